This is an optimization exercise on Yosys and OpenROAD, whose aim is small area, a short achievable clock period and few clock cycles per item, not a production implementation. At most, simulation tests tie the RTL to the original design; equivalence was not proved. Runs are listed by start time; runs that overlapped did not see each other's results, and the first one shown may already differ from the original design. The series may have gaps, and a smaller design here may also do less where the tests do not look. For runs 2 to 8, 10, 11, 15, 16, 18, 19, 21, 22, 24 and 27, only the layout was checked, not whether the RTL still works.

$ cat flow/run.sh
#!/bin/bash
# synth_recipe.tcl (not shown) runs the flow's synth.tcl, then flattens the netlist and writes it again
# the make line also repeats each setting of config.mk as NAME=value (left out here)
make -C /OpenROAD-flow-scripts/flow DESIGN_CONFIG=/design/flow/config.mk WORK_HOME=/design/flow/orfs CLKGATE_MAP_FILE= SYNTH_SCRIPT=/design/flow/synth_recipe.tcl finish
$ cat flow/config.mk
export PLATFORM = sky130hd
export DESIGN_NAME = SystolicArrayAxiWrapper
export DESIGN_NICKNAME = SystolicArrayAxiWrapper
export VERILOG_FILES = /design/flow/design.v
export SDC_FILE = /design/flow/constraint.sdc
export NUM_CORES = 4
export LEC_CHECK = 0
export CAP_MARGIN = 20
export CORE_MARGIN = 2
export CORE_UTILIZATION = 40
export SLEW_MARGIN = 20
$ cat flow/constraint.sdc
create_clock -name core_clock -period 6.5 [get_ports {axi_clk}]
set_input_delay 1.3000 -clock core_clock [delete_from_list [all_inputs] [get_ports {axi_clk}]]
set_output_delay 1.3000 -clock core_clock [all_outputs]
set_load 0.01 [all_outputs]
$ cat flow/design.v
module InputBuffer #(DATA_WIDTH=24, ADDR_WIDTH=2)(
    input logic i_clk, i_rst_n,
    input logic i_rd, i_wr,
    input logic [DATA_WIDTH-1:0] i_wr_data,
    output logic [DATA_WIDTH-1:0] o_data,
    output logic o_is_empty,
    output logic o_is_full
);
logic [DATA_WIDTH-1:0] mem[(2**ADDR_WIDTH)-1:0];
logic [ADDR_WIDTH-1:0]rd_pntr, wr_pntr;
logic [ADDR_WIDTH-1:0] next_wr;
integer i;
always_ff @(posedge i_clk) begin
    if (!i_rst_n) begin
        for (i=0; i<(2**ADDR_WIDTH); ++i) begin
            mem[i] <= 0;
        end
        rd_pntr <= 0;
        wr_pntr <= 0;
    end
    else begin 
        if (i_rd && !o_is_empty) begin
            rd_pntr <= rd_pntr + 1;
        end
        if (i_wr && !o_is_full) begin
            mem[wr_pntr] <= i_wr_data;
            wr_pntr <= wr_pntr + 1;
        end
    end
end
assign o_data = mem[rd_pntr];
assign o_is_empty = (rd_pntr == wr_pntr);
assign next_wr = wr_pntr+1;
assign o_is_full = (next_wr == rd_pntr);
endmodule
`timescale 1ns / 1ps
module MAC(
input i_clk,
input i_rst_n,
input logic signed [7:0] i_a,
input logic signed [7:0] i_b,
output logic [7:0] o_x,
output logic [7:0] o_y,
output logic signed [15:0] o_out,
output logic [3:0] o_transaction_cnt
);
logic [7:0] x_d;
logic [7:0] y_d;
logic [15:0] out_d;
always_comb begin
    x_d = i_a;
    y_d = i_b;
end
always_comb begin
    out_d = i_a*i_b + o_out;
end
always @(posedge i_clk) begin
    if (!i_rst_n) begin
        o_transaction_cnt <= 0;
        o_x <= 0;
        o_y <= 0;
        o_out <= 0;
    end else begin
        o_x <= x_d;
        o_y <= y_d;
        o_out <= out_d;
        if (o_transaction_cnt != 7) begin
            o_transaction_cnt <= o_transaction_cnt + 1;
        end
    end
end
endmodule
`timescale 1ns / 1ps
module SystolicArray(
input logic i_clk,
input logic i_rst_n,
input logic [23:0] i_A,
input logic [23:0] i_B,
output logic [143:0] o_C,
output logic o_C_valid
);
logic [3:0] transaction_cnt;
assign o_C_valid = (transaction_cnt == 7) ? 1 : 0;
logic [7:0] A11;
logic [7:0] A21;
logic [7:0] A31;
logic [7:0] B11;
logic [7:0] B12;
logic [7:0] B13;
always_comb begin
    A11 = i_A[7:0];
    A21 = i_A[15:8];
    A31 = i_A[23:16]; 
    B11 = i_B[7:0];
    B12 = i_B[15:8];
    B13 = i_B[23:16]; 
end
logic [7:0] a11_12, a12_13,
            a21_22, a22_23,
            a31_32, a32_33,
            b11_21, b21_31,
            b12_22, b22_32,
            b13_23, b23_33;
logic [7:0] a21_buffer;
logic [7:0] a31_buffer1, a31_buffer2;
logic [7:0] b12_buffer;
logic [7:0] b13_buffer1, b13_buffer2;
always_ff @(posedge i_clk) begin
    if (!i_rst_n) begin
        a21_buffer <= 0;
        a31_buffer1 <= 0;
        a31_buffer2 <= 0;
        b12_buffer <= 0;
        b13_buffer1 <= 0;
        b13_buffer2 <= 0;
    end else begin
        a21_buffer <= A21;
        a31_buffer1 <= A31;
        a31_buffer2 <= a31_buffer1;
        b12_buffer <= B12;
        b13_buffer1 <= B13;
        b13_buffer2 <= b13_buffer1;
    end
end
MAC mac11 (i_clk, i_rst_n, A11, B11, a11_12, b11_21, o_C[15:0], transaction_cnt);
MAC mac12 (i_clk, i_rst_n, a11_12, b12_buffer, a12_13, b12_22, o_C[31:16]);
MAC mac13 (i_clk, i_rst_n, a12_13, b13_buffer2, , b13_23, o_C[47:32]);
MAC mac21 (i_clk, i_rst_n, a21_buffer, b11_21, a21_22, b21_31, o_C[63:48]);
MAC mac22 (i_clk, i_rst_n, a21_22, b12_22, a22_23, b22_32, o_C[79:64]);
MAC mac23 (i_clk, i_rst_n, a22_23, b13_23, , b23_33, o_C[95:80]);
MAC mac31 (i_clk, i_rst_n, a31_buffer2, b21_31, a31_32, , o_C[111:96]);
MAC mac32 (i_clk, i_rst_n, a31_32, b22_32, a32_33, , o_C[127:112]);
MAC mac33 (i_clk, i_rst_n, a32_33, b23_33, , , o_C[143:128]);
endmodule
module ArrayController(
    input logic i_clk,
    input logic i_rst_n,
    input logic s_axis_valid,
    output logic s_axis_ready,
    input logic m_axis_ready,
    output logic m_axis_valid,
    input logic buff_is_empty, buff_is_full,
    output logic buff_rst_n,
    output logic buff_rd, buff_wr,
    input logic arr_C_valid,
    output logic arr_rst_n
);
typedef enum {WAIT, FILL, PROCESS, OUT} states;
states PS, NS;
always_ff @(posedge i_clk) begin
    if (!i_rst_n) begin
        PS <= WAIT;
    end
    else begin
        PS <= NS;
    end
end
always_comb begin
    m_axis_valid = 0;
    buff_rst_n = 1;
    buff_rd = 0;
    buff_wr = 0;
    arr_rst_n = 1;
    case (PS)
        WAIT: begin
            buff_rst_n = 0;
            arr_rst_n = 0;
            if (s_axis_valid && !buff_is_full) begin
                buff_wr = 1;
                buff_rst_n = 1;
                NS = FILL;
            end
            else NS = WAIT;
        end
        FILL: begin
            if (!buff_is_full && s_axis_valid) begin
                buff_wr = 1;
                NS = FILL;
            end
            else if (buff_is_full) begin
                arr_rst_n = 0;
                buff_wr = 0;
                NS = PROCESS;
            end
            else begin
                buff_wr = 0;
                NS = FILL;
            end
        end
        PROCESS: begin
            if (!arr_C_valid && !buff_is_empty) begin
                buff_rd = 1;
                NS = PROCESS;
            end
            else if (!arr_C_valid) begin
            	buff_rd = 0;
				NS = PROCESS;
            end
            else begin
            	buff_rd = 0;
                NS = OUT;
            end        
        end
        OUT: begin
            m_axis_valid = 1;
            buff_rd = 0;
            if (!m_axis_ready) begin
                NS = OUT;
            end
            else begin
				buff_rst_n = 0;
                NS = WAIT;
            end
        end
        default: NS = WAIT;
    endcase
end
assign s_axis_ready = !buff_is_full && (PS == WAIT || PS == FILL);
endmodule
module SystolicArrayAxiWrapper(
    input axi_clk,
    input axi_rst_n,
    input s_axis_valid,
    input [47:0] s_axis_data,
    output s_axis_ready,
    output m_axis_valid,
    output [143:0] m_axis_data,
    input m_axis_ready
);
parameter DATA_WIDTH=24, ADDR_WIDTH=2;
logic buff_rst_n;
logic buff_rd, buff_wr;  
logic buff_rst_n_all;    
assign buff_rst_n_all = buff_rst_n && axi_rst_n;
logic [DATA_WIDTH-1:0] buff_wr_data_a, o_data_a;
logic o_is_empty_a, o_is_full_a;
assign buff_wr_data_a = s_axis_data[23:0];
InputBuffer #(DATA_WIDTH, ADDR_WIDTH) A_Buffer (
    axi_clk, 
    buff_rst_n_all,
    buff_rd, 
    buff_wr, 
    buff_wr_data_a, 
    o_data_a, 
    o_is_empty_a, 
    o_is_full_a
);
logic [DATA_WIDTH-1:0] buff_wr_data_b, o_data_b;
logic o_is_empty_b, o_is_full_b;
assign buff_wr_data_b = s_axis_data[47:24];
InputBuffer #(DATA_WIDTH, ADDR_WIDTH) B_Buffer (
    axi_clk, 
    buff_rst_n_all,
    buff_rd, 
    buff_wr, 
    buff_wr_data_b, 
    o_data_b, 
    o_is_empty_b, 
    o_is_full_b
);
logic arr_rst_n;
logic arr_C_valid;
SystolicArray Array(
    .i_clk (axi_clk),
    .i_rst_n (arr_rst_n),
    .i_A (o_data_a),
    .i_B (o_data_b),
    .o_C (m_axis_data),
    .o_C_valid (arr_C_valid)
);
logic buff_is_empty, buff_is_full;
assign buff_is_empty = o_is_empty_a || o_is_empty_b;
assign buff_is_full = o_is_full_a || o_is_full_b;
ArrayController Controller(
    .i_clk (axi_clk),
    .i_rst_n (axi_rst_n),
    .s_axis_valid (s_axis_valid),
    .s_axis_ready (s_axis_ready),
    .m_axis_ready (m_axis_ready),
    .m_axis_valid (m_axis_valid),
    .buff_is_empty (buff_is_empty), 
    .buff_is_full (buff_is_full),
    .buff_rst_n (buff_rst_n),
    .buff_rd (buff_rd), 
    .buff_wr (buff_wr),
    .arr_C_valid (arr_C_valid),
    .arr_rst_n (arr_rst_n)
);
endmodule
==> results of run 1 <==
[cell type report]
class | count | area (µm²) | share of cell area [%]
flip-flops and latches | 498 | 11890 | 24.56
multi-input cells | 2667 | 28000 | 57.82
repair buffers | 212 | 2085 | 4.305
well taps | 1391 | 1740 | 3.594
inverters | 707 | 2654 | 5.481
clock inverters | 42 | 476.7 | 0.9845
clock buffers | 72 | 1577 | 3.256
[cell families (layout without fill, tap and decap cells)]
kind of cell	after synthesis	after routing
AOI/OAI and AO/OA	250	250
xor gates and xnor gates	185	185
adders and majority gates	977	977
buffers and inverters	784	1033
DFF	498	498
muxes	52	52
and+or+nand+nor	1203	1203
[worst paths after layout]
| path | depth (start not counted) | slack (ps) | to | from |
|---|---|---|---|---|
| worst min-delay path | 1 | 430 | Array.b13_buffer2[1]$_SDFF_PN0_ | Array.b13_buffer1[1]$_SDFF_PN0_ |
| worst max-delay path | 15 | 690 | Array.mac11.o_out[13]$_SDFF_PN0_ | register |
| worst max register to register | 15 | 690 | Array.mac11.o_out[13]$_SDFF_PN0_ | register |
| worst min register to register | 1 | 430 | Array.b13_buffer2[1]$_SDFF_PN0_ | Array.b13_buffer1[1]$_SDFF_PN0_ |
[state kept, by name (all words and copies together) (netlist names), 16 cells and up, named ones only]
signal and flops:
Array.mac31.o_out 16, Array.mac33.o_out 16, Array.mac21.o_out 16, Array.mac13.o_out 16, Array.mac22.o_out 16, B_Buffer.mem 96, Array.mac12.o_out 16, Array.mac32.o_out 16
Array.mac11.o_out 16, A_Buffer.mem 96, Array.mac23.o_out 16
[layout by cell type (no fill, tap or decap), drive strengths merged, types with 5 or more instances in the layout]
| master | n |
|---|---|
| a21boi | 7 |
| a21o | 43 |
| a21oi | 67 |
| a31o | 6 |
| a31oi | 10 |
| and2 | 701 |
| and3 | 6 |
| buf | 15 |
| bufinv | 8 |
| clkbuf | 72 |
| clkdlybuf4s50 | 197 |
| clkinv | 30 |
| dfxtp | 306 |
| edfxtp | 192 |
| fa | 639 |
| ha | 338 |
| inv | 709 |
| mux4 | 47 |
| nand2 | 232 |
| nand2b | 30 |
| nand3 | 8 |
| nand4 | 8 |
| nor2 | 170 |
| nor2b | 5 |
| nor3 | 33 |
| o21a | 24 |
| o21ai | 54 |
| o21bai | 13 |
| xnor2 | 139 |
| xor2 | 46 |
[metal layers]
| metal | track usage, % | part of all wire [%] |
|---|---|---|
| met1 | 25.14 | 46 |
| met2 | 30.97 | 47 |
| met3 | 3.683 | 5.1 |
| met4 | 3.935 | 1.9 |
| met5 | 0 | 0 |
[stage by stage]
step           utilization (%)  instances  hold WS (ps)  worst slack, ps
2_1_floorplan                -       3949         405.7             1004
3_3_place_gp             43.92       5475         412.2            859.7
3_5_place_dp             43.92       5475         416.0            728.9
4_1_cts                  45.87       5589         429.9            679.4
5_1_grt                  45.87       5589         459.9            272.8
6_report                 45.87       5589         430.4            689.8
[worst max-delay path: stages, from the launching register on]
cell and delay (ps):
dfxtp_1 650, mux4_2 680, and2_1 400, inv_1 150, fa_1 410, inv_1 80
fa_1 440, fa_1 560, fa_1 430, fa_1 380, ha_1 260, a2111oi_0 400
o21ai_0 290, a41oi_1 310, xor2_1 180, nor2_1 50
==> summary.txt, run 1 <==
Worst setup path
  • Worst setup EP type: register
  • Crit-path max FO: 9
  • Startpoint types: register
  • Required time worst endpoint: 7050 ps
  • Critical setup path kind: reg -> reg
  • CP arrival: 6360 ps

Synthesis
  • Post-synth top area cell: fa_1
  • Main area contributors after synthesis: fa_1, dfxtp_1, edfxtp_1, and2_1, ha_1
  • Post-synthesis xor/xnor area fraction: 3.809%
  • Area share of the largest cell type after synthesis: 29.94%
  • Synth Cell Area: 42730 µm²
  • Post-Syn Nets: 4978
  • Yosys cell types: 53
  • Number of synthesized flops with an enable pin: 192
  • Post-synthesis mux area share: 2.600%
  • Async S/R FF share, synth: 0%
  • Synth top cells by count: inv_1, and2_1, fa_1
  • Complex-gate fraction of the synthesized area: 3.780%
  • Post-Synth Simple-Gate Area: 15.20%
  • Main flop type after synthesis: dfxtp_1
  • Adder-cell share of the synthesized area: 39.83%
  • Syn_area_per_cell: 10.82 µm²
  • Count leader, synth: inv_1
  • Synth warnings: 4
  • Main combinational cell family by area after synthesis: adder cells
  • #FFs+latches synth: 498
  • Cells after Synth: 3949
  • Sequential share of the synthesized area: 27.83%

Routing
  • First-pass detailed-route iteration total: 5
  • Routed len/inst: 17.48 µm
  • Final wirelength: 97690 µm
  • Via/cell ratio: 4.773
  • # DRC: 0
  • Starting DRT DRC Count: 1243
  • Via Count: 26680
  • Routed Antenna Nets: 0

STA
  • Setup Skew: 41.70 ps
  • Final Hold Vio Count: 0
  • Max-slew violation count: 0
  • RSZ-0062 raised after global routing: no
  • Setup TNS: 0 ps
  • Max Fclk: 0.1721 GHz
  • Clock period minus worst slack: 5810 ps
  • Worst-Margin Slew: 1068 ps
  • Final period util: 89.39%
  • Slew headroom: 28.83%
  • Final setup fails: 0

Clock network
  • Post-CTS setup buffers: 0
  • Resize count post-CTS: 0
  • Bufs on Longest Clock Path: 3
  • CTS hold repair buffers: 0
  • CTS tree: built
  • Clock transition at path regs: 60 ps
  • CTS sink cnt: 498
  • CTS Buf Count: 60
  • Clock root buffer: clkbuf_16
  • Worst-Skew Late Latency: 680 ps
  • H-tree depth: 2

Floorplanning
  • Die width: 330.9 µm
  • Rows: 119
  • Total I/O pin count: 198
  • Starting Density: 40.48%
  • CORE AREA: 105600 µm²
  • Total die area: 109500 µm²
  • Die Ht: 330.9 µm

Cells and area
  • # diodes: 0
  • Fin area: 48420 µm²
  • Fill cell count: 9798
  • P&R area growth vs syn: 13.31%
  • Share of cells above drive strength 1: 4.478%
  • Fin nets: 5175

Min path
  • Min-Delay Path Class: reg -> reg

Global routing
  • Gr ovfl total: 0
  • Vias in the first global route: 28830
  • Total track usage: 18.59%
  • First-pass GRT wire length: 159000 µm
  • Largest net degree at the start of global routing: 93
  • Initial antenna violation count: 1

Job
  • Max cap viols: 0

Place
  • Placed cell area: 46370 µm²
  • GPL Wtd Cong: 0.8199
  • Count of input and output buffers: 197
  • DP HPWL: 77040 µm

Run status
  • Outcome: timing/DRC/antenna clean
Testbench counts, summed over its fixed seeds: cycles 4,160, items 320.
Power of run 1 is not shown: the default activity estimate is doubtful for this run.
==> inputs of run 2 (changes only) <==
==> flow/design.v (replaced) <==
module SystolicArrayAxiWrapper(
    input axi_clk,
    input axi_rst_n,
    input s_axis_valid,
    input [47:0] s_axis_data,
    output s_axis_ready,
    output m_axis_valid,
    output [143:0] m_axis_data,
    input m_axis_ready
);
logic [1:0] beat;      
logic       ovalid;    
logic [15:0] acc [0:8];
wire fire = s_axis_valid && s_axis_ready;
wire first = (beat == 2'd0);
assign s_axis_ready = !ovalid || m_axis_ready;
assign m_axis_valid = ovalid;
always_ff @(posedge axi_clk) begin
    if (!axi_rst_n) begin
        beat <= 2'd0;
        ovalid <= 1'b0;
    end else begin
        if (fire) beat <= (beat == 2'd2) ? 2'd0 : beat + 2'd1;
        if (fire && beat == 2'd2) ovalid <= 1'b1;
        else if (m_axis_ready) ovalid <= 1'b0;
    end
end
genvar i, j;
generate
    for (i = 0; i < 3; i++) begin : g_row
        for (j = 0; j < 3; j++) begin : g_col
            wire signed [7:0] a = s_axis_data[8*i +: 8];
            wire signed [7:0] b = s_axis_data[24 + 8*j +: 8];
            always_ff @(posedge axi_clk) begin
                if (fire) acc[3*i+j] <= (first ? 16'd0 : acc[3*i+j]) + 16'(a * b);
            end
            assign m_axis_data[16*(3*i+j) +: 16] = acc[3*i+j];
        end
    end
endgenerate
endmodule
==> run 2 against run 1 <==
  * Synthesized area decreased by 27%
  * Still clean on timing, DRC and antenna
  * Via count down 22%
  * Synthesized cell count is 23% lower
  * Final area is 26% lower
  * Worst setup slack worse by 47 ps
  * Clock skew is 25 ps lower
  * Routed wire length decreased by 26%
  * Critical path type is now in -> reg
  * Core utilization increased by 0.43 points
  * Global-route usage grew 0.96 points
  * Count of clock-buffer cells in the layout fell by 53
==> summary.txt, run 2 <==
Routing
  • Final wirelength: 72010 µm (-26%)
  • # DRC: 0 (unchanged)
  • Via Count: 20680 (-22%)
  • First-pass detailed-route iteration total: 6 (+1)
  • Via/cell ratio: 4.838 (+1.4%)
  • Starting DRT DRC Count: 875 (-30%)
  • Routed Antenna Nets: 0 (unchanged)
  • Routed len/inst: 16.84 µm (-3.6%)

Run status
  • Outcome: timing/DRC/antenna clean

Cells and area
  • Leading cell type in the layout, fill and taps excluded: fa_1
  • Biggest register: acc
  • Post-layout util: 46.30% (+0.43 points)
  • Share of cells above drive strength 1: 4.515% (+0.036 points)
  • Fin nets: 4245 (-18%)
  • Top flop regs: acc x144, beat x2, ovalid x1
  • Fin area: 35690 µm² (-26%)
  • Fill cell count: 7384 (-25%)
  • Max reg flops: 144
  • Leading cell types in the layout, fill and taps excluded: fa_1, inv_1, and2_1
  • P&R area growth vs syn: 15.00%

Worst setup path
  • Worst setup EP type: register
  • Worst R2R Path Depth: 18 (+3)
  • Max incr delay on CP: 630 ps (-50 ps)
  • Startpoint types: input pin
  • CP most frequent cell: fa_1
  • Worst reg2reg path startpoint: beat[1]$_SDFFE_PN0P_
  • Stages on the worst setup path: 15 (unchanged)
  • Crit path max-delay family: adder cells
  • Slowest stage cell, crit path: fa_1
  • Reg-to-reg slack, setup: 790 ps (+100 ps)
  • Bufs and invs on worst path: 3 (+1)
  • Critical Path, Cell by Cell: clkdlybuf4s50_1, inv_1, fa_1, fa_1, fa_1, fa_1, fa_1, inv_1, ha_1, o21ai_0, o21ai_1, a21oi_1, o21ai_1, a31oi_1, xnor2_1
  • Critical setup path kind: in -> reg
  • Crit path launch: s_axis_data[39]
  • Crit-path max FO: 6 (-3)
  • CP arrival: 6110 ps (-250 ps)
  • R2R Path End: acc[7][15]$_DFFE_PP_
  • Required time worst endpoint: 6760 ps (-290 ps)
  • End of the critical path: acc[7][15]$_DFFE_PP_

STA
  • Final setup fails: 0 (unchanged)
  • RSZ-0062 raised after global routing: no
  • Worst setup margin: 642.4 ps (-47.40 ps)
  • Setup TNS: 0 ps (unchanged)
  • Worst-Margin Slew: 707.0 ps (-360.6 ps)
  • Slew headroom: 52.87% (+24 points)
  • Final period util: 90.12% (+0.73 points)
  • Setup Skew: 16.59 ps (-25.11 ps)
  • Final Hold Vio Count: 0 (unchanged)
  • Max Fclk: 0.1707 GHz (-0.81%)
  • Clock period minus worst slack: 5858 ps (+47.40 ps)
  • Max-slew violation count: 0 (unchanged)

Clock network
  • CTS sink cnt: 147 (-70%)
  • Clock root buffer: clkbuf_16
  • Bufs on Longest Clock Path: 2 (-1)
  • Clock transition at path regs: 80 ps (+20 ps)
  • CTS Buf Count: 17 (-72%)
  • Post-CTS setup buffers: 0 (unchanged)
  • CTS hold repair buffers: 0 (unchanged)
  • H-tree depth: 4 (+2)
  • CTS tree: built
  • Resize count post-CTS: 0 (unchanged)
  • Worst-Skew Late Latency: 500 ps (-180 ps)

Synthesis
  • Async S/R FF share, synth: 0% (unchanged)
  • Main flop type after synthesis: edfxtp_1
  • Number of synthesized flops with an enable pin: 144 (-25%)
  • Count leader, synth: fa_1
  • Post-synth top area cell: fa_1
  • Syn_area_per_cell: 10.25 µm² (-5.3%)
  • #FFs+latches synth: 147 (-70%)
  • Sequential share of the synthesized area: 14.13% (-14 points)
  • Synth warnings: 2 (-2)
  • Yosys cell types: 46 (-13%)
  • Cells after Synth: 3028 (-23%)
  • Area share of the largest cell type after synthesis: 41.22% (+11 points)
  • Main area contributors after synthesis: fa_1, edfxtp_1, ha_1, and2_1, inv_1
  • Post-Syn Nets: 4052 (-19%)
  • Synth top cells by count: fa_1, inv_1, and2_1
  • Synth Cell Area: 31040 µm² (-27%)

Floorplanning
  • Total I/O pin count: 198 (unchanged)
  • Rows: 102 (-14%)
  • Starting Density: 40.26% (-0.22 points)
  • CORE AREA: 77080 µm² (-27%)
  • Total die area: 79830 µm² (-27%)
  • Die Ht: 282.6 µm (-15%)
  • Die width: 282.6 µm (-15%)

Place
  • Count of input and output buffers: 197 (unchanged)
  • GPL Wtd Cong: 0.8083 (-1.4%)
  • Pre-CTS setup slack: 142.2 ps (-586.7 ps)
  • Placed cell area: 35120 µm² (-24%)
  • DP HPWL: 57690 µm (-25%)

Global routing
  • Vias in the first global route: 22440 (-22%)
  • Gr ovfl total: 0 (unchanged)
  • Largest net degree at the start of global routing: 69 (-26%)
  • First-pass GRT wire length: 120500 µm (-24%)
  • Total track usage: 19.55% (+0.96 points)
  • Initial antenna violation count: 1 (unchanged)

Min path
  • Min-Delay Path Class: reg -> reg

Job
  • Max cap viols: 0 (unchanged)
## run 2: cell types whose count changed after synthesis, sizes merged, moves of 47 or more
cell,delta
and2,-340
dfxtp,-303
inv,-112
nand2,+90
nor2,-75
edfxtp,-48
mux4,-47
## run 2: how the worst min path moves through the flow
stage / slack [ps] / to / from / cells past startpoint
after floorplan: 490 / ovalid$_SDFFE_PN0P_ / beat[1]$_SDFFE_PN0P_ / 2
after global placement: 520 / ovalid$_SDFFE_PN0P_ / beat[1]$_SDFFE_PN0P_ / 2
after detailed placement: 520 / ovalid$_SDFFE_PN0P_ / beat[1]$_SDFFE_PN0P_ / 2
after CTS: 530 / ovalid$_SDFFE_PN0P_ / beat[1]$_SDFFE_PN0P_ / 2
after global routing: 560 / ovalid$_SDFFE_PN0P_ / beat[1]$_SDFFE_PN0P_ / 2
final: 530 / ovalid$_SDFFE_PN0P_ / beat[1]$_SDFFE_PN0P_ / 2
## run 2: cell families (layout without fill, tap and decap cells)
kind of cell | after synthesis | in the layout | synth area share [%]
adder cells (fa/ha/maj) | 972 | 972 | 54.64
flip-flops | 147 | 147 | 14.13
other | 0 | 1 | 0
AND/OR/NAND/NOR | 830 | 830 | 13.32
buffers and inverters | 707 | 913 | 8.567
XOR/XNOR | 183 | 183 | 5.164
AO/OA/AOI/OAI | 189 | 189 | 4.185
## run 2: area by class of cell
cell class              instances  area [µm²]  area share [%]
diodes                          1       2.502        0.007011
clock inverters                13       123.9          0.3471
repair buffers                286        3203           8.974
flip-flops and latches        147        4384           12.28
multi-input cells            2174       24000           67.23
well taps                    1040        1301           3.646
inverters                     595        2238           6.271
clock buffers                  19       442.9           1.241
## run 2: metrics by stage
stage          hold slack, ps  cells
2_1_floorplan           490.2   3028
3_3_place_gp            517.9   4242
3_5_place_dp            518.4   4242
4_1_cts                 531.2   4274
5_1_grt                 561.6   4274
6_report                529.4   4275
## run 2: metal layers
layer  vias up  GRT usage [%]  part of all wire, %
met2       310          32.55                   48
met3        54          2.486                  3.7
met4         0          4.993                  1.7
met1     10760          27.03                   46
met5         -              0                    0
li1       9560              -                    -
## run 2: tightest hold or removal path, stage by stage, from the launching register on
cell and delay, ps:
dfxtp_1 330, nand3b_1 80, a21boi_0 70
Power of run 2 is not shown: the default activity estimate is doubtful for this run.
==> inputs of run 3 (changes only) <==
==> flow/design.v (replaced) <==
module SystolicArrayAxiWrapper(
    input axi_clk,
    input axi_rst_n,
    input s_axis_valid,
    input [47:0] s_axis_data,
    output s_axis_ready,
    output m_axis_valid,
    output [143:0] m_axis_data,
    input m_axis_ready
);
logic [1:0]  beat_in;   
logic        v1;        
logic        f1, l1;    
logic [47:0] d1;
logic        ovalid;    
logic [15:0] acc [0:8];
wire stall2 = f1 && ovalid && !m_axis_ready;
wire go2 = v1 && !stall2;
assign s_axis_ready = !(v1 && stall2);
assign m_axis_valid = ovalid;
wire fire = s_axis_valid && s_axis_ready;
always_ff @(posedge axi_clk) begin
    if (!axi_rst_n) begin
        beat_in <= 2'd0;
        v1 <= 1'b0;
        ovalid <= 1'b0;
    end else begin
        if (fire) beat_in <= (beat_in == 2'd2) ? 2'd0 : beat_in + 2'd1;
        if (s_axis_ready) v1 <= s_axis_valid;
        if (go2 && l1) ovalid <= 1'b1;
        else if (m_axis_ready) ovalid <= 1'b0;
    end
end
always_ff @(posedge axi_clk) begin
    if (s_axis_ready) begin
        d1 <= s_axis_data;
        f1 <= (beat_in == 2'd0);
        l1 <= (beat_in == 2'd2);
    end
end
genvar i, j;
generate
    for (i = 0; i < 3; i++) begin : g_row
        for (j = 0; j < 3; j++) begin : g_col
            wire signed [7:0] a = d1[8*i +: 8];
            wire signed [7:0] b = d1[24 + 8*j +: 8];
            always_ff @(posedge axi_clk) begin
                if (go2) acc[3*i+j] <= (f1 ? 16'd0 : acc[3*i+j]) + 16'(a * b);
            end
            assign m_axis_data[16*(3*i+j) +: 16] = acc[3*i+j];
        end
    end
endgenerate
endmodule
==> run 3 against run 2 <==
  * Highest routed layer unchanged
  * Core utilization fell by 1.0 points
  * Critical path type is now reg -> reg
  * Register-to-register slack better by 20 ps
  * Sequential share of layout area grew 3.6 points
  * Critical path depth increased by 2
  * Critical endpoint is now acc[7][14]$_DFFE_PP_
  * Worst setup slack better by 170 ps
  * Still clean
  * Die area increased by 6.6%
  * Final cell count grew 3.2%
==> summary.txt, run 3 <==
Floorplanning
  • Die width: 291.7 µm (+3.2%)
  • Total die area: 85070 µm² (+6.6%)
  • Total I/O pin count: 198 (unchanged)
  • Starting Density: 40.38% (+0.12 points)
  • Rows: 105 (+2.9%)
  • Die Ht: 291.7 µm (+3.2%)
  • CORE AREA: 81980 µm² (+6.3%)

Cells and area
  • Fin nets: 4350 (+2.5%)
  • Share of cells above drive strength 1: 3.205% (-1.3 points)
  • Fill cell count: 7856 (+6.4%)
  • Area occupied by multi-input gates: 24510 µm² (+2.2%)
  • Max reg flops: 144 (unchanged)
  • Leading cell type in the layout, fill and taps excluded: fa_1
  • Top flop regs: acc x144, d1 x48, beat_in x2
  • Reg area: 5906 µm² (+35%)
  • Leading cell types in the layout, fill and taps excluded: fa_1, inv_1, ha_1
  • P&R area growth vs syn: 12.14%
  • Biggest register: acc

STA
  • Final setup fails: 0 (unchanged)
  • Setup Skew: 16.65 ps (+0.06130 ps)
  • Clock period minus worst slack: 5692 ps (-165.8 ps)
  • Final period util: 87.57% (-2.6 points)
  • Setup TNS: 0 ps (unchanged)
  • RSZ-0062 raised after global routing: no
  • Final Hold Vio Count: 0 (unchanged)
  • Slew headroom: 26.34% (-27 points)
  • Max Fclk: 0.1757 GHz (+2.9%)
  • Worst-Margin Slew: 1105 ps (+397.9 ps)
  • Max-slew violation count: 0 (unchanged)

Routing
  • Via/cell ratio: 4.886 (+0.99%)
  • Routed Antenna Nets: 0 (unchanged)
  • Routed len/inst: 17.75 µm (+5.4%)
  • # DRC: 0 (unchanged)
  • Final wirelength: 78300 µm (+8.7%)
  • First-pass detailed-route iteration total: 5 (-1)
  • Via Count: 21550 (+4.2%)
  • Starting DRT DRC Count: 1073 (+23%)

Worst setup path
  • CP arrival: 6060 ps (-50 ps)
  • Required time worst endpoint: 6870 ps (+110 ps)
  • Critical setup path kind: reg -> reg
  • Crit path launch: f1$_DFFE_PN_
  • Startpoint types: register
  • R2R Path End: acc[7][14]$_DFFE_PP_
  • End of the critical path: acc[7][14]$_DFFE_PP_
  • Crit-path max FO: 19 (+13)
  • Worst setup EP type: register
  • Reg-to-reg slack, setup: 810 ps (+20 ps)
  • Worst reg2reg path startpoint: f1$_DFFE_PN_
  • Worst R2R Path Depth: 17 (-1)

Synthesis
  • Post-synthesis mux area share: 0.1550% (+0.15 points)
  • Adder-cell share of the synthesized area: 51.23% (-3.4 points)
  • Synth top cells by count: fa_1, inv_1, ha_1
  • Synth warnings: 2 (unchanged)
  • Number of synthesized flops with an enable pin: 194 (+35%)
  • Sequential share of the synthesized area: 17.84% (+3.7 points)
  • Complex-gate fraction of the synthesized area: 3.617% (-0.57 points)
  • Yosys cell types: 58 (+26%)
  • Post-synthesis xor/xnor area fraction: 4.763% (-0.40 points)
  • Async S/R FF share, synth: 0% (unchanged)
  • Area share of the largest cell type after synthesis: 38.65% (-2.6 points)
  • Post-synth top area cell: fa_1
  • Synth Cell Area: 33100 µm² (+6.7%)
  • Cells after Synth: 3158 (+4.3%)
  • Count leader, synth: fa_1
  • Post-Syn Nets: 4182 (+3.2%)
  • #FFs+latches synth: 198 (+35%)
  • Post-Synth Simple-Gate Area: 14.22% (+0.90 points)
  • Main area contributors after synthesis: fa_1, edfxtp_1, ha_1, inv_1, and2_1
  • Main combinational cell family by area after synthesis: adder cells
  • Main flop type after synthesis: edfxtp_1
  • Syn_area_per_cell: 10.48 µm² (+2.3%)

Global routing
  • Gr ovfl total: 0 (unchanged)
  • Vias in the first global route: 23270 (+3.7%)
  • First-pass GRT wire length: 129800 µm (+7.7%)
  • Largest net degree at the start of global routing: 145 (+110%)
  • Total track usage: 19.71% (+0.16 points)
  • Initial antenna violation count: 0 (-1)

Clock network
  • Post-CTS setup buffers: 0 (unchanged)
  • CTS hold repair buffers: 0 (unchanged)
  • CTS sink cnt: 198 (+35%)
  • CTS Buf Count: 17 (unchanged)
  • Bufs on Longest Clock Path: 2 (unchanged)
  • Clock transition at path regs: 90 ps (about the same)
  • Worst-Skew Late Latency: 530 ps (+30 ps)
  • H-tree depth: 4 (unchanged)
  • Resize count post-CTS: 0 (unchanged)
  • Clock root buffer: clkbuf_16
  • CTS tree: built

Run status
  • Outcome: timing/DRC/antenna clean

Min path
  • Min-Delay Path Class: reg -> reg
  • HP Start: beat_in[1]$_SDFFE_PN0P_

Place
  • Count of input and output buffers: 197 (unchanged)
  • GPL Wtd Cong: 0.8191 (+1.3%)
  • DP HPWL: 61520 µm (+6.6%)

Job
  • Max cap viols: 0 (unchanged)
==> run 3: logic make-up (layout without fill, tap and decap cells) <==
family          Yosys count  count (layout)
fa+ha+maj               972             972
other cells               0               2
compound gates          179             179
buf+inv                 721             902
flops                   198             198
simple gates            903             903
xor+xnor                180             180
mux                       5               5
==> run 3: worst min-delay path by stage <==
stage | end | slack [ps] | depth (start not counted)
after floorplan | beat_in[1]$_SDFFE_PN0P_ | 460 | 2
after global placement | beat_in[1]$_SDFFE_PN0P_ | 480 | 2
after detailed placement | beat_in[1]$_SDFFE_PN0P_ | 480 | 2
after CTS | beat_in[1]$_SDFFE_PN0P_ | 490 | 2
after global routing | beat_in[0]$_SDFFE_PN0P_ | 550 | 2
final | beat_in[1]$_SDFFE_PN0P_ | 500 | 2
==> run 3: metal layers <==
metal,GRT usage [%],part of all wire (%)
met2,31.32,47
met3,2.436,3.5
met1,28.72,48
met5,0,0
met4,4.803,1.8
==> run 3: per-stage QoR <==
stage | worst slack, ps | util, % | instances | instance area (µm²) | hold slack [ps]
after global routing | 459.0 | 45.27 | 4409 | 37120 | 552.7
after detailed placement | 779.3 | 44.55 | 4377 | 36520 | 483.5
after CTS | 765.4 | 45.27 | 4409 | 37120 | 495.0
after floorplan | 799.8 | - | 3158 | 33110 | 460.2
after global placement | 920.9 | 44.55 | 4377 | 36520 | 482.4
final | 808.2 | 45.28 | 4411 | 37120 | 496.3
==> run 3: cell type report <==
cell class / count / area share (%)
multi-input cells: 2239 / 66.04
flip-flops and latches: 198 / 15.91
repair buffers: 261 / 6.674
inverters: 609 / 6.158
well taps: 1070 / 3.607
clock buffers: 20 / 1.230
clock inverters: 12 / 0.3708
diodes: 2 / 0.01348
==> run 3: critical path, cell delays in order (launching register included) <==
cell,delay (ps)
edfxtp_1,1040
buf_4,390
nand2b_1,170
fa_1,390
inv_1,80
fa_1,430
ha_1,290
inv_1,40
fa_1,470
inv_1,40
ha_1,260
ha_1,240
fa_1,470
a21o_2,210
a211oi_1,380
o21ai_0,240
a211o_1,300
o211ai_1,90
Power of run 3 is not shown: the default activity estimate is doubtful for this run.
==> inputs of run 4 (changes only) <==
==> flow/design.v (replaced) <==
module SystolicArrayAxiWrapper(
    input axi_clk,
    input axi_rst_n,
    input s_axis_valid,
    input [47:0] s_axis_data,
    output s_axis_ready,
    output m_axis_valid,
    output [143:0] m_axis_data,
    input m_axis_ready
);
logic ovalid;    
logic [15:0] acc [0:8];
logic [1:0]  beat_in;   
logic        v1;        
logic        first, last;    
logic [47:0] d;
wire stall = first && ovalid && !m_axis_ready;
wire go = v1 && !stall;
assign s_axis_ready = !(v1 && stall);
assign m_axis_valid = ovalid;
wire fire = s_axis_valid && s_axis_ready;
always_ff @(posedge axi_clk) begin
    if (!axi_rst_n) begin
        beat_in <= 2'd0;
        v1 <= 1'b0;
        ovalid <= 1'b0;
    end else begin
        if (fire) beat_in <= (beat_in == 2'd2) ? 2'd0 : beat_in + 2'd1;
        if (s_axis_ready) v1 <= s_axis_valid;
        if (go && last) ovalid <= 1'b1;
        else if (m_axis_ready) ovalid <= 1'b0;
    end
end
always_ff @(posedge axi_clk) begin
    if (s_axis_ready) begin
        d <= s_axis_data;
        first <= (beat_in == 2'd0);
        last <= (beat_in == 2'd2);
    end
end
logic [3:0] one [0:2], two [0:2], neg [0:2];
genvar j, r;
generate
    for (j = 0; j < 3; j++) begin : g_enc
        wire [8:0] b = {d[24 + 8*j +: 8], 1'b0};
        for (r = 0; r < 4; r++) begin : g_dig
            assign one[j][r] = go & (b[2*r+1] ^ b[2*r]);
            assign two[j][r] = go & ((b[2*r+2] & ~b[2*r+1] & ~b[2*r]) | (~b[2*r+2] & b[2*r+1] & b[2*r]));
            assign neg[j][r] = go & b[2*r+2];
        end
    end
endgenerate
wire clr = go && first;
genvar i, jj;
generate
    for (i = 0; i < 3; i++) begin : g_row
        for (jj = 0; jj < 3; jj++) begin : g_col
            wire [15:0] sum;
            wire [15:0] start = clr ? 16'h0100 : acc[3*i+jj];
            Mac u_mac (.a(d[8*i +: 8]), .one(one[jj]), .two(two[jj]), .neg(neg[jj]), .act(go), .acc(start), .sum(sum));
            always_ff @(posedge axi_clk) acc[3*i+jj] <= sum;
            assign m_axis_data[16*(3*i+jj) +: 16] = acc[3*i+jj];
        end
    end
endgenerate
endmodule
module Mac(
    input [7:0] a,
    input [3:0] one, two, neg,
    input act,
    input [15:0] acc,
    output [15:0] sum
);
    wire p0 = (one[0] & a[0]) ^ neg[0];
    wire p1 = ((one[0] & a[1]) | (two[0] & a[0])) ^ neg[0];
    wire p2 = ((one[0] & a[2]) | (two[0] & a[1])) ^ neg[0];
    wire p3 = ((one[0] & a[3]) | (two[0] & a[2])) ^ neg[0];
    wire p4 = ((one[0] & a[4]) | (two[0] & a[3])) ^ neg[0];
    wire p5 = ((one[0] & a[5]) | (two[0] & a[4])) ^ neg[0];
    wire p6 = ((one[0] & a[6]) | (two[0] & a[5])) ^ neg[0];
    wire p7 = ((one[0] & a[7]) | (two[0] & a[6])) ^ neg[0];
    wire p8 = ((one[0] & a[7]) | (two[0] & a[7])) ^ neg[0];
    wire p9 = ~p8 & act;
    wire p10 = (one[1] & a[0]) ^ neg[1];
    wire p11 = ((one[1] & a[1]) | (two[1] & a[0])) ^ neg[1];
    wire p12 = ((one[1] & a[2]) | (two[1] & a[1])) ^ neg[1];
    wire p13 = ((one[1] & a[3]) | (two[1] & a[2])) ^ neg[1];
    wire p14 = ((one[1] & a[4]) | (two[1] & a[3])) ^ neg[1];
    wire p15 = ((one[1] & a[5]) | (two[1] & a[4])) ^ neg[1];
    wire p16 = ((one[1] & a[6]) | (two[1] & a[5])) ^ neg[1];
    wire p17 = ((one[1] & a[7]) | (two[1] & a[6])) ^ neg[1];
    wire p18 = ((one[1] & a[7]) | (two[1] & a[7])) ^ neg[1];
    wire p19 = ~p18 & act;
    wire p20 = (one[2] & a[0]) ^ neg[2];
    wire p21 = ((one[2] & a[1]) | (two[2] & a[0])) ^ neg[2];
    wire p22 = ((one[2] & a[2]) | (two[2] & a[1])) ^ neg[2];
    wire p23 = ((one[2] & a[3]) | (two[2] & a[2])) ^ neg[2];
    wire p24 = ((one[2] & a[4]) | (two[2] & a[3])) ^ neg[2];
    wire p25 = ((one[2] & a[5]) | (two[2] & a[4])) ^ neg[2];
    wire p26 = ((one[2] & a[6]) | (two[2] & a[5])) ^ neg[2];
    wire p27 = ((one[2] & a[7]) | (two[2] & a[6])) ^ neg[2];
    wire p28 = ((one[2] & a[7]) | (two[2] & a[7])) ^ neg[2];
    wire p29 = ~p28 & act;
    wire p30 = (one[3] & a[0]) ^ neg[3];
    wire p31 = ((one[3] & a[1]) | (two[3] & a[0])) ^ neg[3];
    wire p32 = ((one[3] & a[2]) | (two[3] & a[1])) ^ neg[3];
    wire p33 = ((one[3] & a[3]) | (two[3] & a[2])) ^ neg[3];
    wire p34 = ((one[3] & a[4]) | (two[3] & a[3])) ^ neg[3];
    wire p35 = ((one[3] & a[5]) | (two[3] & a[4])) ^ neg[3];
    wire p36 = ((one[3] & a[6]) | (two[3] & a[5])) ^ neg[3];
    wire p37 = ((one[3] & a[7]) | (two[3] & a[6])) ^ neg[3];
    wire p38 = ((one[3] & a[7]) | (two[3] & a[7])) ^ neg[3];
    wire p39 = ~p38 & act;
    wire s40 = neg[0] ^ acc[0] ^ p0;
    wire c41 = (neg[0] & acc[0]) | (neg[0] & p0) | (acc[0] & p0);
    wire s42 = acc[1] ^ p1 ^ c41;
    wire c43 = (acc[1] & p1) | (acc[1] & c41) | (p1 & c41);
    wire s44 = neg[1] ^ acc[2] ^ p10;
    wire c45 = (neg[1] & acc[2]) | (neg[1] & p10) | (acc[2] & p10);
    wire s46 = p2 ^ s44 ^ c43;
    wire c47 = (p2 & s44) | (p2 & c43) | (s44 & c43);
    wire s48 = acc[3] ^ p11 ^ p3;
    wire c49 = (acc[3] & p11) | (acc[3] & p3) | (p11 & p3);
    wire s50 = c45 ^ s48 ^ c47;
    wire c51 = (c45 & s48) | (c45 & c47) | (s48 & c47);
    wire s52 = neg[2] ^ acc[4] ^ p12;
    wire c53 = (neg[2] & acc[4]) | (neg[2] & p12) | (acc[4] & p12);
    wire s54 = p20 ^ p4 ^ c49;
    wire c55 = (p20 & p4) | (p20 & c49) | (p4 & c49);
    wire s56 = s52 ^ s54 ^ c51;
    wire c57 = (s52 & s54) | (s52 & c51) | (s54 & c51);
    wire s58 = acc[5] ^ p13 ^ p21;
    wire c59 = (acc[5] & p13) | (acc[5] & p21) | (p13 & p21);
    wire s60 = p5 ^ c53 ^ s58;
    wire c61 = (p5 & c53) | (p5 & s58) | (c53 & s58);
    wire s62 = c55 ^ s60 ^ c57;
    wire c63 = (c55 & s60) | (c55 & c57) | (s60 & c57);
    wire s64 = neg[3] ^ acc[6] ^ p14;
    wire c65 = (neg[3] & acc[6]) | (neg[3] & p14) | (acc[6] & p14);
    wire s66 = p22 ^ p30 ^ p6;
    wire c67 = (p22 & p30) | (p22 & p6) | (p30 & p6);
    wire s68 = c59 ^ s64 ^ s66;
    wire c69 = (c59 & s64) | (c59 & s66) | (s64 & s66);
    wire s70 = c61 ^ s68 ^ c63;
    wire c71 = (c61 & s68) | (c61 & c63) | (s68 & c63);
    wire s72 = acc[7] ^ p15 ^ p23;
    wire c73 = (acc[7] & p15) | (acc[7] & p23) | (p15 & p23);
    wire s74 = p31 ^ p7 ^ c65;
    wire c75 = (p31 & p7) | (p31 & c65) | (p7 & c65);
    wire s76 = c67 ^ s72 ^ c69;
    wire c77 = (c67 & s72) | (c67 & c69) | (s72 & c69);
    wire s78 = s74 ^ s76 ^ c71;
    wire c79 = (s74 & s76) | (s74 & c71) | (s76 & c71);
    wire s80 = acc[8] ^ p16 ^ p24;
    wire c81 = (acc[8] & p16) | (acc[8] & p24) | (p16 & p24);
    wire s82 = p32 ^ p9 ^ c73;
    wire c83 = (p32 & p9) | (p32 & c73) | (p9 & c73);
    wire s84 = s80 ^ c75 ^ s82;
    wire c85 = (s80 & c75) | (s80 & s82) | (c75 & s82);
    wire s86 = c77 ^ s84 ^ c79;
    wire c87 = (c77 & s84) | (c77 & c79) | (s84 & c79);
    wire s88 = acc[9] ^ p17 ^ p25;
    wire c89 = (acc[9] & p17) | (acc[9] & p25) | (p17 & p25);
    wire s90 = p33 ^ c81 ^ s88;
    wire c91 = (p33 & c81) | (p33 & s88) | (c81 & s88);
    wire s92 = c83 ^ s90 ^ c85;
    wire c93 = (c83 & s90) | (c83 & c85) | (s90 & c85);
    wire s94 = acc[10] ^ p19 ^ p26;
    wire c95 = (acc[10] & p19) | (acc[10] & p26) | (p19 & p26);
    wire s96 = p34 ^ c89 ^ s94;
    wire c97 = (p34 & c89) | (p34 & s94) | (c89 & s94);
    wire s98 = c91 ^ s96 ^ c93;
    wire c99 = (c91 & s96) | (c91 & c93) | (s96 & c93);
    wire s100 = acc[11] ^ p27 ^ p35;
    wire c101 = (acc[11] & p27) | (acc[11] & p35) | (p27 & p35);
    wire s102 = c95 ^ s100 ^ c97;
    wire c103 = (c95 & s100) | (c95 & c97) | (s100 & c97);
    wire s104 = acc[12] ^ p29 ^ p36;
    wire c105 = (acc[12] & p29) | (acc[12] & p36) | (p29 & p36);
    wire s106 = c101 ^ s104 ^ c103;
    wire c107 = (c101 & s104) | (c101 & c103) | (s104 & c103);
    wire s108 = acc[13] ^ p37 ^ c105;
    wire c109 = (acc[13] & p37) | (acc[13] & c105) | (p37 & c105);
    wire s110 = acc[14] ^ p39 ^ c109;
    wire c111 = (acc[14] & p39) | (acc[14] & c109) | (p39 & c109);
    wire [15:0] rx = {acc[15], s110, s108, s106, s102, s98, s92, s86, s78, s70, s62, s56, s50, s46, s42, s40};
    wire [15:0] ry = {c111, 1'b0, c107, 1'b0, c99, 1'b0, c87, 1'b0, 1'b0, 1'b0, 1'b0, 1'b0, 1'b0, 1'b0, 1'b0, 1'b0};
    assign sum = rx + ry;
endmodule
==> run 4 against run 3 <==
  * Still clean
  * Final area is 23% lower
  * Fmax is 10% lower
  * First-iteration DRC count is 150% higher
  * Worst hold slack better by 4.3 ps
  * Non-clock buffer count is 135 higher
  * Core utilization is 1.2 points higher
  * Sequential cell count stayed put
  * Global-route usage is 7.4 points higher
==> summary.txt, run 4 <==
Global routing
  • Initial antenna violation count: 3 (+3)
  • Total track usage: 27.14% (+7.4 points)
  • Largest net degree at the start of global routing: 65 (-55%)
  • Gr ovfl total: 0 (unchanged)
  • Vias in the first global route: 22810 (-2.0%)
  • First-pass GRT wire length: 132900 µm (+2.4%)

Synthesis
  • Async S/R FF share, synth: 0% (unchanged)
  • Count leader, synth: o21ai_0
  • Syn_area_per_cell: 8.047 µm² (-23%)
  • Yosys cell types: 64 (+10%)
  • Adder-cell share of the synthesized area: 28.45% (-23 points)
  • Main area contributors after synthesis: fa_1, dfxtp_1, o21ai_0, edfxtp_1, nand2_1
  • Main combinational cell family by area after synthesis: adder cells
  • Synth top cells by count: o21ai_0, nand2_1, inv_1
  • Post-synth top area cell: fa_1
  • Post-synthesis mux area share: 1.590% (+1.4 points)
  • Post-Syn Nets: 3469 (-17%)
  • Number of synthesized flops with an enable pin: 50 (-74%)
  • Synth Cell Area: 24700 µm² (-25%)
  • Post-synthesis xor/xnor area fraction: 4.310% (-0.45 points)
  • Main flop type after synthesis: dfxtp_1
  • Sequential share of the synthesized area: 18.07% (+0.23 points)
  • Area share of the largest cell type after synthesis: 24.80% (-14 points)
  • Cells after Synth: 3070 (-2.8%)
  • Post-Synth Simple-Gate Area: 13.40% (-0.82 points)
  • Synth warnings: 9 (+7)
  • Complex-gate fraction of the synthesized area: 23.62% (+20 points)
  • #FFs+latches synth: 198 (unchanged)

Cells and area
  • Leading cell type in the layout, fill and taps excluded: o21ai_0
  • # diodes: 0 (-2)
  • Share of cells above drive strength 1: 9.991% (+6.8 points)
  • Top flop regs: acc x144, d x48, beat_in x2
  • Fin nets: 3549 (-18%)
  • Leading cell types in the layout, fill and taps excluded: o21ai_0, nand2_1, inv_1
  • Biggest register: acc
  • Max reg flops: 144 (unchanged)
  • P&R area growth vs syn: 15.35%
  • Fin cells: 3953 (-10%)

Place
  • Count of input and output buffers: 197 (unchanged)
  • GPL Wtd Cong: 0.9386 (+15%)
  • Pre-CTS setup slack: -661.6 ps (-1441 ps)
  • # placed instances: 3917 (-11%)
  • DP HPWL: 62760 µm (+2.0%)

STA
  • Final setup fails: 0 (unchanged)
  • Worst-Margin Slew: 1104 ps (-0.7786 ps)
  • Final Hold Vio Count: 0 (unchanged)
  • Setup Skew: 17.16 ps (+0.5088 ps)
  • Max Fclk: 0.1580 GHz (-10%)
  • Slew headroom: 26.39% (+0.052 points)
  • Max-slew violation count: 0 (unchanged)
  • Worst setup margin: 171.9 ps (-636.3 ps)
  • Clock period minus worst slack: 6328 ps (+636.3 ps)
  • Final period util: 97.36% (+9.8 points)

Floorplanning
  • Rows: 91 (-13%)
  • Total I/O pin count: 198 (unchanged)
  • Starting Density: 40.25% (-0.12 points)
  • Die Ht: 252.5 µm (-13%)
  • CORE AREA: 61370 µm² (-25%)
  • Total die area: 63760 µm² (-25%)
  • Die width: 252.5 µm (-13%)

Worst setup path
  • Startpoint types: input pin
  • Worst reg2reg path startpoint: d[27]$_DFFE_PN_
  • End of the critical path: acc[8][15]$_DFF_P_
  • Reg-to-reg slack, setup: 680 ps (-130 ps)
  • Critical setup path kind: in -> reg
  • Crit path launch: m_axis_ready
  • Required time worst endpoint: 6900 ps (+30 ps)
  • R2R Path End: acc[0][15]$_DFF_P_
  • Crit-path max FO: 15 (-4)
  • Worst R2R Path Depth: 19 (+2)
  • Worst setup EP type: register
  • CP arrival: 6730 ps (+670 ps)

Clock network
  • Clock transition at path regs: 80 ps (about the same)
  • CTS Buf Count: 17 (unchanged)
  • Bufs on Longest Clock Path: 2 (unchanged)
  • CTS sink cnt: 198 (unchanged)
  • Worst-Skew Late Latency: 520 ps (about the same)
  • CTS tree: built
  • Clock root buffer: clkbuf_16
  • H-tree depth: 4 (unchanged)

Routing
  • Routed len/inst: 21.75 µm (+23%)
  • First-pass detailed-route iteration total: 7 (+2)
  • Via Count: 22960 (+6.5%)
  • Final wirelength: 85990 µm (+9.8%)
  • Max Used Layer: met5
  • Met2 wire len: 39960 µm (+9.4%)
  • # DRC: 0 (unchanged)
  • Via/cell ratio: 5.808 (+19%)
  • Routed Antenna Nets: 0 (unchanged)
  • Met3 wire len: 8288 µm (+200%)
  • Starting DRT DRC Count: 2653 (+150%)
  • Routed met1 length: 34310 µm (-8.7%)

Job
  • Max cap viols: 0 (unchanged)

Min path
  • Min-Delay Path Class: reg -> reg

Run status
  • Outcome: timing/DRC/antenna clean
-- run 4: cell count changes after synthesis, moves of 97 or more --
cell      delta
edfxtp_1   -144
dfxtp_1    +144
inv_1      -296
fa_1       -333
ha_1       -292
and2_1     -211
o21ai_0    +311
nor2_1     +113
a22oi_1    +134
clkbuf_1    +98
xnor2_1     -97
a21oi_1    +104
-- run 4: worst min-delay path by stage --
stage,from,end,slack (ps),depth (start not counted)
4_1_cts,acc[8][0]$_DFF_P_,acc[8][0]$_DFF_P_,500,2
2_1_floorplan,beat_in[1]$_SDFFE_PN0P_,beat_in[1]$_SDFFE_PN0P_,470,2
6_report,acc[6][0]$_DFF_P_,acc[6][0]$_DFF_P_,500,2
5_1_grt,acc[5][0]$_DFF_P_,acc[5][0]$_DFF_P_,520,2
3_5_place_dp,acc[0][0]$_DFF_P_,acc[0][0]$_DFF_P_,490,2
3_3_place_gp,beat_in[1]$_SDFFE_PN0P_,beat_in[1]$_SDFFE_PN0P_,480,2
-- run 4: layer usage --
metal | GRT usage (%) | vias up
li1 | - | 10370
met1 | 35.33 | 11180
met2 | 42.94 | 1229
met3 | 6.694 | 178
met4 | 11.51 | 4
met5 | 0 | -
-- run 4: what timing repair did --
item / 4_1_cts / 5_1_grt
cloned: 1 / 1
hold endpoints to repair: 0 / 0
setup endpoints to repair: 2 / 32
setup buffers: 0 / 2
gates resized for setup: 2 / 42
hold buffers: 0 / 0
pin swaps: 1 / 5
-- run 4: layout make-up --
cell class	count	area (µm²)
inverter	319	1197
sequential	198	4464
tap	790	988.4
multi-input combinational	2218	17740
clock inverter	10	96.34
timing repair buffer	396	3561
clock buffer	22	444.2
fill	5915	32870
-- run 4: stage by stage --
step / cell area (µm²) / hold slack, ps / utilization (%) / setup TNS, ps
after floorplan: 24700 / 465.5 / - / 0
after global placement: 27810 / 475.3 / 45.32 / -13030
after detailed placement: 27810 / 490.9 / 45.32 / -16080
after CTS: 28360 / 502.6 / 46.22 / 0
after global routing: 28500 / 521.8 / 46.43 / -3.813
final: 28500 / 500.6 / 46.43 / 0
-- run 4: kinds of logic (layout without fill, tap and decap cells) --
| group | Yosys count | count (layout) |
|---|---|---|
| AOI/OAI and AO/OA | 923 | 923 |
| and+or+nand+nor | 749 | 751 |
| buffers and inverters | 656 | 747 |
| adders and majority gates | 386 | 386 |
| DFF | 198 | 198 |
| xor gates and xnor gates | 119 | 119 |
| muxes | 39 | 39 |
-- run 4: worst max-delay path, stage by stage --
cell             delay, ps
clkdlybuf4s50_1        470
nor2b_1                 60
buf_6                  140
or2_4                  320
buf_4                  220
and2_1                 190
fa_1                   440
fa_1                   360
inv_1                   70
fa_1                   180
inv_1                   50
fa_1                   380
fa_1                   390
fa_1                   410
fa_1                   380
inv_1                   70
fa_1                   170
inv_1                   70
ha_1                   200
ha_1                   200
a21oi_1                240
nor2_1                  70
o21ai_0                200
xnor2_1                100
Power of run 4 is not shown: the default activity estimate is doubtful for this run.
==> inputs of run 5 (changes only) <==
--- a/flow/design.v
+++ b/flow/design.v
@@ -12,28 +12,17 @@
 logic [15:0] acc [0:8];
-logic [1:0]  beat_in;   
-logic        v1;        
-logic        first, last;    
-logic [47:0] d;
-wire stall = first && ovalid && !m_axis_ready;
-wire go = v1 && !stall;
-assign s_axis_ready = !(v1 && stall);
+logic [1:0] beat;    
+assign s_axis_ready = !ovalid || m_axis_ready;
 assign m_axis_valid = ovalid;
-wire fire = s_axis_valid && s_axis_ready;
+wire go = s_axis_valid && s_axis_ready;
+wire first = (beat == 2'd0);
+wire last = (beat == 2'd2);
+wire [47:0] d = s_axis_data;
 always_ff @(posedge axi_clk) begin
     if (!axi_rst_n) begin
-        beat_in <= 2'd0;
-        v1 <= 1'b0;
+        beat <= 2'd0;
         ovalid <= 1'b0;
     end else begin
-        if (fire) beat_in <= (beat_in == 2'd2) ? 2'd0 : beat_in + 2'd1;
-        if (s_axis_ready) v1 <= s_axis_valid;
+        if (go) beat <= last ? 2'd0 : beat + 2'd1;
         if (go && last) ovalid <= 1'b1;
         else if (m_axis_ready) ovalid <= 1'b0;
-    end
-end
-always_ff @(posedge axi_clk) begin
-    if (s_axis_ready) begin
-        d <= s_axis_data;
-        first <= (beat_in == 2'd0);
-        last <= (beat_in == 2'd2);
     end
==> run 5 against run 4 <==
  * First-iteration DRC count decreased by 0.34%
  * Sequential share of layout area decreased by 5.1 points
  * Largest cell class unchanged
  * Routed wire length decreased by 1.7%
  * Synthesized area decreased by 6.2%
  * Highest routed layer unchanged
  * Register-to-register slack improved by 410 ps
  * Critical endpoint is now acc[4][15]$_DFF_P_
  * Die area decreased by 6.1%
  * Worst hold slack improved by 4.4 ps
  * Synthesized cell count decreased by 2.1%
==> summary.txt, run 5 <==
Synthesis
  • Main flop type after synthesis: dfxtp_1
  • Main area contributors after synthesis: fa_1, dfxtp_1, o21ai_0, nand2_1, inv_1
  • #FFs+latches synth: 147 (-26%)
  • Adder-cell share of the synthesized area: 30.33% (+1.9 points)
  • Post-Synth Simple-Gate Area: 14.48% (+1.1 points)
  • Yosys cell types: 65 (+1.6%)
  • Complex-gate fraction of the synthesized area: 24.44% (+0.82 points)
  • Sequential share of the synthesized area: 12.70% (-5.4 points)
  • Post-synth top area cell: fa_1
  • Synth top cells by count: nand2_1, o21ai_0, inv_1
  • Count leader, synth: nand2_1
  • Area share of the largest cell type after synthesis: 26.43% (+1.6 points)
  • Post-synthesis xor/xnor area fraction: 4.498% (+0.19 points)
  • Syn_area_per_cell: 7.707 µm² (-4.2%)
  • Cells after Synth: 3007 (-2.1%)
  • Synth Cell Area: 23170 µm² (-6.2%)
  • Main combinational cell family by area after synthesis: adder cells
  • Post-Syn Nets: 3406 (-1.8%)
  • Synth warnings: 9 (unchanged)
  • Number of synthesized flops with an enable pin: 0 (-100%)
  • Async S/R FF share, synth: 0% (unchanged)
  • Post-synthesis mux area share: 1.992% (+0.40 points)

Worst setup path
  • Startpoint types: input pin
  • CP arrival: 6750 ps (+20 ps)
  • Slowest stage cell, crit path: clkdlybuf4s50_1
  • Critical Path, Cell by Cell: clkdlybuf4s50_1, or3b_4, nand2b_4, buf_4, and2_4, fa_1, fa_1, inv_1, fa_1, inv_1, fa_1, fa_2, fa_2, fa_1, inv_1, fa_1, inv_1, ha_1, ha_2, a21oi_4, nor2_1, o21ai_1, xnor2_1
  • Required time worst endpoint: 6950 ps (+50 ps)
  • Crit-path max FO: 6 (-9)
  • Critical setup path kind: in -> reg
  • Worst R2R Path Depth: 22 (+3)
  • Max incr delay on CP: 460 ps (about the same)
  • CP most frequent cell: fa_1
  • Reg-to-reg slack, setup: 1090 ps (+410 ps)
  • Worst setup EP type: register

Routing
  • Via Count: 22740 (-0.96%)
  • Final wirelength: 84500 µm (-1.7%)
  • Routed Antenna Nets: 0 (unchanged)
  • Starting DRT DRC Count: 2644 (-0.34%)
  • First-pass detailed-route iteration total: 6 (-1)
  • Via/cell ratio: 5.703 (-1.8%)
  • # DRC: 0 (unchanged)
  • Routed len/inst: 21.19 µm (-2.6%)

Floorplanning
  • Total die area: 59880 µm² (-6.1%)
  • Die Ht: 244.7 µm (-3.1%)
  • Rows: 88 (-3.3%)
  • CORE AREA: 57480 µm² (-6.3%)
  • Total I/O pin count: 198 (unchanged)
  • Starting Density: 40.32% (+0.066 points)
  • Die width: 244.7 µm (-3.1%)

STA
  • Final period util: 97.00% (-0.35 points)
  • Worst setup margin: 194.9 ps (+23.01 ps)
  • Slew headroom: 41.41% (+15 points)
  • Final Hold Vio Count: 0 (unchanged)
  • Max-slew violation count: 0 (unchanged)
  • RSZ-0062 raised after global routing: yes
  • Max Fclk: 0.1586 GHz (+0.37%)
  • Setup Skew: 15.59 ps (-1.568 ps)
  • Worst-Margin Slew: 869.6 ps (-234.6 ps)
  • Clock period minus worst slack: 6305 ps (-23.02 ps)
  • Final setup fails: 0 (unchanged)

Clock network
  • CTS sink cnt: 147 (-26%)
  • CTS tree: built
  • Clock transition at path regs: 70 ps (about the same)
  • CTS hold repair buffers: 0 (unchanged)
  • Clock root buffer: clkbuf_16
  • Worst-Skew Late Latency: 510 ps (about the same)
  • H-tree depth: 4 (unchanged)
  • CTS Buf Count: 17 (unchanged)
  • Bufs on Longest Clock Path: 2 (unchanged)

Global routing
  • Largest net degree at the start of global routing: 57 (-12%)
  • Initial antenna violation count: 2 (-1)
  • Total track usage: 28.58% (+1.4 points)
  • Vias in the first global route: 22290 (-2.3%)
  • First-pass GRT wire length: 132100 µm (-0.58%)
  • Gr ovfl total: 0 (unchanged)

Cells and area
  • Top flop regs: acc x144, beat x2, ovalid x1
  • Max reg flops: 144 (unchanged)
  • Share of cells above drive strength 1: 15.24% (+5.2 points)
  • Fin nets: 3608 (+1.7%)
  • P&R area growth vs syn: 20.75%
  • Leading cell types in the layout, fill and taps excluded: nand2_1, o21ai_0, inv_1
  • Biggest register: acc
  • # diodes: 0 (unchanged)
  • Fin cells: 3987 (+0.86%)
  • Fin area: 27980 µm² (-1.8%)
  • Leading cell type in the layout, fill and taps excluded: nand2_1

Run status
  • Outcome: timing/DRC/antenna clean

Place
  • # placed instances: 3951 (+0.87%)
  • DP HPWL: 62940 µm (+0.30%)
  • GPL Wtd Cong: 0.9112 (-2.9%)
  • Placed cell area: 27160 µm² (-2.4%)
  • Pre-CTS setup slack: -772.4 ps (-110.8 ps)
  • Count of input and output buffers: 197 (unchanged)

Min path
  • Min-Delay Path Class: reg -> reg
  • Worst hold path depth: 2 (unchanged)

Job
  • Max cap viols: 0 (unchanged)
[run 5: critical path, delay by kind of cell]
kind | cells | cell delay, ps
AOI/OAI and AO/OA | 2 | 300
adders and majority gates | 10 | 3240
xor gates and xnor gates | 1 | 120
and+or+nand+nor | 4 | 870
buffers and inverters | 6 | 910
[run 5: metrics by stage]
stage	hold WS, ps	utilization, %	TNS (ps)
final	505.0	48.69	0
after global routing	527.7	48.69	-76.57
after CTS	504.4	48.43	0
after detailed placement	488.6	47.25	-25840
after global placement	477.7	47.25	-22260
after floorplan	460.1	-	0
[run 5: routing by layer]
layer / vias up / track usage, % / part of all wire [%]
li1: 10340 / - / -
met1: 11090 / 40.87 / 44
met2: 1134 / 42.44 / 44
met3: 163 / 5.511 / 8.6
met4: 4 / 11.03 / 3.4
met5: - / 0 / 0.031
[run 5: logic make-up (layout without fill, tap and decap cells)]
group                      count (synthesis)  count (layout)
AOI/OAI and AO/OA                        900             900
adders and majority gates                386             386
muxes                                     45              45
xor gates and xnor gates                 119             119
and+or+nand+nor                          760             762
DFF                                      147             147
buffers and inverters                    650             863
[run 5: final timing paths]
check / endpoint / from
max: acc[4][15]$_DFF_P_ / s_axis_valid
min: beat[1]$_SDFFE_PN0N_ / beat[1]$_SDFFE_PN0N_
max reg2reg: acc[4][15]$_DFF_P_ / beat[1]$_SDFFE_PN0N_
min reg2reg: beat[1]$_SDFFE_PN0N_ / beat[1]$_SDFFE_PN0N_
[run 5: cell type report]
cell class	instances	area, µm²
clock buffer	19	452.9
clock inverter	13	150.1
fill	5586	29490
inverter	321	1205
multi-input combinational	2212	17780
sequential	147	2943
tap	765	957.2
timing repair buffer	510	4498
[run 5: what timing repair did]
item	CTS	global route
setup endpoints to repair	16	30
gates resized for setup	24	47
buffers inserted	0	2
pin swaps	2	21
cloned	2	0
Power of run 5 is not shown: the default activity estimate is doubtful for this run.
==> inputs of run 6 (changes only) <==
==> flow/design.v (replaced) <==
module SystolicArrayAxiWrapper(
    input axi_clk,
    input axi_rst_n,
    input s_axis_valid,
    input [47:0] s_axis_data,
    output s_axis_ready,
    output m_axis_valid,
    output [143:0] m_axis_data,
    input m_axis_ready
);
logic ovalid;    
logic [15:0] acc [0:8];
logic [1:0]  beat_in;   
logic        v1;        
logic        first, last;    
logic [47:0] d;
wire stall = first && ovalid && !m_axis_ready;
wire go = v1 && !stall;
assign s_axis_ready = !(v1 && stall);
assign m_axis_valid = ovalid;
wire fire = s_axis_valid && s_axis_ready;
always_ff @(posedge axi_clk) begin
    if (!axi_rst_n) begin
        beat_in <= 2'd0;
        v1 <= 1'b0;
        ovalid <= 1'b0;
    end else begin
        if (fire) beat_in <= (beat_in == 2'd2) ? 2'd0 : beat_in + 2'd1;
        if (s_axis_ready) v1 <= s_axis_valid;
        if (go && last) ovalid <= 1'b1;
        else if (m_axis_ready) ovalid <= 1'b0;
    end
end
always_ff @(posedge axi_clk) begin
    if (s_axis_ready) begin
        d <= s_axis_data;
        first <= (beat_in == 2'd0);
        last <= (beat_in == 2'd2);
    end
end
logic [3:0] one [0:2], two [0:2], neg [0:2];
genvar j, r;
generate
    for (j = 0; j < 3; j++) begin : g_enc
        wire [8:0] b = {d[24 + 8*j +: 8], 1'b0};
        for (r = 0; r < 4; r++) begin : g_dig
            assign one[j][r] = gate & (b[2*r+1] ^ b[2*r]);
            assign two[j][r] = gate & ((b[2*r+2] & ~b[2*r+1] & ~b[2*r]) | (~b[2*r+2] & b[2*r+1] & b[2*r]));
            assign neg[j][r] = gate & b[2*r+2];
        end
    end
endgenerate
wire gate = 1'b1;
wire clr = first;
genvar i, jj;
generate
    for (i = 0; i < 3; i++) begin : g_row
        for (jj = 0; jj < 3; jj++) begin : g_col
            wire [15:0] sum;
            wire [15:0] start = clr ? 16'h0100 : acc[3*i+jj];
            Mac u_mac (.a(d[8*i +: 8]), .one(one[jj]), .two(two[jj]), .neg(neg[jj]), .act(gate), .acc(start), .sum(sum));
            always_ff @(posedge axi_clk) if (go) acc[3*i+jj] <= sum;
            assign m_axis_data[16*(3*i+jj) +: 16] = acc[3*i+jj];
        end
    end
endgenerate
endmodule
module Mac(
    input [7:0] a,
    input [3:0] one, two, neg,
    input act,
    input [15:0] acc,
    output [15:0] sum
);
    wire p0 = (one[0] & a[0]) ^ neg[0];
    wire p1 = ((one[0] & a[1]) | (two[0] & a[0])) ^ neg[0];
    wire p2 = ((one[0] & a[2]) | (two[0] & a[1])) ^ neg[0];
    wire p3 = ((one[0] & a[3]) | (two[0] & a[2])) ^ neg[0];
    wire p4 = ((one[0] & a[4]) | (two[0] & a[3])) ^ neg[0];
    wire p5 = ((one[0] & a[5]) | (two[0] & a[4])) ^ neg[0];
    wire p6 = ((one[0] & a[6]) | (two[0] & a[5])) ^ neg[0];
    wire p7 = ((one[0] & a[7]) | (two[0] & a[6])) ^ neg[0];
    wire p8 = ((one[0] & a[7]) | (two[0] & a[7])) ^ neg[0];
    wire p9 = ~p8 & act;
    wire p10 = (one[1] & a[0]) ^ neg[1];
    wire p11 = ((one[1] & a[1]) | (two[1] & a[0])) ^ neg[1];
    wire p12 = ((one[1] & a[2]) | (two[1] & a[1])) ^ neg[1];
    wire p13 = ((one[1] & a[3]) | (two[1] & a[2])) ^ neg[1];
    wire p14 = ((one[1] & a[4]) | (two[1] & a[3])) ^ neg[1];
    wire p15 = ((one[1] & a[5]) | (two[1] & a[4])) ^ neg[1];
    wire p16 = ((one[1] & a[6]) | (two[1] & a[5])) ^ neg[1];
    wire p17 = ((one[1] & a[7]) | (two[1] & a[6])) ^ neg[1];
    wire p18 = ((one[1] & a[7]) | (two[1] & a[7])) ^ neg[1];
    wire p19 = ~p18 & act;
    wire p20 = (one[2] & a[0]) ^ neg[2];
    wire p21 = ((one[2] & a[1]) | (two[2] & a[0])) ^ neg[2];
    wire p22 = ((one[2] & a[2]) | (two[2] & a[1])) ^ neg[2];
    wire p23 = ((one[2] & a[3]) | (two[2] & a[2])) ^ neg[2];
    wire p24 = ((one[2] & a[4]) | (two[2] & a[3])) ^ neg[2];
    wire p25 = ((one[2] & a[5]) | (two[2] & a[4])) ^ neg[2];
    wire p26 = ((one[2] & a[6]) | (two[2] & a[5])) ^ neg[2];
    wire p27 = ((one[2] & a[7]) | (two[2] & a[6])) ^ neg[2];
    wire p28 = ((one[2] & a[7]) | (two[2] & a[7])) ^ neg[2];
    wire p29 = ~p28 & act;
    wire p30 = (one[3] & a[0]) ^ neg[3];
    wire p31 = ((one[3] & a[1]) | (two[3] & a[0])) ^ neg[3];
    wire p32 = ((one[3] & a[2]) | (two[3] & a[1])) ^ neg[3];
    wire p33 = ((one[3] & a[3]) | (two[3] & a[2])) ^ neg[3];
    wire p34 = ((one[3] & a[4]) | (two[3] & a[3])) ^ neg[3];
    wire p35 = ((one[3] & a[5]) | (two[3] & a[4])) ^ neg[3];
    wire p36 = ((one[3] & a[6]) | (two[3] & a[5])) ^ neg[3];
    wire p37 = ((one[3] & a[7]) | (two[3] & a[6])) ^ neg[3];
    wire p38 = ((one[3] & a[7]) | (two[3] & a[7])) ^ neg[3];
    wire p39 = ~p38 & act;
    wire s40 = neg[2] ^ acc[4];
    wire c41 = neg[2] & acc[4];
    wire s42 = acc[5] ^ p13;
    wire c43 = acc[5] & p13;
    wire s44 = neg[3] ^ acc[6] ^ p14;
    wire c45 = (neg[3] & acc[6]) | (neg[3] & p14) | (acc[6] & p14);
    wire s46 = p22 ^ p30;
    wire c47 = p22 & p30;
    wire s48 = acc[7] ^ p15 ^ p23;
    wire c49 = (acc[7] & p15) | (acc[7] & p23) | (p15 & p23);
    wire s50 = p31 ^ p7;
    wire c51 = p31 & p7;
    wire s52 = acc[8] ^ p16 ^ p24;
    wire c53 = (acc[8] & p16) | (acc[8] & p24) | (p16 & p24);
    wire s54 = p32 ^ p9;
    wire c55 = p32 & p9;
    wire s56 = acc[9] ^ p17 ^ p25;
    wire c57 = (acc[9] & p17) | (acc[9] & p25) | (p17 & p25);
    wire s58 = acc[10] ^ p19;
    wire c59 = acc[10] & p19;
    wire s60 = neg[1] ^ acc[2];
    wire c61 = neg[1] & acc[2];
    wire s62 = acc[3] ^ p11;
    wire c63 = acc[3] & p11;
    wire s64 = p12 ^ p20 ^ p4;
    wire c65 = (p12 & p20) | (p12 & p4) | (p20 & p4);
    wire s66 = p21 ^ p5 ^ c41;
    wire c67 = (p21 & p5) | (p21 & c41) | (p5 & c41);
    wire s68 = p6 ^ c43 ^ s46;
    wire c69 = (p6 & c43) | (p6 & s46) | (c43 & s46);
    wire s70 = c47 ^ s50 ^ c45;
    wire c71 = (c47 & s50) | (c47 & c45) | (s50 & c45);
    wire s72 = c51 ^ s54 ^ c49;
    wire c73 = (c51 & s54) | (c51 & c49) | (s54 & c49);
    wire s74 = p33 ^ c55 ^ c53;
    wire c75 = (p33 & c55) | (p33 & c53) | (c55 & c53);
    wire s76 = p26 ^ p34 ^ s58;
    wire c77 = (p26 & p34) | (p26 & s58) | (p34 & s58);
    wire s78 = acc[11] ^ p27 ^ p35;
    wire c79 = (acc[11] & p27) | (acc[11] & p35) | (p27 & p35);
    wire s80 = acc[12] ^ p29;
    wire c81 = acc[12] & p29;
    wire s82 = neg[0] ^ acc[0];
    wire c83 = neg[0] & acc[0];
    wire s84 = acc[1] ^ p1;
    wire c85 = acc[1] & p1;
    wire s86 = p10 ^ p2 ^ s60;
    wire c87 = (p10 & p2) | (p10 & s60) | (p2 & s60);
    wire s88 = p3 ^ c61 ^ s62;
    wire c89 = (p3 & c61) | (p3 & s62) | (c61 & s62);
    wire s90 = c63 ^ s40 ^ s64;
    wire c91 = (c63 & s40) | (c63 & s64) | (s40 & s64);
    wire s92 = s42 ^ c65 ^ s66;
    wire c93 = (s42 & c65) | (s42 & s66) | (c65 & s66);
    wire s94 = s44 ^ c67 ^ s68;
    wire c95 = (s44 & c67) | (s44 & s68) | (c67 & s68);
    wire s96 = s48 ^ c69 ^ s70;
    wire c97 = (s48 & c69) | (s48 & s70) | (c69 & s70);
    wire s98 = s52 ^ c71 ^ s72;
    wire c99 = (s52 & c71) | (s52 & s72) | (c71 & s72);
    wire s100 = s56 ^ c73 ^ s74;
    wire c101 = (s56 & c73) | (s56 & s74) | (c73 & s74);
    wire s102 = c57 ^ s76 ^ c75;
    wire c103 = (c57 & s76) | (c57 & c75) | (s76 & c75);
    wire s104 = c59 ^ s78 ^ c77;
    wire c105 = (c59 & s78) | (c59 & c77) | (s78 & c77);
    wire s106 = p36 ^ s80 ^ c79;
    wire c107 = (p36 & s80) | (p36 & c79) | (s80 & c79);
    wire s108 = acc[13] ^ p37 ^ c81;
    wire c109 = (acc[13] & p37) | (acc[13] & c81) | (p37 & c81);
    wire s110 = acc[14] ^ p39;
    wire c111 = acc[14] & p39;
    wire [15:0] rx = {acc[15], s110, s108, s106, s104, c101, c99, c97, c95, c93, c91, c89, c87, c85, c83, p0};
    wire [15:0] ry = {c111, c109, c107, c105, c103, s102, s100, s98, s96, s94, s92, s90, s88, s86, s84, s82};
    assign sum = rx + ry;
endmodule
==> run 6 against run 5 <==
  * Highest routed layer is now met4
  * Non-clock buffer count is 220 lower
  * Synthesized area is 29% higher
  * Still clean
  * First-iteration DRC count is 7.0% higher
  * Final cell count is 15% higher
  * Critical path depth is 6 lower
  * Count of clock-buffer cells in the layout is 2 lower
  * Fmax is 13% higher
  * Routed wire length is 6.2% higher
==> summary.txt, run 6 <==
Worst setup path
  • Startpoint types: register
  • Required time worst endpoint: 6780 ps (-170 ps)
  • Critical Path, Cell by Cell: inv_2, nor2_1, nor2_1, a211oi_1, nor2_1, a221oi_1, fa_1, inv_1, fa_1, fa_1, inv_1, ha_1, o21a_1, o21a_1, a21boi_1, or4_1, and4_1
  • Crit path max-delay family: adder cells
  • Worst setup EP type: register
  • Bufs and invs on worst path: 3 (-3)
  • Crit-path max FO: 23 (+17)
  • Critical setup path kind: reg -> reg
  • Slowest stage cell, crit path: edfxtp_1
  • CP arrival: 5880 ps (-870 ps)
  • Max incr delay on CP: 870 ps (+410 ps)

Global routing
  • Vias in the first global route: 24330 (+9.1%)
  • Largest net degree at the start of global routing: 127 (+120%)
  • Gr ovfl total: 0 (unchanged)
  • Initial antenna violation count: 0 (-2)
  • First-pass GRT wire length: 140900 µm (+6.7%)
  • Total track usage: 23.07% (-5.5 points)

Synthesis
  • Cells after Synth: 3638 (+21%)
  • Main area contributors after synthesis: edfxtp_1, fa_1, ha_1, a21oi_1, inv_1
  • Count leader, synth: a21oi_1
  • Synth Cell Area: 29900 µm² (+29%)
  • Sequential share of the synthesized area: 19.75% (+7.1 points)
  • Synth warnings: 9 (unchanged)
  • Syn_area_per_cell: 8.219 µm² (+6.6%)
  • Number of synthesized flops with an enable pin: 194 (+194)
  • Post-Syn Nets: 4158 (+22%)
  • Area share of the largest cell type after synthesis: 19.48% (-7.0 points)
  • Main flop type after synthesis: edfxtp_1
  • #FFs+latches synth: 198 (+35%)
  • Post-synth top area cell: edfxtp_1
  • Synth top cells by count: a21oi_1, inv_1, nor2_1
  • Async S/R FF share, synth: 0% (unchanged)
  • Yosys cell types: 74 (+14%)

Routing
  • Routed len/inst: 19.51 µm (-8.0%)
  • Via/cell ratio: 5.701 (about the same)
  • Final wirelength: 89730 µm (+6.2%)
  • First-pass detailed-route iteration total: 6 (unchanged)
  • Starting DRT DRC Count: 2828 (+7.0%)
  • Via Count: 26220 (+15%)
  • Routed Antenna Nets: 0 (unchanged)
  • # DRC: 0 (unchanged)

Cells and area
  • Biggest register: acc
  • Fin nets: 4138 (+15%)
  • # diodes: 0 (unchanged)
  • Leading cell type in the layout, fill and taps excluded: a21oi_1
  • Top flop regs: acc x144, d x48, beat_in x2
  • P&R area growth vs syn: 10.93%
  • Max reg flops: 144 (unchanged)
  • Share of cells above drive strength 1: 4.214% (-11 points)
  • Leading cell types in the layout, fill and taps excluded: a21oi_1, inv_1, nor2_1

STA
  • Final period util: 86.13% (-11 points)
  • Max-slew violation count: 0 (unchanged)
  • Clock period minus worst slack: 5598 ps (-706.9 ps)
  • Slew headroom: 27.25% (-14 points)
  • Final setup fails: 0 (unchanged)
  • Worst-Margin Slew: 1091 ps (+221.6 ps)
  • Setup Skew: 18.55 ps (+2.957 ps)
  • Max Fclk: 0.1786 GHz (+13%)
  • Setup TNS: 0 ps (unchanged)
  • RSZ-0062 raised after global routing: no
  • Worst setup margin: 901.8 ps (+706.9 ps)
  • Final Hold Vio Count: 0 (unchanged)

Place
  • DP HPWL: 66580 µm (+5.8%)
  • Count of input and output buffers: 197 (unchanged)
  • Pre-CTS setup slack: 965.0 ps (+1737 ps)
  • GPL Wtd Cong: 0.8847 (-2.9%)

Floorplanning
  • Total I/O pin count: 198 (unchanged)
  • CORE AREA: 74200 µm² (+29%)
  • Total die area: 76950 µm² (+29%)
  • Rows: 100 (+14%)
  • Die width: 277.4 µm (+13%)
  • Die Ht: 277.4 µm (+13%)
  • Starting Density: 40.30% (about the same)

Clock network
  • CTS hold repair buffers: 0 (unchanged)
  • CTS Buf Count: 17 (unchanged)
  • Clock transition at path regs: 90 ps (+20 ps)
  • Resize count post-CTS: 0 (-100%)
  • CTS tree: built
  • Worst-Skew Late Latency: 520 ps (about the same)
  • Post-CTS setup buffers: 0 (unchanged)
  • CTS sink cnt: 198 (+35%)
  • Clock root buffer: clkbuf_16
  • H-tree depth: 4 (unchanged)
  • Bufs on Longest Clock Path: 2 (unchanged)

Job
  • Max cap viols: 0 (unchanged)

Run status
  • Outcome: timing/DRC/antenna clean

Min path
  • Min-Delay Path Class: reg -> reg
-- run 6: cell types whose count changed after synthesis, moves of 73 or more --
| cell | before | now |
|---|---|---|
| buf_2 | 112 | 24 |
| edfxtp_1 | 0 | 194 |
| dfxtp_1 | 147 | 4 |
| nor2b_1 | 21 | 143 |
| o22ai_1 | 30 | 116 |
| a221oi_1 | 3 | 76 |
| fa_1 | 306 | 225 |
| xnor2_1 | 62 | 139 |
| ha_1 | 41 | 243 |
| a21oi_1 | 137 | 440 |
| o21ai_0 | 337 | 143 |
| nand2_1 | 352 | 225 |
-- run 6: worst reg2reg max path, stage by stage, from the launching register on --
cell and delay (ps):
edfxtp_1 870, inv_2 320, nor2_1 580, nor2_1 80, a211oi_1 240, nor2_1 60
a221oi_1 360, fa_1 260, inv_1 60, fa_1 500, fa_1 550, inv_1 50
ha_1 320, o21a_1 200, o21a_1 170, a21boi_1 140, or4_1 400, and4_1 210
-- run 6: final timing paths --
path / end / from / slack, ps / cells after the start
setup / recovery: acc[2][13]$_DFFE_PP_ / d[44]$_DFFE_PN_ / 900 / 17
hold / removal: beat_in[1]$_SDFFE_PN0P_ / beat_in[0]$_SDFFE_PN0P_ / 510 / 2
setup reg to reg: acc[2][13]$_DFFE_PP_ / d[44]$_DFFE_PN_ / 900 / 17
hold reg to reg: beat_in[1]$_SDFFE_PN0P_ / beat_in[0]$_SDFFE_PN0P_ / 510 / 2
-- run 6: cell families after synthesis --
logic type	after synthesis	share of synthesized area, %
AOI/OAI and AO/OA	1168	24.58
xor gates and xnor gates	227	6.649
adders and majority gates	518	26.91
buffers and inverters	706	8.963
DFF	198	19.75
muxes	16	0.5356
and+or+nand+nor	805	12.62
-- run 6: metal layers --
layer  up-vias  wire length [µm]  GRT usage [%]
met1     12510             43380          34.77
met2       936             38130          33.83
met4         0              2095          6.633
li1      12670                 -              -
met3       114              6124          3.512
met5         -                 0              0
-- run 6: stage by stage --
| step | hold WS, ps | utilization, % | area (µm²) | instances |
|---|---|---|---|---|
| floorplan | 475.8 | - | 29900 | 3638 |
| global placement | 495.8 | 43.94 | 32600 | 4568 |
| detailed placement | 502.6 | 43.94 | 32600 | 4568 |
| CTS | 515.7 | 44.70 | 33170 | 4600 |
| global route | 560.5 | 44.70 | 33170 | 4600 |
| finish | 508.9 | 44.70 | 33170 | 4600 |
-- run 6: final cells by class --
| cell class | count | area (µm²) |
|---|---|---|
| clock buffer | 17 | 425.4 |
| clock inverter | 15 | 140.1 |
| fill | 7338 | 41030 |
| inverter | 377 | 1415 |
| multi-input combinational | 2734 | 21340 |
| sequential | 198 | 5906 |
| tap | 969 | 1212 |
| timing repair buffer | 290 | 2733 |
Power of run 6 is not shown: the default activity estimate is doubtful for this run.
==> inputs of run 7 (changes only) <==
--- a/flow/config.mk
+++ b/flow/config.mk
@@ -10,2 +10,3 @@
 export CORE_UTILIZATION = 40
+export SETUP_SLACK_MARGIN = 2.5
 export SLEW_MARGIN = 20
==> run 7 against run 6 <==
  * Count of clock-buffer cells in the layout increased by 1
  * Non-clock buffer count increased by 383
  * Global-route usage increased by 3.9 points
  * Core utilization increased by 11 points
  * Largest cell class unchanged
==> summary.txt, run 7 <==
Run status
  • Outcome: timing/DRC/antenna clean

Routing
  • First-pass detailed-route iteration total: 9 (+3)
  • Starting DRT DRC Count: 3212 (+14%)
  • # DRC: 0 (unchanged)
  • Routed len/inst: 22.15 µm (+14%)
  • Routed Antenna Nets: 0 (unchanged)
  • Via/cell ratio: 5.940 (+4.2%)
  • Final wirelength: 110700 µm (+23%)
  • Via Count: 29670 (+13%)

Synthesis
  • #FFs+latches synth: 198 (unchanged)
  • Count leader, synth: a21oi_1
  • Number of synthesized flops with an enable pin: 194 (unchanged)
  • Synth Cell Area: 29900 µm² (unchanged)
  • Cells after Synth: 3638 (unchanged)
  • Syn_area_per_cell: 8.219 µm² (unchanged)
  • Synth top cells by count: a21oi_1, inv_1, nor2_1
  • Post-synth top area cell: edfxtp_1
  • Synth warnings: 9 (unchanged)
  • Yosys cell types: 74 (unchanged)
  • Post-Syn Nets: 4158 (unchanged)
  • Area share of the largest cell type after synthesis: 19.48% (unchanged)
  • Main flop type after synthesis: edfxtp_1
  • Async S/R FF share, synth: 0% (unchanged)
  • Main area contributors after synthesis: edfxtp_1, fa_1, ha_1, a21oi_1, inv_1
  • Sequential share of the synthesized area: 19.75% (unchanged)

Cells and area
  • Leading cell types in the layout, fill and taps excluded: a21oi_1, buf_4, inv_1
  • # diodes: 0 (unchanged)
  • Max reg flops: 144 (unchanged)
  • Post-layout util: 55.59% (+11 points)
  • Leading cell type in the layout, fill and taps excluded: a21oi_1
  • Share of cells above drive strength 1: 27.22% (+23 points)
  • P&R area growth vs syn: 37.93%
  • Fin nets: 4533 (+9.5%)
  • Top flop regs: acc x144, d x48, beat_in x2
  • Biggest register: acc

Floorplanning
  • Total die area: 76950 µm² (unchanged)
  • Total I/O pin count: 198 (unchanged)
  • Starting Density: 40.30% (unchanged)
  • Rows: 100 (unchanged)
  • CORE AREA: 74200 µm² (unchanged)
  • Die Ht: 277.4 µm (unchanged)
  • Die width: 277.4 µm (unchanged)

Worst setup path
  • Crit path launch: d[43]$_DFFE_PN_
  • Critical setup path kind: reg -> reg
  • Worst setup EP type: register
  • Worst reg2reg path startpoint: d[43]$_DFFE_PN_
  • CP arrival: 4680 ps (-1200 ps)
  • Slowest stage cell, crit path: fa_1
  • Worst R2R Path Depth: 17 (unchanged)
  • Critical Path, Cell by Cell: buf_12, buf_12, xor2_4, and2_4, a221oi_4, ha_4, fa_1, inv_2, fa_1, inv_2, ha_4, a21oi_2, o22ai_2, a211oi_4, a21boi_2, or4_1, and4_1
  • Startpoint types: register
  • Reg-to-reg slack, setup: 2090 ps (+1190 ps)
  • Crit-path max FO: 6 (-74%)
  • Required time worst endpoint: 6770 ps (about the same)
  • Max incr delay on CP: 510 ps (-360 ps)

Clock network
  • Bufs on Longest Clock Path: 2 (unchanged)
  • CTS sink cnt: 198 (unchanged)
  • CTS Buf Count: 17 (unchanged)
  • Clock transition at path regs: 80 ps (about the same)
  • Worst-Skew Late Latency: 520 ps (about the same)
  • Clock root buffer: clkbuf_16
  • H-tree depth: 4 (unchanged)
  • CTS hold repair buffers: 0 (unchanged)
  • CTS tree: built

STA
  • Clock period minus worst slack: 4405 ps (-1193 ps)
  • Final setup fails: 0 (unchanged)
  • Slew headroom: 41.30% (+14 points)
  • Final period util: 67.77% (-18 points)
  • Max Fclk: 0.2270 GHz (+27%)
  • Setup Skew: 14.21 ps (-4.342 ps)
  • Final Hold Vio Count: 0 (unchanged)
  • Max-slew violation count: 0 (unchanged)
  • Worst-Margin Slew: 880.5 ps (-210.7 ps)
  • RSZ-0062 raised after global routing: yes
  • Setup TNS: 0 ps (unchanged)

Global routing
  • Total track usage: 26.96% (+3.9 points)
  • Initial antenna violation count: 1 (+1)
  • Gr ovfl total: 0 (unchanged)
  • Largest net degree at the start of global routing: 79 (-38%)
  • Vias in the first global route: 27810 (+14%)
  • First-pass GRT wire length: 162700 µm (+15%)

Min path
  • Worst hold path depth: 2 (unchanged)
  • HP Start: last$_DFFE_PN_
  • Min-Delay Path Class: reg -> reg

Place
  • GPL Wtd Cong: 0.8808 (-0.44%)
  • Count of input and output buffers: 197 (unchanged)
  • DP HPWL: 68430 µm (+2.8%)

Job
  • Max cap viols: 0 (unchanged)
## run 7: per-layer routing
metal | wire length, µm | GRT usage, %
met5 | 0 | 0
met4 | 5708 | 11.98
met3 | 9878 | 4.245
met2 | 51170 | 43.65
met1 | 43900 | 35.54
## run 7: worst paths after layout
check,endpoint
worst max-delay path,acc[2][13]$_DFFE_PP_
worst min-delay path,ovalid$_SDFFE_PN0P_
worst max register to register,acc[2][13]$_DFFE_PP_
worst min register to register,ovalid$_SDFFE_PN0P_
## run 7: cell type report
class                      count  area [µm²]
sequential                   198        5906
inverter                     377        1519
clock buffer                  18       429.2
multi-input combinational   2746       24850
fill                        6441       32950
timing repair buffer         673        7144
clock inverter                14       186.4
tap                          969        1212
## run 7: worst max-delay path: cells and delay by family, from the launching register on
family	cells	cell delay [ps]
adder cells (fa/ha/maj)	4	1490
flip-flops	1	430
AO/OA/AOI/OAI	5	990
XOR/XNOR	1	150
buffers and inverters	4	380
AND/OR/NAND/NOR	3	710
## run 7: what timing repair did
| action | 4_1_cts | 5_1_grt |
|---|---|---|
| pin swaps | 221 | 204 |
| endpoints found under the setup margin | 94 | 79 |
| gates cloned | 27 | 13 |
| resized for setup | 496 | 272 |
| setup buffers | 282 | 80 |
## run 7: kinds of logic (layout without fill, tap and decap cells)
| group | count (synthesis) | after routing | synth area share [%] |
|---|---|---|---|
| flip-flops | 198 | 198 | 19.75 |
| adder cells (fa/ha/maj) | 518 | 518 | 26.91 |
| XOR/XNOR | 227 | 227 | 6.649 |
| AO/OA/AOI/OAI | 1168 | 1168 | 24.58 |
| multiplexers | 16 | 16 | 0.5356 |
| AND/OR/NAND/NOR | 805 | 817 | 12.62 |
| buffers and inverters | 706 | 1082 | 8.963 |
## run 7: through the flow
step / setup slack [ps] / hold slack, ps / cell area, µm² / instances
6_report: 2095 / 503.9 / 41240 / 4995
3_5_place_dp: 1032 / 490.6 / 33460 / 4561
4_1_cts: 2169 / 509.4 / 39140 / 4902
5_1_grt: 1965 / 550.6 / 41240 / 4995
3_3_place_gp: 1091 / 495.5 / 33460 / 4561
2_1_floorplan: 2239 / 475.8 / 31270 / 3638
Power of run 7 is not shown: the default activity estimate is doubtful for this run.
==> inputs of run 8 (changes only) <==
--- a/flow/design.v
+++ b/flow/design.v
@@ -35,3 +35,3 @@
     if (s_axis_ready) begin
-        d <= s_axis_data;
+        d <= s_axis_data;   
         first <= (beat_in == 2'd0);
@@ -40,2 +40,4 @@
 end
+wire gate = 1'b1;
+wire clr = first;
 logic [3:0] one [0:2], two [0:2], neg [0:2];
@@ -44,7 +46,14 @@
     for (j = 0; j < 3; j++) begin : g_enc
-        wire [8:0] b = {d[24 + 8*j +: 8], 1'b0};
+        wire [8:0] b = {s_axis_data[24 + 8*j +: 8], 1'b0};
         for (r = 0; r < 4; r++) begin : g_dig
-            assign one[j][r] = gate & (b[2*r+1] ^ b[2*r]);
-            assign two[j][r] = gate & ((b[2*r+2] & ~b[2*r+1] & ~b[2*r]) | (~b[2*r+2] & b[2*r+1] & b[2*r]));
-            assign neg[j][r] = gate & b[2*r+2];
+            wire one_d = b[2*r+1] ^ b[2*r];
+            wire two_d = (b[2*r+2] & ~b[2*r+1] & ~b[2*r]) | (~b[2*r+2] & b[2*r+1] & b[2*r]);
+            wire neg_d = b[2*r+2];
+            always_ff @(posedge axi_clk) begin
+                if (s_axis_ready) begin
+                    one[j][r] <= one_d;
+                    two[j][r] <= two_d;
+                    neg[j][r] <= neg_d;
+                end
+            end
         end
@@ -52,4 +61,2 @@
 endgenerate
-wire gate = 1'b1;
-wire clr = first;
 genvar i, jj;
==> run 8 against run 7 <==
  * Still clean
  * Critical path depth decreased by 2
  * Sequential cell count increased by 12
  * First-iteration DRC count decreased by 48%
  * Synthesized area decreased by 13%
  * Via count decreased by 26%
  * Register-to-register slack improved by 220 ps
  * Worst hold slack improved by 2.1 ps
  * Global-route usage decreased by 1.7 points
  * Sequential share of layout area increased by 3.4 points
  * Non-clock buffer count decreased by 121
  * Routed wire length decreased by 20%
  * Final area decreased by 14%
==> summary.txt, run 8 <==
Run status
  • Outcome: timing/DRC/antenna clean

Place
  • GPL Wtd Cong: 0.8639 (-1.9%)
  • DP HPWL: 53640 µm (-22%)
  • Placed cell area: 29140 µm² (-13%)
  • Count of input and output buffers: 197 (unchanged)
  • Pre-CTS setup slack: 1705 ps (+672.7 ps)

STA
  • Final Hold Vio Count: 0 (unchanged)
  • Slew headroom: 30.03% (-11 points)
  • Worst-Margin Slew: 1050 ps (+169.0 ps)
  • Max Fclk: 0.2391 GHz (+5.3%)
  • Max-slew violation count: 0 (unchanged)
  • Final setup fails: 0 (unchanged)
  • Setup Skew: 20.40 ps (+6.195 ps)
  • RSZ-0062 raised after global routing: yes
  • Setup TNS: 0 ps (unchanged)
  • Worst setup margin: 2318 ps (+223.4 ps)
  • Clock period minus worst slack: 4182 ps (-223.4 ps)
  • Final period util: 64.33% (-3.4 points)

Routing
  • Routed len/inst: 22.30 µm (+0.66%)
  • Starting DRT DRC Count: 1656 (-48%)
  • Via/cell ratio: 5.561 (-6.4%)
  • Routed Antenna Nets: 0 (unchanged)
  • # DRC: 0 (unchanged)
  • First-pass detailed-route iteration total: 6 (-3)
  • Final wirelength: 88490 µm (-20%)
  • Via Count: 22070 (-26%)

Floorplanning
  • Die width: 259.1 µm (-6.6%)
  • Die Ht: 259.1 µm (-6.6%)
  • Starting Density: 40.46% (+0.17 points)
  • CORE AREA: 64350 µm² (-13%)
  • Total die area: 67150 µm² (-13%)
  • Total I/O pin count: 198 (unchanged)
  • Rows: 93 (-7.0%)

Synthesis
  • Cells after Synth: 2672 (-27%)
  • Area share of the largest cell type after synthesis: 23.76% (+4.3 points)
  • Post-Syn Nets: 3192 (-23%)
  • Post-synth top area cell: edfxtp_1
  • Number of synthesized flops with an enable pin: 206 (+6.2%)
  • Sequential share of the synthesized area: 24.07% (+4.3 points)
  • Main flop type after synthesis: edfxtp_1
  • Synth warnings: 9 (unchanged)
  • #FFs+latches synth: 210 (+6.1%)
  • Async S/R FF share, synth: 0% (unchanged)
  • Synth Cell Area: 26040 µm² (-13%)
  • Syn_area_per_cell: 9.745 µm² (+19%)
  • Yosys cell types: 62 (-16%)
  • Main area contributors after synthesis: edfxtp_1, fa_1, ha_1, xnor2_1, a22oi_1
  • Synth top cells by count: inv_1, xnor2_1, a22oi_1
  • Count leader, synth: inv_1

Cells and area
  • Leading cell types in the layout, fill and taps excluded: inv_1, xnor2_1, buf_4
  • P&R area growth vs syn: 35.96%
  • Max reg flops: 144 (unchanged)
  • Share of cells above drive strength 1: 24.87% (-2.4 points)
  • Leading cell type in the layout, fill and taps excluded: inv_1
  • Fin nets: 3612 (-20%)
  • Top flop regs: acc x144, d x24
  • Fin area: 35400 µm² (-14%)
  • Biggest register: acc
  • Fill cell count: 5348 (-17%)

Min path
  • Min-Delay Path Class: reg -> reg

Clock network
  • CTS hold repair buffers: 0 (unchanged)
  • Worst-Skew Late Latency: 590 ps (+70 ps)
  • Clock root buffer: clkbuf_16
  • CTS Buf Count: 27 (+10)
  • Bufs on Longest Clock Path: 3 (+1)
  • H-tree depth: 1 (-3)
  • CTS sink cnt: 210 (+6.1%)
  • CTS tree: built
  • Clock transition at path regs: 70 ps (about the same)

Global routing
  • Largest net degree at the start of global routing: 145 (+84%)
  • Initial antenna violation count: 0 (-1)
  • Total track usage: 25.23% (-1.7 points)
  • Vias in the first global route: 22710 (-18%)
  • Gr ovfl total: 0 (unchanged)
  • First-pass GRT wire length: 131600 µm (-19%)

Worst setup path
  • Worst setup EP type: register
  • Critical setup path kind: reg -> reg
  • Required time worst endpoint: 6840 ps (+70 ps)
  • Startpoint types: register
  • CP arrival: 4520 ps (-160 ps)
  • Crit-path max FO: 4 (-2)

Job
  • Max cap viols: 0 (unchanged)
## run 8: cell types whose count changed after synthesis, sizes merged, moves of 48 or more
cell	previous run	this run
a211oi	70	12
a221oi	78	5
buf	88	26
maj3	50	0
a22oi	63	254
o22ai	116	1
xor2	88	136
nor2	272	55
nand2	225	66
o21ai	173	114
xnor2	139	319
a21oi	441	105
clkbuf	241	135
## run 8: metrics by stage
step / std cells / utilization (%) / hold slack (ps)
after floorplan: 2672 / - / 475.8
after global placement: 3613 / 45.26 / 494.4
after detailed placement: 3614 / 45.28 / 501.4
after CTS: 3891 / 52.00 / 509.5
after global routing: 3967 / 55.01 / 567.6
final: 3968 / 55.02 / 506.0
## run 8: final timing paths
check | start | end | slack [ps] | cells past startpoint
setup / recovery | d[22]$_DFFE_PN_ | acc[7][15]$_DFFE_PP_ | 2320 | 15
hold / removal | last$_DFFE_PN_ | ovalid$_SDFFE_PN0P_ | 510 | 2
setup reg to reg | d[22]$_DFFE_PN_ | acc[7][15]$_DFFE_PP_ | 2320 | 15
hold reg to reg | last$_DFFE_PN_ | ovalid$_SDFFE_PN0P_ | 510 | 2
## run 8: logic make-up after synthesis
group	synth area share, %
simple gates	7.751
buf+inv	7.977
compound gates	15.93
flops	24.07
fa+ha+maj	28.98
xor+xnor	15.31
## run 8: cell type report
class	count	area [µm²]	area share (%)
clock buffer	29	683.2	1.930
tap	855	1070	3.022
sequential	210	6266	17.70
multi-input combinational	1910	19830	56.01
clock inverter	20	176.4	0.4983
timing repair buffer	552	5907	16.69
antenna	1	2.502	0.007069
inverter	391	1468	4.146
## run 8: routing by layer
| layer | vias up | GRT usage [%] | share of wire, % |
|---|---|---|---|
| met5 | - | 0 | 0 |
| met3 | 268 | 3.818 | 7.9 |
| met1 | 10940 | 32.41 | 40 |
| met2 | 966 | 42.48 | 47 |
| li1 | 9892 | - | - |
| met4 | 0 | 10.42 | 4.9 |
## run 8: worst max-delay path, stage by stage (launching register included)
cell	delay [ps]
edfxtp_1	440
buf_6	160
bufbuf_16	260
buf_4	140
a22oi_2	220
xor2_1	210
fa_1	430
inv_1	80
fa_1	460
ha_4	270
and2_4	180
a221oi_4	300
o211ai_1	190
a311oi_1	330
o21bai_1	110
xnor2_1	130
## run 8: what timing repair did
action	4_1_cts	5_1_grt
buffers inserted	218	70
setup endpoints to repair	80	58
resized for setup	196	275
gates cloned	10	6
pin swaps	106	216
Power of run 8 is not shown: the default activity estimate is doubtful for this run.
==> inputs of run 9 (changes only) <==
==> flow/design.v (replaced) <==
module SystolicArrayAxiWrapper(
    input axi_clk,
    input axi_rst_n,
    input s_axis_valid,
    input [47:0] s_axis_data,
    output s_axis_ready,
    output m_axis_valid,
    output [143:0] m_axis_data,
    input m_axis_ready
);
logic ovalid;    
logic [15:0] acc [0:8];
logic [1:0]  beat_in;   
logic        v1;        
logic        first, last;    
logic [47:0] d;
wire stall = first && ovalid && !m_axis_ready;
wire go = v1 && !stall;
assign s_axis_ready = !(v1 && stall);
assign m_axis_valid = ovalid;
wire fire = s_axis_valid && s_axis_ready;
always_ff @(posedge axi_clk) begin
    if (!axi_rst_n) begin
        beat_in <= 2'd0;
        v1 <= 1'b0;
        ovalid <= 1'b0;
    end else begin
        if (fire) beat_in <= (beat_in == 2'd2) ? 2'd0 : beat_in + 2'd1;
        if (s_axis_ready) v1 <= s_axis_valid;
        if (go && last) ovalid <= 1'b1;
        else if (m_axis_ready) ovalid <= 1'b0;
    end
end
always_ff @(posedge axi_clk) begin
    if (s_axis_ready) begin
        d <= s_axis_data;
        first <= (beat_in == 2'd0);
        last <= (beat_in == 2'd2);
    end
end
logic [3:0] one [0:2], two [0:2], neg [0:2];
genvar j, r;
generate
    for (j = 0; j < 3; j++) begin : g_enc
        wire [8:0] b = {d[24 + 8*j +: 8], 1'b0};
        for (r = 0; r < 4; r++) begin : g_dig
            assign one[j][r] = gate & (b[2*r+1] ^ b[2*r]);
            assign two[j][r] = gate & ((b[2*r+2] & ~b[2*r+1] & ~b[2*r]) | (~b[2*r+2] & b[2*r+1] & b[2*r]));
            assign neg[j][r] = gate & b[2*r+2];
        end
    end
endgenerate
wire gate = 1'b1;
wire clr = first;
genvar i, jj;
generate
    for (i = 0; i < 3; i++) begin : g_row
        for (jj = 0; jj < 3; jj++) begin : g_col
            wire [15:0] sum;
            wire [15:0] start = clr ? 16'h0100 : acc[3*i+jj];
            Mac u_mac (.a(d[8*i +: 8]), .one(one[jj]), .two(two[jj]), .neg(neg[jj]), .act(gate), .acc(start), .sum(sum));
            always_ff @(posedge axi_clk) if (go) acc[3*i+jj] <= sum;
            assign m_axis_data[16*(3*i+jj) +: 16] = acc[3*i+jj];
        end
    end
endgenerate
endmodule
module Mac(
    input [7:0] a,
    input [3:0] one, two, neg,
    input act,
    input [15:0] acc,
    output [15:0] sum
);
    wire p0 = (one[0] & a[0]) ^ neg[0];
    wire p1 = ((one[0] & a[1]) | (two[0] & a[0])) ^ neg[0];
    wire p2 = ((one[0] & a[2]) | (two[0] & a[1])) ^ neg[0];
    wire p3 = ((one[0] & a[3]) | (two[0] & a[2])) ^ neg[0];
    wire p4 = ((one[0] & a[4]) | (two[0] & a[3])) ^ neg[0];
    wire p5 = ((one[0] & a[5]) | (two[0] & a[4])) ^ neg[0];
    wire p6 = ((one[0] & a[6]) | (two[0] & a[5])) ^ neg[0];
    wire p7 = ((one[0] & a[7]) | (two[0] & a[6])) ^ neg[0];
    wire p8 = ((one[0] & a[7]) | (two[0] & a[7])) ^ neg[0];
    wire p9 = ~p8 & act;
    wire p10 = (one[1] & a[0]) ^ neg[1];
    wire p11 = ((one[1] & a[1]) | (two[1] & a[0])) ^ neg[1];
    wire p12 = ((one[1] & a[2]) | (two[1] & a[1])) ^ neg[1];
    wire p13 = ((one[1] & a[3]) | (two[1] & a[2])) ^ neg[1];
    wire p14 = ((one[1] & a[4]) | (two[1] & a[3])) ^ neg[1];
    wire p15 = ((one[1] & a[5]) | (two[1] & a[4])) ^ neg[1];
    wire p16 = ((one[1] & a[6]) | (two[1] & a[5])) ^ neg[1];
    wire p17 = ((one[1] & a[7]) | (two[1] & a[6])) ^ neg[1];
    wire p18 = ((one[1] & a[7]) | (two[1] & a[7])) ^ neg[1];
    wire p19 = ~p18 & act;
    wire p20 = (one[2] & a[0]) ^ neg[2];
    wire p21 = ((one[2] & a[1]) | (two[2] & a[0])) ^ neg[2];
    wire p22 = ((one[2] & a[2]) | (two[2] & a[1])) ^ neg[2];
    wire p23 = ((one[2] & a[3]) | (two[2] & a[2])) ^ neg[2];
    wire p24 = ((one[2] & a[4]) | (two[2] & a[3])) ^ neg[2];
    wire p25 = ((one[2] & a[5]) | (two[2] & a[4])) ^ neg[2];
    wire p26 = ((one[2] & a[6]) | (two[2] & a[5])) ^ neg[2];
    wire p27 = ((one[2] & a[7]) | (two[2] & a[6])) ^ neg[2];
    wire p28 = ((one[2] & a[7]) | (two[2] & a[7])) ^ neg[2];
    wire p29 = ~p28 & act;
    wire p30 = (one[3] & a[0]) ^ neg[3];
    wire p31 = ((one[3] & a[1]) | (two[3] & a[0])) ^ neg[3];
    wire p32 = ((one[3] & a[2]) | (two[3] & a[1])) ^ neg[3];
    wire p33 = ((one[3] & a[3]) | (two[3] & a[2])) ^ neg[3];
    wire p34 = ((one[3] & a[4]) | (two[3] & a[3])) ^ neg[3];
    wire p35 = ((one[3] & a[5]) | (two[3] & a[4])) ^ neg[3];
    wire p36 = ((one[3] & a[6]) | (two[3] & a[5])) ^ neg[3];
    wire p37 = ((one[3] & a[7]) | (two[3] & a[6])) ^ neg[3];
    wire p38 = ((one[3] & a[7]) | (two[3] & a[7])) ^ neg[3];
    wire p39 = ~p38 & act;
    wire s40 = neg[0] ^ acc[0] ^ p0;
    wire c41 = (neg[0] & acc[0]) | (neg[0] & p0) | (acc[0] & p0);
    wire s42 = acc[1] ^ p1 ^ c41;
    wire c43 = (acc[1] & p1) | (acc[1] & c41) | (p1 & c41);
    wire s44 = neg[1] ^ acc[2] ^ p10;
    wire c45 = (neg[1] & acc[2]) | (neg[1] & p10) | (acc[2] & p10);
    wire s46 = p2 ^ s44 ^ c43;
    wire c47 = (p2 & s44) | (p2 & c43) | (s44 & c43);
    wire s48 = acc[3] ^ p11 ^ p3;
    wire c49 = (acc[3] & p11) | (acc[3] & p3) | (p11 & p3);
    wire s50 = c45 ^ s48 ^ c47;
    wire c51 = (c45 & s48) | (c45 & c47) | (s48 & c47);
    wire s52 = neg[2] ^ acc[4] ^ p12;
    wire c53 = (neg[2] & acc[4]) | (neg[2] & p12) | (acc[4] & p12);
    wire s54 = p20 ^ p4 ^ c49;
    wire c55 = (p20 & p4) | (p20 & c49) | (p4 & c49);
    wire s56 = s52 ^ s54 ^ c51;
    wire c57 = (s52 & s54) | (s52 & c51) | (s54 & c51);
    wire s58 = acc[5] ^ p13 ^ p21;
    wire c59 = (acc[5] & p13) | (acc[5] & p21) | (p13 & p21);
    wire s60 = p5 ^ c53 ^ s58;
    wire c61 = (p5 & c53) | (p5 & s58) | (c53 & s58);
    wire s62 = c55 ^ s60 ^ c57;
    wire c63 = (c55 & s60) | (c55 & c57) | (s60 & c57);
    wire s64 = neg[3] ^ acc[6] ^ p14;
    wire c65 = (neg[3] & acc[6]) | (neg[3] & p14) | (acc[6] & p14);
    wire s66 = p22 ^ p30 ^ p6;
    wire c67 = (p22 & p30) | (p22 & p6) | (p30 & p6);
    wire s68 = c59 ^ s64 ^ s66;
    wire c69 = (c59 & s64) | (c59 & s66) | (s64 & s66);
    wire s70 = c61 ^ s68 ^ c63;
    wire c71 = (c61 & s68) | (c61 & c63) | (s68 & c63);
    wire s72 = acc[7] ^ p15 ^ p23;
    wire c73 = (acc[7] & p15) | (acc[7] & p23) | (p15 & p23);
    wire s74 = p31 ^ p7 ^ c65;
    wire c75 = (p31 & p7) | (p31 & c65) | (p7 & c65);
    wire s76 = c67 ^ s72 ^ c69;
    wire c77 = (c67 & s72) | (c67 & c69) | (s72 & c69);
    wire s78 = s74 ^ s76 ^ c71;
    wire c79 = (s74 & s76) | (s74 & c71) | (s76 & c71);
    wire s80 = acc[8] ^ p16 ^ p24;
    wire c81 = (acc[8] & p16) | (acc[8] & p24) | (p16 & p24);
    wire s82 = p32 ^ p9 ^ c73;
    wire c83 = (p32 & p9) | (p32 & c73) | (p9 & c73);
    wire s84 = s80 ^ c75 ^ s82;
    wire c85 = (s80 & c75) | (s80 & s82) | (c75 & s82);
    wire s86 = c77 ^ s84 ^ c79;
    wire c87 = (c77 & s84) | (c77 & c79) | (s84 & c79);
    wire s88 = acc[9] ^ p17 ^ p25;
    wire c89 = (acc[9] & p17) | (acc[9] & p25) | (p17 & p25);
    wire s90 = p33 ^ c81 ^ s88;
    wire c91 = (p33 & c81) | (p33 & s88) | (c81 & s88);
    wire s92 = c83 ^ s90 ^ c85;
    wire c93 = (c83 & s90) | (c83 & c85) | (s90 & c85);
    wire s94 = acc[10] ^ p19 ^ p26;
    wire c95 = (acc[10] & p19) | (acc[10] & p26) | (p19 & p26);
    wire s96 = p34 ^ c89 ^ s94;
    wire c97 = (p34 & c89) | (p34 & s94) | (c89 & s94);
    wire s98 = c91 ^ s96 ^ c93;
    wire c99 = (c91 & s96) | (c91 & c93) | (s96 & c93);
    wire s100 = acc[11] ^ p27 ^ p35;
    wire c101 = (acc[11] & p27) | (acc[11] & p35) | (p27 & p35);
    wire s102 = c95 ^ s100 ^ c97;
    wire c103 = (c95 & s100) | (c95 & c97) | (s100 & c97);
    wire s104 = acc[12] ^ p29 ^ p36;
    wire c105 = (acc[12] & p29) | (acc[12] & p36) | (p29 & p36);
    wire s106 = c101 ^ s104 ^ c103;
    wire c107 = (c101 & s104) | (c101 & c103) | (s104 & c103);
    wire s108 = acc[13] ^ p37 ^ c105;
    wire c109 = (acc[13] & p37) | (acc[13] & c105) | (p37 & c105);
    wire s110 = acc[14] ^ p39 ^ c109;
    wire c111 = (acc[14] & p39) | (acc[14] & c109) | (p39 & c109);
    wire [15:0] rx = {acc[15], s110, s108, s106, s102, s98, s92, s86, s78, s70, s62, s56, s50, s46, s42, s40};
    wire [15:0] ry = {c111, 1'b0, c107, 1'b0, c99, 1'b0, c87, 1'b0, 1'b0, 1'b0, 1'b0, 1'b0, 1'b0, 1'b0, 1'b0, 1'b0};
    assign sum = rx + ry;
endmodule
==> run 9 against run 8 <==
  * Count of clock-buffer cells in the layout is 11 lower
  * Worst hold slack got worse by 8.0 ps
  * First-iteration DRC count up 63%
  * Final area fell by 5.9%
  * Via count up 5.2%
  * Final cell count decreased by 1.9%
  * Critical path depth increased by 4
  * Clock skew decreased by 5.2 ps
  * Non-clock buffer count is 67 lower
==> summary.txt, run 9 <==
Worst setup path
  • Critical setup path kind: reg -> reg
  • CP arrival: 5340 ps (+820 ps)
  • Worst setup EP type: register
  • Startpoint types: register
  • Worst R2R Path Depth: 19 (+4)
  • R2R Path End: acc[8][15]$_DFFE_PP_
  • Reg-to-reg slack, setup: 1420 ps (-900 ps)
  • Crit-path max FO: 4 (unchanged)
  • Required time worst endpoint: 6760 ps (-80 ps)
  • Worst reg2reg path startpoint: d[41]$_DFFE_PN_

STA
  • Setup Skew: 15.20 ps (-5.201 ps)
  • Final Hold Vio Count: 0 (unchanged)
  • Max Fclk: 0.1967 GHz (-18%)
  • Slew headroom: 21.33% (-8.7 points)
  • RSZ-0062 raised after global routing: yes
  • Worst-Margin Slew: 1180 ps (+130.5 ps)
  • Final setup fails: 0 (unchanged)
  • Clock period minus worst slack: 5083 ps (+901.1 ps)
  • Max-slew violation count: 0 (unchanged)
  • Hold Slack: 498.0 ps (-8.000 ps)
  • Final period util: 78.20% (+14 points)
  • Setup TNS: 0 ps (unchanged)

Cells and area
  • Biggest register: acc
  • Fill cell count: 5985 (+12%)
  • Top flop regs: acc x144, d x48, beat_in x2
  • Leading cell type in the layout, fill and taps excluded: inv_1
  • Share of cells above drive strength 1: 20.84% (-4.0 points)
  • Leading cell types in the layout, fill and taps excluded: inv_1, fa_1, clkdlybuf4s50_1
  • P&R area growth vs syn: 22.88%
  • Area occupied by multi-input gates: 19580 µm² (-1.3%)
  • Max reg flops: 144 (unchanged)
  • Fin nets: 3403 (-5.8%)
  • # diodes: 0 (-1)
  • Reg area: 5906 µm² (-5.8%)

Synthesis
  • Yosys cell types: 62 (unchanged)
  • Synth warnings: 9 (unchanged)
  • Async S/R FF share, synth: 0% (unchanged)
  • Post-synth top area cell: fa_1
  • Count leader, synth: fa_1
  • Cells after Synth: 2860 (+7.0%)
  • Main flop type after synthesis: edfxtp_1
  • Area share of the largest cell type after synthesis: 22.59% (-1.2 points)
  • Synth Cell Area: 27120 µm² (+4.2%)
  • Post-Syn Nets: 3258 (+2.1%)
  • Syn_area_per_cell: 9.483 µm² (-2.7%)
  • Main area contributors after synthesis: fa_1, edfxtp_1, inv_1, buf_2, a21oi_1
  • Synth top cells by count: fa_1, inv_1, edfxtp_1
  • Number of synthesized flops with an enable pin: 194 (-5.8%)
  • #FFs+latches synth: 198 (-5.7%)
  • Sequential share of the synthesized area: 21.78% (-2.3 points)

Clock network
  • CTS tree: built
  • Worst-Skew Late Latency: 520 ps (-70 ps)
  • CTS sink cnt: 198 (-5.7%)
  • CTS Buf Count: 17 (-37%)
  • Clock root buffer: clkbuf_16
  • H-tree depth: 4 (+3)
  • Bufs on Longest Clock Path: 2 (-1)
  • Clock transition at path regs: 80 ps (about the same)

Place
  • DP HPWL: 60090 µm (+12%)
  • GPL Wtd Cong: 0.8783 (+1.7%)
  • Count of input and output buffers: 197 (unchanged)

Job
  • Max cap viols: 0 (unchanged)

Routing
  • First-pass detailed-route iteration total: 7 (+1)
  • Via Count: 23230 (+5.2%)
  • Via/cell ratio: 5.969 (+7.3%)
  • Starting DRT DRC Count: 2698 (+63%)
  • # DRC: 0 (unchanged)
  • Routed Antenna Nets: 0 (unchanged)
  • Routed len/inst: 23.72 µm (+6.3%)
  • Final wirelength: 92280 µm (+4.3%)

Global routing
  • Vias in the first global route: 22120 (-2.6%)
  • First-pass GRT wire length: 139100 µm (+5.7%)
  • Initial antenna violation count: 1 (+1)
  • Total track usage: 26.10% (+0.87 points)
  • Gr ovfl total: 0 (unchanged)
  • Largest net degree at the start of global routing: 145 (unchanged)

Floorplanning
  • Die Ht: 264.4 µm (+2.0%)
  • Rows: 95 (+2.2%)
  • CORE AREA: 67160 µm² (+4.4%)
  • Starting Density: 40.38% (-0.080 points)
  • Die width: 264.4 µm (+2.0%)
  • Total I/O pin count: 198 (unchanged)
  • Total die area: 69900 µm² (+4.1%)

Min path
  • HP Start: beat_in[0]$_SDFFE_PN0P_
  • Worst Hold Endpoint: beat_in[0]$_SDFFE_PN0P_
  • Worst hold path depth: 2 (unchanged)
  • Min-Delay Path Class: reg -> reg

Run status
  • Outcome: timing/DRC/antenna clean
-- run 9: worst max path at each step --
stage	slack, ps	to	start
CTS	1460	acc[8][15]$_DFFE_PP_	d[41]$_DFFE_PN_
global route	1310	acc[8][15]$_DFFE_PP_	d[41]$_DFFE_PN_
detailed placement	840	acc[3][15]$_DFFE_PP_	d[26]$_DFFE_PN_
finish	1420	acc[8][15]$_DFFE_PP_	d[41]$_DFFE_PN_
floorplan	1700	acc[3][15]$_DFFE_PP_	d[25]$_DFFE_PN_
global placement	1010	acc[3][15]$_DFFE_PP_	d[26]$_DFFE_PN_
-- run 9: stage by stage --
stage          utilization (%)  std cells  setup slack (ps)  instance area (µm²)
2_1_floorplan                -       2860              1701                27860
3_3_place_gp             44.78       3683              1006                30080
3_5_place_dp             44.80       3684             844.0                30090
4_1_cts                  48.61       3855              1464                32650
5_1_grt                  49.62       3891              1310                33330
6_report                 49.62       3891              1417                33330
-- run 9: final cells by class --
cell class,instances,area share [%]
well taps,873,3.278
clock buffers,18,1.318
inverters,288,3.296
repair buffers,485,15.22
flip-flops and latches,198,17.72
multi-input cells,2015,58.75
clock inverters,14,0.4205
-- run 9: worst max-delay path, stage by stage (launching register included) --
cell and delay, ps:
edfxtp_1 500, buf_6 190, xor2_4 190, and2_4 180
a221o_1 310, fa_2 540, inv_2 40, fa_2 340
fa_2 380, fa_2 370, fa_2 340, fa_2 340
inv_2 60, fa_2 270, inv_2 90, ha_4 160
ha_4 160, a21oi_4 150, o21ai_2 80, xnor2_1 130
-- run 9: layer usage --
layer / routed length, µm / track usage [%] / share of wire, % / vias to the layer above
met4: 2180 / 7.448 / 2.4 / 4
met3: 7161 / 4.162 / 7.8 / 124
met1: 41450 / 38.52 / 45 / 11730
li1: - / - / - / 10320
met5: 24 / 0 / 0.026 / -
met2: 41470 / 39.52 / 45 / 1045
-- run 9: timing repair --
item	CTS	global route
pin swaps	27	24
endpoints found under the setup margin	89	81
gates resized for setup	153	78
buffers inserted	129	31
gates cloned	10	5
hold buffers	0	0
-- run 9: logic make-up (layout without fill, tap and decap cells) --
logic type                 Yosys count  after routing  share of synthesized area (%)
DFF                                198            198                          21.78
and+or+nand+nor                    613            613                          12.91
adders and majority gates          421            421                          27.21
xor gates and xnor gates           141            141                          4.650
muxes                               51             51                          1.998
AOI/OAI and AO/OA                  789            789                          21.27
buffers and inverters              647            805                          10.19
Testbench counts for the RTL of run 9, summed over its fixed seeds: cycles 976, items 320.
Power of run 9 is not shown: the default activity estimate is doubtful for this run.
==> inputs of run 10 (changes only) <==
==> flow/design.v (replaced) <==
module SystolicArrayAxiWrapper(
    input axi_clk,
    input axi_rst_n,
    input s_axis_valid,
    input [47:0] s_axis_data,
    output s_axis_ready,
    output m_axis_valid,
    output [143:0] m_axis_data,
    input m_axis_ready
);
logic ovalid;    
logic [15:0] acc [0:8];
logic cy [0:8];
logic [1:0]  beat_in;   
logic        v1;        
logic        first, last;    
logic [47:0] d;
wire stall = first && ovalid && !m_axis_ready;
wire go = v1 && !stall;
assign s_axis_ready = !(v1 && stall);
assign m_axis_valid = ovalid;
wire fire = s_axis_valid && s_axis_ready;
always_ff @(posedge axi_clk) begin
    if (!axi_rst_n) begin
        beat_in <= 2'd0;
        v1 <= 1'b0;
        ovalid <= 1'b0;
    end else begin
        if (fire) beat_in <= (beat_in == 2'd2) ? 2'd0 : beat_in + 2'd1;
        if (s_axis_ready) v1 <= s_axis_valid;
        if (go && last) ovalid <= 1'b1;
        else if (m_axis_ready) ovalid <= 1'b0;
    end
end
always_ff @(posedge axi_clk) begin
    if (s_axis_ready) begin
        d <= s_axis_data;
        first <= (beat_in == 2'd0);
        last <= (beat_in == 2'd2);
    end
end
wire gate = 1'b1;
wire clr = first;
logic [3:0] one [0:2], two [0:2], neg [0:2];
genvar j, r;
generate
    for (j = 0; j < 3; j++) begin : g_enc
        wire [8:0] b = {s_axis_data[24 + 8*j +: 8], 1'b0};
        for (r = 0; r < 4; r++) begin : g_dig
            wire one_d = b[2*r+1] ^ b[2*r];
            wire two_d = (b[2*r+2] & ~b[2*r+1] & ~b[2*r]) | (~b[2*r+2] & b[2*r+1] & b[2*r]);
            wire neg_d = b[2*r+2];
            always_ff @(posedge axi_clk) begin
                if (s_axis_ready) begin
                    one[j][r] <= one_d;
                    two[j][r] <= two_d;
                    neg[j][r] <= neg_d;
                end
            end
        end
    end
endgenerate
genvar i, jj;
generate
    for (i = 0; i < 3; i++) begin : g_row
        for (jj = 0; jj < 3; jj++) begin : g_col
            wire [15:0] sum;
            wire cout;
            wire [15:0] start = clr ? 16'h0100 : acc[3*i+jj];
            Mac u_mac (.a(d[8*i +: 8]), .one(one[jj]), .two(two[jj]), .neg(neg[jj]), .act(gate), .acc(start), .cin(!clr && cy[3*i+jj]), .cout(cout), .sum(sum));
            always_ff @(posedge axi_clk) if (go) cy[3*i+jj] <= cout;
            always_ff @(posedge axi_clk) if (go) acc[3*i+jj] <= sum;
            assign m_axis_data[16*(3*i+jj) +: 16] = {acc[3*i+jj][15:8] + 8'(cy[3*i+jj]), acc[3*i+jj][7:0]};
        end
    end
endgenerate
endmodule
module Mac(
    input [7:0] a,
    input [3:0] one, two, neg,
    input act,
    input [15:0] acc,
    input cin,
    output cout,
    output [15:0] sum
);
    wire p0 = (one[0] & a[0]) ^ neg[0];
    wire p1 = ((one[0] & a[1]) | (two[0] & a[0])) ^ neg[0];
    wire p2 = ((one[0] & a[2]) | (two[0] & a[1])) ^ neg[0];
    wire p3 = ((one[0] & a[3]) | (two[0] & a[2])) ^ neg[0];
    wire p4 = ((one[0] & a[4]) | (two[0] & a[3])) ^ neg[0];
    wire p5 = ((one[0] & a[5]) | (two[0] & a[4])) ^ neg[0];
    wire p6 = ((one[0] & a[6]) | (two[0] & a[5])) ^ neg[0];
    wire p7 = ((one[0] & a[7]) | (two[0] & a[6])) ^ neg[0];
    wire p8 = ((one[0] & a[7]) | (two[0] & a[7])) ^ neg[0];
    wire p9 = ~p8 & act;
    wire p10 = (one[1] & a[0]) ^ neg[1];
    wire p11 = ((one[1] & a[1]) | (two[1] & a[0])) ^ neg[1];
    wire p12 = ((one[1] & a[2]) | (two[1] & a[1])) ^ neg[1];
    wire p13 = ((one[1] & a[3]) | (two[1] & a[2])) ^ neg[1];
    wire p14 = ((one[1] & a[4]) | (two[1] & a[3])) ^ neg[1];
    wire p15 = ((one[1] & a[5]) | (two[1] & a[4])) ^ neg[1];
    wire p16 = ((one[1] & a[6]) | (two[1] & a[5])) ^ neg[1];
    wire p17 = ((one[1] & a[7]) | (two[1] & a[6])) ^ neg[1];
    wire p18 = ((one[1] & a[7]) | (two[1] & a[7])) ^ neg[1];
    wire p19 = ~p18 & act;
    wire p20 = (one[2] & a[0]) ^ neg[2];
    wire p21 = ((one[2] & a[1]) | (two[2] & a[0])) ^ neg[2];
    wire p22 = ((one[2] & a[2]) | (two[2] & a[1])) ^ neg[2];
    wire p23 = ((one[2] & a[3]) | (two[2] & a[2])) ^ neg[2];
    wire p24 = ((one[2] & a[4]) | (two[2] & a[3])) ^ neg[2];
    wire p25 = ((one[2] & a[5]) | (two[2] & a[4])) ^ neg[2];
    wire p26 = ((one[2] & a[6]) | (two[2] & a[5])) ^ neg[2];
    wire p27 = ((one[2] & a[7]) | (two[2] & a[6])) ^ neg[2];
    wire p28 = ((one[2] & a[7]) | (two[2] & a[7])) ^ neg[2];
    wire p29 = ~p28 & act;
    wire p30 = (one[3] & a[0]) ^ neg[3];
    wire p31 = ((one[3] & a[1]) | (two[3] & a[0])) ^ neg[3];
    wire p32 = ((one[3] & a[2]) | (two[3] & a[1])) ^ neg[3];
    wire p33 = ((one[3] & a[3]) | (two[3] & a[2])) ^ neg[3];
    wire p34 = ((one[3] & a[4]) | (two[3] & a[3])) ^ neg[3];
    wire p35 = ((one[3] & a[5]) | (two[3] & a[4])) ^ neg[3];
    wire p36 = ((one[3] & a[6]) | (two[3] & a[5])) ^ neg[3];
    wire p37 = ((one[3] & a[7]) | (two[3] & a[6])) ^ neg[3];
    wire p38 = ((one[3] & a[7]) | (two[3] & a[7])) ^ neg[3];
    wire p39 = ~p38 & act;
    wire s40 = neg[2] ^ acc[4];
    wire c41 = neg[2] & acc[4];
    wire s42 = acc[5] ^ p13;
    wire c43 = acc[5] & p13;
    wire s44 = neg[3] ^ acc[6] ^ p14;
    wire c45 = (neg[3] & acc[6]) | (neg[3] & p14) | (acc[6] & p14);
    wire s46 = p22 ^ p30;
    wire c47 = p22 & p30;
    wire s48 = acc[7] ^ p15 ^ p23;
    wire c49 = (acc[7] & p15) | (acc[7] & p23) | (p15 & p23);
    wire s50 = p31 ^ p7;
    wire c51 = p31 & p7;
    wire s52 = acc[8] ^ cin ^ p16;
    wire c53 = (acc[8] & cin) | (acc[8] & p16) | (cin & p16);
    wire s54 = p24 ^ p32 ^ p9;
    wire c55 = (p24 & p32) | (p24 & p9) | (p32 & p9);
    wire s56 = acc[9] ^ p17 ^ p25;
    wire c57 = (acc[9] & p17) | (acc[9] & p25) | (p17 & p25);
    wire s58 = acc[10] ^ p19;
    wire c59 = acc[10] & p19;
    wire s60 = neg[1] ^ acc[2];
    wire c61 = neg[1] & acc[2];
    wire s62 = acc[3] ^ p11;
    wire c63 = acc[3] & p11;
    wire s64 = p12 ^ p20 ^ p4;
    wire c65 = (p12 & p20) | (p12 & p4) | (p20 & p4);
    wire s66 = p21 ^ p5 ^ c41;
    wire c67 = (p21 & p5) | (p21 & c41) | (p5 & c41);
    wire s68 = p6 ^ c43 ^ s46;
    wire c69 = (p6 & c43) | (p6 & s46) | (c43 & s46);
    wire s70 = c47 ^ s50 ^ c45;
    wire c71 = (c47 & s50) | (c47 & c45) | (s50 & c45);
    wire s72 = c51 ^ c49 ^ s52;
    wire c73 = (c51 & c49) | (c51 & s52) | (c49 & s52);
    wire s74 = p33 ^ c53 ^ c55;
    wire c75 = (p33 & c53) | (p33 & c55) | (c53 & c55);
    wire s76 = p26 ^ p34 ^ s58;
    wire c77 = (p26 & p34) | (p26 & s58) | (p34 & s58);
    wire s78 = acc[11] ^ p27 ^ p35;
    wire c79 = (acc[11] & p27) | (acc[11] & p35) | (p27 & p35);
    wire s80 = acc[12] ^ p29;
    wire c81 = acc[12] & p29;
    wire s82 = neg[0] ^ acc[0];
    wire c83 = neg[0] & acc[0];
    wire s84 = acc[1] ^ p1;
    wire c85 = acc[1] & p1;
    wire s86 = p10 ^ p2 ^ s60;
    wire c87 = (p10 & p2) | (p10 & s60) | (p2 & s60);
    wire s88 = p3 ^ c61 ^ s62;
    wire c89 = (p3 & c61) | (p3 & s62) | (c61 & s62);
    wire s90 = c63 ^ s40 ^ s64;
    wire c91 = (c63 & s40) | (c63 & s64) | (s40 & s64);
    wire s92 = s42 ^ c65 ^ s66;
    wire c93 = (s42 & c65) | (s42 & s66) | (c65 & s66);
    wire s94 = s44 ^ c67 ^ s68;
    wire c95 = (s44 & c67) | (s44 & s68) | (c67 & s68);
    wire s96 = s48 ^ c69 ^ s70;
    wire c97 = (s48 & c69) | (s48 & s70) | (c69 & s70);
    wire s98 = s54 ^ c71 ^ s72;
    wire c99 = (s54 & c71) | (s54 & s72) | (c71 & s72);
    wire s100 = s56 ^ c73 ^ s74;
    wire c101 = (s56 & c73) | (s56 & s74) | (c73 & s74);
    wire s102 = c57 ^ s76 ^ c75;
    wire c103 = (c57 & s76) | (c57 & c75) | (s76 & c75);
    wire s104 = c59 ^ s78 ^ c77;
    wire c105 = (c59 & s78) | (c59 & c77) | (s78 & c77);
    wire s106 = p36 ^ s80 ^ c79;
    wire c107 = (p36 & s80) | (p36 & c79) | (s80 & c79);
    wire s108 = acc[13] ^ p37 ^ c81;
    wire c109 = (acc[13] & p37) | (acc[13] & c81) | (p37 & c81);
    wire s110 = acc[14] ^ p39;
    wire c111 = acc[14] & p39;
    wire [15:0] rx = {acc[15], s110, s108, s106, s104, c101, c99, c97, c95, c93, c91, c89, c87, c85, c83, p0};
    wire [15:0] ry = {c111, c109, c107, c105, c103, s102, s100, s98, s96, s94, s92, s90, s88, s86, s84, s82};
    assign {cout, sum[7:0]} = rx[7:0] + ry[7:0];
    assign sum[15:8] = rx[15:8] + ry[15:8];
endmodule
--- a/flow/config.mk
+++ b/flow/config.mk
@@ -10,3 +10,3 @@
 export CORE_UTILIZATION = 40
-export SETUP_SLACK_MARGIN = 2.5
+export SETUP_SLACK_MARGIN = 3.1
 export SLEW_MARGIN = 20
==> run 10 against run 9 <==
  * Sequential cell count grew 21
  * Highest routed layer is now met4
  * Critical path type unchanged
  * Still clean
  * Count of clock-buffer cells in the layout grew 14
  * Critical path depth shrank 2
  * Routed wire length shrank 7.7%
  * Critical endpoint is now acc[5][14]$_DFFE_PP_
  * Die area grew 0.58%
  * Largest cell class unchanged
  * Synthesized area grew 0.59%
  * Core utilization grew 3.8 points
==> summary.txt, run 10 <==
Worst setup path
  • Bufs and invs on worst path: 6 (+2)
  • Crit path max-delay family: adder cells
  • R2R Path End: acc[5][14]$_DFFE_PP_
  • CP arrival: 4500 ps (-840 ps)
  • Worst R2R Path Depth: 17 (-2)
  • Stages on the worst setup path: 17 (-2)
  • Startpoint types: register
  • Required time worst endpoint: 6830 ps (+70 ps)
  • Worst setup EP type: register
  • Worst reg2reg path startpoint: first$_DFFE_PN_
  • End of the critical path: acc[5][14]$_DFFE_PP_
  • Crit-path max FO: 7 (+3)
  • Slowest stage cell, crit path: fa_2
  • Critical setup path kind: reg -> reg
  • Max incr delay on CP: 530 ps (about the same)
  • Critical Path, Cell by Cell: buf_8, buf_16, buf_12, or2_4, fa_2, inv_2, fa_2, fa_1, inv_2, ha_4, inv_2, fa_2, nor2b_2, o21ai_2, a21boi_2, mux2i_1, nand2_1
  • Reg-to-reg slack, setup: 2330 ps (+910 ps)
  • Crit path launch: first$_DFFE_PN_

STA
  • RSZ-0062 raised after global routing: yes
  • Final setup fails: 0 (unchanged)
  • Max-slew violation count: 0 (unchanged)
  • Setup TNS: 0 ps (unchanged)
  • Setup Skew: 28.51 ps (+13.31 ps)
  • Worst-Margin Slew: 990.6 ps (-189.4 ps)
  • Max Fclk: 0.2398 GHz (+22%)
  • Final Hold Vio Count: 0 (unchanged)
  • Clock period minus worst slack: 4171 ps (-912.0 ps)
  • Slew headroom: 33.96% (+13 points)
  • Final period util: 64.16% (-14 points)

Place
  • DP HPWL: 54330 µm (-9.6%)
  • Count of input and output buffers: 197 (unchanged)
  • GPL Wtd Cong: 0.8860 (+0.88%)

Cells and area
  • Leading cell types in the layout, fill and taps excluded: xnor2_1, inv_1, buf_4
  • Post-layout util: 53.42% (+3.8 points)
  • Share of cells above drive strength 1: 27.04% (+6.2 points)
  • Leading cell type in the layout, fill and taps excluded: xnor2_1
  • Top flop regs: acc x144, d x24
  • Max reg flops: 144 (unchanged)
  • # diodes: 0 (unchanged)
  • Fin nets: 3712 (+9.1%)
  • Biggest register: acc
  • P&R area growth vs syn: 31.98%

Floorplanning
  • Total I/O pin count: 198 (unchanged)
  • Total die area: 70310 µm² (+0.58%)
  • Rows: 95 (unchanged)
  • Starting Density: 40.48% (+0.095 points)
  • Die Ht: 265.2 µm (+0.29%)
  • CORE AREA: 67400 µm² (+0.35%)
  • Die width: 265.2 µm (+0.29%)

Synthesis
  • Main area contributors after synthesis: edfxtp_1, fa_1, xnor2_1, ha_1, a22oi_1
  • #FFs+latches synth: 219 (+11%)
  • Post-Syn Nets: 3322 (+2.0%)
  • Area share of the largest cell type after synthesis: 23.67% (+1.1 points)
  • Yosys cell types: 47 (-24%)
  • Syn_area_per_cell: 9.831 µm² (+3.7%)
  • Post-synth top area cell: edfxtp_1
  • Async S/R FF share, synth: 0% (unchanged)
  • Synth top cells by count: inv_1, xnor2_1, a22oi_1, ha_1, fa_1
  • Synth Cell Area: 27280 µm² (+0.59%)
  • Count leader, synth: inv_1
  • Sequential share of the synthesized area: 23.96% (+2.2 points)
  • Main flop type after synthesis: edfxtp_1
  • Synth warnings: 11 (+2)
  • Cells after Synth: 2775 (-3.0%)
  • Number of synthesized flops with an enable pin: 215 (+11%)

Clock network
  • CTS tree: built
  • H-tree depth: 1 (-3)
  • CTS sink cnt: 219 (+11%)
  • CTS Buf Count: 29 (+12)
  • Clock transition at path regs: 60 ps (-20 ps)
  • Worst-Skew Late Latency: 610 ps (+90 ps)
  • Clock root buffer: clkbuf_16
  • CTS hold repair buffers: 0 (unchanged)
  • Bufs on Longest Clock Path: 3 (+1)

Global routing
  • Vias in the first global route: 22330 (+0.94%)
  • Initial antenna violation count: 0 (-1)
  • Largest net degree at the start of global routing: 154 (+6.2%)
  • First-pass GRT wire length: 130200 µm (-6.4%)
  • Total track usage: 23.72% (-2.4 points)
  • Gr ovfl total: 0 (unchanged)

Routing
  • First-pass detailed-route iteration total: 5 (-2)
  • # DRC: 0 (unchanged)
  • Final wirelength: 85200 µm (-7.7%)
  • Routed len/inst: 20.98 µm (-12%)
  • Starting DRT DRC Count: 1800 (-33%)
  • Via Count: 21790 (-6.2%)
  • Routed Antenna Nets: 0 (unchanged)
  • Via/cell ratio: 5.365 (-10%)

Run status
  • Outcome: timing/DRC/antenna clean

Min path
  • Min-Delay Path Class: reg -> reg

Job
  • Max cap viols: 0 (unchanged)
[run 10: what timing repair did]
action,CTS,global route
pin swaps,173,139
resized for setup,403,232
setup buffers,263,58
cloned,9,1
setup endpoints to repair,174,119
[run 10: worst min-delay path, stage by stage (launching register included)]
cell and delay [ps]:
dfxtp_1 340, nand2_1 70, a21boi_1 60
[run 10: worst min-delay path by stage]
stage,startpoint,to,cells past startpoint
final,beat_in[1]$_SDFFE_PN0P_,beat_in[1]$_SDFFE_PN0P_,2
after global routing,last$_DFFE_PN_,ovalid$_SDFFE_PN0P_,2
after CTS,beat_in[1]$_SDFFE_PN0P_,beat_in[1]$_SDFFE_PN0P_,2
after detailed placement,beat_in[1]$_SDFFE_PN0P_,beat_in[1]$_SDFFE_PN0P_,2
after global placement,beat_in[1]$_SDFFE_PN0P_,beat_in[1]$_SDFFE_PN0P_,2
after floorplan,beat_in[1]$_SDFFE_PN0P_,beat_in[1]$_SDFFE_PN0P_,2
[run 10: area by class of cell]
type | count | area (µm²)
Clock buffer | 32 | 737.0
Clock inverter | 22 | 210.2
Fill cell | 5710 | 31390
Inverter | 378 | 1430
Multi-Input combinational cell | 1945 | 20240
Sequential cell | 219 | 6536
Tap cell | 873 | 1092
Timing Repair Buffer | 592 | 5763
[run 10: through the flow]
step	setup WS (ps)	cell area, µm²	cells	hold slack [ps]
5_1_grt	2217	36010	4061	539.0
3_3_place_gp	1818	29900	3676	480.5
3_5_place_dp	1719	29900	3676	509.9
6_report	2329	36010	4061	510.4
4_1_cts	2363	34640	4002	519.5
2_1_floorplan	1990	27740	2775	468.9
[run 10: routing by layer]
layer | up-vias | routed length, µm | track usage (%)
met3 | 157 | 5888 | 2.962
met2 | 880 | 39780 | 38.80
met4 | 0 | 2897 | 7.681
met5 | - | 0 | 0
met1 | 10820 | 36630 | 32.67
li1 | 9929 | - | -
[run 10: logic make-up after synthesis]
family,synth area share (%)
adders and majority gates,29.39
buffers and inverters,9.567
and+or+nand+nor,9.659
AOI/OAI and AO/OA,11.58
muxes,0.1835
xor gates and xnor gates,15.67
DFF,23.96
Power of run 10 is not shown: the default activity estimate is doubtful for this run.
==> inputs of run 11 (changes only) <==
--- a/flow/design.v
+++ b/flow/design.v
@@ -126,76 +126,76 @@
     wire p39 = ~p38 & act;
-    wire s40 = neg[2] ^ acc[4];
-    wire c41 = neg[2] & acc[4];
-    wire s42 = acc[5] ^ p13;
-    wire c43 = acc[5] & p13;
-    wire s44 = neg[3] ^ acc[6] ^ p14;
-    wire c45 = (neg[3] & acc[6]) | (neg[3] & p14) | (acc[6] & p14);
-    wire s46 = p22 ^ p30;
-    wire c47 = p22 & p30;
-    wire s48 = acc[7] ^ p15 ^ p23;
-    wire c49 = (acc[7] & p15) | (acc[7] & p23) | (p15 & p23);
-    wire s50 = p31 ^ p7;
-    wire c51 = p31 & p7;
-    wire s52 = acc[8] ^ cin ^ p16;
-    wire c53 = (acc[8] & cin) | (acc[8] & p16) | (cin & p16);
-    wire s54 = p24 ^ p32 ^ p9;
-    wire c55 = (p24 & p32) | (p24 & p9) | (p32 & p9);
-    wire s56 = acc[9] ^ p17 ^ p25;
-    wire c57 = (acc[9] & p17) | (acc[9] & p25) | (p17 & p25);
-    wire s58 = acc[10] ^ p19;
-    wire c59 = acc[10] & p19;
-    wire s60 = neg[1] ^ acc[2];
-    wire c61 = neg[1] & acc[2];
-    wire s62 = acc[3] ^ p11;
-    wire c63 = acc[3] & p11;
-    wire s64 = p12 ^ p20 ^ p4;
-    wire c65 = (p12 & p20) | (p12 & p4) | (p20 & p4);
-    wire s66 = p21 ^ p5 ^ c41;
-    wire c67 = (p21 & p5) | (p21 & c41) | (p5 & c41);
-    wire s68 = p6 ^ c43 ^ s46;
-    wire c69 = (p6 & c43) | (p6 & s46) | (c43 & s46);
-    wire s70 = c47 ^ s50 ^ c45;
-    wire c71 = (c47 & s50) | (c47 & c45) | (s50 & c45);
-    wire s72 = c51 ^ c49 ^ s52;
-    wire c73 = (c51 & c49) | (c51 & s52) | (c49 & s52);
-    wire s74 = p33 ^ c53 ^ c55;
-    wire c75 = (p33 & c53) | (p33 & c55) | (c53 & c55);
-    wire s76 = p26 ^ p34 ^ s58;
-    wire c77 = (p26 & p34) | (p26 & s58) | (p34 & s58);
-    wire s78 = acc[11] ^ p27 ^ p35;
-    wire c79 = (acc[11] & p27) | (acc[11] & p35) | (p27 & p35);
-    wire s80 = acc[12] ^ p29;
-    wire c81 = acc[12] & p29;
-    wire s82 = neg[0] ^ acc[0];
-    wire c83 = neg[0] & acc[0];
-    wire s84 = acc[1] ^ p1;
-    wire c85 = acc[1] & p1;
-    wire s86 = p10 ^ p2 ^ s60;
-    wire c87 = (p10 & p2) | (p10 & s60) | (p2 & s60);
-    wire s88 = p3 ^ c61 ^ s62;
-    wire c89 = (p3 & c61) | (p3 & s62) | (c61 & s62);
-    wire s90 = c63 ^ s40 ^ s64;
-    wire c91 = (c63 & s40) | (c63 & s64) | (s40 & s64);
-    wire s92 = s42 ^ c65 ^ s66;
-    wire c93 = (s42 & c65) | (s42 & s66) | (c65 & s66);
-    wire s94 = s44 ^ c67 ^ s68;
-    wire c95 = (s44 & c67) | (s44 & s68) | (c67 & s68);
-    wire s96 = s48 ^ c69 ^ s70;
-    wire c97 = (s48 & c69) | (s48 & s70) | (c69 & s70);
-    wire s98 = s54 ^ c71 ^ s72;
-    wire c99 = (s54 & c71) | (s54 & s72) | (c71 & s72);
-    wire s100 = s56 ^ c73 ^ s74;
-    wire c101 = (s56 & c73) | (s56 & s74) | (c73 & s74);
-    wire s102 = c57 ^ s76 ^ c75;
-    wire c103 = (c57 & s76) | (c57 & c75) | (s76 & c75);
-    wire s104 = c59 ^ s78 ^ c77;
-    wire c105 = (c59 & s78) | (c59 & c77) | (s78 & c77);
-    wire s106 = p36 ^ s80 ^ c79;
-    wire c107 = (p36 & s80) | (p36 & c79) | (s80 & c79);
-    wire s108 = acc[13] ^ p37 ^ c81;
-    wire c109 = (acc[13] & p37) | (acc[13] & c81) | (p37 & c81);
-    wire s110 = acc[14] ^ p39;
-    wire c111 = acc[14] & p39;
-    wire [15:0] rx = {acc[15], s110, s108, s106, s104, c101, c99, c97, c95, c93, c91, c89, c87, c85, c83, p0};
-    wire [15:0] ry = {c111, c109, c107, c105, c103, s102, s100, s98, s96, s94, s92, s90, s88, s86, s84, s82};
+    wire s40 = neg[2] ^ p12;
+    wire c41 = neg[2] & p12;
+    wire s42 = p13 ^ p21;
+    wire c43 = p13 & p21;
+    wire s44 = neg[3] ^ p14 ^ p22;
+    wire c45 = (neg[3] & p14) | (neg[3] & p22) | (p14 & p22);
+    wire s46 = p30 ^ p6;
+    wire c47 = p30 & p6;
+    wire s48 = p15 ^ p23 ^ p31;
+    wire c49 = (p15 & p23) | (p15 & p31) | (p23 & p31);
+    wire s50 = p7 ^ acc[7];
+    wire c51 = p7 & acc[7];
+    wire s52 = p16 ^ p24 ^ p32;
+    wire c53 = (p16 & p24) | (p16 & p32) | (p24 & p32);
+    wire s54 = p9 ^ acc[8] ^ cin;
+    wire c55 = (p9 & acc[8]) | (p9 & cin) | (acc[8] & cin);
+    wire s56 = p17 ^ p25 ^ p33;
+    wire c57 = (p17 & p25) | (p17 & p33) | (p25 & p33);
+    wire s58 = p19 ^ p26;
+    wire c59 = p19 & p26;
+    wire s60 = neg[1] ^ p10;
+    wire c61 = neg[1] & p10;
+    wire s62 = p11 ^ p3;
+    wire c63 = p11 & p3;
+    wire s64 = p20 ^ p4 ^ s40;
+    wire c65 = (p20 & p4) | (p20 & s40) | (p4 & s40);
+    wire s66 = p5 ^ c41 ^ s42;
+    wire c67 = (p5 & c41) | (p5 & s42) | (c41 & s42);
+    wire s68 = c43 ^ s46 ^ s44;
+    wire c69 = (c43 & s46) | (c43 & s44) | (s46 & s44);
+    wire s70 = c47 ^ c45 ^ s48;
+    wire c71 = (c47 & c45) | (c47 & s48) | (c45 & s48);
+    wire s72 = c49 ^ s52 ^ c51;
+    wire c73 = (c49 & s52) | (c49 & c51) | (s52 & c51);
+    wire s74 = c53 ^ s56 ^ acc[9];
+    wire c75 = (c53 & s56) | (c53 & acc[9]) | (s56 & acc[9]);
+    wire s76 = p34 ^ s58 ^ c57;
+    wire c77 = (p34 & s58) | (p34 & c57) | (s58 & c57);
+    wire s78 = p27 ^ p35 ^ c59;
+    wire c79 = (p27 & p35) | (p27 & c59) | (p35 & c59);
+    wire s80 = p29 ^ p36;
+    wire c81 = p29 & p36;
+    wire s82 = neg[0] ^ p0;
+    wire c83 = neg[0] & p0;
+    wire s84 = p1 ^ acc[1];
+    wire c85 = p1 & acc[1];
+    wire s86 = p2 ^ s60 ^ acc[2];
+    wire c87 = (p2 & s60) | (p2 & acc[2]) | (s60 & acc[2]);
+    wire s88 = c61 ^ s62 ^ acc[3];
+    wire c89 = (c61 & s62) | (c61 & acc[3]) | (s62 & acc[3]);
+    wire s90 = c63 ^ acc[4] ^ s64;
+    wire c91 = (c63 & acc[4]) | (c63 & s64) | (acc[4] & s64);
+    wire s92 = acc[5] ^ c65 ^ s66;
+    wire c93 = (acc[5] & c65) | (acc[5] & s66) | (c65 & s66);
+    wire s94 = acc[6] ^ c67 ^ s68;
+    wire c95 = (acc[6] & c67) | (acc[6] & s68) | (c67 & s68);
+    wire s96 = c69 ^ s70 ^ s50;
+    wire c97 = (c69 & s70) | (c69 & s50) | (s70 & s50);
+    wire s98 = c71 ^ s54 ^ s72;
+    wire c99 = (c71 & s54) | (c71 & s72) | (s54 & s72);
+    wire s100 = c55 ^ s74 ^ c73;
+    wire c101 = (c55 & s74) | (c55 & c73) | (s74 & c73);
+    wire s102 = acc[10] ^ s76 ^ c75;
+    wire c103 = (acc[10] & s76) | (acc[10] & c75) | (s76 & c75);
+    wire s104 = acc[11] ^ s78 ^ c77;
+    wire c105 = (acc[11] & s78) | (acc[11] & c77) | (s78 & c77);
+    wire s106 = s80 ^ c79 ^ acc[12];
+    wire c107 = (s80 & c79) | (s80 & acc[12]) | (c79 & acc[12]);
+    wire s108 = p37 ^ c81 ^ acc[13];
+    wire c109 = (p37 & c81) | (p37 & acc[13]) | (c81 & acc[13]);
+    wire s110 = p39 ^ acc[14];
+    wire c111 = p39 & acc[14];
+    wire [15:0] rx = {acc[15], s110, c107, s106, s104, s102, c99, c97, c95, c93, c91, c89, c87, c85, c83, s82};
+    wire [15:0] ry = {c111, c109, s108, c105, c103, c101, s100, s98, s96, s94, s92, s90, s88, s86, s84, acc[0]};
     assign {cout, sum[7:0]} = rx[7:0] + ry[7:0];
--- a/flow/config.mk
+++ b/flow/config.mk
@@ -10,3 +10,3 @@
 export CORE_UTILIZATION = 40
-export SETUP_SLACK_MARGIN = 3.1
+export SETUP_SLACK_MARGIN = 2.6
 export SLEW_MARGIN = 20
==> run 11 against run 10 <==
  * Worst setup slack worse by 12 ps
  * Sequential cell count unchanged
  * Core utilization fell by 1.4 points
  * Die area grew 0.17%
  * Worst hold slack lost 9.6 ps
  * Final area fell by 2.6%
  * Fmax fell by 0.29%
  * Critical path depth unchanged
  * Critical path type unchanged
  * Critical endpoint is now acc[1][14]$_DFFE_PP_
  * Largest cell class unchanged
==> summary.txt, run 11 <==
Cells and area
  • Biggest register: acc
  • P&R area growth vs syn: 28.34%
  • Leading cell types in the layout, fill and taps excluded: inv_1, xnor2_1, fa_1
  • Share of cells above drive strength 1: 22.12% (-4.9 points)
  • Fin nets: 3663 (-1.3%)
  • # diodes: 0 (unchanged)
  • Fill cell count: 5816 (+1.9%)
  • Top flop regs: acc x144, d x24
  • Max reg flops: 144 (unchanged)
  • Leading cell type in the layout, fill and taps excluded: inv_1

Floorplanning
  • CORE AREA: 67400 µm² (unchanged)
  • Starting Density: 40.55% (+0.069 points)
  • Total I/O pin count: 198 (unchanged)
  • Die width: 265.4 µm (about the same)
  • Die Ht: 265.4 µm (about the same)
  • Rows: 95 (unchanged)
  • Total die area: 70430 µm² (+0.17%)

Worst setup path
  • Startpoint types: register
  • Crit-path max FO: 3 (-4)
  • Bufs and invs on worst path: 5 (-1)
  • Slowest stage cell, crit path: fa_2
  • Required time worst endpoint: 6850 ps (+20 ps)
  • Max incr delay on CP: 540 ps (about the same)
  • CP arrival: 4530 ps (+30 ps)
  • Critical Path, Cell by Cell: buf_6, buf_4, a22oi_2, xnor2_1, fa_1, inv_1, fa_1, inv_1, fa_2, ha_4, inv_2, fa_2, nor2b_4, o21ai_2, a21boi_2, nor4_1, a311o_1
  • Crit path max-delay family: adder cells
  • Critical setup path kind: reg -> reg
  • Worst setup EP type: register

Place
  • GPL Wtd Cong: 0.8822 (-0.43%)
  • DP HPWL: 53690 µm (-1.2%)
  • Pre-CTS setup slack: 1758 ps (+38.58 ps)
  • Count of input and output buffers: 197 (unchanged)

Synthesis
  • Post-synth top area cell: edfxtp_1
  • Main area contributors after synthesis: edfxtp_1, fa_1, ha_1, xnor2_1, a22oi_1
  • Syn_area_per_cell: 9.777 µm² (-0.55%)
  • Synth warnings: 11 (unchanged)
  • Async S/R FF share, synth: 0% (unchanged)
  • #FFs+latches synth: 219 (unchanged)
  • Synth Cell Area: 27330 µm² (+0.17%)
  • Area share of the largest cell type after synthesis: 23.63% (-0.040 points)
  • Count leader, synth: inv_1
  • Cells after Synth: 2795 (+0.72%)
  • Sequential share of the synthesized area: 23.92% (-0.041 points)
  • Synth top cells by count: inv_1, xnor2_1, a22oi_1
  • Yosys cell types: 47 (unchanged)
  • Number of synthesized flops with an enable pin: 215 (unchanged)
  • Main flop type after synthesis: edfxtp_1
  • Post-Syn Nets: 3339 (+0.51%)

STA
  • Max-slew violation count: 0 (unchanged)
  • Slew headroom: 37.94% (+4.0 points)
  • Worst setup margin: 2317 ps (-11.97 ps)
  • Setup Skew: 12.21 ps (-16.31 ps)
  • Worst-Margin Slew: 930.9 ps (-59.72 ps)
  • Final Hold Vio Count: 0 (unchanged)
  • Clock period minus worst slack: 4183 ps (+11.97 ps)
  • Final period util: 64.35% (+0.18 points)
  • Max Fclk: 0.2391 GHz (-0.29%)
  • Setup TNS: 0 ps (unchanged)
  • RSZ-0062 raised after global routing: yes
  • Final setup fails: 0 (unchanged)

Clock network
  • CTS Buf Count: 31 (+6.9%)
  • H-tree depth: 1 (unchanged)
  • CTS tree: built
  • Bufs on Longest Clock Path: 3 (unchanged)
  • Clock root buffer: clkbuf_16
  • CTS sink cnt: 219 (unchanged)
  • Worst-Skew Late Latency: 600 ps (about the same)
  • Clock transition at path regs: 60 ps (about the same)

Global routing
  • Initial antenna violation count: 1 (+1)
  • First-pass GRT wire length: 126600 µm (-2.8%)
  • Gr ovfl total: 0 (unchanged)
  • Total track usage: 22.93% (-0.79 points)
  • Largest net degree at the start of global routing: 94 (-39%)
  • Vias in the first global route: 22670 (+1.5%)

Routing
  • Final wirelength: 81570 µm (-4.3%)
  • Routed Antenna Nets: 0 (unchanged)
  • Via/cell ratio: 5.358 (-0.13%)
  • Via Count: 21510 (-1.3%)
  • Routed len/inst: 20.32 µm (-3.2%)
  • First-pass detailed-route iteration total: 6 (+1)
  • # DRC: 0 (unchanged)
  • Starting DRT DRC Count: 1521 (-16%)

Job
  • Max cap viols: 0 (unchanged)

Min path
  • Min-Delay Path Class: reg -> reg

Run status
  • Outcome: timing/DRC/antenna clean
run 11: changes by cell type in the layout (fill, tap and decap cells not counted), moves of 21 or more:
cell,before,now
a22oi_1,192,161
a22oi_2,60,91
buf_12,30,51
buf_4,250,213
buf_6,98,57
clkdlybuf4s50_1,139,191
dlygate4sd2_1,29,0
fa_1,192,218
fa_2,51,25
ha_1,182,215
ha_4,61,23
inv_1,324,363
nand2b_1,39,68
run 11: kinds of logic after synthesis:
family / count (synthesis) / synth area share, %
DFF: 219 / 23.92
AOI/OAI and AO/OA: 461 / 11.45
muxes: 6 / 0.2198
and+or+nand+nor: 498 / 9.803
xor gates and xnor gates: 485 / 15.54
adders and majority gates: 492 / 29.20
buffers and inverters: 634 / 9.867
run 11: final cells by class:
type / instances / area (µm²) / share of cell area (%)
flip-flops and latches: 219 / 6536 / 18.64
clock buffers: 35 / 820.8 / 2.340
repair buffers: 524 / 5364 / 15.29
clock inverters: 21 / 157.7 / 0.4495
multi-input cells: 1942 / 19580 / 55.83
inverters: 401 / 1519 / 4.331
well taps: 873 / 1092 / 3.115
run 11: repair_timing:
action                     4_1_cts  5_1_grt
pin swaps                      119      180
gates cloned                     2        0
hold buffers                     0        0
setup buffers                  232       32
setup endpoints to repair       97       70
gates resized for setup        174      207
run 11: stage by stage:
step / utilization [%] / instances / cell area (µm²) / hold WS, ps
2_1_floorplan: - / 2795 / 27950 / 468.9
3_3_place_gp: 44.34 / 3693 / 29880 / 480.0
3_5_place_dp: 44.34 / 3693 / 29880 / 496.8
4_1_cts: 50.28 / 3983 / 33890 / 504.3
5_1_grt: 52.04 / 4015 / 35070 / 530.3
6_report: 52.04 / 4015 / 35070 / 500.9
run 11: per-layer routing:
layer  share of wire, %  track usage, %
met5              0.016               0
met1                 40           28.95
met4                3.4           8.047
met2                 49           39.83
met3                7.1           3.527
run 11: final timing paths:
path         cells past startpoint                     from                       to  slack [ps]
max                             17      two[1][3]$_DFFE_PN_     acc[1][14]$_DFFE_PP_        2320
max reg2reg                     17      two[1][3]$_DFFE_PN_     acc[1][14]$_DFFE_PP_        2320
min                              2  beat_in[1]$_SDFFE_PN0P_  beat_in[1]$_SDFFE_PN0P_         500
min reg2reg                      2  beat_in[1]$_SDFFE_PN0P_  beat_in[1]$_SDFFE_PN0P_         500
run 11: worst min-delay path, stage by stage (launching register included):
cell,delay (ps)
dfxtp_1,340
nand2_1,60
a21boi_1,50
Power of run 11 is not shown: the default activity estimate is doubtful for this run.
==> inputs of run 12 (changes only) <==
--- a/flow/design.v
+++ b/flow/design.v
@@ -12,3 +12,3 @@
 logic [15:0] acc [0:8];
-logic cy [0:8];
+logic [2:0] cy [0:8];
 logic [1:0]  beat_in;   
@@ -67,8 +67,8 @@
             wire [15:0] sum;
-            wire cout;
+            wire [2:0] cout;
             wire [15:0] start = clr ? 16'h0100 : acc[3*i+jj];
-            Mac u_mac (.a(d[8*i +: 8]), .one(one[jj]), .two(two[jj]), .neg(neg[jj]), .act(gate), .acc(start), .cin(!clr && cy[3*i+jj]), .cout(cout), .sum(sum));
+            Mac u_mac (.a(d[8*i +: 8]), .one(one[jj]), .two(two[jj]), .neg(neg[jj]), .act(gate), .acc(start), .cin(clr ? 3'd0 : cy[3*i+jj]), .cout(cout), .sum(sum));
             always_ff @(posedge axi_clk) if (go) cy[3*i+jj] <= cout;
             always_ff @(posedge axi_clk) if (go) acc[3*i+jj] <= sum;
-            assign m_axis_data[16*(3*i+jj) +: 16] = {acc[3*i+jj][15:8] + 8'(cy[3*i+jj]), acc[3*i+jj][7:0]};
+            assign m_axis_data[16*(3*i+jj) +: 16] = acc[3*i+jj] + {1'b0, 1'b0, 1'b0, cy[3*i+jj][2], 1'b0, 1'b0, 1'b0, cy[3*i+jj][1], 1'b0, 1'b0, 1'b0, cy[3*i+jj][0], 1'b0, 1'b0, 1'b0, 1'b0};
         end
@@ -82,4 +82,4 @@
     input [15:0] acc,
-    input cin,
-    output cout,
+    input [2:0] cin,
+    output [2:0] cout,
     output [15:0] sum
@@ -126,4 +126,4 @@
     wire p39 = ~p38 & act;
-    wire s40 = neg[2] ^ p12;
-    wire c41 = neg[2] & p12;
+    wire s40 = neg[2] ^ p12 ^ p20;
+    wire c41 = (neg[2] & p12) | (neg[2] & p20) | (p12 & p20);
     wire s42 = p13 ^ p21;
@@ -140,4 +140,4 @@
     wire c53 = (p16 & p24) | (p16 & p32) | (p24 & p32);
-    wire s54 = p9 ^ acc[8] ^ cin;
-    wire c55 = (p9 & acc[8]) | (p9 & cin) | (acc[8] & cin);
+    wire s54 = p9 ^ acc[8] ^ cin[1];
+    wire c55 = (p9 & acc[8]) | (p9 & cin[1]) | (acc[8] & cin[1]);
     wire s56 = p17 ^ p25 ^ p33;
@@ -150,6 +150,6 @@
     wire c63 = p11 & p3;
-    wire s64 = p20 ^ p4 ^ s40;
-    wire c65 = (p20 & p4) | (p20 & s40) | (p4 & s40);
-    wire s66 = p5 ^ c41 ^ s42;
-    wire c67 = (p5 & c41) | (p5 & s42) | (c41 & s42);
+    wire s64 = p4 ^ s40 ^ acc[4];
+    wire c65 = (p4 & s40) | (p4 & acc[4]) | (s40 & acc[4]);
+    wire s66 = p5 ^ s42 ^ c41;
+    wire c67 = (p5 & s42) | (p5 & c41) | (s42 & c41);
     wire s68 = c43 ^ s46 ^ s44;
@@ -166,4 +166,4 @@
     wire c79 = (p27 & p35) | (p27 & c59) | (p35 & c59);
-    wire s80 = p29 ^ p36;
-    wire c81 = p29 & p36;
+    wire s80 = p29 ^ p36 ^ acc[12];
+    wire c81 = (p29 & p36) | (p29 & acc[12]) | (p36 & acc[12]);
     wire s82 = neg[0] ^ p0;
@@ -176,6 +176,6 @@
     wire c89 = (c61 & s62) | (c61 & acc[3]) | (s62 & acc[3]);
-    wire s90 = c63 ^ acc[4] ^ s64;
-    wire c91 = (c63 & acc[4]) | (c63 & s64) | (acc[4] & s64);
-    wire s92 = acc[5] ^ c65 ^ s66;
-    wire c93 = (acc[5] & c65) | (acc[5] & s66) | (c65 & s66);
+    wire s90 = c63 ^ cin[0] ^ s64;
+    wire c91 = (c63 & cin[0]) | (c63 & s64) | (cin[0] & s64);
+    wire s92 = acc[5] ^ s66 ^ c65;
+    wire c93 = (acc[5] & s66) | (acc[5] & c65) | (s66 & c65);
     wire s94 = acc[6] ^ c67 ^ s68;
@@ -192,12 +192,14 @@
     wire c105 = (acc[11] & s78) | (acc[11] & c77) | (s78 & c77);
-    wire s106 = s80 ^ c79 ^ acc[12];
-    wire c107 = (s80 & c79) | (s80 & acc[12]) | (c79 & acc[12]);
-    wire s108 = p37 ^ c81 ^ acc[13];
-    wire c109 = (p37 & c81) | (p37 & acc[13]) | (c81 & acc[13]);
+    wire s106 = c79 ^ cin[2] ^ s80;
+    wire c107 = (c79 & cin[2]) | (c79 & s80) | (cin[2] & s80);
+    wire s108 = p37 ^ acc[13] ^ c81;
+    wire c109 = (p37 & acc[13]) | (p37 & c81) | (acc[13] & c81);
     wire s110 = p39 ^ acc[14];
     wire c111 = p39 & acc[14];
-    wire [15:0] rx = {acc[15], s110, c107, s106, s104, s102, c99, c97, c95, c93, c91, c89, c87, c85, c83, s82};
-    wire [15:0] ry = {c111, c109, s108, c105, c103, c101, s100, s98, s96, s94, s92, s90, s88, s86, s84, acc[0]};
-    assign {cout, sum[7:0]} = rx[7:0] + ry[7:0];
-    assign sum[15:8] = rx[15:8] + ry[15:8];
+    wire [15:0] rx = {acc[15], s110, c107, c105, s104, s102, c99, c97, c95, s94, c91, c89, c87, c85, c83, s82};
+    wire [15:0] ry = {c111, c109, s108, s106, c103, c101, s100, s98, s96, c93, s92, s90, s88, s86, s84, acc[0]};
+    assign {cout[0], sum[3:0]} = rx[3:0] + ry[3:0];
+    assign {cout[1], sum[7:4]} = rx[7:4] + ry[7:4];
+    assign {cout[2], sum[11:8]} = rx[11:8] + ry[11:8];
+    assign sum[15:12] = rx[15:12] + ry[15:12];
 endmodule
--- a/flow/config.mk
+++ b/flow/config.mk
@@ -10,3 +10,3 @@
 export CORE_UTILIZATION = 40
-export SETUP_SLACK_MARGIN = 2.6
+export SETUP_SLACK_MARGIN = 3.0
 export SLEW_MARGIN = 20
==> run 12 against run 11 <==
  * Critical path type unchanged
  * Global-route usage grew 0.27 points
  * Critical endpoint is now acc[2][9]$_DFFE_PP_
  * Fmax rose by 14%
  * Synthesized area is 5.3% higher
  * First-iteration DRC count is 8.7% higher
  * Worst hold slack lost 2.0 ps
  * Largest cell class unchanged
  * Register-to-register slack better by 520 ps
==> summary.txt, run 12 <==
Worst setup path
  • Critical setup path kind: reg -> reg
  • Startpoint types: register
  • CP arrival: 4030 ps (-500 ps)
  • Crit-path max FO: 7 (+4)
  • Worst reg2reg path startpoint: d[2]$_DFFE_PN_
  • Worst setup EP type: register
  • Required time worst endpoint: 6870 ps (+20 ps)
  • Crit path launch: d[2]$_DFFE_PN_

Place
  • Pre-CTS setup slack: 2018 ps (+259.6 ps)
  • GPL Wtd Cong: 0.8356 (-5.3%)
  • Count of input and output buffers: 197 (unchanged)
  • DP HPWL: 54070 µm (+0.72%)

STA
  • Slew headroom: 28.98% (-9.0 points)
  • Final Hold Vio Count: 0 (unchanged)
  • RSZ-0062 raised after global routing: yes
  • Setup Skew: 16.99 ps (+4.784 ps)
  • Clock period minus worst slack: 3667 ps (-515.9 ps)
  • Setup TNS: 0 ps (unchanged)
  • Max-slew violation count: 0 (unchanged)
  • Worst setup margin: 2833 ps (+515.9 ps)
  • Final period util: 56.41% (-7.9 points)
  • Max Fclk: 0.2727 GHz (+14%)
  • Worst-Margin Slew: 1065 ps (+134.4 ps)
  • Final setup fails: 0 (unchanged)

Global routing
  • First-pass GRT wire length: 135800 µm (+7.2%)
  • Vias in the first global route: 24110 (+6.4%)
  • Largest net degree at the start of global routing: 114 (+21%)
  • Initial antenna violation count: 0 (-1)
  • Total track usage: 23.20% (+0.27 points)
  • Gr ovfl total: 0 (unchanged)

Cells and area
  • Fill cell count: 6322 (+8.7%)
  • Share of cells above drive strength 1: 24.43% (+2.3 points)
  • Biggest register: acc
  • Max reg flops: 144 (unchanged)
  • Fin nets: 3695 (+0.87%)
  • Leading cell type in the layout, fill and taps excluded: xnor2_1
  • Reg area: 7077 µm² (+8.3%)
  • Area occupied by multi-input gates: 21470 µm² (+9.6%)
  • P&R area growth vs syn: 28.20%
  • Leading cell types in the layout, fill and taps excluded: xnor2_1, inv_1, fa_1
  • Top flop regs: acc x144, cy x27, d x24
  • # diodes: 0 (unchanged)

Synthesis
  • Sequential share of the synthesized area: 24.59% (+0.67 points)
  • Count leader, synth: xnor2_1
  • Post-synth top area cell: edfxtp_1
  • Synth warnings: 11 (unchanged)
  • Main area contributors after synthesis: edfxtp_1, fa_1, ha_1, xnor2_1, a22oi_1
  • Post-Syn Nets: 3388 (+1.5%)
  • Yosys cell types: 51 (+8.5%)
  • Syn_area_per_cell: 10.22 µm² (+4.5%)
  • Synth Cell Area: 28780 µm² (+5.3%)
  • Cells after Synth: 2817 (+0.79%)
  • #FFs+latches synth: 237 (+8.2%)
  • Async S/R FF share, synth: 0% (unchanged)
  • Number of synthesized flops with an enable pin: 233 (+8.4%)
  • Main flop type after synthesis: edfxtp_1
  • Synth top cells by count: xnor2_1, inv_1, fa_1
  • Area share of the largest cell type after synthesis: 24.31% (+0.68 points)

Floorplanning
  • Die Ht: 272.2 µm (+2.6%)
  • Total I/O pin count: 198 (unchanged)
  • CORE AREA: 71360 µm² (+5.9%)
  • Total die area: 74110 µm² (+5.2%)
  • Starting Density: 40.33% (-0.22 points)
  • Rows: 98 (+3.2%)
  • Die width: 272.2 µm (+2.6%)

Clock network
  • Worst-Skew Late Latency: 610 ps (about the same)
  • Clock transition at path regs: 60 ps (about the same)
  • Clock root buffer: clkbuf_16
  • CTS sink cnt: 237 (+8.2%)
  • CTS tree: built
  • CTS Buf Count: 30 (-3.2%)
  • H-tree depth: 1 (unchanged)
  • Bufs on Longest Clock Path: 3 (unchanged)

Job
  • Max cap viols: 0 (unchanged)

Routing
  • Final wirelength: 87560 µm (+7.3%)
  • Starting DRT DRC Count: 1653 (+8.7%)
  • First-pass detailed-route iteration total: 6 (unchanged)
  • # DRC: 0 (unchanged)
  • Routed len/inst: 21.37 µm (+5.2%)
  • Via Count: 22680 (+5.4%)
  • Via/cell ratio: 5.534 (+3.3%)
  • Routed Antenna Nets: 0 (unchanged)

Min path
  • Min-Delay Path Class: reg -> reg
  • HP Start: v1$_SDFFE_PN0N_

Run status
  • Outcome: timing/DRC/antenna clean
-- run 12: critical path, stage by stage, from the launching register on --
cell      delay, ps
edfxtp_1        420
buf_12          150
buf_8           120
buf_8           130
a22oi_1         190
xnor2_1         130
fa_1            540
fa_2            410
fa_1            540
ha_2            180
inv_2            40
fa_2            520
inv_2            30
-- run 12: cell type report --
type / count / share of cell area, %
multi-input combinational: 2027 / 58.19
inverter: 340 / 3.506
tap: 950 / 3.221
sequential: 237 / 19.18
timing repair buffer: 488 / 13.16
clock inverter: 23 / 0.6205
clock buffer: 33 / 2.123
-- run 12: cells by family (layout without fill, tap and decap cells) --
group                    count (synthesis)  after routing  synth area share [%]
buffers and inverters                  553            884                 7.955
flip-flops                             237            237                 24.59
adder cells (fa/ha/maj)                519            519                 29.60
multiplexers                            20             20                0.7347
AND/OR/NAND/NOR                        521            521                 10.66
AO/OA/AOI/OAI                          502            502                 12.30
XOR/XNOR                               465            465                 14.15
-- run 12: final timing paths --
path / to / slack, ps / depth (start not counted)
setup reg to reg: acc[2][9]$_DFFE_PP_ / 2830 / 12
hold / removal: ovalid$_SDFFE_PN0P_ / 500 / 2
hold reg to reg: ovalid$_SDFFE_PN0P_ / 500 / 2
setup / recovery: acc[2][9]$_DFFE_PP_ / 2830 / 12
-- run 12: through the flow --
| stage | instances | hold slack [ps] | utilization, % | instance area [µm²] |
|---|---|---|---|---|
| floorplan | 2817 | 454.3 | - | 28940 |
| global placement | 3789 | 464.8 | 43.85 | 31290 |
| detailed placement | 3790 | 499.4 | 43.89 | 31320 |
| CTS | 4060 | 511.1 | 50.08 | 35740 |
| global route | 4098 | 527.2 | 51.71 | 36900 |
| finish | 4098 | 498.8 | 51.71 | 36900 |
-- run 12: routing by layer --
| metal | track usage [%] | part of all wire [%] | up-vias |
|---|---|---|---|
| met4 | 6.434 | 2.7 | 0 |
| li1 | - | - | 10170 |
| met2 | 40.77 | 50 | 778 |
| met3 | 3.615 | 6.5 | 150 |
| met5 | 0 | 0 | - |
| met1 | 29.50 | 41 | 11580 |
-- run 12: what timing repair did --
action	CTS	global route
hold buffers	0	0
pin swaps	197	191
cloned	5	1
gates resized for setup	520	208
setup buffers	209	37
endpoints found under the setup margin	199	133
hold endpoints to repair	0	0
Testbench counts for the RTL of run 12, summed over its fixed seeds: cycles 976, items 320.
Power of run 12 is not shown: the default activity estimate is doubtful for this run.
==> inputs of run 13 (changes only) <==
==> flow/flow/run.sh (new file) <==
#!/bin/bash
# The standard layout, with plain buf_1 cells as the port buffers instead of the delay-cell
# buffers buffer_ports picks by default. Each port still gets its own buffer.
set -euo pipefail
export BUFFER_PORTS_ARGS="-buffer_cell sky130_fd_sc_hd__buf_1"
bash standard.sh > standard.log 2>&1
==> flow/standard.sh (new file) <==
#!/bin/bash
# synth_recipe.tcl (not shown) runs the flow's synth.tcl, then flattens the netlist and writes it again
# the make line also repeats each setting of config.mk as NAME=value (left out here)
make -C /OpenROAD-flow-scripts/flow DESIGN_CONFIG=/design/flow/config.mk WORK_HOME=/design/flow/orfs CLKGATE_MAP_FILE= SYNTH_SCRIPT=/design/flow/synth_recipe.tcl "${@:-finish}"
removed: flow/run.sh
==> run 13 against run 12 <==
  * Clock skew barely moved
  * Synthesized cell count did not move
  * Worst setup slack got worse by 36 ps
  * Fmax fell by 0.97%
  * Count of clock-buffer cells in the layout rose by 2
  * Largest cell class unchanged
  * Highest routed layer is now met5
==> summary.txt, run 13 <==
Routing
  • First-pass detailed-route iteration total: 6 (unchanged)
  • Routed len/inst: 21.70 µm (+1.6%)
  • Final wirelength: 89470 µm (+2.2%)
  • Routed Antenna Nets: 0 (unchanged)
  • Via Count: 22880 (+0.90%)
  • Starting DRT DRC Count: 1777 (+7.5%)
  • Via/cell ratio: 5.551 (+0.31%)
  • # DRC: 0 (unchanged)

Floorplanning
  • Total I/O pin count: 198 (unchanged)
  • Total die area: 74110 µm² (unchanged)
  • Die Ht: 272.2 µm (unchanged)
  • CORE AREA: 71360 µm² (unchanged)
  • Die width: 272.2 µm (unchanged)
  • Rows: 98 (unchanged)
  • Starting Density: 40.33% (unchanged)

Worst setup path
  • Bufs and invs on worst path: 6 (+1)
  • Critical setup path kind: reg -> reg
  • Worst setup EP type: register
  • Max incr delay on CP: 550 ps (about the same)
  • Worst reg2reg path startpoint: d[17]$_DFFE_PN_
  • CP arrival: 4040 ps (about the same)
  • Crit-path max FO: 6 (-1)
  • Required time worst endpoint: 6840 ps (-30 ps)
  • Startpoint types: register
  • Critical Path, Cell by Cell: buf_4, buf_12, buf_4, a22oi_2, xor2_1, fa_1, inv_1, fa_1, inv_1, fa_1, inv_1, ha_4, nor2b_1, o21ai_1, nand2b_1
  • Crit path max-delay family: adder cells
  • Crit path launch: d[17]$_DFFE_PN_
  • Slowest stage cell, crit path: fa_1

Synthesis
  • Sequential share of the synthesized area: 24.59% (unchanged)
  • Async S/R FF share, synth: 0% (unchanged)
  • Number of synthesized flops with an enable pin: 233 (unchanged)
  • Post-Syn Nets: 3388 (unchanged)
  • Yosys cell types: 51 (unchanged)
  • Synth warnings: 11 (unchanged)
  • Cells after Synth: 2817 (unchanged)
  • Synth Cell Area: 28780 µm² (unchanged)
  • Syn_area_per_cell: 10.22 µm² (unchanged)
  • Synth top cells by count: xnor2_1, inv_1, fa_1
  • Main flop type after synthesis: edfxtp_1
  • #FFs+latches synth: 237 (unchanged)
  • Main area contributors after synthesis: edfxtp_1, fa_1, ha_1, xnor2_1, a22oi_1
  • Area share of the largest cell type after synthesis: 24.31% (unchanged)
  • Count leader, synth: xnor2_1
  • Post-synth top area cell: edfxtp_1

Cells and area
  • Share of cells above drive strength 1: 23.90% (-0.53 points)
  • Leading cell types in the layout, fill and taps excluded: inv_1, xnor2_1, fa_1
  • Fill cell count: 6317 (-0.079%)
  • Max reg flops: 144 (unchanged)
  • Top flop regs: acc x144, cy x27, d x24
  • Post-layout util: 50.53% (-1.2 points)
  • # diodes: 0 (unchanged)
  • Fin area: 36060 µm² (-2.3%)
  • Fin nets: 3721 (+0.70%)
  • P&R area growth vs syn: 25.29%
  • Reg area: 7077 µm² (unchanged)
  • Biggest register: acc
  • Area occupied by multi-input gates: 21390 µm² (-0.36%)
  • Leading cell type in the layout, fill and taps excluded: inv_1

STA
  • Max-slew violation count: 0 (unchanged)
  • Final setup fails: 0 (unchanged)
  • Max Fclk: 0.2701 GHz (-0.97%)
  • Final Hold Vio Count: 0 (unchanged)
  • Final period util: 56.96% (+0.55 points)
  • Worst-Margin Slew: 933.2 ps (-132.1 ps)
  • Setup Skew: 16.75 ps (-0.2388 ps)
  • Slew headroom: 37.79% (+8.8 points)
  • Worst setup margin: 2797 ps (-35.91 ps)
  • Clock period minus worst slack: 3703 ps (+35.91 ps)
  • RSZ-0062 raised after global routing: yes
  • Setup TNS: 0 ps (unchanged)

Min path
  • Min-Delay Path Class: reg -> reg
  • HP Start: beat_in[1]$_SDFFE_PN0P_

Global routing
  • Total track usage: 23.35% (+0.15 points)
  • Largest net degree at the start of global routing: 114 (unchanged)
  • First-pass GRT wire length: 136500 µm (+0.50%)
  • Gr ovfl total: 0 (unchanged)
  • Vias in the first global route: 24150 (+0.16%)
  • Initial antenna violation count: 1 (+1)

Place
  • Pre-CTS setup slack: 1998 ps (-19.84 ps)
  • DP HPWL: 54900 µm (+1.5%)
  • GPL Wtd Cong: 0.8466 (+1.3%)
  • Count of input and output buffers: 197 (unchanged)
  • Placed cell area: 30070 µm² (-4.0%)

Clock network
  • CTS sink cnt: 237 (unchanged)
  • CTS Buf Count: 29 (-3.3%)
  • H-tree depth: 1 (unchanged)
  • Clock root buffer: clkbuf_16
  • Bufs on Longest Clock Path: 3 (unchanged)
  • Worst-Skew Late Latency: 600 ps (about the same)
  • CTS hold repair buffers: 0 (unchanged)
  • Clock transition at path regs: 60 ps (about the same)
  • CTS tree: built

Run status
  • Outcome: timing/DRC/antenna clean

Job
  • Max cap viols: 0 (unchanged)
-- run 13: cell counts after synthesis --
No cell type changed its count.
-- run 13: layout make-up --
| type | instances | area share (%) |
|---|---|---|
| repair buffers | 515 | 11.58 |
| well taps | 950 | 3.296 |
| flip-flops and latches | 237 | 19.62 |
| clock inverters | 18 | 0.5205 |
| inverters | 340 | 3.574 |
| multi-input cells | 2027 | 59.33 |
| clock buffers | 35 | 2.075 |
-- run 13: timing repair --
item	4_1_cts	5_1_grt
buffers inserted	212	57
cloned	8	3
pin swaps	111	166
setup endpoints to repair	155	133
gates resized for setup	250	261
-- run 13: path summary, 6_finish.rpt --
path	endpoint	slack, ps	depth (start not counted)
worst min-delay path	beat_in[1]$_SDFFE_PN0P_	490	2
worst max-delay path	cy[7][1]$_DFFE_PP_	2800	15
worst max register to register	cy[7][1]$_DFFE_PP_	2800	15
worst min register to register	beat_in[1]$_SDFFE_PN0P_	490	2
-- run 13: cells by family (layout without fill, tap and decap cells) --
logic type,count (synthesis),after routing,share of synthesized area (%)
adders and majority gates,519,519,29.60
xor gates and xnor gates,465,465,14.15
AOI/OAI and AO/OA,502,502,12.30
muxes,20,20,0.7347
and+or+nand+nor,521,521,10.66
DFF,237,237,24.59
buffers and inverters,553,908,7.955
-- run 13: layer usage --
| metal | vias to the layer above | share of wire [%] | GRT usage [%] |
|---|---|---|---|
| li1 | 10220 | - | - |
| met1 | 11570 | 39 | 29.48 |
| met2 | 900 | 50 | 40.97 |
| met3 | 195 | 7.9 | 3.773 |
| met4 | 2 | 3.4 | 6.940 |
| met5 | - | 0.013 | 0 |
-- run 13: through the flow --
step                      instances  hold WS [ps]
final                          4122         491.4
after global routing           4122         531.1
after CTS                      4062         495.8
after detailed placement       3789         486.9
after global placement         3789         465.4
after floorplan                2817         454.3
-- run 13: worst reg2reg max path: cells and delay by family (launching register included) --
| family | cells | cell delay, ps |
|---|---|---|
| DFF | 1 | 370 |
| adders and majority gates | 4 | 1770 |
| xor gates and xnor gates | 1 | 100 |
| buffers and inverters | 6 | 690 |
| AOI/OAI and AO/OA | 2 | 300 |
| and+or+nand+nor | 2 | 210 |
Power of run 13 is not shown: the default activity estimate is doubtful for this run.
==> inputs of run 14 (changes only) <==
==> flow/run.sh (new file) <==
#!/bin/bash
# synth_recipe.tcl (not shown) runs the flow's synth.tcl, then flattens the netlist and writes it again
# the make line also repeats each setting of config.mk as NAME=value (left out here)
make -C /OpenROAD-flow-scripts/flow DESIGN_CONFIG=/design/flow/config.mk WORK_HOME=/design/flow/orfs CLKGATE_MAP_FILE= SYNTH_SCRIPT=/design/flow/synth_recipe.tcl finish
--- a/flow/config.mk
+++ b/flow/config.mk
@@ -10,3 +10,3 @@
 export CORE_UTILIZATION = 40
-export SETUP_SLACK_MARGIN = 3.0
+export SETUP_SLACK_MARGIN = 2.6
 export SLEW_MARGIN = 20
removed: flow/flow/run.sh
removed: flow/standard.sh
==> run 14 against run 13 <==
  * Still clean on timing, DRC and antenna
  * Critical path type is now reg -> out
  * Core utilization fell by 2.8 points
  * Sequential cell count is the same
  * Worst setup slack lost 140 ps
  * Register-to-register slack lost 60 ps
  * Largest cell class unchanged
==> summary.txt, run 14 <==
Min path
  • HP Start: beat_in[0]$_SDFFE_PN0P_
  • Min-Delay Path Class: reg -> reg

Synthesis
  • Post-synthesis xor/xnor area fraction: 14.15% (unchanged)
  • Syn_area_per_cell: 10.22 µm² (unchanged)
  • Area share of the largest cell type after synthesis: 24.31% (unchanged)
  • Yosys cell types: 51 (unchanged)
  • Adder-cell share of the synthesized area: 29.60% (unchanged)
  • Number of synthesized flops with an enable pin: 233 (unchanged)
  • Synth Cell Area: 28780 µm² (unchanged)
  • Complex-gate fraction of the synthesized area: 12.30% (unchanged)
  • Synth warnings: 11 (unchanged)
  • Post-synthesis mux area share: 0.7347% (unchanged)
  • Post-Syn Nets: 3388 (unchanged)
  • Cells after Synth: 2817 (unchanged)
  • Main flop type after synthesis: edfxtp_1
  • Main combinational cell family by area after synthesis: adder cells
  • Post-synth top area cell: edfxtp_1
  • Main area contributors after synthesis: edfxtp_1, fa_1, ha_1, xnor2_1, a22oi_1
  • Count leader, synth: xnor2_1
  • Async S/R FF share, synth: 0% (unchanged)
  • Post-Synth Simple-Gate Area: 10.66% (unchanged)
  • #FFs+latches synth: 237 (unchanged)
  • Synth top cells by count: xnor2_1, inv_1, fa_1
  • Sequential share of the synthesized area: 24.59% (unchanged)

Cells and area
  • Biggest register: acc
  • P&R area growth vs syn: 18.31%
  • Leading cell types in the layout, fill and taps excluded: xnor2_1, inv_1, fa_1
  • Fin area: 34050 µm² (-5.6%)
  • Top flop regs: acc x144, cy x27, d x24
  • Fin nets: 3599 (-3.3%)
  • Leading cell type in the layout, fill and taps excluded: xnor2_1
  • Max reg flops: 144 (unchanged)
  • Share of cells above drive strength 1: 9.639% (-14 points)

Worst setup path
  • End of the critical path: m_axis_data[125]
  • Crit-path max FO: 3 (-3)
  • Crit path launch: cy[7][2]$_DFFE_PP_
  • Worst R2R Path Depth: 13 (-2)
  • Reg-to-reg slack, setup: 2740 ps (-60 ps)
  • Worst reg2reg path startpoint: d[6]$_DFFE_PN_
  • R2R Path End: cy[2][2]$_DFFE_PP_
  • CP arrival: 2540 ps (-1500 ps)
  • Startpoint types: register
  • Required time worst endpoint: 5200 ps (-1640 ps)
  • Worst setup EP type: primary output
  • Critical setup path kind: reg -> out

Global routing
  • Initial antenna violation count: 1 (unchanged)
  • Vias in the first global route: 22640 (-6.3%)
  • Gr ovfl total: 0 (unchanged)
  • Largest net degree at the start of global routing: 109 (-4.4%)
  • First-pass GRT wire length: 126700 µm (-7.1%)
  • Total track usage: 21.63% (-1.7 points)

Routing
  • Via Count: 21910 (-4.2%)
  • Routed len/inst: 20.35 µm (-6.2%)
  • Routed Antenna Nets: 0 (unchanged)
  • Starting DRT DRC Count: 1772 (-0.28%)
  • # DRC: 0 (unchanged)
  • Via/cell ratio: 5.477 (-1.3%)
  • First-pass detailed-route iteration total: 5 (-1)
  • Final wirelength: 81420 µm (-9.0%)

Clock network
  • CTS sink cnt: 237 (unchanged)
  • CTS hold repair buffers: 0 (unchanged)
  • Clock root buffer: clkbuf_16
  • Worst-Skew Late Latency: 610 ps (about the same)
  • Bufs on Longest Clock Path: 3 (unchanged)
  • H-tree depth: 1 (unchanged)
  • CTS Buf Count: 31 (+6.9%)
  • CTS tree: built
  • Clock transition at path regs: 60 ps (about the same)

Floorplanning
  • Die width: 272.2 µm (unchanged)
  • CORE AREA: 71360 µm² (unchanged)
  • Starting Density: 40.33% (unchanged)
  • Total die area: 74110 µm² (unchanged)
  • Total I/O pin count: 198 (unchanged)
  • Die Ht: 272.2 µm (unchanged)
  • Rows: 98 (unchanged)

Place
  • Placed cell area: 31210 µm² (+3.8%)
  • GPL Wtd Cong: 0.8414 (-0.61%)
  • DP HPWL: 53390 µm (-2.7%)
  • Count of input and output buffers: 197 (unchanged)

Job
  • Max cap viols: 0 (unchanged)

STA
  • Slew headroom: 30.73% (-7.1 points)
  • Worst-Margin Slew: 1039 ps (+106.0 ps)
  • Final setup fails: 0 (unchanged)
  • Clock period minus worst slack: 3843 ps (+140.3 ps)
  • Setup TNS: 0 ps (unchanged)
  • RSZ-0062 raised after global routing: yes
  • Final Hold Vio Count: 0 (unchanged)
  • Final period util: 59.12% (+2.2 points)
  • Setup Skew: 23.00 ps (+6.253 ps)
  • Max Fclk: 0.2602 GHz (-3.7%)
  • Max-slew violation count: 0 (unchanged)

Run status
  • Outcome: timing/DRC/antenna clean
## run 14: cell count changes in the layout (fill, tap and decap cells not counted), moves of 50 or more
cell             before  now
buf_1               154    0
clkdlybuf4s50_1       0  149
a22oi_1             165  241
a22oi_2              87   11
buf_4               204  135
ha_1                185  235
## run 14: logic make-up (layout without fill, tap and decap cells)
logic type,after synthesis,in the layout
buf+inv,553,786
simple gates,521,521
fa+ha+maj,519,519
compound gates,502,502
xor+xnor,465,465
flops,237,237
mux,20,20
other cells,0,1
## run 14: how the worst min path moves through the flow
stage,end,slack [ps],depth (start not counted)
4_1_cts,beat_in[0]$_SDFFE_PN0P_,500,2
2_1_floorplan,beat_in[1]$_SDFFE_PN0P_,450,2
5_1_grt,beat_in[0]$_SDFFE_PN0P_,540,2
3_3_place_gp,beat_in[1]$_SDFFE_PN0P_,470,2
3_5_place_dp,beat_in[0]$_SDFFE_PN0P_,490,2
6_report,beat_in[0]$_SDFFE_PN0P_,500,2
## run 14: critical path: stages, from the launching register on
cell and delay, ps:
edfxtp_1 500, ha_4 330, nand4_1 150, or4_1 530, o2111ai_1 130, dlygate4sd2_1 300
## run 14: layout make-up
type | instances | area (µm²)
well taps | 950 | 1189
clock buffers | 37 | 798.3
flip-flops and latches | 237 | 7077
repair buffers | 391 | 3851
clock inverters | 18 | 163.9
multi-input cells | 2027 | 19690
inverters | 340 | 1284
fillers | 6630 | 37310
diodes | 1 | 2.502
## run 14: timing repair
| item | in CTS | in global routing |
|---|---|---|
| endpoints found under the setup margin | 104 | 64 |
| resized for setup | 57 | 38 |
| setup buffers | 89 | 72 |
| pin swaps | 2 | 9 |
## run 14: stage by stage
| step | hold WS [ps] | utilization, % | setup slack (ps) | std cells |
|---|---|---|---|---|
| after floorplan | 454.3 | - | 1990 | 2817 |
| after global placement | 467.3 | 43.73 | 2326 | 3784 |
| after detailed placement | 490.4 | 43.73 | 2242 | 3784 |
| after CTS | 498.2 | 46.38 | 2607 | 3928 |
| after global routing | 536.8 | 47.72 | 2557 | 4001 |
| final | 495.8 | 47.72 | 2657 | 4001 |
## run 14: metal layers
layer | share of wire, % | global-route usage, % | wire length, µm | vias to the layer above
met5 | 0 | 0 | 0 | -
met4 | 2.4 | 5.654 | 1933 | 0
met3 | 7.0 | 3.218 | 5739 | 120
met2 | 49 | 36.49 | 39650 | 776
met1 | 42 | 29.02 | 34100 | 11030
li1 | - | - | - | 9991
Power of run 14 is not shown: the default activity estimate is doubtful for this run.
==> inputs of run 15 (changes only) <==
--- a/flow/design.v
+++ b/flow/design.v
@@ -126,76 +126,76 @@
     wire p39 = ~p38 & act;
-    wire s40 = neg[2] ^ p12 ^ p20;
-    wire c41 = (neg[2] & p12) | (neg[2] & p20) | (p12 & p20);
-    wire s42 = p13 ^ p21;
-    wire c43 = p13 & p21;
-    wire s44 = neg[3] ^ p14 ^ p22;
-    wire c45 = (neg[3] & p14) | (neg[3] & p22) | (p14 & p22);
-    wire s46 = p30 ^ p6;
-    wire c47 = p30 & p6;
-    wire s48 = p15 ^ p23 ^ p31;
-    wire c49 = (p15 & p23) | (p15 & p31) | (p23 & p31);
-    wire s50 = p7 ^ acc[7];
-    wire c51 = p7 & acc[7];
-    wire s52 = p16 ^ p24 ^ p32;
-    wire c53 = (p16 & p24) | (p16 & p32) | (p24 & p32);
-    wire s54 = p9 ^ acc[8] ^ cin[1];
-    wire c55 = (p9 & acc[8]) | (p9 & cin[1]) | (acc[8] & cin[1]);
-    wire s56 = p17 ^ p25 ^ p33;
-    wire c57 = (p17 & p25) | (p17 & p33) | (p25 & p33);
-    wire s58 = p19 ^ p26;
-    wire c59 = p19 & p26;
-    wire s60 = neg[1] ^ p10;
-    wire c61 = neg[1] & p10;
-    wire s62 = p11 ^ p3;
-    wire c63 = p11 & p3;
-    wire s64 = p4 ^ s40 ^ acc[4];
-    wire c65 = (p4 & s40) | (p4 & acc[4]) | (s40 & acc[4]);
-    wire s66 = p5 ^ s42 ^ c41;
-    wire c67 = (p5 & s42) | (p5 & c41) | (s42 & c41);
-    wire s68 = c43 ^ s46 ^ s44;
-    wire c69 = (c43 & s46) | (c43 & s44) | (s46 & s44);
-    wire s70 = c47 ^ c45 ^ s48;
-    wire c71 = (c47 & c45) | (c47 & s48) | (c45 & s48);
-    wire s72 = c49 ^ s52 ^ c51;
-    wire c73 = (c49 & s52) | (c49 & c51) | (s52 & c51);
-    wire s74 = c53 ^ s56 ^ acc[9];
-    wire c75 = (c53 & s56) | (c53 & acc[9]) | (s56 & acc[9]);
-    wire s76 = p34 ^ s58 ^ c57;
-    wire c77 = (p34 & s58) | (p34 & c57) | (s58 & c57);
-    wire s78 = p27 ^ p35 ^ c59;
-    wire c79 = (p27 & p35) | (p27 & c59) | (p35 & c59);
-    wire s80 = p29 ^ p36 ^ acc[12];
-    wire c81 = (p29 & p36) | (p29 & acc[12]) | (p36 & acc[12]);
-    wire s82 = neg[0] ^ p0;
-    wire c83 = neg[0] & p0;
-    wire s84 = p1 ^ acc[1];
-    wire c85 = p1 & acc[1];
-    wire s86 = p2 ^ s60 ^ acc[2];
-    wire c87 = (p2 & s60) | (p2 & acc[2]) | (s60 & acc[2]);
-    wire s88 = c61 ^ s62 ^ acc[3];
-    wire c89 = (c61 & s62) | (c61 & acc[3]) | (s62 & acc[3]);
-    wire s90 = c63 ^ cin[0] ^ s64;
-    wire c91 = (c63 & cin[0]) | (c63 & s64) | (cin[0] & s64);
-    wire s92 = acc[5] ^ s66 ^ c65;
-    wire c93 = (acc[5] & s66) | (acc[5] & c65) | (s66 & c65);
-    wire s94 = acc[6] ^ c67 ^ s68;
-    wire c95 = (acc[6] & c67) | (acc[6] & s68) | (c67 & s68);
-    wire s96 = c69 ^ s70 ^ s50;
-    wire c97 = (c69 & s70) | (c69 & s50) | (s70 & s50);
-    wire s98 = c71 ^ s54 ^ s72;
-    wire c99 = (c71 & s54) | (c71 & s72) | (s54 & s72);
-    wire s100 = c55 ^ s74 ^ c73;
-    wire c101 = (c55 & s74) | (c55 & c73) | (s74 & c73);
-    wire s102 = acc[10] ^ s76 ^ c75;
-    wire c103 = (acc[10] & s76) | (acc[10] & c75) | (s76 & c75);
-    wire s104 = acc[11] ^ s78 ^ c77;
-    wire c105 = (acc[11] & s78) | (acc[11] & c77) | (s78 & c77);
-    wire s106 = c79 ^ cin[2] ^ s80;
-    wire c107 = (c79 & cin[2]) | (c79 & s80) | (cin[2] & s80);
-    wire s108 = p37 ^ acc[13] ^ c81;
-    wire c109 = (p37 & acc[13]) | (p37 & c81) | (acc[13] & c81);
-    wire s110 = p39 ^ acc[14];
-    wire c111 = p39 & acc[14];
-    wire [15:0] rx = {acc[15], s110, c107, c105, s104, s102, c99, c97, c95, s94, c91, c89, c87, c85, c83, s82};
-    wire [15:0] ry = {c111, c109, s108, s106, c103, c101, s100, s98, s96, c93, s92, s90, s88, s86, s84, acc[0]};
+    wire s40 = neg[0] ^ p0 ^ acc[0];
+    wire c41 = (neg[0] & p0) | (neg[0] & acc[0]) | (p0 & acc[0]);
+    wire s42 = neg[1] ^ p10 ^ p2;
+    wire c43 = (neg[1] & p10) | (neg[1] & p2) | (p10 & p2);
+    wire s44 = p11 ^ p3 ^ acc[3];
+    wire c45 = (p11 & p3) | (p11 & acc[3]) | (p3 & acc[3]);
+    wire s46 = neg[2] ^ p12 ^ p20;
+    wire c47 = (neg[2] & p12) | (neg[2] & p20) | (p12 & p20);
+    wire s48 = p4 ^ acc[4] ^ cin[0];
+    wire c49 = (p4 & acc[4]) | (p4 & cin[0]) | (acc[4] & cin[0]);
+    wire s50 = p13 ^ p21 ^ p5;
+    wire c51 = (p13 & p21) | (p13 & p5) | (p21 & p5);
+    wire s52 = neg[3] ^ p14 ^ p22;
+    wire c53 = (neg[3] & p14) | (neg[3] & p22) | (p14 & p22);
+    wire s54 = p30 ^ p6 ^ acc[6];
+    wire c55 = (p30 & p6) | (p30 & acc[6]) | (p6 & acc[6]);
+    wire s56 = p15 ^ p23 ^ p31;
+    wire c57 = (p15 & p23) | (p15 & p31) | (p23 & p31);
+    wire s58 = p16 ^ p24 ^ p32;
+    wire c59 = (p16 & p24) | (p16 & p32) | (p24 & p32);
+    wire s60 = p9 ^ acc[8] ^ cin[1];
+    wire c61 = (p9 & acc[8]) | (p9 & cin[1]) | (acc[8] & cin[1]);
+    wire s62 = p17 ^ p25 ^ p33;
+    wire c63 = (p17 & p25) | (p17 & p33) | (p25 & p33);
+    wire s64 = p19 ^ p26 ^ p34;
+    wire c65 = (p19 & p26) | (p19 & p34) | (p26 & p34);
+    wire s66 = p27 ^ p35 ^ acc[11];
+    wire c67 = (p27 & p35) | (p27 & acc[11]) | (p35 & acc[11]);
+    wire s68 = p29 ^ p36 ^ acc[12];
+    wire c69 = (p29 & p36) | (p29 & acc[12]) | (p36 & acc[12]);
+    wire s70 = p1 ^ acc[1] ^ c41;
+    wire c71 = (p1 & acc[1]) | (p1 & c41) | (acc[1] & c41);
+    wire s72 = s46 ^ c45 ^ s48;
+    wire c73 = (s46 & c45) | (s46 & s48) | (c45 & s48);
+    wire s74 = c47 ^ s50 ^ acc[5];
+    wire c75 = (c47 & s50) | (c47 & acc[5]) | (s50 & acc[5]);
+    wire s76 = c51 ^ s52 ^ s54;
+    wire c77 = (c51 & s52) | (c51 & s54) | (s52 & s54);
+    wire s78 = p7 ^ c53 ^ s56;
+    wire c79 = (p7 & c53) | (p7 & s56) | (c53 & s56);
+    wire s80 = c57 ^ s58 ^ s60;
+    wire c81 = (c57 & s58) | (c57 & s60) | (s58 & s60);
+    wire s82 = c59 ^ s62 ^ acc[9];
+    wire c83 = (c59 & s62) | (c59 & acc[9]) | (s62 & acc[9]);
+    wire s84 = c63 ^ s64 ^ acc[10];
+    wire c85 = (c63 & s64) | (c63 & acc[10]) | (s64 & acc[10]);
+    wire s86 = cin[2] ^ c67 ^ s68;
+    wire c87 = (cin[2] & c67) | (cin[2] & s68) | (c67 & s68);
+    wire s88 = p37 ^ acc[13] ^ c69;
+    wire c89 = (p37 & acc[13]) | (p37 & c69) | (acc[13] & c69);
+    wire s90 = s42 ^ acc[2] ^ c71;
+    wire c91 = (s42 & acc[2]) | (s42 & c71) | (acc[2] & c71);
+    wire s92 = c49 ^ s74 ^ c73;
+    wire c93 = (c49 & s74) | (c49 & c73) | (s74 & c73);
+    wire s94 = acc[7] ^ s78 ^ c55;
+    wire c95 = (acc[7] & s78) | (acc[7] & c55) | (s78 & c55);
+    wire s96 = c61 ^ s82 ^ c81;
+    wire c97 = (c61 & s82) | (c61 & c81) | (s82 & c81);
+    wire s98 = c65 ^ c85 ^ s66;
+    wire c99 = (c65 & c85) | (c65 & s66) | (c85 & s66);
+    wire s100 = p39 ^ acc[14] ^ c89;
+    wire c101 = (p39 & acc[14]) | (p39 & c89) | (acc[14] & c89);
+    wire s102 = c43 ^ s44 ^ c91;
+    wire c103 = (c43 & s44) | (c43 & c91) | (s44 & c91);
+    wire s104 = c75 ^ s76 ^ c93;
+    wire c105 = (c75 & s76) | (c75 & c93) | (s76 & c93);
+    wire s106 = c79 ^ c95 ^ s80;
+    wire c107 = (c79 & c95) | (c79 & s80) | (c95 & s80);
+    wire s108 = c83 ^ s84 ^ c97;
+    wire c109 = (c83 & s84) | (c83 & c97) | (s84 & c97);
+    wire s110 = c77 ^ s94 ^ c105;
+    wire c111 = (c77 & s94) | (c77 & c105) | (s94 & c105);
+    wire [15:0] rx = {acc[15], s100, c87, c99, s98, s108, c107, s106, s110, s104, s92, s72, s102, s90, s70, s40};
+    wire [15:0] ry = {c101, 1'b0, s88, s86, c109, 1'b0, s96, c111, 1'b0, 1'b0, 1'b0, c103, 1'b0, 1'b0, 1'b0, 1'b0};
     assign {cout[0], sum[3:0]} = rx[3:0] + ry[3:0];
--- a/flow/config.mk
+++ b/flow/config.mk
@@ -10,3 +10,3 @@
 export CORE_UTILIZATION = 40
-export SETUP_SLACK_MARGIN = 2.6
+export SETUP_SLACK_MARGIN = 3.0
 export SLEW_MARGIN = 20
==> run 15 against run 14 <==
  * Worst hold slack improved by 3.3 ps
  * Count of clock-buffer cells in the layout up 4
  * Sequential cell count shrank 9
  * Clock skew down 1.7 ps
  * Fmax fell by 6.0%
  * Register-to-register slack got worse by 330 ps
  * Routed wire length decreased by 5.5%
  * Global-route usage is 1.8 points higher
  * Synthesized cell count fell by 15%
  * Critical path type is now reg -> reg
==> summary.txt, run 15 <==
STA
  • Setup Skew: 21.31 ps (-1.694 ps)
  • Final setup fails: 0 (unchanged)
  • Slew headroom: 27.38% (-3.3 points)
  • Max-slew violation count: 0 (unchanged)
  • Final period util: 62.89% (+3.8 points)
  • Setup TNS: 0 ps (unchanged)
  • Worst-Margin Slew: 1089 ps (+50.13 ps)
  • Final Hold Vio Count: 0 (unchanged)
  • Max Fclk: 0.2446 GHz (-6.0%)
  • RSZ-0062 raised after global routing: yes
  • Clock period minus worst slack: 4088 ps (+244.9 ps)

Routing
  • Routed Antenna Nets: 0 (unchanged)
  • # DRC: 0 (unchanged)
  • Via/cell ratio: 5.377 (-1.8%)
  • Final wirelength: 76900 µm (-5.5%)
  • Starting DRT DRC Count: 1544 (-13%)
  • First-pass detailed-route iteration total: 6 (+1)
  • Via Count: 18960 (-13%)
  • Routed len/inst: 21.81 µm (+7.2%)

Cells and area
  • Leading cell type in the layout, fill and taps excluded: inv_1
  • Biggest register: acc
  • Fill cell count: 5604 (-15%)
  • Leading cell types in the layout, fill and taps excluded: inv_1, fa_1, xnor2_1
  • Top flop regs: acc x144, d x24, cy x18
  • Fin nets: 3117 (-13%)
  • Share of cells above drive strength 1: 23.48% (+14 points)
  • Max reg flops: 144 (unchanged)
  • P&R area growth vs syn: 26.62%

Clock network
  • CTS Buf Count: 34 (+9.7%)
  • Bufs on Longest Clock Path: 3 (unchanged)
  • CTS sink cnt: 228 (-3.8%)
  • Clock transition at path regs: 50 ps (about the same)
  • Worst-Skew Late Latency: 560 ps (-50 ps)
  • Clock root buffer: clkbuf_16
  • H-tree depth: 2 (+1)
  • CTS hold repair buffers: 0 (unchanged)
  • CTS tree: built

Job
  • Max cap viols: 0 (unchanged)

Synthesis
  • Syn_area_per_cell: 10.73 µm² (+5.0%)
  • Synth top cells by count: inv_1, fa_1, a22oi_1
  • Area share of the largest cell type after synthesis: 26.32% (+2.0 points)
  • Synth warnings: 11 (unchanged)
  • Post-Syn Nets: 2839 (-16%)
  • Yosys cell types: 40 (-22%)
  • Async S/R FF share, synth: 0% (unchanged)
  • Post-synth top area cell: edfxtp_1
  • #FFs+latches synth: 228 (-3.8%)
  • Main flop type after synthesis: edfxtp_1
  • Main area contributors after synthesis: edfxtp_1, fa_1, xnor2_1, a22oi_1, xor2_1
  • Sequential share of the synthesized area: 26.64% (+2.0 points)
  • Cells after Synth: 2382 (-15%)
  • Count leader, synth: inv_1
  • Synth Cell Area: 25550 µm² (-11%)
  • Number of synthesized flops with an enable pin: 224 (-3.9%)

Floorplanning
  • Starting Density: 40.51% (+0.18 points)
  • Die width: 256.8 µm (-5.7%)
  • Rows: 92 (-6.1%)
  • Die Ht: 256.8 µm (-5.7%)
  • Total I/O pin count: 198 (unchanged)
  • Total die area: 65920 µm² (-11%)
  • CORE AREA: 63080 µm² (-12%)

Worst setup path
  • Crit path max-delay family: adder cells
  • Bufs and invs on worst path: 2 (+1)
  • Worst reg2reg path startpoint: one[1][1]$_DFFE_PN_
  • CP arrival: 4380 ps (+1840 ps)
  • Crit-path max FO: 4 (+1)
  • Critical Path, Cell by Cell: buf_4, a22oi_2, xor2_2, fa_1, inv_1, fa_1, fa_2, fa_2, fa_2, ha_4, fa_2, a31o_2
  • Worst setup EP type: register
  • Slowest stage cell, crit path: edfxtp_1
  • Crit path launch: one[1][1]$_DFFE_PN_
  • Required time worst endpoint: 6800 ps (+1600 ps)
  • Startpoint types: register
  • CP most frequent cell: fa_2
  • Max incr delay on CP: 470 ps (-60 ps)
  • Critical setup path kind: reg -> reg

Min path
  • HP Start: beat_in[0]$_SDFFE_PN0P_
  • Min-Delay Path Class: reg -> reg

Place
  • DP HPWL: 48150 µm (-9.8%)
  • Count of input and output buffers: 197 (unchanged)
  • GPL Wtd Cong: 0.8363 (-0.61%)

Global routing
  • Vias in the first global route: 20290 (-10%)
  • First-pass GRT wire length: 119700 µm (-5.5%)
  • Total track usage: 23.46% (+1.8 points)
  • Largest net degree at the start of global routing: 163 (+50%)
  • Gr ovfl total: 0 (unchanged)
  • Initial antenna violation count: 1 (unchanged)

Run status
  • Outcome: timing/DRC/antenna clean
## run 15: cell types whose count changed after synthesis, moves of 24 or more
cell | before | now
a21o_1 | 56 | 6
a21oi_1 | 42 | 18
buf_2 | 63 | 93
buf_4 | 36 | 81
clkbuf_1 | 112 | 58
fa_1 | 270 | 306
ha_1 | 249 | 99
nand2_1 | 123 | 63
nand2b_1 | 38 | 65
nor2b_1 | 174 | 107
o21ai_0 | 79 | 50
xnor2_1 | 348 | 232
xor2_1 | 117 | 209
## run 15: layer usage
metal / track usage [%] / up-vias / part of all wire [%]
met3: 4.913 / 135 / 8.2
met1: 31.36 / 9692 / 41
met5: 0 / - / 0
met4: 7.930 / 0 / 3.9
met2: 37.90 / 795 / 47
li1: - / 8337 / -
## run 15: stage by stage
step | instance area (µm²) | worst slack, ps | cells | hold WS [ps] | util [%]
after CTS | 31850 | 2423 | 3510 | 503.5 | 50.50
final | 32360 | 2412 | 3526 | 499.1 | 51.29
after detailed placement | 28160 | 1847 | 3245 | 496.6 | 44.65
after global routing | 32360 | 2300 | 3526 | 518.3 | 51.29
after floorplan | 26170 | 1990 | 2382 | 454.7 | -
after global placement | 28160 | 1884 | 3245 | 464.1 | 44.65
## run 15: cell type report
type,instances,area (µm²),area share (%)
Sequential cell,228,6807,21.04
Clock buffer,41,918.4,2.838
Timing Repair Buffer,480,4875,15.07
Multi-Input combinational cell,1599,17360,53.65
Clock inverter,14,147.6,0.4563
Inverter,317,1190,3.677
Antenna cell,1,2.502,0.007734
Tap cell,846,1059,3.271
## run 15: worst paths after layout
kind,cells past startpoint,slack [ps],endpoint
hold reg to reg,2,500,beat_in[0]$_SDFFE_PN0P_
hold / removal,2,500,beat_in[0]$_SDFFE_PN0P_
setup / recovery,12,2410,cy[1][2]$_DFFE_PP_
setup reg to reg,12,2410,cy[1][2]$_DFFE_PP_
## run 15: timing repair
action	CTS	global route
cloned	4	1
setup buffers	206	14
pin swaps	93	67
resized for setup	200	115
endpoints found under the setup margin	161	106
## run 15: worst reg2reg max path, stage by stage (launching register included)
cell	delay (ps)
edfxtp_1	470
buf_4	200
a22oi_2	200
xor2_2	180
fa_1	440
inv_1	80
fa_1	420
fa_2	350
fa_2	340
fa_2	380
ha_4	180
fa_2	340
a31o_2	230
## run 15: kinds of logic after synthesis
| logic type | Yosys count | synth area share [%] |
|---|---|---|
| compound gates | 361 | 10.22 |
| xor+xnor | 441 | 15.11 |
| fa+ha+maj | 405 | 28.82 |
| flops | 228 | 26.64 |
| simple gates | 363 | 8.059 |
| mux | 29 | 1.224 |
| buf+inv | 555 | 9.925 |
Power of run 15 is not shown: the default activity estimate is doubtful for this run.
==> inputs of run 16 (changes only) <==
--- a/flow/design.v
+++ b/flow/design.v
@@ -12,3 +12,3 @@
 logic [15:0] acc [0:8];
-logic [2:0] cy [0:8];
+logic [1:0] cy [0:8];
 logic [1:0]  beat_in;   
@@ -67,8 +67,8 @@
             wire [15:0] sum;
-            wire [2:0] cout;
+            wire [1:0] cout;
             wire [15:0] start = clr ? 16'h0100 : acc[3*i+jj];
-            Mac u_mac (.a(d[8*i +: 8]), .one(one[jj]), .two(two[jj]), .neg(neg[jj]), .act(gate), .acc(start), .cin(clr ? 3'd0 : cy[3*i+jj]), .cout(cout), .sum(sum));
+            Mac u_mac (.a(d[8*i +: 8]), .one(one[jj]), .two(two[jj]), .neg(neg[jj]), .act(gate), .acc(start), .cin(clr ? 2'd0 : cy[3*i+jj]), .cout(cout), .sum(sum));
             always_ff @(posedge axi_clk) if (go) cy[3*i+jj] <= cout;
             always_ff @(posedge axi_clk) if (go) acc[3*i+jj] <= sum;
-            assign m_axis_data[16*(3*i+jj) +: 16] = acc[3*i+jj] + {1'b0, 1'b0, 1'b0, cy[3*i+jj][2], 1'b0, 1'b0, 1'b0, cy[3*i+jj][1], 1'b0, 1'b0, 1'b0, cy[3*i+jj][0], 1'b0, 1'b0, 1'b0, 1'b0};
+            assign m_axis_data[16*(3*i+jj) +: 16] = acc[3*i+jj] + {1'b0, 1'b0, 1'b0, 1'b0, 1'b0, cy[3*i+jj][1], 1'b0, 1'b0, 1'b0, 1'b0, cy[3*i+jj][0], 1'b0, 1'b0, 1'b0, 1'b0, 1'b0};
         end
@@ -82,4 +82,4 @@
     input [15:0] acc,
-    input [2:0] cin,
-    output [2:0] cout,
+    input [1:0] cin,
+    output [1:0] cout,
     output [15:0] sum
@@ -134,72 +134,71 @@
     wire c47 = (neg[2] & p12) | (neg[2] & p20) | (p12 & p20);
-    wire s48 = p4 ^ acc[4] ^ cin[0];
-    wire c49 = (p4 & acc[4]) | (p4 & cin[0]) | (acc[4] & cin[0]);
-    wire s50 = p13 ^ p21 ^ p5;
-    wire c51 = (p13 & p21) | (p13 & p5) | (p21 & p5);
-    wire s52 = neg[3] ^ p14 ^ p22;
-    wire c53 = (neg[3] & p14) | (neg[3] & p22) | (p14 & p22);
-    wire s54 = p30 ^ p6 ^ acc[6];
-    wire c55 = (p30 & p6) | (p30 & acc[6]) | (p6 & acc[6]);
-    wire s56 = p15 ^ p23 ^ p31;
-    wire c57 = (p15 & p23) | (p15 & p31) | (p23 & p31);
-    wire s58 = p16 ^ p24 ^ p32;
-    wire c59 = (p16 & p24) | (p16 & p32) | (p24 & p32);
-    wire s60 = p9 ^ acc[8] ^ cin[1];
-    wire c61 = (p9 & acc[8]) | (p9 & cin[1]) | (acc[8] & cin[1]);
-    wire s62 = p17 ^ p25 ^ p33;
-    wire c63 = (p17 & p25) | (p17 & p33) | (p25 & p33);
-    wire s64 = p19 ^ p26 ^ p34;
-    wire c65 = (p19 & p26) | (p19 & p34) | (p26 & p34);
-    wire s66 = p27 ^ p35 ^ acc[11];
-    wire c67 = (p27 & p35) | (p27 & acc[11]) | (p35 & acc[11]);
-    wire s68 = p29 ^ p36 ^ acc[12];
-    wire c69 = (p29 & p36) | (p29 & acc[12]) | (p36 & acc[12]);
-    wire s70 = p1 ^ acc[1] ^ c41;
-    wire c71 = (p1 & acc[1]) | (p1 & c41) | (acc[1] & c41);
-    wire s72 = s46 ^ c45 ^ s48;
-    wire c73 = (s46 & c45) | (s46 & s48) | (c45 & s48);
-    wire s74 = c47 ^ s50 ^ acc[5];
-    wire c75 = (c47 & s50) | (c47 & acc[5]) | (s50 & acc[5]);
-    wire s76 = c51 ^ s52 ^ s54;
-    wire c77 = (c51 & s52) | (c51 & s54) | (s52 & s54);
-    wire s78 = p7 ^ c53 ^ s56;
-    wire c79 = (p7 & c53) | (p7 & s56) | (c53 & s56);
-    wire s80 = c57 ^ s58 ^ s60;
-    wire c81 = (c57 & s58) | (c57 & s60) | (s58 & s60);
-    wire s82 = c59 ^ s62 ^ acc[9];
-    wire c83 = (c59 & s62) | (c59 & acc[9]) | (s62 & acc[9]);
-    wire s84 = c63 ^ s64 ^ acc[10];
-    wire c85 = (c63 & s64) | (c63 & acc[10]) | (s64 & acc[10]);
-    wire s86 = cin[2] ^ c67 ^ s68;
-    wire c87 = (cin[2] & c67) | (cin[2] & s68) | (c67 & s68);
-    wire s88 = p37 ^ acc[13] ^ c69;
-    wire c89 = (p37 & acc[13]) | (p37 & c69) | (acc[13] & c69);
-    wire s90 = s42 ^ acc[2] ^ c71;
-    wire c91 = (s42 & acc[2]) | (s42 & c71) | (acc[2] & c71);
-    wire s92 = c49 ^ s74 ^ c73;
-    wire c93 = (c49 & s74) | (c49 & c73) | (s74 & c73);
-    wire s94 = acc[7] ^ s78 ^ c55;
-    wire c95 = (acc[7] & s78) | (acc[7] & c55) | (s78 & c55);
-    wire s96 = c61 ^ s82 ^ c81;
-    wire c97 = (c61 & s82) | (c61 & c81) | (s82 & c81);
-    wire s98 = c65 ^ c85 ^ s66;
-    wire c99 = (c65 & c85) | (c65 & s66) | (c85 & s66);
-    wire s100 = p39 ^ acc[14] ^ c89;
-    wire c101 = (p39 & acc[14]) | (p39 & c89) | (acc[14] & c89);
-    wire s102 = c43 ^ s44 ^ c91;
-    wire c103 = (c43 & s44) | (c43 & c91) | (s44 & c91);
-    wire s104 = c75 ^ s76 ^ c93;
-    wire c105 = (c75 & s76) | (c75 & c93) | (s76 & c93);
-    wire s106 = c79 ^ c95 ^ s80;
-    wire c107 = (c79 & c95) | (c79 & s80) | (c95 & s80);
-    wire s108 = c83 ^ s84 ^ c97;
-    wire c109 = (c83 & s84) | (c83 & c97) | (s84 & c97);
-    wire s110 = c77 ^ s94 ^ c105;
-    wire c111 = (c77 & s94) | (c77 & c105) | (s94 & c105);
-    wire [15:0] rx = {acc[15], s100, c87, c99, s98, s108, c107, s106, s110, s104, s92, s72, s102, s90, s70, s40};
-    wire [15:0] ry = {c101, 1'b0, s88, s86, c109, 1'b0, s96, c111, 1'b0, 1'b0, 1'b0, c103, 1'b0, 1'b0, 1'b0, 1'b0};
-    assign {cout[0], sum[3:0]} = rx[3:0] + ry[3:0];
-    assign {cout[1], sum[7:4]} = rx[7:4] + ry[7:4];
-    assign {cout[2], sum[11:8]} = rx[11:8] + ry[11:8];
-    assign sum[15:12] = rx[15:12] + ry[15:12];
+    wire s48 = p13 ^ p21 ^ p5;
+    wire c49 = (p13 & p21) | (p13 & p5) | (p21 & p5);
+    wire s50 = neg[3] ^ p14 ^ p22;
+    wire c51 = (neg[3] & p14) | (neg[3] & p22) | (p14 & p22);
+    wire s52 = p30 ^ p6 ^ acc[6];
+    wire c53 = (p30 & p6) | (p30 & acc[6]) | (p6 & acc[6]);
+    wire s54 = p15 ^ p23 ^ p31;
+    wire c55 = (p15 & p23) | (p15 & p31) | (p23 & p31);
+    wire s56 = p16 ^ p24 ^ p32;
+    wire c57 = (p16 & p24) | (p16 & p32) | (p24 & p32);
+    wire s58 = p17 ^ p25 ^ p33;
+    wire c59 = (p17 & p25) | (p17 & p33) | (p25 & p33);
+    wire s60 = p19 ^ p26 ^ p34;
+    wire c61 = (p19 & p26) | (p19 & p34) | (p26 & p34);
+    wire s62 = p27 ^ p35 ^ acc[11];
+    wire c63 = (p27 & p35) | (p27 & acc[11]) | (p35 & acc[11]);
+    wire s64 = p29 ^ p36 ^ acc[12];
+    wire c65 = (p29 & p36) | (p29 & acc[12]) | (p36 & acc[12]);
+    wire s66 = p1 ^ acc[1] ^ c41;
+    wire c67 = (p1 & acc[1]) | (p1 & c41) | (acc[1] & c41);
+    wire s68 = p4 ^ s46 ^ acc[4];
+    wire c69 = (p4 & s46) | (p4 & acc[4]) | (s46 & acc[4]);
+    wire s70 = c47 ^ s48 ^ acc[5];
+    wire c71 = (c47 & s48) | (c47 & acc[5]) | (s48 & acc[5]);
+    wire s72 = c49 ^ s50 ^ s52;
+    wire c73 = (c49 & s50) | (c49 & s52) | (s50 & s52);
+    wire s74 = p7 ^ c51 ^ s54;
+    wire c75 = (p7 & c51) | (p7 & s54) | (c51 & s54);
+    wire s76 = p9 ^ c55 ^ s56;
+    wire c77 = (p9 & c55) | (p9 & s56) | (c55 & s56);
+    wire s78 = c57 ^ s58 ^ acc[9];
+    wire c79 = (c57 & s58) | (c57 & acc[9]) | (s58 & acc[9]);
+    wire s80 = c59 ^ s60 ^ acc[10];
+    wire c81 = (c59 & s60) | (c59 & acc[10]) | (s60 & acc[10]);
+    wire s82 = p37 ^ acc[13] ^ c65;
+    wire c83 = (p37 & acc[13]) | (p37 & c65) | (acc[13] & c65);
+    wire s84 = s42 ^ acc[2] ^ c67;
+    wire c85 = (s42 & acc[2]) | (s42 & c67) | (acc[2] & c67);
+    wire s86 = cin[0] ^ c69 ^ s70;
+    wire c87 = (cin[0] & c69) | (cin[0] & s70) | (c69 & s70);
+    wire s88 = acc[7] ^ s74 ^ c53;
+    wire c89 = (acc[7] & s74) | (acc[7] & c53) | (s74 & c53);
+    wire s90 = acc[8] ^ c75 ^ s76;
+    wire c91 = (acc[8] & c75) | (acc[8] & s76) | (c75 & s76);
+    wire s92 = cin[1] ^ c79 ^ s80;
+    wire c93 = (cin[1] & c79) | (cin[1] & s80) | (c79 & s80);
+    wire s94 = c61 ^ c81 ^ s62;
+    wire c95 = (c61 & c81) | (c61 & s62) | (c81 & s62);
+    wire s96 = p39 ^ acc[14] ^ c83;
+    wire c97 = (p39 & acc[14]) | (p39 & c83) | (acc[14] & c83);
+    wire s98 = c43 ^ s44 ^ c85;
+    wire c99 = (c43 & s44) | (c43 & c85) | (s44 & c85);
+    wire s100 = c71 ^ c87 ^ s72;
+    wire c101 = (c71 & c87) | (c71 & s72) | (c87 & s72);
+    wire s102 = c77 ^ s78 ^ c91;
+    wire c103 = (c77 & s78) | (c77 & c91) | (s78 & c91);
+    wire s104 = c63 ^ s64 ^ c95;
+    wire c105 = (c63 & s64) | (c63 & c95) | (s64 & c95);
+    wire s106 = c45 ^ s68 ^ c99;
+    wire c107 = (c45 & s68) | (c45 & c99) | (s68 & c99);
+    wire s108 = c73 ^ s88 ^ c101;
+    wire c109 = (c73 & s88) | (c73 & c101) | (s88 & c101);
+    wire s110 = s90 ^ c89 ^ c109;
+    wire c111 = (s90 & c89) | (s90 & c109) | (c89 & c109);
+    wire [15:0] rx = {acc[15], s96, s82, s104, c93, s92, s102, s110, s108, s100, s86, s106, s98, s84, s66, s40};
+    wire [15:0] ry = {c97, 1'b0, c105, 1'b0, s94, c103, c111, 1'b0, 1'b0, 1'b0, c107, 1'b0, 1'b0, 1'b0, 1'b0, 1'b0};
+    assign {cout[0], sum[4:0]} = rx[4:0] + ry[4:0];
+    assign {cout[1], sum[9:5]} = rx[9:5] + ry[9:5];
+    assign sum[15:10] = rx[15:10] + ry[15:10];
 endmodule
--- a/flow/config.mk
+++ b/flow/config.mk
@@ -10,3 +10,3 @@
 export CORE_UTILIZATION = 40
-export SETUP_SLACK_MARGIN = 3.0
+export SETUP_SLACK_MARGIN = 2.6
 export SLEW_MARGIN = 20
==> run 16 against run 15 <==
  * Via count fell by 8.9%
  * Sequential share of layout area increased by 0.32 points
  * Die area down 5.2%
  * Worst setup slack worse by 43 ps
  * Clock skew down 1.6 ps
==> summary.txt, run 16 <==
Synthesis
  • Async S/R FF share, synth: 0% (unchanged)
  • Main flop type after synthesis: edfxtp_1
  • Synth Cell Area: 24190 µm² (-5.3%)
  • Number of synthesized flops with an enable pin: 215 (-4.0%)
  • Area share of the largest cell type after synthesis: 26.68% (+0.36 points)
  • Cells after Synth: 2208 (-7.3%)
  • Count leader, synth: fa_1
  • Syn_area_per_cell: 10.96 µm² (+2.1%)
  • Post-synth top area cell: edfxtp_1
  • #FFs+latches synth: 219 (-3.9%)
  • Synth top cells by count: fa_1, a22oi_1, inv_1
  • Synth warnings: 11 (unchanged)
  • Post-Syn Nets: 2638 (-7.1%)
  • Main area contributors after synthesis: edfxtp_1, fa_1, xnor2_1, xor2_1, a22oi_1
  • Yosys cell types: 37 (-7.5%)
  • Sequential share of the synthesized area: 27.02% (+0.38 points)

Place
  • GPL Wtd Cong: 0.8281 (-0.98%)
  • Count of input and output buffers: 197 (unchanged)
  • DP HPWL: 45090 µm (-6.4%)

Routing
  • Via Count: 17280 (-8.9%)
  • Final wirelength: 71250 µm (-7.3%)
  • First-pass detailed-route iteration total: 5 (-1)
  • Max Used Layer: met4
  • Met2 wire len: 34830 µm (-3.5%)
  • Starting DRT DRC Count: 1433 (-7.2%)
  • Via/cell ratio: 5.337 (-0.75%)
  • Routed Antenna Nets: 0 (unchanged)
  • Routed met1 length: 29030 µm (-8.0%)
  • Routed len/inst: 22.01 µm (+0.92%)
  • Met3 wire len: 5077 µm (-19%)
  • # DRC: 0 (unchanged)

Worst setup path
  • Worst reg2reg path startpoint: one[0][0]$_DFFE_PN_
  • Critical setup path kind: reg -> reg
  • CP most frequent cell: fa_2
  • Critical Path, Cell by Cell: buf_4, a22oi_1, xnor2_1, fa_1, fa_1, ha_2, fa_2, fa_2, fa_2, ha_4, and3_4, a31o_2
  • Slowest stage cell, crit path: fa_1
  • Required time worst endpoint: 6830 ps (+30 ps)
  • Crit path max-delay family: adder cells
  • Crit-path max FO: 6 (+2)
  • CP arrival: 4460 ps (+80 ps)
  • Max incr delay on CP: 500 ps (+30 ps)
  • Startpoint types: register
  • Crit path launch: one[0][0]$_DFFE_PN_
  • Worst setup EP type: register
  • Bufs and invs on worst path: 1 (-1)

STA
  • Final setup fails: 0 (unchanged)
  • Clock period minus worst slack: 4131 ps (+43.10 ps)
  • Max Fclk: 0.2421 GHz (-1.0%)
  • Max-slew violation count: 0 (unchanged)
  • Worst-Margin Slew: 1010 ps (-79.69 ps)
  • Slew headroom: 32.70% (+5.3 points)
  • Setup TNS: 0 ps (unchanged)
  • Final Hold Vio Count: 0 (unchanged)
  • RSZ-0062 raised after global routing: yes
  • Setup Skew: 19.67 ps (-1.636 ps)
  • Final period util: 63.55% (+0.66 points)

Clock network
  • CTS tree: built
  • H-tree depth: 1 (-1)
  • Clock transition at path regs: 60 ps (about the same)
  • Worst-Skew Late Latency: 590 ps (+30 ps)
  • CTS Buf Count: 29 (-15%)
  • Bufs on Longest Clock Path: 3 (unchanged)
  • CTS sink cnt: 219 (-3.9%)
  • Clock root buffer: clkbuf_16

Floorplanning
  • Total die area: 62470 µm² (-5.2%)
  • Die Ht: 249.9 µm (-2.7%)
  • Starting Density: 40.24% (-0.28 points)
  • Die width: 249.9 µm (-2.7%)
  • Rows: 90 (-2.2%)
  • CORE AREA: 60130 µm² (-4.7%)
  • Total I/O pin count: 198 (unchanged)

Global routing
  • Vias in the first global route: 18830 (-7.2%)
  • Gr ovfl total: 0 (unchanged)
  • First-pass GRT wire length: 110200 µm (-7.9%)
  • Initial antenna violation count: 1 (unchanged)
  • Total track usage: 22.75% (-0.70 points)
  • Largest net degree at the start of global routing: 154 (-5.5%)

Cells and area
  • Fill cell count: 5278 (-5.8%)
  • Fin nets: 2863 (-8.1%)
  • Biggest register: acc
  • Leading cell types in the layout, fill and taps excluded: inv_1, fa_1, edfxtp_1
  • P&R area growth vs syn: 26.51% (about the same)
  • Leading cell type in the layout, fill and taps excluded: inv_1
  • Max reg flops: 144 (unchanged)
  • Top flop regs: acc x144, d x24
  • Share of cells above drive strength 1: 24.37% (+0.89 points)

Min path
  • HP Start: beat_in[1]$_SDFFE_PN0P_
  • Min-Delay Path Class: reg -> reg

Job
  • Max cap viols: 0 (unchanged)

Run status
  • Outcome: timing/DRC/antenna clean
==> run 16: final cells by class <==
class	instances	area [µm²]	area share, %
tap	782	978.4	3.197
inverter	248	930.9	3.041
clock inverter	13	117.6	0.3842
multi-input combinational	1490	16650	54.38
sequential	219	6536	21.35
clock buffer	39	793.3	2.592
timing repair buffer	445	4604	15.04
antenna	1	2.502	0.008175
==> run 16: metrics by stage <==
step	instances	area [µm²]	hold slack, ps	utilization (%)	setup WS [ps]
floorplan	2208	24750	454.3	-	1990
global placement	2992	26560	463.7	44.17	1820
detailed placement	2992	26560	495.8	44.17	1775
CTS	3214	29630	501.8	49.27	2406
global route	3236	30610	519.8	50.90	2261
finish	3237	30610	498.6	50.90	2369
==> run 16: cells by family after synthesis <==
kind of cell	synth area share, %
AND/OR/NAND/NOR	7.106
adder cells (fa/ha/maj)	28.76
XOR/XNOR	16.09
flip-flops	27.02
AO/OA/AOI/OAI	9.965
buffers and inverters	9.774
multiplexers	1.288
==> run 16: path summary, 6_finish.rpt <==
path / endpoint / slack (ps) / cells after the start
max reg2reg: cy[6][1]$_DFFE_PP_ / 2370 / 12
min reg2reg: beat_in[1]$_SDFFE_PN0P_ / 500 / 2
max: cy[6][1]$_DFFE_PP_ / 2370 / 12
min: beat_in[1]$_SDFFE_PN0P_ / 500 / 2
==> run 16: layer usage <==
layer / track usage, % / vias up
li1: - / 7623
met5: 0 / -
met1: 29.68 / 8848
met2: 38.34 / 664
met4: 8.383 / 0
met3: 3.473 / 140
==> run 16: worst reg2reg max path, stage by stage (launching register included) <==
cell      delay, ps
edfxtp_1        440
buf_4           210
a22oi_1         200
xnor2_1         190
fa_1            500
fa_1            480
ha_2            200
fa_2            330
fa_2            350
fa_2            410
ha_4            230
and3_4          160
a31o_2          190
==> run 16: repair_timing <==
item                       CTS  global route
cloned                       2             2
setup endpoints to repair   85            60
setup buffers              168            20
pin swaps                   82           132
gates resized for setup    118           172
hold buffers                 0             0
Power of run 16 is not shown: the default activity estimate is doubtful for this run.
==> inputs of run 17 (changes only) <==
==> flow/design.v: back to that of run 12 <==
--- a/flow/config.mk
+++ b/flow/config.mk
@@ -10,3 +10,3 @@
 export CORE_UTILIZATION = 40
-export SETUP_SLACK_MARGIN = 2.6
+export SETUP_SLACK_MARGIN = 2.2
 export SLEW_MARGIN = 20
==> run 17 against run 16 <==
  * Still clean
  * Non-clock buffer count shrank 191
  * First-iteration DRC count grew 2.2%
  * Synthesized cell count grew 28%
  * Critical endpoint is now m_axis_data[125]
==> summary.txt, run 17 <==
Run status
  • Outcome: timing/DRC/antenna clean

Job
  • Max cap viols: 0 (unchanged)

Synthesis
  • Yosys cell types: 51 (+38%)
  • Main flop type after synthesis: edfxtp_1
  • Main area contributors after synthesis: edfxtp_1, fa_1, ha_1, xnor2_1, a22oi_1
  • Count leader, synth: xnor2_1
  • Area share of the largest cell type after synthesis: 24.31% (-2.4 points)
  • #FFs+latches synth: 237 (+8.2%)
  • Post-synth top area cell: edfxtp_1
  • Synth top cells by count: xnor2_1, inv_1, fa_1
  • Async S/R FF share, synth: 0% (unchanged)
  • Synth Cell Area: 28780 µm² (+19%)
  • Synth warnings: 11 (unchanged)
  • Post-Syn Nets: 3388 (+28%)
  • Syn_area_per_cell: 10.22 µm² (-6.8%)
  • Sequential share of the synthesized area: 24.59% (-2.4 points)
  • Cells after Synth: 2817 (+28%)
  • Number of synthesized flops with an enable pin: 233 (+8.4%)

STA
  • Final setup fails: 0 (unchanged)
  • Max-slew violation count: 0 (unchanged)
  • Worst-Margin Slew: 1061 ps (+51.74 ps)
  • Final Hold Vio Count: 0 (unchanged)
  • Slew headroom: 29.25% (-3.4 points)
  • Setup Skew: 26.39 ps (+6.719 ps)
  • Clock period minus worst slack: 4156 ps (+25.27 ps)
  • RSZ-0062 raised after global routing: yes
  • Max Fclk: 0.2406 GHz (-0.61%)
  • Setup TNS: 0 ps (unchanged)
  • Final period util: 63.94% (+0.39 points)

Clock network
  • Clock root buffer: clkbuf_16
  • CTS sink cnt: 237 (+8.2%)
  • Resize count post-CTS: 0 (-100%)
  • CTS tree: built
  • Bufs on Longest Clock Path: 3 (unchanged)
  • Worst-Skew Late Latency: 600 ps (about the same)
  • Clock transition at path regs: 60 ps (about the same)
  • H-tree depth: 1 (unchanged)
  • CTS Buf Count: 30 (+3.4%)

Place
  • GPL Wtd Cong: 0.8446 (+2.0%)
  • Count of input and output buffers: 197 (unchanged)
  • # placed instances: 3784 (+26%)
  • DP HPWL: 54090 µm (+20%)
  • Placed cell area: 31210 µm² (+18%)

Floorplanning
  • Rows: 98 (+8.9%)
  • Total I/O pin count: 198 (unchanged)
  • Die Ht: 272.2 µm (+8.9%)
  • CORE AREA: 71360 µm² (+19%)
  • Starting Density: 40.33% (+0.096 points)
  • Total die area: 74110 µm² (+19%)
  • Die width: 272.2 µm (+8.9%)

Routing
  • First-pass detailed-route iteration total: 5 (unchanged)
  • Via Count: 21210 (+23%)
  • Routed len/inst: 20.00 µm (-9.1%)
  • Routed Antenna Nets: 0 (unchanged)
  • Via/cell ratio: 5.488 (+2.8%)
  • Final wirelength: 77300 µm (+8.5%)
  • # DRC: 0 (unchanged)
  • Starting DRT DRC Count: 1465 (+2.2%)

Cells and area
  • Fin nets: 3461 (+21%)
  • Leading cell types in the layout, fill and taps excluded: xnor2_1, inv_1, fa_1
  • Share of cells above drive strength 1: 4.393% (-20 points)
  • Fill cell count: 6637 (+26%)
  • Leading cell type in the layout, fill and taps excluded: xnor2_1
  • Biggest register: acc
  • P&R area growth vs syn: 13.25%
  • Max reg flops: 144 (unchanged)
  • Top flop regs: acc x144, cy x27, d x24
  • Fin area: 32600 µm² (+6.5%)
  • Fin cells: 3865 (+19%)

Global routing
  • Initial antenna violation count: 1 (unchanged)
  • Largest net degree at the start of global routing: 135 (-12%)
  • Vias in the first global route: 22150 (+18%)
  • First-pass GRT wire length: 119800 µm (+8.7%)
  • Total track usage: 20.01% (-2.7 points)
  • Gr ovfl total: 0 (unchanged)

Worst setup path
  • Worst setup EP type: primary output
  • CP arrival: 2860 ps (-1600 ps)
  • Startpoint types: register
  • Critical setup path kind: reg -> out
  • Crit-path max FO: 3 (-3)
  • Required time worst endpoint: 5200 ps (-1630 ps)

Min path
  • Min-Delay Path Class: reg -> reg
run 17: cell count changes after synthesis, sizes merged, moves of 55 or more:
cell	delta
a21o	+55
buf	-83
ha	+168
inv	+92
nand2	+68
nor2b	+73
xnor2	+120
xor2	-96
run 17: worst paths after layout:
kind,from,to,slack [ps],cells past startpoint
worst max-delay path,cy[7][2]$_DFFE_PP_,m_axis_data[125],2340,5
worst min register to register,beat_in[1]$_SDFFE_PN0P_,beat_in[1]$_SDFFE_PN0P_,490,2
worst max register to register,two[1][1]$_DFFE_PN_,acc[7][11]$_DFFE_PP_,2380,10
worst min-delay path,beat_in[1]$_SDFFE_PN0P_,beat_in[1]$_SDFFE_PN0P_,490,2
run 17: cells by family after synthesis:
group / count (synthesis) / share of synthesized area (%)
xor gates and xnor gates: 465 / 14.15
and+or+nand+nor: 521 / 10.66
adders and majority gates: 519 / 29.60
AOI/OAI and AO/OA: 502 / 12.30
DFF: 237 / 24.59
buffers and inverters: 553 / 7.955
muxes: 20 / 0.7347
run 17: layout make-up:
type / instances / area [µm²] / area share [%]
Antenna cell: 1 / 2.502 / 0.007677
Clock buffer: 39 / 855.8 / 2.626
Clock inverter: 17 / 240.2 / 0.7370
Inverter: 340 / 1276 / 3.915
Multi-Input combinational cell: 2027 / 19420 / 59.58
Sequential cell: 237 / 7077 / 21.71
Tap cell: 950 / 1189 / 3.647
Timing Repair Buffer: 254 / 2534 / 7.773
run 17: routing by layer:
layer,global-route usage (%),routed length [µm],share of wire (%),vias up
met5,0,0,0,-
met4,5.133,2150,2.8,0
met3,3.138,5129,6.6,115
met2,34.99,38250,49,734
met1,25.73,31770,41,10650
li1,-,-,-,9710
run 17: worst max-delay path: stages (launching register included):
cell and delay [ps]:
edfxtp_1 450, ha_1 380, nand4_1 180, or4_1 540
o2111ai_1 130, clkdlybuf4s50_1 580
run 17: metrics by stage:
step | hold slack, ps | setup WS, ps | utilization, %
finish | 488.0 | 2344 | 45.68
global route | 514.9 | 2181 | 45.68
CTS | 490.4 | 2218 | 45.27
detailed placement | 480.6 | 2228 | 43.73
global placement | 465.3 | 2334 | 43.73
floorplan | 454.3 | 1990 | -
run 17: repair_timing:
item                       CTS  global route
buffers inserted             0            24
setup endpoints to repair    0            31
hold buffers                 0             0
Testbench counts for the RTL of run 17, summed over its fixed seeds: cycles 976, items 320.
Power of run 17 is not shown: the default activity estimate is doubtful for this run.
==> inputs of run 18 (changes only) <==
--- a/flow/design.v
+++ b/flow/design.v
@@ -178,6 +178,6 @@
     wire c91 = (c63 & cin[0]) | (c63 & s64) | (cin[0] & s64);
-    wire s92 = acc[5] ^ s66 ^ c65;
-    wire c93 = (acc[5] & s66) | (acc[5] & c65) | (s66 & c65);
-    wire s94 = acc[6] ^ c67 ^ s68;
-    wire c95 = (acc[6] & c67) | (acc[6] & s68) | (c67 & s68);
+    wire s92 = s66 ^ acc[5] ^ c65;
+    wire c93 = (s66 & acc[5]) | (s66 & c65) | (acc[5] & c65);
+    wire s94 = c67 ^ s68 ^ acc[6];
+    wire c95 = (c67 & s68) | (c67 & acc[6]) | (s68 & acc[6]);
     wire s96 = c69 ^ s70 ^ s50;
@@ -188,6 +188,6 @@
     wire c101 = (c55 & s74) | (c55 & c73) | (s74 & c73);
-    wire s102 = acc[10] ^ s76 ^ c75;
-    wire c103 = (acc[10] & s76) | (acc[10] & c75) | (s76 & c75);
-    wire s104 = acc[11] ^ s78 ^ c77;
-    wire c105 = (acc[11] & s78) | (acc[11] & c77) | (s78 & c77);
+    wire s102 = s76 ^ acc[10] ^ c75;
+    wire c103 = (s76 & acc[10]) | (s76 & c75) | (acc[10] & c75);
+    wire s104 = s78 ^ c77 ^ acc[11];
+    wire c105 = (s78 & c77) | (s78 & acc[11]) | (c77 & acc[11]);
     wire s106 = c79 ^ cin[2] ^ s80;
--- a/flow/config.mk
+++ b/flow/config.mk
@@ -10,3 +10,3 @@
 export CORE_UTILIZATION = 40
-export SETUP_SLACK_MARGIN = 2.2
+export SETUP_SLACK_MARGIN = 2.6
 export SLEW_MARGIN = 20
==> run 18 against run 17 <==
  * First-iteration DRC count up 22%
  * Fmax increased by 9.1%
  * Largest cell class unchanged
  * Synthesized cell count fell by 0.50%
  * Critical path type is now reg -> reg
  * Global-route usage is 1.4 points higher
  * Core utilization increased by 1.9 points
  * Register-to-register slack gained 310 ps
==> summary.txt, run 18 <==
Run status
  • Outcome: timing/DRC/antenna clean

Synthesis
  • Synth warnings: 11 (unchanged)
  • Post-synth top area cell: edfxtp_1
  • Sequential share of the synthesized area: 24.63% (+0.041 points)
  • Number of synthesized flops with an enable pin: 233 (unchanged)
  • Yosys cell types: 51 (unchanged)
  • Synth Cell Area: 28730 µm² (-0.17%)
  • Async S/R FF share, synth: 0% (unchanged)
  • Count leader, synth: xnor2_1
  • Syn_area_per_cell: 10.25 µm² (+0.33%)
  • Main flop type after synthesis: edfxtp_1
  • Main area contributors after synthesis: edfxtp_1, fa_1, ha_1, xnor2_1, a22oi_1
  • #FFs+latches synth: 237 (unchanged)
  • Synth top cells by count: xnor2_1, inv_1, fa_1
  • Cells after Synth: 2803 (-0.50%)
  • Area share of the largest cell type after synthesis: 24.35% (+0.040 points)
  • Post-Syn Nets: 3374 (-0.41%)

Routing
  • Starting DRT DRC Count: 1783 (+22%)
  • Final wirelength: 80180 µm (+3.7%)
  • Via/cell ratio: 5.461 (-0.49%)
  • First-pass detailed-route iteration total: 6 (+1)
  • # DRC: 0 (unchanged)
  • Via Count: 21610 (+1.9%)
  • Routed len/inst: 20.26 µm (+1.3%)
  • Routed Antenna Nets: 0 (unchanged)

Clock network
  • Clock root buffer: clkbuf_16
  • Worst-Skew Late Latency: 610 ps (about the same)
  • CTS tree: built
  • CTS hold repair buffers: 0 (unchanged)
  • Clock transition at path regs: 60 ps (about the same)
  • H-tree depth: 1 (unchanged)
  • CTS sink cnt: 237 (unchanged)
  • Bufs on Longest Clock Path: 3 (unchanged)
  • CTS Buf Count: 31 (+3.3%)

STA
  • Final period util: 58.63% (-5.3 points)
  • Hold Slack: 489.0 ps (+1.065 ps)
  • Max Fclk: 0.2624 GHz (+9.1%)
  • Max-slew violation count: 0 (unchanged)
  • Setup Skew: 28.64 ps (+2.246 ps)
  • RSZ-0062 raised after global routing: yes
  • Worst-Margin Slew: 1001 ps (-59.98 ps)
  • Clock period minus worst slack: 3811 ps (-345.3 ps)
  • Slew headroom: 33.25% (+4.0 points)
  • Final setup fails: 0 (unchanged)
  • Setup TNS: 0 ps (unchanged)
  • Final Hold Vio Count: 0 (unchanged)

Place
  • DP HPWL: 53630 µm (-0.85%)
  • Count of input and output buffers: 197 (unchanged)
  • GPL Wtd Cong: 0.8261 (-2.2%)

Worst setup path
  • Worst setup EP type: register
  • CP arrival: 4170 ps (+1310 ps)
  • Reg-to-reg slack, setup: 2690 ps (+310 ps)
  • Slowest stage cell, crit path: edfxtp_1
  • Max incr delay on CP: 550 ps (-30 ps)
  • Critical Path, Cell by Cell: buf_12, a22oi_1, xnor2_1, fa_1, fa_1, inv_1, fa_1, inv_1, ha_1, inv_1, fa_2, nor2b_1, o21ai_0, nand2b_1
  • Required time worst endpoint: 6860 ps (+1660 ps)
  • Startpoint types: register
  • Crit-path max FO: 7 (+4)
  • Critical setup path kind: reg -> reg

Cells and area
  • P&R area growth vs syn: 18.10%
  • Biggest register: acc
  • Leading cell type in the layout, fill and taps excluded: xnor2_1
  • Top flop regs: acc x144, cy x27, d x24
  • Share of cells above drive strength 1: 9.145% (+4.8 points)
  • Leading cell types in the layout, fill and taps excluded: xnor2_1, inv_1, fa_1
  • Max reg flops: 144 (unchanged)
  • Fin nets: 3554 (+2.7%)

Floorplanning
  • Total I/O pin count: 198 (unchanged)
  • CORE AREA: 71360 µm² (unchanged)
  • Total die area: 73990 µm² (-0.16%)
  • Starting Density: 40.26% (-0.067 points)
  • Rows: 98 (unchanged)
  • Die Ht: 272.0 µm (about the same)
  • Die width: 272.0 µm (about the same)

Global routing
  • Initial antenna violation count: 3 (+2)
  • Total track usage: 21.38% (+1.4 points)
  • Vias in the first global route: 22300 (+0.67%)
  • Gr ovfl total: 0 (unchanged)
  • Largest net degree at the start of global routing: 134 (-0.74%)
  • First-pass GRT wire length: 126200 µm (+5.4%)

Min path
  • Min-Delay Path Class: reg -> reg

Job
  • Max cap viols: 0 (unchanged)
[run 18: changes by cell type in the layout (fill, tap and decap cells not counted), moves of 10 or more]
cell / before / now
ha_4: 0 / 13
buf_6: 12 / 23
a22oi_2: 0 / 10
dlygate4sd2_1: 0 / 37
a22oi_1: 252 / 242
buf_12: 3 / 21
ha_1: 249 / 233
clkdlybuf4s50_1: 197 / 152
buf_4: 35 / 117
inv_1: 338 / 310
[run 18: final timing paths]
| path | from | end | cells past startpoint |
|---|---|---|---|
| max | d[17]$_DFFE_PN_ | cy[7][2]$_DFFE_PP_ | 14 |
| min | beat_in[1]$_SDFFE_PN0P_ | beat_in[1]$_SDFFE_PN0P_ | 2 |
| max reg2reg | d[17]$_DFFE_PN_ | cy[7][2]$_DFFE_PP_ | 14 |
| min reg2reg | beat_in[1]$_SDFFE_PN0P_ | beat_in[1]$_SDFFE_PN0P_ | 2 |
[run 18: through the flow]
| stage | area (µm²) | utilization [%] | instances | setup WS, ps |
|---|---|---|---|---|
| 2_1_floorplan | 28740 | - | 2803 | 1985 |
| 3_3_place_gp | 31200 | 43.72 | 3773 | 2043 |
| 3_5_place_dp | 31230 | 43.76 | 3774 | 1949 |
| 4_1_cts | 33060 | 46.33 | 3890 | 2604 |
| 5_1_grt | 33930 | 47.55 | 3957 | 2534 |
| 6_report | 33940 | 47.55 | 3958 | 2689 |
[run 18: timing repair]
| action | in CTS | in global routing |
|---|---|---|
| resized for setup | 61 | 53 |
| pin swaps | 1 | 11 |
| setup endpoints to repair | 109 | 63 |
| buffers inserted | 59 | 67 |
[run 18: final cells by class]
| class | count | area, µm² |
|---|---|---|
| Multi-Input combinational cell | 2036 | 19820 |
| Sequential cell | 237 | 7077 |
| Timing Repair Buffer | 363 | 3573 |
| Antenna cell | 1 | 2.502 |
| Clock buffer | 33 | 783.3 |
| Tap cell | 950 | 1189 |
| Fill cell | 6588 | 37430 |
| Clock inverter | 24 | 306.5 |
| Inverter | 314 | 1187 |
[run 18: kinds of logic (layout without fill, tap and decap cells)]
kind of cell | count (synthesis) | in the layout | share of synthesized area (%)
compound gates | 502 | 502 | 12.28
xor+xnor | 465 | 465 | 14.17
fa+ha+maj | 519 | 519 | 29.65
buf+inv | 530 | 734 | 7.655
flops | 237 | 237 | 24.63
mux | 20 | 20 | 0.7316
other cells | 0 | 1 | 0
simple gates | 530 | 530 | 10.88
[run 18: layer usage]
metal  wire, µm  part of all wire [%]  track usage [%]
met3       5613                   7.0            3.535
met2      37720                    47            35.30
met5         43                 0.054                0
met4       2555                   3.2            6.680
met1      34240                    43            28.72
[run 18: critical path: cells and delay by family (launching register included)]
| kind | cells | cell delay [ps] |
|---|---|---|
| simple gates | 2 | 140 |
| compound gates | 2 | 370 |
| flops | 1 | 550 |
| buf+inv | 4 | 410 |
| fa+ha+maj | 5 | 1960 |
| xor+xnor | 1 | 170 |
Power of run 18 is not shown: the default activity estimate is doubtful for this run.
==> inputs of run 19 (changes only) <==
==> flow/design.v: back to that of run 16 <==
--- a/flow/config.mk
+++ b/flow/config.mk
@@ -12 +12,2 @@
 export SLEW_MARGIN = 20
+export TNS_END_PERCENT = 0
==> run 19 against run 18 <==
  * Still clean on timing, DRC and antenna
  * Count of clock-buffer cells in the layout increased by 2
  * Non-clock buffer count increased by 87
  * Critical path depth decreased by 2
  * Routed wire length decreased by 15%
  * Largest cell class unchanged
  * Highest routed layer unchanged
==> summary.txt, run 19 <==
Run status
  • Outcome: timing/DRC/antenna clean

Cells and area
  • Leading cell type in the layout, fill and taps excluded: fa_1
  • Max reg flops: 144 (unchanged)
  • Fin area: 29420 µm² (-13%)
  • Top flop regs: acc x144, d x24
  • Share of cells above drive strength 1: 17.08% (+7.9 points)
  • Leading cell types in the layout, fill and taps excluded: fa_1, inv_1, xnor2_1
  • Biggest register: acc
  • Fin nets: 2867 (-19%)
  • P&R area growth vs syn: 21.60%
  • # diodes: 0 (-1)

Worst setup path
  • CP arrival: 4530 ps (+360 ps)
  • Crit-path max FO: 4 (-3)
  • Worst setup EP type: register
  • Critical setup path kind: reg -> reg
  • Bufs and invs on worst path: 2 (-2)
  • Critical Path, Cell by Cell: buf_6, a22oi_2, xor2_1, fa_1, inv_1, fa_1, fa_1, fa_2, fa_2, ha_4, and3_4, a31o_2
  • Slowest stage cell, crit path: fa_1
  • Crit path max-delay family: adder cells
  • Startpoint types: register
  • Max incr delay on CP: 570 ps (+20 ps)
  • Required time worst endpoint: 6820 ps (-40 ps)
  • CP most frequent cell: fa_1

Floorplanning
  • Total die area: 62470 µm² (-16%)
  • CORE AREA: 60130 µm² (-16%)
  • Total I/O pin count: 198 (unchanged)
  • Die Ht: 249.9 µm (-8.1%)
  • Rows: 90 (-8.2%)
  • Die width: 249.9 µm (-8.1%)
  • Starting Density: 40.24% (about the same)

Clock network
  • Clock root buffer: clkbuf_16
  • Worst-Skew Late Latency: 580 ps (-30 ps)
  • CTS hold repair buffers: 0 (unchanged)
  • Bufs on Longest Clock Path: 3 (unchanged)
  • H-tree depth: 1 (unchanged)
  • CTS sink cnt: 219 (-7.6%)
  • CTS tree: built
  • CTS Buf Count: 28 (-9.7%)
  • Clock transition at path regs: 60 ps (about the same)

STA
  • Worst-Margin Slew: 1131 ps (+129.2 ps)
  • Final Hold Vio Count: 0 (unchanged)
  • Hold Slack: 493.0 ps (+3.945 ps)
  • Clock period minus worst slack: 4208 ps (+397.3 ps)
  • Max-slew violation count: 0 (unchanged)
  • Setup Skew: 14.78 ps (-13.85 ps)
  • Max Fclk: 0.2376 GHz (-9.4%)
  • Setup TNS: 0 ps (unchanged)
  • Slew headroom: 24.63% (-8.6 points)
  • RSZ-0062 raised after global routing: yes
  • Final period util: 64.74% (+6.1 points)
  • Final setup fails: 0 (unchanged)

Synthesis
  • Yosys cell types: 37 (-27%)
  • Synth top cells by count: fa_1, a22oi_1, inv_1
  • Synth warnings: 11 (unchanged)
  • Number of synthesized flops with an enable pin: 215 (-7.7%)
  • Area share of the largest cell type after synthesis: 26.68% (+2.3 points)
  • Post-synth top area cell: edfxtp_1
  • #FFs+latches synth: 219 (-7.6%)
  • Sequential share of the synthesized area: 27.02% (+2.4 points)
  • Cells after Synth: 2208 (-21%)
  • Count leader, synth: fa_1
  • Post-Syn Nets: 2638 (-22%)
  • Main area contributors after synthesis: edfxtp_1, fa_1, xnor2_1, xor2_1, a22oi_1
  • Synth Cell Area: 24190 µm² (-16%)
  • Syn_area_per_cell: 10.96 µm² (+6.9%)
  • Main flop type after synthesis: edfxtp_1
  • Async S/R FF share, synth: 0% (unchanged)

Routing
  • Via Count: 17200 (-20%)
  • Final wirelength: 68250 µm (-15%)
  • First-pass detailed-route iteration total: 5 (-1)
  • Starting DRT DRC Count: 1308 (-27%)
  • Routed len/inst: 21.06 µm (+3.9%)
  • # DRC: 0 (unchanged)
  • Via/cell ratio: 5.308 (-2.8%)
  • Routed Antenna Nets: 0 (unchanged)

Global routing
  • Initial antenna violation count: 2 (-1)
  • Largest net degree at the start of global routing: 154 (+15%)
  • First-pass GRT wire length: 106600 µm (-16%)
  • Total track usage: 21.92% (+0.54 points)
  • Gr ovfl total: 0 (unchanged)
  • Vias in the first global route: 18320 (-18%)

Min path
  • Min-Delay Path Class: reg -> reg

Place
  • DP HPWL: 45220 µm (-16%)
  • Count of input and output buffers: 197 (unchanged)
  • Placed cell area: 26200 µm² (-16%)
  • GPL Wtd Cong: 0.8645 (+4.6%)

Job
  • Max cap viols: 0 (unchanged)
-- run 19: changes by cell type in the layout (fill, tap and decap cells not counted), moves of 55 or more --
cell,before,now
a21o_1,56,1
nand2_1,126,55
nor2b_1,179,102
xnor2_1,346,219
xor2_1,117,210
buf_4,117,195
ha_1,233,69
inv_1,310,247
-- run 19: worst paths after layout --
kind,end,depth (start not counted),start,slack (ps)
worst max-delay path,cy[7][1]$_DFFE_PP_,12,one[1][1]$_DFFE_PN_,2290
worst min-delay path,beat_in[1]$_SDFFE_PN0P_,2,beat_in[1]$_SDFFE_PN0P_,490
worst min register to register,beat_in[1]$_SDFFE_PN0P_,2,beat_in[1]$_SDFFE_PN0P_,490
worst max register to register,cy[7][1]$_DFFE_PP_,12,one[1][1]$_DFFE_PN_,2290
-- run 19: metrics by stage --
stage	std cells	worst slack, ps	utilization [%]
2_1_floorplan	2208	1990	-
3_3_place_gp	2995	1707	43.57
3_5_place_dp	2995	1563	43.57
4_1_cts	3218	2305	48.17
5_1_grt	3241	2169	48.92
6_report	3241	2292	48.92
-- run 19: worst reg2reg max path: cells and delay by family (launching register included) --
family	cells	cell delay, ps
compound gates	2	430
xor+xnor	1	120
fa+ha+maj	6	2520
buf+inv	2	260
flops	1	500
simple gates	1	140
-- run 19: routing by layer --
layer / vias up / share of wire, % / track usage [%]
met4: 4 / 3.6 / 7.494
li1: 7643 / - / -
met1: 8735 / 42 / 29.12
met5: - / 0.041 / 0
met2: 683 / 48 / 36.96
met3: 137 / 6.4 / 2.879
-- run 19: cells by family after synthesis --
family,share of synthesized area (%)
mux,1.288
simple gates,7.106
compound gates,9.965
buf+inv,9.774
flops,27.02
fa+ha+maj,28.76
xor+xnor,16.09
-- run 19: layout make-up --
cell class | count | area [µm²]
clock inverters | 17 | 130.1
multi-input cells | 1490 | 15760
well taps | 782 | 978.4
fillers | 5448 | 30710
repair buffers | 450 | 4339
inverters | 248 | 930.9
flip-flops and latches | 219 | 6536
clock buffers | 35 | 748.2
-- run 19: what timing repair did --
action,CTS,global route
gates resized for setup,65,57
pin swaps,49,48
gates cloned,2,0
endpoints found under the setup margin,85,71
setup buffers,169,23
Power of run 19 is not shown: the default activity estimate is doubtful for this run.
==> inputs of run 20 (changes only) <==
--- a/flow/design.v
+++ b/flow/design.v
@@ -72,3 +72,3 @@
             always_ff @(posedge axi_clk) if (go) acc[3*i+jj] <= sum;
-            assign m_axis_data[16*(3*i+jj) +: 16] = acc[3*i+jj] + {1'b0, 1'b0, 1'b0, 1'b0, 1'b0, cy[3*i+jj][1], 1'b0, 1'b0, 1'b0, 1'b0, cy[3*i+jj][0], 1'b0, 1'b0, 1'b0, 1'b0, 1'b0};
+            assign m_axis_data[16*(3*i+jj) +: 16] = acc[3*i+jj] + {1'b0, 1'b0, 1'b0, cy[3*i+jj][1], 1'b0, 1'b0, 1'b0, 1'b0, 1'b0, cy[3*i+jj][0], 1'b0, 1'b0, 1'b0, 1'b0, 1'b0, 1'b0};
         end
@@ -126,79 +126,79 @@
     wire p39 = ~p38 & act;
-    wire s40 = neg[0] ^ p0 ^ acc[0];
-    wire c41 = (neg[0] & p0) | (neg[0] & acc[0]) | (p0 & acc[0]);
-    wire s42 = neg[1] ^ p10 ^ p2;
-    wire c43 = (neg[1] & p10) | (neg[1] & p2) | (p10 & p2);
-    wire s44 = p11 ^ p3 ^ acc[3];
-    wire c45 = (p11 & p3) | (p11 & acc[3]) | (p3 & acc[3]);
-    wire s46 = neg[2] ^ p12 ^ p20;
-    wire c47 = (neg[2] & p12) | (neg[2] & p20) | (p12 & p20);
-    wire s48 = p13 ^ p21 ^ p5;
-    wire c49 = (p13 & p21) | (p13 & p5) | (p21 & p5);
-    wire s50 = neg[3] ^ p14 ^ p22;
-    wire c51 = (neg[3] & p14) | (neg[3] & p22) | (p14 & p22);
-    wire s52 = p30 ^ p6 ^ acc[6];
-    wire c53 = (p30 & p6) | (p30 & acc[6]) | (p6 & acc[6]);
-    wire s54 = p15 ^ p23 ^ p31;
-    wire c55 = (p15 & p23) | (p15 & p31) | (p23 & p31);
-    wire s56 = p16 ^ p24 ^ p32;
-    wire c57 = (p16 & p24) | (p16 & p32) | (p24 & p32);
-    wire s58 = p17 ^ p25 ^ p33;
-    wire c59 = (p17 & p25) | (p17 & p33) | (p25 & p33);
-    wire s60 = p19 ^ p26 ^ p34;
-    wire c61 = (p19 & p26) | (p19 & p34) | (p26 & p34);
-    wire s62 = p27 ^ p35 ^ acc[11];
-    wire c63 = (p27 & p35) | (p27 & acc[11]) | (p35 & acc[11]);
-    wire s64 = p29 ^ p36 ^ acc[12];
-    wire c65 = (p29 & p36) | (p29 & acc[12]) | (p36 & acc[12]);
-    wire s66 = p1 ^ acc[1] ^ c41;
-    wire c67 = (p1 & acc[1]) | (p1 & c41) | (acc[1] & c41);
-    wire s68 = p4 ^ s46 ^ acc[4];
-    wire c69 = (p4 & s46) | (p4 & acc[4]) | (s46 & acc[4]);
-    wire s70 = c47 ^ s48 ^ acc[5];
-    wire c71 = (c47 & s48) | (c47 & acc[5]) | (s48 & acc[5]);
-    wire s72 = c49 ^ s50 ^ s52;
-    wire c73 = (c49 & s50) | (c49 & s52) | (s50 & s52);
-    wire s74 = p7 ^ c51 ^ s54;
-    wire c75 = (p7 & c51) | (p7 & s54) | (c51 & s54);
-    wire s76 = p9 ^ c55 ^ s56;
-    wire c77 = (p9 & c55) | (p9 & s56) | (c55 & s56);
-    wire s78 = c57 ^ s58 ^ acc[9];
-    wire c79 = (c57 & s58) | (c57 & acc[9]) | (s58 & acc[9]);
-    wire s80 = c59 ^ s60 ^ acc[10];
-    wire c81 = (c59 & s60) | (c59 & acc[10]) | (s60 & acc[10]);
-    wire s82 = p37 ^ acc[13] ^ c65;
-    wire c83 = (p37 & acc[13]) | (p37 & c65) | (acc[13] & c65);
-    wire s84 = s42 ^ acc[2] ^ c67;
-    wire c85 = (s42 & acc[2]) | (s42 & c67) | (acc[2] & c67);
-    wire s86 = cin[0] ^ c69 ^ s70;
-    wire c87 = (cin[0] & c69) | (cin[0] & s70) | (c69 & s70);
-    wire s88 = acc[7] ^ s74 ^ c53;
-    wire c89 = (acc[7] & s74) | (acc[7] & c53) | (s74 & c53);
-    wire s90 = acc[8] ^ c75 ^ s76;
-    wire c91 = (acc[8] & c75) | (acc[8] & s76) | (c75 & s76);
-    wire s92 = cin[1] ^ c79 ^ s80;
-    wire c93 = (cin[1] & c79) | (cin[1] & s80) | (c79 & s80);
-    wire s94 = c61 ^ c81 ^ s62;
-    wire c95 = (c61 & c81) | (c61 & s62) | (c81 & s62);
-    wire s96 = p39 ^ acc[14] ^ c83;
-    wire c97 = (p39 & acc[14]) | (p39 & c83) | (acc[14] & c83);
-    wire s98 = c43 ^ s44 ^ c85;
-    wire c99 = (c43 & s44) | (c43 & c85) | (s44 & c85);
-    wire s100 = c71 ^ c87 ^ s72;
-    wire c101 = (c71 & c87) | (c71 & s72) | (c87 & s72);
-    wire s102 = c77 ^ s78 ^ c91;
-    wire c103 = (c77 & s78) | (c77 & c91) | (s78 & c91);
-    wire s104 = c63 ^ s64 ^ c95;
-    wire c105 = (c63 & s64) | (c63 & c95) | (s64 & c95);
-    wire s106 = c45 ^ s68 ^ c99;
-    wire c107 = (c45 & s68) | (c45 & c99) | (s68 & c99);
-    wire s108 = c73 ^ s88 ^ c101;
-    wire c109 = (c73 & s88) | (c73 & c101) | (s88 & c101);
-    wire s110 = s90 ^ c89 ^ c109;
-    wire c111 = (s90 & c89) | (s90 & c109) | (c89 & c109);
-    wire [15:0] rx = {acc[15], s96, s82, s104, c93, s92, s102, s110, s108, s100, s86, s106, s98, s84, s66, s40};
-    wire [15:0] ry = {c97, 1'b0, c105, 1'b0, s94, c103, c111, 1'b0, 1'b0, 1'b0, c107, 1'b0, 1'b0, 1'b0, 1'b0, 1'b0};
-    assign {cout[0], sum[4:0]} = rx[4:0] + ry[4:0];
-    assign {cout[1], sum[9:5]} = rx[9:5] + ry[9:5];
-    assign sum[15:10] = rx[15:10] + ry[15:10];
+    wire s40 = neg[0] ^ acc[0] ^ p0;
+    wire c41 = (neg[0] & acc[0]) | (neg[0] & p0) | (acc[0] & p0);
+    wire s42 = neg[1] ^ acc[2] ^ p10;
+    wire c43 = (neg[1] & acc[2]) | (neg[1] & p10) | (acc[2] & p10);
+    wire s44 = acc[3] ^ p11 ^ p3;
+    wire c45 = (acc[3] & p11) | (acc[3] & p3) | (p11 & p3);
+    wire s46 = neg[2] ^ acc[4] ^ p12;
+    wire c47 = (neg[2] & acc[4]) | (neg[2] & p12) | (acc[4] & p12);
+    wire s48 = acc[5] ^ p13 ^ p21;
+    wire c49 = (acc[5] & p13) | (acc[5] & p21) | (p13 & p21);
+    wire s50 = neg[3] ^ acc[6] ^ cin[0];
+    wire c51 = (neg[3] & acc[6]) | (neg[3] & cin[0]) | (acc[6] & cin[0]);
+    wire s52 = p14 ^ p22 ^ p30;
+    wire c53 = (p14 & p22) | (p14 & p30) | (p22 & p30);
+    wire s54 = acc[7] ^ p15 ^ p23;
+    wire c55 = (acc[7] & p15) | (acc[7] & p23) | (p15 & p23);
+    wire s56 = acc[8] ^ p16 ^ p24;
+    wire c57 = (acc[8] & p16) | (acc[8] & p24) | (p16 & p24);
+    wire s58 = acc[9] ^ p17 ^ p25;
+    wire c59 = (acc[9] & p17) | (acc[9] & p25) | (p17 & p25);
+    wire s60 = acc[10] ^ p19 ^ p26;
+    wire c61 = (acc[10] & p19) | (acc[10] & p26) | (p19 & p26);
+    wire s62 = acc[11] ^ p27 ^ p35;
+    wire c63 = (acc[11] & p27) | (acc[11] & p35) | (p27 & p35);
+    wire s64 = acc[12] ^ cin[1] ^ p29;
+    wire c65 = (acc[12] & cin[1]) | (acc[12] & p29) | (cin[1] & p29);
+    wire s66 = acc[1] ^ p1 ^ c41;
+    wire c67 = (acc[1] & p1) | (acc[1] & c41) | (p1 & c41);
+    wire s68 = p20 ^ p4 ^ c45;
+    wire c69 = (p20 & p4) | (p20 & c45) | (p4 & c45);
+    wire s70 = p5 ^ c47 ^ s48;
+    wire c71 = (p5 & c47) | (p5 & s48) | (c47 & s48);
+    wire s72 = p6 ^ c49 ^ s50;
+    wire c73 = (p6 & c49) | (p6 & s50) | (c49 & s50);
+    wire s74 = p31 ^ p7 ^ c51;
+    wire c75 = (p31 & p7) | (p31 & c51) | (p7 & c51);
+    wire s76 = p32 ^ p9 ^ c55;
+    wire c77 = (p32 & p9) | (p32 & c55) | (p9 & c55);
+    wire s78 = p33 ^ c57 ^ s58;
+    wire c79 = (p33 & c57) | (p33 & s58) | (c57 & s58);
+    wire s80 = p34 ^ c59 ^ s60;
+    wire c81 = (p34 & c59) | (p34 & s60) | (c59 & s60);
+    wire s82 = p36 ^ c63 ^ s64;
+    wire c83 = (p36 & c63) | (p36 & s64) | (c63 & s64);
+    wire s84 = acc[13] ^ p37 ^ c65;
+    wire c85 = (acc[13] & p37) | (acc[13] & c65) | (p37 & c65);
+    wire s86 = p2 ^ s42 ^ c67;
+    wire c87 = (p2 & s42) | (p2 & c67) | (s42 & c67);
+    wire s88 = s52 ^ c71 ^ s72;
+    wire c89 = (s52 & c71) | (s52 & s72) | (c71 & s72);
+    wire s90 = c53 ^ s54 ^ c73;
+    wire c91 = (c53 & s54) | (c53 & c73) | (s54 & c73);
+    wire s92 = s56 ^ c75 ^ s76;
+    wire c93 = (s56 & c75) | (s56 & s76) | (c75 & s76);
+    wire s94 = c61 ^ s62 ^ c81;
+    wire c95 = (c61 & s62) | (c61 & c81) | (s62 & c81);
+    wire s96 = acc[14] ^ p39 ^ c85;
+    wire c97 = (acc[14] & p39) | (acc[14] & c85) | (p39 & c85);
+    wire s98 = c43 ^ s44 ^ c87;
+    wire c99 = (c43 & s44) | (c43 & c87) | (s44 & c87);
+    wire s100 = s74 ^ c89 ^ s90;
+    wire c101 = (s74 & c89) | (s74 & s90) | (c89 & s90);
+    wire s102 = c77 ^ s78 ^ c93;
+    wire c103 = (c77 & s78) | (c77 & c93) | (s78 & c93);
+    wire s104 = s46 ^ s68 ^ c99;
+    wire c105 = (s46 & s68) | (s46 & c99) | (s68 & c99);
+    wire s106 = c91 ^ s92 ^ c101;
+    wire c107 = (c91 & s92) | (c91 & c101) | (s92 & c101);
+    wire s108 = c79 ^ s80 ^ c103;
+    wire c109 = (c79 & s80) | (c79 & c103) | (s80 & c103);
+    wire s110 = c69 ^ s70 ^ c105;
+    wire c111 = (c69 & s70) | (c69 & c105) | (s70 & c105);
+    wire [15:0] rx = {acc[15], s96, c83, s82, s94, s108, s102, s106, s100, s88, s110, s104, s98, s86, s66, s40};
+    wire [15:0] ry = {c97, 1'b0, s84, c95, c109, 1'b0, c107, 1'b0, 1'b0, c111, 1'b0, 1'b0, 1'b0, 1'b0, 1'b0, 1'b0};
+    assign {cout[0], sum[5:0]} = rx[5:0] + ry[5:0];
+    assign {cout[1], sum[11:6]} = rx[11:6] + ry[11:6];
+    assign sum[15:12] = rx[15:12] + ry[15:12];
 endmodule
--- a/flow/config.mk
+++ b/flow/config.mk
@@ -12,2 +12 @@
 export SLEW_MARGIN = 20
-export TNS_END_PERCENT = 0
==> run 20 against run 19 <==
  * Global-route usage is 0.77 points higher
  * Still clean
  * Sequential cell count unchanged
  * Die area rose by 0.84%
  * Highest routed layer is now met4
  * Synthesized cell count is 2.9% higher
  * Synthesized area rose by 0.86%
  * Final cell count up 0.46%
  * Core utilization increased by 0.43 points
  * Worst setup slack gained 230 ps
==> summary.txt, run 20 <==
Clock network
  • CTS Buf Count: 28 (unchanged)
  • Bufs on Longest Clock Path: 3 (unchanged)
  • H-tree depth: 1 (unchanged)
  • Clock transition at path regs: 60 ps (about the same)
  • CTS tree: built
  • CTS hold repair buffers: 0 (unchanged)
  • Clock root buffer: clkbuf_16
  • Worst-Skew Late Latency: 590 ps (about the same)
  • CTS sink cnt: 219 (unchanged)

STA
  • Setup Skew: 13.41 ps (-1.376 ps)
  • Max-slew violation count: 0 (unchanged)
  • Worst setup margin: 2525 ps (+233.5 ps)
  • RSZ-0062 raised after global routing: yes
  • Setup TNS: 0 ps (unchanged)
  • Slew headroom: 30.27% (+5.6 points)
  • Final period util: 61.15% (-3.6 points)
  • Final setup fails: 0 (unchanged)
  • Worst-Margin Slew: 1046 ps (-84.55 ps)
  • Clock period minus worst slack: 3975 ps (-233.5 ps)
  • Final Hold Vio Count: 0 (unchanged)
  • Max Fclk: 0.2516 GHz (+5.9%)

Synthesis
  • Count leader, synth: inv_1
  • Post-synth top area cell: edfxtp_1
  • Synth warnings: 11 (unchanged)
  • Cells after Synth: 2272 (+2.9%)
  • Yosys cell types: 34 (-8.1%)
  • Main area contributors after synthesis: edfxtp_1, fa_1, xnor2_1, a22oi_1, xor2_1
  • Main flop type after synthesis: edfxtp_1
  • Async S/R FF share, synth: 0% (unchanged)
  • #FFs+latches synth: 219 (unchanged)
  • Number of synthesized flops with an enable pin: 215 (unchanged)
  • Sequential share of the synthesized area: 26.79% (-0.23 points)
  • Post-Syn Nets: 2711 (+2.8%)
  • Synth Cell Area: 24400 µm² (+0.86%)
  • Syn_area_per_cell: 10.74 µm² (-2.0%)
  • Area share of the largest cell type after synthesis: 26.46% (-0.23 points)
  • Synth top cells by count: inv_1, fa_1, xnor2_1

Cells and area
  • Leading cell type in the layout, fill and taps excluded: inv_1
  • Fin cells: 3256 (+0.46%)
  • P&R area growth vs syn: 22.08%
  • Max reg flops: 144 (unchanged)
  • Top flop regs: acc x144, d x24
  • Fin area: 29790 µm² (+1.3%)
  • Fin nets: 2893 (+0.91%)
  • Fill cell count: 5425 (-0.42%)
  • Share of cells above drive strength 1: 19.94% (+2.9 points)
  • Leading cell types in the layout, fill and taps excluded: inv_1, xnor2_1, fa_1
  • Biggest register: acc

Global routing
  • Initial antenna violation count: 2 (unchanged)
  • Total track usage: 22.69% (+0.77 points)
  • Gr ovfl total: 0 (unchanged)
  • First-pass GRT wire length: 109700 µm (+2.9%)
  • Vias in the first global route: 18570 (+1.4%)
  • Largest net degree at the start of global routing: 154 (unchanged)

Worst setup path
  • Crit path max-delay family: adder cells
  • Worst setup EP type: register
  • Crit-path max FO: 5 (+1)
  • Required time worst endpoint: 6830 ps (about the same)
  • CP most frequent cell: fa_2
  • CP arrival: 4300 ps (-230 ps)
  • Critical setup path kind: reg -> reg
  • Critical Path, Cell by Cell: buf_6, buf_6, a22oi_2, xnor2_2, fa_2, inv_2, fa_2, fa_2, fa_2, fa_2, ha_4, a41oi_2, nor2_1, xor2_1
  • Bufs and invs on worst path: 3 (+1)
  • Slowest stage cell, crit path: fa_2
  • Max incr delay on CP: 570 ps (about the same)
  • Startpoint types: register

Floorplanning
  • CORE AREA: 60360 µm² (+0.37%)
  • Total I/O pin count: 198 (unchanged)
  • Total die area: 63000 µm² (+0.84%)
  • Die width: 251.0 µm (+0.42%)
  • Rows: 90 (unchanged)
  • Die Ht: 251.0 µm (+0.42%)
  • Starting Density: 40.43% (+0.19 points)

Routing
  • First-pass detailed-route iteration total: 5 (unchanged)
  • Final wirelength: 71400 µm (+4.6%)
  • # DRC: 0 (unchanged)
  • Routed len/inst: 21.93 µm (+4.1%)
  • Routed Antenna Nets: 0 (unchanged)
  • Via/cell ratio: 5.281 (-0.50%)
  • Via Count: 17200 (-0.035%)
  • Starting DRT DRC Count: 1336 (+2.1%)

Place
  • Pre-CTS setup slack: 1773 ps (+209.9 ps)
  • Count of input and output buffers: 197 (unchanged)
  • # placed instances: 3048 (+1.8%)
  • GPL Wtd Cong: 0.8603 (-0.49%)
  • Placed cell area: 26410 µm² (+0.81%)
  • DP HPWL: 47160 µm (+4.3%)

Min path
  • Min-Delay Path Class: reg -> reg

Run status
  • Outcome: timing/DRC/antenna clean

Job
  • Max cap viols: 0 (unchanged)
[run 20: cell count changes after synthesis, moves of 10 or more]
cell / previous run / this run
and3_1: 13 / 1
nand2_1: 55 / 43
buf_2: 84 / 136
buf_4: 95 / 124
clkbuf_1: 67 / 6
nand3_1: 41 / 17
inv_1: 248 / 349
mux2i_1: 12 / 2
xnor2_1: 224 / 261
a21oi_1: 9 / 19
nor2_1: 12 / 24
xor2_1: 213 / 153
[run 20: path summary, 6_finish.rpt]
check / slack, ps / cells past startpoint / from / to
worst max-delay path: 2530 / 14 / d[9]$_DFFE_PN_ / acc[3][11]$_DFFE_PP_
worst min-delay path: 490 / 2 / beat_in[1]$_SDFFE_PN0P_ / beat_in[1]$_SDFFE_PN0P_
worst max register to register: 2530 / 14 / d[9]$_DFFE_PN_ / acc[3][11]$_DFFE_PP_
worst min register to register: 490 / 2 / beat_in[1]$_SDFFE_PN0P_ / beat_in[1]$_SDFFE_PN0P_
[run 20: cell families (layout without fill, tap and decap cells)]
kind of cell | count (synthesis) | count (layout) | synth area share (%)
compound gates | 345 | 345 | 9.942
xor+xnor | 414 | 414 | 14.86
fa+ha+maj | 387 | 387 | 29.26
buf+inv | 621 | 822 | 12.23
flops | 219 | 219 | 26.79
mux | 11 | 11 | 0.4974
other cells | 0 | 1 | 0
simple gates | 275 | 275 | 6.425
[run 20: what timing repair did]
item | in CTS | in global routing
endpoints found under the setup margin | 85 | 35
endpoints found under the hold margin | 0 | 0
buffers inserted | 146 | 12
pin swaps | 57 | 43
resized for setup | 113 | 139
[run 20: per-layer routing]
layer | vias up | share of wire [%] | routed length [µm] | track usage, %
met5 | - | 0 | 0 | 0
met1 | 8826 | 41 | 29280 | 30.39
met3 | 119 | 7.8 | 5600 | 3.572
met4 | 0 | 2.8 | 1978 | 6.548
met2 | 683 | 48 | 34540 | 38.13
li1 | 7568 | - | - | -
[run 20: area by class of cell]
cell class                 instances  area (µm²)  area share [%]
timing repair buffer             421        4063           13.64
inverter                         352        1355           4.549
antenna                            1       2.502        0.008400
multi-input combinational       1432       16000           53.71
tap                              782       978.4           3.284
clock inverter                    11       116.4          0.3906
sequential                       219        6536           21.94
clock buffer                      38       738.2           2.478
[run 20: metrics by stage]
step / hold WS (ps) / util, %
after detailed placement: 488.3 / 43.76
after floorplan: 454.3 / -
after global routing: 515.9 / 49.35
after CTS: 495.8 / 48.10
final: 493.2 / 49.36
after global placement: 464.2 / 43.76
[run 20: worst reg2reg max path, stage by stage (launching register included)]
cell and delay [ps]:
edfxtp_1 500, buf_6 190, buf_6 130, a22oi_2 180, xnor2_2 120, fa_2 570, inv_2 40, fa_2 350
fa_2 350, fa_2 340, fa_2 360, ha_4 300, a41oi_2 80, nor2_1 150, xor2_1 80
Testbench counts for the RTL of run 20, summed over its fixed seeds: cycles 976, items 320.
Power of run 20 is not shown: the default activity estimate is doubtful for this run.
==> inputs of run 21 (changes only) <==
--- a/flow/design.v
+++ b/flow/design.v
@@ -12,3 +12,3 @@
 logic [15:0] acc [0:8];
-logic [1:0] cy [0:8];
+logic [0:0] cy [0:8];
 logic [1:0]  beat_in;   
@@ -67,8 +67,8 @@
             wire [15:0] sum;
-            wire [1:0] cout;
+            wire [0:0] cout;
             wire [15:0] start = clr ? 16'h0100 : acc[3*i+jj];
-            Mac u_mac (.a(d[8*i +: 8]), .one(one[jj]), .two(two[jj]), .neg(neg[jj]), .act(gate), .acc(start), .cin(clr ? 2'd0 : cy[3*i+jj]), .cout(cout), .sum(sum));
+            Mac u_mac (.a(d[8*i +: 8]), .one(one[jj]), .two(two[jj]), .neg(neg[jj]), .act(gate), .acc(start), .cin(clr ? 1'd0 : cy[3*i+jj]), .cout(cout), .sum(sum));
             always_ff @(posedge axi_clk) if (go) cy[3*i+jj] <= cout;
             always_ff @(posedge axi_clk) if (go) acc[3*i+jj] <= sum;
-            assign m_axis_data[16*(3*i+jj) +: 16] = acc[3*i+jj] + {1'b0, 1'b0, 1'b0, cy[3*i+jj][1], 1'b0, 1'b0, 1'b0, 1'b0, 1'b0, cy[3*i+jj][0], 1'b0, 1'b0, 1'b0, 1'b0, 1'b0, 1'b0};
+            assign m_axis_data[16*(3*i+jj) +: 16] = {acc[3*i+jj][15:7] + 9'(cy[3*i+jj]), acc[3*i+jj][6:0]};
         end
@@ -82,4 +82,4 @@
     input [15:0] acc,
-    input [1:0] cin,
-    output [1:0] cout,
+    input [0:0] cin,
+    output [0:0] cout,
     output [15:0] sum
@@ -136,69 +136,68 @@
     wire c49 = (acc[5] & p13) | (acc[5] & p21) | (p13 & p21);
-    wire s50 = neg[3] ^ acc[6] ^ cin[0];
-    wire c51 = (neg[3] & acc[6]) | (neg[3] & cin[0]) | (acc[6] & cin[0]);
-    wire s52 = p14 ^ p22 ^ p30;
-    wire c53 = (p14 & p22) | (p14 & p30) | (p22 & p30);
-    wire s54 = acc[7] ^ p15 ^ p23;
-    wire c55 = (acc[7] & p15) | (acc[7] & p23) | (p15 & p23);
-    wire s56 = acc[8] ^ p16 ^ p24;
-    wire c57 = (acc[8] & p16) | (acc[8] & p24) | (p16 & p24);
-    wire s58 = acc[9] ^ p17 ^ p25;
-    wire c59 = (acc[9] & p17) | (acc[9] & p25) | (p17 & p25);
-    wire s60 = acc[10] ^ p19 ^ p26;
-    wire c61 = (acc[10] & p19) | (acc[10] & p26) | (p19 & p26);
-    wire s62 = acc[11] ^ p27 ^ p35;
-    wire c63 = (acc[11] & p27) | (acc[11] & p35) | (p27 & p35);
-    wire s64 = acc[12] ^ cin[1] ^ p29;
-    wire c65 = (acc[12] & cin[1]) | (acc[12] & p29) | (cin[1] & p29);
-    wire s66 = acc[1] ^ p1 ^ c41;
-    wire c67 = (acc[1] & p1) | (acc[1] & c41) | (p1 & c41);
-    wire s68 = p20 ^ p4 ^ c45;
-    wire c69 = (p20 & p4) | (p20 & c45) | (p4 & c45);
-    wire s70 = p5 ^ c47 ^ s48;
-    wire c71 = (p5 & c47) | (p5 & s48) | (c47 & s48);
-    wire s72 = p6 ^ c49 ^ s50;
-    wire c73 = (p6 & c49) | (p6 & s50) | (c49 & s50);
-    wire s74 = p31 ^ p7 ^ c51;
-    wire c75 = (p31 & p7) | (p31 & c51) | (p7 & c51);
-    wire s76 = p32 ^ p9 ^ c55;
-    wire c77 = (p32 & p9) | (p32 & c55) | (p9 & c55);
-    wire s78 = p33 ^ c57 ^ s58;
-    wire c79 = (p33 & c57) | (p33 & s58) | (c57 & s58);
-    wire s80 = p34 ^ c59 ^ s60;
-    wire c81 = (p34 & c59) | (p34 & s60) | (c59 & s60);
-    wire s82 = p36 ^ c63 ^ s64;
-    wire c83 = (p36 & c63) | (p36 & s64) | (c63 & s64);
-    wire s84 = acc[13] ^ p37 ^ c65;
-    wire c85 = (acc[13] & p37) | (acc[13] & c65) | (p37 & c65);
-    wire s86 = p2 ^ s42 ^ c67;
-    wire c87 = (p2 & s42) | (p2 & c67) | (s42 & c67);
-    wire s88 = s52 ^ c71 ^ s72;
-    wire c89 = (s52 & c71) | (s52 & s72) | (c71 & s72);
-    wire s90 = c53 ^ s54 ^ c73;
-    wire c91 = (c53 & s54) | (c53 & c73) | (s54 & c73);
-    wire s92 = s56 ^ c75 ^ s76;
-    wire c93 = (s56 & c75) | (s56 & s76) | (c75 & s76);
-    wire s94 = c61 ^ s62 ^ c81;
-    wire c95 = (c61 & s62) | (c61 & c81) | (s62 & c81);
-    wire s96 = acc[14] ^ p39 ^ c85;
-    wire c97 = (acc[14] & p39) | (acc[14] & c85) | (p39 & c85);
-    wire s98 = c43 ^ s44 ^ c87;
-    wire c99 = (c43 & s44) | (c43 & c87) | (s44 & c87);
-    wire s100 = s74 ^ c89 ^ s90;
-    wire c101 = (s74 & c89) | (s74 & s90) | (c89 & s90);
-    wire s102 = c77 ^ s78 ^ c93;
-    wire c103 = (c77 & s78) | (c77 & c93) | (s78 & c93);
-    wire s104 = s46 ^ s68 ^ c99;
-    wire c105 = (s46 & s68) | (s46 & c99) | (s68 & c99);
-    wire s106 = c91 ^ s92 ^ c101;
-    wire c107 = (c91 & s92) | (c91 & c101) | (s92 & c101);
-    wire s108 = c79 ^ s80 ^ c103;
-    wire c109 = (c79 & s80) | (c79 & c103) | (s80 & c103);
-    wire s110 = c69 ^ s70 ^ c105;
-    wire c111 = (c69 & s70) | (c69 & c105) | (s70 & c105);
-    wire [15:0] rx = {acc[15], s96, c83, s82, s94, s108, s102, s106, s100, s88, s110, s104, s98, s86, s66, s40};
-    wire [15:0] ry = {c97, 1'b0, s84, c95, c109, 1'b0, c107, 1'b0, 1'b0, c111, 1'b0, 1'b0, 1'b0, 1'b0, 1'b0, 1'b0};
-    assign {cout[0], sum[5:0]} = rx[5:0] + ry[5:0];
-    assign {cout[1], sum[11:6]} = rx[11:6] + ry[11:6];
-    assign sum[15:12] = rx[15:12] + ry[15:12];
+    wire s50 = neg[3] ^ acc[6] ^ p14;
+    wire c51 = (neg[3] & acc[6]) | (neg[3] & p14) | (acc[6] & p14);
+    wire s52 = p22 ^ p30 ^ p6;
+    wire c53 = (p22 & p30) | (p22 & p6) | (p30 & p6);
+    wire s54 = acc[7] ^ cin[0] ^ p15;
+    wire c55 = (acc[7] & cin[0]) | (acc[7] & p15) | (cin[0] & p15);
+    wire s56 = p23 ^ p31 ^ p7;
+    wire c57 = (p23 & p31) | (p23 & p7) | (p31 & p7);
+    wire s58 = acc[8] ^ p16 ^ p24;
+    wire c59 = (acc[8] & p16) | (acc[8] & p24) | (p16 & p24);
+    wire s60 = acc[9] ^ p17 ^ p25;
+    wire c61 = (acc[9] & p17) | (acc[9] & p25) | (p17 & p25);
+    wire s62 = acc[10] ^ p19 ^ p26;
+    wire c63 = (acc[10] & p19) | (acc[10] & p26) | (p19 & p26);
+    wire s64 = acc[11] ^ p27 ^ p35;
+    wire c65 = (acc[11] & p27) | (acc[11] & p35) | (p27 & p35);
+    wire s66 = acc[12] ^ p29 ^ p36;
+    wire c67 = (acc[12] & p29) | (acc[12] & p36) | (p29 & p36);
+    wire s68 = acc[1] ^ p1 ^ c41;
+    wire c69 = (acc[1] & p1) | (acc[1] & c41) | (p1 & c41);
+    wire s70 = p20 ^ p4 ^ c45;
+    wire c71 = (p20 & p4) | (p20 & c45) | (p4 & c45);
+    wire s72 = p5 ^ c47 ^ s48;
+    wire c73 = (p5 & c47) | (p5 & s48) | (c47 & s48);
+    wire s74 = c49 ^ s50 ^ s52;
+    wire c75 = (c49 & s50) | (c49 & s52) | (s50 & s52);
+    wire s76 = c51 ^ c53 ^ s54;
+    wire c77 = (c51 & c53) | (c51 & s54) | (c53 & s54);
+    wire s78 = p32 ^ p9 ^ c55;
+    wire c79 = (p32 & p9) | (p32 & c55) | (p9 & c55);
+    wire s80 = p33 ^ c59 ^ s60;
+    wire c81 = (p33 & c59) | (p33 & s60) | (c59 & s60);
+    wire s82 = p34 ^ c61 ^ s62;
+    wire c83 = (p34 & c61) | (p34 & s62) | (c61 & s62);
+    wire s84 = acc[13] ^ p37 ^ c67;
+    wire c85 = (acc[13] & p37) | (acc[13] & c67) | (p37 & c67);
+    wire s86 = p2 ^ s42 ^ c69;
+    wire c87 = (p2 & s42) | (p2 & c69) | (s42 & c69);
+    wire s88 = s56 ^ c75 ^ s76;
+    wire c89 = (s56 & c75) | (s56 & s76) | (c75 & s76);
+    wire s90 = c57 ^ s58 ^ c77;
+    wire c91 = (c57 & s58) | (c57 & c77) | (s58 & c77);
+    wire s92 = c63 ^ s64 ^ c83;
+    wire c93 = (c63 & s64) | (c63 & c83) | (s64 & c83);
+    wire s94 = acc[14] ^ p39 ^ c85;
+    wire c95 = (acc[14] & p39) | (acc[14] & c85) | (p39 & c85);
+    wire s96 = c43 ^ s44 ^ c87;
+    wire c97 = (c43 & s44) | (c43 & c87) | (s44 & c87);
+    wire s98 = s78 ^ c89 ^ s90;
+    wire c99 = (s78 & c89) | (s78 & s90) | (c89 & s90);
+    wire s100 = c79 ^ s80 ^ c91;
+    wire c101 = (c79 & s80) | (c79 & c91) | (s80 & c91);
+    wire s102 = c65 ^ s66 ^ c93;
+    wire c103 = (c65 & s66) | (c65 & c93) | (s66 & c93);
+    wire s104 = s46 ^ s70 ^ c97;
+    wire c105 = (s46 & s70) | (s46 & c97) | (s70 & c97);
+    wire s106 = c81 ^ s82 ^ c101;
+    wire c107 = (c81 & s82) | (c81 & c101) | (s82 & c101);
+    wire s108 = c71 ^ s72 ^ c105;
+    wire c109 = (c71 & s72) | (c71 & c105) | (s72 & c105);
+    wire s110 = c73 ^ s74 ^ c109;
+    wire c111 = (c73 & s74) | (c73 & c109) | (s74 & c109);
+    wire [15:0] rx = {acc[15], s94, s84, s102, s92, s106, c99, s98, s88, s110, s108, s104, s96, s86, s68, s40};
+    wire [15:0] ry = {c95, 1'b0, c103, 1'b0, c107, 1'b0, s100, 1'b0, c111, 1'b0, 1'b0, 1'b0, 1'b0, 1'b0, 1'b0, 1'b0};
+    assign {cout[0], sum[6:0]} = rx[6:0] + ry[6:0];
+    assign sum[15:7] = rx[15:7] + ry[15:7];
 endmodule
==> run 21 against run 20 <==
  * Still clean
  * Die area is 7.2% lower
  * Final area up 0.79%
  * Sequential share of layout area down 1.1 points
  * Count of clock-buffer cells in the layout shrank 5
  * Core utilization grew 4.1 points
  * Synthesized area down 7.3%
  * Global-route usage increased by 2.5 points
  * Sequential cell count is 9 lower
  * Critical path type unchanged
  * Largest cell class unchanged
==> summary.txt, run 21 <==
Synthesis
  • Main area contributors after synthesis: edfxtp_1, fa_1, xnor2_1, a22oi_1, xor2_1
  • Count leader, synth: fa_1
  • Syn_area_per_cell: 11.04 µm² (+2.8%)
  • Cells after Synth: 2048 (-9.9%)
  • Post-Syn Nets: 2451 (-9.6%)
  • Area share of the largest cell type after synthesis: 27.35% (+0.89 points)
  • Synth warnings: 11 (unchanged)
  • Post-synth top area cell: edfxtp_1
  • Synth Cell Area: 22620 µm² (-7.3%)
  • Synth top cells by count: fa_1, xnor2_1, inv_1
  • Number of synthesized flops with an enable pin: 206 (-4.2%)
  • Sequential share of the synthesized area: 27.70% (+0.92 points)
  • Async S/R FF share, synth: 0% (unchanged)
  • #FFs+latches synth: 210 (-4.1%)
  • Main flop type after synthesis: edfxtp_1
  • Yosys cell types: 34 (unchanged)

Clock network
  • Worst-Skew Late Latency: 610 ps (+20 ps)
  • CTS hold repair buffers: 0 (unchanged)
  • H-tree depth: 1 (unchanged)
  • CTS Buf Count: 30 (+7.1%)
  • Bufs on Longest Clock Path: 3 (unchanged)
  • Clock transition at path regs: 60 ps (about the same)
  • Clock root buffer: clkbuf_16
  • CTS sink cnt: 210 (-4.1%)
  • CTS tree: built

Min path
  • Min-Delay Path Class: reg -> reg

Global routing
  • Gr ovfl total: 0 (unchanged)
  • Largest net degree at the start of global routing: 145 (-5.8%)
  • Total track usage: 25.17% (+2.5 points)
  • Initial antenna violation count: 1 (-1)
  • Vias in the first global route: 18490 (-0.43%)
  • First-pass GRT wire length: 112700 µm (+2.7%)

Floorplanning
  • Die Ht: 241.8 µm (-3.7%)
  • Total die area: 58470 µm² (-7.2%)
  • Rows: 87 (-3.3%)
  • CORE AREA: 56170 µm² (-6.9%)
  • Die width: 241.8 µm (-3.7%)
  • Starting Density: 40.27% (-0.16 points)
  • Total I/O pin count: 198 (unchanged)

Cells and area
  • Leading cell types in the layout, fill and taps excluded: xnor2_1, inv_1, a22oi_1
  • Post-layout util: 53.46% (+4.1 points)
  • Biggest register: acc
  • Fill cell count: 4904 (-9.6%)
  • Fin area: 30030 µm² (+0.79%)
  • P&R area growth vs syn: 32.75%
  • Leading cell type in the layout, fill and taps excluded: xnor2_1
  • Share of cells above drive strength 1: 26.53% (+6.6 points)
  • Top flop regs: acc x144, d x24
  • Max reg flops: 144 (unchanged)
  • # diodes: 0 (-1)
  • Fin nets: 2821 (-2.5%)

STA
  • Worst-Margin Slew: 925.8 ps (-120.2 ps)
  • Hold Slack: 498.1 ps (+4.923 ps)
  • Clock period minus worst slack: 4259 ps (+284.5 ps)
  • Setup Skew: 28.94 ps (+15.53 ps)
  • Final Hold Vio Count: 0 (unchanged)
  • Setup TNS: 0 ps (unchanged)
  • RSZ-0062 raised after global routing: yes
  • Final setup fails: 0 (unchanged)
  • Max Fclk: 0.2348 GHz (-6.7%)
  • Final period util: 65.53% (+4.4 points)
  • Slew headroom: 38.28% (+8.0 points)
  • Max-slew violation count: 0 (unchanged)

Routing
  • Via/cell ratio: 5.395 (+2.2%)
  • Starting DRT DRC Count: 1501 (+12%)
  • Routed Antenna Nets: 0 (unchanged)
  • First-pass detailed-route iteration total: 5 (unchanged)
  • Via Count: 17240 (+0.24%)
  • # DRC: 0 (unchanged)
  • Final wirelength: 73710 µm (+3.2%)
  • Routed len/inst: 23.07 µm (+5.2%)

Worst setup path
  • Worst setup EP type: register
  • Crit path max-delay family: adder cells
  • Startpoint types: register
  • Max incr delay on CP: 410 ps (-160 ps)
  • Slowest stage cell, crit path: edfxtp_1
  • CP arrival: 4620 ps (+320 ps)
  • Crit-path max FO: 3 (-2)
  • Bufs and invs on worst path: 8 (+5)
  • Critical Path, Cell by Cell: buf_12, buf_12, buf_12, buf_6, nor2b_4, mux2_4, fa_2, fa_2, inv_2, fa_2, inv_2, fa_2, fa_2, inv_2, fa_2, inv_2, ha_4, ha_4, a21oi_4, nand4b_1, a21oi_2, xnor2_1
  • Critical setup path kind: reg -> reg
  • Required time worst endpoint: 6860 ps (+30 ps)
  • CP most frequent cell: fa_2

Place
  • Count of input and output buffers: 197 (unchanged)
  • Placed cell area: 25440 µm² (-3.7%)
  • GPL Wtd Cong: 0.8391 (-2.5%)
  • DP HPWL: 43770 µm (-7.2%)

Run status
  • Outcome: timing/DRC/antenna clean

Job
  • Max cap viols: 0 (unchanged)
==> run 21: changes by cell type in the layout (fill, tap and decap cells not counted), moves of 19 or more <==
cell and change:
xnor2_1 +19, inv_1 -97, ha_1 -27, xor2_1 -24, inv_2 +24, nor2b_2 +19, buf_4 +44, nor2b_1 -37
fa_1 -22
==> run 21: cells by family after synthesis <==
logic type,Yosys count,share of synthesized area (%)
AOI/OAI and AO/OA,364,11.10
xor gates and xnor gates,405,15.68
adders and majority gates,351,29.27
buffers and inverters,439,8.784
DFF,210,27.70
muxes,19,0.8906
and+or+nand+nor,260,6.571
==> run 21: path summary, 6_finish.rpt <==
path	start	end	slack, ps	depth (start not counted)
worst max-delay path	first$_DFFE_PN_	acc[4][15]$_DFFE_PP_	2240	22
worst min-delay path	beat_in[1]$_SDFFE_PN0P_	beat_in[1]$_SDFFE_PN0P_	500	2
worst max register to register	first$_DFFE_PN_	acc[4][15]$_DFFE_PP_	2240	22
worst min register to register	beat_in[1]$_SDFFE_PN0P_	beat_in[1]$_SDFFE_PN0P_	500	2
==> run 21: area by class of cell <==
class / instances / area (µm²) / share of cell area [%]
inverters: 279 / 1060 / 3.529
flip-flops and latches: 210 / 6266 / 20.87
multi-input cells: 1400 / 15730 / 52.38
repair buffers: 497 / 5044 / 16.80
clock buffers: 33 / 762.0 / 2.538
well taps: 756 / 945.9 / 3.150
clock inverters: 20 / 221.5 / 0.7376
==> run 21: worst reg2reg max path: cells and delay by family (launching register included) <==
| kind | cells | cell delay, ps |
|---|---|---|
| multiplexers | 1 | 270 |
| buffers and inverters | 8 | 710 |
| AND/OR/NAND/NOR | 2 | 200 |
| adder cells (fa/ha/maj) | 8 | 2050 |
| XOR/XNOR | 1 | 130 |
| flip-flops | 1 | 410 |
| AO/OA/AOI/OAI | 2 | 260 |
==> run 21: stage by stage <==
| stage | std cells | worst slack, ps |
|---|---|---|
| 6_report | 3195 | 2241 |
| 5_1_grt | 3195 | 2122 |
| 4_1_cts | 3175 | 2284 |
| 3_5_place_dp | 2893 | 1677 |
| 3_3_place_gp | 2893 | 1761 |
| 2_1_floorplan | 2048 | 2348 |
==> run 21: timing repair <==
action / CTS / global route
gates cloned: 11 / 0
pin swaps: 106 / 58
resized for setup: 230 / 63
setup endpoints to repair: 89 / 64
setup buffers: 218 / 20
endpoints found under the hold margin: 0 / 0
==> run 21: metal layers <==
layer | track usage [%] | up-vias | wire length, µm
li1 | - | 7450 | -
met3 | 5.150 | 108 | 6629
met5 | 0 | - | 0
met4 | 7.135 | 0 | 2023
met2 | 41.83 | 785 | 35860
met1 | 33.35 | 8894 | 29190
Power of run 21 is not shown: the default activity estimate is doubtful for this run.
==> inputs of run 22 (changes only) <==
--- a/flow/design.v
+++ b/flow/design.v
@@ -12,3 +12,3 @@
 logic [15:0] acc [0:8];
-logic [0:0] cy [0:8];
+logic [1:0] cy [0:8];
 logic [1:0]  beat_in;   
@@ -67,8 +67,8 @@
             wire [15:0] sum;
-            wire [0:0] cout;
+            wire [1:0] cout;
             wire [15:0] start = clr ? 16'h0100 : acc[3*i+jj];
-            Mac u_mac (.a(d[8*i +: 8]), .one(one[jj]), .two(two[jj]), .neg(neg[jj]), .act(gate), .acc(start), .cin(clr ? 1'd0 : cy[3*i+jj]), .cout(cout), .sum(sum));
+            Mac u_mac (.a(d[8*i +: 8]), .one(one[jj]), .two(two[jj]), .neg(neg[jj]), .act(gate), .acc(start), .cin(clr ? 2'd0 : cy[3*i+jj]), .cout(cout), .sum(sum));
             always_ff @(posedge axi_clk) if (go) cy[3*i+jj] <= cout;
             always_ff @(posedge axi_clk) if (go) acc[3*i+jj] <= sum;
-            assign m_axis_data[16*(3*i+jj) +: 16] = {acc[3*i+jj][15:7] + 9'(cy[3*i+jj]), acc[3*i+jj][6:0]};
+            assign m_axis_data[16*(3*i+jj) +: 16] = acc[3*i+jj] + {1'b0, 1'b0, 1'b0, cy[3*i+jj][1], 1'b0, 1'b0, 1'b0, 1'b0, cy[3*i+jj][0], 1'b0, 1'b0, 1'b0, 1'b0, 1'b0, 1'b0, 1'b0};
         end
@@ -82,4 +82,4 @@
     input [15:0] acc,
-    input [0:0] cin,
-    output [0:0] cout,
+    input [1:0] cin,
+    output [1:0] cout,
     output [15:0] sum
@@ -152,4 +152,4 @@
     wire c65 = (acc[11] & p27) | (acc[11] & p35) | (p27 & p35);
-    wire s66 = acc[12] ^ p29 ^ p36;
-    wire c67 = (acc[12] & p29) | (acc[12] & p36) | (p29 & p36);
+    wire s66 = acc[12] ^ cin[1] ^ p29;
+    wire c67 = (acc[12] & cin[1]) | (acc[12] & p29) | (cin[1] & p29);
     wire s68 = acc[1] ^ p1 ^ c41;
@@ -170,26 +170,26 @@
     wire c83 = (p34 & c61) | (p34 & s62) | (c61 & s62);
-    wire s84 = acc[13] ^ p37 ^ c67;
-    wire c85 = (acc[13] & p37) | (acc[13] & c67) | (p37 & c67);
-    wire s86 = p2 ^ s42 ^ c69;
-    wire c87 = (p2 & s42) | (p2 & c69) | (s42 & c69);
-    wire s88 = s56 ^ c75 ^ s76;
-    wire c89 = (s56 & c75) | (s56 & s76) | (c75 & s76);
-    wire s90 = c57 ^ s58 ^ c77;
-    wire c91 = (c57 & s58) | (c57 & c77) | (s58 & c77);
-    wire s92 = c63 ^ s64 ^ c83;
-    wire c93 = (c63 & s64) | (c63 & c83) | (s64 & c83);
-    wire s94 = acc[14] ^ p39 ^ c85;
-    wire c95 = (acc[14] & p39) | (acc[14] & c85) | (p39 & c85);
-    wire s96 = c43 ^ s44 ^ c87;
-    wire c97 = (c43 & s44) | (c43 & c87) | (s44 & c87);
-    wire s98 = s78 ^ c89 ^ s90;
-    wire c99 = (s78 & c89) | (s78 & s90) | (c89 & s90);
-    wire s100 = c79 ^ s80 ^ c91;
-    wire c101 = (c79 & s80) | (c79 & c91) | (s80 & c91);
-    wire s102 = c65 ^ s66 ^ c93;
-    wire c103 = (c65 & s66) | (c65 & c93) | (s66 & c93);
-    wire s104 = s46 ^ s70 ^ c97;
-    wire c105 = (s46 & s70) | (s46 & c97) | (s70 & c97);
-    wire s106 = c81 ^ s82 ^ c101;
-    wire c107 = (c81 & s82) | (c81 & c101) | (s82 & c101);
+    wire s84 = p36 ^ c65 ^ s66;
+    wire c85 = (p36 & c65) | (p36 & s66) | (c65 & s66);
+    wire s86 = acc[13] ^ p37 ^ c67;
+    wire c87 = (acc[13] & p37) | (acc[13] & c67) | (p37 & c67);
+    wire s88 = p2 ^ s42 ^ c69;
+    wire c89 = (p2 & s42) | (p2 & c69) | (s42 & c69);
+    wire s90 = s56 ^ c75 ^ s76;
+    wire c91 = (s56 & c75) | (s56 & s76) | (c75 & s76);
+    wire s92 = c57 ^ s58 ^ c77;
+    wire c93 = (c57 & s58) | (c57 & c77) | (s58 & c77);
+    wire s94 = c63 ^ s64 ^ c83;
+    wire c95 = (c63 & s64) | (c63 & c83) | (s64 & c83);
+    wire s96 = acc[14] ^ p39 ^ c87;
+    wire c97 = (acc[14] & p39) | (acc[14] & c87) | (p39 & c87);
+    wire s98 = c43 ^ s44 ^ c89;
+    wire c99 = (c43 & s44) | (c43 & c89) | (s44 & c89);
+    wire s100 = s78 ^ c91 ^ s92;
+    wire c101 = (s78 & c91) | (s78 & s92) | (c91 & s92);
+    wire s102 = c79 ^ s80 ^ c93;
+    wire c103 = (c79 & s80) | (c79 & c93) | (s80 & c93);
+    wire s104 = s46 ^ s70 ^ c99;
+    wire c105 = (s46 & s70) | (s46 & c99) | (s70 & c99);
+    wire s106 = c81 ^ s82 ^ c103;
+    wire c107 = (c81 & s82) | (c81 & c103) | (s82 & c103);
     wire s108 = c71 ^ s72 ^ c105;
@@ -198,6 +198,7 @@
     wire c111 = (c73 & s74) | (c73 & c109) | (s74 & c109);
-    wire [15:0] rx = {acc[15], s94, s84, s102, s92, s106, c99, s98, s88, s110, s108, s104, s96, s86, s68, s40};
-    wire [15:0] ry = {c95, 1'b0, c103, 1'b0, c107, 1'b0, s100, 1'b0, c111, 1'b0, 1'b0, 1'b0, 1'b0, 1'b0, 1'b0, 1'b0};
+    wire [15:0] rx = {acc[15], s96, c85, s84, s94, s106, c101, s100, s90, s110, s108, s104, s98, s88, s68, s40};
+    wire [15:0] ry = {c97, 1'b0, s86, c95, c107, 1'b0, s102, 1'b0, c111, 1'b0, 1'b0, 1'b0, 1'b0, 1'b0, 1'b0, 1'b0};
     assign {cout[0], sum[6:0]} = rx[6:0] + ry[6:0];
-    assign sum[15:7] = rx[15:7] + ry[15:7];
+    assign {cout[1], sum[11:7]} = rx[11:7] + ry[11:7];
+    assign sum[15:12] = rx[15:12] + ry[15:12];
 endmodule
==> run 22 against run 21 <==
  * Still clean on timing, DRC and antenna
  * Clock skew down 18 ps
  * Die area up 6.2%
  * Fmax is 6.9% higher
==> summary.txt, run 22 <==
Run status
  • Outcome: timing/DRC/antenna clean

Synthesis
  • Main combinational cell family by area after synthesis: adder cells
  • Synth Cell Area: 24060 µm² (+6.4%)
  • Post-synthesis mux area share: 0.8790% (-0.012 points)
  • Async S/R FF share, synth: 0% (unchanged)
  • Post-Syn Nets: 2646 (+8.0%)
  • Complex-gate fraction of the synthesized area: 9.784% (-1.3 points)
  • Area share of the largest cell type after synthesis: 26.84% (-0.51 points)
  • Synth top cells by count: inv_1, fa_1, xnor2_1
  • Synth warnings: 11 (unchanged)
  • Sequential share of the synthesized area: 27.17% (-0.53 points)
  • Post-Synth Simple-Gate Area: 6.013% (-0.56 points)
  • Number of synthesized flops with an enable pin: 215 (+4.4%)
  • Post-synth top area cell: edfxtp_1
  • Cells after Synth: 2207 (+7.8%)
  • Main area contributors after synthesis: edfxtp_1, fa_1, xnor2_1, a22oi_1, inv_1
  • Count leader, synth: inv_1
  • Yosys cell types: 29 (-15%)
  • Syn_area_per_cell: 10.90 µm² (-1.3%)
  • #FFs+latches synth: 219 (+4.3%)
  • Adder-cell share of the synthesized area: 29.68% (+0.41 points)
  • Post-synthesis xor/xnor area fraction: 14.75% (-0.94 points)
  • Main flop type after synthesis: edfxtp_1

STA
  • RSZ-0062 raised after global routing: yes
  • Max-slew violation count: 0 (unchanged)
  • Setup Skew: 10.91 ps (-18.03 ps)
  • Worst-Margin Slew: 985.2 ps (+59.48 ps)
  • Slew headroom: 34.32% (-4.0 points)
  • Final Hold Vio Count: 0 (unchanged)
  • Setup TNS: 0 ps (unchanged)
  • Max Fclk: 0.2510 GHz (+6.9%)
  • Clock period minus worst slack: 3984 ps (-275.6 ps)
  • Final period util: 61.29% (-4.2 points)
  • Final setup fails: 0 (unchanged)

Floorplanning
  • Total die area: 62120 µm² (+6.2%)
  • Starting Density: 40.61% (+0.34 points)
  • Total I/O pin count: 198 (unchanged)
  • Rows: 89 (+2.3%)
  • Die Ht: 249.2 µm (+3.1%)
  • CORE AREA: 59240 µm² (+5.5%)
  • Die width: 249.2 µm (+3.1%)

Routing
  • Via/cell ratio: 5.286 (-2.0%)
  • Routed len/inst: 22.55 µm (-2.2%)
  • Starting DRT DRC Count: 1256 (-16%)
  • Via Count: 16900 (-1.9%)
  • First-pass detailed-route iteration total: 7 (+2)
  • # DRC: 0 (unchanged)
  • Routed Antenna Nets: 0 (unchanged)
  • Final wirelength: 72130 µm (-2.1%)

Cells and area
  • Reg area: 6536 µm² (+4.3%)
  • Area occupied by multi-input gates: 15740 µm² (about the same)
  • Biggest register: acc
  • Leading cell type in the layout, fill and taps excluded: inv_1
  • Leading cell types in the layout, fill and taps excluded: inv_1, xnor2_1, fa_1
  • Share of cells above drive strength 1: 21.40% (-5.1 points)
  • Fin cells: 3198 (+0.094%)
  • # diodes: 0 (unchanged)
  • Max reg flops: 144 (unchanged)
  • P&R area growth vs syn: 23.82%
  • Fin nets: 2842 (+0.74%)
  • Fill cell count: 5240 (+6.9%)
  • Top flop regs: acc x144, d x24

Worst setup path
  • Worst setup EP type: register
  • Slowest stage cell, crit path: fa_2
  • Bufs and invs on worst path: 6 (-2)
  • Critical Path, Cell by Cell: buf_6, buf_12, nor2b_2, mux2_2, fa_2, fa_2, inv_2, fa_2, inv_1, fa_2, fa_2, inv_2, fa_2, inv_1, ha_4, ha_4, a21oi_2, nor2_1, xor2_1
  • Max incr delay on CP: 360 ps (-50 ps)
  • CP arrival: 4310 ps (-310 ps)
  • Critical setup path kind: reg -> reg
  • Crit-path max FO: 7 (+4)
  • Required time worst endpoint: 6830 ps (-30 ps)
  • CP most frequent cell: fa_2
  • Crit path max-delay family: adder cells
  • Startpoint types: register

Job
  • Max cap viols: 0 (unchanged)

Clock network
  • CTS tree: built
  • Clock transition at path regs: 60 ps (about the same)
  • CTS Buf Count: 30 (unchanged)
  • Bufs on Longest Clock Path: 3 (unchanged)
  • CTS sink cnt: 219 (+4.3%)
  • Clock root buffer: clkbuf_16
  • Worst-Skew Late Latency: 580 ps (-30 ps)
  • H-tree depth: 1 (unchanged)

Global routing
  • Vias in the first global route: 18190 (-1.6%)
  • Initial antenna violation count: 1 (unchanged)
  • First-pass GRT wire length: 110400 µm (-2.0%)
  • Gr ovfl total: 0 (unchanged)
  • Total track usage: 23.09% (-2.1 points)
  • Largest net degree at the start of global routing: 154 (+6.2%)

Min path
  • Min-Delay Path Class: reg -> reg

Place
  • # placed instances: 2974 (+2.8%)
  • GPL Wtd Cong: 0.8286 (-1.3%)
  • DP HPWL: 45930 µm (+4.9%)
  • Count of input and output buffers: 197 (unchanged)
-- run 22: worst min-delay path, cell delays in order (launching register included) --
cell	delay, ps
dfxtp_1	330
nand2_1	60
mux2i_1	50
-- run 22: path summary, 6_finish.rpt --
path | end | slack [ps] | from | cells past startpoint
setup / recovery | acc[6][11]$_DFFE_PP_ | 2520 | first$_DFFE_PN_ | 19
hold / removal | beat_in[0]$_SDFFE_PN0P_ | 500 | beat_in[0]$_SDFFE_PN0P_ | 2
setup reg to reg | acc[6][11]$_DFFE_PP_ | 2520 | first$_DFFE_PN_ | 19
hold reg to reg | beat_in[0]$_SDFFE_PN0P_ | 500 | beat_in[0]$_SDFFE_PN0P_ | 2
-- run 22: kinds of logic after synthesis --
group	after synthesis
multiplexers	20
XOR/XNOR	405
AO/OA/AOI/OAI	336
flip-flops	219
adder cells (fa/ha/maj)	387
AND/OR/NAND/NOR	257
buffers and inverters	583
-- run 22: cell type report --
| type | count | area share, % |
|---|---|---|
| flip-flops and latches | 219 | 21.94 |
| repair buffers | 432 | 14.73 |
| multi-input cells | 1405 | 52.83 |
| inverters | 315 | 4.020 |
| clock buffers | 35 | 2.655 |
| clock inverters | 19 | 0.5713 |
| well taps | 773 | 3.247 |
-- run 22: per-stage QoR --
| step | hold WS [ps] | utilization (%) | cell area (µm²) | setup slack (ps) |
|---|---|---|---|---|
| after floorplan | 454.3 | - | 24270 | 2201 |
| after detailed placement | 491.8 | 43.92 | 26020 | 1804 |
| after global placement | 464.1 | 43.92 | 26020 | 1898 |
| after CTS | 501.6 | 49.06 | 29070 | 2537 |
| final | 499.7 | 50.28 | 29790 | 2516 |
| after global routing | 525.7 | 50.28 | 29790 | 2389 |
-- run 22: what timing repair did --
item / in CTS / in global routing
pin swaps: 52 / 45
resized for setup: 137 / 126
setup endpoints to repair: 74 / 42
cloned: 6 / 2
hold buffers: 0 / 0
buffers inserted: 147 / 15
-- run 22: routing by layer --
layer | up-vias | track usage [%] | routed length [µm]
li1 | 7423 | - | -
met3 | 134 | 3.741 | 5092
met4 | 0 | 8.812 | 2944
met2 | 602 | 37.09 | 33770
met1 | 8745 | 31.40 | 30320
met5 | - | 0 | 0
Power of run 22 is not shown: the default activity estimate is doubtful for this run.
==> inputs of run 23 (changes only) <==
==> flow/design.v: back to that of run 20 <==
--- a/flow/config.mk
+++ b/flow/config.mk
@@ -12 +12,2 @@
 export SLEW_MARGIN = 20
+export TNS_END_PERCENT = 0
==> run 23 against run 22 <==
  * Critical path type unchanged
  * Fmax down 0.48%
  * Critical path depth fell by 5
  * Die area increased by 1.4%
  * Largest cell class unchanged
==> summary.txt, run 23 <==
Global routing
  • Gr ovfl total: 0 (unchanged)
  • Largest net degree at the start of global routing: 100 (-35%)
  • Vias in the first global route: 18090 (-0.53%)
  • First-pass GRT wire length: 108000 µm (-2.1%)
  • Total track usage: 22.32% (-0.77 points)
  • Initial antenna violation count: 1 (unchanged)

Synthesis
  • Area share of the largest cell type after synthesis: 26.46% (-0.38 points)
  • Main flop type after synthesis: edfxtp_1
  • Syn_area_per_cell: 10.74 µm² (-1.5%)
  • Count leader, synth: inv_1
  • Sequential share of the synthesized area: 26.79% (-0.39 points)
  • Async S/R FF share, synth: 0% (unchanged)
  • Yosys cell types: 34 (+17%)
  • Post-Syn Nets: 2711 (+2.5%)
  • Post-synth top area cell: edfxtp_1
  • Main area contributors after synthesis: edfxtp_1, fa_1, xnor2_1, a22oi_1, xor2_1
  • Number of synthesized flops with an enable pin: 215 (unchanged)
  • Synth top cells by count: inv_1, fa_1, xnor2_1
  • Synth Cell Area: 24400 µm² (+1.4%)
  • Synth warnings: 11 (unchanged)
  • Cells after Synth: 2272 (+2.9%)
  • #FFs+latches synth: 219 (unchanged)

STA
  • Worst setup margin: 2497 ps (-19.01 ps)
  • RSZ-0062 raised after global routing: yes
  • Slew headroom: 33.92% (-0.40 points)
  • Clock period minus worst slack: 4003 ps (+19.01 ps)
  • Max Fclk: 0.2498 GHz (-0.48%)
  • Worst-Margin Slew: 991.3 ps (+6.035 ps)
  • Final setup fails: 0 (unchanged)
  • Max-slew violation count: 0 (unchanged)
  • Setup TNS: 0 ps (unchanged)
  • Final period util: 61.58% (+0.29 points)
  • Final Hold Vio Count: 0 (unchanged)
  • Setup Skew: 16.16 ps (+5.258 ps)

Place
  • DP HPWL: 46140 µm (+0.46%)
  • Count of input and output buffers: 197 (unchanged)
  • GPL Wtd Cong: 0.8494 (+2.5%)
  • # placed instances: 3057 (+2.8%)
  • Pre-CTS setup slack: 1438 ps (-365.3 ps)

Job
  • Max cap viols: 0 (unchanged)

Worst setup path
  • Crit path max-delay family: adder cells
  • Startpoint types: register
  • Worst setup EP type: register
  • Required time worst endpoint: 6830 ps (about the same)
  • R2R Path End: acc[8][11]$_DFFE_PP_
  • Critical Path, Cell by Cell: buf_4, buf_4, a22oi_2, xnor2_1, fa_1, inv_1, fa_1, fa_2, fa_2, fa_2, ha_4, a41oi_2, nor2_1, xor2_1
  • Worst R2R Path Depth: 14 (-5)
  • Crit path launch: d[16]$_DFFE_PN_
  • Bufs and invs on worst path: 3 (-3)
  • Max incr delay on CP: 450 ps (+90 ps)
  • Stages on the worst setup path: 14 (-5)
  • Crit-path max FO: 10 (+3)
  • Slowest stage cell, crit path: fa_1
  • CP most frequent cell: fa_2
  • CP arrival: 4340 ps (+30 ps)
  • Worst reg2reg path startpoint: d[16]$_DFFE_PN_
  • Critical setup path kind: reg -> reg
  • Reg-to-reg slack, setup: 2500 ps (-20 ps)

Routing
  • Via/cell ratio: 5.210 (-1.4%)
  • Met2 wire len: 33260 µm (-1.5%)
  • First-pass detailed-route iteration total: 5 (-2)
  • Met3 wire len: 4967 µm (-2.5%)
  • Routed len/inst: 21.42 µm (-5.0%)
  • Routed met1 length: 29310 µm (-3.3%)
  • Routed Antenna Nets: 0 (unchanged)
  • Via Count: 17020 (+0.66%)
  • Starting DRT DRC Count: 1248 (-0.64%)
  • Max Used Layer: met4
  • Final wirelength: 69960 µm (-3.0%)
  • # DRC: 0 (unchanged)

Cells and area
  • Max reg flops: 144 (unchanged)
  • Top flop regs: acc x144, d x24
  • Fill cell count: 5351 (+2.1%)
  • Leading cell type in the layout, fill and taps excluded: inv_1
  • Share of cells above drive strength 1: 18.52% (-2.9 points)
  • Leading cell types in the layout, fill and taps excluded: inv_1, xnor2_1, fa_1
  • # diodes: 0 (unchanged)
  • Fin nets: 2900 (+2.0%)
  • Biggest register: acc
  • P&R area growth vs syn: 22.35%
  • Fin cells: 3266 (+2.1%)

Floorplanning
  • Rows: 90 (+1.1%)
  • Starting Density: 40.43% (-0.18 points)
  • CORE AREA: 60360 µm² (+1.9%)
  • Total I/O pin count: 198 (unchanged)
  • Die Ht: 251.0 µm (+0.71%)
  • Die width: 251.0 µm (+0.71%)
  • Total die area: 63000 µm² (+1.4%)

Clock network
  • Bufs on Longest Clock Path: 3 (unchanged)
  • Clock root buffer: clkbuf_16
  • CTS Buf Count: 29 (-3.3%)
  • CTS sink cnt: 219 (unchanged)
  • Worst-Skew Late Latency: 590 ps (about the same)
  • CTS hold repair buffers: 0 (unchanged)
  • CTS tree: built
  • H-tree depth: 1 (unchanged)
  • Clock transition at path regs: 60 ps (about the same)

Run status
  • Outcome: timing/DRC/antenna clean

Min path
  • Min-Delay Path Class: reg -> reg
  • Worst Hold Endpoint: beat_in[1]$_SDFFE_PN0P_
  • HP Start: beat_in[1]$_SDFFE_PN0P_
  • Worst hold path depth: 2 (unchanged)
## run 23: cell type report
type / instances / area, µm² / share of cell area, %
clock buffers: 33 / 760.7 / 2.548
clock inverters: 21 / 306.5 / 1.027
repair buffers: 427 / 4222 / 14.14
well taps: 782 / 978.4 / 3.277
multi-input cells: 1432 / 15710 / 52.61
flip-flops and latches: 219 / 6536 / 21.89
inverters: 352 / 1346 / 4.509
## run 23: metrics by stage
stage	hold slack, ps	area (µm²)	util [%]
6_report	511.3	29860	49.47
5_1_grt	531.7	29860	49.47
4_1_cts	503.5	29750	49.29
3_5_place_dp	490.7	26310	43.59
3_3_place_gp	465.8	26280	43.54
2_1_floorplan	454.3	24410	-
## run 23: timing repair
action,CTS,global route
endpoints found under the setup margin,67,40
cloned,4,0
resized for setup,206,19
setup buffers,150,1
pin swaps,82,16
## run 23: layer usage
metal,GRT usage [%],up-vias
li1,-,7595
met1,29.81,8679
met2,36.63,620
met3,3.914,121
met4,7.891,0
met5,0,-
## run 23: tightest hold or removal path, delay by kind of cell (launching register included)
kind	cells	cell delay, ps
DFF	1	330
and+or+nand+nor	1	70
muxes	1	60
## run 23: logic make-up (layout without fill, tap and decap cells)
logic type | count (synthesis) | count (layout) | synth area share, %
simple gates | 275 | 275 | 6.425
fa+ha+maj | 387 | 387 | 29.26
mux | 11 | 11 | 0.4974
buf+inv | 621 | 833 | 12.23
compound gates | 345 | 345 | 9.942
xor+xnor | 414 | 414 | 14.86
flops | 219 | 219 | 26.79
## run 23: how the worst max path moves through the flow
stage                      endpoint
2_1_floorplan   acc[0][0]$_DFFE_PP_
3_3_place_gp   acc[3][11]$_DFFE_PP_
3_5_place_dp   acc[3][11]$_DFFE_PP_
4_1_cts        acc[2][11]$_DFFE_PP_
5_1_grt        acc[4][11]$_DFFE_PP_
6_report       acc[8][11]$_DFFE_PP_
Testbench counts for the RTL of run 23, summed over its fixed seeds: cycles 976, items 320.
Power of run 23 is not shown: the default activity estimate is doubtful for this run.
==> inputs of run 24 (changes only) <==
--- a/flow/design.v
+++ b/flow/design.v
@@ -128,74 +128,74 @@
     wire c41 = (neg[0] & acc[0]) | (neg[0] & p0) | (acc[0] & p0);
-    wire s42 = neg[1] ^ acc[2] ^ p10;
-    wire c43 = (neg[1] & acc[2]) | (neg[1] & p10) | (acc[2] & p10);
-    wire s44 = acc[3] ^ p11 ^ p3;
-    wire c45 = (acc[3] & p11) | (acc[3] & p3) | (p11 & p3);
-    wire s46 = neg[2] ^ acc[4] ^ p12;
-    wire c47 = (neg[2] & acc[4]) | (neg[2] & p12) | (acc[4] & p12);
-    wire s48 = acc[5] ^ p13 ^ p21;
-    wire c49 = (acc[5] & p13) | (acc[5] & p21) | (p13 & p21);
-    wire s50 = neg[3] ^ acc[6] ^ cin[0];
-    wire c51 = (neg[3] & acc[6]) | (neg[3] & cin[0]) | (acc[6] & cin[0]);
-    wire s52 = p14 ^ p22 ^ p30;
-    wire c53 = (p14 & p22) | (p14 & p30) | (p22 & p30);
-    wire s54 = acc[7] ^ p15 ^ p23;
-    wire c55 = (acc[7] & p15) | (acc[7] & p23) | (p15 & p23);
-    wire s56 = acc[8] ^ p16 ^ p24;
-    wire c57 = (acc[8] & p16) | (acc[8] & p24) | (p16 & p24);
-    wire s58 = acc[9] ^ p17 ^ p25;
-    wire c59 = (acc[9] & p17) | (acc[9] & p25) | (p17 & p25);
-    wire s60 = acc[10] ^ p19 ^ p26;
-    wire c61 = (acc[10] & p19) | (acc[10] & p26) | (p19 & p26);
-    wire s62 = acc[11] ^ p27 ^ p35;
-    wire c63 = (acc[11] & p27) | (acc[11] & p35) | (p27 & p35);
-    wire s64 = acc[12] ^ cin[1] ^ p29;
-    wire c65 = (acc[12] & cin[1]) | (acc[12] & p29) | (cin[1] & p29);
-    wire s66 = acc[1] ^ p1 ^ c41;
-    wire c67 = (acc[1] & p1) | (acc[1] & c41) | (p1 & c41);
-    wire s68 = p20 ^ p4 ^ c45;
-    wire c69 = (p20 & p4) | (p20 & c45) | (p4 & c45);
-    wire s70 = p5 ^ c47 ^ s48;
-    wire c71 = (p5 & c47) | (p5 & s48) | (c47 & s48);
-    wire s72 = p6 ^ c49 ^ s50;
-    wire c73 = (p6 & c49) | (p6 & s50) | (c49 & s50);
-    wire s74 = p31 ^ p7 ^ c51;
-    wire c75 = (p31 & p7) | (p31 & c51) | (p7 & c51);
-    wire s76 = p32 ^ p9 ^ c55;
-    wire c77 = (p32 & p9) | (p32 & c55) | (p9 & c55);
-    wire s78 = p33 ^ c57 ^ s58;
-    wire c79 = (p33 & c57) | (p33 & s58) | (c57 & s58);
-    wire s80 = p34 ^ c59 ^ s60;
-    wire c81 = (p34 & c59) | (p34 & s60) | (c59 & s60);
-    wire s82 = p36 ^ c63 ^ s64;
-    wire c83 = (p36 & c63) | (p36 & s64) | (c63 & s64);
-    wire s84 = acc[13] ^ p37 ^ c65;
-    wire c85 = (acc[13] & p37) | (acc[13] & c65) | (p37 & c65);
-    wire s86 = p2 ^ s42 ^ c67;
-    wire c87 = (p2 & s42) | (p2 & c67) | (s42 & c67);
-    wire s88 = s52 ^ c71 ^ s72;
-    wire c89 = (s52 & c71) | (s52 & s72) | (c71 & s72);
-    wire s90 = c53 ^ s54 ^ c73;
-    wire c91 = (c53 & s54) | (c53 & c73) | (s54 & c73);
-    wire s92 = s56 ^ c75 ^ s76;
-    wire c93 = (s56 & c75) | (s56 & s76) | (c75 & s76);
-    wire s94 = c61 ^ s62 ^ c81;
-    wire c95 = (c61 & s62) | (c61 & c81) | (s62 & c81);
-    wire s96 = acc[14] ^ p39 ^ c85;
-    wire c97 = (acc[14] & p39) | (acc[14] & c85) | (p39 & c85);
-    wire s98 = c43 ^ s44 ^ c87;
-    wire c99 = (c43 & s44) | (c43 & c87) | (s44 & c87);
-    wire s100 = s74 ^ c89 ^ s90;
-    wire c101 = (s74 & c89) | (s74 & s90) | (c89 & s90);
-    wire s102 = c77 ^ s78 ^ c93;
-    wire c103 = (c77 & s78) | (c77 & c93) | (s78 & c93);
-    wire s104 = s46 ^ s68 ^ c99;
-    wire c105 = (s46 & s68) | (s46 & c99) | (s68 & c99);
-    wire s106 = c91 ^ s92 ^ c101;
-    wire c107 = (c91 & s92) | (c91 & c101) | (s92 & c101);
-    wire s108 = c79 ^ s80 ^ c103;
-    wire c109 = (c79 & s80) | (c79 & c103) | (s80 & c103);
-    wire s110 = c69 ^ s70 ^ c105;
-    wire c111 = (c69 & s70) | (c69 & c105) | (s70 & c105);
-    wire [15:0] rx = {acc[15], s96, c83, s82, s94, s108, s102, s106, s100, s88, s110, s104, s98, s86, s66, s40};
-    wire [15:0] ry = {c97, 1'b0, s84, c95, c109, 1'b0, c107, 1'b0, 1'b0, c111, 1'b0, 1'b0, 1'b0, 1'b0, 1'b0, 1'b0};
+    wire s42 = acc[1] ^ p1;
+    wire c43 = acc[1] & p1;
+    wire s44 = neg[1] ^ acc[2] ^ p10;
+    wire c45 = (neg[1] & acc[2]) | (neg[1] & p10) | (acc[2] & p10);
+    wire s46 = p2 ^ c43 ^ s44;
+    wire c47 = (p2 & c43) | (p2 & s44) | (c43 & s44);
+    wire s48 = acc[3] ^ p11 ^ p3;
+    wire c49 = (acc[3] & p11) | (acc[3] & p3) | (p11 & p3);
+    wire s50 = c45 ^ s48;
+    wire c51 = c45 & s48;
+    wire s52 = neg[2] ^ acc[4] ^ p12;
+    wire c53 = (neg[2] & acc[4]) | (neg[2] & p12) | (acc[4] & p12);
+    wire s54 = p20 ^ p4 ^ c49;
+    wire c55 = (p20 & p4) | (p20 & c49) | (p4 & c49);
+    wire s56 = s52 ^ c51 ^ s54;
+    wire c57 = (s52 & c51) | (s52 & s54) | (c51 & s54);
+    wire s58 = acc[5] ^ p13 ^ p21;
+    wire c59 = (acc[5] & p13) | (acc[5] & p21) | (p13 & p21);
+    wire s60 = p5 ^ c53 ^ s58;
+    wire c61 = (p5 & c53) | (p5 & s58) | (c53 & s58);
+    wire s62 = c55 ^ s60;
+    wire c63 = c55 & s60;
+    wire s64 = neg[3] ^ acc[6] ^ cin[0];
+    wire c65 = (neg[3] & acc[6]) | (neg[3] & cin[0]) | (acc[6] & cin[0]);
+    wire s66 = p14 ^ p22 ^ p30;
+    wire c67 = (p14 & p22) | (p14 & p30) | (p22 & p30);
+    wire s68 = p6 ^ c59 ^ s64;
+    wire c69 = (p6 & c59) | (p6 & s64) | (c59 & s64);
+    wire s70 = s66 ^ c61 ^ s68;
+    wire c71 = (s66 & c61) | (s66 & s68) | (c61 & s68);
+    wire s72 = acc[7] ^ p15 ^ p23;
+    wire c73 = (acc[7] & p15) | (acc[7] & p23) | (p15 & p23);
+    wire s74 = p31 ^ p7 ^ c65;
+    wire c75 = (p31 & p7) | (p31 & c65) | (p7 & c65);
+    wire s76 = c67 ^ s72 ^ c69;
+    wire c77 = (c67 & s72) | (c67 & c69) | (s72 & c69);
+    wire s78 = s74 ^ c71 ^ s76;
+    wire c79 = (s74 & c71) | (s74 & s76) | (c71 & s76);
+    wire s80 = acc[8] ^ p16 ^ p24;
+    wire c81 = (acc[8] & p16) | (acc[8] & p24) | (p16 & p24);
+    wire s82 = p32 ^ p9 ^ c73;
+    wire c83 = (p32 & p9) | (p32 & c73) | (p9 & c73);
+    wire s84 = s80 ^ c75 ^ s82;
+    wire c85 = (s80 & c75) | (s80 & s82) | (c75 & s82);
+    wire s86 = c77 ^ s84;
+    wire c87 = c77 & s84;
+    wire s88 = acc[9] ^ p17 ^ p25;
+    wire c89 = (acc[9] & p17) | (acc[9] & p25) | (p17 & p25);
+    wire s90 = p33 ^ c81 ^ s88;
+    wire c91 = (p33 & c81) | (p33 & s88) | (c81 & s88);
+    wire s92 = c83 ^ s90 ^ c85;
+    wire c93 = (c83 & s90) | (c83 & c85) | (s90 & c85);
+    wire s94 = acc[10] ^ p19 ^ p26;
+    wire c95 = (acc[10] & p19) | (acc[10] & p26) | (p19 & p26);
+    wire s96 = p34 ^ c89 ^ s94;
+    wire c97 = (p34 & c89) | (p34 & s94) | (c89 & s94);
+    wire s98 = c91 ^ s96;
+    wire c99 = c91 & s96;
+    wire s100 = acc[11] ^ p27 ^ p35;
+    wire c101 = (acc[11] & p27) | (acc[11] & p35) | (p27 & p35);
+    wire s102 = c95 ^ s100 ^ c97;
+    wire c103 = (c95 & s100) | (c95 & c97) | (s100 & c97);
+    wire s104 = acc[12] ^ cin[1] ^ p29;
+    wire c105 = (acc[12] & cin[1]) | (acc[12] & p29) | (cin[1] & p29);
+    wire s106 = p36 ^ c101 ^ s104;
+    wire c107 = (p36 & c101) | (p36 & s104) | (c101 & s104);
+    wire s108 = acc[13] ^ p37 ^ c105;
+    wire c109 = (acc[13] & p37) | (acc[13] & c105) | (p37 & c105);
+    wire s110 = acc[14] ^ p39;
+    wire c111 = acc[14] & p39;
+    wire [15:0] rx = {acc[15], s110, c107, s106, c99, s98, c87, s86, s78, c63, s62, s56, s50, s46, s42, s40};
+    wire [15:0] ry = {c111, c109, s108, c103, s102, c93, s92, c79, 1'b0, s70, c57, 1'b0, c47, 1'b0, c41, 1'b0};
     assign {cout[0], sum[5:0]} = rx[5:0] + ry[5:0];
--- a/flow/config.mk
+++ b/flow/config.mk
@@ -12,2 +12 @@
 export SLEW_MARGIN = 20
-export TNS_END_PERCENT = 0
==> run 24 against run 23 <==
  * Critical path depth decreased by 1
  * Clock skew is 4.0 ps higher
  * Non-clock buffer count fell by 16
  * Die area rose by 8.8%
  * Count of clock-buffer cells in the layout grew 1
  * Global-route usage up 0.40 points
==> summary.txt, run 24 <==
Run status
  • Outcome: timing/DRC/antenna clean

Worst setup path
  • Worst setup EP type: register
  • Reg-to-reg slack, setup: 2580 ps (+80 ps)
  • Slowest stage cell, crit path: fa_1
  • Max incr delay on CP: 580 ps (+130 ps)
  • Startpoint types: register
  • CP arrival: 4250 ps (-90 ps)
  • CP most frequent cell: fa_1
  • Required time worst endpoint: 6830 ps (about the same)
  • Critical setup path kind: reg -> reg
  • Critical Path, Cell by Cell: bufinv_16, nand2_2, fa_1, inv_1, fa_2, inv_2, fa_1, fa_1, inv_2, ha_4, a211oi_2, o21bai_1, a21o_1
  • Crit-path max FO: 7 (-3)

STA
  • Max-slew violation count: 0 (unchanged)
  • Slew headroom: 29.62% (-4.3 points)
  • Final period util: 60.35% (-1.2 points)
  • RSZ-0062 raised after global routing: yes
  • Hold Slack: 489.3 ps (-21.98 ps)
  • Final setup fails: 0 (unchanged)
  • Setup Skew: 20.18 ps (+4.017 ps)
  • Max Fclk: 0.2549 GHz (+2.0%)
  • Setup TNS: 0 ps (unchanged)
  • Clock period minus worst slack: 3923 ps (-79.95 ps)
  • Final Hold Vio Count: 0 (unchanged)
  • Worst-Margin Slew: 1056 ps (+64.45 ps)

Routing
  • Via Count: 20260 (+19%)
  • Final wirelength: 80340 µm (+15%)
  • Starting DRT DRC Count: 1693 (+36%)
  • First-pass detailed-route iteration total: 7 (+2)
  • Routed Antenna Nets: 0 (unchanged)
  • Via/cell ratio: 5.536 (+6.3%)
  • Routed len/inst: 21.95 µm (+2.5%)
  • # DRC: 0 (unchanged)

Clock network
  • CTS Buf Count: 29 (unchanged)
  • CTS hold repair buffers: 0 (unchanged)
  • Bufs on Longest Clock Path: 3 (unchanged)
  • CTS sink cnt: 228 (+4.1%)
  • Clock transition at path regs: 60 ps (about the same)
  • Worst-Skew Late Latency: 590 ps (about the same)
  • Clock root buffer: clkbuf_16
  • H-tree depth: 1 (unchanged)
  • CTS tree: built

Floorplanning
  • Die Ht: 261.8 µm (+4.3%)
  • Rows: 94 (+4.4%)
  • Total I/O pin count: 198 (unchanged)
  • Die width: 261.8 µm (+4.3%)
  • CORE AREA: 65750 µm² (+8.9%)
  • Total die area: 68550 µm² (+8.8%)
  • Starting Density: 40.44% (about the same)

Job
  • Max cap viols: 0 (unchanged)

Synthesis
  • Synth top cells by count: xnor2_1, inv_1, fa_1
  • Main area contributors after synthesis: edfxtp_1, fa_1, xnor2_1, ha_1, a22oi_1
  • Yosys cell types: 44 (+29%)
  • Count leader, synth: xnor2_1
  • Number of synthesized flops with an enable pin: 224 (+4.2%)
  • Main flop type after synthesis: edfxtp_1
  • Area share of the largest cell type after synthesis: 25.30% (-1.2 points)
  • Syn_area_per_cell: 10.44 µm² (-2.8%)
  • Cells after Synth: 2547 (+12%)
  • Sequential share of the synthesized area: 25.60% (-1.2 points)
  • Async S/R FF share, synth: 0% (unchanged)
  • Post-synth top area cell: edfxtp_1
  • Synth Cell Area: 26590 µm² (+9.0%)
  • #FFs+latches synth: 228 (+4.1%)
  • Post-Syn Nets: 3058 (+13%)
  • Synth warnings: 11 (unchanged)

Cells and area
  • Fin nets: 3284 (+13%)
  • Leading cell types in the layout, fill and taps excluded: xnor2_1, inv_1, fa_1
  • Biggest register: acc
  • Top flop regs: acc x144, d x24, cy x18
  • P&R area growth vs syn: 22.71%
  • Fill cell count: 5842 (+9.2%)
  • Max reg flops: 144 (unchanged)
  • Share of cells above drive strength 1: 17.45% (-1.1 points)
  • Fin cells: 3660 (+12%)
  • Leading cell type in the layout, fill and taps excluded: xnor2_1
  • Post-layout util: 49.63% (+0.17 points)
  • # diodes: 0 (unchanged)

Place
  • # placed instances: 3451 (+13%)
  • GPL Wtd Cong: 0.8857 (+4.3%)
  • Count of input and output buffers: 197 (unchanged)
  • DP HPWL: 51490 µm (+12%)

Min path
  • Min-Delay Path Class: reg -> reg

Global routing
  • Largest net degree at the start of global routing: 163 (+63%)
  • Gr ovfl total: 0 (unchanged)
  • Vias in the first global route: 20850 (+15%)
  • Total track usage: 22.72% (+0.40 points)
  • First-pass GRT wire length: 120300 µm (+11%)
  • Initial antenna violation count: 1 (unchanged)
## run 24: routing by layer
layer	up-vias	routed length, µm	global-route usage (%)	share of wire, %
met4	0	3084	7.876	3.8
met2	825	37770	37.53	47
met3	177	6519	3.492	8.1
li1	9025	-	-	-
met5	-	0	0	0
met1	10240	32960	30.39	41
## run 24: what timing repair did
action / CTS / global route
setup buffers: 121 / 27
resized for setup: 77 / 193
cloned: 3 / 4
pin swaps: 10 / 60
setup endpoints to repair: 67 / 47
## run 24: final cells by class
cell class	instances	area, µm²	share of cell area [%]
multi-input cells	1821	18430	56.49
well taps	864	1081	3.313
repair buffers	411	4095	12.55
clock inverters	20	254.0	0.7784
repair inverters	4	73.82	0.2262
clock buffers	34	794.5	2.435
flip-flops and latches	228	6807	20.86
inverters	278	1091	3.344
## run 24: per-stage QoR
step                instance area, µm²  setup slack, ps
floorplan                        26640             2613
global placement                 28920             1713
detailed placement               28920             1626
CTS                              31480             2569
global route                     32630             2491
finish                           32630             2577
## run 24: final timing paths
kind                                               from                      end  cells past startpoint
worst min-delay path            beat_in[1]$_SDFFE_PN0P_  beat_in[1]$_SDFFE_PN0P_                      2
worst max register to register          first$_DFFE_PN_       cy[1][1]$_DFFE_PP_                     13
worst max-delay path                    first$_DFFE_PN_       cy[1][1]$_DFFE_PP_                     13
worst min register to register  beat_in[1]$_SDFFE_PN0P_  beat_in[1]$_SDFFE_PN0P_                      2
## run 24: critical path: cells and delay by family (launching register included)
kind            cells  cell delay, ps
simple gates        1              70
fa+ha+maj           5            2070
flops               1             500
buf+inv             4             480
compound gates      3             530
## run 24: cells by family (layout without fill, tap and decap cells)
family                     count (synthesis)  count (layout)  synth area share, %
muxes                                     20              20               0.8376
adders and majority gates                459             459                28.97
buffers and inverters                    498             747                8.719
AOI/OAI and AO/OA                        453             453                11.87
xor gates and xnor gates                 481             481                15.84
DFF                                      228             228                25.60
and+or+nand+nor                          408             408                8.164
Power of run 24 is not shown: the default activity estimate is doubtful for this run.
==> inputs of run 25 (changes only) <==
==> flow/design.v: back to that of run 20 <==
--- a/flow/config.mk
+++ b/flow/config.mk
@@ -9,3 +9,3 @@
 export CORE_MARGIN = 2
-export CORE_UTILIZATION = 40
+export CORE_UTILIZATION = 55
 export SETUP_SLACK_MARGIN = 2.6
==> run 25 against run 24 <==
  * Synthesized area down 8.2%
  * Register-to-register slack got worse by 50 ps
  * Count of clock-buffer cells in the layout is 2 higher
  * Non-clock buffer count up 78
  * Via count decreased by 12%
  * Critical path type unchanged
==> summary.txt, run 25 <==
Synthesis
  • Count leader, synth: inv_1
  • Main area contributors after synthesis: edfxtp_1, fa_1, xnor2_1, a22oi_1, xor2_1
  • Async S/R FF share, synth: 0% (unchanged)
  • Synth top cells by count: inv_1, fa_1, xnor2_1
  • Main flop type after synthesis: edfxtp_1
  • Synth Cell Area: 24400 µm² (-8.2%)
  • Number of synthesized flops with an enable pin: 215 (-4.0%)
  • Area share of the largest cell type after synthesis: 26.46% (+1.2 points)
  • Syn_area_per_cell: 10.74 µm² (+2.9%)
  • Synth warnings: 11 (unchanged)
  • Post-Syn Nets: 2711 (-11%)
  • Post-synth top area cell: edfxtp_1
  • Yosys cell types: 34 (-23%)
  • Cells after Synth: 2272 (-11%)
  • Sequential share of the synthesized area: 26.79% (+1.2 points)
  • #FFs+latches synth: 219 (-3.9%)

Cells and area
  • Top flop regs: acc x144, d x24
  • Max reg flops: 144 (unchanged)
  • Leading cell type in the layout, fill and taps excluded: inv_1
  • Fin cells: 3137 (-14%)
  • Fill cell count: 3289 (-44%)
  • Biggest register: acc
  • P&R area growth vs syn: 25.98%
  • # diodes: 0 (unchanged)
  • Fin nets: 2962 (-9.8%)
  • Leading cell types in the layout, fill and taps excluded: inv_1, xnor2_1, fa_1
  • Share of cells above drive strength 1: 23.89% (+6.4 points)

Routing
  • Via/cell ratio: 5.702 (+3.0%)
  • Via Count: 17890 (-12%)
  • First-pass detailed-route iteration total: 6 (-1)
  • Routed Antenna Nets: 0 (unchanged)
  • Starting DRT DRC Count: 1624 (-4.1%)
  • Routed len/inst: 23.77 µm (+8.3%)
  • Final wirelength: 74570 µm (-7.2%)
  • # DRC: 0 (unchanged)

STA
  • Setup TNS: 0 ps (unchanged)
  • Max Fclk: 0.2516 GHz (-1.3%)
  • Max-slew violation count: 0 (unchanged)
  • Final Hold Vio Count: 0 (unchanged)
  • Clock period minus worst slack: 3975 ps (+52.50 ps)
  • Final setup fails: 0 (unchanged)
  • Final period util: 61.16% (+0.81 points)
  • RSZ-0062 raised after global routing: yes
  • Setup Skew: 29.42 ps (+9.241 ps)
  • Worst-Margin Slew: 1069 ps (+13.08 ps)
  • Slew headroom: 28.75% (-0.87 points)

Clock network
  • Clock transition at path regs: 60 ps (about the same)
  • CTS hold repair buffers: 0 (unchanged)
  • Clock root buffer: clkbuf_16
  • CTS Buf Count: 29 (unchanged)
  • CTS tree: built
  • H-tree depth: 1 (unchanged)
  • CTS sink cnt: 219 (-3.9%)
  • Worst-Skew Late Latency: 600 ps (about the same)
  • Bufs on Longest Clock Path: 3 (unchanged)

Worst setup path
  • Crit-path max FO: 5 (-2)
  • Slowest stage cell, crit path: fa_2
  • Max incr delay on CP: 540 ps (-40 ps)
  • Required time worst endpoint: 6840 ps (about the same)
  • Startpoint types: register
  • Critical Path, Cell by Cell: buf_4, buf_6, a22oi_1, xor2_1, fa_2, inv_1, fa_2, fa_2, fa_2, fa_2, ha_4, a41oi_2, nor2_1, xor2_1
  • Critical setup path kind: reg -> reg
  • Worst setup EP type: register
  • CP arrival: 4310 ps (+60 ps)
  • CP most frequent cell: fa_2
  • Bufs and invs on worst path: 3 (-1)
  • Crit path max-delay family: adder cells

Global routing
  • Vias in the first global route: 18770 (-10%)
  • Total track usage: 32.48% (+9.8 points)
  • First-pass GRT wire length: 113600 µm (-5.5%)
  • Gr ovfl total: 0 (unchanged)
  • Initial antenna violation count: 2 (+1)
  • Largest net degree at the start of global routing: 109 (-33%)

Floorplanning
  • Total I/O pin count: 198 (unchanged)
  • Total die area: 46070 µm² (-33%)
  • CORE AREA: 44030 µm² (-33%)
  • Starting Density: 55.42% (+15 points)
  • Die Ht: 214.6 µm (-18%)
  • Die width: 214.6 µm (-18%)
  • Rows: 77 (-18%)

Min path
  • Min-Delay Path Class: reg -> reg

Place
  • GPL Wtd Cong: 0.8707 (-1.7%)
  • # placed instances: 2853 (-17%)
  • DP HPWL: 44630 µm (-13%)
  • Count of input and output buffers: 197 (unchanged)

Job
  • Max cap viols: 0 (unchanged)

Run status
  • Outcome: timing/DRC/antenna clean
run 25: cell types whose count changed after synthesis, sizes merged, moves of 45 or more:
cell   change
ha       -117
xnor2    -100
nand2     -82
inv       +76
buf       +47
fa        +45
run 25: timing repair:
| item | CTS | global route |
|---|---|---|
| resized for setup | 134 | 162 |
| endpoints found under the setup margin | 69 | 41 |
| cloned | 6 | 2 |
| pin swaps | 63 | 91 |
| setup buffers | 201 | 22 |
run 25: area by class of cell:
type	count	area, µm²	share of cell area, %
Multi-Input combinational cell	1432	16240	52.83
Sequential cell	219	6536	21.26
Timing Repair Buffer	489	4913	15.98
Inverter	352	1355	4.408
Clock buffer	36	782.0	2.544
Tap cell	592	740.7	2.410
Clock inverter	17	172.7	0.5617
run 25: routing by layer:
layer  share of wire (%)  GRT usage, %  routed length [µm]
met1                  41         44.57               30360
met2                  46         51.88               34540
met3                 8.6         6.582                6434
met4                 4.3         10.86                3237
met5                   0             0                   0
run 25: final timing paths:
path | startpoint | end | slack (ps) | depth (start not counted)
worst max-delay path | d[11]$_DFFE_PN_ | acc[3][11]$_DFFE_PP_ | 2520 | 14
worst min-delay path | beat_in[1]$_SDFFE_PN0P_ | beat_in[1]$_SDFFE_PN0P_ | 500 | 2
worst max register to register | d[11]$_DFFE_PN_ | acc[3][11]$_DFFE_PP_ | 2520 | 14
worst min register to register | beat_in[1]$_SDFFE_PN0P_ | beat_in[1]$_SDFFE_PN0P_ | 500 | 2
run 25: cells by family after synthesis:
group	count (synthesis)	synth area share (%)
compound gates	345	9.942
xor+xnor	414	14.86
fa+ha+maj	387	29.26
buf+inv	621	12.23
flops	219	26.79
mux	11	0.4974
simple gates	275	6.425
run 25: per-stage QoR:
step	util [%]	setup slack (ps)	hold slack, ps	area, µm²
finish	69.82	2525	500.3	30740
global route	69.82	2411	526.2	30740
CTS	67.46	2527	505.3	29700
detailed placement	59.40	1766	496.2	26150
global placement	59.40	1799	467.3	26150
floorplan	-	2201	454.3	24640
run 25: worst min-delay path: cells and delay by family (launching register included):
family / cells / cell delay, ps
mux: 1 / 60
flops: 1 / 320
simple gates: 1 / 60
Testbench counts for the RTL of run 25, summed over its fixed seeds: cycles 976, items 320.
Power of run 25 is not shown: the default activity estimate is doubtful for this run.
==> inputs of run 26 (changes only) <==
--- a/flow/config.mk
+++ b/flow/config.mk
@@ -9,4 +9,4 @@
 export CORE_MARGIN = 2
-export CORE_UTILIZATION = 55
-export SETUP_SLACK_MARGIN = 2.6
+export CORE_UTILIZATION = 40
+export SETUP_SLACK_MARGIN = 2.8
 export SLEW_MARGIN = 20
==> run 26 against run 25 <==
  * Still clean
  * Synthesized cell count did not move
  * Count of clock-buffer cells in the layout fell by 2
  * Clock skew rose by 4.8 ps
  * Sequential share of layout area fell by 0.22 points
  * Non-clock buffer count decreased by 8
  * Routed wire length decreased by 2.5%
  * Sequential cell count is the same
  * Fmax barely moved
  * Die area rose by 37%
  * Final cell count increased by 6.0%
==> summary.txt, run 26 <==
Synthesis
  • Post-synth top area cell: edfxtp_1
  • Yosys cell types: 34 (unchanged)
  • Number of synthesized flops with an enable pin: 215 (unchanged)
  • Main area contributors after synthesis: edfxtp_1, fa_1, xnor2_1, a22oi_1, xor2_1
  • Synth top cells by count: inv_1, fa_1, xnor2_1
  • Sequential share of the synthesized area: 26.79% (unchanged)
  • Count leader, synth: inv_1
  • Cells after Synth: 2272 (unchanged)
  • Area share of the largest cell type after synthesis: 26.46% (unchanged)
  • #FFs+latches synth: 219 (unchanged)
  • Post-Syn Nets: 2711 (unchanged)
  • Async S/R FF share, synth: 0% (unchanged)
  • Syn_area_per_cell: 10.74 µm² (unchanged)
  • Main flop type after synthesis: edfxtp_1
  • Synth Cell Area: 24400 µm² (unchanged)
  • Synth warnings: 11 (unchanged)

Routing
  • First-pass detailed-route iteration total: 6 (unchanged)
  • Via Count: 17610 (-1.6%)
  • Final wirelength: 72700 µm (-2.5%)
  • Routed met1 length: 29370 µm (-3.3%)
  • Routed len/inst: 21.87 µm (-8.0%)
  • Met3 wire len: 5827 µm (-9.4%)
  • Met2 wire len: 34800 µm (+0.76%)
  • Max Used Layer: met5
  • # DRC: 0 (unchanged)
  • Starting DRT DRC Count: 1588 (-2.2%)
  • Via/cell ratio: 5.297 (-7.1%)
  • Routed Antenna Nets: 0 (unchanged)

Worst setup path
  • Critical Path, Cell by Cell: buf_12, buf_4, buf_4, nand2b_4, fa_2, inv_1, fa_2, fa_2, fa_2, fa_2, ha_4, a41oi_2, nor2_1, xor2_1
  • Reg-to-reg slack, setup: 2530 ps (about the same)
  • Worst setup EP type: register
  • Startpoint types: register
  • Critical setup path kind: reg -> reg
  • Crit-path max FO: 10 (+5)
  • Required time worst endpoint: 6850 ps (about the same)
  • Max incr delay on CP: 550 ps (about the same)
  • Worst R2R Path Depth: 14 (unchanged)
  • Worst reg2reg path startpoint: first$_DFFE_PN_
  • CP most frequent cell: fa_2
  • Slowest stage cell, crit path: fa_2
  • R2R Path End: acc[5][11]$_DFFE_PP_
  • Crit path max-delay family: adder cells
  • Bufs and invs on worst path: 4 (+1)
  • CP arrival: 4320 ps (about the same)

STA
  • Final Hold Vio Count: 0 (unchanged)
  • Final period util: 61.13% (about the same)
  • Setup Skew: 34.24 ps (+4.815 ps)
  • Final setup fails: 0 (unchanged)
  • Clock period minus worst slack: 3974 ps (-1.580 ps)
  • Max-slew violation count: 0 (unchanged)
  • Worst-Margin Slew: 990.0 ps (-78.81 ps)
  • Max Fclk: 0.2517 GHz (about the same)
  • Setup TNS: 0 ps (unchanged)
  • Slew headroom: 34.00% (+5.3 points)
  • RSZ-0062 raised after global routing: yes

Cells and area
  • # diodes: 0 (unchanged)
  • Fin area: 31060 µm² (+1.0%)
  • P&R area growth vs syn: 27.28%
  • Max reg flops: 144 (unchanged)
  • Leading cell types in the layout, fill and taps excluded: inv_1, xnor2_1, edfxtp_1
  • Biggest register: acc
  • Leading cell type in the layout, fill and taps excluded: inv_1
  • Top flop regs: acc x144, d x24
  • Share of cells above drive strength 1: 25.30% (+1.4 points)
  • Fin nets: 2956 (-0.20%)

Place
  • DP HPWL: 47200 µm (+5.8%)
  • GPL Wtd Cong: 0.8272 (-5.0%)
  • Count of input and output buffers: 197 (unchanged)
  • Placed cell area: 26750 µm² (+2.3%)

Min path
  • Worst Hold Endpoint: beat_in[1]$_SDFFE_PN0P_
  • Min-Delay Path Class: reg -> reg
  • Worst hold path depth: 2 (unchanged)
  • HP Start: beat_in[1]$_SDFFE_PN0P_

Clock network
  • Clock transition at path regs: 60 ps (about the same)
  • Clock root buffer: clkbuf_16
  • Worst-Skew Late Latency: 610 ps (about the same)
  • CTS Buf Count: 31 (+6.9%)
  • Bufs on Longest Clock Path: 3 (unchanged)
  • CTS tree: built
  • CTS hold repair buffers: 0 (unchanged)
  • CTS sink cnt: 219 (unchanged)
  • H-tree depth: 1 (unchanged)

Global routing
  • Largest net degree at the start of global routing: 117 (+7.3%)
  • Gr ovfl total: 0 (unchanged)
  • Initial antenna violation count: 2 (unchanged)
  • Total track usage: 23.06% (-9.4 points)
  • First-pass GRT wire length: 111300 µm (-2.1%)
  • Vias in the first global route: 18760 (-0.059%)

Floorplanning
  • Starting Density: 40.43% (-15 points)
  • Total I/O pin count: 198 (unchanged)
  • CORE AREA: 60360 µm² (+37%)
  • Rows: 90 (+17%)
  • Die Ht: 251.0 µm (+17%)
  • Total die area: 63000 µm² (+37%)
  • Die width: 251.0 µm (+17%)

Job
  • Max cap viols: 0 (unchanged)

Run status
  • Outcome: timing/DRC/antenna clean
## run 26: changes by cell type in the layout (fill, tap and decap cells not counted), sizes merged
cell | previous run | this run
bufinv | 3 | 5
clkinv | 9 | 14
clkbuf | 38 | 34
clkinvlp | 5 | 4
dlygate4sd2 | 0 | 1
buf | 287 | 282
dlymetal6s2s | 1 | 0
inv | 352 | 353
bufbuf | 3 | 2
## run 26: worst register-to-register path, delay by kind of cell, from the launching register on
family	cells	cell delay (ps)
compound gates	1	140
simple gates	2	220
fa+ha+maj	6	2250
buf+inv	4	550
flops	1	410
xor+xnor	1	160
## run 26: worst max-delay path by stage
stage                     from                   end  depth (start not counted)
2_1_floorplan     m_axis_ready   acc[0][0]$_DFFE_PP_                          2
3_3_place_gp   d[17]$_DFFE_PN_  acc[6][10]$_DFFE_PP_                         16
3_5_place_dp   d[17]$_DFFE_PN_  acc[6][11]$_DFFE_PP_                         15
4_1_cts        d[17]$_DFFE_PN_  acc[6][11]$_DFFE_PP_                         14
5_1_grt         d[1]$_DFFE_PN_  acc[2][11]$_DFFE_PP_                         13
6_report       first$_DFFE_PN_  acc[5][11]$_DFFE_PP_                         14
## run 26: cells by family (layout without fill, tap and decap cells)
family	after synthesis	in the layout	synth area share, %
adder cells (fa/ha/maj)	387	387	29.26
XOR/XNOR	414	414	14.86
flip-flops	219	219	26.79
AO/OA/AOI/OAI	345	345	9.942
multiplexers	11	11	0.4974
buffers and inverters	621	891	12.23
AND/OR/NAND/NOR	275	275	6.425
## run 26: final cells by class
cell class | instances | area [µm²]
clock inverter | 24 | 262.8
clock buffer | 34 | 787.0
fill | 5239 | 29300
timing repair buffer | 481 | 4793
multi-input combinational | 1432 | 16340
sequential | 219 | 6536
tap | 782 | 978.4
inverter | 352 | 1360
## run 26: metal layers
metal  track usage (%)  vias up
met3             4.556      169
met1             30.11     8947
met4             8.112        4
met5                 0        -
li1                  -     7699
met2             38.27      788
## run 26: stage by stage
| stage | util, % | instances | hold slack, ps | setup slack (ps) |
|---|---|---|---|---|
| floorplan | - | 2272 | 454.3 | 2201 |
| finish | 51.46 | 3324 | 493.4 | 2526 |
| detailed placement | 44.32 | 3047 | 488.6 | 2027 |
| global route | 51.46 | 3324 | 532.3 | 2441 |
| CTS | 50.40 | 3304 | 498.7 | 2497 |
| global placement | 44.32 | 3047 | 465.5 | 2106 |
## run 26: repair_timing
action / CTS / global route
gates resized for setup: 159 / 124
endpoints found under the hold margin: 0 / 0
endpoints found under the setup margin: 90 / 64
pin swaps: 89 / 76
buffers inserted: 197 / 20
gates cloned: 2 / 0
Power of run 26 is not shown: the default activity estimate is doubtful for this run.
==> inputs of run 27 (changes only) <==
--- a/flow/design.v
+++ b/flow/design.v
@@ -126,76 +126,76 @@
     wire p39 = ~p38 & act;
-    wire s40 = neg[0] ^ acc[0] ^ p0;
-    wire c41 = (neg[0] & acc[0]) | (neg[0] & p0) | (acc[0] & p0);
-    wire s42 = neg[1] ^ acc[2] ^ p10;
-    wire c43 = (neg[1] & acc[2]) | (neg[1] & p10) | (acc[2] & p10);
-    wire s44 = acc[3] ^ p11 ^ p3;
-    wire c45 = (acc[3] & p11) | (acc[3] & p3) | (p11 & p3);
-    wire s46 = neg[2] ^ acc[4] ^ p12;
-    wire c47 = (neg[2] & acc[4]) | (neg[2] & p12) | (acc[4] & p12);
-    wire s48 = acc[5] ^ p13 ^ p21;
-    wire c49 = (acc[5] & p13) | (acc[5] & p21) | (p13 & p21);
-    wire s50 = neg[3] ^ acc[6] ^ cin[0];
-    wire c51 = (neg[3] & acc[6]) | (neg[3] & cin[0]) | (acc[6] & cin[0]);
-    wire s52 = p14 ^ p22 ^ p30;
-    wire c53 = (p14 & p22) | (p14 & p30) | (p22 & p30);
-    wire s54 = acc[7] ^ p15 ^ p23;
-    wire c55 = (acc[7] & p15) | (acc[7] & p23) | (p15 & p23);
-    wire s56 = acc[8] ^ p16 ^ p24;
-    wire c57 = (acc[8] & p16) | (acc[8] & p24) | (p16 & p24);
-    wire s58 = acc[9] ^ p17 ^ p25;
-    wire c59 = (acc[9] & p17) | (acc[9] & p25) | (p17 & p25);
-    wire s60 = acc[10] ^ p19 ^ p26;
-    wire c61 = (acc[10] & p19) | (acc[10] & p26) | (p19 & p26);
-    wire s62 = acc[11] ^ p27 ^ p35;
-    wire c63 = (acc[11] & p27) | (acc[11] & p35) | (p27 & p35);
-    wire s64 = acc[12] ^ cin[1] ^ p29;
-    wire c65 = (acc[12] & cin[1]) | (acc[12] & p29) | (cin[1] & p29);
-    wire s66 = acc[1] ^ p1 ^ c41;
-    wire c67 = (acc[1] & p1) | (acc[1] & c41) | (p1 & c41);
-    wire s68 = p20 ^ p4 ^ c45;
-    wire c69 = (p20 & p4) | (p20 & c45) | (p4 & c45);
-    wire s70 = p5 ^ c47 ^ s48;
-    wire c71 = (p5 & c47) | (p5 & s48) | (c47 & s48);
-    wire s72 = p6 ^ c49 ^ s50;
-    wire c73 = (p6 & c49) | (p6 & s50) | (c49 & s50);
-    wire s74 = p31 ^ p7 ^ c51;
-    wire c75 = (p31 & p7) | (p31 & c51) | (p7 & c51);
-    wire s76 = p32 ^ p9 ^ c55;
-    wire c77 = (p32 & p9) | (p32 & c55) | (p9 & c55);
-    wire s78 = p33 ^ c57 ^ s58;
-    wire c79 = (p33 & c57) | (p33 & s58) | (c57 & s58);
-    wire s80 = p34 ^ c59 ^ s60;
-    wire c81 = (p34 & c59) | (p34 & s60) | (c59 & s60);
-    wire s82 = p36 ^ c63 ^ s64;
-    wire c83 = (p36 & c63) | (p36 & s64) | (c63 & s64);
-    wire s84 = acc[13] ^ p37 ^ c65;
-    wire c85 = (acc[13] & p37) | (acc[13] & c65) | (p37 & c65);
-    wire s86 = p2 ^ s42 ^ c67;
-    wire c87 = (p2 & s42) | (p2 & c67) | (s42 & c67);
-    wire s88 = s52 ^ c71 ^ s72;
-    wire c89 = (s52 & c71) | (s52 & s72) | (c71 & s72);
-    wire s90 = c53 ^ s54 ^ c73;
-    wire c91 = (c53 & s54) | (c53 & c73) | (s54 & c73);
-    wire s92 = s56 ^ c75 ^ s76;
-    wire c93 = (s56 & c75) | (s56 & s76) | (c75 & s76);
-    wire s94 = c61 ^ s62 ^ c81;
-    wire c95 = (c61 & s62) | (c61 & c81) | (s62 & c81);
-    wire s96 = acc[14] ^ p39 ^ c85;
-    wire c97 = (acc[14] & p39) | (acc[14] & c85) | (p39 & c85);
-    wire s98 = c43 ^ s44 ^ c87;
-    wire c99 = (c43 & s44) | (c43 & c87) | (s44 & c87);
-    wire s100 = s74 ^ c89 ^ s90;
-    wire c101 = (s74 & c89) | (s74 & s90) | (c89 & s90);
-    wire s102 = c77 ^ s78 ^ c93;
-    wire c103 = (c77 & s78) | (c77 & c93) | (s78 & c93);
-    wire s104 = s46 ^ s68 ^ c99;
-    wire c105 = (s46 & s68) | (s46 & c99) | (s68 & c99);
-    wire s106 = c91 ^ s92 ^ c101;
-    wire c107 = (c91 & s92) | (c91 & c101) | (s92 & c101);
-    wire s108 = c79 ^ s80 ^ c103;
-    wire c109 = (c79 & s80) | (c79 & c103) | (s80 & c103);
-    wire s110 = c69 ^ s70 ^ c105;
-    wire c111 = (c69 & s70) | (c69 & c105) | (s70 & c105);
-    wire [15:0] rx = {acc[15], s96, c83, s82, s94, s108, s102, s106, s100, s88, s110, s104, s98, s86, s66, s40};
-    wire [15:0] ry = {c97, 1'b0, s84, c95, c109, 1'b0, c107, 1'b0, 1'b0, c111, 1'b0, 1'b0, 1'b0, 1'b0, 1'b0, 1'b0};
+    wire s40, c40;
+    assign {c40, s40} = neg[0] + acc[0] + p0;
+    wire s41, c41;
+    assign {c41, s41} = neg[1] + acc[2] + p10;
+    wire s42, c42;
+    assign {c42, s42} = acc[3] + p11 + p3;
+    wire s43, c43;
+    assign {c43, s43} = neg[2] + acc[4] + p12;
+    wire s44, c44;
+    assign {c44, s44} = acc[5] + p13 + p21;
+    wire s45, c45;
+    assign {c45, s45} = neg[3] + acc[6] + cin[0];
+    wire s46, c46;
+    assign {c46, s46} = p14 + p22 + p30;
+    wire s47, c47;
+    assign {c47, s47} = acc[7] + p15 + p23;
+    wire s48, c48;
+    assign {c48, s48} = acc[8] + p16 + p24;
+    wire s49, c49;
+    assign {c49, s49} = acc[9] + p17 + p25;
+    wire s50, c50;
+    assign {c50, s50} = acc[10] + p19 + p26;
+    wire s51, c51;
+    assign {c51, s51} = acc[11] + p27 + p35;
+    wire s52, c52;
+    assign {c52, s52} = acc[12] + cin[1] + p29;
+    wire s53, c53;
+    assign {c53, s53} = acc[1] + p1 + c40;
+    wire s54, c54;
+    assign {c54, s54} = p20 + p4 + c42;
+    wire s55, c55;
+    assign {c55, s55} = p5 + c43 + s44;
+    wire s56, c56;
+    assign {c56, s56} = p6 + c44 + s45;
+    wire s57, c57;
+    assign {c57, s57} = p31 + p7 + c45;
+    wire s58, c58;
+    assign {c58, s58} = p32 + p9 + c47;
+    wire s59, c59;
+    assign {c59, s59} = p33 + c48 + s49;
+    wire s60, c60;
+    assign {c60, s60} = p34 + c49 + s50;
+    wire s61, c61;
+    assign {c61, s61} = p36 + c51 + s52;
+    wire s62, c62;
+    assign {c62, s62} = acc[13] + p37 + c52;
+    wire s63, c63;
+    assign {c63, s63} = p2 + s41 + c53;
+    wire s64, c64;
+    assign {c64, s64} = s46 + c55 + s56;
+    wire s65, c65;
+    assign {c65, s65} = c46 + s47 + c56;
+    wire s66, c66;
+    assign {c66, s66} = s48 + c57 + s58;
+    wire s67, c67;
+    assign {c67, s67} = c50 + s51 + c60;
+    wire s68, c68;
+    assign {c68, s68} = acc[14] + p39 + c62;
+    wire s69, c69;
+    assign {c69, s69} = c41 + s42 + c63;
+    wire s70, c70;
+    assign {c70, s70} = s57 + c64 + s65;
+    wire s71, c71;
+    assign {c71, s71} = c58 + s59 + c66;
+    wire s72, c72;
+    assign {c72, s72} = s43 + s54 + c69;
+    wire s73, c73;
+    assign {c73, s73} = c65 + s66 + c70;
+    wire s74, c74;
+    assign {c74, s74} = c59 + s60 + c71;
+    wire s75, c75;
+    assign {c75, s75} = c54 + s55 + c72;
+    wire [15:0] rx = {acc[15], s68, c61, s61, s67, s74, s71, s73, s70, s64, s75, s72, s69, s63, s53, s40};
+    wire [15:0] ry = {c68, 1'b0, s62, c67, c74, 1'b0, c73, 1'b0, 1'b0, c75, 1'b0, 1'b0, 1'b0, 1'b0, 1'b0, 1'b0};
     assign {cout[0], sum[5:0]} = rx[5:0] + ry[5:0];
--- a/flow/config.mk
+++ b/flow/config.mk
@@ -10,3 +10,3 @@
 export CORE_UTILIZATION = 40
-export SETUP_SLACK_MARGIN = 2.8
+export SETUP_SLACK_MARGIN = 2.6
 export SLEW_MARGIN = 20
==> run 27 against run 26 <==
  * Via count increased by 0.21%
  * Worst hold slack improved by 6.4 ps
  * Largest cell class unchanged
  * Final cell count decreased by 1.6%
  * Die area decreased by 1.0%
  * Still clean
  * Critical endpoint is now acc[7][11]$_DFFE_PP_
  * First-iteration DRC count decreased by 3.1%
  * Routed wire length increased by 4.9%
==> summary.txt, run 27 <==
Synthesis
  • Post-Syn Nets: 2618 (-3.4%)
  • Cells after Synth: 2177 (-4.2%)
  • Main area contributors after synthesis: edfxtp_1, fa_1, xor2_1, a22oi_1, xnor2_1
  • Synth top cells by count: fa_1, inv_1, a22oi_1, xor2_1, edfxtp_1
  • Async S/R FF share, synth: 0% (unchanged)
  • Post-synth top area cell: edfxtp_1
  • Count leader, synth: fa_1
  • Number of synthesized flops with an enable pin: 215 (unchanged)
  • Synth warnings: 11 (unchanged)
  • Main flop type after synthesis: edfxtp_1
  • #FFs+latches synth: 219 (unchanged)
  • Synth Cell Area: 24140 µm² (-1.1%)
  • Sequential share of the synthesized area: 27.07% (+0.29 points)
  • Area share of the largest cell type after synthesis: 26.74% (+0.29 points)
  • Syn_area_per_cell: 11.09 µm² (+3.3%)
  • Yosys cell types: 32 (-5.9%)

STA
  • Setup Skew: 19.54 ps (-14.70 ps)
  • Final period util: 62.86% (+1.7 points)
  • Final Hold Vio Count: 0 (unchanged)
  • Final setup fails: 0 (unchanged)
  • Max-slew violation count: 0 (unchanged)
  • Clock period minus worst slack: 4086 ps (+112.4 ps)
  • Setup TNS: 0 ps (unchanged)
  • Worst setup margin: 2414 ps (-112.4 ps)
  • RSZ-0062 raised after global routing: yes
  • Worst-Margin Slew: 894.9 ps (-95.05 ps)
  • Max Fclk: 0.2447 GHz (-2.8%)
  • Slew headroom: 40.34% (+6.3 points)

Worst setup path
  • Max incr delay on CP: 540 ps (about the same)
  • CP most frequent cell: inv_1
  • Slowest stage cell, crit path: fa_1
  • Crit-path max FO: 5 (-5)
  • Worst setup EP type: register
  • CP arrival: 4430 ps (+110 ps)
  • Required time worst endpoint: 6850 ps (about the same)
  • Reg-to-reg slack, setup: 2410 ps (-110 ps)
  • Critical Path, Cell by Cell: buf_4, buf_6, a22oi_2, xor2_1, fa_2, inv_1, fa_1, inv_1, fa_2, fa_1, inv_1, ha_4, nor4bb_4, o21bai_1, xnor2_1
  • Critical setup path kind: reg -> reg
  • Startpoint types: register

Cells and area
  • Reg area: 6536 µm² (unchanged)
  • Share of cells above drive strength 1: 28.23% (+2.9 points)
  • Top flop regs: acc x144, d x24
  • P&R area growth vs syn: 29.11%
  • Leading cell types in the layout, fill and taps excluded: inv_1, xor2_1, buf_4
  • Leading cell type in the layout, fill and taps excluded: inv_1
  • Fin nets: 2908 (-1.6%)
  • Biggest register: acc
  • Area occupied by multi-input gates: 16440 µm² (+0.57%)
  • Fill cell count: 5191 (-0.92%)
  • Max reg flops: 144 (unchanged)
  • # diodes: 0 (unchanged)

Job
  • Max cap viols: 0 (unchanged)

Clock network
  • H-tree depth: 1 (unchanged)
  • CTS Buf Count: 31 (unchanged)
  • CTS sink cnt: 219 (unchanged)
  • Clock transition at path regs: 60 ps (about the same)
  • Bufs on Longest Clock Path: 3 (unchanged)
  • CTS tree: built
  • Worst-Skew Late Latency: 600 ps (about the same)
  • Clock root buffer: clkbuf_16

Global routing
  • Total track usage: 24.14% (+1.1 points)
  • Gr ovfl total: 0 (unchanged)
  • Largest net degree at the start of global routing: 53 (-55%)
  • First-pass GRT wire length: 114700 µm (+3.1%)
  • Initial antenna violation count: 4 (+2)
  • Vias in the first global route: 18750 (-0.048%)

Place
  • DP HPWL: 45740 µm (-3.1%)
  • Count of input and output buffers: 197 (unchanged)
  • Pre-CTS setup slack: 1750 ps (-277.1 ps)
  • GPL Wtd Cong: 0.8188 (-1.0%)

Routing
  • Routed len/inst: 23.30 µm (+6.5%)
  • Via/cell ratio: 5.392 (+1.8%)
  • # DRC: 0 (unchanged)
  • Starting DRT DRC Count: 1538 (-3.1%)
  • Routed Antenna Nets: 0 (unchanged)
  • First-pass detailed-route iteration total: 5 (-1)
  • Via Count: 17640 (+0.21%)
  • Final wirelength: 76230 µm (+4.9%)

Floorplanning
  • CORE AREA: 60020 µm² (-0.56%)
  • Rows: 90 (unchanged)
  • Total die area: 62340 µm² (-1.0%)
  • Starting Density: 40.22% (-0.21 points)
  • Total I/O pin count: 198 (unchanged)
  • Die width: 249.7 µm (-0.53%)
  • Die Ht: 249.7 µm (-0.53%)

Min path
  • Min-Delay Path Class: reg -> reg

Run status
  • Outcome: timing/DRC/antenna clean
[run 27: cell count changes after synthesis, moves of 5 or more]
cell      delta
mux2_2       +8
and3_1       +5
inv_1       -91
or2_2        -7
o21bai_1     +8
a41oi_1      -8
buf_4        +5
nand2b_1    +12
nor4bb_1     +7
nand3_1      -7
a21oi_1      -8
nor2b_1     -13
xnor2_1     -99
xor2_1      +99
[run 27: timing repair]
item,CTS,global route
gates resized for setup,201,114
cloned,9,3
setup buffers,211,42
pin swaps,149,120
hold buffers,0,0
setup endpoints to repair,78,46
[run 27: final timing paths]
kind / startpoint / endpoint / cells past startpoint
setup / recovery: d[19]$_DFFE_PN_ / acc[7][11]$_DFFE_PP_ / 15
hold / removal: beat_in[1]$_SDFFE_PN0P_ / beat_in[1]$_SDFFE_PN0P_ / 2
setup reg to reg: d[19]$_DFFE_PN_ / acc[7][11]$_DFFE_PP_ / 15
hold reg to reg: beat_in[1]$_SDFFE_PN0P_ / beat_in[1]$_SDFFE_PN0P_ / 2
[run 27: metal layers]
metal,vias to the layer above,part of all wire (%),track usage [%]
met1,9151,40,32.35
met2,777,48,39.71
met4,2,2.8,6.902
met5,-,0.017,0
li1,7589,-,-
met3,125,9.2,4.819
[run 27: area by class of cell]
class	instances	area share (%)
multi-input cells	1431	52.73
inverters	258	3.115
repair buffers	526	16.96
clock inverters	10	0.3131
clock buffers	46	2.766
well taps	782	3.139
flip-flops and latches	219	20.97
[run 27: worst max-delay path: cells and delay by family (launching register included)]
family,cells,cell delay [ps]
AOI/OAI and AO/OA,2,320
buffers and inverters,5,480
adders and majority gates,5,1930
xor gates and xnor gates,2,370
DFF,1,530
and+or+nand+nor,1,200
[run 27: cells by family after synthesis]
logic type	count (synthesis)	synth area share [%]
multiplexers	20	0.9225
XOR/XNOR	414	15.02
AO/OA/AOI/OAI	337	9.842
flip-flops	219	27.07
AND/OR/NAND/NOR	271	6.541
adder cells (fa/ha/maj)	389	29.68
buffers and inverters	527	10.93
[run 27: stage by stage]
stage | hold WS, ps | std cells | instance area, µm² | utilization [%]
6_report | 499.8 | 3272 | 31170 | 51.93
5_1_grt | 529.4 | 3272 | 31170 | 51.93
4_1_cts | 503.0 | 3227 | 30220 | 50.34
3_5_place_dp | 497.0 | 2951 | 26320 | 43.85
3_3_place_gp | 463.4 | 2951 | 26320 | 43.85
2_1_floorplan | 454.7 | 2177 | 24630 | -
Power of run 27 is not shown: the default activity estimate is doubtful for this run.
==> inputs of run 28 (changes only) <==
==> flow/design.v: back to that of run 20 <==
==> flow/flow/run.sh (new file) <==
#!/bin/bash
# The standard layout, with plain buf_1 cells as the port buffers instead of the delay-cell
# buffers buffer_ports picks by default. Each port still gets its own buffer.
set -euo pipefail
export BUFFER_PORTS_ARGS="-buffer_cell sky130_fd_sc_hd__buf_1"
bash standard.sh > standard.log 2>&1
==> flow/standard.sh (new file) <==
#!/bin/bash
# synth_recipe.tcl (not shown) runs the flow's synth.tcl, then flattens the netlist and writes it again
# the make line also repeats each setting of config.mk as NAME=value (left out here)
make -C /OpenROAD-flow-scripts/flow DESIGN_CONFIG=/design/flow/config.mk WORK_HOME=/design/flow/orfs CLKGATE_MAP_FILE= SYNTH_SCRIPT=/design/flow/synth_recipe.tcl "${@:-finish}"
removed: flow/run.sh
==> run 28 against run 27 <==
  * Critical path depth shrank 1
  * Sequential cell count is the same
  * Register-to-register slack gained 90 ps
  * Critical endpoint is now acc[5][11]$_DFFE_PP_
  * Via count shrank 0.14%
  * Clock skew grew 3.3 ps
  * Count of clock-buffer cells in the layout shrank 10
  * Global-route usage shrank 1.2 points
==> summary.txt, run 28 <==
Min path
  • Min-Delay Path Class: reg -> reg
  • Worst hold path depth: 2 (unchanged)

Floorplanning
  • Rows: 90 (unchanged)
  • Total die area: 63000 µm² (+1.1%)
  • Die width: 251.0 µm (+0.53%)
  • Total I/O pin count: 198 (unchanged)
  • Die Ht: 251.0 µm (+0.53%)
  • Starting Density: 40.43% (+0.21 points)
  • CORE AREA: 60360 µm² (+0.56%)

Clock network
  • CTS Buf Count: 29 (-6.5%)
  • CTS sink cnt: 219 (unchanged)
  • Clock root buffer: clkbuf_16
  • Clock transition at path regs: 60 ps (about the same)
  • Worst-Skew Late Latency: 590 ps (about the same)
  • H-tree depth: 1 (unchanged)
  • CTS hold repair buffers: 0 (unchanged)
  • CTS tree: built
  • Bufs on Longest Clock Path: 3 (unchanged)

STA
  • Max Fclk: 0.2501 GHz (+2.2%)
  • Clock period minus worst slack: 3999 ps (-86.92 ps)
  • Max-slew violation count: 0 (unchanged)
  • Final period util: 61.52% (-1.3 points)
  • Setup TNS: 0 ps (unchanged)
  • Worst-Margin Slew: 1260 ps (+365.4 ps)
  • Setup Skew: 22.80 ps (+3.263 ps)
  • Slew headroom: 15.98% (-24 points)
  • Final Hold Vio Count: 0 (unchanged)
  • RSZ-0062 raised after global routing: yes
  • Final setup fails: 0 (unchanged)

Synthesis
  • Synth Cell Area: 24400 µm² (+1.1%)
  • Sequential share of the synthesized area: 26.79% (-0.29 points)
  • Post-synth top area cell: edfxtp_1
  • Count leader, synth: inv_1
  • Main area contributors after synthesis: edfxtp_1, fa_1, xnor2_1, a22oi_1, xor2_1
  • Main flop type after synthesis: edfxtp_1
  • Async S/R FF share, synth: 0% (unchanged)
  • Number of synthesized flops with an enable pin: 215 (unchanged)
  • Synth top cells by count: inv_1, fa_1, xnor2_1
  • Syn_area_per_cell: 10.74 µm² (-3.1%)
  • Post-Syn Nets: 2711 (+3.6%)
  • #FFs+latches synth: 219 (unchanged)
  • Cells after Synth: 2272 (+4.4%)
  • Area share of the largest cell type after synthesis: 26.46% (-0.29 points)
  • Synth warnings: 11 (unchanged)
  • Yosys cell types: 34 (+6.3%)

Routing
  • First-pass detailed-route iteration total: 5 (unchanged)
  • Via/cell ratio: 5.318 (-1.4%)
  • Final wirelength: 73870 µm (-3.1%)
  • Routed len/inst: 22.30 µm (-4.3%)
  • Via Count: 17620 (-0.14%)
  • Starting DRT DRC Count: 1463 (-4.9%)
  • # DRC: 0 (unchanged)
  • Routed Antenna Nets: 0 (unchanged)

Cells and area
  • Top flop regs: acc x144, d x24
  • Biggest register: acc
  • Leading cell types in the layout, fill and taps excluded: inv_1, xnor2_1, fa_1
  • Leading cell type in the layout, fill and taps excluded: inv_1
  • P&R area growth vs syn: 21.27%
  • # diodes: 0 (unchanged)
  • Fin cells: 3313 (+1.3%)
  • Max reg flops: 144 (unchanged)
  • Fin nets: 2950 (+1.4%)
  • Share of cells above drive strength 1: 23.47% (-4.8 points)

Global routing
  • First-pass GRT wire length: 110500 µm (-3.7%)
  • Vias in the first global route: 18760 (+0.075%)
  • Largest net degree at the start of global routing: 154 (+190%)
  • Total track usage: 22.92% (-1.2 points)
  • Gr ovfl total: 0 (unchanged)
  • Initial antenna violation count: 3 (-1)

Place
  • DP HPWL: 47730 µm (+4.3%)
  • GPL Wtd Cong: 0.8682 (+6.0%)
  • Count of input and output buffers: 197 (unchanged)
  • # placed instances: 3051 (+3.4%)

Run status
  • Outcome: timing/DRC/antenna clean

Job
  • Max cap viols: 0 (unchanged)

Worst setup path
  • Startpoint types: register
  • Worst R2R Path Depth: 14 (-1)
  • Crit-path max FO: 7 (+2)
  • Max incr delay on CP: 570 ps (+30 ps)
  • Worst setup EP type: register
  • CP most frequent cell: fa_2
  • Critical setup path kind: reg -> reg
  • Required time worst endpoint: 6840 ps (about the same)
  • CP arrival: 4340 ps (-90 ps)
  • Reg-to-reg slack, setup: 2500 ps (+90 ps)
  • Critical Path, Cell by Cell: buf_6, buf_12, buf_6, nand2b_4, fa_2, inv_2, fa_2, fa_2, fa_2, fa_2, ha_4, a41oi_2, nor2_1, xor2_1
  • Slowest stage cell, crit path: fa_2
-- run 28: area by class of cell --
class / instances / area, µm²
repair buffers: 477 / 3573
inverters: 352 / 1353
multi-input cells: 1432 / 16200
fillers: 5407 / 30760
well taps: 782 / 978.4
clock buffers: 36 / 752.0
clock inverters: 15 / 202.7
flip-flops and latches: 219 / 6536
-- run 28: metrics by stage --
stage | setup WS (ps) | util [%] | cell area [µm²] | hold WS [ps]
finish | 2501 | 49.03 | 29590 | 495.9
global route | 2407 | 49.03 | 29590 | 533.7
CTS | 2520 | 47.08 | 28410 | 500.7
detailed placement | 1769 | 41.78 | 25220 | 494.5
global placement | 1870 | 41.78 | 25220 | 462.8
floorplan | 2201 | - | 24640 | 454.3
-- run 28: routing by layer --
layer | track usage [%] | up-vias | part of all wire [%]
li1 | - | 7682 | -
met5 | 0 | - | 0.032
met1 | 29.92 | 9013 | 40
met2 | 37.36 | 767 | 47
met3 | 5.250 | 153 | 9.0
met4 | 8.384 | 4 | 3.9
-- run 28: cells by family after synthesis --
logic type	after synthesis	synth area share, %
simple gates	275	6.425
mux	11	0.4974
compound gates	345	9.942
flops	219	26.79
buf+inv	621	12.23
fa+ha+maj	387	29.26
xor+xnor	414	14.86
-- run 28: critical path, delay by kind of cell, from the launching register on --
kind                     cells  cell delay [ps]
AND/OR/NAND/NOR              2              270
adder cells (fa/ha/maj)      6             2410
XOR/XNOR                     1               90
buffers and inverters        4              460
flip-flops                   1              420
AO/OA/AOI/OAI                1               90
-- run 28: worst paths after layout --
check,startpoint,end
worst max-delay path,first$_DFFE_PN_,acc[5][11]$_DFFE_PP_
worst min-delay path,beat_in[1]$_SDFFE_PN0P_,beat_in[1]$_SDFFE_PN0P_
worst max register to register,first$_DFFE_PN_,acc[5][11]$_DFFE_PP_
worst min register to register,beat_in[1]$_SDFFE_PN0P_,beat_in[1]$_SDFFE_PN0P_
-- run 28: repair_timing --
item,CTS,global route
buffers inserted,169,37
endpoints found under the setup margin,67,38
gates cloned,1,4
pin swaps,44,101
gates resized for setup,132,174
Testbench counts for the RTL of run 28, summed over its fixed seeds: cycles 976, items 320.
Power of run 28 is not shown: the default activity estimate is doubtful for this run.
==> inputs of run 29 (changes only) <==
==> flow/run.sh (new file) <==
#!/bin/bash
# synth_recipe.tcl (not shown) runs the flow's synth.tcl, then flattens the netlist and writes it again
# the make line also repeats each setting of config.mk as NAME=value (left out here)
make -C /OpenROAD-flow-scripts/flow DESIGN_CONFIG=/design/flow/config.mk WORK_HOME=/design/flow/orfs CLKGATE_MAP_FILE= SYNTH_SCRIPT=/design/flow/synth_recipe.tcl finish
--- a/flow/config.mk
+++ b/flow/config.mk
@@ -10,3 +10,3 @@
 export CORE_UTILIZATION = 40
-export SETUP_SLACK_MARGIN = 2.6
+export SETUP_SLACK_MARGIN = 2.4
 export SLEW_MARGIN = 20
removed: flow/flow/run.sh
removed: flow/standard.sh
==> run 29 against run 28 <==
  * Still clean on timing, DRC and antenna
  * Final cell count decreased by 1.2%
  * Fmax is 0.76% lower
  * Clock skew is 6.7 ps higher
  * Die area unchanged
  * Register-to-register slack worse by 30 ps
  * First-iteration DRC count decreased by 9.7%
==> summary.txt, run 29 <==
Run status
  • Outcome: timing/DRC/antenna clean

Routing
  • # DRC: 0 (unchanged)
  • Routed Antenna Nets: 0 (unchanged)
  • Routed len/inst: 21.66 µm (-2.9%)
  • Via Count: 17240 (-2.2%)
  • Starting DRT DRC Count: 1321 (-9.7%)
  • Via/cell ratio: 5.266 (-0.99%)
  • Final wirelength: 70920 µm (-4.0%)
  • First-pass detailed-route iteration total: 5 (unchanged)

Cells and area
  • Biggest register: acc
  • Post-layout util: 49.27% (+0.24 points)
  • Top flop regs: acc x144, d x24
  • P&R area growth vs syn: 21.86%
  • Fill cell count: 5412 (+0.092%)
  • Fin nets: 2909 (-1.4%)
  • Max reg flops: 144 (unchanged)
  • Leading cell type in the layout, fill and taps excluded: inv_1
  • Leading cell types in the layout, fill and taps excluded: inv_1, xnor2_1, fa_1
  • # diodes: 0 (unchanged)
  • Share of cells above drive strength 1: 18.70% (-4.8 points)

Place
  • DP HPWL: 47200 µm (-1.1%)
  • Count of input and output buffers: 197 (unchanged)
  • GPL Wtd Cong: 0.8462 (-2.5%)

Synthesis
  • Main area contributors after synthesis: edfxtp_1, fa_1, xnor2_1, a22oi_1, xor2_1
  • Synth Cell Area: 24400 µm² (unchanged)
  • Count leader, synth: inv_1
  • Post-Syn Nets: 2711 (unchanged)
  • Area share of the largest cell type after synthesis: 26.46% (unchanged)
  • Main flop type after synthesis: edfxtp_1
  • Async S/R FF share, synth: 0% (unchanged)
  • Synth top cells by count: inv_1, fa_1, xnor2_1
  • Cells after Synth: 2272 (unchanged)
  • #FFs+latches synth: 219 (unchanged)
  • Synth warnings: 11 (unchanged)
  • Syn_area_per_cell: 10.74 µm² (unchanged)
  • Post-synth top area cell: edfxtp_1
  • Yosys cell types: 34 (unchanged)
  • Number of synthesized flops with an enable pin: 215 (unchanged)
  • Sequential share of the synthesized area: 26.79% (unchanged)

STA
  • Hold Slack: 505.2 ps (+9.256 ps)
  • Worst-Margin Slew: 1166 ps (-94.36 ps)
  • Max-slew violation count: 0 (unchanged)
  • Final period util: 61.99% (+0.47 points)
  • Final Hold Vio Count: 0 (unchanged)
  • Setup Skew: 29.49 ps (+6.692 ps)
  • RSZ-0062 raised after global routing: yes
  • Max Fclk: 0.2482 GHz (-0.76%)
  • Setup TNS: 0 ps (unchanged)
  • Final setup fails: 0 (unchanged)
  • Slew headroom: 22.27% (+6.3 points)
  • Clock period minus worst slack: 4029 ps (+30.46 ps)

Clock network
  • Clock root buffer: clkbuf_16
  • Clock transition at path regs: 60 ps (about the same)
  • CTS Buf Count: 30 (+3.4%)
  • CTS sink cnt: 219 (unchanged)
  • Worst-Skew Late Latency: 600 ps (about the same)
  • CTS tree: built
  • H-tree depth: 1 (unchanged)
  • Bufs on Longest Clock Path: 3 (unchanged)
  • CTS hold repair buffers: 0 (unchanged)

Global routing
  • Largest net degree at the start of global routing: 154 (unchanged)
  • Gr ovfl total: 0 (unchanged)
  • Total track usage: 22.42% (-0.50 points)
  • Vias in the first global route: 18340 (-2.2%)
  • First-pass GRT wire length: 108600 µm (-1.6%)
  • Initial antenna violation count: 0 (-3)

Floorplanning
  • Die width: 251.0 µm (unchanged)
  • Rows: 90 (unchanged)
  • Total I/O pin count: 198 (unchanged)
  • Total die area: 63000 µm² (unchanged)
  • CORE AREA: 60360 µm² (unchanged)
  • Starting Density: 40.43% (unchanged)
  • Die Ht: 251.0 µm (unchanged)

Worst setup path
  • CP arrival: 4360 ps (+20 ps)
  • Worst setup EP type: register
  • Worst reg2reg path startpoint: first$_DFFE_PN_
  • Reg-to-reg slack, setup: 2470 ps (-30 ps)
  • Required time worst endpoint: 6830 ps (about the same)
  • Critical setup path kind: reg -> reg
  • Crit path launch: first$_DFFE_PN_
  • Startpoint types: register
  • Crit-path max FO: 16 (+9)

Job
  • Max cap viols: 0 (unchanged)

Min path
  • Min-Delay Path Class: reg -> reg
  • HP Start: beat_in[0]$_SDFFE_PN0P_
-- run 29: cell counts after synthesis --
Identical to the previous run, type by type.
-- run 29: critical path, stage by stage (launching register included) --
cell	delay (ps)
edfxtp_1	460
buf_4	150
buf_6	130
buf_16	180
nor2b_1	100
fa_2	380
fa_1	570
inv_1	70
fa_2	390
fa_1	450
fa_1	360
inv_1	80
ha_1	260
xor2_1	170
-- run 29: logic make-up (layout without fill, tap and decap cells) --
kind of cell,count (synthesis),count (layout),share of synthesized area [%]
fa+ha+maj,387,387,29.26
compound gates,345,345,9.942
buf+inv,621,841,12.23
simple gates,275,275,6.425
xor+xnor,414,414,14.86
mux,11,11,0.4974
flops,219,219,26.79
-- run 29: per-layer routing --
layer  GRT usage, %  wire length, µm  vias to the layer above
met5              0                0                        -
met4          7.704             2407                        0
met3          3.075             4926                      130
met2          36.98            33840                      692
met1          30.43            29740                     8816
li1               -                -                     7602
-- run 29: area by class of cell --
| type | count | area [µm²] | area share (%) |
|---|---|---|---|
| multi-input cells | 1432 | 15640 | 52.60 |
| flip-flops and latches | 219 | 6536 | 21.98 |
| repair buffers | 435 | 4238 | 14.25 |
| inverters | 352 | 1346 | 4.527 |
| well taps | 782 | 978.4 | 3.290 |
| clock buffers | 40 | 858.3 | 2.886 |
| clock inverters | 14 | 138.9 | 0.4671 |
-- run 29: stage by stage --
stage               cells  worst slack [ps]  cell area (µm²)
floorplan            2272              2201            24450
global placement     3055              1893            26310
detailed placement   3055              1808            26310
CTS                  3242              2349            28850
global route         3274              2326            29740
finish               3274              2471            29740
-- run 29: path summary, 6_finish.rpt --
path | endpoint | depth (start not counted)
max | acc[3][11]$_DFFE_PP_ | 13
min | beat_in[0]$_SDFFE_PN0P_ | 2
max reg2reg | acc[3][11]$_DFFE_PP_ | 13
min reg2reg | beat_in[0]$_SDFFE_PN0P_ | 2
-- run 29: what timing repair did --
action | 4_1_cts | 5_1_grt
resized for setup | 50 | 144
pin swaps | 6 | 61
endpoints found under the setup margin | 54 | 34
setup buffers | 131 | 31
cloned | 2 | 1
Power of run 29 is not shown: the default activity estimate is doubtful for this run.
==> inputs of run 30 (changes only) <==
--- a/flow/config.mk
+++ b/flow/config.mk
@@ -9,4 +9,4 @@
 export CORE_MARGIN = 2
-export CORE_UTILIZATION = 40
-export SETUP_SLACK_MARGIN = 2.4
+export CORE_UTILIZATION = 30
+export SETUP_SLACK_MARGIN = 2.6
 export SLEW_MARGIN = 20
==> run 30 against run 29 <==
  * Still clean on timing, DRC and antenna
  * Die area increased by 33%
  * Via count increased by 0.68%
  * Count of clock-buffer cells in the layout is 3 lower
  * Sequential share of layout area is 1.1 points lower
  * Sequential cell count unchanged
  * Non-clock buffer count increased by 25
  * Register-to-register slack better by 80 ps
==> summary.txt, run 30 <==
Cells and area
  • # diodes: 0 (unchanged)
  • Post-layout util: 38.95% (-10 points)
  • Fin nets: 2938 (+1.0%)
  • Biggest register: acc
  • Share of cells above drive strength 1: 23.67% (+5.0 points)
  • Leading cell types in the layout, fill and taps excluded: inv_1, xnor2_1, fa_1
  • Leading cell type in the layout, fill and taps excluded: inv_1
  • P&R area growth vs syn: 28.57%
  • Top flop regs: acc x144, d x24
  • Max reg flops: 144 (unchanged)

Clock network
  • Worst-Skew Late Latency: 560 ps (-40 ps)
  • Bufs on Longest Clock Path: 3 (unchanged)
  • CTS hold repair buffers: 0 (unchanged)
  • CTS Buf Count: 34 (+13%)
  • CTS tree: built
  • Clock transition at path regs: 60 ps (about the same)
  • H-tree depth: 2 (+1)
  • CTS sink cnt: 219 (unchanged)
  • Clock root buffer: clkbuf_16

Synthesis
  • Synth Cell Area: 24400 µm² (unchanged)
  • Main flop type after synthesis: edfxtp_1
  • Async S/R FF share, synth: 0% (unchanged)
  • Synth warnings: 11 (unchanged)
  • Synth top cells by count: inv_1, fa_1, xnor2_1
  • Post-Syn Nets: 2711 (unchanged)
  • Count leader, synth: inv_1
  • Post-synthesis xor/xnor area fraction: 14.86% (unchanged)
  • Cells after Synth: 2272 (unchanged)
  • Main combinational cell family by area after synthesis: adder cells
  • #FFs+latches synth: 219 (unchanged)
  • Number of synthesized flops with an enable pin: 215 (unchanged)
  • Sequential share of the synthesized area: 26.79% (unchanged)
  • Yosys cell types: 34 (unchanged)
  • Post-Synth Simple-Gate Area: 6.425% (unchanged)
  • Area share of the largest cell type after synthesis: 26.46% (unchanged)
  • Adder-cell share of the synthesized area: 29.26% (unchanged)
  • Post-synth top area cell: edfxtp_1
  • Main area contributors after synthesis: edfxtp_1, fa_1, xnor2_1, a22oi_1, xor2_1
  • Complex-gate fraction of the synthesized area: 9.942% (unchanged)
  • Syn_area_per_cell: 10.74 µm² (unchanged)
  • Post-synthesis mux area share: 0.4974% (unchanged)

Floorplanning
  • Starting Density: 30.30% (-10 points)
  • Die width: 289.2 µm (+15%)
  • Total I/O pin count: 198 (unchanged)
  • Rows: 104 (+16%)
  • Total die area: 83640 µm² (+33%)
  • CORE AREA: 80550 µm² (+33%)
  • Die Ht: 289.2 µm (+15%)

Worst setup path
  • Critical setup path kind: reg -> reg
  • Startpoint types: register
  • Crit-path max FO: 5 (-11)
  • CP arrival: 4240 ps (-120 ps)
  • Required time worst endpoint: 6790 ps (-40 ps)
  • Worst setup EP type: register

Place
  • DP HPWL: 48840 µm (+3.5%)
  • GPL Wtd Cong: 0.8237 (-2.7%)
  • Count of input and output buffers: 197 (unchanged)

Global routing
  • First-pass GRT wire length: 110800 µm (+2.0%)
  • Met3 usage: 3.394% (+0.32 points)
  • Global routing usage on met1: 23.27% (-7.2 points)
  • Initial antenna violation count: 3 (+3)
  • Vias in the first global route: 17950 (-2.1%)
  • Largest net degree at the start of global routing: 151 (-1.9%)
  • Gr ovfl total: 0 (unchanged)
  • Busiest layer in global routing: met2
  • Total track usage: 17.58% (-4.8 points)
  • Met2 usage: 29.32% (-7.7 points)

Run status
  • Outcome: timing/DRC/antenna clean

Routing
  • Routed Antenna Nets: 0 (unchanged)
  • Final wirelength: 74300 µm (+4.8%)
  • First-pass detailed-route iteration total: 7 (+2)
  • Routed len/inst: 20.74 µm (-4.2%)
  • Via Count: 17360 (+0.68%)
  • # DRC: 0 (unchanged)
  • Via/cell ratio: 4.846 (-8.0%)
  • Starting DRT DRC Count: 1092 (-17%)

STA
  • Max Fclk: 0.2530 GHz (+2.0%)
  • Setup Skew: 29.04 ps (-0.4476 ps)
  • Final Hold Vio Count: 0 (unchanged)
  • Slew headroom: 36.16% (+14 points)
  • Final setup fails: 0 (unchanged)
  • Setup TNS: 0 ps (unchanged)
  • Clock period minus worst slack: 3952 ps (-77.56 ps)
  • RSZ-0062 raised after global routing: yes
  • Worst-Margin Slew: 957.6 ps (-208.3 ps)
  • Final period util: 60.80% (-1.2 points)
  • Max-slew violation count: 0 (unchanged)

Min path
  • Min-Delay Path Class: reg -> reg

Job
  • Max cap viols: 0 (unchanged)
## run 30: cell counts after synthesis
Identical to the previous run, type by type.
## run 30: logic make-up (layout without fill, tap and decap cells)
group                    count (synthesis)  after routing
AO/OA/AOI/OAI                          345            345
XOR/XNOR                               414            414
adder cells (fa/ha/maj)                387            387
buffers and inverters                  621            871
flip-flops                             219            219
multiplexers                            11             11
AND/OR/NAND/NOR                        275            275
## run 30: what timing repair did
action | CTS | global route
buffers inserted | 148 | 29
endpoints found under the setup margin | 69 | 36
cloned | 6 | 1
resized for setup | 150 | 168
pin swaps | 84 | 110
## run 30: per-layer routing
| layer | share of wire (%) | wire length, µm | vias to the layer above |
|---|---|---|---|
| li1 | - | - | 7681 |
| met1 | 43 | 31580 | 8929 |
| met2 | 48 | 35690 | 619 |
| met3 | 6.7 | 4969 | 121 |
| met4 | 2.7 | 2015 | 8 |
| met5 | 0.059 | 44 | - |
## run 30: area by class of cell
cell class                      count  area (µm²)
Multi-Input combinational cell   1432       16170
Sequential cell                   219        6536
Clock buffer                       37       883.3
Fill cell                        7710       49170
Timing Repair Buffer              460        4747
Inverter                          352        1368
Tap cell                         1060        1326
Clock inverter                     22       344.1
## run 30: through the flow
step	hold WS, ps	setup WS (ps)	cells	area, µm²
after floorplan	454.3	2201	2272	24640
after CTS	495.5	2526	3552	30400
after global placement	473.8	1984	3339	26900
final	489.8	2548	3582	31370
after detailed placement	484.9	1978	3339	26900
after global routing	543.0	2422	3582	31370
## run 30: critical path, cell delays in order (launching register included)
cell      delay (ps)
edfxtp_1         420
buf_12           170
buf_8            120
buf_6            120
a22oi_2          190
xnor2_2           90
fa_2             350
fa_2             540
inv_2             40
fa_2             370
inv_2             60
fa_2             210
fa_2             490
nor4bb_4         330
o21ai_2           80
xnor2_1          120
## run 30: worst paths after layout
kind	start	endpoint	slack, ps	depth (start not counted)
worst max register to register	d[9]$_DFFE_PN_	acc[4][11]$_DFFE_PP_	2550	15
worst min-delay path	beat_in[0]$_SDFFE_PN0P_	beat_in[0]$_SDFFE_PN0P_	490	2
worst min register to register	beat_in[0]$_SDFFE_PN0P_	beat_in[0]$_SDFFE_PN0P_	490	2
worst max-delay path	d[9]$_DFFE_PN_	acc[4][11]$_DFFE_PP_	2550	15
Power of run 30 is not shown: the default activity estimate is doubtful for this run.
==> inputs of run 31 (changes only) <==
--- a/flow/config.mk
+++ b/flow/config.mk
@@ -9,3 +9,4 @@
 export CORE_MARGIN = 2
-export CORE_UTILIZATION = 30
+export CORE_UTILIZATION = 40
+export PLACE_DENSITY = 0.75
 export SETUP_SLACK_MARGIN = 2.6
==> run 31 against run 30 <==
  * Still clean
  * Die area is 25% lower
  * Final area is 2.6% lower
  * Fmax is 0.10% higher
  * Core utilization is 12 points higher
  * Via count is 2.9% higher
==> summary.txt, run 31 <==
Clock network
  • Clock transition at path regs: 70 ps (about the same)
  • Worst-Skew Late Latency: 580 ps (+20 ps)
  • Clock root buffer: clkbuf_16
  • CTS sink cnt: 219 (unchanged)
  • Bufs on Longest Clock Path: 3 (unchanged)
  • H-tree depth: 1 (-1)
  • CTS hold repair buffers: 0 (unchanged)
  • CTS Buf Count: 28 (-18%)
  • CTS tree: built

Worst setup path
  • Critical Path, Cell by Cell: buf_6, buf_4, a22oi_2, xnor2_2, fa_2, inv_2, fa_2, fa_2, fa_2, fa_2, ha_4, a41oi_2, nor2_1, xor2_1
  • R2R Path End: acc[5][11]$_DFFE_PP_
  • Reg-to-reg slack, setup: 2550 ps (about the same)
  • Startpoint types: register
  • Crit-path max FO: 5 (unchanged)
  • Critical setup path kind: reg -> reg
  • Stages on the worst setup path: 14 (-1)
  • Max incr delay on CP: 530 ps (about the same)
  • Worst R2R Path Depth: 14 (-1)
  • CP arrival: 4280 ps (+40 ps)
  • Crit path max-delay family: adder cells
  • Required time worst endpoint: 6830 ps (+40 ps)
  • Worst setup EP type: register
  • Worst reg2reg path startpoint: d[8]$_DFFE_PN_
  • Bufs and invs on worst path: 3 (-2)
  • Slowest stage cell, crit path: fa_2
  • CP most frequent cell: fa_2

Synthesis
  • Main area contributors after synthesis: edfxtp_1, fa_1, xnor2_1, a22oi_1, xor2_1
  • Area share of the largest cell type after synthesis: 26.46% (unchanged)
  • Post-Syn Nets: 2711 (unchanged)
  • Synth Cell Area: 24400 µm² (unchanged)
  • Syn_area_per_cell: 10.74 µm² (unchanged)
  • Count leader, synth: inv_1
  • Sequential share of the synthesized area: 26.79% (unchanged)
  • #FFs+latches synth: 219 (unchanged)
  • Async S/R FF share, synth: 0% (unchanged)
  • Number of synthesized flops with an enable pin: 215 (unchanged)
  • Yosys cell types: 34 (unchanged)
  • Synth warnings: 11 (unchanged)
  • Cells after Synth: 2272 (unchanged)
  • Post-synth top area cell: edfxtp_1
  • Main flop type after synthesis: edfxtp_1
  • Synth top cells by count: inv_1, fa_1, xnor2_1

Routing
  • Final wirelength: 74350 µm (about the same)
  • Via Count: 17860 (+2.9%)
  • First-pass detailed-route iteration total: 5 (-2)
  • Routed len/inst: 22.65 µm (+9.2%)
  • Routed Antenna Nets: 0 (unchanged)
  • # DRC: 0 (unchanged)
  • Via/cell ratio: 5.439 (+12%)
  • Starting DRT DRC Count: 1730 (+58%)

Cells and area
  • Fin nets: 2915 (-0.78%)
  • Max reg flops: 144 (unchanged)
  • Fill cell count: 5147 (-33%)
  • Area occupied by multi-input gates: 16210 µm² (+0.24%)
  • Biggest register: acc
  • P&R area growth vs syn: 25.25%
  • Top flop regs: acc x144, d x24
  • Leading cell type in the layout, fill and taps excluded: inv_1
  • Post-layout util: 50.64% (+12 points)
  • Share of cells above drive strength 1: 23.14% (-0.53 points)
  • Reg area: 6536 µm² (unchanged)
  • Leading cell types in the layout, fill and taps excluded: inv_1, xnor2_1, fa_1
  • Fin area: 30560 µm² (-2.6%)

STA
  • Clock period minus worst slack: 3948 ps (-4.020 ps)
  • Slew headroom: 30.57% (-5.6 points)
  • Final setup fails: 0 (unchanged)
  • RSZ-0062 raised after global routing: yes
  • Setup Skew: 12.50 ps (-16.55 ps)
  • Worst-Margin Slew: 1042 ps (+83.89 ps)
  • Max Fclk: 0.2533 GHz (+0.10%)
  • Max-slew violation count: 0 (unchanged)
  • Final Hold Vio Count: 0 (unchanged)
  • Setup TNS: 0 ps (unchanged)
  • Final period util: 60.74% (-0.062 points)

Floorplanning
  • Starting Density: 40.43% (+10 points)
  • Total I/O pin count: 198 (unchanged)
  • Total die area: 63000 µm² (-25%)
  • CORE AREA: 60360 µm² (-25%)
  • Die Ht: 251.0 µm (-13%)
  • Die width: 251.0 µm (-13%)
  • Rows: 90 (-13%)

Min path
  • Worst hold path depth: 2 (unchanged)
  • HP Start: last$_DFFE_PN_
  • Worst Hold Endpoint: ovalid$_SDFFE_PN0P_
  • Min-Delay Path Class: reg -> reg

Global routing
  • Gr ovfl total: 0 (unchanged)
  • First-pass GRT wire length: 112600 µm (+1.6%)
  • Total track usage: 23.27% (+5.7 points)
  • Initial antenna violation count: 3 (unchanged)
  • Vias in the first global route: 19200 (+6.9%)
  • Largest net degree at the start of global routing: 154 (+2.0%)

Run status
  • Outcome: timing/DRC/antenna clean

Place
  • Count of input and output buffers: 197 (unchanged)
  • DP HPWL: 46780 µm (-4.2%)
  • GPL Wtd Cong: 0.8689 (+5.5%)
  • Placed cell area: 26380 µm² (-1.9%)

Job
  • Max cap viols: 0 (unchanged)
[run 31: routing by layer]
layer	vias to the layer above	share of wire [%]	global-route usage (%)	routed length [µm]
met3	211	9.3	4.659	6924
met5	-	0.017	0	13
met1	9098	38	29.59	28080
met4	2	5.1	10.48	3759
met2	916	48	38.47	35570
li1	7630	-	-	-
[run 31: how the worst max path moves through the flow]
stage | start | endpoint | slack [ps]
2_1_floorplan | m_axis_ready | acc[0][0]$_DFFE_PP_ | 2200
3_3_place_gp | one[0][2]$_DFFE_PN_ | acc[0][11]$_DFFE_PP_ | 2030
3_5_place_dp | d[8]$_DFFE_PN_ | cy[4][1]$_DFFE_PP_ | 1900
4_1_cts | d[0]$_DFFE_PN_ | acc[1][11]$_DFFE_PP_ | 2560
5_1_grt | d[8]$_DFFE_PN_ | acc[4][11]$_DFFE_PP_ | 2430
6_report | d[8]$_DFFE_PN_ | acc[5][11]$_DFFE_PP_ | 2550
[run 31: worst register-to-register path, cell delays in order (launching register included)]
cell	delay [ps]
edfxtp_1	430
buf_6	170
buf_4	130
a22oi_2	210
xnor2_2	110
fa_2	540
inv_2	40
fa_2	330
fa_2	350
fa_2	360
fa_2	410
ha_4	280
a41oi_2	120
nor2_1	70
xor2_1	160
[run 31: cells by family after synthesis]
logic type / after synthesis / synth area share [%]
flops: 219 / 26.79
compound gates: 345 / 9.942
xor+xnor: 414 / 14.86
buf+inv: 621 / 12.23
simple gates: 275 / 6.425
mux: 11 / 0.4974
fa+ha+maj: 387 / 29.26
[run 31: per-stage QoR]
step	instances	hold WS, ps	worst slack [ps]
final	3283	524.5	2552
after global routing	3281	542.2	2428
after CTS	3246	524.8	2557
after detailed placement	3042	513.1	1897
after global placement	3042	465.1	2033
after floorplan	2272	454.3	2201
[run 31: cell type report]
class | count | share of cell area (%)
multi-input cells | 1432 | 53.03
flip-flops and latches | 219 | 21.39
repair buffers | 443 | 14.82
inverters | 352 | 4.475
well taps | 782 | 3.201
clock buffers | 32 | 2.411
clock inverters | 20 | 0.6468
diodes | 3 | 0.02456
[run 31: what timing repair did]
| item | in CTS | in global routing |
|---|---|---|
| pin swaps | 88 | 96 |
| cloned | 8 | 1 |
| endpoints found under the hold margin | 0 | 0 |
| buffers inserted | 144 | 33 |
| resized for setup | 146 | 176 |
| setup endpoints to repair | 61 | 44 |
Power of run 31 is not shown: the default activity estimate is doubtful for this run.

separate check: timing with driven ports:
How much do the figures lean on ideal ports? The routed layouts below were timed once more, with nothing changed but the port constraints. Step 1 sets driving cells, clkbuf_16 on the clock port and buf_2 on the other inputs (assumed; they add their load-dependent delay and slew). Step 2 also shifts input and output timing later by t, the mid clock arrival at the registers, as if the neighbouring blocks saw the same clock. Three values: ideal ports, drivers, drivers and shift; two values: the first two.
run | shift t [ns] | slack for setup (ns) | worst register clock-pin slew, ns | pins driven straight from the clock port
run 1 | 0.726 | 0.690 / 0.690 / 0.690 | 0.06 / 0.06 | 1
run 2 | 0.552 | 0.642 / 0.677 / 0.126 | 0.08 / 0.08 | 1
run 3 | 0.581 | 0.808 / 0.808 / 0.808 | 0.09 / 0.09 | 1
run 4 | 0.579 | 0.172 / 0.211 / -0.368 | 0.09 / 0.09 | 1
run 5 | 0.565 | 0.195 / 0.224 / -0.340 | 0.08 / 0.08 | 1
run 6 | 0.579 | 0.902 / 0.902 / 0.902 | 0.09 / 0.09 | 1
run 7 | 0.577 | 2.095 / 2.095 / 2.095 | 0.09 / 0.09 | 1
run 8 | 0.639 | 2.318 / 2.318 / 2.318 | 0.07 / 0.07 | 1
run 9 | 0.573 | 1.417 / 1.417 / 1.417 | 0.09 / 0.09 | 1
run 10 | 0.651 | 2.329 / 2.329 / 2.329 | 0.07 / 0.07 | 1
run 11 | 0.663 | 2.317 / 2.317 / 2.317 | 0.06 / 0.06 | 1
run 12 | 0.661 | 2.833 / 2.774 / 2.833 | 0.07 / 0.07 | 1
run 13 | 0.649 | 2.797 / 2.763 / 2.797 | 0.07 / 0.07 | 1
run 14 | 0.664 | 2.657 / 2.595 / 2.742 | 0.06 / 0.06 | 1
run 15 | 0.609 | 2.412 / 2.412 / 2.412 | 0.06 / 0.06 | 1
run 16 | 0.635 | 2.369 / 2.369 / 2.369 | 0.07 / 0.07 | 1
run 17 | 0.647 | 2.344 / 2.282 / 2.376 | 0.06 / 0.06 | 1
run 18 | 0.656 | 2.689 / 2.638 / 2.689 | 0.06 / 0.06 | 1
run 19 | 0.629 | 2.292 / 2.292 / 2.292 | 0.06 / 0.06 | 1
run 20 | 0.635 | 2.525 / 2.525 / 2.525 | 0.07 / 0.07 | 1
run 21 | 0.649 | 2.241 / 2.241 / 2.241 | 0.06 / 0.06 | 1
run 22 | 0.639 | 2.516 / 2.516 / 2.516 | 0.06 / 0.06 | 1
run 23 | 0.641 | 2.497 / 2.497 / 2.497 | 0.07 / 0.07 | 1
run 24 | 0.641 | 2.577 / 2.577 / 2.577 | 0.07 / 0.07 | 1
run 25 | 0.643 | 2.525 / 2.525 / 2.525 | 0.07 / 0.07 | 1
run 26 | 0.645 | 2.526 / 2.526 / 2.526 | 0.07 / 0.07 | 1
run 27 | 0.647 | 2.414 / 2.414 / 2.414 | 0.07 / 0.07 | 1
run 28 | 0.637 | 2.501 / 2.501 / 2.501 | 0.07 / 0.07 | 1
run 29 | 0.646 | 2.471 / 2.471 / 2.471 | 0.07 / 0.07 | 1
run 30 | 0.603 | 2.548 / 2.548 / 2.548 | 0.06 / 0.06 | 1
run 31 | 0.627 | 2.552 / 2.552 / 2.552 | 0.07 / 0.07 | 1
With both steps, setup timing fails in run 4 and run 5, where it was met with ideal ports. For run 4, which loses most, drivers alone change the setup slack by +0.039 ns; drivers and shift together by -0.540 ns.
